From an optimization exercise on the open Yosys and OpenROAD flow, aimed at small area and a short achievable clock period; shortcuts taken in it are not production practice.
Where RTL was checked, it was by simulation tests only, not by an equivalence proof against the original.
The runs stand in the order in which they began. Some may have run side by side, so a run need not build on the results above it, and the first need not be the original design.
Some runs may be left out. An edit can pass the tests and still lose a function that they never use.
Only the layout flow was run in runs 9, 13, 16, 18 to 20, 24 and 27; the RTL was not checked for function there.
Power is estimated from default activity; no workload was simulated.

--- config.mk ---
export PLATFORM = sky130hd
export DESIGN_NAME = fp_adder_synth
export DESIGN_NICKNAME = fp_adder_synth
export VERILOG_FILES = /design/flow/design.v
export SDC_FILE = /design/flow/constraint.sdc
export NUM_CORES = 4
export LEC_CHECK = 0
export CAP_MARGIN = 20
export CORE_MARGIN = 2
export CORE_UTILIZATION = 40
export SLEW_MARGIN = 20
--- constraint.sdc ---
create_clock -name core_clock -period 12.5 [get_ports {clk}]
set_input_delay 2.5000 -clock core_clock [delete_from_list [all_inputs] [get_ports {clk}]]
set_output_delay 2.5000 -clock core_clock [all_outputs]
set_load 0.01 [all_outputs]
--- design.v ---
module FpAdd (
    input      [31:0] iA,
    input      [31:0] iB,
    output     [31:0] oSum
);
    wire        A_s;
    wire [7:0]  A_e;
    wire [23:0] A_f; 
    wire        B_s;
    wire [7:0]  B_e;
    wire [23:0] B_f;
    assign A_s = iA[31];
    assign A_e = iA[30:23];
    assign A_f = {1'b1, iA[22:0]};  
    assign B_s = iB[31];
    assign B_e = iB[30:23];
    assign B_f = {1'b1, iB[22:0]};
    wire A_larger;
    wire [7:0]  exp_diff_A;
    wire [7:0]  exp_diff_B;
    wire [7:0]  larger_exp;
    wire [48:0] A_f_shifted;  
    wire [48:0] B_f_shifted;
    assign exp_diff_A = B_e - A_e;  
    assign exp_diff_B = A_e - B_e;  
    assign larger_exp = (B_e > A_e) ? B_e : A_e;
    assign A_f_shifted = A_larger             ? {1'b0,  A_f, 24'b0} :
                         ({1'b0, A_f, 24'b0} >> exp_diff_A);  
    assign B_f_shifted = ~A_larger            ? {1'b0,  B_f, 24'b0} :  
                         ({1'b0, B_f, 24'b0} >> exp_diff_B);
    assign A_larger =    (A_e > B_e)                   ? 1'b1  :
                         ((A_e == B_e) && (A_f > B_f)) ? 1'b1  :
                         1'b0;
    wire [48:0] pre_sum;  
    assign pre_sum = ((A_s^B_s) &  A_larger) ? A_f_shifted - B_f_shifted :
                     ((A_s^B_s) & ~A_larger) ? B_f_shifted - A_f_shifted :
                     A_f_shifted + B_f_shifted;
    wire  [48:0] buf_pre_sum;
    wire  [7:0]  buf_larger_exp;
    wire         buf_A_e_zero;
    wire         buf_B_e_zero;
    wire  [31:0] buf_A;
    wire  [31:0] buf_B;
    wire        buf_oSum_s;
    assign    buf_pre_sum  = pre_sum;
    assign    buf_larger_exp = larger_exp;
    assign    buf_A_e_zero   = (A_e == 8'b0);
    assign    buf_B_e_zero   = (B_e == 8'b0);
    assign    buf_A          = iA;
    assign    buf_B          = iB;
    assign    buf_oSum_s     = A_larger ? A_s : B_s;
    wire [48:0] pre_frac;
    assign pre_frac = buf_pre_sum;
    wire [22:0] oSum_f;
    wire [7:0]  shft_amt;
    assign shft_amt = pre_frac[48] ? 8'd0  : pre_frac[47] ? 8'd1  :
    pre_frac[46] ? 8'd2  : pre_frac[45] ? 8'd3  :
    pre_frac[44] ? 8'd4  : pre_frac[43] ? 8'd5  :
    pre_frac[42] ? 8'd6  : pre_frac[41] ? 8'd7  :
    pre_frac[40] ? 8'd8  : pre_frac[39] ? 8'd9  :
    pre_frac[38] ? 8'd10 : pre_frac[37] ? 8'd11 :
    pre_frac[36] ? 8'd12 : pre_frac[35] ? 8'd13 :
    pre_frac[34] ? 8'd14 : pre_frac[33] ? 8'd15 :
    pre_frac[32] ? 8'd16 : pre_frac[31] ? 8'd17 :
    pre_frac[30] ? 8'd18 : pre_frac[29] ? 8'd19 :
    pre_frac[28] ? 8'd20 : pre_frac[27] ? 8'd21 :
    pre_frac[26] ? 8'd22 : pre_frac[25] ? 8'd23 :
    pre_frac[24] ? 8'd24 : pre_frac[23] ? 8'd25 :
    pre_frac[22] ? 8'd26 : pre_frac[21] ? 8'd27 :
    pre_frac[20] ? 8'd28 : pre_frac[19] ? 8'd29 :
    pre_frac[18] ? 8'd30 : pre_frac[17] ? 8'd31 :
    pre_frac[16] ? 8'd32 : pre_frac[15] ? 8'd33 :
    pre_frac[14] ? 8'd34 : pre_frac[13] ? 8'd35 :
    pre_frac[12] ? 8'd36 : pre_frac[11] ? 8'd37 :
    pre_frac[10] ? 8'd38 : pre_frac[9] ? 8'd39  :
    pre_frac[8] ? 8'd40  : pre_frac[7] ? 8'd41  :
    pre_frac[6] ? 8'd42  : pre_frac[5] ? 8'd43  :
    pre_frac[4] ? 8'd44  : pre_frac[3] ? 8'd45  :
    pre_frac[2] ? 8'd46  : pre_frac[1] ? 8'd47  :
    pre_frac[0] ? 8'd48  : 8'd49;
    wire [64:0] pre_frac_shft;  
    assign pre_frac_shft = {pre_frac, 16'b0} << (shft_amt);  
    assign oSum_f = pre_frac_shft[63:41];  
    wire [7:0] oSum_e;
    assign oSum_e = buf_larger_exp - shft_amt + 8'b1;
    wire underflow;
    assign underflow = ~oSum_e[7] && buf_larger_exp[7] && (shft_amt != 8'b0);
    assign oSum = (buf_A_e_zero && buf_B_e_zero)    ? 32'b0 :
                  buf_A_e_zero                     ? buf_B :
                  buf_B_e_zero                     ? buf_A :
                  underflow                        ? 32'b0 :
                  (pre_frac == 0)                  ? 32'b0 :
                  {buf_oSum_s, oSum_e, oSum_f};
endmodule
`timescale 1ns/10ps
module fp_adder_synth
                                (data,  
                                value, row, clk, rst);
    output [31:0] data;
    input [31:0] value;
    input [31:0] row;
    input clk;
    input rst;
    wire [31:0] value_w;
    wire [31:0] row_w;
    wire [31:0] data_w;
    D_FF_32 DF1(row_w, row, clk, rst);
    D_FF_32 DF2(value_w, value, clk, rst);
    FpAdd FP1(value_w, row_w, data_w);
    D_FF_32 DF3(data, data_w, clk, rst);
endmodule
module D_FF_32(q, in, clk, reset);  
  	output [31:0] q;
  	input [31:0] in;
  	input clk, reset;
  	reg [31:0] q;
    	always @ (posedge clk)
  	  begin
      	   if(!reset)
             q <= 32'b0;
            else
             q <= in;
      end
endmodule
--- run.sh ---
#!/bin/bash
# synth_recipe.tcl (not shown) runs the flow's synth.tcl, then flattens the netlist and writes it again
# the make line also repeats each setting of config.mk as NAME=value (left out here)
make -C /OpenROAD-flow-scripts/flow DESIGN_CONFIG=/design/flow/config.mk WORK_HOME=/design/flow/orfs CLKGATE_MAP_FILE= SYNTH_SCRIPT=/design/flow/synth_recipe.tcl finish
==> impl_metrics.json, run 1 <==
{
  "regToRegStartpoint": "DF2.q[23]",
  "tritoncts_clock_tree": "done",
  "hpwlAfterDp_mm": 93.55,
  "final_min_period_over_clock_period_pct": 96.42,
  "delay_of_the_slowest_critical_path_stage_ns": 0.83,
  "post_drt_wl_per_cell_um": 29.64,
  "rr_endpoint": "DF3.q[4]",
  "synth-xor-area-share_pct": 4.891,
  "fmax_mhz": 82.97,
  "post_route_skew_ns": 0.01213,
  "result_of_the_run": "timing/DRC/antenna clean",
  "synth_warnings": 1,
  "grt_max_degree": 88,
  "design.die.area_sq_um": 56310,
  "start_kind": "register",
  "mux_share_of_post_synthesis_cell_area_pct": 13.33,
  "setup-violations-final": 0,
  "grt-ovfl-total": 0,
  "critical_path_required_ns": 12.77,
  "synth-async-reset-ratio_pct": 0,
  "timing.reg2reg.setup_slack_ns": 0.45,
  "first_iter_violations": 3558,
  "synth-main-ff-cell": "sky130_fd_sc_hd__dfxtp_1",
  "combinational_family_with_the_most_area_after_synthesis": "compound AO/OA/AOI/OAI gates",
  "critical-path-top-cell-by-count": "sky130_fd_sc_hd__a21o_1",
  "power.static_leakage_nw": 10.76,
  "placement.io_buffers": 97,
  "syn_inst": 3068,
  "worst_hold_path_type": "reg -> reg",
  "number_of_flip_flops_and_latches_in_the_synthesized_netlist": 96,
  "cts.sink_count": 96,
  "slowest_library_cell_on_the_worst_path": "sky130_fd_sc_hd__xor2_2",
  "synth_cell_types": 126,
  "post_synth_instance_area_sq_um": 21770,
  "top_level_ports": 98,
  "grt_util_all_layers_pct": 39.33,
  "cts-hold-fix-buffers": 0,
  "synth_compound_gate_area_share_pct": 32.39,
  "post_route_cells_drive_above_1_share_pct": 12.97,
  "finalWeightedCongestion": 1.035,
  "cp.buffers_inverters": 4,
  "worst_slew_margin_pct": 13.17,
  "detailroute.via_count": 26370,
  "placedCellCount": 3862,
  "clkSlewWorstSetupHoldPaths_ns": 0.07,
  "cap_violations": 0,
  "cts_buffers": 9,
  "worst_ir_drop_vdd_mv": 0.2279,
  "critical_path.max_fanout": 15,
  "cts_buffer_depth": 2,
  "detailedRoute.firstPassIterationCount": 6,
  "worst-r2r-cell-count": 43,
  "die_w_um": 237.3,
  "die_y_um": 237.3,
  "synth_area_per_cell_sq_um": 7.096,
  "detail-route-antenna-nets": 0,
  "synth_sequential_area_ratio_pct": 8.828,
  "finalNetCount": 3396,
  "drv_slew": 0,
  "num_antenna_cells": 0,
  "vias_in_the_first_global_route": 24440,
  "fraction_of_the_mapped_netlist_area_in_simple_logic_gates_pct": 26.29,
  "powerDensity_nw_per_um2": 300.6,
  "areaGrowthSynthToFinish_pct": 14.03,
  "final_period_minus_worst_setup_slack_ns": 12.05,
  "post_synth_edffs": 0,
  "rows": 85,
  "critical-path-top-delay-family": "compound AO/OA/AOI/OAI gates",
  "floorplan.initialDensity_pct": 40.46,
  "fp.coreArea_sq_um": 53810,
  "seqCellArea_sq_um": 1922,
  "timing.critical_path.arrival_ns": 12.32,
  "critical_path.endpoint_type": "register",
  "synthAdderAreaFrac_pct": 7.897,
  "worst_hold_path.num_cells": 2,
  "utilization_pct": 46.13,
  "vias_per_cell": 6.770,
  "worstMarginPinSlew_ns": 1.289,
  "combined_area_of_the_multi_input_logic_cells_sq_um": 18750,
  "path_class": "reg -> reg",
  "layoutNonFillerInstCount": 3895,
  "worst_hold_path.endpoint": "DF3.q[29]",
  "worstSkewPairLatency_ns": 0.36,
  "h_tree_depth": 3,
  "antenna_found_initial": 1,
  "cts_root_buf": "sky130_fd_sc_hd__clkbuf_16",
  "grt_pass1_wl_mm": 166.2,
  "number_of_filler_cells_placed_in_the_layout": 5501,
  "worstHoldStart": "DF1.q[29]",
  "routed_wl_mm": 115.5,
  "hold_viol": 0,
  "detail_route.drc_violations": 0
}
-- worst max-delay path by stage --
stage	cells after the start	slack, ns	end	from
floorplan	56	0.77	DF3.q[4]	DF1.q[23]
global placement	53	0.22	DF3.q[12]	DF1.q[23]
detailed placement	54	0.14	DF3.q[1]	DF1.q[23]
CTS	54	0.07	DF3.q[1]	DF1.q[23]
global route	56	-0.002	DF3.q[10]	DF1.q[23]
finish	43	0.45	DF3.q[4]	DF2.q[23]
-- what timing repair did --
action                     4_1_cts  5_1_grt
setup endpoints to repair        0       32
gates resized for setup          0       45
buffers inserted                 0       18
-- logic make-up (layout without fill, tap and decap cells) --
| group | count (synthesis) | in the layout |
|---|---|---|
| flip-flops | 96 | 96 |
| buffers and inverters | 321 | 452 |
| AO/OA/AOI/OAI | 1010 | 1010 |
| multiplexers | 254 | 254 |
| adder cells (fa/ha/maj) | 135 | 135 |
| XOR/XNOR | 113 | 113 |
| AND/OR/NAND/NOR | 1139 | 1139 |
-- cell usage after synthesis (49+ instances only) --
library cell / number / share of area (%)
sky130_fd_sc_hd__nand3_1: 108 / 2.5
sky130_fd_sc_hd__nand2_1: 299 / 5.2
sky130_fd_sc_hd__nor2_1: 234 / 4.0
sky130_fd_sc_hd__a21o_1: 78 / 2.7
sky130_fd_sc_hd__clkbuf_1: 87 / 1.5
sky130_fd_sc_hd__xnor2_1: 64 / 2.6
sky130_fd_sc_hd__a21oi_1: 229 / 5.3
sky130_fd_sc_hd__o21ai_0: 150 / 3.4
sky130_fd_sc_hd__inv_1: 142 / 2.4
sky130_fd_sc_hd__ha_1: 131 / 7.5
sky130_fd_sc_hd__mux2i_1: 182 / 8.4
sky130_fd_sc_hd__nor3_1: 106 / 2.4
sky130_fd_sc_hd__buf_2: 49 / 1.1
sky130_fd_sc_hd__dfxtp_1: 96 / 8.8
sky130_fd_sc_hd__and2_1: 103 / 3.0
-- per-stage QoR --
step,setup WS (ns),TNS [ns],area (sq um),hold slack (ns),power (mW)
after floorplan,0.7692,0,21770,0.4829,4.473
after global placement,0.2181,0,24150,0.5455,6.786
after detailed placement,0.1403,0,24150,0.5514,6.763
after CTS,0.06776,0,24450,0.5648,7.078
after global routing,-0.002173,-0.002173,24830,0.5975,7.769
final,0.4469,0,24830,0.5670,7.462
-- worst reg2reg max path, delay by kind of cell, from the launching register on --
family / cells / cell delay (ns)
compound gates: 18 / 4.96
xor+xnor: 4 / 1.33
fa+ha+maj: 5 / 1.90
buf+inv: 4 / 0.43
flops: 1 / 0.37
mux: 3 / 0.75
simple gates: 9 / 2.26
-- area by class of cell --
cell class                      count  area share [%]
Inverter                          148           2.243
Tap cell                          696           3.508
Clock inverter                      5          0.2570
Timing Repair Buffer              289           9.758
Multi-Input combinational cell   2651           75.53
Sequential cell                    96           7.742
Clock buffer                       10          0.9627
-- routing by layer --
layer | wire [um] | track usage (%) | vias up | share of wire (%)
li1 | - | - | 11770 | -
met1 | 50380 | 55.15 | 12730 | 44
met2 | 48080 | 58.44 | 1614 | 42
met3 | 10800 | 7.119 | 257 | 9.4
met4 | 6189 | 17.55 | 2 | 5.4
met5 | 13 | 0 | - | 0.011
-- cell usage in the layout (no fill, tap or decap), types with 20 or more instances in the layout --
cell type / instances
sky130_fd_sc_hd__or3_1: 40
sky130_fd_sc_hd__o21a_1: 32
sky130_fd_sc_hd__ha_1: 125
sky130_fd_sc_hd__mux2i_1: 179
sky130_fd_sc_hd__nor2_1: 229
sky130_fd_sc_hd__inv_1: 142
sky130_fd_sc_hd__nand2b_1: 35
sky130_fd_sc_hd__a22oi_1: 28
sky130_fd_sc_hd__o21ai_0: 147
sky130_fd_sc_hd__nor4_1: 29
sky130_fd_sc_hd__nor2b_1: 23
sky130_fd_sc_hd__xnor2_1: 61
sky130_fd_sc_hd__buf_4: 190
sky130_fd_sc_hd__mux4_2: 24
sky130_fd_sc_hd__dfxtp_1: 96
sky130_fd_sc_hd__o21ai_1: 27
sky130_fd_sc_hd__o21bai_1: 20
sky130_fd_sc_hd__o22ai_1: 29
sky130_fd_sc_hd__a21oi_1: 228
sky130_fd_sc_hd__a31oi_1: 47
sky130_fd_sc_hd__nand4_1: 34
sky130_fd_sc_hd__nor3_1: 105
sky130_fd_sc_hd__mux2_2: 43
sky130_fd_sc_hd__and3_1: 32
sky130_fd_sc_hd__o211ai_1: 46
sky130_fd_sc_hd__xor2_1: 40
sky130_fd_sc_hd__and2_1: 102
sky130_fd_sc_hd__nand2_1: 297
sky130_fd_sc_hd__o31ai_1: 25
sky130_fd_sc_hd__a211oi_1: 46
sky130_fd_sc_hd__nand3_1: 107
sky130_fd_sc_hd__a21o_1: 78
sky130_fd_sc_hd__clkdlybuf4s50_1: 96
-- report_power, final --
part / internal [mW] / switching, mW / total, mW
sequential: 0.361 / 0.0450 / 0.406
combinational: 2.30 / 4.47 / 6.77
clock: 0.161 / 0.123 / 0.284
total: 2.82 / 4.64 / 7.46
-- flip-flops by register name, indices dropped and copies added, names as in the netlist --
name	cells
DF2.q	32
DF1.q	32
DF3.q	32
==> run 2, diff against run 1 <==
==> design.v (replaced) <==
module FpAlign (
    input  [31:0] iA,
    input  [31:0] iB,
    output        oLs,
    output [7:0]  oLe,
    output [22:0] oLf,
    output [24:0] oSal,      
    output        oSticky,   
    output        oSez,      
    output        oSub
);
    wire a_larger = iA[30:0] > iB[30:0];
    wire [7:0]  a_e = iA[30:23];
    wire [7:0]  b_e = iB[30:23];
    wire [7:0]  d_ab = a_e - b_e;
    wire [7:0]  d_ba = b_e - a_e;
    wire [7:0]  d = a_larger ? d_ab : d_ba;
    wire [31:0] l = a_larger ? iA : iB;
    wire [22:0] s_f = a_larger ? iB[22:0] : iA[22:0];
    wire [7:0]  s_e = a_larger ? b_e : a_e;
    assign oLs  = l[31];
    assign oLe  = l[30:23];
    assign oLf  = l[22:0];
    assign oSub = iA[31] ^ iB[31];
    assign oSez = (s_e == 8'b0);
    wire [24:0] x = {1'b1, s_f, 1'b0};
    assign oSal = (d[7:5] != 3'b0) ? 25'b0 : (x >> d[4:0]);
    wire [22:0] mask;
    genvar i;
    generate
        for (i = 0; i < 23; i = i + 1) begin : g_mask
            assign mask[i] = (d >= i + 2);
        end
    endgenerate
    assign oSticky = (d <= 8'd47) && ((d >= 8'd25) || |(s_f & mask));
endmodule
module FpNorm (
    input         iV,
    input         iLs,
    input  [7:0]  iLe,
    input  [22:0] iLf,
    input  [24:0] iSal,
    input         iSticky,
    input         iSez,
    input         iSub,
    output [31:0] oSum
);
    wire [25:0] lsh = {2'b01, iLf, 1'b0};
    wire [25:0] pre = lsh + ({1'b0, iSal} ^ {26{iSub}}) + (iSub & ~iSticky);
    wire        z16 = (pre[25:10] == 16'b0);
    wire [25:0] n1  = z16 ? {pre[9:0], 16'b0} : pre;
    wire        z8  = (n1[25:18] == 8'b0);
    wire [25:0] n2  = z8 ? {n1[17:0], 8'b0} : n1;
    wire        z4  = (n2[25:22] == 4'b0);
    wire [25:0] n3  = z4 ? {n2[21:0], 4'b0} : n2;
    wire        z2  = (n3[25:24] == 2'b0);
    wire [25:0] n4  = z2 ? {n3[23:0], 2'b0} : n3;
    wire        z1  = ~n4[25];
    wire [25:0] n5  = z1 ? {n4[24:0], 1'b0} : n4;
    wire [4:0]  s   = {z16, z8, z4, z2, z1};
    wire [22:0] frac = n5[24:2];
    wire [7:0]  e    = iLe + 8'd1 - {3'b0, s};
    wire [25:0] top;
    genvar i;
    generate
        for (i = 0; i < 26; i = i + 1) begin : g_top
            assign top[25 - i] = ({1'b0, iLe[6:0]} + 8'd2 > i);
        end
    endgenerate
    wire underflow = iLe[7] && ((pre & top) == 26'b0);
    wire zero      = (pre == 26'b0);
    assign oSum = (!iV || iLe == 8'b0) ? 32'b0 :
                  iSez                 ? {iLs, iLe, iLf} :
                  (underflow || zero)  ? 32'b0 :
                  {iLs, e, frac};
endmodule
`timescale 1ns/10ps
module fp_adder_synth (data, value, row, clk, rst);
    output [31:0] data;
    input  [31:0] value;
    input  [31:0] row;
    input         clk;
    input         rst;
    wire        l_s;
    wire [7:0]  l_e;
    wire [22:0] l_f;
    wire [24:0] s_al;
    wire        s_sticky;
    wire        s_ez;
    wire        op_sub;
    FpAlign AL (.iA(value), .iB(row), .oLs(l_s), .oLe(l_e), .oLf(l_f),
                .oSal(s_al), .oSticky(s_sticky), .oSez(s_ez), .oSub(op_sub));
    reg         r_v;
    reg         r_ls;
    reg  [7:0]  r_le;
    reg  [22:0] r_lf;
    reg  [24:0] r_sal;
    reg         r_sticky;
    reg         r_sez;
    reg         r_sub;
    always @(posedge clk) begin
        r_v      <= rst;
        r_ls     <= l_s;
        r_le     <= l_e;
        r_lf     <= l_f;
        r_sal    <= s_al;
        r_sticky <= s_sticky;
        r_sez    <= s_ez;
        r_sub    <= op_sub;
    end
    wire [31:0] sum;
    FpNorm NM (.iV(r_v), .iLs(r_ls), .iLe(r_le), .iLf(r_lf), .iSal(r_sal),
               .iSticky(r_sticky), .iSez(r_sez), .iSub(r_sub), .oSum(sum));
    reg [31:0] data;
    always @(posedge clk) begin
        if (!rst)
            data <= 32'b0;
        else
            data <= sum;
    end
endmodule
==> impl_metrics.json, run 2 <==
{
  "result_of_the_run": "timing/DRC/antenna clean",
  "post_synth_edffs": 0,
  "placement.io_buffers": 97,
  "floorplan.initialDensity_pct": 40.98,
  "fin_ws_ns": 4.470,
  "setup-violations-final": 0,
  "cts_post_setup_buffers_inserted": 0,
  "drv_slew": 0,
  "synth_top_cells_by_count": "sky130_fd_sc_hd__nand2_1, sky130_fd_sc_hd__a21oi_1, sky130_fd_sc_hd__nor2_1",
  "worst_hold_path.endpoint": "data[31]",
  "number_of_filler_cells_placed_in_the_layout": 2551,
  "synth_top_area_share_pct": 17.94,
  "utilization_pct": 47.29,
  "power_switching_mw": 1.009,
  "delay_of_the_slowest_critical_path_stage_ns": 0.73,
  "antenna_found_initial": 0,
  "post_route_cells_drive_above_1_share_pct": 5.007,
  "postCtsResizedCells": 0,
  "final_period_minus_worst_setup_slack_ns": 8.030,
  "tritoncts_clock_tree": "done",
  "grt_pass1_wl_mm": 56.52,
  "worstMarginPinSlew_ns": 1.160,
  "die_y_um": 165.1,
  "cap_violations": 0,
  "timing.reg2reg.setup_slack_ns": 4.47,
  "routed_wl_mm": 36.28,
  "detailroute.via_count": 11040,
  "most_common_cell_after_layout_fill_and_taps_aside": "sky130_fd_sc_hd__nand2_1",
  "worst-r2r-cell-count": 28,
  "global_route.usage.met3_pct": 2.922,
  "cellInternalPower_mw": 1.035,
  "post_drt_wl_per_cell_um": 20.29,
  "hold_viol": 0,
  "layoutNonFillerInstCount": 1788,
  "combined_area_of_the_multi_input_logic_cells_sq_um": 7945,
  "top_level_ports": 98,
  "start_kind": "register",
  "synth_sequential_area_ratio_pct": 17.94,
  "cts-hold-fix-buffers": 0,
  "timing.critical_path.arrival_ns": 8.28,
  "pwr-share-seq_pct": 18.7,
  "critical_path.max_fanout": 33,
  "powerDensity_nw_per_um2": 170.7,
  "unrepaired_setup_endpoints_after_global_routing": "false",
  "yosys.area.top_type": "sky130_fd_sc_hd__dfxtp_1",
  "detail-route-antenna-nets": 0,
  "dpl_worst_slack_ns": 4.363,
  "critical_path_required_ns": 12.75,
  "finalNetCount": 1602,
  "synth-main-ff-cell": "sky130_fd_sc_hd__dfxtp_1",
  "grt_max_degree": 61,
  "finalWeightedCongestion": 0.9873,
  "rows": 58,
  "grt_util_all_layers_pct": 26.67,
  "gr-usage-met2_pct": 43.14,
  "power.static_leakage_nw": 5.100,
  "design.die.area_sq_um": 27250,
  "syn_inst": 1409,
  "layout_top_registers": "data: 32 flops, r_sal: 25 flops, r_lf: 23 flops",
  "final_cell_mix": "sky130_fd_sc_hd__nand2_1, sky130_fd_sc_hd__a21oi_1, sky130_fd_sc_hd__nor2_1, sky130_fd_sc_hd__clkdlybuf4s50_1, sky130_fd_sc_hd__dfxtp_1",
  "post_route_skew_ns": 0.01539,
  "worst_hold_path.num_cells": 2,
  "clkSlewWorstSetupHoldPaths_ns": 0.08,
  "die_w_um": 165.1,
  "synth_cell_types": 83,
  "worst_hold_path_type": "reg -> reg",
  "seqCellArea_sq_um": 1862,
  "cts_root_buf": "sky130_fd_sc_hd__clkbuf_16",
  "largest_register_ff_count": 32,
  "power.share.combinational_pct": 67.0,
  "synth_area_per_cell_sq_um": 7.366,
  "h_tree_depth": 3,
  "post_synth_instance_area_sq_um": 10380,
  "fp.coreArea_sq_um": 25330,
  "worst_ir_drop_vdd_mv": 0.1009,
  "count_leader_synth": "sky130_fd_sc_hd__nand2_1",
  "placedCellCount": 1770,
  "detailedRoute.firstPassIterationCount": 6,
  "worst_slew_margin_pct": 21.66,
  "grt.met1_usage_pct": 35.39,
  "areaGrowthSynthToFinish_pct": 15.39,
  "synth-async-reset-ratio_pct": 0,
  "num_antenna_cells": 0,
  "share_clk_of_total_power_pct": 14.3,
  "hpwlAfterDp_mm": 29.18,
  "worstSkewPairLatency_ns": 0.37,
  "slowest_library_cell_on_the_worst_path": "sky130_fd_sc_hd__a2111oi_1",
  "detail_route.drc_violations": 0,
  "vias_per_cell": 6.173,
  "cts_buffers": 9,
  "final_min_period_over_clock_period_pct": 64.24,
  "grt-ovfl-total": 0,
  "worstHoldStart": "r_ls",
  "cts_buffer_depth": 2,
  "fin_tns_setup_ns": 0,
  "switching_share_pct": 49.37,
  "max_flop_register": "data",
  "synth_warnings": 1,
  "grt-busiest-layer": "met2",
  "regToRegStartpoint": "r_sub",
  "synth.top_cells.by_area": "sky130_fd_sc_hd__dfxtp_1, sky130_fd_sc_hd__ha_1, sky130_fd_sc_hd__mux2i_1, sky130_fd_sc_hd__a21oi_1, sky130_fd_sc_hd__nand2_1",
  "rr_endpoint": "data[30]",
  "first_iter_violations": 974,
  "report.power.total_mw": 2.044,
  "fmax_mhz": 124.5,
  "critical_path.endpoint_type": "register",
  "vias_in_the_first_global_route": 10150,
  "cts.sink_count": 93,
  "cp-startpoint": "r_sub",
  "number_of_flip_flops_and_latches_in_the_synthesized_netlist": 93,
  "path_class": "reg -> reg"
}
run 2: metal layers:
metal	routed length, um	vias up
met4	1709	0
met1	16040	5178
met5	0	-
met3	2220	97
li1	-	5291
met2	16320	471
run 2: per-stage QoR:
stage,instance area (sq um),hold WS [ns]
floorplan,10380,0.3949
global route,11980,0.5135
detailed placement,11600,0.4958
CTS,11920,0.4914
finish,11980,0.4960
global placement,11600,0.5062
run 2: critical path: cells and delay by family, from the launching register on:
family,cells,cell delay [ns]
XOR/XNOR,2,0.33
buffers and inverters,3,0.76
AND/OR/NAND/NOR,6,1.64
flip-flops,1,0.31
adder cells (fa/ha/maj),5,1.48
AO/OA/AOI/OAI,12,3.36
run 2: final cells by class:
type,instances,share of cell area [%]
multi-input combinational,1161,66.34
sequential,93,15.55
timing repair buffer,120,9.883
tap,330,3.448
inverter,68,2.131
clock buffer,9,1.880
clock inverter,7,0.7731
run 2: power groups by stage:
| stage | registers [mW] | logic, mW | clock network [mW] |
|---|---|---|---|
| global placement | 0.388 | 1.33 | 0 |
| detailed placement | 0.389 | 1.33 | 0 |
| finish | 0.382 | 1.37 | 0.293 |
| global route | 0.387 | 1.49 | 0.311 |
| CTS | 0.382 | 1.33 | 0.299 |
| floorplan | 0.387 | 0.934 | 0 |
run 2: kinds of logic after synthesis:
kind of cell | synth area share, %
AND/OR/NAND/NOR | 20.35
flip-flops | 17.94
buffers and inverters | 6.172
adder cells (fa/ha/maj) | 10.39
XOR/XNOR | 4.557
multiplexers | 8.403
AO/OA/AOI/OAI | 32.19
run 2: worst max-delay path by stage:
| stage | cells after the start | slack (ns) | end |
|---|---|---|---|
| after floorplan | 31 | 5.57 | data[30] |
| after global placement | 16 | 4.41 | r_sticky |
| after detailed placement | 16 | 4.36 | r_sticky |
| after CTS | 28 | 4.52 | data[30] |
| after global routing | 28 | 3.80 | data[30] |
| final | 28 | 4.47 | data[30] |
==> run 3, diff against run 2 <==
==> design.v (replaced) <==
module FpAlign (
    input  [31:0] iA,
    input  [31:0] iB,
    output        oLs,
    output [7:0]  oLe,
    output [22:0] oLf,
    output [24:0] oSal,      
    output        oSticky,   
    output        oSub
);
    wire [7:0]  a_e = iA[30:23];
    wire [7:0]  b_e = iB[30:23];
    wire        a_larger = iA[30:0] > iB[30:0];
    wire        e_gt = a_e > b_e;
    wire        e_eq = a_e == b_e;
    wire [7:0]  d = e_gt ? a_e - b_e : b_e - a_e;
    wire [22:0] s_f  = e_gt ? iB[22:0] : iA[22:0];
    wire [22:0] s_fq = a_larger ? iB[22:0] : iA[22:0];
    assign oLs  = a_larger ? iA[31] : iB[31];
    assign oLe  = e_gt ? a_e : b_e;
    assign oLf  = a_larger ? iA[22:0] : iB[22:0];
    assign oSub = iA[31] ^ iB[31];
    wire   sez = (a_e == 8'b0) || (b_e == 8'b0);
    wire [24:0] x = {1'b1, s_f, 1'b0};
    assign oSal = e_eq ? {1'b1, s_fq, 1'b0} :
                  (sez || d[7:5] != 3'b0) ? 25'b0 : (x >> d[4:0]);
    wire [22:0] mask;
    genvar i;
    generate
        for (i = 0; i < 23; i = i + 1) begin : g_mask
            assign mask[i] = (d >= i + 2);
        end
    endgenerate
    assign oSticky = !sez && (d <= 8'd47) && ((d >= 8'd25) || |(s_f & mask));
endmodule
module FpNorm (
    input         iV,
    input         iLs,
    input  [7:0]  iLe,
    input  [22:0] iLf,
    input  [24:0] iSal,
    input         iSticky,
    input         iSub,
    output [31:0] oSum
);
    wire [25:0] lsh = {2'b01, iLf, 1'b0};
    wire [25:0] pre = lsh + ({1'b0, iSal} ^ {26{iSub}}) + (iSub & ~iSticky);
    reg [4:0] s;
    integer k;
    always @* begin
        s = 5'd31;
        for (k = 0; k < 26; k = k + 1)
            if (pre[k]) s = 25 - k;
    end
    wire [25:0] n5 = pre << s;
    wire [22:0] frac = n5[24:2];
    wire [7:0]  e    = iLe + 8'd1 - {3'b0, s};
    wire [25:0] top;
    genvar i;
    generate
        for (i = 0; i < 26; i = i + 1) begin : g_top
            assign top[25 - i] = ({1'b0, iLe[6:0]} + 8'd2 > i);
        end
    endgenerate
    wire underflow = iLe[7] && ((pre & top) == 26'b0);
    wire zero      = (pre == 26'b0);
    assign oSum = (!iV || iLe == 8'b0) ? 32'b0 :
                  (underflow || zero)  ? 32'b0 :
                  {iLs, e, frac};
endmodule
`timescale 1ns/10ps
module fp_adder_synth (data, value, row, clk, rst);
    output [31:0] data;
    input  [31:0] value;
    input  [31:0] row;
    input         clk;
    input         rst;
    wire        l_s;
    wire [7:0]  l_e;
    wire [22:0] l_f;
    wire [24:0] s_al;
    wire        s_sticky;
    wire        op_sub;
    FpAlign AL (.iA(value), .iB(row), .oLs(l_s), .oLe(l_e), .oLf(l_f),
                .oSal(s_al), .oSticky(s_sticky), .oSub(op_sub));
    reg         r_v;
    reg         r_ls;
    reg  [7:0]  r_le;
    reg  [22:0] r_lf;
    reg  [24:0] r_sal;
    reg         r_sticky;
    reg         r_sub;
    always @(posedge clk) begin
        r_v      <= rst;
        r_ls     <= l_s;
        r_le     <= l_e;
        r_lf     <= l_f;
        r_sal    <= s_al;
        r_sticky <= s_sticky;
        r_sub    <= op_sub;
    end
    wire [31:0] sum;
    FpNorm NM (.iV(r_v), .iLs(r_ls), .iLe(r_le), .iLf(r_lf), .iSal(r_sal),
               .iSticky(r_sticky), .iSub(r_sub), .oSum(sum));
    reg [31:0] data;
    always @(posedge clk) begin
        if (!rst)
            data <= 32'b0;
        else
            data <= sum;
    end
endmodule
==> impl_metrics.json, run 3 <==
{
  "result_of_the_run": "timing/DRC/antenna clean",
  "start_kind": "input pin",
  "post_drt_wl_per_cell_um": 19.22,
  "most_common_cell_after_layout_fill_and_taps_aside": "sky130_fd_sc_hd__a21oi_1",
  "max_flop_register": "data",
  "synth-main-ff-cell": "sky130_fd_sc_hd__dfxtp_1",
  "grt_max_degree": 36,
  "worstSkewPairLatency_ns": 0.35,
  "first_iter_violations": 769,
  "vias_in_the_first_global_route": 10030,
  "synth_warnings": 2,
  "cp.buffers_inverters": 3,
  "delay_of_the_slowest_critical_path_stage_ns": 0.70,
  "tritoncts_clock_tree": "done",
  "timing.critical_path.arrival_ns": 7.63,
  "setup-violations-final": 0,
  "worstMarginPinSlew_ns": 0.9315,
  "detailroute.via_count": 10540,
  "cts_buffer_depth": 2,
  "synth_top_cells_by_count": "sky130_fd_sc_hd__a21oi_1, sky130_fd_sc_hd__dfxtp_1, sky130_fd_sc_hd__mux2i_1",
  "synth.top_cells.by_area": "sky130_fd_sc_hd__dfxtp_1, sky130_fd_sc_hd__ha_1, sky130_fd_sc_hd__mux2i_1, sky130_fd_sc_hd__a21oi_1, sky130_fd_sc_hd__o21ai_0",
  "worst_slew_margin_pct": 37.63,
  "number_of_flip_flops_and_latches_in_the_synthesized_netlist": 92,
  "areaGrowthSynthToFinish_pct": 13.32,
  "drv_slew": 0,
  "die_y_um": 166.4,
  "vias_per_cell": 6.051,
  "cts_root_buf": "sky130_fd_sc_hd__clkbuf_16",
  "worst_hold_path_type": "reg -> reg",
  "synth_top_area_share_pct": 17.46,
  "grt_util_all_layers_pct": 23.48,
  "worst_hold_path.num_cells": 2,
  "design.die.area_sq_um": 27680,
  "critical_path.endpoint_type": "register",
  "clkSlewWorstSetupHoldPaths_ns": 0.07,
  "post_route_skew_ns": 0.007617,
  "post_route_cells_drive_above_1_share_pct": 7.747,
  "final_min_period_over_clock_period_pct": 58.99,
  "worst-r2r-cell-count": 22,
  "detail-route-antenna-nets": 0,
  "top_level_ports": 98,
  "h_tree_depth": 3,
  "final_cell_mix": "sky130_fd_sc_hd__a21oi_1, sky130_fd_sc_hd__clkdlybuf4s50_1, sky130_fd_sc_hd__dfxtp_1, sky130_fd_sc_hd__mux2i_1, sky130_fd_sc_hd__nand2_1",
  "regToRegStartpoint": "r_sub",
  "grt_pass1_wl_mm": 53.48,
  "report.power.total_mw": 2.177,
  "unrepaired_setup_endpoints_after_global_routing": "false",
  "path_class": "in -> reg",
  "post_synth_instance_area_sq_um": 10550,
  "cts-hold-fix-buffers": 0,
  "finalWeightedCongestion": 0.9205,
  "critical_path_required_ns": 12.75,
  "slowest_library_cell_on_the_worst_path": "sky130_fd_sc_hd__and2_1",
  "timing.reg2reg.setup_slack_ns": 5.67,
  "synth_cell_types": 95,
  "grt-ovfl-total": 0,
  "synth_sequential_area_ratio_pct": 17.46,
  "num_antenna_cells": 0,
  "hpwlAfterDp_mm": 26.76,
  "rows": 59,
  "power.static_leakage_nw": 4.998,
  "postCtsResizedCells": 0,
  "fp.coreArea_sq_um": 25980,
  "yosys.area.top_type": "sky130_fd_sc_hd__dfxtp_1",
  "hold_viol": 0,
  "worst_ir_drop_vdd_mv": 0.08599,
  "synth-async-reset-ratio_pct": 0,
  "powerDensity_nw_per_um2": 182.1,
  "fmax_mhz": 135.6,
  "antenna_found_initial": 0,
  "routed_wl_mm": 33.49,
  "worst_hold_path.endpoint": "data[31]",
  "cap_violations": 0,
  "critical_path.max_fanout": 35,
  "cp_cell_sequence": "clkdlybuf4s50_1 > inv_1 > ha_1 > buf_4 > and4_1 > and2_1 > or2_1 > mux2_2 > a21oi_1 > xnor2_1 > o311a_1 > o2111ai_1 > or3_1 > nor2_1 > o2bb2ai_1",
  "critical-path-top-delay-family": "simple AND/OR/NAND/NOR gates",
  "worstHoldStart": "r_ls",
  "final_period_minus_worst_setup_slack_ns": 7.374,
  "number_of_filler_cells_placed_in_the_layout": 2609,
  "layout_top_registers": "data: 32 flops, r_sal: 25 flops, r_lf: 23 flops",
  "finalNetCount": 1552,
  "detailedRoute.firstPassIterationCount": 5,
  "cts_post_setup_buffers_inserted": 0,
  "post_synth_edffs": 0,
  "syn_inst": 1362,
  "floorplan.initialDensity_pct": 40.59,
  "cts_buffers": 9,
  "largest_register_ff_count": 32,
  "die_w_um": 166.4,
  "placement.io_buffers": 97,
  "cts.sink_count": 92,
  "count_leader_synth": "sky130_fd_sc_hd__a21oi_1",
  "fin_tns_setup_ns": 0,
  "synth_area_per_cell_sq_um": 7.743,
  "detail_route.drc_violations": 0,
  "rr_endpoint": "data[30]"
}
-- run 3: how the worst max path moves through the flow --
stage | endpoint | cells past startpoint | start | slack, ns
CTS | r_sal[18] | 15 | value[23] | 5.18
global placement | r_sal[20] | 15 | value[23] | 4.99
global route | r_sal[18] | 15 | value[23] | 4.72
floorplan | r_sticky | 16 | value[23] | 6.43
detailed placement | r_sal[18] | 15 | value[23] | 4.83
finish | r_sal[18] | 15 | value[23] | 5.13
-- run 3: layout make-up --
cell class | count | area [sq um] | area share (%)
clock inverters | 5 | 36.28 | 0.3036
flip-flops and latches | 92 | 1842 | 15.41
clock buffers | 10 | 239.0 | 2.000
inverters | 80 | 300.3 | 2.513
multi-input cells | 1111 | 8054 | 67.39
repair buffers | 109 | 1061 | 8.878
well taps | 335 | 419.2 | 3.507
-- run 3: metal layers --
layer	routed length (um)	GRT usage, %
met3	1514	2.026
met1	15280	31.16
met5	0	0
met2	15800	39.99
met4	894	8.133
-- run 3: worst reg2reg max path, stage by stage, from the launching register on --
cell,delay [ns]
sky130_fd_sc_hd__dfxtp_1,0.30
sky130_fd_sc_hd__buf_4,0.38
sky130_fd_sc_hd__xor2_1,0.15
sky130_fd_sc_hd__ha_1,0.56
sky130_fd_sc_hd__o211ai_1,0.22
sky130_fd_sc_hd__a21oi_1,0.41
sky130_fd_sc_hd__a21oi_2,0.21
sky130_fd_sc_hd__nor4_1,0.50
sky130_fd_sc_hd__nor2_1,0.13
sky130_fd_sc_hd__nor3_1,0.34
sky130_fd_sc_hd__o211a_1,0.51
sky130_fd_sc_hd__nand4_1,0.39
sky130_fd_sc_hd__a21oi_2,0.72
sky130_fd_sc_hd__inv_2,0.27
sky130_fd_sc_hd__ha_1,0.35
sky130_fd_sc_hd__ha_1,0.32
sky130_fd_sc_hd__nor2b_1,0.15
sky130_fd_sc_hd__o21ai_0,0.15
sky130_fd_sc_hd__nand2b_1,0.11
sky130_fd_sc_hd__a21o_1,0.19
sky130_fd_sc_hd__a21oi_1,0.17
sky130_fd_sc_hd__xnor2_1,0.13
sky130_fd_sc_hd__nor2_1,0.05
-- run 3: cell families (layout without fill, tap and decap cells) --
family / Yosys count / count (layout) / synth area share [%]
AOI/OAI and AO/OA: 461 / 461 / 30.50
muxes: 124 / 124 / 12.27
DFF: 92 / 92 / 17.46
buffers and inverters: 159 / 204 / 6.371
xor gates and xnor gates: 57 / 57 / 4.734
and+or+nand+nor: 385 / 385 / 18.44
adders and majority gates: 84 / 84 / 10.23
-- run 3: power breakdown --
part           leakage [nW]  total (mW)  internal (mW)  switching [mW]
Combinational          4.11        1.55          0.593           0.956
Sequential            0.760       0.370          0.347          0.0231
Clock                 0.127       0.257          0.139           0.118
Total                  5.00        2.18           1.08            1.10
-- run 3: stage by stage --
step	util, %	hold slack [ns]	cell area (sq um)	instances	setup WS (ns)
after floorplan	-	0.3936	10550	1362	6.430
after global placement	44.93	0.5467	11680	1727	4.995
after detailed placement	44.93	0.5445	11680	1727	4.826
after CTS	45.99	0.5494	11950	1742	5.176
after global routing	45.99	0.5387	11950	1742	4.719
final	45.99	0.5140	11950	1742	5.126
==> run 4, diff against run 3 <==
--- a/config.mk
+++ b/config.mk
@@ -8,4 +8,5 @@
 export CAP_MARGIN = 20
 export CORE_MARGIN = 2
 export CORE_UTILIZATION = 40
+export SETUP_SLACK_MARGIN = 5
 export SLEW_MARGIN = 20
==> impl_metrics.json, run 4 <==
{
  "result_of_the_run": "timing/DRC/antenna clean",
  "worst_hold_path_type": "reg -> reg",
  "final_min_period_over_clock_period_pct": 57.05,
  "fin_tns_setup_ns": 0,
  "layoutNonFillerInstCount": 1742,
  "vias_in_the_first_global_route": 10030,
  "routed_wl_mm": 33.49,
  "hold_viol": 0,
  "detailedRoute.firstPassIterationCount": 6,
  "synth-async-reset-ratio_pct": 0,
  "gr-usage-met2_pct": 39.99,
  "die_y_um": 166.4,
  "setup-violations-final": 0,
  "cts_buffers": 9,
  "powerDensity_nw_per_um2": 182.0,
  "power.share.combinational_pct": 71.2,
  "placed_area_sq_um": 11680,
  "post_route_cells_drive_above_1_share_pct": 7.818,
  "detail_route.drc_violations": 0,
  "top_level_ports": 98,
  "slowest_library_cell_on_the_worst_path": "sky130_fd_sc_hd__or3_1",
  "syn_inst": 1362,
  "most_common_cell_after_layout_fill_and_taps_aside": "sky130_fd_sc_hd__a21oi_1",
  "report.power.total_mw": 2.176,
  "tritoncts_clock_tree": "done",
  "grt_max_degree": 36,
  "cts_root_buf": "sky130_fd_sc_hd__clkbuf_16",
  "cts_buffer_depth": 2,
  "synth_warnings": 2,
  "grt-ovfl-total": 0,
  "cts.sink_count": 92,
  "cp_cell_sequence": "clkdlybuf4s50_1 > inv_1 > ha_1 > buf_4 > and4_1 > and2_2 > or2_1 > mux2_2 > a21oi_1 > xnor2_1 > o311a_1 > o2111ai_1 > or3_1 > nor2_1 > o2bb2ai_1",
  "path_class": "in -> reg",
  "synth.top_cells.by_area": "sky130_fd_sc_hd__dfxtp_1, sky130_fd_sc_hd__ha_1, sky130_fd_sc_hd__mux2i_1, sky130_fd_sc_hd__a21oi_1, sky130_fd_sc_hd__o21ai_0",
  "layout_top_registers": "data: 32 flops, r_sal: 25 flops, r_lf: 23 flops",
  "post_synth_instance_area_sq_um": 10550,
  "synth_area_per_cell_sq_um": 7.743,
  "utilization_pct": 46.00,
  "die_w_um": 166.4,
  "post_route_skew_ns": 0.007615,
  "drv_slew": 0,
  "critical_path.max_fanout": 35,
  "fin_ws_ns": 5.369,
  "cellInternalPower_mw": 1.080,
  "switching_share_pct": 50.38,
  "fp.coreArea_sq_um": 25980,
  "delay_of_the_slowest_critical_path_stage_ns": 0.63,
  "dpl_worst_slack_ns": 4.826,
  "first_iter_violations": 769,
  "worst_ir_drop_vdd_mv": 0.08598,
  "number_of_flip_flops_and_latches_in_the_synthesized_netlist": 92,
  "worstSkewPairLatency_ns": 0.35,
  "cap_violations": 0,
  "detailroute.via_count": 10540,
  "final_cell_mix": "sky130_fd_sc_hd__a21oi_1, sky130_fd_sc_hd__clkdlybuf4s50_1, sky130_fd_sc_hd__dfxtp_1, sky130_fd_sc_hd__mux2i_1, sky130_fd_sc_hd__nand2_1",
  "share_clk_of_total_power_pct": 11.8,
  "final_period_minus_worst_setup_slack_ns": 7.131,
  "placedCellCount": 1727,
  "timing.hold.ws_ns": 0.5143,
  "finalNetCount": 1552,
  "synth-main-ff-cell": "sky130_fd_sc_hd__dfxtp_1",
  "clkSlewWorstSetupHoldPaths_ns": 0.07,
  "hpwlAfterDp_mm": 26.76,
  "critical_path.endpoint_type": "register",
  "critical-path-top-delay-family": "simple AND/OR/NAND/NOR gates",
  "synth_top_area_share_pct": 17.46,
  "grt.met1_usage_pct": 31.16,
  "finalInstanceArea_sq_um": 11950,
  "fmax_mhz": 140.2,
  "critical_path_required_ns": 12.76,
  "unrepaired_setup_endpoints_after_global_routing": "false",
  "worst_slew_margin_pct": 37.62,
  "count_leader_synth": "sky130_fd_sc_hd__a21oi_1",
  "cp.buffers_inverters": 3,
  "largest_register_ff_count": 32,
  "yosys.area.top_type": "sky130_fd_sc_hd__dfxtp_1",
  "power_switching_mw": 1.096,
  "h_tree_depth": 3,
  "areaGrowthSynthToFinish_pct": 13.33,
  "vias_per_cell": 6.052,
  "detail-route-antenna-nets": 0,
  "post_synth_edffs": 0,
  "max_flop_register": "data",
  "placement.io_buffers": 97,
  "worstMarginPinSlew_ns": 0.9317,
  "timing.critical_path.arrival_ns": 7.39,
  "pwr-share-seq_pct": 17.0,
  "grt_util_all_layers_pct": 23.48,
  "antenna_found_initial": 0,
  "finalWeightedCongestion": 0.9205,
  "design.die.area_sq_um": 27680,
  "grt_pass1_wl_mm": 53.48,
  "synth_top_cells_by_count": "sky130_fd_sc_hd__a21oi_1, sky130_fd_sc_hd__dfxtp_1, sky130_fd_sc_hd__mux2i_1",
  "cts_post_setup_buffers_inserted": 0,
  "start_kind": "input pin",
  "power.static_leakage_nw": 4.999,
  "synth_cell_types": 95,
  "floorplan.initialDensity_pct": 40.59,
  "grt-busiest-layer": "met2",
  "num_antenna_cells": 0,
  "global_route.usage.met3_pct": 2.026,
  "post_drt_wl_per_cell_um": 19.23,
  "rows": 59,
  "synth_sequential_area_ratio_pct": 17.46
}
==> run 4: path summary, 6_finish.rpt <==
check / cells past startpoint / startpoint / end / slack, ns
hold / removal: 2 / r_ls / data[31] / 0.51
hold reg to reg: 2 / r_ls / data[31] / 0.51
setup reg to reg: 22 / r_sub / data[30] / 5.68
setup / recovery: 15 / value[23] / r_sal[18] / 5.37
==> run 4: kinds of logic (layout without fill, tap and decap cells) <==
family,count (synthesis),count (layout),share of synthesized area (%)
adders and majority gates,84,84,10.23
and+or+nand+nor,385,385,18.44
muxes,124,124,12.27
AOI/OAI and AO/OA,461,461,30.50
buffers and inverters,159,204,6.371
xor gates and xnor gates,57,57,4.734
DFF,92,92,17.46
==> run 4: routing by layer <==
metal / wire length, um / share of wire, %
met1: 15280 / 46
met2: 15820 / 47
met3: 1502 / 4.5
met4: 881 / 2.6
met5: 0 / 0
==> run 4: area by class of cell <==
type | instances | area (sq um)
inverter | 80 | 300.3
clock inverter | 5 | 36.28
tap | 335 | 419.2
multi-input combinational | 1111 | 8055
fill | 2609 | 14030
sequential | 92 | 1842
timing repair buffer | 109 | 1061
clock buffer | 10 | 239.0
==> run 4: repair_timing <==
item,4_1_cts,5_1_grt
hold buffers,0,0
endpoints found under the setup margin,0,9
gates resized for setup,0,1
==> run 4: power by group through the flow <==
stage | clock [mW] | sequential (mW) | combinational (mW)
global route | 0.277 | 0.376 | 1.69
finish | 0.257 | 0.370 | 1.55
global placement | 0 | 0.377 | 1.52
floorplan | 0 | 0.389 | 1.12
detailed placement | 0 | 0.378 | 1.52
CTS | 0.263 | 0.371 | 1.52
==> run 4: worst reg2reg max path, delay by kind of cell, from the launching register on <==
kind / cells / cell delay, ns
and+or+nand+nor: 7 / 1.67
AOI/OAI and AO/OA: 8 / 2.57
adders and majority gates: 3 / 1.23
xor gates and xnor gates: 2 / 0.28
DFF: 1 / 0.30
buffers and inverters: 2 / 0.65
==> run 5, diff against run 4 <==
--- a/design.v
+++ b/design.v
@@ -13,17 +13,20 @@
     wire        a_larger = iA[30:0] > iB[30:0];
     wire        e_gt = a_e > b_e;
     wire        e_eq = a_e == b_e;
+    wire        sub  = iA[31] ^ iB[31];
     wire [7:0]  d = e_gt ? a_e - b_e : b_e - a_e;
     wire [22:0] s_f  = e_gt ? iB[22:0] : iA[22:0];
     wire [22:0] s_fq = a_larger ? iB[22:0] : iA[22:0];
     assign oLs  = a_larger ? iA[31] : iB[31];
     assign oLe  = e_gt ? a_e : b_e;
     assign oLf  = a_larger ? iA[22:0] : iB[22:0];
-    assign oSub = iA[31] ^ iB[31];
+    assign oSub = sub;
     wire   sez = (a_e == 8'b0) || (b_e == 8'b0);
-    wire [24:0] x = {1'b1, s_f, 1'b0};
-    assign oSal = e_eq ? {1'b1, s_fq, 1'b0} :
-                  (sez || d[7:5] != 3'b0) ? 25'b0 : (x >> d[4:0]);
+    wire [24:0] x   = {1'b1, s_f, 1'b0} ^ {25{sub}};
+    wire [24:0] xq  = {1'b1, s_fq, 1'b0} ^ {25{sub}};
+    wire [55:0] xs  = {{31{sub}}, x} >> d[4:0];
+    assign oSal = e_eq ? xq :
+                  (sez || d[7:5] != 3'b0) ? {25{sub}} : xs[24:0];
     wire [22:0] mask;
     genvar i;
     generate
@@ -44,7 +47,7 @@
     output [31:0] oSum
 );
     wire [25:0] lsh = {2'b01, iLf, 1'b0};
-    wire [25:0] pre = lsh + ({1'b0, iSal} ^ {26{iSub}}) + (iSub & ~iSticky);
+    wire [25:0] pre = lsh + {iSub, iSal} + (iSub & ~iSticky);
     reg [4:0] s;
     integer k;
     always @* begin
@@ -52,7 +55,11 @@
         for (k = 0; k < 26; k = k + 1)
             if (pre[k]) s = 25 - k;
     end
-    wire [25:0] n5 = pre << s;
+    wire [25:0] n1 = s[4] ? {pre[9:0], 16'b0} : pre;
+    wire [25:0] n2 = s[3] ? {n1[17:0], 8'b0} : n1;
+    wire [25:0] n3 = s[2] ? {n2[21:0], 4'b0} : n2;
+    wire [25:0] n4 = s[1] ? {n3[23:0], 2'b0} : n3;
+    wire [25:0] n5 = s[0] ? {n4[24:0], 1'b0} : n4;
     wire [22:0] frac = n5[24:2];
     wire [7:0]  e    = iLe + 8'd1 - {3'b0, s};
     wire [25:0] top;
==> impl_metrics.json, run 5 <==
{
  "clkSlewWorstSetupHoldPaths_ns": 0.08,
  "post_route_skew_ns": 0.01376,
  "fmax_mhz": 140.1,
  "timing.critical_path.arrival_ns": 7.35,
  "layoutNonFillerInstCount": 1813,
  "cts_buffers": 9,
  "start_kind": "input pin",
  "cp_cell_sequence": "clkdlybuf4s50_1 > inv_1 > ha_1 > and2_1 > nand3_2 > or2_2 > nand2_1 > buf_6 > a21oi_1 > mux2i_1 > xnor2_1 > o21ai_0 > o21ai_0 > a221oi_1 > a211oi_1",
  "post_synth_instance_area_sq_um": 10800,
  "synth_cell_types": 96,
  "report.power.total_mw": 2.267,
  "fraction_of_the_mapped_netlist_area_in_simple_logic_gates_pct": 18.98,
  "fin_ws_ns": 5.361,
  "design.die.area_sq_um": 28320,
  "synth.top_cells.by_area": "sky130_fd_sc_hd__dfxtp_1, sky130_fd_sc_hd__mux2i_1, sky130_fd_sc_hd__ha_1, sky130_fd_sc_hd__a21oi_1, sky130_fd_sc_hd__xnor2_1",
  "path_class": "in -> reg",
  "unrepaired_setup_endpoints_after_global_routing": "false",
  "floorplan.initialDensity_pct": 40.39,
  "cap_violations": 0,
  "worst_hold_path.endpoint": "data[31]",
  "post_route_cells_drive_above_1_share_pct": 6.793,
  "powerDensity_nw_per_um2": 184.5,
  "hpwlAfterDp_mm": 29.06,
  "post_drt_wl_per_cell_um": 20.36,
  "worst-r2r-cell-count": 22,
  "mux_share_of_post_synthesis_cell_area_pct": 12.40,
  "regToRegStartpoint": "r_sub",
  "die_w_um": 168.3,
  "critical_path.endpoint_type": "register",
  "combinational_family_with_the_most_area_after_synthesis": "compound AO/OA/AOI/OAI gates",
  "hold_viol": 0,
  "antenna_found_initial": 1,
  "setup-violations-final": 0,
  "layout_top_registers": "data: 32 flops, r_sal: 25 flops, r_lf: 23 flops",
  "fp.coreArea_sq_um": 26730,
  "synth_area_per_cell_sq_um": 7.549,
  "most_common_cell_after_layout_fill_and_taps_aside": "sky130_fd_sc_hd__nand2_1",
  "slowest_library_cell_on_the_worst_path": "sky130_fd_sc_hd__a21oi_1",
  "first_iter_violations": 859,
  "synth-main-ff-cell": "sky130_fd_sc_hd__dfxtp_1",
  "power.static_leakage_nw": 4.931,
  "detail_route.drc_violations": 0,
  "detailroute.via_count": 10920,
  "final_period_minus_worst_setup_slack_ns": 7.139,
  "number_of_flip_flops_and_latches_in_the_synthesized_netlist": 92,
  "vias_per_cell": 6.023,
  "dpl_worst_slack_ns": 4.809,
  "synth_warnings": 2,
  "rr_endpoint": "data[30]",
  "areaGrowthSynthToFinish_pct": 13.80,
  "cts.sink_count": 92,
  "drv_slew": 0,
  "worst_slew_margin_pct": 33.05,
  "grt_pass1_wl_mm": 57.13,
  "finalWeightedCongestion": 0.9771,
  "num_antenna_cells": 0,
  "worstHoldStart": "r_ls",
  "delay_of_the_slowest_critical_path_stage_ns": 0.73,
  "fin_tns_setup_ns": 0,
  "final_cell_mix": "sky130_fd_sc_hd__nand2_1, sky130_fd_sc_hd__a21oi_1, sky130_fd_sc_hd__mux2i_1, sky130_fd_sc_hd__nor2_1, sky130_fd_sc_hd__clkdlybuf4s50_1",
  "yosys.area.top_type": "sky130_fd_sc_hd__dfxtp_1",
  "worstSkewPairLatency_ns": 0.36,
  "critical_path_required_ns": 12.71,
  "critical_path.max_fanout": 43,
  "count_leader_synth": "sky130_fd_sc_hd__nand2_1",
  "critical-path-top-cell-by-count": "sky130_fd_sc_hd__o21ai_0",
  "grt-ovfl-total": 0,
  "cts_root_buf": "sky130_fd_sc_hd__clkbuf_16",
  "synth_compound_gate_area_share_pct": 28.77,
  "cts_buffer_depth": 2,
  "synth_top_area_share_pct": 17.06,
  "h_tree_depth": 3,
  "syn_inst": 1430,
  "grt_util_all_layers_pct": 25.46,
  "max_flop_register": "data",
  "placedCellCount": 1797,
  "synth_sequential_area_ratio_pct": 17.06,
  "synth-async-reset-ratio_pct": 0,
  "timing.reg2reg.setup_slack_ns": 5.91,
  "vias_in_the_first_global_route": 10180,
  "synth-xor-area-share_pct": 6.467,
  "largest_register_ff_count": 32,
  "finalNetCount": 1616,
  "utilization_pct": 45.97,
  "tritoncts_clock_tree": "done",
  "detail-route-antenna-nets": 0,
  "worst_ir_drop_vdd_mv": 0.1022,
  "routed_wl_mm": 36.91,
  "synthAdderAreaFrac_pct": 9.991,
  "final_min_period_over_clock_period_pct": 57.11,
  "rows": 60,
  "placement.io_buffers": 97,
  "worst_hold_path.num_cells": 1,
  "worstMarginPinSlew_ns": 1.004,
  "die_y_um": 168.3,
  "cp-startpoint": "value[27]",
  "post_synth_edffs": 0,
  "synth_top_cells_by_count": "sky130_fd_sc_hd__nand2_1, sky130_fd_sc_hd__a21oi_1, sky130_fd_sc_hd__mux2i_1",
  "worst_hold_path_type": "reg -> reg",
  "grt_max_degree": 53,
  "detailedRoute.firstPassIterationCount": 7,
  "top_level_ports": 98,
  "result_of_the_run": "timing/DRC/antenna clean"
}
run 5: cells by family after synthesis:
| group | Yosys count |
|---|---|
| xor gates and xnor gates | 78 |
| AOI/OAI and AO/OA | 467 |
| muxes | 124 |
| DFF | 92 |
| and+or+nand+nor | 427 |
| adders and majority gates | 84 |
| buffers and inverters | 158 |
run 5: stage by stage:
stage | hold slack (ns) | area [sq um]
finish | 0.4282 | 12290
CTS | 0.4331 | 12250
global placement | 0.4142 | 11940
floorplan | 0.4057 | 10800
detailed placement | 0.4139 | 11940
global route | 0.4445 | 12290
run 5: metal layers:
layer | part of all wire [%] | vias to the layer above | wire length, um | track usage (%)
li1 | - | 5344 | - | -
met1 | 44 | 5102 | 16180 | 33.84
met2 | 45 | 403 | 16700 | 40.70
met3 | 7.7 | 71 | 2858 | 5.454
met4 | 3.2 | 0 | 1174 | 9.108
met5 | 0 | - | 0 | 0
run 5: worst max-delay path by stage:
stage	depth (start not counted)	end	slack, ns
after floorplan	17	r_sal[3]	6.66
after global placement	15	r_sal[9]	4.91
after detailed placement	15	r_sal[9]	4.81
after CTS	15	r_sal[9]	5.19
after global routing	15	r_sal[23]	5.04
final	15	r_sal[3]	5.36
run 5: area by class of cell:
type,count,area [sq um]
flip-flops and latches,92,1842
fillers,2729,14440
clock buffers,9,225.2
inverters,72,270.3
well taps,341,426.7
multi-input cells,1180,8343
repair buffers,112,1087
clock inverters,7,91.34
run 5: where the power goes:
part           switching, mW  internal [mW]  total [mW]
sequential            0.0288          0.368       0.396
clock                  0.130          0.160       0.291
combinational          0.961          0.619        1.58
run 5: worst max-delay path, delay by kind of cell:
kind                     cells  cell delay (ns)
AO/OA/AOI/OAI                5             1.76
XOR/XNOR                     1             0.10
adder cells (fa/ha/maj)      1             0.38
buffers and inverters        3             0.95
multiplexers                 1             0.30
AND/OR/NAND/NOR              4             1.33
run 5: timing repair:
item | 4_1_cts | 5_1_grt
resized for setup | 0 | 5
setup buffers | 0 | 0
hold buffers | 0 | 0
setup endpoints to repair | 0 | 22
==> run 6, diff against run 5 <==
==> flow/run.sh (new file) <==
#!/bin/bash
# Standard synthesis and layout; the port buffers use plain buffers instead
# of the default delay cells, and timing repair aims for more setup slack.
set -euo pipefail
bash standard.sh BUFFER_PORTS_ARGS="-buffer_cell sky130_fd_sc_hd__buf_2" SETUP_SLACK_MARGIN=7 finish > standard.log 2>&1
==> standard.sh (new file) <==
#!/bin/bash
# synth_recipe.tcl (not shown) runs the flow's synth.tcl, then flattens the netlist and writes it again
# the make line also repeats each setting of config.mk as NAME=value (left out here)
make -C /OpenROAD-flow-scripts/flow DESIGN_CONFIG=/design/flow/config.mk WORK_HOME=/design/flow/orfs CLKGATE_MAP_FILE= SYNTH_SCRIPT=/design/flow/synth_recipe.tcl "${@:-finish}"
--- a/config.mk
+++ b/config.mk
@@ -8,5 +8,4 @@
 export CAP_MARGIN = 20
 export CORE_MARGIN = 2
 export CORE_UTILIZATION = 40
-export SETUP_SLACK_MARGIN = 5
 export SLEW_MARGIN = 20
removed: run.sh
==> impl_metrics.json, run 6 <==
{
  "finalWeightedCongestion": 0.9756,
  "floorplan.initialDensity_pct": 40.39,
  "largest_register_ff_count": 32,
  "cts_buffer_depth": 2,
  "hold_viol": 0,
  "cp-startpoint": "value[23]",
  "detailroute.via_count": 11730,
  "critical_path.endpoint_type": "register",
  "finalNetCount": 1683,
  "power_switching_mw": 1.211,
  "max_flop_register": "data",
  "setup-violations-final": 0,
  "worst-r2r-cell-count": 24,
  "final_period_minus_worst_setup_slack_ns": 5.622,
  "detail_route.drc_violations": 0,
  "synth_warnings": 2,
  "cts-hold-fix-buffers": 0,
  "syn_inst": 1430,
  "hpwlAfterDp_mm": 28.71,
  "count_leader_synth": "sky130_fd_sc_hd__nand2_1",
  "final_cell_mix": "sky130_fd_sc_hd__nand2_1, sky130_fd_sc_hd__a21oi_1, sky130_fd_sc_hd__buf_2, sky130_fd_sc_hd__nor2_1",
  "cts_root_buf": "sky130_fd_sc_hd__clkbuf_16",
  "synth-main-ff-cell": "sky130_fd_sc_hd__dfxtp_1",
  "clkSlewWorstSetupHoldPaths_ns": 0.08,
  "post_route_skew_ns": 0.01311,
  "worst_hold_path.endpoint": "data[31]",
  "synth_top_cells_by_count": "sky130_fd_sc_hd__nand2_1, sky130_fd_sc_hd__a21oi_1, sky130_fd_sc_hd__mux2i_1",
  "top_level_ports": 98,
  "synth_area_per_cell_sq_um": 7.549,
  "result_of_the_run": "timing/DRC/antenna clean",
  "layoutNonFillerInstCount": 1881,
  "gr-usage-met2_pct": 42.76,
  "timing.hold.ws_ns": 0.4310,
  "worst_hold_path.num_cells": 1,
  "share_clk_of_total_power_pct": 11.3,
  "tritoncts_clock_tree": "done",
  "fmax_mhz": 177.9,
  "post_synth_edffs": 0,
  "power.static_leakage_nw": 5.459,
  "worstMarginPinSlew_ns": 0.9133,
  "critical_path.max_fanout": 6,
  "most_common_cell_after_layout_fill_and_taps_aside": "sky130_fd_sc_hd__nand2_1",
  "grt_util_all_layers_pct": 26.81,
  "start_kind": "input pin",
  "worstHoldStart": "r_ls",
  "switching_share_pct": 50.77,
  "number_of_flip_flops_and_latches_in_the_synthesized_netlist": 92,
  "h_tree_depth": 3,
  "worst_hold_path_type": "reg -> reg",
  "delay_of_the_slowest_critical_path_stage_ns": 0.36,
  "dpl_worst_slack_ns": 5.190,
  "synth_sequential_area_ratio_pct": 17.06,
  "worst_slew_margin_pct": 38.68,
  "cts.sink_count": 92,
  "utilization_pct": 49.14,
  "power.share.combinational_pct": 72.2,
  "fin_ws_ns": 6.878,
  "final_min_period_over_clock_period_pct": 44.98,
  "vias_per_cell": 6.238,
  "rr_endpoint": "data[30]",
  "powerDensity_nw_per_um2": 181.7,
  "finalInstanceArea_sq_um": 13130,
  "routed_wl_mm": 40.11,
  "post_route_cells_drive_above_1_share_pct": 22.35,
  "placed_area_sq_um": 11490,
  "synth.top_cells.by_area": "sky130_fd_sc_hd__dfxtp_1, sky130_fd_sc_hd__mux2i_1, sky130_fd_sc_hd__ha_1, sky130_fd_sc_hd__a21oi_1, sky130_fd_sc_hd__xnor2_1",
  "worst_ir_drop_vdd_mv": 0.09329,
  "timing.critical_path.arrival_ns": 5.86,
  "areaGrowthSynthToFinish_pct": 21.66,
  "synth_cell_types": 96,
  "yosys.area.top_type": "sky130_fd_sc_hd__dfxtp_1",
  "cap_violations": 0,
  "first_iter_violations": 1058,
  "antenna_found_initial": 1,
  "unrepaired_setup_endpoints_after_global_routing": "true",
  "cts_buffers": 9,
  "vias_in_the_first_global_route": 10750,
  "placedCellCount": 1795,
  "grt_pass1_wl_mm": 59.85,
  "regToRegStartpoint": "r_sub",
  "worstSkewPairLatency_ns": 0.36,
  "synth_top_area_share_pct": 17.06,
  "cellInternalPower_mw": 1.175,
  "post_drt_wl_per_cell_um": 21.33,
  "cp_cell_sequence": "buf_12 > inv_12 > ha_4 > inv_2 > fa_2 > a21o_1 > a21oi_4 > o221a_4 > nor2_4 > buf_12 > mux2_4 > o2111ai_2 > o211ai_1 > nor4_4 > buf_4 > buf_4 > nand2_8 > o32ai_2 > a31oi_2 > xnor2_1",
  "grt-ovfl-total": 0,
  "pwr-share-seq_pct": 16.6,
  "grt.met1_usage_pct": 33.85,
  "post_synth_instance_area_sq_um": 10800,
  "timing.reg2reg.setup_slack_ns": 7.04,
  "report.power.total_mw": 2.386,
  "design.die.area_sq_um": 28320,
  "grt-busiest-layer": "met2",
  "critical_path_required_ns": 12.73,
  "placement.io_buffers": 97,
  "layout_top_registers": "data: 32 flops, r_sal: 25 flops, r_lf: 23 flops",
  "path_class": "in -> reg",
  "fp.coreArea_sq_um": 26730,
  "global_route.usage.met3_pct": 6.323,
  "detailedRoute.firstPassIterationCount": 7,
  "drv_slew": 0,
  "detail-route-antenna-nets": 0,
  "die_w_um": 168.3,
  "synth-async-reset-ratio_pct": 0,
  "rows": 60,
  "die_y_um": 168.3,
  "grt_max_degree": 71,
  "slowest_library_cell_on_the_worst_path": "sky130_fd_sc_hd__fa_2",
  "fin_tns_setup_ns": 0
}
## run 6: cell counts after synthesis
No cell type changed its count.
## run 6: repair_timing
action | 4_1_cts | 5_1_grt
setup endpoints to repair | 31 | 29
buffers inserted | 39 | 19
cloned | 8 | 3
resized for setup | 83 | 65
pin swaps | 27 | 25
## run 6: worst max-delay path by stage
| stage | to | slack, ns | cells after the start |
|---|---|---|---|
| after floorplan | r_sal[22] | 6.85 | 17 |
| after global placement | r_sal[23] | 5.24 | 16 |
| after detailed placement | r_sal[23] | 5.19 | 16 |
| after CTS | r_sal[2] | 6.88 | 19 |
| after global routing | r_sal[18] | 6.76 | 19 |
| final | r_sal[23] | 6.88 | 20 |
## run 6: metal layers
metal,routed length (um),vias up
met3,3677,136
li1,-,5498
met5,0,-
met1,16570,5482
met4,1990,0
met2,17870,618
## run 6: logic make-up after synthesis
group | after synthesis | synth area share [%]
XOR/XNOR | 78 | 6.467
buffers and inverters | 158 | 6.328
AND/OR/NAND/NOR | 427 | 18.98
multiplexers | 124 | 12.40
AO/OA/AOI/OAI | 467 | 28.77
adder cells (fa/ha/maj) | 84 | 9.991
flip-flops | 92 | 17.06
## run 6: layout make-up
class                      count  area (sq um)
antenna                        1         2.502
multi-input combinational   1186          9062
clock buffer                   9         225.2
tap                          341         426.7
timing repair buffer         173          1232
clock inverter                 7         56.30
fill                        2684         13590
sequential                    92          1843
inverter                      72         285.3
## run 6: power groups by stage
| stage | clock, mW | combinational [mW] | sequential (mW) |
|---|---|---|---|
| 3_5_place_dp | 0 | 1.49 | 0.403 |
| 2_1_floorplan | 0 | 1.09 | 0.417 |
| 4_1_cts | 0.274 | 1.61 | 0.396 |
| 6_report | 0.269 | 1.72 | 0.395 |
| 3_3_place_gp | 0 | 1.49 | 0.401 |
| 5_1_grt | 0.285 | 1.85 | 0.401 |
## run 6: worst max-delay path: cells and delay by family
kind / cells / cell delay [ns]
xor gates and xnor gates: 1 / 0.17
muxes: 1 / 0.32
buffers and inverters: 6 / 0.67
AOI/OAI and AO/OA: 7 / 1.33
and+or+nand+nor: 3 / 0.36
adders and majority gates: 2 / 0.49
==> run 7, diff against run 6 <==
--- a/design.v
+++ b/design.v
@@ -8,25 +8,22 @@
     output        oSticky,   
     output        oSub
 );
+    wire a_larger = iA[30:0] > iB[30:0];
     wire [7:0]  a_e = iA[30:23];
     wire [7:0]  b_e = iB[30:23];
-    wire        a_larger = iA[30:0] > iB[30:0];
-    wire        e_gt = a_e > b_e;
-    wire        e_eq = a_e == b_e;
-    wire        sub  = iA[31] ^ iB[31];
-    wire [7:0]  d = e_gt ? a_e - b_e : b_e - a_e;
-    wire [22:0] s_f  = e_gt ? iB[22:0] : iA[22:0];
-    wire [22:0] s_fq = a_larger ? iB[22:0] : iA[22:0];
-    assign oLs  = a_larger ? iA[31] : iB[31];
-    assign oLe  = e_gt ? a_e : b_e;
-    assign oLf  = a_larger ? iA[22:0] : iB[22:0];
-    assign oSub = sub;
+    wire [7:0]  d_ab = a_e - b_e;
+    wire [7:0]  d_ba = b_e - a_e;
+    wire [7:0]  d = a_larger ? d_ab : d_ba;
+    wire [31:0] l = a_larger ? iA : iB;
+    wire [22:0] s_f = a_larger ? iB[22:0] : iA[22:0];
+    wire [7:0]  s_e = a_larger ? b_e : a_e;
+    assign oLs  = l[31];
+    assign oLe  = l[30:23];
+    assign oLf  = l[22:0];
+    assign oSub = iA[31] ^ iB[31];
     wire   sez = (a_e == 8'b0) || (b_e == 8'b0);
-    wire [24:0] x   = {1'b1, s_f, 1'b0} ^ {25{sub}};
-    wire [24:0] xq  = {1'b1, s_fq, 1'b0} ^ {25{sub}};
-    wire [55:0] xs  = {{31{sub}}, x} >> d[4:0];
-    assign oSal = e_eq ? xq :
-                  (sez || d[7:5] != 3'b0) ? {25{sub}} : xs[24:0];
+    wire [24:0] x = {1'b1, s_f, 1'b0};
+    assign oSal = (sez || d[7:5] != 3'b0) ? 25'b0 : (x >> d[4:0]);
     wire [22:0] mask;
     genvar i;
     generate
@@ -47,7 +44,7 @@
     output [31:0] oSum
 );
     wire [25:0] lsh = {2'b01, iLf, 1'b0};
-    wire [25:0] pre = lsh + {iSub, iSal} + (iSub & ~iSticky);
+    wire [25:0] pre = lsh + ({1'b0, iSal} ^ {26{iSub}}) + (iSub & ~iSticky);
     reg [4:0] s;
     integer k;
     always @* begin
@@ -55,11 +52,7 @@
         for (k = 0; k < 26; k = k + 1)
             if (pre[k]) s = 25 - k;
     end
-    wire [25:0] n1 = s[4] ? {pre[9:0], 16'b0} : pre;
-    wire [25:0] n2 = s[3] ? {n1[17:0], 8'b0} : n1;
-    wire [25:0] n3 = s[2] ? {n2[21:0], 4'b0} : n2;
-    wire [25:0] n4 = s[1] ? {n3[23:0], 2'b0} : n3;
-    wire [25:0] n5 = s[0] ? {n4[24:0], 1'b0} : n4;
+    wire [25:0] n5 = pre << s;
     wire [22:0] frac = n5[24:2];
     wire [7:0]  e    = iLe + 8'd1 - {3'b0, s};
     wire [25:0] top;
==> run.sh (new file) <==
#!/bin/bash
# synth_recipe.tcl (not shown) runs the flow's synth.tcl, then flattens the netlist and writes it again
# the make line also repeats each setting of config.mk as NAME=value (left out here)
make -C /OpenROAD-flow-scripts/flow DESIGN_CONFIG=/design/flow/config.mk WORK_HOME=/design/flow/orfs CLKGATE_MAP_FILE= SYNTH_SCRIPT=/design/flow/synth_recipe.tcl finish
--- a/config.mk
+++ b/config.mk
@@ -5,7 +5,9 @@
 export SDC_FILE = /design/flow/constraint.sdc
 export NUM_CORES = 4
 export LEC_CHECK = 0
+export ABC_AREA = 1
 export CAP_MARGIN = 20
 export CORE_MARGIN = 2
 export CORE_UTILIZATION = 40
+export SETUP_SLACK_MARGIN = 5
 export SLEW_MARGIN = 20
removed: flow/run.sh
removed: standard.sh
==> impl_metrics.json, run 7 <==
{
  "detailedRoute.firstPassIterationCount": 5,
  "final_period_minus_worst_setup_slack_ns": 7.000,
  "cap_violations": 0,
  "first_iter_violations": 735,
  "post_route_skew_ns": 0.01133,
  "dpl_worst_slack_ns": 4.109,
  "grt_max_degree": 107,
  "syn_inst": 1531,
  "die_y_um": 156.8,
  "fp.coreArea_sq_um": 22780,
  "worst_slew_margin_pct": 53.86,
  "grt_util_all_layers_pct": 25.02,
  "worst_ir_drop_vdd_mv": 0.06187,
  "h_tree_depth": 3,
  "synth_area_per_cell_sq_um": 6.102,
  "areaGrowthSynthToFinish_pct": 15.94,
  "cts_root_buf": "sky130_fd_sc_hd__clkbuf_16",
  "detailroute.via_count": 10050,
  "fmax_mhz": 142.9,
  "tritoncts_clock_tree": "done",
  "most_common_cell_after_layout_fill_and_taps_aside": "sky130_fd_sc_hd__nand2_1",
  "detail_route.drc_violations": 0,
  "placed_area_sq_um": 10500,
  "power_switching_mw": 0.9588,
  "routed_wl_mm": 30.35,
  "detail-route-antenna-nets": 0,
  "finalNetCount": 1743,
  "switching_share_pct": 51.06,
  "vias_per_cell": 5.257,
  "post_drt_wl_per_cell_um": 15.88,
  "cts-hold-fix-buffers": 0,
  "timing.critical_path.arrival_ns": 7.22,
  "worstMarginPinSlew_ns": 0.6848,
  "cts_buffers": 9,
  "placedCellCount": 1894,
  "synth-main-ff-cell": "sky130_fd_sc_hd__dfxtp_1",
  "path_class": "in -> reg",
  "critical_path_required_ns": 12.72,
  "post_route_cells_drive_above_1_share_pct": 5.194,
  "final_cell_mix": "sky130_fd_sc_hd__nand2_1, sky130_fd_sc_hd__inv_1, sky130_fd_sc_hd__nand3_1, sky130_fd_sc_hd__o21ai_0, sky130_fd_sc_hd__nor2_1",
  "top_level_ports": 98,
  "synth-async-reset-ratio_pct": 0,
  "max_flop_register": "data",
  "final_min_period_over_clock_period_pct": 56.00,
  "worst_hold_path.num_cells": 2,
  "hpwlAfterDp_mm": 25.02,
  "clkSlewWorstSetupHoldPaths_ns": 0.07,
  "setup-violations-final": 0,
  "number_of_flip_flops_and_latches_in_the_synthesized_netlist": 92,
  "placement.io_buffers": 97,
  "synth_cell_types": 57,
  "synth_sequential_area_ratio_pct": 19.71,
  "power.static_leakage_nw": 5.376,
  "cellInternalPower_mw": 0.9190,
  "result_of_the_run": "timing/DRC/antenna clean",
  "design.die.area_sq_um": 24600,
  "synth.top_cells.by_area": "sky130_fd_sc_hd__dfxtp_1, sky130_fd_sc_hd__nand2_1, sky130_fd_sc_hd__ha_1, sky130_fd_sc_hd__nand3_1, sky130_fd_sc_hd__inv_1",
  "cts.sink_count": 92,
  "post_synth_edffs": 0,
  "floorplan.initialDensity_pct": 41.02,
  "seqCellArea_sq_um": 1842,
  "power.share.combinational_pct": 65.4,
  "vias_in_the_first_global_route": 9253,
  "post_synth_instance_area_sq_um": 9343,
  "worst-r2r-cell-count": 34,
  "synth_top_cells_by_count": "sky130_fd_sc_hd__nand2_1, sky130_fd_sc_hd__inv_1, sky130_fd_sc_hd__nand3_1",
  "antenna_found_initial": 1,
  "layoutNonFillerInstCount": 1911,
  "synth_warnings": 2,
  "finalInstanceArea_sq_um": 10830,
  "grt_pass1_wl_mm": 48.44,
  "powerDensity_nw_per_um2": 173.4,
  "cts_buffer_depth": 2,
  "worstSkewPairLatency_ns": 0.35,
  "worst_hold_path_type": "reg -> reg",
  "unrepaired_setup_endpoints_after_global_routing": "false",
  "largest_register_ff_count": 32,
  "critical_path.max_fanout": 106,
  "yosys.area.top_type": "sky130_fd_sc_hd__dfxtp_1",
  "pwr-share-seq_pct": 19.5,
  "fin_ws_ns": 5.500,
  "finalWeightedCongestion": 0.9380,
  "start_kind": "input pin",
  "fin_tns_setup_ns": 0,
  "synth_top_area_share_pct": 19.71,
  "layout_top_registers": "data: 32 flops, r_sal: 25 flops, r_lf: 23 flops",
  "num_antenna_cells": 0,
  "hold_viol": 0,
  "number_of_filler_cells_placed_in_the_layout": 2415,
  "rows": 55,
  "utilization_pct": 47.55,
  "drv_slew": 0,
  "grt-ovfl-total": 0,
  "share_clk_of_total_power_pct": 15.1,
  "combined_area_of_the_multi_input_logic_cells_sq_um": 6492,
  "critical_path.endpoint_type": "register",
  "count_leader_synth": "sky130_fd_sc_hd__nand2_1",
  "die_w_um": 156.8
}
-- run 7: cell types whose count changed after synthesis, sizes merged, moves of 25 or more --
| cell | change |
|---|---|
| a21o | -25 |
| xor2 | +25 |
| xnor2 | -58 |
| inv | +131 |
| o21ai | +33 |
| a21oi | -44 |
| mux2i | -96 |
| nor3 | -25 |
| nand3 | +134 |
| nand2 | +293 |
-- run 7: logic make-up after synthesis --
group	Yosys count	share of synthesized area, %
AND/OR/NAND/NOR	762	35.56
AO/OA/AOI/OAI	286	17.42
buffers and inverters	258	11.01
flip-flops	92	19.71
adder cells (fa/ha/maj)	84	11.57
XOR/XNOR	45	4.299
multiplexers	4	0.4286
-- run 7: final timing paths --
path	slack (ns)	startpoint	end
worst max register to register	6.52	r_sub	data[30]
worst min register to register	0.41	r_ls	data[31]
worst min-delay path	0.41	r_ls	data[31]
worst max-delay path	5.50	row[23]	r_sal[1]
-- run 7: worst max-delay path, stage by stage --
cell and delay, ns:
sky130_fd_sc_hd__clkdlybuf4s50_1 0.55, sky130_fd_sc_hd__inv_1 0.07, sky130_fd_sc_hd__ha_1 0.22, sky130_fd_sc_hd__fa_1 0.43, sky130_fd_sc_hd__inv_1 0.11, sky130_fd_sc_hd__o21ai_1 0.08, sky130_fd_sc_hd__nand2_1 0.07, sky130_fd_sc_hd__o311ai_1 0.15
sky130_fd_sc_hd__a31oi_1 0.17, sky130_fd_sc_hd__o21ai_1 0.10, sky130_fd_sc_hd__nand2_2 0.07, sky130_fd_sc_hd__buf_6 0.47, sky130_fd_sc_hd__inv_2 0.26, sky130_fd_sc_hd__nand2_1 0.13, sky130_fd_sc_hd__nand2_2 0.28, sky130_fd_sc_hd__nand2_1 0.47
sky130_fd_sc_hd__clkinv_1 0.37, sky130_fd_sc_hd__o31ai_1 0.24, sky130_fd_sc_hd__o221ai_1 0.20, sky130_fd_sc_hd__o21ai_0 0.20, sky130_fd_sc_hd__a21oi_1 0.06
-- run 7: metal layers --
metal  vias to the layer above  wire length (um)  GRT usage [%]
met5                         -                 0              0
met4                         0               847          8.650
met3                        47              1491          3.434
met2                       321             14440          43.36
met1                      4525             13560          31.72
li1                       5154                 -              -
-- run 7: through the flow --
step	power (mW)	hold slack, ns
2_1_floorplan	1.251	0.3936
3_3_place_gp	1.582	0.3990
3_5_place_dp	1.580	0.4052
4_1_cts	1.872	0.4163
5_1_grt	2.052	0.4294
6_report	1.878	0.4130
-- run 7: cell type report --
cell class	count	area share (%)
multi-input combinational	1181	59.94
inverter	206	7.197
timing repair buffer	102	9.345
tap	313	3.616
timing repair inverter	1	0.04621
clock inverter	6	0.6469
sequential	92	17.00
clock buffer	10	2.206
-- run 7: power groups by stage --
stage	Combinational [mW]	Sequential [mW]	Clock [mW]
floorplan	0.871	0.379	0
global placement	1.21	0.373	0
detailed placement	1.21	0.373	0
CTS	1.21	0.367	0.293
global route	1.38	0.371	0.302
finish	1.23	0.366	0.284
-- run 7: what timing repair did --
action / CTS / global route
resized for setup: 2 / 5
endpoints found under the setup margin: 20 / 26
gates cloned: 0 / 1
pin swaps: 0 / 0
buffers inserted: 0 / 0
hold endpoints to repair: 0 / 0
==> run 8, diff against run 7 <==
==> flow/run.sh (new file) <==
#!/bin/bash
# Standard synthesis and layout; the port buffers use plain buffers instead
# of the default delay cells, and timing repair aims for more setup slack.
set -euo pipefail
bash standard.sh BUFFER_PORTS_ARGS="-buffer_cell sky130_fd_sc_hd__buf_2" SETUP_SLACK_MARGIN=7 finish > standard.log 2>&1
==> standard.sh (new file) <==
#!/bin/bash
# synth_recipe.tcl (not shown) runs the flow's synth.tcl, then flattens the netlist and writes it again
# the make line also repeats each setting of config.mk as NAME=value (left out here)
make -C /OpenROAD-flow-scripts/flow DESIGN_CONFIG=/design/flow/config.mk WORK_HOME=/design/flow/orfs CLKGATE_MAP_FILE= SYNTH_SCRIPT=/design/flow/synth_recipe.tcl "${@:-finish}"
--- a/config.mk
+++ b/config.mk
@@ -9,5 +9,4 @@
 export CAP_MARGIN = 20
 export CORE_MARGIN = 2
 export CORE_UTILIZATION = 40
-export SETUP_SLACK_MARGIN = 5
 export SLEW_MARGIN = 20
removed: run.sh
==> impl_metrics.json, run 8 <==
{
  "yosys.area.top_type": "sky130_fd_sc_hd__dfxtp_1",
  "grt_util_all_layers_pct": 26.15,
  "drv_slew": 0,
  "largest_register_ff_count": 32,
  "fin_ws_ns": 7.116,
  "cts_buffers": 9,
  "final_period_minus_worst_setup_slack_ns": 5.384,
  "top_level_ports": 98,
  "post_synth_edffs": 0,
  "tritoncts_clock_tree": "done",
  "vias_in_the_first_global_route": 9647,
  "power.static_leakage_nw": 5.912,
  "die_y_um": 156.8,
  "hold_viol": 0,
  "final_cell_mix": "sky130_fd_sc_hd__nand2_1, sky130_fd_sc_hd__inv_1, sky130_fd_sc_hd__nand3_1, sky130_fd_sc_hd__nor2_1, sky130_fd_sc_hd__buf_2",
  "syn_inst": 1531,
  "detailroute.via_count": 10540,
  "synth_cell_types": 57,
  "global_route.usage.met3_pct": 3.019,
  "combined_area_of_the_multi_input_logic_cells_sq_um": 7123,
  "synth_area_per_cell_sq_um": 6.102,
  "fin_tns_setup_ns": 0,
  "result_of_the_run": "timing/DRC/antenna clean",
  "synth-main-ff-cell": "sky130_fd_sc_hd__dfxtp_1",
  "cts.sink_count": 92,
  "areaGrowthSynthToFinish_pct": 25.20,
  "fp.coreArea_sq_um": 22780,
  "synth_top_cells_by_count": "sky130_fd_sc_hd__nand2_1, sky130_fd_sc_hd__inv_1, sky130_fd_sc_hd__nand3_1",
  "powerDensity_nw_per_um2": 174.0,
  "cts-hold-fix-buffers": 0,
  "rows": 55,
  "fmax_mhz": 185.7,
  "unrepaired_setup_endpoints_after_global_routing": "true",
  "cts_buffer_depth": 2,
  "floorplan.initialDensity_pct": 41.02,
  "delay_of_the_slowest_critical_path_stage_ns": 0.37,
  "clkSlewWorstSetupHoldPaths_ns": 0.07,
  "h_tree_depth": 3,
  "start_kind": "input pin",
  "detail_route.drc_violations": 0,
  "critical-path-top-cell-by-count": "sky130_fd_sc_hd__nand2_1",
  "worstSkewPairLatency_ns": 0.36,
  "worstMarginPinSlew_ns": 0.6831,
  "timing.critical_path.arrival_ns": 5.63,
  "timing.reg2reg.setup_slack_ns": 7.31,
  "detailedRoute.firstPassIterationCount": 8,
  "worst_ir_drop_vdd_mv": 0.07153,
  "critical_path.max_fanout": 7,
  "cp-startpoint": "row[23]",
  "most_common_cell_after_layout_fill_and_taps_aside": "sky130_fd_sc_hd__nand2_1",
  "setup-violations-final": 0,
  "grt-busiest-layer": "met2",
  "placement.io_buffers": 97,
  "grt_pass1_wl_mm": 50.41,
  "die_w_um": 156.8,
  "cp.buffers_inverters": 7,
  "post_synth_instance_area_sq_um": 9343,
  "finalNetCount": 1805,
  "gr-usage-met2_pct": 45.22,
  "worst-r2r-cell-count": 39,
  "slowest_library_cell_on_the_worst_path": "sky130_fd_sc_hd__fa_2",
  "rr_endpoint": "data[29]",
  "regToRegStartpoint": "r_sub",
  "layout_top_registers": "data: 32 flops, r_sal: 25 flops, r_lf: 23 flops",
  "grt_max_degree": 54,
  "post_drt_wl_per_cell_um": 16.67,
  "critPathCapture": "r_sticky",
  "cap_violations": 0,
  "detail-route-antenna-nets": 0,
  "placedCellCount": 1893,
  "finalWeightedCongestion": 0.9602,
  "synth.top_cells.by_area": "sky130_fd_sc_hd__dfxtp_1, sky130_fd_sc_hd__nand2_1, sky130_fd_sc_hd__ha_1, sky130_fd_sc_hd__nand3_1, sky130_fd_sc_hd__inv_1",
  "post_route_cells_drive_above_1_share_pct": 20.31,
  "cp_cell_sequence": "buf_2 > inv_1 > ha_2 > fa_2 > inv_2 > o21ai_1 > nand2_1 > o311ai_2 > a31oi_1 > o21ai_1 > nand2_2 > buf_4 > clkbuf_16 > nand2_1 > nand3_1 > nand2_1 > nor2_4 > inv_1 > nor2_4 > inv_2 > o21ai_0 > nand4_1 > nor2_1 > nor2_1",
  "max_flop_register": "data",
  "path_class": "in -> reg",
  "critical_path_required_ns": 12.74,
  "synth-async-reset-ratio_pct": 0,
  "worst_hold_path_type": "reg -> reg",
  "vias_per_cell": 5.343,
  "number_of_flip_flops_and_latches_in_the_synthesized_netlist": 92,
  "critical_path.endpoint_type": "register",
  "count_leader_synth": "sky130_fd_sc_hd__nand2_1",
  "number_of_filler_cells_placed_in_the_layout": 2365,
  "first_iter_violations": 813,
  "utilization_pct": 51.35,
  "synth_sequential_area_ratio_pct": 19.71,
  "synth_top_area_share_pct": 19.71,
  "critical-path-top-delay-family": "simple AND/OR/NAND/NOR gates",
  "cts_root_buf": "sky130_fd_sc_hd__clkbuf_16",
  "design.die.area_sq_um": 24600,
  "layoutNonFillerInstCount": 1972,
  "post_route_skew_ns": 0.008950,
  "seqCellArea_sq_um": 1846,
  "timing.critical_path.depth": 24,
  "hpwlAfterDp_mm": 24.40,
  "dpl_worst_slack_ns": 4.542,
  "routed_wl_mm": 32.88,
  "grt.met1_usage_pct": 32.95,
  "synth_warnings": 2,
  "worst_slew_margin_pct": 54.46,
  "grt-ovfl-total": 0,
  "antenna_found_initial": 0,
  "final_min_period_over_clock_period_pct": 43.07,
  "num_antenna_cells": 0
}
==> run 8: cell counts after synthesis <==
No cell type changed its count.
==> run 8: power by group <==
part	switching [mW]	leakage (nW)	total (mW)	internal, mW
sequential	0.0233	0.760	0.366	0.343
clock	0.124	0.131	0.279	0.155
combinational	0.902	5.02	1.39	0.488
==> run 8: worst register-to-register path, delay by kind of cell, from the launching register on <==
family / cells / cell delay (ns)
AND/OR/NAND/NOR: 28 / 2.91
adder cells (fa/ha/maj): 4 / 1.01
buffers and inverters: 4 / 0.43
AO/OA/AOI/OAI: 3 / 0.38
flip-flops: 1 / 0.37
==> run 8: how the worst min path moves through the flow <==
stage	startpoint	endpoint	depth (start not counted)
after floorplan	r_ls	data[31]	2
after global routing	r_ls	data[31]	2
after global placement	r_ls	data[31]	2
after detailed placement	r_ls	data[31]	2
final	r_ls	data[31]	2
after CTS	r_ls	data[31]	2
==> run 8: final cells by class <==
class	instances	area share, %
flip-flops and latches	92	15.78
clock inverters	5	0.5241
repair buffers	157	10.24
clock buffers	10	1.957
multi-input cells	1186	60.89
inverters	206	7.070
repair inverters	3	0.1925
well taps	313	3.348
==> run 8: cell families (layout without fill, tap and decap cells) <==
logic type,Yosys count,in the layout,synth area share (%)
AND/OR/NAND/NOR,762,766,35.56
multiplexers,4,4,0.4286
buffers and inverters,258,381,11.01
flip-flops,92,92,19.71
XOR/XNOR,45,45,4.299
adder cells (fa/ha/maj),84,84,11.57
AO/OA/AOI/OAI,286,287,17.42
==> run 8: what timing repair did <==
action,4_1_cts,5_1_grt
setup endpoints to repair,39,29
pin swaps,6,43
setup buffers,15,34
resized for setup,57,175
cloned,8,7
==> run 8: stage by stage <==
stage / power, mW / hold slack [ns] / instance area (sq um)
after CTS: 1.892 / 0.4111 / 10760
after global routing: 2.209 / 0.4681 / 11700
after detailed placement: 1.535 / 0.3993 / 10010
after global placement: 1.537 / 0.4015 / 10010
final: 2.035 / 0.4106 / 11700
after floorplan: 1.251 / 0.3936 / 9343
==> run 8: layer usage <==
| metal | share of wire (%) | vias to the layer above |
|---|---|---|
| met3 | 6.0 | 79 |
| met4 | 3.7 | 0 |
| met1 | 42 | 4749 |
| met2 | 48 | 423 |
| met5 | 0 | - |
| li1 | - | 5285 |
==> run 9, diff against run 8 <==
--- a/design.v
+++ b/design.v
@@ -6,7 +6,8 @@
     output [22:0] oLf,
     output [24:0] oSal,      
     output        oSticky,   
-    output        oSub
+    output        oSub,
+    output        oNear      
 );
     wire a_larger = iA[30:0] > iB[30:0];
     wire [7:0]  a_e = iA[30:23];
@@ -21,6 +22,7 @@
     assign oLe  = l[30:23];
     assign oLf  = l[22:0];
     assign oSub = iA[31] ^ iB[31];
+    assign oNear = oSub && (d[7:1] == 7'b0);
     wire   sez = (a_e == 8'b0) || (b_e == 8'b0);
     wire [24:0] x = {1'b1, s_f, 1'b0};
     assign oSal = (sez || d[7:5] != 3'b0) ? 25'b0 : (x >> d[4:0]);
@@ -41,20 +43,31 @@
     input  [24:0] iSal,
     input         iSticky,
     input         iSub,
+    input         iNear,
     output [31:0] oSum
 );
-    wire [25:0] lsh = {2'b01, iLf, 1'b0};
-    wire [25:0] pre = lsh + ({1'b0, iSal} ^ {26{iSub}}) + (iSub & ~iSticky);
-    reg [4:0] s;
+    wire [25:0] x   = {2'b01, iLf, 1'b0};
+    wire [25:0] y   = {1'b0, iSal};
+    wire [25:0] pre = x + (y ^ {26{iSub}}) + (iSub & ~iSticky);
+    wire [25:0] kill = ~x & y;
+    wire [25:0] f    = (x ^ y) & ~{kill[24:0], 1'b0};
+    reg  [4:0]  lza;
     integer k;
     always @* begin
-        s = 5'd31;
+        lza = 5'd0;
         for (k = 0; k < 26; k = k + 1)
-            if (pre[k]) s = 25 - k;
+            if (f[k]) lza = 25 - k;
     end
-    wire [25:0] n5 = pre << s;
-    wire [22:0] frac = n5[24:2];
-    wire [7:0]  e    = iLe + 8'd1 - {3'b0, s};
+    wire [4:0]  p  = iNear ? lza : {4'b0, iSub};
+    wire [25:0] n1 = p[4] ? {pre[9:0], 16'b0} : pre;
+    wire [25:0] n2 = p[3] ? {n1[17:0], 8'b0} : n1;
+    wire [25:0] n3 = p[2] ? {n2[21:0], 4'b0} : n2;
+    wire [25:0] n4 = p[1] ? {n3[23:0], 2'b0} : n3;
+    wire [25:0] n5 = p[0] ? {n4[24:0], 1'b0} : n4;
+    wire        c  = ~n5[25];
+    wire [22:0] frac = c ? n5[23:1] : n5[24:2];
+    wire [7:0]  ep = iLe + 8'd1 - {3'b0, p};
+    wire [7:0]  e  = c ? ep - 8'd1 : ep;
     wire [25:0] top;
     genvar i;
     generate
@@ -81,8 +94,9 @@
     wire [24:0] s_al;
     wire        s_sticky;
     wire        op_sub;
+    wire        op_near;
     FpAlign AL (.iA(value), .iB(row), .oLs(l_s), .oLe(l_e), .oLf(l_f),
-                .oSal(s_al), .oSticky(s_sticky), .oSub(op_sub));
+                .oSal(s_al), .oSticky(s_sticky), .oSub(op_sub), .oNear(op_near));
     reg         r_v;
     reg         r_ls;
     reg  [7:0]  r_le;
@@ -90,6 +104,7 @@
     reg  [24:0] r_sal;
     reg         r_sticky;
     reg         r_sub;
+    reg         r_near;
     always @(posedge clk) begin
         r_v      <= rst;
         r_ls     <= l_s;
@@ -98,10 +113,11 @@
         r_sal    <= s_al;
         r_sticky <= s_sticky;
         r_sub    <= op_sub;
+        r_near   <= op_near;
     end
     wire [31:0] sum;
     FpNorm NM (.iV(r_v), .iLs(r_ls), .iLe(r_le), .iLf(r_lf), .iSal(r_sal),
-               .iSticky(r_sticky), .iSub(r_sub), .oSum(sum));
+               .iSticky(r_sticky), .iSub(r_sub), .iNear(r_near), .oSum(sum));
     reg [31:0] data;
     always @(posedge clk) begin
         if (!rst)
==> flow/run.sh (replaced) <==
#!/bin/bash
# Standard synthesis and layout; the port buffers use plain buffers instead
# of the default delay cells, and timing repair aims for more setup slack.
set -euo pipefail
bash standard.sh BUFFER_PORTS_ARGS="-buffer_cell sky130_fd_sc_hd__buf_1" SETUP_SLACK_MARGIN=7 finish > standard.log 2>&1
==> impl_metrics.json, run 9 <==
{
  "cts-hold-fix-buffers": 0,
  "synth_cell_types": 61,
  "synth_top_cells_by_count": "sky130_fd_sc_hd__nand2_1, sky130_fd_sc_hd__inv_1, sky130_fd_sc_hd__nor2_1",
  "timing.reg2reg.setup_slack_ns": 7.40,
  "fin_tns_setup_ns": 0,
  "grt-ovfl-total": 0,
  "grt_max_degree": 58,
  "synth_warnings": 2,
  "largest_register_ff_count": 32,
  "fin_ws_ns": 7.056,
  "critical_path.max_fanout": 15,
  "areaGrowthSynthToFinish_pct": 10.80,
  "final_min_period_over_clock_period_pct": 43.55,
  "detail_route.drc_violations": 0,
  "synth_sequential_area_ratio_pct": 17.05,
  "dr.max_layer_used": "met4",
  "worst_ir_drop_vdd_mv": 0.08327,
  "grt_pass1_wl_mm": 56.08,
  "dpl_worst_slack_ns": 5.642,
  "placedCellCount": 2183,
  "max_flop_register": "data",
  "design.die.area_sq_um": 28630,
  "grt_util_all_layers_pct": 24.51,
  "rows": 60,
  "post_route_skew_ns": 0.01389,
  "start_kind": "input pin",
  "placed_area_sq_um": 11310,
  "slowest_library_cell_on_the_worst_path": "sky130_fd_sc_hd__fa_1",
  "cts.sink_count": 93,
  "rr_endpoint": "data[29]",
  "worstMarginPinSlew_ns": 0.9772,
  "synth_area_per_cell_sq_um": 6.031,
  "worst_hold_path.num_cells": 2,
  "worst_hold_path_type": "reg -> reg",
  "vias_in_the_first_global_route": 10950,
  "detailroute.via_count": 11790,
  "die_y_um": 169.2,
  "synth-main-ff-cell": "sky130_fd_sc_hd__dfxtp_1",
  "top_level_ports": 98,
  "synth_top_area_share_pct": 17.98,
  "post_drt_wl_per_cell_um": 15.90,
  "floorplan.initialDensity_pct": 40.62,
  "synth-async-reset-ratio_pct": 0,
  "cts_buffer_depth": 2,
  "finalNetCount": 2059,
  "layoutNonFillerInstCount": 2232,
  "cts_root_buf": "sky130_fd_sc_hd__clkbuf_16",
  "fp.coreArea_sq_um": 26880,
  "timing.critical_path.arrival_ns": 5.69,
  "number_of_flip_flops_and_latches_in_the_synthesized_netlist": 93,
  "hold_viol": 0,
  "count_leader_synth": "sky130_fd_sc_hd__nand2_1",
  "cap_violations": 0,
  "result_of_the_run": "timing/DRC/antenna clean",
  "syn_inst": 1810,
  "path_class": "in -> reg",
  "detail-route-antenna-nets": 0,
  "die_w_um": 169.2,
  "detailroute.wirelength.met2_mm": 15.81,
  "worst_hold_path.endpoint": "data[31]",
  "cp_cell_sequence": "buf_1 > inv_1 > ha_1 > fa_1 > nand2_1 > nand2_1 > nand2_1 > o211ai_1 > a21oi_2 > nand2_4 > buf_12 > nand2_8 > o21ai_1 > or2_2 > o21ai_1 > o21ai_1 > nand2_1 > nand2_1 > nand2_1 > nor2_1",
  "hpwlAfterDp_mm": 27.89,
  "clkSlewWorstSetupHoldPaths_ns": 0.07,
  "unrepaired_setup_endpoints_after_global_routing": "true",
  "critical_path.endpoint_type": "register",
  "worst_slew_margin_pct": 34.78,
  "routed_wl_mm": 35.50,
  "vias_per_cell": 5.283,
  "tritoncts_clock_tree": "done",
  "post_synth_edffs": 0,
  "post_synth_instance_area_sq_um": 10920,
  "cts_buffers": 9,
  "final_period_minus_worst_setup_slack_ns": 5.444,
  "most_common_cell_after_layout_fill_and_taps_aside": "sky130_fd_sc_hd__nand2_1",
  "finalInstanceArea_sq_um": 12100,
  "powerDensity_nw_per_um2": 159.0,
  "power.static_leakage_nw": 6.150,
  "layout_top_registers": "data: 32 flops, r_sal: 25 flops, r_lf: 23 flops",
  "post_route_cells_drive_above_1_share_pct": 7.615,
  "final_cell_mix": "sky130_fd_sc_hd__nand2_1, sky130_fd_sc_hd__inv_1, sky130_fd_sc_hd__nor2_1, sky130_fd_sc_hd__o21ai_0, sky130_fd_sc_hd__nand3_1",
  "drv_slew": 0,
  "num_antenna_cells": 0,
  "delay_of_the_slowest_critical_path_stage_ns": 0.43,
  "critical_path_required_ns": 12.74,
  "regToRegStartpoint": "r_sal[3]",
  "setup-violations-final": 0,
  "synth.top_cells.by_area": "sky130_fd_sc_hd__nand2_1, sky130_fd_sc_hd__dfxtp_1, sky130_fd_sc_hd__ha_1, sky130_fd_sc_hd__inv_1, sky130_fd_sc_hd__nor2_1",
  "worst-r2r-cell-count": 18,
  "wl_met3_mm": 2.223,
  "worstHoldStart": "r_ls",
  "first_iter_violations": 875,
  "worstSkewPairLatency_ns": 0.36,
  "yosys.area.top_type": "sky130_fd_sc_hd__nand2_1",
  "critical-path-top-cell-by-count": "sky130_fd_sc_hd__nand2_1",
  "route.layer.met1.wl_mm": 16.25,
  "report.power.total_mw": 1.923,
  "finalWeightedCongestion": 0.9704,
  "h_tree_depth": 3,
  "detailedRoute.firstPassIterationCount": 5,
  "fmax_mhz": 183.7,
  "antenna_found_initial": 0,
  "placement.io_buffers": 97
}
==> run 9: what timing repair did <==
action	4_1_cts	5_1_grt
gates resized for setup	15	39
buffers inserted	6	19
pin swaps	1	8
setup endpoints to repair	27	28
cloned	4	4
==> run 9: through the flow <==
stage / utilization [%] / hold WS (ns)
6_report: 45.00 / 0.4152
5_1_grt: 45.00 / 0.4592
4_1_cts: 43.67 / 0.4196
3_5_place_dp: 42.09 / 0.4069
3_3_place_gp: 42.09 / 0.4021
2_1_floorplan: - / 0.3936
==> run 9: logic make-up (layout without fill, tap and decap cells) <==
family,after synthesis,after routing,synth area share [%]
and+or+nand+nor,907,913,35.54
AOI/OAI and AO/OA,340,340,17.68
buffers and inverters,293,368,11.54
adders and majority gates,107,107,12.54
DFF,93,93,17.05
xor gates and xnor gates,69,69,5.536
muxes,1,1,0.1031
==> run 9: power by group <==
| part | switching [mW] | internal, mW | total (mW) |
|---|---|---|---|
| Clock | 0.134 | 0.139 | 0.273 |
| Combinational | 0.860 | 0.422 | 1.28 |
| Sequential | 0.0278 | 0.341 | 0.369 |
==> run 9: critical path, delay by kind of cell <==
kind / cells / cell delay, ns
and+or+nand+nor: 10 / 1.10
AOI/OAI and AO/OA: 5 / 1.03
adders and majority gates: 2 / 0.66
buffers and inverters: 3 / 0.41
==> run 9: area by class of cell <==
type | instances | area [sq um]
flip-flops and latches | 93 | 1862
fillers | 2926 | 14780
multi-input cells | 1430 | 8055
repair buffers | 124 | 594.3
inverters | 226 | 859.6
repair inverters | 2 | 15.01
clock buffers | 10 | 229.0
well taps | 341 | 426.7
clock inverters | 6 | 53.80
==> run 9: worst max path at each step <==
| stage | start | end | slack [ns] | cells after the start |
|---|---|---|---|---|
| finish | row[23] | r_sal[1] | 7.06 | 20 |
| global route | row[23] | r_sal[3] | 6.88 | 21 |
| CTS | value[24] | r_sticky | 6.96 | 20 |
| detailed placement | value[23] | r_sal[3] | 5.64 | 16 |
| global placement | value[23] | r_sal[3] | 5.69 | 16 |
| floorplan | row[23] | r_sticky | 7.62 | 21 |
==> run 9: routing by layer <==
metal | track usage [%] | vias to the layer above
li1 | - | 6026
met5 | 0 | -
met2 | 40.09 | 410
met1 | 33.25 | 5282
met3 | 3.032 | 74
met4 | 8.621 | 0
==> run 10, diff against run 9 <==
==> design.v: back to that of run 7 <==
==> flow/run.sh (replaced) <==
#!/bin/bash
# Standard synthesis and layout; the port buffers use plain buffers instead
# of the default delay cells, and timing repair aims for more setup slack.
set -euo pipefail
bash standard.sh BUFFER_PORTS_ARGS="-buffer_cell sky130_fd_sc_hd__buf_1" SETUP_SLACK_MARGIN=9 finish > standard.log 2>&1
==> impl_metrics.json, run 10 <==
{
  "final_min_period_over_clock_period_pct": 42.69,
  "path_class": "in -> reg",
  "die_w_um": 156.8,
  "critical_path_required_ns": 12.75,
  "grt-ovfl-total": 0,
  "unrepaired_setup_endpoints_after_global_routing": "true",
  "critical_path.max_fanout": 13,
  "post_route_cells_drive_above_1_share_pct": 34.79,
  "placed_area_sq_um": 10350,
  "finalNetCount": 1933,
  "fp.coreArea_sq_um": 22780,
  "detail_route.drc_violations": 0,
  "largest_register_ff_count": 32,
  "synth_cell_types": 57,
  "power_switching_mw": 1.440,
  "pwr-share-seq_pct": 13.5,
  "placedCellCount": 1890,
  "powerDensity_nw_per_um2": 186.8,
  "finalInstanceArea_sq_um": 14540,
  "detailroute.via_count": 12080,
  "cts-hold-fix-buffers": 0,
  "hold_viol": 0,
  "detail-route-antenna-nets": 0,
  "cts_root_buf": "sky130_fd_sc_hd__clkbuf_16",
  "grt_util_all_layers_pct": 32.14,
  "timing.hold.ws_ns": 0.4326,
  "cts.sink_count": 92,
  "vias_per_cell": 5.741,
  "top_level_ports": 98,
  "worst_hold_path_type": "reg -> reg",
  "h_tree_depth": 3,
  "synth_area_per_cell_sq_um": 6.102,
  "synth.top_cells.by_area": "sky130_fd_sc_hd__dfxtp_1, sky130_fd_sc_hd__nand2_1, sky130_fd_sc_hd__ha_1, sky130_fd_sc_hd__nand3_1, sky130_fd_sc_hd__inv_1",
  "layoutNonFillerInstCount": 2104,
  "critical_path.endpoint_type": "register",
  "cap_violations": 0,
  "post_synth_instance_area_sq_um": 9343,
  "post_route_skew_ns": 0.01938,
  "final_cell_mix": "sky130_fd_sc_hd__nand2_1, sky130_fd_sc_hd__inv_1, sky130_fd_sc_hd__buf_4, sky130_fd_sc_hd__nand3_1, sky130_fd_sc_hd__dfxtp_1",
  "worst_ir_drop_vdd_mv": 0.08967,
  "setup-violations-final": 0,
  "cts_buffer_depth": 2,
  "tritoncts_clock_tree": "done",
  "most_common_cell_after_layout_fill_and_taps_aside": "sky130_fd_sc_hd__nand2_1",
  "switching_share_pct": 53.00,
  "cts_buffers": 9,
  "start_kind": "input pin",
  "areaGrowthSynthToFinish_pct": 55.64,
  "worst_slew_margin_pct": 14.93,
  "grt_max_degree": 30,
  "final_period_minus_worst_setup_slack_ns": 5.336,
  "first_iter_violations": 1552,
  "worstMarginPinSlew_ns": 1.276,
  "routed_wl_mm": 41.32,
  "synth-async-reset-ratio_pct": 0,
  "yosys.area.top_type": "sky130_fd_sc_hd__dfxtp_1",
  "layout_top_registers": "data: 32 flops, r_sal: 25 flops, r_lf: 23 flops",
  "share_clk_of_total_power_pct": 10.4,
  "design.die.area_sq_um": 24600,
  "result_of_the_run": "timing/DRC/antenna clean",
  "synth-main-ff-cell": "sky130_fd_sc_hd__dfxtp_1",
  "hpwlAfterDp_mm": 25.55,
  "detailedRoute.firstPassIterationCount": 8,
  "timing.critical_path.arrival_ns": 5.58,
  "drv_slew": 0,
  "syn_inst": 1531,
  "post_drt_wl_per_cell_um": 19.64,
  "floorplan.initialDensity_pct": 41.02,
  "fin_tns_setup_ns": 0,
  "count_leader_synth": "sky130_fd_sc_hd__nand2_1",
  "rows": 55,
  "finalWeightedCongestion": 0.9481,
  "clkSlewWorstSetupHoldPaths_ns": 0.07,
  "number_of_flip_flops_and_latches_in_the_synthesized_netlist": 92,
  "worstSkewPairLatency_ns": 0.36,
  "synth_warnings": 2,
  "vias_in_the_first_global_route": 11370,
  "synth_top_area_share_pct": 19.71,
  "die_y_um": 156.8,
  "synth_top_cells_by_count": "sky130_fd_sc_hd__nand2_1, sky130_fd_sc_hd__inv_1, sky130_fd_sc_hd__nand3_1",
  "placement.io_buffers": 97,
  "cellInternalPower_mw": 1.277,
  "grt_pass1_wl_mm": 61.09,
  "power.static_leakage_nw": 6.713,
  "synth_sequential_area_ratio_pct": 19.71,
  "power.share.combinational_pct": 76.1,
  "utilization_pct": 63.84,
  "max_flop_register": "data",
  "post_synth_edffs": 0,
  "antenna_found_initial": 6,
  "fmax_mhz": 187.4
}
## run 10: cell types whose count changed after synthesis, sizes merged, moves of 24 or more
cell,before,now
o21ai,173,147
a21oi,109,80
nand2,541,423
nand3,115,166
nor2,189,117
buf,48,24
## run 10: final cells by class
class	instances	area [sq um]
Antenna cell	3	7.507
Clock inverter	7	76.32
Multi-Input combinational cell	1201	8927
Timing Repair inverter	4	48.80
Tap cell	313	391.6
Clock buffer	9	225.2
Timing Repair Buffer	269	2115
Fill cell	1942	8237
Inverter	206	904.6
Sequential cell	92	1846
## run 10: power groups by stage
stage	clock network [mW]	logic [mW]	registers [mW]
global placement	0	1.26	0.375
CTS	0.286	1.73	0.366
finish	0.282	2.07	0.368
floorplan	0	0.981	0.380
detailed placement	0	1.26	0.376
global route	0.300	2.20	0.373
## run 10: through the flow
step	worst slack [ns]	total power, mW
2_1_floorplan	7.554	1.361
3_3_place_gp	4.503	1.638
3_5_place_dp	4.360	1.638
4_1_cts	7.344	2.378
5_1_grt	6.983	2.869
6_report	7.164	2.716
## run 10: cell families (layout without fill, tap and decap cells)
logic type,Yosys count,in the layout,share of synthesized area (%)
AOI/OAI and AO/OA,286,287,17.42
xor gates and xnor gates,45,45,4.299
adders and majority gates,84,84,11.57
buffers and inverters,258,495,11.01
DFF,92,92,19.71
muxes,4,4,0.4286
other,0,3,0
and+or+nand+nor,762,781,35.56
## run 10: worst paths after layout
path               to  startpoint  cells after the start  slack [ns]
max          r_sal[7]     row[20]                     20        7.16
min          data[31]        r_ls                      2        0.43
max reg2reg  data[30]       r_sub                     35        7.51
min reg2reg  data[31]        r_ls                      2        0.43
## run 10: routing by layer
metal / wire length (um) / up-vias / track usage (%)
li1: - / 5605 / -
met1: 16930 / 5503 / 42.68
met2: 18330 / 768 / 51.00
met3: 3999 / 204 / 6.702
met4: 2049 / 0 / 12.41
met5: 0 / - / 0
## run 10: what timing repair did
action	in CTS	in global routing
endpoints found under the setup margin	90	90
pin swaps	108	93
resized for setup	365	150
buffers inserted	119	49
gates cloned	22	5
## run 10: worst max-delay path, cell delays in order
cell and delay (ns):
sky130_fd_sc_hd__buf_1 0.23, sky130_fd_sc_hd__inv_1 0.08, sky130_fd_sc_hd__ha_1 0.30, sky130_fd_sc_hd__nand2_1 0.05
sky130_fd_sc_hd__nor2_1 0.21, sky130_fd_sc_hd__nand2_1 0.09, sky130_fd_sc_hd__o211ai_1 0.17, sky130_fd_sc_hd__a31oi_4 0.15
sky130_fd_sc_hd__o21ai_4 0.12, sky130_fd_sc_hd__buf_4 0.16, sky130_fd_sc_hd__buf_12 0.13, sky130_fd_sc_hd__nand2_8 0.11
sky130_fd_sc_hd__o21ai_4 0.23, sky130_fd_sc_hd__nand2_1 0.07, sky130_fd_sc_hd__o21ai_1 0.22, sky130_fd_sc_hd__mux2i_4 0.15
sky130_fd_sc_hd__o211ai_1 0.20, sky130_fd_sc_hd__o221ai_1 0.14, sky130_fd_sc_hd__a21oi_1 0.18, sky130_fd_sc_hd__nor2_1 0.06
==> run 11, diff against run 10 <==
--- a/design.v
+++ b/design.v
@@ -34,7 +34,7 @@
     assign oSticky = !sez && (d <= 8'd47) && ((d >= 8'd25) || |(s_f & mask));
 endmodule
 module FpNorm (
-    input         iV,
+    input         iV,        
     input         iLs,
     input  [7:0]  iLe,
     input  [22:0] iLf,
@@ -64,7 +64,7 @@
     endgenerate
     wire underflow = iLe[7] && ((pre & top) == 26'b0);
     wire zero      = (pre == 26'b0);
-    assign oSum = (!iV || iLe == 8'b0) ? 32'b0 :
+    assign oSum = !iV                  ? 32'b0 :
                   (underflow || zero)  ? 32'b0 :
                   {iLs, e, frac};
 endmodule
@@ -90,8 +90,9 @@
     reg  [24:0] r_sal;
     reg         r_sticky;
     reg         r_sub;
+    wire both_ez = (value[30:23] == 8'b0) && (row[30:23] == 8'b0);
     always @(posedge clk) begin
-        r_v      <= rst;
+        r_v      <= rst && !both_ez;
         r_ls     <= l_s;
         r_le     <= l_e;
         r_lf     <= l_f;
==> flow/run.sh (replaced) <==
#!/bin/bash
# Standard synthesis and layout; the port buffers use plain buffers instead
# of the default delay cells, and timing repair aims for more setup slack.
set -euo pipefail
bash standard.sh BUFFER_PORTS_ARGS="-buffer_cell sky130_fd_sc_hd__buf_1" SETUP_SLACK_MARGIN=7.5 finish > standard.log 2>&1
==> impl_metrics.json, run 11 <==
{
  "synth_area_per_cell_sq_um": 6.121,
  "timing.hold.ws_ns": 0.4090,
  "die_y_um": 158.6,
  "critical_path_required_ns": 12.74,
  "grt_pass1_wl_mm": 52.71,
  "num_antenna_cells": 0,
  "power.static_leakage_nw": 5.866,
  "final_cell_mix": "sky130_fd_sc_hd__nand2_1, sky130_fd_sc_hd__inv_1, sky130_fd_sc_hd__nand3_1, sky130_fd_sc_hd__nor2_1, sky130_fd_sc_hd__dfxtp_1",
  "post_synth_instance_area_sq_um": 9560,
  "detail_route.drc_violations": 0,
  "design.die.area_sq_um": 25150,
  "count_leader_synth": "sky130_fd_sc_hd__nand2_1",
  "utilization_pct": 51.74,
  "fp.coreArea_sq_um": 23470,
  "yosys.area.top_type": "sky130_fd_sc_hd__dfxtp_1",
  "drv_slew": 0,
  "post_synth_edffs": 0,
  "powerDensity_nw_per_um2": 176.1,
  "floorplan.initialDensity_pct": 40.73,
  "antenna_found_initial": 1,
  "fin_tns_setup_ns": 0,
  "synth-main-ff-cell": "sky130_fd_sc_hd__dfxtp_1",
  "unrepaired_setup_endpoints_after_global_routing": "true",
  "placedCellCount": 1930,
  "worstMarginPinSlew_ns": 0.8906,
  "worst_slew_margin_pct": 40.56,
  "dpl_worst_slack_ns": 5.428,
  "fmax_mhz": 186.7,
  "cts_buffer_depth": 2,
  "number_of_filler_cells_placed_in_the_layout": 2407,
  "placed_area_sq_um": 10180,
  "synth_sequential_area_ratio_pct": 19.26,
  "hpwlAfterDp_mm": 25.37,
  "routed_wl_mm": 33.87,
  "final_period_minus_worst_setup_slack_ns": 5.357,
  "hold_viol": 0,
  "setup-violations-final": 0,
  "clkSlewWorstSetupHoldPaths_ns": 0.07,
  "finalInstanceArea_sq_um": 12140,
  "syn_inst": 1562,
  "grt-ovfl-total": 0,
  "post_drt_wl_per_cell_um": 16.77,
  "cts_buffers": 9,
  "max_flop_register": "data",
  "grt_util_all_layers_pct": 27.06,
  "h_tree_depth": 3,
  "placement.io_buffers": 97,
  "critical_path.max_fanout": 11,
  "synth-async-reset-ratio_pct": 0,
  "layout_top_registers": "data: 32 flops, r_sal: 25 flops, r_lf: 23 flops",
  "worst-r2r-cell-count": 24,
  "worst_hold_path_type": "reg -> reg",
  "cts_root_buf": "sky130_fd_sc_hd__clkbuf_16",
  "top_level_ports": 98,
  "timing.critical_path.arrival_ns": 5.60,
  "fin_ws_ns": 7.143,
  "synth.top_cells.by_area": "sky130_fd_sc_hd__dfxtp_1, sky130_fd_sc_hd__nand2_1, sky130_fd_sc_hd__ha_1, sky130_fd_sc_hd__nand3_1, sky130_fd_sc_hd__inv_1",
  "cap_violations": 0,
  "cts.sink_count": 92,
  "detail-route-antenna-nets": 0,
  "tritoncts_clock_tree": "done",
  "worst_hold_path.endpoint": "data[31]",
  "grt_max_degree": 54,
  "largest_register_ff_count": 32,
  "worstHoldStart": "r_ls",
  "result_of_the_run": "timing/DRC/antenna clean",
  "timing.reg2reg.setup_slack_ns": 7.35,
  "synth_cell_types": 65,
  "die_w_um": 158.6,
  "worstSkewPairLatency_ns": 0.35,
  "first_iter_violations": 776,
  "synth_top_area_share_pct": 19.26,
  "critical_path.endpoint_type": "register",
  "rows": 56,
  "vias_per_cell": 5.388,
  "post_route_cells_drive_above_1_share_pct": 17.35,
  "synth_top_cells_by_count": "sky130_fd_sc_hd__nand2_1, sky130_fd_sc_hd__inv_1, sky130_fd_sc_hd__nand3_1",
  "path_class": "in -> reg",
  "final_min_period_over_clock_period_pct": 42.85,
  "vias_in_the_first_global_route": 10030,
  "number_of_flip_flops_and_latches_in_the_synthesized_netlist": 92,
  "synth_warnings": 2,
  "detailroute.via_count": 10880,
  "layoutNonFillerInstCount": 2019,
  "finalNetCount": 1845,
  "most_common_cell_after_layout_fill_and_taps_aside": "sky130_fd_sc_hd__nand2_1",
  "rr_endpoint": "data[30]",
  "finalWeightedCongestion": 0.9616,
  "start_kind": "input pin",
  "worst_hold_path.num_cells": 2,
  "worst_ir_drop_vdd_mv": 0.07394,
  "report.power.total_mw": 2.139,
  "post_route_skew_ns": 0.01353,
  "detailedRoute.firstPassIterationCount": 8,
  "areaGrowthSynthToFinish_pct": 27.02,
  "regToRegStartpoint": "r_sub"
}
[run 11: worst max-delay path by stage]
stage / start / slack, ns / end
after floorplan: row[2] / 7.47 / r_sticky
after detailed placement: value[23] / 5.43 / r_sticky
after CTS: row[2] / 7.19 / r_sticky
after global placement: value[23] / 5.54 / r_sticky
final: value[23] / 7.14 / r_sticky
after global routing: row[2] / 6.90 / r_sticky
[run 11: worst max-delay path: stages]
cell                         delay (ns)
sky130_fd_sc_hd__buf_1             0.12
sky130_fd_sc_hd__inv_1             0.10
sky130_fd_sc_hd__ha_4              0.39
sky130_fd_sc_hd__nand2_1           0.14
sky130_fd_sc_hd__nor4_1            0.34
sky130_fd_sc_hd__nand4_1           0.15
sky130_fd_sc_hd__buf_4             0.18
sky130_fd_sc_hd__nand2_8           0.09
sky130_fd_sc_hd__buf_12            0.14
sky130_fd_sc_hd__bufbuf_16         0.28
sky130_fd_sc_hd__nand2_2           0.07
sky130_fd_sc_hd__nand2_4           0.16
sky130_fd_sc_hd__clkinvlp_4        0.20
sky130_fd_sc_hd__a21oi_1           0.19
sky130_fd_sc_hd__nor2_1            0.06
sky130_fd_sc_hd__nor2_1            0.11
sky130_fd_sc_hd__nand2_1           0.07
sky130_fd_sc_hd__nor2_1            0.10
sky130_fd_sc_hd__nand3_1           0.10
sky130_fd_sc_hd__nand2_1           0.07
sky130_fd_sc_hd__inv_1             0.04
[run 11: cell type report]
type	instances	area [sq um]	area share, %
clock inverters	5	85.08	0.7006
flip-flops and latches	92	1843	15.18
inverters	208	844.6	6.954
repair buffers	166	1155	9.510
clock buffers	10	239.0	1.968
repair inverters	1	5.005	0.04121
multi-input cells	1218	7574	62.36
well taps	319	399.1	3.287
[run 11: logic make-up (layout without fill, tap and decap cells)]
kind of cell    after synthesis  in the layout  synth area share (%)
compound gates              290            291                 17.21
xor+xnor                     48             48                 4.554
fa+ha+maj                    83             83                 11.18
buf+inv                     258            390                 11.03
flops                        92             92                 19.26
mux                           9              9                0.9554
simple gates                782            787                 35.81
[run 11: routing by layer]
layer	track usage, %	share of wire (%)
met1	35.34	44
met2	44.65	45
met3	2.912	5.9
met4	12.74	5.0
met5	0	0
[run 11: repair_timing]
item,CTS,global route
hold buffers,0,0
gates cloned,12,1
pin swaps,43,16
gates resized for setup,206,30
setup endpoints to repair,62,31
buffers inserted,53,8
[run 11: power by group]
group,internal (mW),switching [mW]
combinational,0.494,0.979
sequential,0.345,0.0200
clock,0.181,0.121
==> run 12, diff against run 11 <==
==> flow/run.sh (replaced) <==
#!/bin/bash
# Standard synthesis and layout; the port buffers use plain buffers instead
# of the default delay cells, and timing repair aims for more setup slack.
set -euo pipefail
bash standard.sh BUFFER_PORTS_ARGS="-buffer_cell sky130_fd_sc_hd__buf_1" SETUP_SLACK_MARGIN=6 finish > standard.log 2>&1
==> impl_metrics.json, run 12 <==
{
  "delay_of_the_slowest_critical_path_stage_ns": 0.62,
  "share_clk_of_total_power_pct": 14.5,
  "gr-usage-met2_pct": 40.69,
  "final_cell_mix": "sky130_fd_sc_hd__nand2_1, sky130_fd_sc_hd__inv_1, sky130_fd_sc_hd__nand3_1, sky130_fd_sc_hd__o21ai_0, sky130_fd_sc_hd__nor2_1",
  "timing.reg2reg.setup_slack_ns": 6.71,
  "count_leader_synth": "sky130_fd_sc_hd__nand2_1",
  "syn_inst": 1562,
  "tritoncts_clock_tree": "done",
  "cts.sink_count": 92,
  "power_switching_mw": 1.010,
  "die_w_um": 158.6,
  "cp.buffers_inverters": 2,
  "synth-async-reset-ratio_pct": 0,
  "grt.met1_usage_pct": 34.54,
  "post_synth_edffs": 0,
  "start_kind": "input pin",
  "cts_buffer_depth": 2,
  "power.share.combinational_pct": 65.9,
  "clkSlewWorstSetupHoldPaths_ns": 0.08,
  "worstHoldStart": "r_ls",
  "slowest_library_cell_on_the_worst_path": "sky130_fd_sc_hd__o21ai_0",
  "dpl_worst_slack_ns": 4.893,
  "post_drt_wl_per_cell_um": 15.77,
  "post_route_cells_drive_above_1_share_pct": 5.457,
  "switching_share_pct": 54.23,
  "finalNetCount": 1775,
  "vias_per_cell": 5.207,
  "top_level_ports": 98,
  "routed_wl_mm": 30.77,
  "timing.critical_path.depth": 15,
  "h_tree_depth": 3,
  "synth.top_cells.by_area": "sky130_fd_sc_hd__dfxtp_1, sky130_fd_sc_hd__nand2_1, sky130_fd_sc_hd__ha_1, sky130_fd_sc_hd__nand3_1, sky130_fd_sc_hd__inv_1",
  "grt-busiest-layer": "met2",
  "post_route_skew_ns": 0.01214,
  "setup-violations-final": 0,
  "worst_ir_drop_vdd_mv": 0.06846,
  "worst-r2r-cell-count": 38,
  "floorplan.initialDensity_pct": 40.73,
  "worst_slew_margin_pct": 54.23,
  "hold_viol": 0,
  "rows": 56,
  "fmax_mhz": 161.1,
  "largest_register_ff_count": 32,
  "drv_slew": 0,
  "worst_hold_path_type": "reg -> reg",
  "utilization_pct": 44.48,
  "cp-startpoint": "value[24]",
  "antenna_found_initial": 0,
  "global_route.usage.met3_pct": 2.749,
  "post_synth_instance_area_sq_um": 9560,
  "placement.io_buffers": 97,
  "synth_area_per_cell_sq_um": 6.121,
  "cp_cell_sequence": "buf_1 > inv_1 > ha_1 > nand2_1 > nor3b_1 > nand2_1 > o21ai_4 > nand2_8 > o21ai_0 > o21ai_0 > a21boi_1 > o21ai_0 > nand2_1 > a21oi_1 > o21a_1",
  "fin_tns_setup_ns": 0,
  "yosys.area.top_type": "sky130_fd_sc_hd__dfxtp_1",
  "cts_root_buf": "sky130_fd_sc_hd__clkbuf_16",
  "synth_sequential_area_ratio_pct": 19.26,
  "max_flop_register": "data",
  "grt_pass1_wl_mm": 48.99,
  "cts_buffers": 9,
  "critical-path-top-delay-family": "compound AO/OA/AOI/OAI gates",
  "grt_max_degree": 60,
  "grt_util_all_layers_pct": 24.96,
  "critical_path_required_ns": 12.74,
  "timing.critical_path.arrival_ns": 6.45,
  "critical_path.endpoint_type": "register",
  "layout_top_registers": "data: 32 flops, r_sal: 25 flops, r_lf: 23 flops",
  "fp.coreArea_sq_um": 23470,
  "synth-main-ff-cell": "sky130_fd_sc_hd__dfxtp_1",
  "final_period_minus_worst_setup_slack_ns": 6.206,
  "detailroute.via_count": 10160,
  "vias_in_the_first_global_route": 9342,
  "most_common_cell_after_layout_fill_and_taps_aside": "sky130_fd_sc_hd__nand2_1",
  "powerDensity_nw_per_um2": 178.4,
  "result_of_the_run": "timing/DRC/antenna clean",
  "synth_cell_types": 65,
  "worst_hold_path.endpoint": "data[31]",
  "fin_ws_ns": 6.294,
  "synth_warnings": 2,
  "critical_path.max_fanout": 60,
  "synth_top_cells_by_count": "sky130_fd_sc_hd__nand2_1, sky130_fd_sc_hd__inv_1, sky130_fd_sc_hd__nand3_1",
  "power.static_leakage_nw": 5.226,
  "worstSkewPairLatency_ns": 0.36,
  "finalWeightedCongestion": 0.9829,
  "grt-ovfl-total": 0,
  "design.die.area_sq_um": 25150,
  "hpwlAfterDp_mm": 25.00,
  "final_min_period_over_clock_period_pct": 49.65,
  "number_of_flip_flops_and_latches_in_the_synthesized_netlist": 92,
  "rr_endpoint": "data[30]",
  "synth_top_area_share_pct": 19.26,
  "unrepaired_setup_endpoints_after_global_routing": "false",
  "cellInternalPower_mw": 0.8526,
  "worst_hold_path.num_cells": 2,
  "die_y_um": 158.6,
  "first_iter_violations": 694,
  "worstMarginPinSlew_ns": 0.6842,
  "cap_violations": 0,
  "detail-route-antenna-nets": 0,
  "pwr-share-seq_pct": 19.6,
  "detailedRoute.firstPassIterationCount": 6,
  "path_class": "in -> reg",
  "detail_route.drc_violations": 0,
  "regToRegStartpoint": "r_sub",
  "cts-hold-fix-buffers": 0,
  "areaGrowthSynthToFinish_pct": 9.214
}
## run 12: cell count changes in the layout (fill, tap and decap cells not counted), sizes merged, moves of 2 or more
cell,before,now
inv,205,210
nand2,450,448
bufinv,2,0
bufbuf,3,0
nand3,167,165
buf,163,101
clkinvlp,3,1
## run 12: power by group through the flow
stage	combinational (mW)	clock (mW)	sequential, mW
2_1_floorplan	0.899	0	0.382
3_3_place_gp	1.20	0	0.372
3_5_place_dp	1.20	0	0.372
4_1_cts	1.21	0.277	0.365
5_1_grt	1.39	0.290	0.372
6_report	1.23	0.270	0.365
## run 12: cell type report
class                           instances  area (sq um)
Fill cell                            2536         13030
Multi-Input combinational cell       1214          6728
Sequential cell                        92          1842
Inverter                              208         790.8
Tap cell                              319         399.1
Timing Repair Buffer                  101         394.1
Clock buffer                           10         229.0
Clock inverter                          6         56.30
Antenna cell                            1         2.502
## run 12: per-stage QoR
stage | instance area, sq um | total power [mW] | cells | hold WS, ns
after floorplan | 9560 | 1.281 | 1562 | 0.3936
after global placement | 10070 | 1.572 | 1930 | 0.3972
after detailed placement | 10070 | 1.570 | 1930 | 0.4150
after CTS | 10410 | 1.850 | 1949 | 0.4238
after global routing | 10440 | 2.048 | 1950 | 0.4802
final | 10440 | 1.863 | 1951 | 0.4194
## run 12: how the worst max path moves through the flow
stage	end	slack, ns
2_1_floorplan	r_sal[0]	7.27
3_3_place_gp	r_sticky	5.12
3_5_place_dp	r_sticky	4.89
4_1_cts	r_sticky	6.16
5_1_grt	r_sticky	6.02
6_report	r_sal[1]	6.29
## run 12: cell families (layout without fill, tap and decap cells)
family                     count (synthesis)  count (layout)  share of synthesized area (%)
and+or+nand+nor                          782             783                          35.81
AOI/OAI and AO/OA                        290             291                          17.21
buffers and inverters                    258             325                          11.03
DFF                                       92              92                          19.26
adders and majority gates                 83              83                          11.18
xor gates and xnor gates                  48              48                          4.554
muxes                                      9               9                         0.9554
other                                      0               1                              0
## run 12: routing by layer
layer,vias to the layer above,part of all wire [%]
met5,-,0
met4,0,2.7
met3,52,5.4
met2,348,44
met1,4507,47
li1,5252,-
## run 12: worst reg2reg max path: cells and delay by family (launching register included)
kind / cells / cell delay [ns]
AOI/OAI and AO/OA: 6 / 1.14
buffers and inverters: 7 / 1.02
and+or+nand+nor: 20 / 2.08
adders and majority gates: 5 / 1.19
DFF: 1 / 0.32
## run 12: repair_timing
item,4_1_cts,5_1_grt
setup endpoints to repair,20,6
setup buffers,2,0
cloned,1,1
pin swaps,2,1
gates resized for setup,6,6
==> run 13, diff against run 12 <==
==> design.v (replaced) <==
module FpAlign (
    input  [31:0] iA,
    input  [31:0] iB,
    output        oLs,
    output [7:0]  oLe,
    output [22:0] oLf,
    output [24:0] oSal,      
    output        oSh16,     
    output        oKill,     
    output        oSticky,   
    output        oSub
);
    wire [7:0]  a_e = iA[30:23];
    wire [7:0]  b_e = iB[30:23];
    wire        a_larger;
    FpGreater #(.W(31)) CA (.iA(iA[30:0]), .iB(iB[30:0]), .oGt(a_larger));
    wire        e_gt;
    FpGreater #(.W(8)) CE (.iA(a_e), .iB(b_e), .oGt(e_gt));
    wire        e_eq = (a_e == b_e);
    wire [7:0]  d_ab = a_e - b_e;
    wire [7:0]  d_ba = b_e - a_e;
    wire [7:0]  d    = e_gt ? d_ab : d_ba;
    wire [22:0] s_f  = e_gt ? iB[22:0] : iA[22:0];
    wire [22:0] s_fq = a_larger ? iB[22:0] : iA[22:0];
    assign oLs  = a_larger ? iA[31] : iB[31];
    assign oLe  = e_gt ? a_e : b_e;
    assign oLf  = a_larger ? iA[22:0] : iB[22:0];
    assign oSub = iA[31] ^ iB[31];
    wire   sez = (a_e == 8'b0) || (b_e == 8'b0);
    wire [24:0] x = {1'b1, s_f, 1'b0};
    assign oSal  = e_eq ? {1'b1, s_fq, 1'b0} : (x >> d[3:0]);
    assign oSh16 = !e_eq && d[4];
    assign oKill = !e_eq && (sez || d[7:5] != 3'b0);
    wire [4:0]  tz_a = fp_tz(iA[22:0]);
    wire [4:0]  tz_b = fp_tz(iB[22:0]);
    wire        st_a = (d_ba >= {3'b0, tz_a} + 8'd2) && (d_ba <= 8'd47);
    wire        st_b = (d_ab >= {3'b0, tz_b} + 8'd2) && (d_ab <= 8'd47);
    assign oSticky = !sez && !e_eq && (e_gt ? st_b : st_a);
    function [4:0] fp_tz(input [22:0] f);
        integer k;
        begin
            fp_tz = 5'd23;
            for (k = 22; k >= 0; k = k - 1)
                if (f[k]) fp_tz = k;
        end
    endfunction
endmodule
module FpNorm (
    input         iV,        
    input         iLs,
    input  [7:0]  iLe,
    input  [22:0] iLf,
    input  [24:0] iSal,
    input         iSh16,
    input         iKill,
    input         iSticky,
    input         iSub,
    output [31:0] oSum
);
    wire [25:0] lsh = {2'b01, iLf, 1'b0};
    wire [24:0] sal = iKill ? 25'b0 : iSh16 ? {16'b0, iSal[24:16]} : iSal;
    wire [25:0] pre = lsh + ({1'b0, sal} ^ {26{iSub}}) + (iSub & ~iSticky);
    reg [4:0] s;
    integer k;
    always @* begin
        s = 5'd31;
        for (k = 0; k < 26; k = k + 1)
            if (pre[k]) s = 25 - k;
    end
    wire [25:0] n5 = pre << s;
    wire [22:0] frac = n5[24:2];
    wire [7:0]  e1   = iLe + 8'd1;
    wire [4:0]  eh0  = e1[7:3];
    wire [4:0]  eh1  = eh0 - 5'd1;
    wire [4:0]  eh2  = eh0 - 5'd2;
    wire [4:0]  eh3  = eh0 - 5'd3;
    wire [4:0]  eh4  = eh0 - 5'd4;
    reg  [2:0]  el_c [0:7];
    reg  [7:0]  el_b;
    integer j;
    always @* begin
        for (j = 0; j < 8; j = j + 1) begin
            el_c[j] = e1[2:0] - j;
            el_b[j] = (j > e1[2:0]);
        end
    end
    wire [3:0]  el   = {el_b[s[2:0]], el_c[s[2:0]]};
    reg  [4:0]  eh;
    always @* begin
        case ({s[4:3], el[3]})
            3'b000:  eh = eh0;
            3'b001:  eh = eh1;
            3'b010:  eh = eh1;
            3'b011:  eh = eh2;
            3'b100:  eh = eh2;
            3'b101:  eh = eh3;
            3'b110:  eh = eh3;
            default: eh = eh4;
        endcase
    end
    wire [7:0]  e    = {eh, el[2:0]};
    wire [25:0] top;
    genvar i;
    generate
        for (i = 0; i < 26; i = i + 1) begin : g_top
            assign top[25 - i] = ({1'b0, iLe[6:0]} + 8'd2 > i);
        end
    endgenerate
    wire underflow = iLe[7] && ((pre & top) == 26'b0);
    wire zero      = (pre == 26'b0);
    assign oSum = !iV                  ? 32'b0 :
                  (underflow || zero)  ? 32'b0 :
                  {iLs, e, frac};
endmodule
module FpGreater #(parameter W = 31) (
    input  [W-1:0] iA,
    input  [W-1:0] iB,
    output         oGt
);
    localparam N = 1 << $clog2(W);
    wire [2*N-2:0] g, l;
    genvar i;
    generate
        for (i = 0; i < N; i = i + 1) begin : g_leaf
            if (i < W) begin : g_bit
                assign g[N-1+i] = iA[i] & ~iB[i];
                assign l[N-1+i] = ~iA[i] & iB[i];
            end else begin : g_pad
                assign g[N-1+i] = 1'b0;
                assign l[N-1+i] = 1'b0;
            end
        end
        for (i = N - 2; i >= 0; i = i - 1) begin : g_node
            assign g[i] = g[2*i+2] | (~l[2*i+2] & g[2*i+1]);
            assign l[i] = l[2*i+2] | (~g[2*i+2] & l[2*i+1]);
        end
    endgenerate
    assign oGt = g[0];
endmodule
`timescale 1ns/10ps
module fp_adder_synth (data, value, row, clk, rst);
    output [31:0] data;
    input  [31:0] value;
    input  [31:0] row;
    input         clk;
    input         rst;
    wire        l_s;
    wire [7:0]  l_e;
    wire [22:0] l_f;
    wire [24:0] s_al;
    wire        s_sticky;
    wire        s_sh16;
    wire        s_kill;
    wire        op_sub;
    FpAlign AL (.iA(value), .iB(row), .oLs(l_s), .oLe(l_e), .oLf(l_f),
                .oSal(s_al), .oSh16(s_sh16), .oKill(s_kill), .oSticky(s_sticky), .oSub(op_sub));
    reg         r_v;
    reg         r_ls;
    reg  [7:0]  r_le;
    reg  [22:0] r_lf;
    reg  [24:0] r_sal;
    reg         r_sticky;
    reg         r_sh16;
    reg         r_kill;
    reg         r_sub;
    wire both_ez = (value[30:23] == 8'b0) && (row[30:23] == 8'b0);
    always @(posedge clk) begin
        r_v      <= rst && !both_ez;
        r_ls     <= l_s;
        r_le     <= l_e;
        r_lf     <= l_f;
        r_sal    <= s_al;
        r_sticky <= s_sticky;
        r_sh16   <= s_sh16;
        r_kill   <= s_kill;
        r_sub    <= op_sub;
    end
    wire [31:0] sum;
    FpNorm NM (.iV(r_v), .iLs(r_ls), .iLe(r_le), .iLf(r_lf), .iSal(r_sal), .iSh16(r_sh16), .iKill(r_kill),
               .iSticky(r_sticky), .iSub(r_sub), .oSum(sum));
    reg [31:0] data;
    always @(posedge clk) begin
        if (!rst)
            data <= 32'b0;
        else
            data <= sum;
    end
endmodule
==> flow/run.sh (replaced) <==
#!/bin/bash
# Standard synthesis and layout; the port buffers use plain buffers instead
# of the default delay cells, and timing repair aims for more setup slack.
set -euo pipefail
bash standard.sh BUFFER_PORTS_ARGS="-buffer_cell sky130_fd_sc_hd__buf_1" SETUP_SLACK_MARGIN=6.5 finish > standard.log 2>&1
==> impl_metrics.json, run 13 <==
{
  "fin_tns_setup_ns": 0,
  "layout_top_registers": "data: 32 flops, r_sal: 25 flops, r_lf: 23 flops",
  "most_common_cell_after_layout_fill_and_taps_aside": "sky130_fd_sc_hd__nand2_1",
  "tritoncts_clock_tree": "done",
  "placement.io_buffers": 97,
  "worst_ir_drop_vdd_mv": 0.08362,
  "antenna_found_initial": 0,
  "worst-r2r-cell-count": 34,
  "count_leader_synth": "sky130_fd_sc_hd__nand2_1",
  "routed_wl_mm": 35.93,
  "critical_path_required_ns": 12.75,
  "vias_in_the_first_global_route": 10700,
  "placed_area_sq_um": 11220,
  "finalNetCount": 1979,
  "vias_per_cell": 5.396,
  "finalInstanceArea_sq_um": 11850,
  "detailedRoute.firstPassIterationCount": 16,
  "final_min_period_over_clock_period_pct": 45.03,
  "finalWeightedCongestion": 0.9949,
  "worstSkewPairLatency_ns": 0.36,
  "post_synth_edffs": 0,
  "cts_root_buf": "sky130_fd_sc_hd__clkbuf_16",
  "first_iter_violations": 1018,
  "critical_path.max_fanout": 19,
  "critPathCapture": "data[30]",
  "cp-startpoint": "r_sub",
  "worstMarginPinSlew_ns": 0.8350,
  "synth_sequential_area_ratio_pct": 17.66,
  "cts.sink_count": 94,
  "fmax_mhz": 177.7,
  "detailroute.via_count": 11740,
  "delay_of_the_slowest_critical_path_stage_ns": 0.47,
  "grt-ovfl-total": 0,
  "cap_violations": 0,
  "rr_endpoint": "data[30]",
  "cts_buffers": 9,
  "final_period_minus_worst_setup_slack_ns": 5.629,
  "top_level_ports": 98,
  "detail_route.drc_violations": 0,
  "areaGrowthSynthToFinish_pct": 11.22,
  "fp.coreArea_sq_um": 26130,
  "grt_pass1_wl_mm": 55.55,
  "cts_buffer_depth": 2,
  "start_kind": "register",
  "synth_warnings": 4,
  "post_synth_instance_area_sq_um": 10660,
  "post_route_cells_drive_above_1_share_pct": 7.609,
  "number_of_filler_cells_placed_in_the_layout": 2838,
  "hold_viol": 0,
  "yosys.area.top_type": "sky130_fd_sc_hd__dfxtp_1",
  "slowest_library_cell_on_the_worst_path": "sky130_fd_sc_hd__fa_1",
  "worst_slew_margin_pct": 44.14,
  "grt_max_degree": 82,
  "max_flop_register": "data",
  "clkSlewWorstSetupHoldPaths_ns": 0.08,
  "synth.top_cells.by_area": "sky130_fd_sc_hd__dfxtp_1, sky130_fd_sc_hd__nand2_1, sky130_fd_sc_hd__o21ai_0, sky130_fd_sc_hd__ha_1, sky130_fd_sc_hd__inv_1",
  "h_tree_depth": 3,
  "setup-violations-final": 0,
  "result_of_the_run": "timing/DRC/antenna clean",
  "post_drt_wl_per_cell_um": 16.51,
  "largest_register_ff_count": 32,
  "die_y_um": 167.2,
  "floorplan.initialDensity_pct": 40.78,
  "powerDensity_nw_per_um2": 224.6,
  "drv_slew": 0,
  "synth_area_per_cell_sq_um": 6.062,
  "hpwlAfterDp_mm": 29.12,
  "die_w_um": 167.2,
  "timing.hold.ws_ns": 0.4503,
  "path_class": "reg -> reg",
  "regToRegStartpoint": "r_sub",
  "number_of_flip_flops_and_latches_in_the_synthesized_netlist": 94,
  "synth_top_cells_by_count": "sky130_fd_sc_hd__nand2_1, sky130_fd_sc_hd__inv_1, sky130_fd_sc_hd__o21ai_0",
  "critical-path-top-cell-by-count": "sky130_fd_sc_hd__nand2_1",
  "synth_top_area_share_pct": 17.66,
  "syn_inst": 1758,
  "detail-route-antenna-nets": 0,
  "final_cell_mix": "sky130_fd_sc_hd__nand2_1, sky130_fd_sc_hd__inv_1, sky130_fd_sc_hd__o21ai_0, sky130_fd_sc_hd__nor2_1, sky130_fd_sc_hd__buf_1",
  "synth-main-ff-cell": "sky130_fd_sc_hd__dfxtp_1",
  "worst_hold_path_type": "reg -> reg",
  "synth-async-reset-ratio_pct": 0,
  "grt_util_all_layers_pct": 24.68,
  "critical_path.endpoint_type": "register",
  "rows": 59,
  "timing.reg2reg.setup_slack_ns": 6.87,
  "post_route_skew_ns": 0.01144,
  "timing.critical_path.arrival_ns": 5.88,
  "design.die.area_sq_um": 27970,
  "unrepaired_setup_endpoints_after_global_routing": "true",
  "synth_cell_types": 66,
  "power.static_leakage_nw": 5.636
}
[run 13: per-stage QoR]
stage	cells	utilization, %	total power, mW	setup slack [ns]
floorplan	1759	-	1.852	7.302
detailed placement	2137	42.92	2.266	5.719
finish	2176	45.36	2.662	6.871
global placement	2137	42.92	2.270	5.893
global route	2175	45.35	2.900	6.417
CTS	2158	44.39	2.561	6.559
[run 13: repair_timing]
action / 4_1_cts / 5_1_grt
pin swaps: 1 / 5
resized for setup: 11 / 24
gates cloned: 0 / 5
endpoints found under the setup margin: 4 / 14
hold buffers: 0 / 0
buffers inserted: 5 / 12
[run 13: how the worst min path moves through the flow]
stage | endpoint | slack (ns) | cells past startpoint | start
2_1_floorplan | data[31] | 0.39 | 2 | r_ls
4_1_cts | data[31] | 0.47 | 2 | r_ls
3_3_place_gp | data[31] | 0.46 | 2 | r_ls
5_1_grt | data[31] | 0.49 | 2 | r_ls
6_report | data[31] | 0.45 | 2 | r_ls
3_5_place_dp | data[31] | 0.46 | 2 | r_ls
[run 13: where the power goes]
group / internal (mW) / switching (mW) / total [mW]
clock network: 0.143 / 0.134 / 0.278
registers: 0.400 / 0.0440 / 0.444
logic: 0.617 / 1.32 / 1.94
[run 13: cell type report]
class	instances	area, sq um	share of cell area [%]
clock buffers	9	225.2	1.900
multi-input cells	1364	7714	65.07
well taps	335	419.2	3.536
diodes	1	2.502	0.02111
flip-flops and latches	94	1891	15.95
inverters	244	948.4	8.001
repair buffers	121	560.5	4.729
clock inverters	7	88.84	0.7494
repair inverters	1	5.005	0.04222
[run 13: cell families (layout without fill, tap and decap cells)]
family                   count (synthesis)  after routing  share of synthesized area [%]
other                                    1              3                        0.03519
multiplexers                            12             12                          1.127
AND/OR/NAND/NOR                        748            752                          29.74
AO/OA/AOI/OAI                          452            452                          24.74
adder cells (fa/ha/maj)                 78             78                          9.439
buffers and inverters                  305            382                          11.33
XOR/XNOR                                68             68                          5.940
flip-flops                              94             94                          17.66
[run 13: routing by layer]
layer / GRT usage [%] / share of wire [%]
met1: 30.97 / 43
met2: 43.30 / 48
met3: 2.883 / 5.5
met4: 9.527 / 3.5
met5: 0 / 0
[run 13: worst max-delay path, delay by kind of cell (launching register included)]
family                   cells  cell delay, ns
AO/OA/AOI/OAI                5            0.81
AND/OR/NAND/NOR             18            1.94
adder cells (fa/ha/maj)      2            0.83
flip-flops                   1            0.43
buffers and inverters        6            0.81
XOR/XNOR                     3            0.68
==> run 14, diff against run 13 <==
==> design.v: back to that of run 11 <==
==> impl_metrics.json, run 14 <==
{
  "finalNetCount": 1788,
  "critical_path_required_ns": 12.74,
  "die_w_um": 158.6,
  "cap_violations": 0,
  "final_cell_mix": "sky130_fd_sc_hd__nand2_1, sky130_fd_sc_hd__inv_1, sky130_fd_sc_hd__nand3_1, sky130_fd_sc_hd__o21ai_0, sky130_fd_sc_hd__nor2_1",
  "number_of_flip_flops_and_latches_in_the_synthesized_netlist": 92,
  "synth_cell_types": 65,
  "result_of_the_run": "timing/DRC/antenna clean",
  "synth_warnings": 2,
  "antenna_found_initial": 0,
  "timing.critical_path.arrival_ns": 6.01,
  "grt_util_all_layers_pct": 25.09,
  "top_level_ports": 98,
  "pwr-share-seq_pct": 19.3,
  "critical_path.max_fanout": 30,
  "clkSlewWorstSetupHoldPaths_ns": 0.07,
  "share_clk_of_total_power_pct": 14.2,
  "cellInternalPower_mw": 0.8703,
  "fmax_mhz": 173.5,
  "cts.sink_count": 92,
  "die_y_um": 158.6,
  "synth.top_cells.by_area": "sky130_fd_sc_hd__dfxtp_1, sky130_fd_sc_hd__nand2_1, sky130_fd_sc_hd__ha_1, sky130_fd_sc_hd__nand3_1, sky130_fd_sc_hd__inv_1",
  "placement.io_buffers": 97,
  "regToRegStartpoint": "r_sub",
  "synth-main-ff-cell": "sky130_fd_sc_hd__dfxtp_1",
  "power.static_leakage_nw": 5.302,
  "worst_hold_path.endpoint": "data[31]",
  "layoutNonFillerInstCount": 1963,
  "grt_max_degree": 61,
  "synth-async-reset-ratio_pct": 0,
  "finalWeightedCongestion": 0.9829,
  "first_iter_violations": 738,
  "switching_share_pct": 54.10,
  "layout_top_registers": "data: 32 flops, r_sal: 25 flops, r_lf: 23 flops",
  "start_kind": "input pin",
  "worst_slew_margin_pct": 52.40,
  "grt_pass1_wl_mm": 49.19,
  "timing.hold.ws_ns": 0.4186,
  "finalInstanceArea_sq_um": 10630,
  "num_antenna_cells": 0,
  "placedCellCount": 1930,
  "combined_area_of_the_multi_input_logic_cells_sq_um": 6798,
  "timing.reg2reg.setup_slack_ns": 6.99,
  "mux_share_of_post_synthesis_cell_area_pct": 0.9554,
  "number_of_filler_cells_placed_in_the_layout": 2537,
  "synthAdderAreaFrac_pct": 11.18,
  "utilization_pct": 45.29,
  "cts_root_buf": "sky130_fd_sc_hd__clkbuf_16",
  "most_common_cell_after_layout_fill_and_taps_aside": "sky130_fd_sc_hd__nand2_1",
  "final_period_minus_worst_setup_slack_ns": 5.765,
  "cts_buffers": 9,
  "fp.coreArea_sq_um": 23470,
  "grt-ovfl-total": 0,
  "synth-xor-area-share_pct": 4.554,
  "critical_path.endpoint_type": "register",
  "worstSkewPairLatency_ns": 0.36,
  "syn_inst": 1562,
  "combinational_family_with_the_most_area_after_synthesis": "simple AND/OR/NAND/NOR gates",
  "floorplan.initialDensity_pct": 40.73,
  "synth_sequential_area_ratio_pct": 19.26,
  "vias_in_the_first_global_route": 9371,
  "placed_area_sq_um": 10070,
  "design.die.area_sq_um": 25150,
  "hpwlAfterDp_mm": 25.00,
  "worst_ir_drop_vdd_mv": 0.06787,
  "worst_hold_path.num_cells": 2,
  "rr_endpoint": "data[30]",
  "tritoncts_clock_tree": "done",
  "areaGrowthSynthToFinish_pct": 11.19,
  "fin_tns_setup_ns": 0,
  "unrepaired_setup_endpoints_after_global_routing": "true",
  "cts-hold-fix-buffers": 0,
  "worst_hold_path_type": "reg -> reg",
  "largest_register_ff_count": 32,
  "worstMarginPinSlew_ns": 0.7133,
  "post_synth_instance_area_sq_um": 9560,
  "fraction_of_the_mapped_netlist_area_in_simple_logic_gates_pct": 35.81,
  "synth_compound_gate_area_share_pct": 17.21,
  "detailedRoute.firstPassIterationCount": 6,
  "detailroute.via_count": 10250,
  "post_synth_edffs": 0,
  "synth_top_area_share_pct": 19.26,
  "worstHoldStart": "r_ls",
  "max_flop_register": "data",
  "powerDensity_nw_per_um2": 178.4,
  "seqCellArea_sq_um": 1842,
  "drv_slew": 0,
  "final_min_period_over_clock_period_pct": 46.12,
  "cts_buffer_depth": 2,
  "synth_area_per_cell_sq_um": 6.121,
  "setup-violations-final": 0,
  "post_route_cells_drive_above_1_share_pct": 6.630,
  "power_switching_mw": 1.026,
  "synth_top_cells_by_count": "sky130_fd_sc_hd__nand2_1, sky130_fd_sc_hd__inv_1, sky130_fd_sc_hd__nand3_1",
  "path_class": "in -> reg",
  "h_tree_depth": 3,
  "yosys.area.top_type": "sky130_fd_sc_hd__dfxtp_1",
  "detail-route-antenna-nets": 0,
  "count_leader_synth": "sky130_fd_sc_hd__nand2_1",
  "post_drt_wl_per_cell_um": 15.87,
  "vias_per_cell": 5.220,
  "power.share.combinational_pct": 66.5,
  "post_route_skew_ns": 0.01213,
  "hold_viol": 0,
  "rows": 56,
  "detail_route.drc_violations": 0,
  "routed_wl_mm": 31.16,
  "worst-r2r-cell-count": 37
}
-- run 14: logic make-up after synthesis --
logic type / after synthesis
flops: 92
xor+xnor: 48
mux: 9
buf+inv: 258
simple gates: 782
compound gates: 290
fa+ha+maj: 83
-- run 14: what timing repair did --
| item | in CTS | in global routing |
|---|---|---|
| gates cloned | 2 | 1 |
| pin swaps | 3 | 3 |
| setup endpoints to repair | 26 | 27 |
| hold endpoints to repair | 0 | 0 |
| gates resized for setup | 13 | 23 |
| buffers inserted | 2 | 12 |
-- run 14: critical path, stage by stage --
cell                       delay [ns]
sky130_fd_sc_hd__buf_1           0.13
sky130_fd_sc_hd__inv_1           0.06
sky130_fd_sc_hd__ha_1            0.27
sky130_fd_sc_hd__nand2_1         0.07
sky130_fd_sc_hd__o21ai_1         0.12
sky130_fd_sc_hd__a21oi_1         0.08
sky130_fd_sc_hd__o211ai_1        0.19
sky130_fd_sc_hd__a21oi_1         0.11
sky130_fd_sc_hd__nor2_1          0.09
sky130_fd_sc_hd__nor2_1          0.04
sky130_fd_sc_hd__nor2_1          0.08
sky130_fd_sc_hd__nor2_1          0.08
sky130_fd_sc_hd__o21ai_4         0.33
sky130_fd_sc_hd__nand2_8         0.21
sky130_fd_sc_hd__o21ai_1         0.40
sky130_fd_sc_hd__o21ai_0         0.25
sky130_fd_sc_hd__a21boi_1        0.45
sky130_fd_sc_hd__o21ai_0         0.20
sky130_fd_sc_hd__nand2_1         0.15
sky130_fd_sc_hd__a21oi_1         0.09
sky130_fd_sc_hd__o21a_1          0.11
-- run 14: layer usage --
metal | global-route usage (%) | wire [um]
met3 | 2.749 | 1672
met2 | 41.00 | 13880
met5 | 0 | 0
met1 | 34.66 | 14790
met4 | 7.679 | 814
-- run 14: layout make-up --
| class | count | area share [%] |
|---|---|---|
| timing repair buffer | 113 | 4.790 |
| inverter | 208 | 7.498 |
| multi-input combinational | 1215 | 63.95 |
| clock buffer | 10 | 2.154 |
| clock inverter | 6 | 0.5297 |
| sequential | 92 | 17.33 |
| tap | 319 | 3.755 |
-- run 14: power groups by stage --
stage                     Sequential (mW)  Combinational (mW)  Clock, mW
after floorplan                     0.382               0.899          0
after CTS                           0.365                1.21      0.277
after global routing                0.372                1.42      0.290
final                               0.365                1.26      0.270
after global placement              0.372                1.20          0
after detailed placement            0.372                1.20          0
-- run 14: worst max-delay path by stage --
stage / slack [ns] / endpoint / start
finish: 6.73 / r_sal[1] / row[1]
global route: 6.46 / r_sticky / row[2]
CTS: 6.51 / r_sal[2] / value[24]
detailed placement: 4.89 / r_sticky / value[23]
global placement: 5.12 / r_sticky / value[23]
floorplan: 7.27 / r_sal[0] / row[23]
-- run 14: through the flow --
| stage | total power [mW] | setup slack (ns) |
|---|---|---|
| floorplan | 1.281 | 7.273 |
| global placement | 1.572 | 5.116 |
| detailed placement | 1.570 | 4.893 |
| CTS | 1.855 | 6.510 |
| global route | 2.078 | 6.465 |
| finish | 1.896 | 6.735 |
==> run 15, diff against run 14 <==
--- a/config.mk
+++ b/config.mk
@@ -8,5 +8,5 @@
 export ABC_AREA = 1
 export CAP_MARGIN = 20
 export CORE_MARGIN = 2
-export CORE_UTILIZATION = 40
+export CORE_UTILIZATION = 55
 export SLEW_MARGIN = 20
==> impl_metrics.json, run 15 <==
{
  "rows": 48,
  "critical-path-top-delay-family": "simple AND/OR/NAND/NOR gates",
  "largest_register_ff_count": 32,
  "post_synth_instance_area_sq_um": 9560,
  "cts_buffer_depth": 2,
  "synth.top_cells.by_area": "sky130_fd_sc_hd__dfxtp_1, sky130_fd_sc_hd__nand2_1, sky130_fd_sc_hd__ha_1, sky130_fd_sc_hd__nand3_1, sky130_fd_sc_hd__inv_1",
  "grt-ovfl-total": 0,
  "cts.sink_count": 92,
  "cts-hold-fix-buffers": 0,
  "final_cell_mix": "sky130_fd_sc_hd__nand2_1, sky130_fd_sc_hd__inv_1, sky130_fd_sc_hd__nand3_1, sky130_fd_sc_hd__o21ai_0, sky130_fd_sc_hd__nor2_1",
  "vias_in_the_first_global_route": 9494,
  "placed_area_sq_um": 9947,
  "finalNetCount": 1787,
  "clkSlewWorstSetupHoldPaths_ns": 0.07,
  "powerDensity_nw_per_um2": 183.3,
  "cts_buffers": 9,
  "finalWeightedCongestion": 0.9681,
  "vias_per_cell": 5.680,
  "power.static_leakage_nw": 5.325,
  "setup-violations-final": 0,
  "synth_top_cells_by_count": "sky130_fd_sc_hd__nand2_1, sky130_fd_sc_hd__inv_1, sky130_fd_sc_hd__nand3_1",
  "synth-async-reset-ratio_pct": 0,
  "finalInstanceArea_sq_um": 10550,
  "fin_tns_setup_ns": 0,
  "synth_warnings": 2,
  "yosys.area.top_type": "sky130_fd_sc_hd__dfxtp_1",
  "worst_slew_margin_pct": 36.33,
  "unrepaired_setup_endpoints_after_global_routing": "true",
  "grt_util_all_layers_pct": 32.95,
  "post_route_skew_ns": 0.009117,
  "synth_sequential_area_ratio_pct": 19.26,
  "critical_path.max_fanout": 15,
  "first_iter_violations": 1091,
  "design.die.area_sq_um": 18450,
  "top_level_ports": 98,
  "detail-route-antenna-nets": 0,
  "fmax_mhz": 175.1,
  "path_class": "in -> reg",
  "routed_wl_mm": 30.51,
  "post_route_cells_drive_above_1_share_pct": 6.756,
  "worstHoldStart": "r_ls",
  "hold_viol": 0,
  "cts_root_buf": "sky130_fd_sc_hd__clkbuf_16",
  "placement.io_buffers": 97,
  "final_period_minus_worst_setup_slack_ns": 5.710,
  "synth_area_per_cell_sq_um": 6.121,
  "worst-r2r-cell-count": 38,
  "detail_route.drc_violations": 0,
  "cap_violations": 0,
  "grt_max_degree": 61,
  "start_kind": "input pin",
  "critical_path.endpoint_type": "register",
  "timing.reg2reg.setup_slack_ns": 7.00,
  "detailedRoute.firstPassIterationCount": 5,
  "synth_top_area_share_pct": 19.26,
  "result_of_the_run": "timing/DRC/antenna clean",
  "worst_hold_path.endpoint": "data[31]",
  "floorplan.initialDensity_pct": 55.86,
  "tritoncts_clock_tree": "done",
  "synth-main-ff-cell": "sky130_fd_sc_hd__dfxtp_1",
  "antenna_found_initial": 2,
  "synth_cell_types": 65,
  "worst_ir_drop_vdd_mv": 0.1017,
  "number_of_flip_flops_and_latches_in_the_synthesized_netlist": 92,
  "layout_top_registers": "data: 32 flops, r_sal: 25 flops, r_lf: 23 flops",
  "layoutNonFillerInstCount": 1870,
  "placedCellCount": 1835,
  "cp.buffers_inverters": 5,
  "post_synth_edffs": 0,
  "worst_hold_path_type": "reg -> reg",
  "critical-path-top-cell-by-count": "sky130_fd_sc_hd__nor2_1",
  "regToRegStartpoint": "r_sub",
  "critical_path_required_ns": 12.76,
  "delay_of_the_slowest_critical_path_stage_ns": 0.34,
  "final_min_period_over_clock_period_pct": 45.68,
  "die_y_um": 135.8,
  "grt_pass1_wl_mm": 47.89,
  "most_common_cell_after_layout_fill_and_taps_aside": "sky130_fd_sc_hd__nand2_1",
  "fp.coreArea_sq_um": 17120,
  "post_drt_wl_per_cell_um": 16.31,
  "hpwlAfterDp_mm": 23.87,
  "dpl_worst_slack_ns": 4.884,
  "die_w_um": 135.8,
  "h_tree_depth": 3,
  "worstMarginPinSlew_ns": 0.9543,
  "slowest_library_cell_on_the_worst_path": "sky130_fd_sc_hd__o21ai_4",
  "count_leader_synth": "sky130_fd_sc_hd__nand2_1",
  "worst_hold_path.num_cells": 2,
  "drv_slew": 0,
  "report.power.total_mw": 1.934,
  "fin_ws_ns": 6.790,
  "areaGrowthSynthToFinish_pct": 10.37,
  "timing.critical_path.arrival_ns": 5.97,
  "syn_inst": 1562,
  "utilization_pct": 61.64,
  "rr_endpoint": "data[30]",
  "detailroute.via_count": 10620,
  "worstSkewPairLatency_ns": 0.36,
  "max_flop_register": "data",
  "timing.hold.ws_ns": 0.4238
}
run 15: cell counts after synthesis:
No cell type changed its count.
run 15: worst max-delay path by stage:
stage,from,slack [ns],end,cells after the start
6_report,row[2],6.79,r_sticky,27
5_1_grt,row[23],6.47,r_sticky,25
4_1_cts,value[29],6.53,r_sal[1],17
3_5_place_dp,value[23],4.88,r_sticky,22
3_3_place_gp,value[23],5.09,r_sticky,22
2_1_floorplan,row[23],7.27,r_sal[0],20
run 15: logic make-up after synthesis:
| group | synth area share (%) |
|---|---|
| muxes | 0.9554 |
| adders and majority gates | 11.18 |
| xor gates and xnor gates | 4.554 |
| buffers and inverters | 11.03 |
| and+or+nand+nor | 35.81 |
| DFF | 19.26 |
| AOI/OAI and AO/OA | 17.21 |
run 15: area by class of cell:
| class | instances | area (sq um) |
|---|---|---|
| inverters | 208 | 795.8 |
| flip-flops and latches | 92 | 1842 |
| fillers | 1708 | 6565 |
| clock buffers | 9 | 225.2 |
| multi-input cells | 1217 | 6827 |
| clock inverters | 7 | 93.84 |
| repair buffers | 110 | 481.7 |
| diodes | 2 | 5.005 |
| well taps | 225 | 281.5 |
run 15: per-layer routing:
metal,vias up,routed length (um),GRT usage [%]
li1,5285,-,-
met1,4767,12440,39.70
met2,456,14700,57.52
met3,113,1835,4.661
met4,0,1532,16.03
met5,-,0,0
run 15: worst reg2reg max path, delay by kind of cell, from the launching register on:
kind                       cells  cell delay, ns
AOI/OAI and AO/OA              6            1.13
DFF                            1            0.34
and+or+nand+nor               20            2.00
buffers and inverters          7            0.81
adders and majority gates      5            1.18
run 15: what timing repair did:
item,in CTS,in global routing
cloned,2,3
resized for setup,9,29
buffers inserted,2,10
setup endpoints to repair,26,28
pin swaps,3,5
run 15: power by group:
part           internal [mW]  switching [mW]  leakage [nW]
clock                  0.161           0.140         0.153
combinational          0.382           0.882          4.41
sequential             0.345          0.0246         0.760
total                  0.887            1.05          5.32
==> run 16, diff against run 15 <==
--- a/design.v
+++ b/design.v
@@ -8,15 +8,16 @@
     output        oSticky,   
     output        oSub
 );
-    wire a_larger = iA[30:0] > iB[30:0];
     wire [7:0]  a_e = iA[30:23];
     wire [7:0]  b_e = iB[30:23];
-    wire [7:0]  d_ab = a_e - b_e;
+    wire [8:0]  d_ab = {1'b0, a_e} - {1'b0, b_e};
     wire [7:0]  d_ba = b_e - a_e;
-    wire [7:0]  d = a_larger ? d_ab : d_ba;
+    wire        e_eq = (a_e == b_e);
+    wire        f_gt = iA[22:0] > iB[22:0];
+    wire        a_larger = e_eq ? f_gt : !d_ab[8];
+    wire [7:0]  d = d_ab[8] ? d_ba : d_ab[7:0];
     wire [31:0] l = a_larger ? iA : iB;
     wire [22:0] s_f = a_larger ? iB[22:0] : iA[22:0];
-    wire [7:0]  s_e = a_larger ? b_e : a_e;
     assign oLs  = l[31];
     assign oLe  = l[30:23];
     assign oLf  = l[22:0];
--- a/config.mk
+++ b/config.mk
@@ -8,5 +8,5 @@
 export ABC_AREA = 1
 export CAP_MARGIN = 20
 export CORE_MARGIN = 2
-export CORE_UTILIZATION = 55
+export CORE_UTILIZATION = 40
 export SLEW_MARGIN = 20
==> impl_metrics.json, run 16 <==
{
  "result_of_the_run": "timing/DRC/antenna clean",
  "timing.critical_path.arrival_ns": 6.06,
  "hold_viol": 0,
  "final_min_period_over_clock_period_pct": 46.59,
  "critical_path_required_ns": 12.73,
  "fin_tns_setup_ns": 0,
  "fraction_of_the_mapped_netlist_area_in_simple_logic_gates_pct": 34.27,
  "path_class": "in -> reg",
  "count_leader_synth": "sky130_fd_sc_hd__nand2_1",
  "clkSlewWorstSetupHoldPaths_ns": 0.07,
  "grt.met1_usage_pct": 30.25,
  "delay_of_the_slowest_critical_path_stage_ns": 0.36,
  "synth_top_area_share_pct": 19.99,
  "die_w_um": 155.8,
  "post_route_cells_drive_above_1_share_pct": 6.654,
  "synth-async-reset-ratio_pct": 0,
  "start_kind": "input pin",
  "mux_share_of_post_synthesis_cell_area_pct": 0.5569,
  "post_synth_instance_area_sq_um": 9211,
  "vias_in_the_first_global_route": 9081,
  "most_common_cell_after_layout_fill_and_taps_aside": "sky130_fd_sc_hd__nand2_1",
  "unrepaired_setup_endpoints_after_global_routing": "true",
  "synth_warnings": 2,
  "worst_slew_margin_pct": 52.15,
  "grt_pass1_wl_mm": 46.14,
  "gr-usage-met2_pct": 40.58,
  "final_period_minus_worst_setup_slack_ns": 5.824,
  "detailedRoute.firstPassIterationCount": 5,
  "synthAdderAreaFrac_pct": 11.60,
  "vias_per_cell": 5.306,
  "setup-violations-final": 0,
  "areaGrowthSynthToFinish_pct": 12.05,
  "global_route.usage.met3_pct": 2.556,
  "finalWeightedCongestion": 0.9636,
  "worst-r2r-cell-count": 37,
  "cts_root_buf": "sky130_fd_sc_hd__clkbuf_16",
  "antenna_found_initial": 0,
  "grt_max_degree": 97,
  "placement.io_buffers": 97,
  "synth_top_cells_by_count": "sky130_fd_sc_hd__nand2_1, sky130_fd_sc_hd__inv_1, sky130_fd_sc_hd__nand3_1",
  "final_cell_mix": "sky130_fd_sc_hd__nand2_1, sky130_fd_sc_hd__inv_1, sky130_fd_sc_hd__nand3_1, sky130_fd_sc_hd__o21ai_0, sky130_fd_sc_hd__nor2_1",
  "die_y_um": 155.8,
  "worstMarginPinSlew_ns": 0.7170,
  "synth-xor-area-share_pct": 4.632,
  "design.die.area_sq_um": 24260,
  "syn_inst": 1494,
  "cts_buffer_depth": 2,
  "fp.coreArea_sq_um": 22640,
  "post_synth_edffs": 0,
  "synth_compound_gate_area_share_pct": 17.89,
  "synth_cell_types": 59,
  "worst_ir_drop_vdd_mv": 0.07087,
  "synth_sequential_area_ratio_pct": 19.99,
  "regToRegStartpoint": "r_sub",
  "floorplan.initialDensity_pct": 40.69,
  "grt-ovfl-total": 0,
  "max_flop_register": "data",
  "post_route_skew_ns": 0.007556,
  "post_drt_wl_per_cell_um": 15.72,
  "number_of_filler_cells_placed_in_the_layout": 2453,
  "largest_register_ff_count": 32,
  "combinational_family_with_the_most_area_after_synthesis": "simple AND/OR/NAND/NOR gates",
  "powerDensity_nw_per_um2": 190.0,
  "slowest_library_cell_on_the_worst_path": "sky130_fd_sc_hd__mux2i_1",
  "finalNetCount": 1722,
  "synth-main-ff-cell": "sky130_fd_sc_hd__dfxtp_1",
  "rows": 55,
  "number_of_flip_flops_and_latches_in_the_synthesized_netlist": 92,
  "detail-route-antenna-nets": 0,
  "num_antenna_cells": 0,
  "cts.sink_count": 92,
  "drv_slew": 0,
  "cp_cell_sequence": "buf_1 > inv_1 > ha_2 > inv_1 > fa_1 > inv_1 > o21ai_1 > nand2_1 > nand2_2 > mux2i_1 > xor2_1 > buf_4 > nand2_1 > nor2_1 > o21ai_0 > nand2_1 > o2111ai_1 > nor3_1 > a21oi_1",
  "first_iter_violations": 660,
  "grt_util_all_layers_pct": 23.77,
  "h_tree_depth": 3,
  "cp-startpoint": "value[23]",
  "layout_top_registers": "data: 32 flops, r_sal: 25 flops, r_lf: 23 flops",
  "cts_buffers": 9,
  "critical_path.endpoint_type": "register",
  "worst_hold_path.num_cells": 2,
  "utilization_pct": 45.59,
  "detailroute.via_count": 9886,
  "critical_path.max_fanout": 15,
  "tritoncts_clock_tree": "done",
  "grt-busiest-layer": "met2",
  "top_level_ports": 98,
  "cap_violations": 0,
  "worstSkewPairLatency_ns": 0.36,
  "yosys.area.top_type": "sky130_fd_sc_hd__dfxtp_1",
  "synth_area_per_cell_sq_um": 6.166,
  "synth.top_cells.by_area": "sky130_fd_sc_hd__dfxtp_1, sky130_fd_sc_hd__nand2_1, sky130_fd_sc_hd__ha_1, sky130_fd_sc_hd__nand3_1, sky130_fd_sc_hd__inv_1",
  "fmax_mhz": 171.7,
  "hpwlAfterDp_mm": 23.29,
  "detail_route.drc_violations": 0,
  "power.static_leakage_nw": 5.130,
  "routed_wl_mm": 29.28,
  "worst_hold_path_type": "reg -> reg",
  "report.power.total_mw": 1.961,
  "worstHoldStart": "r_ls"
}
-- run 16: cell types whose count changed in the layout (fill, tap and decap cells not counted), sizes merged, moves of 4 or more --
cell and change:
a21oi +5, clkinv +4, inv -7, mux2i -4, nand2 -49, nand3 -8, nor2 +4, nor3 -8
o21a -5, o21ai -10, o22ai +10, xor2 -5
-- run 16: metrics by stage --
stage	worst slack, ns	cell area, sq um	hold slack (ns)	cells
floorplan	7.030	9211	0.3936	1494
global placement	5.820	9762	0.3997	1835
detailed placement	5.902	9762	0.4043	1835
CTS	6.490	10150	0.4154	1853
global route	6.360	10320	0.4497	1863
finish	6.676	10320	0.4139	1863
-- run 16: final timing paths --
check / endpoint / slack (ns)
worst max-delay path: r_sticky / 6.68
worst min-delay path: data[31] / 0.41
worst min register to register: data[31] / 0.41
worst max register to register: data[30] / 6.91
-- run 16: area by class of cell --
type                    count  area, sq um  area share, %
multi-input cells        1148         6426          62.26
clock inverters             6        116.4          1.127
inverters                 207        778.2          7.540
clock buffers              10        239.0          2.315
repair buffers            115        559.3          5.419
well taps                 285        356.6          3.455
flip-flops and latches     92         1846          17.88
-- run 16: where the power goes --
part	total (mW)	switching (mW)	internal (mW)
Sequential	0.371	0.0250	0.346
Combinational	1.26	0.857	0.405
Clock	0.327	0.124	0.203
-- run 16: cells by family after synthesis --
kind of cell             Yosys count
flip-flops                        92
adder cells (fa/ha/maj)           83
AND/OR/NAND/NOR                  724
buffers and inverters            255
AO/OA/AOI/OAI                    291
multiplexers                       5
XOR/XNOR                          44
-- run 16: worst max-delay path, delay by kind of cell --
kind	cells	cell delay, ns
compound gates	4	0.67
xor+xnor	1	0.19
fa+ha+maj	2	0.38
buf+inv	5	0.60
mux	1	0.36
simple gates	6	1.35
-- run 16: per-layer routing --
metal  routed length, um  vias up
met3                1470       64
li1                    -     5061
met4                1058        0
met5                   0        -
met1               12900     4422
met2               13850      339
-- run 16: timing repair --
item,4_1_cts,5_1_grt
buffers inserted,1,8
setup endpoints to repair,23,29
gates cloned,1,2
gates resized for setup,5,18
pin swaps,1,5
hold buffers,0,0
==> run 17, diff against run 16 <==
--- a/design.v
+++ b/design.v
@@ -56,14 +56,7 @@
     wire [25:0] n5 = pre << s;
     wire [22:0] frac = n5[24:2];
     wire [7:0]  e    = iLe + 8'd1 - {3'b0, s};
-    wire [25:0] top;
-    genvar i;
-    generate
-        for (i = 0; i < 26; i = i + 1) begin : g_top
-            assign top[25 - i] = ({1'b0, iLe[6:0]} + 8'd2 > i);
-        end
-    endgenerate
-    wire underflow = iLe[7] && ((pre & top) == 26'b0);
+    wire underflow = iLe[7] && ({3'b0, s} >= {1'b0, iLe[6:0]} + 8'd2);
     wire zero      = (pre == 26'b0);
     assign oSum = !iV                  ? 32'b0 :
                   (underflow || zero)  ? 32'b0 :
==> impl_metrics.json, run 17 <==
{
  "detail-route-antenna-nets": 0,
  "grt_pass1_wl_mm": 44.15,
  "detailedRoute.firstPassIterationCount": 7,
  "cap_violations": 0,
  "fmax_mhz": 174.7,
  "floorplan.initialDensity_pct": 40.91,
  "power.static_leakage_nw": 4.931,
  "finalNetCount": 1647,
  "synth_area_per_cell_sq_um": 6.271,
  "worst-r2r-cell-count": 31,
  "timing.critical_path.arrival_ns": 5.96,
  "finalWeightedCongestion": 0.9607,
  "critical_path_required_ns": 12.74,
  "worstSkewPairLatency_ns": 0.36,
  "critical-path-top-delay-family": "compound AO/OA/AOI/OAI gates",
  "synth-async-reset-ratio_pct": 0,
  "critical_path.max_fanout": 11,
  "final_min_period_over_clock_period_pct": 45.79,
  "synth_top_cells_by_count": "sky130_fd_sc_hd__nand2_1, sky130_fd_sc_hd__nand3_1, sky130_fd_sc_hd__inv_1",
  "vias_in_the_first_global_route": 8753,
  "synth.top_cells.by_area": "sky130_fd_sc_hd__dfxtp_1, sky130_fd_sc_hd__nand2_1, sky130_fd_sc_hd__nand3_1, sky130_fd_sc_hd__ha_1, sky130_fd_sc_hd__inv_1",
  "worst_slew_margin_pct": 48.82,
  "delay_of_the_slowest_critical_path_stage_ns": 0.36,
  "hpwlAfterDp_mm": 21.55,
  "number_of_filler_cells_placed_in_the_layout": 2379,
  "clkSlewWorstSetupHoldPaths_ns": 0.07,
  "largest_register_ff_count": 32,
  "cts_root_buf": "sky130_fd_sc_hd__clkbuf_16",
  "timing.hold.ws_ns": 0.4246,
  "post_route_skew_ns": 0.01551,
  "cp_cell_sequence": "buf_1 > inv_1 > ha_1 > a21oi_1 > o21bai_1 > a21oi_2 > nand2_4 > mux2i_4 > o221ai_1 > xor2_1 > nand2_1 > inv_1 > nand2_1 > nor2_2 > clkinv_2 > a211oi_2",
  "placement.io_buffers": 97,
  "final_period_minus_worst_setup_slack_ns": 5.723,
  "syn_inst": 1428,
  "worst_hold_path_type": "reg -> reg",
  "fp.coreArea_sq_um": 21890,
  "vias_per_cell": 5.386,
  "tritoncts_clock_tree": "done",
  "slowest_library_cell_on_the_worst_path": "sky130_fd_sc_hd__ha_1",
  "setup-violations-final": 0,
  "hold_viol": 0,
  "worstMarginPinSlew_ns": 0.7669,
  "first_iter_violations": 825,
  "unrepaired_setup_endpoints_after_global_routing": "false",
  "design.die.area_sq_um": 23600,
  "post_drt_wl_per_cell_um": 15.51,
  "combined_area_of_the_multi_input_logic_cells_sq_um": 6334,
  "post_route_cells_drive_above_1_share_pct": 7.053,
  "areaGrowthSynthToFinish_pct": 12.00,
  "detail_route.drc_violations": 0,
  "share_clk_of_total_power_pct": 14.9,
  "synth_top_area_share_pct": 20.57,
  "post_synth_edffs": 0,
  "result_of_the_run": "timing/DRC/antenna clean",
  "cts.sink_count": 92,
  "worst_hold_path.num_cells": 2,
  "detailroute.via_count": 9604,
  "cellInternalPower_mw": 0.9130,
  "cts_buffers": 9,
  "path_class": "in -> reg",
  "finalInstanceArea_sq_um": 10030,
  "layout_top_registers": "data: 32 flops, r_sal: 25 flops, r_lf: 23 flops",
  "pwr-share-seq_pct": 19.3,
  "antenna_found_initial": 0,
  "num_antenna_cells": 0,
  "dpl_worst_slack_ns": 5.347,
  "grt_util_all_layers_pct": 22.74,
  "top_level_ports": 98,
  "placed_area_sq_um": 9434,
  "final_cell_mix": "sky130_fd_sc_hd__nand2_1, sky130_fd_sc_hd__nand3_1, sky130_fd_sc_hd__inv_1, sky130_fd_sc_hd__buf_1, sky130_fd_sc_hd__nor2_1",
  "rows": 54,
  "synth_warnings": 2,
  "number_of_flip_flops_and_latches_in_the_synthesized_netlist": 92,
  "grt_max_degree": 109,
  "power.share.combinational_pct": 65.8,
  "synth_cell_types": 56,
  "power_switching_mw": 1.021,
  "fin_ws_ns": 6.777,
  "worst_ir_drop_vdd_mv": 0.08222,
  "report.power.total_mw": 1.934,
  "h_tree_depth": 3,
  "post_synth_instance_area_sq_um": 8955,
  "yosys.area.top_type": "sky130_fd_sc_hd__dfxtp_1",
  "drv_slew": 0,
  "grt-ovfl-total": 0,
  "fin_tns_setup_ns": 0,
  "switching_share_pct": 52.80,
  "cts_buffer_depth": 2,
  "start_kind": "input pin",
  "die_y_um": 153.6,
  "cp.buffers_inverters": 4,
  "most_common_cell_after_layout_fill_and_taps_aside": "sky130_fd_sc_hd__nand2_1",
  "die_w_um": 153.6,
  "timing.critical_path.depth": 16,
  "count_leader_synth": "sky130_fd_sc_hd__nand2_1",
  "seqCellArea_sq_um": 1843,
  "synth-main-ff-cell": "sky130_fd_sc_hd__dfxtp_1",
  "powerDensity_nw_per_um2": 192.9,
  "routed_wl_mm": 27.66,
  "critical_path.endpoint_type": "register",
  "synth_sequential_area_ratio_pct": 20.57,
  "max_flop_register": "data"
}
-- run 17: changes by cell type in the layout (fill, tap and decap cells not counted), sizes merged, moves of 7 or more --
cell,delta
nor2,-17
a21oi,-19
inv,-28
o22ai,-11
nand2,-22
o21ai,-46
nand3,+62
a211oi,+7
-- run 17: routing by layer --
metal	wire, um	up-vias	global-route usage (%)
met1	12830	4347	31.71
met2	12510	354	37.02
met4	484	0	5.941
li1	-	4874	-
met3	1837	29	3.129
met5	0	-	0
-- run 17: final timing paths --
kind / from / end / slack, ns
worst max register to register: r_sub / data[29] / 6.99
worst max-delay path: value[28] / r_sal[12] / 6.78
worst min register to register: r_ls / data[31] / 0.42
worst min-delay path: r_ls / data[31] / 0.42
-- run 17: worst min-delay path, stage by stage, from the launching register on --
cell and delay, ns:
sky130_fd_sc_hd__dfxtp_1 0.30, sky130_fd_sc_hd__inv_1 0.05, sky130_fd_sc_hd__nor2_1 0.04
-- run 17: cell type report --
class	instances	area share [%]
Timing Repair inverter	1	0.04990
Clock inverter	7	0.8234
Inverter	178	6.911
Clock buffer	9	2.246
Timing Repair Buffer	109	4.953
Tap cell	280	3.493
Sequential cell	92	18.38
Multi-Input combinational cell	1107	63.15
-- run 17: kinds of logic (layout without fill, tap and decap cells) --
| logic type | count (synthesis) | count (layout) | share of synthesized area (%) |
|---|---|---|---|
| multiplexers | 2 | 2 | 0.2375 |
| flip-flops | 92 | 92 | 20.57 |
| XOR/XNOR | 48 | 49 | 5.030 |
| buffers and inverters | 233 | 304 | 10.58 |
| AO/OA/AOI/OAI | 226 | 227 | 15.45 |
| AND/OR/NAND/NOR | 744 | 746 | 36.12 |
| adder cells (fa/ha/maj) | 83 | 83 | 12.02 |
-- run 17: power by group through the flow --
stage	Sequential, mW	Combinational [mW]	Clock, mW
finish	0.374	1.27	0.288
CTS	0.374	1.22	0.293
floorplan	0.390	0.928	0
global placement	0.381	1.20	0
global route	0.380	1.43	0.304
detailed placement	0.381	1.20	0
-- run 17: what timing repair did --
action	in CTS	in global routing
resized for setup	18	29
setup buffers	0	6
setup endpoints to repair	57	47
hold buffers	0	0
cloned	1	5
pin swaps	1	5
-- run 17: stage by stage --
stage,instances,utilization [%]
after floorplan,1428,-
after global placement,1755,43.10
after detailed placement,1755,43.10
after CTS,1772,44.84
after global routing,1783,45.82
final,1783,45.82
==> run 18, diff against run 17 <==
--- a/design.v
+++ b/design.v
@@ -10,12 +10,14 @@
 );
     wire [7:0]  a_e = iA[30:23];
     wire [7:0]  b_e = iB[30:23];
-    wire [8:0]  d_ab = {1'b0, a_e} - {1'b0, b_e};
+    wire [7:0]  d_ab = a_e - b_e;
     wire [7:0]  d_ba = b_e - a_e;
-    wire        e_eq = (a_e == b_e);
-    wire        f_gt = iA[22:0] > iB[22:0];
-    wire        a_larger = e_eq ? f_gt : !d_ab[8];
-    wire [7:0]  d = d_ab[8] ? d_ba : d_ab[7:0];
+    wire        e_gt, e_lt, f_gt, f_lt;
+    FpGreater #(.W(8))  CE (.iA(a_e), .iB(b_e), .oGt(e_gt), .oLt(e_lt));
+    FpGreater #(.W(23)) CF (.iA(iA[22:0]), .iB(iB[22:0]), .oGt(f_gt), .oLt(f_lt));
+    wire        e_eq = !e_gt && !e_lt;
+    wire        a_larger = e_eq ? f_gt : e_gt;
+    wire [7:0]  d = e_gt ? d_ab : d_ba;
     wire [31:0] l = a_larger ? iA : iB;
     wire [22:0] s_f = a_larger ? iB[22:0] : iA[22:0];
     assign oLs  = l[31];
@@ -62,6 +64,33 @@
                   (underflow || zero)  ? 32'b0 :
                   {iLs, e, frac};
 endmodule
+module FpGreater #(parameter W = 31) (
+    input  [W-1:0] iA,
+    input  [W-1:0] iB,
+    output         oGt,
+    output         oLt
+);
+    localparam N = 1 << $clog2(W);
+    wire [2*N-2:0] g, l;
+    genvar i;
+    generate
+        for (i = 0; i < N; i = i + 1) begin : g_leaf
+            if (i < W) begin : g_bit
+                assign g[N-1+i] = iA[i] & ~iB[i];
+                assign l[N-1+i] = ~iA[i] & iB[i];
+            end else begin : g_pad
+                assign g[N-1+i] = 1'b0;
+                assign l[N-1+i] = 1'b0;
+            end
+        end
+        for (i = N - 2; i >= 0; i = i - 1) begin : g_node
+            assign g[i] = g[2*i+2] | (~l[2*i+2] & g[2*i+1]);
+            assign l[i] = l[2*i+2] | (~g[2*i+2] & l[2*i+1]);
+        end
+    endgenerate
+    assign oGt = g[0];
+    assign oLt = l[0];
+endmodule
 `timescale 1ns/10ps
 module fp_adder_synth (data, value, row, clk, rst);
     output [31:0] data;
==> impl_metrics.json, run 18 <==
{
  "regToRegStartpoint": "r_sub",
  "routed_wl_mm": 27.74,
  "post_synth_instance_area_sq_um": 9196,
  "detail_route.drc_violations": 0,
  "post_synth_edffs": 0,
  "number_of_filler_cells_placed_in_the_layout": 2440,
  "slowest_library_cell_on_the_worst_path": "sky130_fd_sc_hd__nand2_1",
  "cp_cell_sequence": "buf_1 > inv_1 > ha_1 > inv_1 > fa_1 > inv_1 > o21ai_0 > xor2_1 > nand2_1 > nand2_1 > inv_1 > nor2_4 > clkinv_1 > o21ai_0 > o21ai_1 > nor2_1 > nand4_1 > nor2_1 > a21oi_1",
  "grt-ovfl-total": 0,
  "num_antenna_cells": 0,
  "grt_max_degree": 66,
  "hpwlAfterDp_mm": 22.18,
  "drv_slew": 0,
  "timing.reg2reg.setup_slack_ns": 7.00,
  "fp.coreArea_sq_um": 22570,
  "cts_root_buf": "sky130_fd_sc_hd__clkbuf_16",
  "cts_buffer_depth": 2,
  "count_leader_synth": "sky130_fd_sc_hd__nand2_1",
  "critical_path_required_ns": 12.73,
  "cts_buffers": 9,
  "detail-route-antenna-nets": 0,
  "syn_inst": 1503,
  "critical-path-top-cell-by-count": "sky130_fd_sc_hd__inv_1",
  "design.die.area_sq_um": 24220,
  "worst_hold_path.num_cells": 2,
  "vias_per_cell": 5.312,
  "rr_endpoint": "data[29]",
  "detailedRoute.firstPassIterationCount": 6,
  "hold_viol": 0,
  "layoutNonFillerInstCount": 1866,
  "first_iter_violations": 732,
  "rows": 55,
  "cts.sink_count": 92,
  "unrepaired_setup_endpoints_after_global_routing": "true",
  "power_switching_mw": 1.063,
  "fin_tns_setup_ns": 0,
  "critical_path.max_fanout": 14,
  "placedCellCount": 1840,
  "setup-violations-final": 0,
  "cap_violations": 0,
  "synth_top_cells_by_count": "sky130_fd_sc_hd__nand2_1, sky130_fd_sc_hd__nand3_1, sky130_fd_sc_hd__inv_1",
  "synth_sequential_area_ratio_pct": 20.03,
  "switching_share_pct": 52.67,
  "critical_path.endpoint_type": "register",
  "worstSkewPairLatency_ns": 0.35,
  "synth_warnings": 2,
  "cts-hold-fix-buffers": 0,
  "path_class": "in -> reg",
  "number_of_flip_flops_and_latches_in_the_synthesized_netlist": 92,
  "vias_in_the_first_global_route": 8932,
  "detailroute.via_count": 9913,
  "largest_register_ff_count": 32,
  "h_tree_depth": 3,
  "worst_ir_drop_vdd_mv": 0.07512,
  "post_drt_wl_per_cell_um": 14.87,
  "power.static_leakage_nw": 5.094,
  "worst_hold_path_type": "reg -> reg",
  "final_period_minus_worst_setup_slack_ns": 5.700,
  "cellInternalPower_mw": 0.9555,
  "power.share.combinational_pct": 67.7,
  "tritoncts_clock_tree": "done",
  "clkSlewWorstSetupHoldPaths_ns": 0.07,
  "synth-async-reset-ratio_pct": 0,
  "worst-r2r-cell-count": 30,
  "start_kind": "input pin",
  "finalNetCount": 1704,
  "areaGrowthSynthToFinish_pct": 10.72,
  "timing.critical_path.arrival_ns": 5.93,
  "grt_pass1_wl_mm": 44.93,
  "post_route_cells_drive_above_1_share_pct": 6.388,
  "synth-main-ff-cell": "sky130_fd_sc_hd__dfxtp_1",
  "finalInstanceArea_sq_um": 10180,
  "result_of_the_run": "timing/DRC/antenna clean",
  "finalWeightedCongestion": 1.013,
  "final_cell_mix": "sky130_fd_sc_hd__nand2_1, sky130_fd_sc_hd__nand3_1, sky130_fd_sc_hd__inv_1, sky130_fd_sc_hd__nor2_1, sky130_fd_sc_hd__buf_1",
  "most_common_cell_after_layout_fill_and_taps_aside": "sky130_fd_sc_hd__nand2_1",
  "synth_area_per_cell_sq_um": 6.119,
  "share_clk_of_total_power_pct": 13.6,
  "placement.io_buffers": 97,
  "die_w_um": 155.6,
  "worstHoldStart": "r_ls",
  "synth_top_area_share_pct": 20.03,
  "final_min_period_over_clock_period_pct": 45.60,
  "worst_hold_path.endpoint": "data[31]",
  "post_route_skew_ns": 0.008538,
  "die_y_um": 155.6,
  "synth_cell_types": 63,
  "worst_slew_margin_pct": 53.66,
  "worstMarginPinSlew_ns": 0.6944,
  "layout_top_registers": "data: 32 flops, r_sal: 25 flops, r_lf: 23 flops",
  "pwr-share-seq_pct": 18.7,
  "powerDensity_nw_per_um2": 198.3,
  "delay_of_the_slowest_critical_path_stage_ns": 0.39,
  "fmax_mhz": 175.4,
  "grt_util_all_layers_pct": 22.65,
  "seqCellArea_sq_um": 1842,
  "antenna_found_initial": 0,
  "synth.top_cells.by_area": "sky130_fd_sc_hd__dfxtp_1, sky130_fd_sc_hd__nand3_1, sky130_fd_sc_hd__nand2_1, sky130_fd_sc_hd__ha_1, sky130_fd_sc_hd__inv_1",
  "floorplan.initialDensity_pct": 40.74,
  "placed_area_sq_um": 9694,
  "max_flop_register": "data",
  "yosys.area.top_type": "sky130_fd_sc_hd__dfxtp_1",
  "combined_area_of_the_multi_input_logic_cells_sq_um": 6416,
  "top_level_ports": 98
}
[run 18: cell count changes after synthesis, sizes merged, moves of 4 or more]
| cell | change |
|---|---|
| nand3 | +86 |
| ha | -21 |
| inv | +16 |
| nor2 | +14 |
| o21ai | -7 |
| o22ai | +7 |
| a31oi | +6 |
| a21oi | +4 |
| buf | -4 |
| o2111ai | -4 |
[run 18: repair_timing]
item                                    4_1_cts  5_1_grt
pin swaps                                     1        4
gates cloned                                  1        2
resized for setup                             3       26
setup buffers                                 0        7
endpoints found under the setup margin       15       41
[run 18: final cells by class]
class                      instances  area share [%]
timing repair buffer             111           4.854
multi-input combinational       1168           63.01
tap                              285           3.502
clock buffer                      12           2.421
clock inverter                     4          0.5530
sequential                        92           18.09
inverter                         194           7.569
[run 18: worst max-delay path by stage]
| stage | start | end | slack (ns) |
|---|---|---|---|
| global route | r_sub | data[30] | 6.49 |
| CTS | r_sub | data[19] | 6.52 |
| global placement | r_sub | data[19] | 6.40 |
| detailed placement | r_sub | data[19] | 6.28 |
| finish | value[23] | r_sticky | 6.80 |
| floorplan | r_sub | data[30] | 7.13 |
[run 18: logic make-up (layout without fill, tap and decap cells)]
| group | count (synthesis) | in the layout | synth area share [%] |
|---|---|---|---|
| AOI/OAI and AO/OA | 219 | 219 | 14.30 |
| xor gates and xnor gates | 47 | 47 | 4.844 |
| adders and majority gates | 63 | 63 | 8.952 |
| buffers and inverters | 246 | 321 | 10.99 |
| DFF | 92 | 92 | 20.03 |
| muxes | 1 | 1 | 0.1224 |
| and+or+nand+nor | 835 | 838 | 40.76 |
[run 18: metal layers]
layer,GRT usage [%],part of all wire (%),vias to the layer above
li1,-,-,5113
met1,31.49,46,4455
met2,38.26,47,314
met3,1.722,4.8,31
met4,5.242,1.6,0
met5,0,0,-
[run 18: per-stage QoR]
stage	power, mW	hold slack, ns	setup WS (ns)	util, %
after floorplan	1.419	0.3936	7.132	-
after global placement	1.692	0.3962	6.403	42.95
after detailed placement	1.694	0.4095	6.277	42.95
after CTS	1.979	0.4197	6.515	44.35
after global routing	2.225	0.4471	6.492	45.11
final	2.019	0.4151	6.800	45.11
[run 18: power groups by stage]
stage	clock network, mW	registers [mW]	logic, mW
floorplan	0	0.396	1.02
global placement	0	0.383	1.31
detailed placement	0	0.383	1.31
CTS	0.283	0.377	1.32
global route	0.295	0.382	1.55
finish	0.275	0.377	1.37
[run 18: worst max-delay path, delay by kind of cell]
kind                       cells  cell delay, ns
buffers and inverters          6            1.07
adders and majority gates      2            0.45
AOI/OAI and AO/OA              4            0.61
xor gates and xnor gates       1            0.17
and+or+nand+nor                6            1.11
==> run 19, diff against run 18 <==
--- a/design.v
+++ b/design.v
@@ -25,16 +25,17 @@
     assign oLf  = l[22:0];
     assign oSub = iA[31] ^ iB[31];
     wire   sez = (a_e == 8'b0) || (b_e == 8'b0);
-    wire [24:0] x = {1'b1, s_f, 1'b0};
-    assign oSal = (sez || d[7:5] != 3'b0) ? 25'b0 : (x >> d[4:0]);
-    wire [22:0] mask;
-    genvar i;
-    generate
-        for (i = 0; i < 23; i = i + 1) begin : g_mask
-            assign mask[i] = (d >= i + 2);
-        end
-    endgenerate
-    assign oSticky = !sez && (d <= 8'd47) && ((d >= 8'd25) || |(s_f & mask));
+    wire [24:0] t0 = {1'b1, s_f, 1'b0};
+    wire [24:0] t1 = d[0] ? {1'b0, t0[24:1]} : t0;
+    wire [24:0] t2 = d[1] ? {2'b0, t1[24:2]} : t1;
+    wire [24:0] t3 = d[2] ? {4'b0, t2[24:4]} : t2;
+    wire [24:0] t4 = d[3] ? {8'b0, t3[24:8]} : t3;
+    wire [24:0] t5 = d[4] ? {16'b0, t4[24:16]} : t4;
+    wire        out_low = (d[0] & t0[0]) | (d[1] & |t1[1:0]) | (d[2] & |t2[3:0]) |
+                          (d[3] & |t3[7:0]) | (d[4] & |t4[15:0]);
+    wire        d_hi = (d[7:5] != 3'b0);
+    assign oSal = (sez || d_hi) ? 25'b0 : t5;
+    assign oSticky = !sez && (d_hi ? (d <= 8'd47) : out_low);
 endmodule
 module FpNorm (
     input         iV,        
==> impl_metrics.json, run 19 <==
{
  "max_flop_register": "data",
  "power.static_leakage_nw": 4.983,
  "die_w_um": 152.6,
  "path_class": "in -> reg",
  "final_min_period_over_clock_period_pct": 46.27,
  "worstSkewPairLatency_ns": 0.35,
  "finalInstanceArea_sq_um": 10050,
  "finalNetCount": 1666,
  "setup-violations-final": 0,
  "cts_buffers": 9,
  "placed_area_sq_um": 9319,
  "cts.sink_count": 92,
  "pwr-share-seq_pct": 18.4,
  "powerDensity_nw_per_um2": 203.6,
  "synth_top_cells_by_count": "sky130_fd_sc_hd__nand2_1, sky130_fd_sc_hd__nand3_1, sky130_fd_sc_hd__inv_1",
  "finalWeightedCongestion": 0.8856,
  "areaGrowthSynthToFinish_pct": 13.82,
  "cp-startpoint": "row[23]",
  "grt_max_degree": 72,
  "utilization_pct": 46.18,
  "worstHoldStart": "r_ls",
  "vias_in_the_first_global_route": 8601,
  "placedCellCount": 1781,
  "most_common_cell_after_layout_fill_and_taps_aside": "sky130_fd_sc_hd__nand2_1",
  "critical_path.endpoint_type": "register",
  "design.die.area_sq_um": 23270,
  "antenna_found_initial": 0,
  "worst_hold_path_type": "reg -> reg",
  "report.power.total_mw": 2.046,
  "critical_path_required_ns": 12.73,
  "fmax_mhz": 172.9,
  "synth_sequential_area_ratio_pct": 20.86,
  "yosys.area.top_type": "sky130_fd_sc_hd__dfxtp_1",
  "fin_ws_ns": 6.717,
  "first_iter_violations": 684,
  "detailroute.via_count": 9546,
  "synth-async-reset-ratio_pct": 0,
  "detail-route-antenna-nets": 0,
  "grt_pass1_wl_mm": 42.37,
  "clkSlewWorstSetupHoldPaths_ns": 0.06,
  "worstMarginPinSlew_ns": 0.8539,
  "timing.hold.ws_ns": 0.4089,
  "fin_tns_setup_ns": 0,
  "worst_ir_drop_vdd_mv": 0.08380,
  "detailedRoute.firstPassIterationCount": 6,
  "regToRegStartpoint": "r_sub",
  "cts_buffer_depth": 2,
  "post_route_cells_drive_above_1_share_pct": 7.902,
  "timing.critical_path.arrival_ns": 6.01,
  "synth.top_cells.by_area": "sky130_fd_sc_hd__dfxtp_1, sky130_fd_sc_hd__nand2_1, sky130_fd_sc_hd__nand3_1, sky130_fd_sc_hd__ha_1, sky130_fd_sc_hd__inv_1",
  "h_tree_depth": 3,
  "worst_hold_path.num_cells": 2,
  "number_of_flip_flops_and_latches_in_the_synthesized_netlist": 92,
  "floorplan.initialDensity_pct": 40.57,
  "start_kind": "input pin",
  "layout_top_registers": "data: 32 flops, r_sal: 25 flops, r_lf: 23 flops",
  "largest_register_ff_count": 32,
  "post_synth_edffs": 0,
  "rows": 54,
  "drv_slew": 0,
  "hold_viol": 0,
  "placement.io_buffers": 97,
  "die_y_um": 152.6,
  "grt_util_all_layers_pct": 22.17,
  "cap_violations": 0,
  "unrepaired_setup_endpoints_after_global_routing": "true",
  "layoutNonFillerInstCount": 1824,
  "power_switching_mw": 1.067,
  "cts_root_buf": "sky130_fd_sc_hd__clkbuf_16",
  "top_level_ports": 98,
  "cellInternalPower_mw": 0.9785,
  "power.share.combinational_pct": 68.0,
  "synth-main-ff-cell": "sky130_fd_sc_hd__dfxtp_1",
  "result_of_the_run": "timing/DRC/antenna clean",
  "switching_share_pct": 52.16,
  "fp.coreArea_sq_um": 21760,
  "post_route_skew_ns": 0.009533,
  "num_antenna_cells": 0,
  "vias_per_cell": 5.234,
  "dpl_worst_slack_ns": 5.623,
  "count_leader_synth": "sky130_fd_sc_hd__nand2_1",
  "final_cell_mix": "sky130_fd_sc_hd__nand2_1, sky130_fd_sc_hd__nand3_1, sky130_fd_sc_hd__inv_1, sky130_fd_sc_hd__nor2_1, sky130_fd_sc_hd__buf_1",
  "synth_top_area_share_pct": 20.86,
  "number_of_filler_cells_placed_in_the_layout": 2382,
  "hpwlAfterDp_mm": 20.70,
  "critical_path.max_fanout": 26,
  "share_clk_of_total_power_pct": 13.7,
  "worst-r2r-cell-count": 31,
  "post_drt_wl_per_cell_um": 14.52,
  "post_synth_instance_area_sq_um": 8827,
  "grt-ovfl-total": 0,
  "final_period_minus_worst_setup_slack_ns": 5.783,
  "synth_warnings": 2,
  "synth_cell_types": 52,
  "syn_inst": 1451,
  "tritoncts_clock_tree": "done",
  "worst_slew_margin_pct": 43.01,
  "routed_wl_mm": 26.49,
  "detail_route.drc_violations": 0,
  "synth_area_per_cell_sq_um": 6.084
}
==> run 19: changes by cell type after synthesis, moves of 5 or more <==
cell / previous run / this run
sky130_fd_sc_hd__nor2_1: 112 / 107
sky130_fd_sc_hd__inv_1: 183 / 159
sky130_fd_sc_hd__nand3_1: 300 / 231
sky130_fd_sc_hd__o21ai_0: 81 / 94
sky130_fd_sc_hd__nand2_2: 20 / 12
sky130_fd_sc_hd__a21oi_1: 66 / 58
sky130_fd_sc_hd__a31oi_1: 12 / 6
sky130_fd_sc_hd__nor3_1: 9 / 20
sky130_fd_sc_hd__o21ai_2: 0 / 5
sky130_fd_sc_hd__nand2_1: 354 / 408
sky130_fd_sc_hd__o22ai_1: 8 / 2
==> run 19: final timing paths <==
check             endpoint  slack (ns)
setup / recovery  r_sticky        6.72
setup reg to reg  data[16]        6.85
hold / removal    data[31]        0.41
hold reg to reg   data[31]        0.41
==> run 19: kinds of logic after synthesis <==
family / count (synthesis) / share of synthesized area (%)
buffers and inverters: 219 / 10.19
xor gates and xnor gates: 49 / 5.202
and+or+nand+nor: 815 / 40.11
AOI/OAI and AO/OA: 213 / 14.32
adders and majority gates: 61 / 9.072
DFF: 92 / 20.86
muxes: 2 / 0.2410
==> run 19: final cells by class <==
cell class | instances | area, sq um | share of cell area [%]
multi-input combinational | 1145 | 6284 | 62.54
sequential | 92 | 1843 | 18.34
inverter | 168 | 663.1 | 6.600
timing repair buffer | 123 | 596.8 | 5.940
tap | 280 | 350.3 | 3.487
clock buffer | 11 | 252.7 | 2.516
clock inverter | 5 | 57.56 | 0.5729
==> run 19: critical path, cell delays in order <==
cell	delay, ns
sky130_fd_sc_hd__buf_1	0.10
sky130_fd_sc_hd__inv_1	0.08
sky130_fd_sc_hd__ha_1	0.21
sky130_fd_sc_hd__fa_1	0.39
sky130_fd_sc_hd__nand2_1	0.08
sky130_fd_sc_hd__nand2_1	0.05
sky130_fd_sc_hd__nand2_1	0.08
sky130_fd_sc_hd__nand2_2	0.18
sky130_fd_sc_hd__o21ai_1	0.43
sky130_fd_sc_hd__xor2_4	0.60
sky130_fd_sc_hd__clkinvlp_4	0.51
sky130_fd_sc_hd__nand3_1	0.23
sky130_fd_sc_hd__nand2_1	0.07
sky130_fd_sc_hd__nor2_1	0.10
sky130_fd_sc_hd__nand2_1	0.07
sky130_fd_sc_hd__nor2_1	0.15
sky130_fd_sc_hd__nand2_1	0.07
sky130_fd_sc_hd__nand2_1	0.05
sky130_fd_sc_hd__a21oi_1	0.05
==> run 19: per-layer routing <==
metal	global-route usage, %	up-vias	wire length [um]
li1	-	4937	-
met1	29.57	4310	12180
met2	37.39	257	12190
met3	3.328	42	1625
met4	6.261	0	490
met5	0	-	0
==> run 19: repair_timing <==
action / CTS / global route
setup buffers: 0 / 21
setup endpoints to repair: 50 / 56
cloned: 3 / 3
hold buffers: 0 / 0
pin swaps: 1 / 11
resized for setup: 16 / 31
==> run 19: power groups by stage <==
stage | clock network (mW) | registers (mW) | logic, mW
2_1_floorplan | 0 | 0.394 | 0.998
3_3_place_gp | 0 | 0.382 | 1.28
3_5_place_dp | 0 | 0.382 | 1.28
4_1_cts | 0.286 | 0.376 | 1.32
5_1_grt | 0.300 | 0.382 | 1.57
6_report | 0.280 | 0.376 | 1.39
==> run 20, diff against run 19 <==
--- a/design.v
+++ b/design.v
@@ -10,14 +10,12 @@
 );
     wire [7:0]  a_e = iA[30:23];
     wire [7:0]  b_e = iB[30:23];
-    wire [7:0]  d_ab = a_e - b_e;
+    wire [8:0]  d_ab = {1'b0, a_e} - {1'b0, b_e};
     wire [7:0]  d_ba = b_e - a_e;
-    wire        e_gt, e_lt, f_gt, f_lt;
-    FpGreater #(.W(8))  CE (.iA(a_e), .iB(b_e), .oGt(e_gt), .oLt(e_lt));
-    FpGreater #(.W(23)) CF (.iA(iA[22:0]), .iB(iB[22:0]), .oGt(f_gt), .oLt(f_lt));
-    wire        e_eq = !e_gt && !e_lt;
-    wire        a_larger = e_eq ? f_gt : e_gt;
-    wire [7:0]  d = e_gt ? d_ab : d_ba;
+    wire        e_eq = (a_e == b_e);
+    wire        f_gt = iA[22:0] > iB[22:0];
+    wire        a_larger = e_eq ? f_gt : !d_ab[8];
+    wire [7:0]  d = d_ab[8] ? d_ba : d_ab[7:0];
     wire [31:0] l = a_larger ? iA : iB;
     wire [22:0] s_f = a_larger ? iB[22:0] : iA[22:0];
     assign oLs  = l[31];
@@ -65,33 +63,6 @@
                   (underflow || zero)  ? 32'b0 :
                   {iLs, e, frac};
 endmodule
-module FpGreater #(parameter W = 31) (
-    input  [W-1:0] iA,
-    input  [W-1:0] iB,
-    output         oGt,
-    output         oLt
-);
-    localparam N = 1 << $clog2(W);
-    wire [2*N-2:0] g, l;
-    genvar i;
-    generate
-        for (i = 0; i < N; i = i + 1) begin : g_leaf
-            if (i < W) begin : g_bit
-                assign g[N-1+i] = iA[i] & ~iB[i];
-                assign l[N-1+i] = ~iA[i] & iB[i];
-            end else begin : g_pad
-                assign g[N-1+i] = 1'b0;
-                assign l[N-1+i] = 1'b0;
-            end
-        end
-        for (i = N - 2; i >= 0; i = i - 1) begin : g_node
-            assign g[i] = g[2*i+2] | (~l[2*i+2] & g[2*i+1]);
-            assign l[i] = l[2*i+2] | (~g[2*i+2] & l[2*i+1]);
-        end
-    endgenerate
-    assign oGt = g[0];
-    assign oLt = l[0];
-endmodule
 `timescale 1ns/10ps
 module fp_adder_synth (data, value, row, clk, rst);
     output [31:0] data;
==> impl_metrics.json, run 20 <==
{
  "result_of_the_run": "timing/DRC/antenna clean",
  "clkSlewWorstSetupHoldPaths_ns": 0.06,
  "post_synth_instance_area_sq_um": 8924,
  "final_min_period_over_clock_period_pct": 45.55,
  "drv_slew": 0,
  "cts_root_buf": "sky130_fd_sc_hd__clkbuf_16",
  "worst_slew_margin_pct": 48.24,
  "path_class": "in -> reg",
  "slowest_library_cell_on_the_worst_path": "sky130_fd_sc_hd__and3_2",
  "placedCellCount": 1755,
  "timing.critical_path.arrival_ns": 5.93,
  "synth.top_cells.by_area": "sky130_fd_sc_hd__dfxtp_1, sky130_fd_sc_hd__nand3_1, sky130_fd_sc_hd__nand2_1, sky130_fd_sc_hd__ha_1, sky130_fd_sc_hd__inv_1",
  "max_flop_register": "data",
  "worst_ir_drop_vdd_mv": 0.07000,
  "synth-async-reset-ratio_pct": 0,
  "synth_cell_types": 56,
  "hpwlAfterDp_mm": 21.16,
  "cts-hold-fix-buffers": 0,
  "detailedRoute.firstPassIterationCount": 5,
  "design.die.area_sq_um": 23520,
  "die_y_um": 153.4,
  "synth-main-ff-cell": "sky130_fd_sc_hd__dfxtp_1",
  "first_iter_violations": 675,
  "finalInstanceArea_sq_um": 10120,
  "critical_path_required_ns": 12.73,
  "worstSkewPairLatency_ns": 0.35,
  "areaGrowthSynthToFinish_pct": 13.43,
  "cap_violations": 0,
  "post_synth_edffs": 0,
  "layout_top_registers": "data: 32 flops, r_sal: 25 flops, r_lf: 23 flops",
  "worstMarginPinSlew_ns": 0.7756,
  "start_kind": "input pin",
  "grt.met1_usage_pct": 30.92,
  "unrepaired_setup_endpoints_after_global_routing": "false",
  "count_leader_synth": "sky130_fd_sc_hd__nand2_1",
  "synth_top_area_share_pct": 20.64,
  "timing.hold.ws_ns": 0.4172,
  "grt_util_all_layers_pct": 22.25,
  "grt-busiest-layer": "met2",
  "fp.coreArea_sq_um": 21890,
  "final_cell_mix": "sky130_fd_sc_hd__nand2_1, sky130_fd_sc_hd__nand3_1, sky130_fd_sc_hd__inv_1, sky130_fd_sc_hd__buf_1, sky130_fd_sc_hd__dfxtp_1",
  "worst_hold_path_type": "reg -> reg",
  "yosys.area.top_type": "sky130_fd_sc_hd__dfxtp_1",
  "critical_path.endpoint_type": "register",
  "synth_sequential_area_ratio_pct": 20.64,
  "grt-ovfl-total": 0,
  "grt_max_degree": 75,
  "synth_area_per_cell_sq_um": 6.258,
  "fmax_mhz": 175.6,
  "detail_route.drc_violations": 0,
  "antenna_found_initial": 0,
  "regToRegStartpoint": "r_sub",
  "cts.sink_count": 92,
  "top_level_ports": 98,
  "critical_path.max_fanout": 12,
  "placed_area_sq_um": 9394,
  "die_w_um": 153.4,
  "report.power.total_mw": 1.898,
  "worstHoldStart": "r_ls",
  "delay_of_the_slowest_critical_path_stage_ns": 0.39,
  "num_antenna_cells": 0,
  "post_drt_wl_per_cell_um": 15.09,
  "detailroute.via_count": 9460,
  "cts_buffer_depth": 2,
  "cp-startpoint": "value[28]",
  "syn_inst": 1426,
  "cts_buffers": 9,
  "fin_tns_setup_ns": 0,
  "grt_pass1_wl_mm": 43.06,
  "rows": 54,
  "powerDensity_nw_per_um2": 187.5,
  "most_common_cell_after_layout_fill_and_taps_aside": "sky130_fd_sc_hd__nand2_1",
  "gr-usage-met2_pct": 36.90,
  "finalWeightedCongestion": 0.9270,
  "largest_register_ff_count": 32,
  "vias_in_the_first_global_route": 8783,
  "hold_viol": 0,
  "global_route.usage.met3_pct": 3.119,
  "vias_per_cell": 5.276,
  "power.static_leakage_nw": 4.999,
  "setup-violations-final": 0,
  "finalNetCount": 1657,
  "cp_cell_sequence": "buf_1 > inv_1 > ha_1 > a21oi_1 > o21bai_1 > a21oi_1 > nand2_2 > inv_1 > or2_2 > o221ai_1 > a21oi_1 > o211ai_1 > xor2_1 > nor2_1 > and3_2 > nand2_1 > o21ai_1",
  "synth_top_cells_by_count": "sky130_fd_sc_hd__nand2_1, sky130_fd_sc_hd__nand3_1, sky130_fd_sc_hd__inv_1",
  "number_of_flip_flops_and_latches_in_the_synthesized_netlist": 92,
  "post_route_skew_ns": 0.006832,
  "layoutNonFillerInstCount": 1793,
  "routed_wl_mm": 27.06,
  "floorplan.initialDensity_pct": 40.76,
  "placement.io_buffers": 97,
  "post_route_cells_drive_above_1_share_pct": 8.130,
  "h_tree_depth": 3,
  "final_period_minus_worst_setup_slack_ns": 5.694,
  "detail-route-antenna-nets": 0,
  "synth_warnings": 2,
  "tritoncts_clock_tree": "done",
  "critical-path-top-cell-by-count": "sky130_fd_sc_hd__a21oi_1"
}
==> run 20: worst paths after layout <==
check             slack (ns)  depth (start not counted)  endpoint
hold reg to reg         0.42                          2  data[31]
hold / removal          0.42                          2  data[31]
setup / recovery        6.81                         17  r_sal[7]
setup reg to reg        6.85                         36  data[16]
==> run 20: cells by family (layout without fill, tap and decap cells) <==
logic type               after synthesis  count (layout)  synth area share, %
AO/OA/AOI/OAI                        179             179                11.65
XOR/XNOR                              44              44                4.697
adder cells (fa/ha/maj)               83              83                12.06
buffers and inverters                220             304                10.32
flip-flops                            92              92                20.64
multiplexers                           2               2               0.2384
AND/OR/NAND/NOR                      806             809                40.40
==> run 20: report_power, final <==
group	switching (mW)	internal (mW)
Clock	0.113	0.140
Sequential	0.0208	0.349
Combinational	0.857	0.419
==> run 20: repair_timing <==
item,in CTS,in global routing
gates resized for setup,11,51
cloned,0,7
pin swaps,0,10
setup buffers,0,15
hold endpoints to repair,0,0
setup endpoints to repair,37,57
==> run 20: final cells by class <==
class,count,area (sq um)
clock buffer,11,242.7
clock inverter,5,37.54
fill,2409,11770
inverter,166,665.6
multi-input combinational,1117,6354
sequential,92,1843
tap,280,350.3
timing repair buffer,120,616.8
timing repair inverter,2,12.51
==> run 20: metal layers <==
| layer | wire length, um | share of wire (%) | up-vias |
|---|---|---|---|
| li1 | - | - | 4880 |
| met4 | 376 | 1.4 | 0 |
| met5 | 0 | 0 | - |
| met3 | 1433 | 5.3 | 29 |
| met1 | 12880 | 48 | 4316 |
| met2 | 12370 | 46 | 235 |
==> run 20: critical path, delay by kind of cell <==
family / cells / cell delay, ns
AOI/OAI and AO/OA: 7 / 1.25
adders and majority gates: 1 / 0.36
xor gates and xnor gates: 1 / 0.15
buffers and inverters: 3 / 0.44
and+or+nand+nor: 5 / 1.21
==> run 20: through the flow <==
stage	setup slack [ns]	utilization [%]
2_1_floorplan	7.175	-
3_3_place_gp	5.389	42.91
3_5_place_dp	5.380	42.91
4_1_cts	6.474	44.40
5_1_grt	6.458	46.24
6_report	6.806	46.24
==> run 21, diff against run 20 <==
--- a/design.v
+++ b/design.v
@@ -23,17 +23,16 @@
     assign oLf  = l[22:0];
     assign oSub = iA[31] ^ iB[31];
     wire   sez = (a_e == 8'b0) || (b_e == 8'b0);
-    wire [24:0] t0 = {1'b1, s_f, 1'b0};
-    wire [24:0] t1 = d[0] ? {1'b0, t0[24:1]} : t0;
-    wire [24:0] t2 = d[1] ? {2'b0, t1[24:2]} : t1;
-    wire [24:0] t3 = d[2] ? {4'b0, t2[24:4]} : t2;
-    wire [24:0] t4 = d[3] ? {8'b0, t3[24:8]} : t3;
-    wire [24:0] t5 = d[4] ? {16'b0, t4[24:16]} : t4;
-    wire        out_low = (d[0] & t0[0]) | (d[1] & |t1[1:0]) | (d[2] & |t2[3:0]) |
-                          (d[3] & |t3[7:0]) | (d[4] & |t4[15:0]);
-    wire        d_hi = (d[7:5] != 3'b0);
-    assign oSal = (sez || d_hi) ? 25'b0 : t5;
-    assign oSticky = !sez && (d_hi ? (d <= 8'd47) : out_low);
+    wire [24:0] x = {1'b1, s_f, 1'b0};
+    assign oSal = (sez || d[7:5] != 3'b0) ? 25'b0 : (x >> d[4:0]);
+    wire [22:0] mask;
+    genvar i;
+    generate
+        for (i = 0; i < 23; i = i + 1) begin : g_mask
+            assign mask[i] = (d >= i + 2);
+        end
+    endgenerate
+    assign oSticky = !sez && (d <= 8'd47) && ((d >= 8'd25) || |(s_f & mask));
 endmodule
 module FpNorm (
     input         iV,        
==> flow/run.sh (replaced) <==
#!/bin/bash
# Standard synthesis and layout; the port buffers use plain buffers instead
# of the default delay cells, and timing repair aims for more setup slack.
set -euo pipefail
bash standard.sh BUFFER_PORTS_ARGS="-buffer_cell sky130_fd_sc_hd__buf_1" SETUP_SLACK_MARGIN=7 finish > standard.log 2>&1
==> impl_metrics.json, run 21 <==
{
  "hpwlAfterDp_mm": 21.55,
  "grt-busiest-layer": "met2",
  "result_of_the_run": "timing/DRC/antenna clean",
  "worstMarginPinSlew_ns": 0.7079,
  "detailedRoute.firstPassIterationCount": 7,
  "global_route.usage.met3_pct": 3.692,
  "critical-path-top-delay-family": "compound AO/OA/AOI/OAI gates",
  "h_tree_depth": 3,
  "fin_tns_setup_ns": 0,
  "hold_viol": 0,
  "post_drt_wl_per_cell_um": 16.06,
  "post_synth_instance_area_sq_um": 8955,
  "detail_route.drc_violations": 0,
  "critical_path_required_ns": 12.76,
  "number_of_filler_cells_placed_in_the_layout": 2308,
  "cts_buffer_depth": 2,
  "synth-main-ff-cell": "sky130_fd_sc_hd__dfxtp_1",
  "num_antenna_cells": 0,
  "worstSkewPairLatency_ns": 0.36,
  "critical-path-top-cell-by-count": "sky130_fd_sc_hd__nand2_1",
  "cp_cell_sequence": "buf_1 > ha_1 > nand2_1 > nor2_1 > a211oi_2 > o221ai_2 > nand3_1 > o2111ai_1 > nand2_1 > nand2_4 > clkbuf_16 > nand2_1 > o21ai_0 > o21ai_1 > nand2_1 > nand2_1 > nand2_1 > a21oi_1 > o21ai_0 > a41oi_1",
  "max_flop_register": "data",
  "rows": 54,
  "layout_top_registers": "data: 32 flops, r_sal: 25 flops, r_lf: 23 flops",
  "post_synth_edffs": 0,
  "final_cell_mix": "sky130_fd_sc_hd__nand2_1, sky130_fd_sc_hd__nand3_1, sky130_fd_sc_hd__inv_1, sky130_fd_sc_hd__buf_1, sky130_fd_sc_hd__nor2_1",
  "number_of_flip_flops_and_latches_in_the_synthesized_netlist": 92,
  "detailroute.via_count": 9848,
  "cp.buffers_inverters": 2,
  "timing.critical_path.arrival_ns": 5.67,
  "vias_in_the_first_global_route": 8899,
  "die_y_um": 153.6,
  "synth_warnings": 2,
  "first_iter_violations": 823,
  "die_w_um": 153.6,
  "grt-ovfl-total": 0,
  "count_leader_synth": "sky130_fd_sc_hd__nand2_1",
  "synth_top_cells_by_count": "sky130_fd_sc_hd__nand2_1, sky130_fd_sc_hd__nand3_1, sky130_fd_sc_hd__inv_1",
  "combined_area_of_the_multi_input_logic_cells_sq_um": 6551,
  "gr-usage-met2_pct": 37.90,
  "finalWeightedCongestion": 0.9607,
  "worst_ir_drop_vdd_mv": 0.07847,
  "power.static_leakage_nw": 5.184,
  "grt_max_degree": 109,
  "start_kind": "input pin",
  "finalNetCount": 1680,
  "final_period_minus_worst_setup_slack_ns": 5.403,
  "cts_root_buf": "sky130_fd_sc_hd__clkbuf_16",
  "synth_sequential_area_ratio_pct": 20.57,
  "worst_slew_margin_pct": 52.81,
  "drv_slew": 0,
  "seqCellArea_sq_um": 1846,
  "syn_inst": 1428,
  "fin_ws_ns": 7.097,
  "grt_pass1_wl_mm": 45.44,
  "post_route_skew_ns": 0.01404,
  "cts.sink_count": 92,
  "final_min_period_over_clock_period_pct": 43.23,
  "powerDensity_nw_per_um2": 194.7,
  "areaGrowthSynthToFinish_pct": 18.35,
  "largest_register_ff_count": 32,
  "path_class": "in -> reg",
  "critical_path.max_fanout": 27,
  "placement.io_buffers": 97,
  "design.die.area_sq_um": 23600,
  "setup-violations-final": 0,
  "yosys.area.top_type": "sky130_fd_sc_hd__dfxtp_1",
  "post_route_cells_drive_above_1_share_pct": 11.59,
  "synth_top_area_share_pct": 20.57,
  "floorplan.initialDensity_pct": 40.91,
  "clkSlewWorstSetupHoldPaths_ns": 0.07,
  "detail-route-antenna-nets": 0,
  "most_common_cell_after_layout_fill_and_taps_aside": "sky130_fd_sc_hd__nand2_1",
  "worst_hold_path_type": "reg -> reg",
  "unrepaired_setup_endpoints_after_global_routing": "true",
  "synth_cell_types": 56,
  "critical_path.endpoint_type": "register",
  "grt_util_all_layers_pct": 23.58,
  "timing.hold.ws_ns": 0.4266,
  "vias_per_cell": 5.423,
  "grt.met1_usage_pct": 32.88,
  "synth.top_cells.by_area": "sky130_fd_sc_hd__dfxtp_1, sky130_fd_sc_hd__nand2_1, sky130_fd_sc_hd__nand3_1, sky130_fd_sc_hd__ha_1, sky130_fd_sc_hd__inv_1",
  "dpl_worst_slack_ns": 5.347,
  "cap_violations": 0,
  "cts-hold-fix-buffers": 0,
  "top_level_ports": 98,
  "delay_of_the_slowest_critical_path_stage_ns": 0.32,
  "cts_buffers": 9,
  "slowest_library_cell_on_the_worst_path": "sky130_fd_sc_hd__ha_1",
  "fmax_mhz": 185.1,
  "antenna_found_initial": 0,
  "tritoncts_clock_tree": "done",
  "synth-async-reset-ratio_pct": 0,
  "routed_wl_mm": 29.17,
  "fp.coreArea_sq_um": 21890,
  "synth_area_per_cell_sq_um": 6.271
}
run 21: logic make-up after synthesis:
family          Yosys count  share of synthesized area [%]
simple gates            744                          36.12
buf+inv                 233                          10.58
compound gates          226                          15.45
mux                       2                         0.2375
flops                    92                          20.57
fa+ha+maj                83                          12.02
xor+xnor                 48                          5.030
run 21: final cells by class:
cell class              count  area share, %
multi-input cells        1108          61.82
flip-flops and latches     92          17.41
repair buffers            140          7.639
inverters                 178          6.800
well taps                 280          3.306
clock buffers               9          2.125
clock inverters             7         0.7792
repair inverters            2         0.1181
run 21: power breakdown:
group          internal (mW)  total, mW  switching [mW]
clock                  0.158      0.288           0.130
combinational          0.476       1.40           0.925
sequential             0.350      0.374          0.0244
total                  0.984       2.06            1.08
run 21: repair_timing:
item                                    4_1_cts  5_1_grt
gates cloned                                  6        4
pin swaps                                     7       26
resized for setup                            55       65
endpoints found under the setup margin       58       57
setup buffers                                 8       27
run 21: path summary, 6_finish.rpt:
kind / from / cells past startpoint / end / slack (ns)
worst min-delay path: r_ls / 2 / data[31] / 0.43
worst max register to register: r_sub / 32 / data[11] / 7.25
worst max-delay path: value[2] / 20 / r_sal[1] / 7.10
worst min register to register: r_ls / 2 / data[31] / 0.43
run 21: per-stage QoR:
step	instance area, sq um	power [mW]	std cells	utilization (%)
after floorplan	8955	1.318	1428	-
after global placement	9434	1.583	1755	43.10
after detailed placement	9434	1.583	1755	43.10
after CTS	10080	1.936	1785	46.05
after global routing	10600	2.242	1816	48.41
final	10600	2.063	1816	48.41
run 21: worst reg2reg max path: cells and delay by family (launching register included):
| family | cells | cell delay, ns |
|---|---|---|
| DFF | 1 | 0.36 |
| buffers and inverters | 5 | 0.60 |
| adders and majority gates | 4 | 1.17 |
| xor gates and xnor gates | 2 | 0.42 |
| and+or+nand+nor | 11 | 1.04 |
| AOI/OAI and AO/OA | 10 | 1.60 |
run 21: routing by layer:
metal | up-vias | routed length, um | part of all wire, %
met2 | 378 | 13090 | 45
met3 | 44 | 2047 | 7.0
met4 | 0 | 707 | 2.4
li1 | 4942 | - | -
met5 | - | 0 | 0
met1 | 4484 | 13330 | 46
==> run 22, diff against run 21 <==
==> flow/run.sh (replaced) <==
#!/bin/bash
# Standard synthesis and layout; the port buffers use plain buffers instead
# of the default delay cells, and timing repair aims for more setup slack.
set -euo pipefail
bash standard.sh BUFFER_PORTS_ARGS="-buffer_cell sky130_fd_sc_hd__buf_1" SETUP_SLACK_MARGIN=6.75 finish > standard.log 2>&1
--- a/config.mk
+++ b/config.mk
@@ -6,7 +6,7 @@
 export NUM_CORES = 4
 export LEC_CHECK = 0
 export ABC_AREA = 1
-export CAP_MARGIN = 20
+export CAP_MARGIN = 5
 export CORE_MARGIN = 2
 export CORE_UTILIZATION = 40
-export SLEW_MARGIN = 20
+export SLEW_MARGIN = 5
==> impl_metrics.json, run 22 <==
{
  "synth_cell_types": 56,
  "final_cell_mix": "sky130_fd_sc_hd__nand2_1, sky130_fd_sc_hd__nand3_1, sky130_fd_sc_hd__inv_1, sky130_fd_sc_hd__buf_1, sky130_fd_sc_hd__nor2_1",
  "path_class": "in -> reg",
  "timing.critical_path.arrival_ns": 5.76,
  "post_route_skew_ns": 0.01259,
  "top_level_ports": 98,
  "antenna_found_initial": 0,
  "combinational_family_with_the_most_area_after_synthesis": "simple AND/OR/NAND/NOR gates",
  "grt_pass1_wl_mm": 44.52,
  "post_route_cells_drive_above_1_share_pct": 9.342,
  "fp.coreArea_sq_um": 21890,
  "worst_ir_drop_vdd_mv": 0.07973,
  "final_period_minus_worst_setup_slack_ns": 5.524,
  "report.power.total_mw": 1.999,
  "synth_top_area_share_pct": 20.57,
  "worst_slew_margin_pct": 52.95,
  "fmax_mhz": 181.0,
  "count_leader_synth": "sky130_fd_sc_hd__nand2_1",
  "most_common_cell_after_layout_fill_and_taps_aside": "sky130_fd_sc_hd__nand2_1",
  "max_flop_register": "data",
  "first_iter_violations": 844,
  "synthAdderAreaFrac_pct": 12.02,
  "worstSkewPairLatency_ns": 0.36,
  "grt_util_all_layers_pct": 22.98,
  "critical_path.max_fanout": 11,
  "areaGrowthSynthToFinish_pct": 14.83,
  "cts_buffer_depth": 2,
  "synth_warnings": 2,
  "h_tree_depth": 3,
  "powerDensity_nw_per_um2": 194.5,
  "worstMarginPinSlew_ns": 0.7057,
  "grt-ovfl-total": 0,
  "cts_root_buf": "sky130_fd_sc_hd__clkbuf_16",
  "synth_area_per_cell_sq_um": 6.271,
  "detailedRoute.firstPassIterationCount": 8,
  "hold_viol": 0,
  "layout_top_registers": "data: 32 flops, r_sal: 25 flops, r_lf: 23 flops",
  "layoutNonFillerInstCount": 1800,
  "unrepaired_setup_endpoints_after_global_routing": "true",
  "post_drt_wl_per_cell_um": 15.67,
  "post_synth_instance_area_sq_um": 8955,
  "drv_slew": 0,
  "synth_top_cells_by_count": "sky130_fd_sc_hd__nand2_1, sky130_fd_sc_hd__nand3_1, sky130_fd_sc_hd__inv_1",
  "critical_path.endpoint_type": "register",
  "hpwlAfterDp_mm": 21.55,
  "dpl_worst_slack_ns": 5.347,
  "number_of_filler_cells_placed_in_the_layout": 2357,
  "die_w_um": 153.6,
  "fraction_of_the_mapped_netlist_area_in_simple_logic_gates_pct": 36.12,
  "fin_ws_ns": 6.976,
  "die_y_um": 153.6,
  "grt_max_degree": 109,
  "cts.sink_count": 92,
  "setup-violations-final": 0,
  "detail_route.drc_violations": 0,
  "power.static_leakage_nw": 5.025,
  "start_kind": "input pin",
  "finalWeightedCongestion": 0.9607,
  "vias_in_the_first_global_route": 8822,
  "synth-main-ff-cell": "sky130_fd_sc_hd__dfxtp_1",
  "post_synth_edffs": 0,
  "detailroute.via_count": 9721,
  "vias_per_cell": 5.401,
  "rows": 54,
  "number_of_flip_flops_and_latches_in_the_synthesized_netlist": 92,
  "detail-route-antenna-nets": 0,
  "cts_buffers": 9,
  "cts-hold-fix-buffers": 0,
  "synth_compound_gate_area_share_pct": 15.45,
  "design.die.area_sq_um": 23600,
  "result_of_the_run": "timing/DRC/antenna clean",
  "worst_hold_path_type": "reg -> reg",
  "synth-async-reset-ratio_pct": 0,
  "syn_inst": 1428,
  "floorplan.initialDensity_pct": 40.91,
  "largest_register_ff_count": 32,
  "clkSlewWorstSetupHoldPaths_ns": 0.07,
  "placement.io_buffers": 97,
  "finalNetCount": 1664,
  "num_antenna_cells": 0,
  "critical_path_required_ns": 12.74,
  "cap_violations": 0,
  "synth_sequential_area_ratio_pct": 20.57,
  "final_min_period_over_clock_period_pct": 44.19,
  "mux_share_of_post_synthesis_cell_area_pct": 0.2375,
  "synth.top_cells.by_area": "sky130_fd_sc_hd__dfxtp_1, sky130_fd_sc_hd__nand2_1, sky130_fd_sc_hd__nand3_1, sky130_fd_sc_hd__ha_1, sky130_fd_sc_hd__inv_1",
  "yosys.area.top_type": "sky130_fd_sc_hd__dfxtp_1",
  "tritoncts_clock_tree": "done",
  "synth-xor-area-share_pct": 5.030,
  "placedCellCount": 1755,
  "fin_tns_setup_ns": 0,
  "routed_wl_mm": 28.21
}
## run 22: routing by layer
metal	track usage [%]	wire length (um)	up-vias
met5	0	0	-
li1	-	-	4900
met1	32.14	12970	4398
met4	6.466	637	0
met2	37.08	12650	370
met3	3.129	1955	53
## run 22: cells by family (layout without fill, tap and decap cells)
logic type / after synthesis / after routing
fa+ha+maj: 83 / 83
mux: 2 / 2
flops: 92 / 92
compound gates: 226 / 227
simple gates: 744 / 747
buf+inv: 233 / 320
xor+xnor: 48 / 49
## run 22: area by class of cell
cell class	instances	area [sq um]	area share (%)
repair buffers	124	629.4	6.121
clock buffers	9	225.2	2.190
flip-flops and latches	92	1843	17.92
clock inverters	7	82.58	0.8031
repair inverters	2	10.01	0.09735
well taps	280	350.3	3.407
inverters	178	710.7	6.912
multi-input cells	1108	6431	62.55
## run 22: critical path, cell delays in order
cell and delay [ns]:
sky130_fd_sc_hd__buf_1 0.19, sky130_fd_sc_hd__inv_1 0.07, sky130_fd_sc_hd__ha_1 0.36, sky130_fd_sc_hd__a21oi_1 0.21, sky130_fd_sc_hd__o21bai_1 0.09, sky130_fd_sc_hd__a21oi_2 0.28
sky130_fd_sc_hd__nand2_4 0.17, sky130_fd_sc_hd__mux2i_4 0.23, sky130_fd_sc_hd__o221ai_1 0.20, sky130_fd_sc_hd__xor2_1 0.26, sky130_fd_sc_hd__nand2_2 0.18, sky130_fd_sc_hd__inv_1 0.17
sky130_fd_sc_hd__nand2_2 0.14, sky130_fd_sc_hd__nor2_4 0.18, sky130_fd_sc_hd__clkinv_2 0.19, sky130_fd_sc_hd__a211oi_2 0.34
## run 22: report_power, final
part	internal [mW]	switching (mW)	total [mW]
logic	0.441	0.897	1.34
clock network	0.158	0.129	0.287
registers	0.350	0.0241	0.374
total	0.949	1.05	2.00
## run 22: stage by stage
| step | hold slack [ns] | util [%] | area (sq um) |
|---|---|---|---|
| global placement | 0.4250 | 43.10 | 9434 |
| CTS | 0.4321 | 45.27 | 9910 |
| detailed placement | 0.4222 | 43.10 | 9434 |
| finish | 0.4239 | 46.97 | 10280 |
| global route | 0.4505 | 46.97 | 10280 |
| floorplan | 0.3936 | - | 8955 |
## run 22: timing repair
action,CTS,global route
setup buffers,3,18
gates cloned,3,5
pin swaps,1,9
endpoints found under the setup margin,58,53
gates resized for setup,29,46
## run 22: path summary, 6_finish.rpt
path              from        end  slack [ns]  cells past startpoint
max          value[28]  r_sal[12]        6.98                     16
min               r_ls   data[31]        0.42                      2
max reg2reg      r_sub   data[11]        7.17                     35
min reg2reg       r_ls   data[31]        0.42                      2
==> run 23, diff against run 22 <==
--- a/config.mk
+++ b/config.mk
@@ -6,7 +6,7 @@
 export NUM_CORES = 4
 export LEC_CHECK = 0
 export ABC_AREA = 1
-export CAP_MARGIN = 5
+export CAP_MARGIN = 20
 export CORE_MARGIN = 2
 export CORE_UTILIZATION = 40
-export SLEW_MARGIN = 5
+export SLEW_MARGIN = 20
==> impl_metrics.json, run 23 <==
{
  "synth_cell_types": 56,
  "most_common_cell_after_layout_fill_and_taps_aside": "sky130_fd_sc_hd__nand2_1",
  "rows": 54,
  "antenna_found_initial": 0,
  "post_route_cells_drive_above_1_share_pct": 9.342,
  "critical_path.max_fanout": 11,
  "max_flop_register": "data",
  "critical_path.endpoint_type": "register",
  "worst_hold_path.num_cells": 2,
  "post_synth_edffs": 0,
  "yosys.area.top_type": "sky130_fd_sc_hd__dfxtp_1",
  "path_class": "in -> reg",
  "post_synth_instance_area_sq_um": 8955,
  "delay_of_the_slowest_critical_path_stage_ns": 0.36,
  "worstSkewPairLatency_ns": 0.36,
  "areaGrowthSynthToFinish_pct": 14.83,
  "fp.coreArea_sq_um": 21890,
  "synth_sequential_area_ratio_pct": 20.57,
  "synth-main-ff-cell": "sky130_fd_sc_hd__dfxtp_1",
  "cts_buffers": 9,
  "combined_area_of_the_multi_input_logic_cells_sq_um": 6431,
  "final_min_period_over_clock_period_pct": 44.19,
  "cts.sink_count": 92,
  "largest_register_ff_count": 32,
  "result_of_the_run": "timing/DRC/antenna clean",
  "cts_buffer_depth": 2,
  "powerDensity_nw_per_um2": 194.5,
  "grt_pass1_wl_mm": 44.52,
  "start_kind": "input pin",
  "design.die.area_sq_um": 23600,
  "detailedRoute.firstPassIterationCount": 8,
  "floorplan.initialDensity_pct": 40.91,
  "critical-path-top-delay-family": "compound AO/OA/AOI/OAI gates",
  "number_of_flip_flops_and_latches_in_the_synthesized_netlist": 92,
  "critical_path_required_ns": 12.74,
  "timing.critical_path.arrival_ns": 5.76,
  "post_route_skew_ns": 0.01259,
  "layout_top_registers": "data: 32 flops, r_sal: 25 flops, r_lf: 23 flops",
  "hpwlAfterDp_mm": 21.55,
  "setup-violations-final": 0,
  "slowest_library_cell_on_the_worst_path": "sky130_fd_sc_hd__ha_1",
  "worst_ir_drop_vdd_mv": 0.07973,
  "seqCellArea_sq_um": 1843,
  "tritoncts_clock_tree": "done",
  "synth_warnings": 2,
  "detailroute.via_count": 9721,
  "synth_area_per_cell_sq_um": 6.271,
  "worst_hold_path_type": "reg -> reg",
  "routed_wl_mm": 28.21,
  "grt_max_degree": 109,
  "worst_hold_path.endpoint": "data[31]",
  "cp-startpoint": "value[28]",
  "first_iter_violations": 844,
  "detail_route.drc_violations": 0,
  "power.static_leakage_nw": 5.025,
  "cp_cell_sequence": "buf_1 > inv_1 > ha_1 > a21oi_1 > o21bai_1 > a21oi_2 > nand2_4 > mux2i_4 > o221ai_1 > xor2_1 > nand2_2 > inv_1 > nand2_2 > nor2_4 > clkinv_2 > a211oi_2",
  "finalNetCount": 1664,
  "final_period_minus_worst_setup_slack_ns": 5.524,
  "grt_util_all_layers_pct": 22.98,
  "fin_tns_setup_ns": 0,
  "worstHoldStart": "r_ls",
  "syn_inst": 1428,
  "drv_slew": 0,
  "utilization_pct": 46.97,
  "die_y_um": 153.6,
  "num_antenna_cells": 0,
  "cp.buffers_inverters": 4,
  "cts_root_buf": "sky130_fd_sc_hd__clkbuf_16",
  "vias_in_the_first_global_route": 8822,
  "vias_per_cell": 5.401,
  "final_cell_mix": "sky130_fd_sc_hd__nand2_1, sky130_fd_sc_hd__nand3_1, sky130_fd_sc_hd__inv_1, sky130_fd_sc_hd__buf_1, sky130_fd_sc_hd__nor2_1",
  "synth_top_cells_by_count": "sky130_fd_sc_hd__nand2_1, sky130_fd_sc_hd__nand3_1, sky130_fd_sc_hd__inv_1",
  "grt-ovfl-total": 0,
  "unrepaired_setup_endpoints_after_global_routing": "true",
  "cap_violations": 0,
  "fmax_mhz": 181.0,
  "die_w_um": 153.6,
  "timing.reg2reg.setup_slack_ns": 7.17,
  "synth.top_cells.by_area": "sky130_fd_sc_hd__dfxtp_1, sky130_fd_sc_hd__nand2_1, sky130_fd_sc_hd__nand3_1, sky130_fd_sc_hd__ha_1, sky130_fd_sc_hd__inv_1",
  "post_drt_wl_per_cell_um": 15.67,
  "cts-hold-fix-buffers": 0,
  "hold_viol": 0,
  "worstMarginPinSlew_ns": 0.7057,
  "placement.io_buffers": 97,
  "worst-r2r-cell-count": 35,
  "finalWeightedCongestion": 0.9607,
  "regToRegStartpoint": "r_sub",
  "clkSlewWorstSetupHoldPaths_ns": 0.07,
  "top_level_ports": 98,
  "worst_slew_margin_pct": 52.95,
  "h_tree_depth": 3,
  "synth-async-reset-ratio_pct": 0,
  "detail-route-antenna-nets": 0,
  "synth_top_area_share_pct": 20.57,
  "count_leader_synth": "sky130_fd_sc_hd__nand2_1",
  "number_of_filler_cells_placed_in_the_layout": 2357,
  "rr_endpoint": "data[11]",
  "placedCellCount": 1755,
  "layoutNonFillerInstCount": 1800
}
-- run 23: per-layer routing --
layer / global-route usage, % / routed length [um]
met3: 3.129 / 1955
met5: 0 / 0
met2: 37.08 / 12650
met4: 6.466 / 637
met1: 32.14 / 12970
-- run 23: layout make-up --
type / count / share of cell area (%)
tap: 280 / 3.407
multi-input combinational: 1108 / 62.55
sequential: 92 / 17.92
timing repair buffer: 124 / 6.121
clock buffer: 9 / 2.190
clock inverter: 7 / 0.8031
inverter: 178 / 6.912
timing repair inverter: 2 / 0.09735
-- run 23: what timing repair did --
item	4_1_cts	5_1_grt
gates cloned	3	5
buffers inserted	3	18
gates resized for setup	29	46
pin swaps	1	9
setup endpoints to repair	58	53
-- run 23: power by group --
| part | internal, mW | switching [mW] |
|---|---|---|
| registers | 0.350 | 0.0241 |
| clock network | 0.158 | 0.129 |
| logic | 0.441 | 0.897 |
-- run 23: worst reg2reg max path: cells and delay by family, from the launching register on --
| family | cells | cell delay (ns) |
|---|---|---|
| AOI/OAI and AO/OA | 8 | 1.17 |
| xor gates and xnor gates | 2 | 0.46 |
| adders and majority gates | 3 | 0.86 |
| buffers and inverters | 6 | 0.82 |
| DFF | 1 | 0.36 |
| and+or+nand+nor | 16 | 1.61 |
-- run 23: worst max-delay path by stage --
stage / endpoint / slack (ns) / depth (start not counted)
2_1_floorplan: data[30] / 7.14 / 30
3_3_place_gp: data[20] / 5.30 / 26
3_5_place_dp: data[19] / 5.35 / 26
4_1_cts: r_sticky / 6.75 / 18
5_1_grt: data[20] / 6.72 / 40
6_report: r_sal[12] / 6.98 / 16
-- run 23: metrics by stage --
step	instance area (sq um)	setup slack [ns]	total power, mW	hold slack (ns)
2_1_floorplan	8955	7.145	1.318	0.3936
3_3_place_gp	9434	5.304	1.583	0.4250
3_5_place_dp	9434	5.347	1.583	0.4222
4_1_cts	9910	6.754	1.898	0.4321
5_1_grt	10280	6.718	2.180	0.4505
6_report	10280	6.976	1.999	0.4239
-- run 23: logic make-up (layout without fill, tap and decap cells) --
family,count (synthesis),in the layout,synth area share [%]
compound gates,226,227,15.45
xor+xnor,48,49,5.030
fa+ha+maj,83,83,12.02
buf+inv,233,320,10.58
flops,92,92,20.57
mux,2,2,0.2375
simple gates,744,747,36.12
==> run 24, diff against run 23 <==
--- a/design.v
+++ b/design.v
@@ -5,6 +5,7 @@
     output [7:0]  oLe,
     output [22:0] oLf,
     output [24:0] oSal,      
+    output        oKill,     
     output        oSticky,   
     output        oSub
 );
@@ -24,7 +25,8 @@
     assign oSub = iA[31] ^ iB[31];
     wire   sez = (a_e == 8'b0) || (b_e == 8'b0);
     wire [24:0] x = {1'b1, s_f, 1'b0};
-    assign oSal = (sez || d[7:5] != 3'b0) ? 25'b0 : (x >> d[4:0]);
+    assign oSal  = x >> d[4:0];
+    assign oKill = sez || d[7:5] != 3'b0;
     wire [22:0] mask;
     genvar i;
     generate
@@ -40,12 +42,14 @@
     input  [7:0]  iLe,
     input  [22:0] iLf,
     input  [24:0] iSal,
+    input         iKill,
     input         iSticky,
     input         iSub,
     output [31:0] oSum
 );
     wire [25:0] lsh = {2'b01, iLf, 1'b0};
-    wire [25:0] pre = lsh + ({1'b0, iSal} ^ {26{iSub}}) + (iSub & ~iSticky);
+    wire [24:0] sal = iKill ? 25'b0 : iSal;
+    wire [25:0] pre = lsh + ({1'b0, sal} ^ {26{iSub}}) + (iSub & ~iSticky);
     reg [4:0] s;
     integer k;
     always @* begin
@@ -74,15 +78,17 @@
     wire [22:0] l_f;
     wire [24:0] s_al;
     wire        s_sticky;
+    wire        s_kill;
     wire        op_sub;
     FpAlign AL (.iA(value), .iB(row), .oLs(l_s), .oLe(l_e), .oLf(l_f),
-                .oSal(s_al), .oSticky(s_sticky), .oSub(op_sub));
+                .oSal(s_al), .oKill(s_kill), .oSticky(s_sticky), .oSub(op_sub));
     reg         r_v;
     reg         r_ls;
     reg  [7:0]  r_le;
     reg  [22:0] r_lf;
     reg  [24:0] r_sal;
     reg         r_sticky;
+    reg         r_kill;
     reg         r_sub;
     wire both_ez = (value[30:23] == 8'b0) && (row[30:23] == 8'b0);
     always @(posedge clk) begin
@@ -92,10 +98,11 @@
         r_lf     <= l_f;
         r_sal    <= s_al;
         r_sticky <= s_sticky;
+        r_kill   <= s_kill;
         r_sub    <= op_sub;
     end
     wire [31:0] sum;
-    FpNorm NM (.iV(r_v), .iLs(r_ls), .iLe(r_le), .iLf(r_lf), .iSal(r_sal),
+    FpNorm NM (.iV(r_v), .iLs(r_ls), .iLe(r_le), .iLf(r_lf), .iSal(r_sal), .iKill(r_kill),
                .iSticky(r_sticky), .iSub(r_sub), .oSum(sum));
     reg [31:0] data;
     always @(posedge clk) begin
==> impl_metrics.json, run 24 <==
{
  "result_of_the_run": "timing/DRC/antenna clean",
  "h_tree_depth": 3,
  "timing.hold.ws_ns": 0.4625,
  "critical_path.max_fanout": 20,
  "synth-async-reset-ratio_pct": 0,
  "grt_pass1_wl_mm": 43.92,
  "cp-startpoint": "value[23]",
  "detail-route-antenna-nets": 0,
  "synth_top_area_share_pct": 20.62,
  "power.static_leakage_nw": 5.205,
  "synth-main-ff-cell": "sky130_fd_sc_hd__dfxtp_1",
  "clkSlewWorstSetupHoldPaths_ns": 0.06,
  "number_of_filler_cells_placed_in_the_layout": 2376,
  "vias_per_cell": 5.274,
  "cts_buffer_depth": 2,
  "setup-violations-final": 0,
  "timing.reg2reg.setup_slack_ns": 7.15,
  "regToRegStartpoint": "r_kill",
  "die_w_um": 154.3,
  "cp_cell_sequence": "buf_1 > inv_1 > ha_1 > inv_1 > fa_1 > nand3_1 > nand2_1 > nand2_1 > nand2_4 > inv_4 > nand3_1 > o21ai_2 > xor2_1 > buf_4 > clkinv_1 > nor2_2 > inv_1 > o211ai_1",
  "antenna_found_initial": 0,
  "powerDensity_nw_per_um2": 197.4,
  "tritoncts_clock_tree": "done",
  "grt_util_all_layers_pct": 22.73,
  "report.power.total_mw": 2.093,
  "worst_hold_path_type": "reg -> reg",
  "cts_buffers": 9,
  "finalWeightedCongestion": 0.9601,
  "number_of_flip_flops_and_latches_in_the_synthesized_netlist": 93,
  "synth_area_per_cell_sq_um": 6.190,
  "vias_in_the_first_global_route": 8789,
  "post_route_cells_drive_above_1_share_pct": 11.23,
  "die_y_um": 154.3,
  "post_synth_instance_area_sq_um": 9031,
  "synth_sequential_area_ratio_pct": 20.62,
  "detailroute.via_count": 9789,
  "detail_route.drc_violations": 0,
  "worst_ir_drop_vdd_mv": 0.07160,
  "cts_root_buf": "sky130_fd_sc_hd__clkbuf_16",
  "syn_inst": 1459,
  "final_cell_mix": "sky130_fd_sc_hd__nand2_1, sky130_fd_sc_hd__inv_1, sky130_fd_sc_hd__nand3_1, sky130_fd_sc_hd__o21ai_0, sky130_fd_sc_hd__buf_1",
  "first_iter_violations": 742,
  "unrepaired_setup_endpoints_after_global_routing": "true",
  "rows": 54,
  "final_min_period_over_clock_period_pct": 44.51,
  "areaGrowthSynthToFinish_pct": 17.41,
  "largest_register_ff_count": 32,
  "design.die.area_sq_um": 23800,
  "most_common_cell_after_layout_fill_and_taps_aside": "sky130_fd_sc_hd__nand2_1",
  "count_leader_synth": "sky130_fd_sc_hd__nand2_1",
  "start_kind": "input pin",
  "max_flop_register": "data",
  "delay_of_the_slowest_critical_path_stage_ns": 0.40,
  "path_class": "in -> reg",
  "critical_path.endpoint_type": "register",
  "finalNetCount": 1720,
  "placement.io_buffers": 97,
  "synth_top_cells_by_count": "sky130_fd_sc_hd__nand2_1, sky130_fd_sc_hd__inv_1, sky130_fd_sc_hd__nand3_1",
  "top_level_ports": 98,
  "synth_cell_types": 60,
  "synth_warnings": 2,
  "hold_viol": 0,
  "final_period_minus_worst_setup_slack_ns": 5.564,
  "drv_slew": 0,
  "grt-ovfl-total": 0,
  "fp.coreArea_sq_um": 22030,
  "layout_top_registers": "data: 32 flops, r_sal: 25 flops, r_lf: 23 flops",
  "cap_violations": 0,
  "synth.top_cells.by_area": "sky130_fd_sc_hd__dfxtp_1, sky130_fd_sc_hd__nand2_1, sky130_fd_sc_hd__ha_1, sky130_fd_sc_hd__inv_1, sky130_fd_sc_hd__nand3_1",
  "num_antenna_cells": 0,
  "post_route_skew_ns": 0.01040,
  "cts.sink_count": 93,
  "post_drt_wl_per_cell_um": 15.01,
  "detailedRoute.firstPassIterationCount": 6,
  "cts-hold-fix-buffers": 0,
  "slowest_library_cell_on_the_worst_path": "sky130_fd_sc_hd__nor2_2",
  "worst_slew_margin_pct": 53.26,
  "floorplan.initialDensity_pct": 41.00,
  "hpwlAfterDp_mm": 21.34,
  "rr_endpoint": "data[19]",
  "worstMarginPinSlew_ns": 0.6938,
  "routed_wl_mm": 27.87,
  "worstSkewPairLatency_ns": 0.36,
  "fmax_mhz": 179.7,
  "yosys.area.top_type": "sky130_fd_sc_hd__dfxtp_1",
  "post_synth_edffs": 0,
  "utilization_pct": 48.14,
  "critical-path-top-cell-by-count": "sky130_fd_sc_hd__inv_1",
  "timing.critical_path.arrival_ns": 5.81,
  "critical_path_required_ns": 12.74,
  "fin_tns_setup_ns": 0,
  "worst-r2r-cell-count": 39,
  "critPathCapture": "r_sal[8]",
  "grt_max_degree": 99
}
## run 24: cell count changes after synthesis, moves of 5 or more
cell and delta:
sky130_fd_sc_hd__a211oi_1 -5, sky130_fd_sc_hd__buf_2 -6, sky130_fd_sc_hd__clkbuf_1 +6, sky130_fd_sc_hd__inv_1 +25, sky130_fd_sc_hd__inv_2 -6, sky130_fd_sc_hd__nand2_1 +60, sky130_fd_sc_hd__nand2_2 +5, sky130_fd_sc_hd__nand3_1 -86
sky130_fd_sc_hd__nor2_1 -6, sky130_fd_sc_hd__o211ai_1 +13, sky130_fd_sc_hd__o21ai_0 +41
## run 24: logic make-up after synthesis
logic type               synth area share [%]
AO/OA/AOI/OAI                           16.94
XOR/XNOR                                5.043
buffers and inverters                   11.18
adder cells (fa/ha/maj)                 11.91
AND/OR/NAND/NOR                         34.19
multiplexers                           0.1108
flip-flops                              20.62
## run 24: critical path, delay by kind of cell
kind	cells	cell delay (ns)
adder cells (fa/ha/maj)	2	0.57
buffers and inverters	7	1.20
AND/OR/NAND/NOR	6	0.95
AO/OA/AOI/OAI	2	0.40
XOR/XNOR	1	0.19
## run 24: layer usage
layer,part of all wire (%),vias to the layer above,GRT usage [%]
met5,0,-,0
met3,6.2,46,2.690
met1,46,4442,31.79
met4,1.7,0,5.952
li1,-,4986,-
met2,46,315,37.24
## run 24: what timing repair did
| action | 4_1_cts | 5_1_grt |
|---|---|---|
| pin swaps | 3 | 16 |
| buffers inserted | 4 | 38 |
| resized for setup | 34 | 71 |
| endpoints found under the setup margin | 54 | 53 |
| cloned | 4 | 3 |
## run 24: cell type report
class                           instances  area (sq um)  share of cell area, %
Multi-Input combinational cell       1118          6425                  60.59
Clock inverter                          7         98.84                 0.9322
Timing Repair Buffer                  150         853.3                  8.047
Clock buffer                            9         225.2                  2.124
Timing Repair inverter                  2         10.01                0.09440
Tap cell                              280         350.3                  3.304
Inverter                              197         777.0                  7.327
Sequential cell                        93          1864                  17.58
## run 24: how the worst min path moves through the flow
stage / start / end / slack (ns) / cells past startpoint
CTS: r_ls / data[31] / 0.46 / 2
finish: r_ls / data[31] / 0.46 / 2
global route: r_ls / data[31] / 0.48 / 2
floorplan: r_ls / data[31] / 0.39 / 2
detailed placement: r_ls / data[31] / 0.46 / 2
global placement: r_ls / data[31] / 0.46 / 2
## run 24: per-stage QoR
stage          instances  instance area, sq um  setup slack (ns)
2_1_floorplan       1459                  9031             6.958
3_3_place_gp        1791                  9559             5.652
3_5_place_dp        1791                  9559             5.678
4_1_cts             1815                 10080             6.744
5_1_grt             1856                 10600             6.685
6_report            1856                 10600             6.936
## run 24: power breakdown
part / internal, mW / switching, mW / leakage (nW)
registers: 0.377 / 0.0315 / 0.773
clock network: 0.176 / 0.120 / 0.156
logic: 0.484 / 0.905 / 4.28
==> run 25, diff against run 24 <==
--- a/design.v
+++ b/design.v
@@ -5,7 +5,6 @@
     output [7:0]  oLe,
     output [22:0] oLf,
     output [24:0] oSal,      
-    output        oKill,     
     output        oSticky,   
     output        oSub
 );
@@ -25,8 +24,7 @@
     assign oSub = iA[31] ^ iB[31];
     wire   sez = (a_e == 8'b0) || (b_e == 8'b0);
     wire [24:0] x = {1'b1, s_f, 1'b0};
-    assign oSal  = x >> d[4:0];
-    assign oKill = sez || d[7:5] != 3'b0;
+    assign oSal = (sez || d[7:5] != 3'b0) ? 25'b0 : (x >> d[4:0]);
     wire [22:0] mask;
     genvar i;
     generate
@@ -42,14 +40,12 @@
     input  [7:0]  iLe,
     input  [22:0] iLf,
     input  [24:0] iSal,
-    input         iKill,
     input         iSticky,
     input         iSub,
     output [31:0] oSum
 );
     wire [25:0] lsh = {2'b01, iLf, 1'b0};
-    wire [24:0] sal = iKill ? 25'b0 : iSal;
-    wire [25:0] pre = lsh + ({1'b0, sal} ^ {26{iSub}}) + (iSub & ~iSticky);
+    wire [25:0] pre = lsh + ({1'b0, iSal} ^ {26{iSub}}) + (iSub & ~iSticky);
     reg [4:0] s;
     integer k;
     always @* begin
@@ -78,17 +74,15 @@
     wire [22:0] l_f;
     wire [24:0] s_al;
     wire        s_sticky;
-    wire        s_kill;
     wire        op_sub;
     FpAlign AL (.iA(value), .iB(row), .oLs(l_s), .oLe(l_e), .oLf(l_f),
-                .oSal(s_al), .oKill(s_kill), .oSticky(s_sticky), .oSub(op_sub));
+                .oSal(s_al), .oSticky(s_sticky), .oSub(op_sub));
     reg         r_v;
     reg         r_ls;
     reg  [7:0]  r_le;
     reg  [22:0] r_lf;
     reg  [24:0] r_sal;
     reg         r_sticky;
-    reg         r_kill;
     reg         r_sub;
     wire both_ez = (value[30:23] == 8'b0) && (row[30:23] == 8'b0);
     always @(posedge clk) begin
@@ -98,11 +92,10 @@
         r_lf     <= l_f;
         r_sal    <= s_al;
         r_sticky <= s_sticky;
-        r_kill   <= s_kill;
         r_sub    <= op_sub;
     end
     wire [31:0] sum;
-    FpNorm NM (.iV(r_v), .iLs(r_ls), .iLe(r_le), .iLf(r_lf), .iSal(r_sal), .iKill(r_kill),
+    FpNorm NM (.iV(r_v), .iLs(r_ls), .iLe(r_le), .iLf(r_lf), .iSal(r_sal),
                .iSticky(r_sticky), .iSub(r_sub), .oSum(sum));
     reg [31:0] data;
     always @(posedge clk) begin
==> flow/run.sh (replaced) <==
#!/bin/bash
# Standard synthesis and layout; the port buffers use plain buffers instead
# of the default delay cells, and timing repair aims for more setup slack.
set -euo pipefail
bash standard.sh BUFFER_PORTS_ARGS="-buffer_cell sky130_fd_sc_hd__buf_1" SETUP_SLACK_MARGIN=6.85 finish > standard.log 2>&1
==> impl_metrics.json, run 25 <==
{
  "vias_in_the_first_global_route": 8873,
  "detail-route-antenna-nets": 0,
  "fmax_mhz": 182.9,
  "layoutNonFillerInstCount": 1806,
  "regToRegStartpoint": "r_sub",
  "timing.reg2reg.setup_slack_ns": 7.17,
  "rr_endpoint": "data[20]",
  "synth_top_area_share_pct": 20.57,
  "grt_util_all_layers_pct": 23.35,
  "worst_ir_drop_vdd_mv": 0.08659,
  "cts_root_buf": "sky130_fd_sc_hd__clkbuf_16",
  "synth_cell_types": 56,
  "number_of_filler_cells_placed_in_the_layout": 2337,
  "power.share.combinational_pct": 67.3,
  "unrepaired_setup_endpoints_after_global_routing": "true",
  "finalNetCount": 1670,
  "antenna_found_initial": 0,
  "timing.critical_path.arrival_ns": 5.70,
  "die_w_um": 153.6,
  "design.die.area_sq_um": 23600,
  "cts_buffers": 9,
  "fp.coreArea_sq_um": 21890,
  "finalWeightedCongestion": 0.9607,
  "syn_inst": 1428,
  "number_of_flip_flops_and_latches_in_the_synthesized_netlist": 92,
  "detailroute.via_count": 9736,
  "worst_slew_margin_pct": 51.01,
  "worst-r2r-cell-count": 31,
  "cts_buffer_depth": 2,
  "most_common_cell_after_layout_fill_and_taps_aside": "sky130_fd_sc_hd__nand2_1",
  "num_antenna_cells": 0,
  "placed_area_sq_um": 9434,
  "detailedRoute.firstPassIterationCount": 5,
  "finalInstanceArea_sq_um": 10400,
  "fin_tns_setup_ns": 0,
  "cts.sink_count": 92,
  "critical_path.endpoint_type": "register",
  "cts-hold-fix-buffers": 0,
  "drv_slew": 0,
  "cellInternalPower_mw": 0.9640,
  "timing.hold.ws_ns": 0.4253,
  "areaGrowthSynthToFinish_pct": 16.17,
  "result_of_the_run": "timing/DRC/antenna clean",
  "synth_area_per_cell_sq_um": 6.271,
  "utilization_pct": 47.52,
  "grt-ovfl-total": 0,
  "post_synth_instance_area_sq_um": 8955,
  "synth_warnings": 2,
  "rows": 54,
  "yosys.area.top_type": "sky130_fd_sc_hd__dfxtp_1",
  "die_y_um": 153.6,
  "vias_per_cell": 5.391,
  "pwr-share-seq_pct": 18.4,
  "cap_violations": 0,
  "layout_top_registers": "data: 32 flops, r_sal: 25 flops, r_lf: 23 flops",
  "final_cell_mix": "sky130_fd_sc_hd__nand2_1, sky130_fd_sc_hd__nand3_1, sky130_fd_sc_hd__inv_1, sky130_fd_sc_hd__buf_1, sky130_fd_sc_hd__nor2_1",
  "grt_max_degree": 109,
  "post_route_skew_ns": 0.01264,
  "first_iter_violations": 767,
  "synth_top_cells_by_count": "sky130_fd_sc_hd__nand2_1, sky130_fd_sc_hd__nand3_1, sky130_fd_sc_hd__inv_1",
  "floorplan.initialDensity_pct": 40.91,
  "post_drt_wl_per_cell_um": 15.93,
  "post_route_cells_drive_above_1_share_pct": 10.35,
  "critical_path_required_ns": 12.73,
  "grt_pass1_wl_mm": 45.10,
  "max_flop_register": "data",
  "critical_path.max_fanout": 54,
  "worstSkewPairLatency_ns": 0.36,
  "synth-async-reset-ratio_pct": 0,
  "power.static_leakage_nw": 5.081,
  "final_min_period_over_clock_period_pct": 43.74,
  "final_period_minus_worst_setup_slack_ns": 5.467,
  "power_switching_mw": 1.067,
  "worstMarginPinSlew_ns": 0.7348,
  "synth.top_cells.by_area": "sky130_fd_sc_hd__dfxtp_1, sky130_fd_sc_hd__nand2_1, sky130_fd_sc_hd__nand3_1, sky130_fd_sc_hd__ha_1, sky130_fd_sc_hd__inv_1",
  "dpl_worst_slack_ns": 5.347,
  "report.power.total_mw": 2.031,
  "synth-main-ff-cell": "sky130_fd_sc_hd__dfxtp_1",
  "share_clk_of_total_power_pct": 14.2,
  "detail_route.drc_violations": 0,
  "top_level_ports": 98,
  "placedCellCount": 1755,
  "setup-violations-final": 0,
  "fin_ws_ns": 7.033,
  "path_class": "in -> reg",
  "h_tree_depth": 3,
  "powerDensity_nw_per_um2": 195.2,
  "start_kind": "input pin",
  "worstHoldStart": "r_ls",
  "routed_wl_mm": 28.76,
  "largest_register_ff_count": 32,
  "worst_hold_path.endpoint": "data[31]",
  "post_synth_edffs": 0,
  "clkSlewWorstSetupHoldPaths_ns": 0.07,
  "hpwlAfterDp_mm": 21.55,
  "hold_viol": 0,
  "placement.io_buffers": 97,
  "worst_hold_path.num_cells": 2,
  "tritoncts_clock_tree": "done",
  "switching_share_pct": 52.53,
  "count_leader_synth": "sky130_fd_sc_hd__nand2_1",
  "synth_sequential_area_ratio_pct": 20.57,
  "worst_hold_path_type": "reg -> reg"
}
-- run 25: cell count changes in the layout (fill, tap and decap cells not counted), sizes merged, moves of 4 or more --
cell    previous run  this run
o311ai             5         1
nor2              97       105
o21ai            136       102
a21o               1         5
inv              192       176
nand2            447       381
o211ai            19         6
a211oi             4         9
buf              148       127
nand3            136       219
or2                8         4
nor4               4         8
-- run 25: layout make-up --
class / count / area [sq um] / share of cell area [%]
sequential: 92 / 1846 / 17.74
timing repair inverter: 2 / 12.51 / 0.1203
multi-input combinational: 1108 / 6487 / 62.36
inverter: 178 / 714.4 / 6.868
clock buffer: 9 / 225.2 / 2.165
timing repair buffer: 130 / 684.4 / 6.579
clock inverter: 7 / 82.58 / 0.7938
tap: 280 / 350.3 / 3.368
-- run 25: worst max-delay path: stages --
cell and delay, ns:
sky130_fd_sc_hd__buf_1 0.23, sky130_fd_sc_hd__ha_1 0.31, sky130_fd_sc_hd__nand2_1 0.07, sky130_fd_sc_hd__nor2_1 0.04, sky130_fd_sc_hd__a211oi_1 0.26, sky130_fd_sc_hd__o221ai_1 0.24
sky130_fd_sc_hd__nand3_1 0.15, sky130_fd_sc_hd__o2111ai_1 0.13, sky130_fd_sc_hd__nand2_1 0.13, sky130_fd_sc_hd__nand2_2 0.14, sky130_fd_sc_hd__buf_16 0.22, sky130_fd_sc_hd__o21ai_0 0.38
sky130_fd_sc_hd__inv_1 0.17, sky130_fd_sc_hd__nand2_1 0.12, sky130_fd_sc_hd__nand3_1 0.13, sky130_fd_sc_hd__a311oi_1 0.28, sky130_fd_sc_hd__nand2_1 0.08, sky130_fd_sc_hd__nand2_1 0.06
sky130_fd_sc_hd__a31oi_1 0.04
-- run 25: cells by family (layout without fill, tap and decap cells) --
kind of cell / after synthesis / count (layout) / synth area share [%]
simple gates: 744 / 747 / 36.12
buf+inv: 233 / 326 / 10.58
compound gates: 226 / 227 / 15.45
flops: 92 / 92 / 20.57
fa+ha+maj: 83 / 83 / 12.02
xor+xnor: 48 / 49 / 5.030
mux: 2 / 2 / 0.2375
-- run 25: how the worst max path moves through the flow --
stage / slack [ns] / end / start
final: 7.03 / r_sal[0] / value[2]
after global routing: 6.84 / r_sal[0] / value[2]
after CTS: 6.85 / data[11] / r_sub
after detailed placement: 5.35 / data[19] / r_sub
after global placement: 5.30 / data[20] / r_sub
after floorplan: 7.14 / data[30] / r_sub
-- run 25: power by group through the flow --
stage	clock network (mW)	registers [mW]	logic, mW
6_report	0.289	0.374	1.37
5_1_grt	0.305	0.380	1.52
4_1_cts	0.293	0.374	1.25
3_5_place_dp	0	0.381	1.20
3_3_place_gp	0	0.381	1.20
2_1_floorplan	0	0.390	0.928
-- run 25: repair_timing --
action                                  in CTS  in global routing
setup buffers                                3                 23
resized for setup                           39                 62
cloned                                       5                  4
pin swaps                                    3                 19
endpoints found under the setup margin      58                 57
-- run 25: layer usage --
metal | vias up | routed length (um) | GRT usage [%]
met3 | 34 | 1862 | 4.115
met5 | - | 0 | 0
met2 | 359 | 12950 | 37.61
li1 | 4927 | - | -
met4 | 0 | 605 | 6.073
met1 | 4416 | 13340 | 32.35
==> run 26, diff against run 25 <==
==> flow/run.sh (replaced) <==
#!/bin/bash
# Standard synthesis and layout; the port buffers use plain buffers instead
# of the default delay cells, and timing repair aims for more setup slack.
set -euo pipefail
bash standard.sh BUFFER_PORTS_ARGS="-buffer_cell sky130_fd_sc_hd__buf_1" SETUP_SLACK_MARGIN=6.75 finish > standard.log 2>&1
--- a/config.mk
+++ b/config.mk
@@ -5,7 +5,6 @@
 export SDC_FILE = /design/flow/constraint.sdc
 export NUM_CORES = 4
 export LEC_CHECK = 0
-export ABC_AREA = 1
 export CAP_MARGIN = 20
 export CORE_MARGIN = 2
 export CORE_UTILIZATION = 40
==> impl_metrics.json, run 26 <==
{
  "top_level_ports": 98,
  "vias_in_the_first_global_route": 8786,
  "cts_root_buf": "sky130_fd_sc_hd__clkbuf_16",
  "fmax_mhz": 173.5,
  "cap_violations": 0,
  "cts_buffer_depth": 2,
  "critical_path_required_ns": 12.73,
  "fp.coreArea_sq_um": 23330,
  "cp-startpoint": "value[23]",
  "synth-main-ff-cell": "sky130_fd_sc_hd__dfxtp_1",
  "clkSlewWorstSetupHoldPaths_ns": 0.07,
  "final_cell_mix": "sky130_fd_sc_hd__nand2_1, sky130_fd_sc_hd__buf_1, sky130_fd_sc_hd__dfxtp_1, sky130_fd_sc_hd__a21oi_1, sky130_fd_sc_hd__mux2i_1",
  "antenna_found_initial": 0,
  "largest_register_ff_count": 32,
  "path_class": "in -> reg",
  "floorplan.initialDensity_pct": 40.42,
  "hpwlAfterDp_mm": 21.96,
  "detail-route-antenna-nets": 0,
  "number_of_flip_flops_and_latches_in_the_synthesized_netlist": 92,
  "count_leader_synth": "sky130_fd_sc_hd__nand2_1",
  "timing.critical_path.arrival_ns": 6.00,
  "final_min_period_over_clock_period_pct": 46.12,
  "cts_buffers": 9,
  "routed_wl_mm": 30.40,
  "share_clk_of_total_power_pct": 11.2,
  "power_switching_mw": 1.204,
  "num_antenna_cells": 0,
  "timing.reg2reg.setup_slack_ns": 6.84,
  "h_tree_depth": 3,
  "pwr-share-seq_pct": 15.7,
  "worst_slew_margin_pct": 32.19,
  "detail_route.drc_violations": 0,
  "syn_inst": 1197,
  "worstMarginPinSlew_ns": 1.010,
  "report.power.total_mw": 2.393,
  "switching_share_pct": 50.31,
  "finalNetCount": 1491,
  "most_common_cell_after_layout_fill_and_taps_aside": "sky130_fd_sc_hd__nand2_1",
  "detailroute.via_count": 9610,
  "regToRegStartpoint": "r_sub",
  "first_iter_violations": 661,
  "design.die.area_sq_um": 24820,
  "post_synth_edffs": 0,
  "powerDensity_nw_per_um2": 199.9,
  "cts.sink_count": 92,
  "die_y_um": 157.5,
  "post_route_skew_ns": 0.006882,
  "rows": 56,
  "rr_endpoint": "data[20]",
  "power.share.combinational_pct": 73.1,
  "synth_area_per_cell_sq_um": 7.878,
  "worst-r2r-cell-count": 27,
  "detailedRoute.firstPassIterationCount": 5,
  "setup-violations-final": 0,
  "final_period_minus_worst_setup_slack_ns": 5.765,
  "finalWeightedCongestion": 0.9163,
  "fin_tns_setup_ns": 0,
  "grt_max_degree": 54,
  "synth.top_cells.by_area": "sky130_fd_sc_hd__dfxtp_1, sky130_fd_sc_hd__ha_1, sky130_fd_sc_hd__mux2i_1, sky130_fd_sc_hd__nand2_1, sky130_fd_sc_hd__a21oi_1",
  "drv_slew": 0,
  "synth_cell_types": 101,
  "power.static_leakage_nw": 5.001,
  "cellInternalPower_mw": 1.189,
  "worst_ir_drop_vdd_mv": 0.1204,
  "unrepaired_setup_endpoints_after_global_routing": "true",
  "max_flop_register": "data",
  "synth_top_area_share_pct": 19.53,
  "die_w_um": 157.5,
  "result_of_the_run": "timing/DRC/antenna clean",
  "tritoncts_clock_tree": "done",
  "layout_top_registers": "data: 32 flops, r_sal: 25 flops, r_lf: 23 flops",
  "critPathCapture": "r_sticky",
  "synth_sequential_area_ratio_pct": 19.53,
  "post_synth_instance_area_sq_um": 9430,
  "synth_warnings": 2,
  "critical_path.max_fanout": 4,
  "grt_pass1_wl_mm": 47.15,
  "start_kind": "input pin",
  "post_route_cells_drive_above_1_share_pct": 21.75,
  "vias_per_cell": 5.768,
  "synth-async-reset-ratio_pct": 0,
  "worstSkewPairLatency_ns": 0.35,
  "post_drt_wl_per_cell_um": 18.25,
  "worst_hold_path_type": "reg -> reg",
  "critical_path.endpoint_type": "register",
  "yosys.area.top_type": "sky130_fd_sc_hd__dfxtp_1",
  "hold_viol": 0,
  "synth_top_cells_by_count": "sky130_fd_sc_hd__nand2_1, sky130_fd_sc_hd__a21oi_1, sky130_fd_sc_hd__dfxtp_1",
  "placement.io_buffers": 97,
  "areaGrowthSynthToFinish_pct": 26.96,
  "grt_util_all_layers_pct": 23.77,
  "grt-ovfl-total": 0
}
## run 26: changes by cell type after synthesis, sizes merged, moves of 15 or more
| cell | delta |
|---|---|
| nand2 | -251 |
| nand3 | -187 |
| inv | -104 |
| mux2i | +87 |
| a21oi | +30 |
| nor2 | -24 |
| a21o | +20 |
| xnor2 | +20 |
| o21ai | -18 |
| nor3 | +15 |
## run 26: critical path, cell delays in order
cell and delay [ns]:
sky130_fd_sc_hd__buf_8 0.11, sky130_fd_sc_hd__inv_4 0.05, sky130_fd_sc_hd__ha_4 0.12, sky130_fd_sc_hd__inv_4 0.03, sky130_fd_sc_hd__fa_2 0.35, sky130_fd_sc_hd__a21o_1 0.20, sky130_fd_sc_hd__a21oi_4 0.17, sky130_fd_sc_hd__o221ai_4 0.16
sky130_fd_sc_hd__buf_6 0.16, sky130_fd_sc_hd__mux2_4 0.30, sky130_fd_sc_hd__a31oi_4 0.23, sky130_fd_sc_hd__o221ai_4 0.14, sky130_fd_sc_hd__a21bo_2 0.23, sky130_fd_sc_hd__o32a_1 0.18, sky130_fd_sc_hd__o22ai_2 0.19, sky130_fd_sc_hd__nand2_2 0.13
sky130_fd_sc_hd__or4_1 0.48, sky130_fd_sc_hd__o31a_1 0.25
## run 26: cell families after synthesis
| family | after synthesis | synth area share, % |
|---|---|---|
| AND/OR/NAND/NOR | 347 | 17.25 |
| AO/OA/AOI/OAI | 372 | 27.50 |
| adder cells (fa/ha/maj) | 84 | 11.52 |
| buffers and inverters | 131 | 5.931 |
| XOR/XNOR | 67 | 6.661 |
| flip-flops | 92 | 19.53 |
| multiplexers | 104 | 11.61 |
## run 26: what timing repair did
action	4_1_cts	5_1_grt
setup buffers	27	57
gates resized for setup	72	98
pin swaps	22	63
endpoints found under the setup margin	58	56
cloned	5	2
hold buffers	0	0
## run 26: how the worst min path moves through the flow
stage          startpoint  endpoint  slack [ns]  cells past startpoint
3_3_place_gp         r_ls  data[31]        0.40                      2
5_1_grt              r_ls  data[31]        0.46                      2
4_1_cts              r_ls  data[31]        0.41                      2
2_1_floorplan        r_ls  data[31]        0.39                      2
6_report             r_ls  data[31]        0.41                      2
3_5_place_dp         r_ls  data[31]        0.40                      2
## run 26: routing by layer
metal	vias up	track usage, %	wire length, um	part of all wire [%]
met2	363	39.16	14380	47
met3	76	2.175	1417	4.7
met4	0	10.13	1107	3.6
li1	4688	-	-	-
met1	4483	31.75	13500	44
met5	-	0	0	0
## run 26: layout make-up
type / count / area (sq um)
fillers: 2219 / 11360
inverters: 71 / 286.5
clock buffers: 11 / 232.7
clock inverters: 5 / 60.06
well taps: 319 / 399.1
repair buffers: 188 / 1170
flip-flops and latches: 92 / 1846
repair inverters: 1 / 6.256
multi-input cells: 979 / 7973
## run 26: power by group through the flow
stage               sequential, mW  clock [mW]  combinational, mW
floorplan                    0.398           0               1.11
global placement             0.381           0               1.44
detailed placement           0.381           0               1.45
CTS                          0.375       0.275               1.56
global route                 0.381       0.289               1.88
finish                       0.375       0.269               1.75
## run 26: stage by stage
step	instances	worst slack [ns]	instance area (sq um)	hold WS (ns)	util, %
2_1_floorplan	1197	6.755	9598	0.3936	-
3_3_place_gp	1559	5.503	10090	0.4002	43.26
3_5_place_dp	1559	5.429	10090	0.4037	43.26
4_1_cts	1607	6.734	10990	0.4149	47.11
5_1_grt	1666	6.552	11970	0.4609	51.31
6_report	1666	6.735	11970	0.4114	51.31
==> run 27, diff against run 26 <==
--- a/design.v
+++ b/design.v
@@ -11,11 +11,10 @@
     wire [7:0]  a_e = iA[30:23];
     wire [7:0]  b_e = iB[30:23];
     wire [8:0]  d_ab = {1'b0, a_e} - {1'b0, b_e};
-    wire [7:0]  d_ba = b_e - a_e;
     wire        e_eq = (a_e == b_e);
     wire        f_gt = iA[22:0] > iB[22:0];
     wire        a_larger = e_eq ? f_gt : !d_ab[8];
-    wire [7:0]  d = d_ab[8] ? d_ba : d_ab[7:0];
+    wire [7:0]  d = d_ab[8] ? -d_ab[7:0] : d_ab[7:0];
     wire [31:0] l = a_larger ? iA : iB;
     wire [22:0] s_f = a_larger ? iB[22:0] : iA[22:0];
     assign oLs  = l[31];
--- a/config.mk
+++ b/config.mk
@@ -5,6 +5,7 @@
 export SDC_FILE = /design/flow/constraint.sdc
 export NUM_CORES = 4
 export LEC_CHECK = 0
+export ABC_AREA = 1
 export CAP_MARGIN = 20
 export CORE_MARGIN = 2
 export CORE_UTILIZATION = 40
==> impl_metrics.json, run 27 <==
{
  "number_of_filler_cells_placed_in_the_layout": 2278,
  "number_of_flip_flops_and_latches_in_the_synthesized_netlist": 92,
  "synth_area_per_cell_sq_um": 6.250,
  "final_min_period_over_clock_period_pct": 44.27,
  "cts-hold-fix-buffers": 0,
  "synth.top_cells.by_area": "sky130_fd_sc_hd__dfxtp_1, sky130_fd_sc_hd__nand2_1, sky130_fd_sc_hd__nand3_1, sky130_fd_sc_hd__ha_1, sky130_fd_sc_hd__inv_1",
  "areaGrowthSynthToFinish_pct": 17.17,
  "result_of_the_run": "timing/DRC/antenna clean",
  "utilization_pct": 47.44,
  "power.static_leakage_nw": 5.021,
  "placed_area_sq_um": 9326,
  "power.share.combinational_pct": 69.7,
  "timing.reg2reg.setup_slack_ns": 7.01,
  "grt_max_degree": 47,
  "final_period_minus_worst_setup_slack_ns": 5.534,
  "vias_per_cell": 5.352,
  "report.power.total_mw": 2.121,
  "post_drt_wl_per_cell_um": 15.85,
  "drv_slew": 0,
  "timing.critical_path.arrival_ns": 5.77,
  "floorplan.initialDensity_pct": 40.49,
  "pwr-share-seq_pct": 17.9,
  "power_switching_mw": 1.125,
  "rows": 54,
  "detail-route-antenna-nets": 0,
  "worst_ir_drop_vdd_mv": 0.08565,
  "worst_hold_path_type": "reg -> reg",
  "hpwlAfterDp_mm": 21.35,
  "start_kind": "input pin",
  "worstSkewPairLatency_ns": 0.35,
  "post_synth_edffs": 0,
  "fin_tns_setup_ns": 0,
  "vias_in_the_first_global_route": 8750,
  "post_route_cells_drive_above_1_share_pct": 10.41,
  "grt_pass1_wl_mm": 44.97,
  "critical_path.endpoint_type": "register",
  "share_clk_of_total_power_pct": 12.4,
  "routed_wl_mm": 28.49,
  "cts_root_buf": "sky130_fd_sc_hd__clkbuf_16",
  "worstMarginPinSlew_ns": 0.6811,
  "first_iter_violations": 1226,
  "grt-ovfl-total": 0,
  "layout_top_registers": "data: 32 flops, r_sal: 25 flops, r_lf: 23 flops",
  "worst_slew_margin_pct": 54.59,
  "critical_path.max_fanout": 13,
  "synth_warnings": 2,
  "most_common_cell_after_layout_fill_and_taps_aside": "sky130_fd_sc_hd__nand2_1",
  "setup-violations-final": 0,
  "syn_inst": 1405,
  "count_leader_synth": "sky130_fd_sc_hd__nand2_1",
  "critical_path_required_ns": 12.73,
  "hold_viol": 0,
  "finalInstanceArea_sq_um": 10290,
  "fp.coreArea_sq_um": 21690,
  "placement.io_buffers": 97,
  "die_w_um": 152.2,
  "grt_util_all_layers_pct": 23.76,
  "detailroute.via_count": 9623,
  "synth-main-ff-cell": "sky130_fd_sc_hd__dfxtp_1",
  "synth_top_area_share_pct": 20.97,
  "path_class": "in -> reg",
  "post_synth_instance_area_sq_um": 8781,
  "num_antenna_cells": 0,
  "h_tree_depth": 3,
  "cellInternalPower_mw": 0.9966,
  "synth_sequential_area_ratio_pct": 20.97,
  "powerDensity_nw_per_um2": 206.2,
  "synth-async-reset-ratio_pct": 0,
  "switching_share_pct": 53.02,
  "cap_violations": 0,
  "finalWeightedCongestion": 0.9984,
  "max_flop_register": "data",
  "top_level_ports": 98,
  "finalNetCount": 1655,
  "cts.sink_count": 92,
  "tritoncts_clock_tree": "done",
  "unrepaired_setup_endpoints_after_global_routing": "true",
  "cts_buffer_depth": 2,
  "fmax_mhz": 180.7,
  "detailedRoute.firstPassIterationCount": 6,
  "synth_cell_types": 56,
  "cts_buffers": 9,
  "detail_route.drc_violations": 0,
  "antenna_found_initial": 0,
  "die_y_um": 152.2,
  "largest_register_ff_count": 32,
  "final_cell_mix": "sky130_fd_sc_hd__nand2_1, sky130_fd_sc_hd__nand3_1, sky130_fd_sc_hd__inv_1, sky130_fd_sc_hd__buf_1, sky130_fd_sc_hd__nor2_1",
  "clkSlewWorstSetupHoldPaths_ns": 0.06,
  "yosys.area.top_type": "sky130_fd_sc_hd__dfxtp_1",
  "synth_top_cells_by_count": "sky130_fd_sc_hd__nand2_1, sky130_fd_sc_hd__nand3_1, sky130_fd_sc_hd__inv_1",
  "post_route_skew_ns": 0.007486,
  "design.die.area_sq_um": 23150
}
## run 27: cell types whose count changed after synthesis, sizes merged, moves of 12 or more
cell,previous run,this run
inv,71,161
mux2,13,1
nand2,128,394
xnor2,26,10
nand2b,13,0
nand3,32,184
nor2,80,102
a21oi,96,64
mux2i,88,1
o21ai,84,108
a211oi,22,4
o221ai,13,1
a21o,25,3
## run 27: timing repair
| action | in CTS | in global routing |
|---|---|---|
| gates resized for setup | 31 | 52 |
| buffers inserted | 5 | 27 |
| cloned | 6 | 4 |
| endpoints found under the hold margin | 0 | 0 |
| pin swaps | 2 | 12 |
| endpoints found under the setup margin | 73 | 53 |
## run 27: power by group through the flow
stage	clock network [mW]	logic [mW]	registers (mW)
2_1_floorplan	0	1.00	0.394
3_3_place_gp	0	1.31	0.387
3_5_place_dp	0	1.31	0.387
4_1_cts	0.268	1.36	0.381
5_1_grt	0.283	1.65	0.387
6_report	0.262	1.48	0.380
## run 27: critical path: stages
cell	delay, ns
sky130_fd_sc_hd__buf_1	0.19
sky130_fd_sc_hd__ha_4	0.16
sky130_fd_sc_hd__inv_1	0.05
sky130_fd_sc_hd__fa_1	0.54
sky130_fd_sc_hd__inv_1	0.06
sky130_fd_sc_hd__ha_1	0.21
sky130_fd_sc_hd__inv_1	0.18
sky130_fd_sc_hd__nor2_1	0.11
sky130_fd_sc_hd__nand4_1	0.10
sky130_fd_sc_hd__nand2_1	0.06
sky130_fd_sc_hd__xor2_1	0.14
sky130_fd_sc_hd__nor2_1	0.18
sky130_fd_sc_hd__nand2_1	0.14
sky130_fd_sc_hd__inv_2	0.15
sky130_fd_sc_hd__nand2_2	0.16
sky130_fd_sc_hd__nor2_4	0.19
sky130_fd_sc_hd__inv_2	0.16
sky130_fd_sc_hd__nor2_4	0.15
sky130_fd_sc_hd__buf_4	0.14
sky130_fd_sc_hd__nand3_1	0.08
sky130_fd_sc_hd__o31ai_1	0.10
## run 27: final cells by class
type | count | area [sq um] | share of cell area, %
multi-input cells | 1105 | 6380 | 62.01
inverters | 163 | 638.1 | 6.202
well taps | 280 | 350.3 | 3.405
clock buffers | 9 | 225.2 | 2.189
flip-flops and latches | 92 | 1843 | 17.91
repair inverters | 3 | 16.27 | 0.1581
repair buffers | 139 | 780.7 | 7.588
clock inverters | 7 | 55.05 | 0.5351
## run 27: cells by family after synthesis
kind of cell | share of synthesized area (%)
adders and majority gates | 11.17
muxes | 0.2422
AOI/OAI and AO/OA | 15.03
DFF | 20.97
and+or+nand+nor | 36.99
buffers and inverters | 9.661
xor gates and xnor gates | 5.928
## run 27: per-stage QoR
step / worst slack (ns) / hold slack [ns] / std cells
after floorplan: 7.209 / 0.3936 / 1405
after global placement: 5.014 / 0.4272 / 1740
after detailed placement: 4.957 / 0.4251 / 1740
after CTS: 6.751 / 0.4369 / 1767
after global routing: 6.654 / 0.4473 / 1798
final: 6.966 / 0.4317 / 1798
## run 27: path summary, 6_finish.rpt
path                                  to  cells after the start  startpoint
worst min-delay path            data[31]                      2        r_ls
worst max register to register  data[17]                     36       r_sub
worst max-delay path            r_sal[9]                     21     row[23]
worst min register to register  data[31]                      2        r_ls
## run 27: routing by layer
layer / share of wire (%) / GRT usage, % / vias up
met2: 45 / 38.10 / 382
met5: 0 / 0 / -
met3: 7.8 / 4.266 / 43
met4: 2.5 / 7.165 / 0
met1: 45 / 32.66 / 4339
li1: - / - / 4859
==> run 28, diff against run 27 <==
--- a/design.v
+++ b/design.v
@@ -11,10 +11,11 @@
     wire [7:0]  a_e = iA[30:23];
     wire [7:0]  b_e = iB[30:23];
     wire [8:0]  d_ab = {1'b0, a_e} - {1'b0, b_e};
+    wire [7:0]  d_ba = b_e - a_e;
     wire        e_eq = (a_e == b_e);
     wire        f_gt = iA[22:0] > iB[22:0];
     wire        a_larger = e_eq ? f_gt : !d_ab[8];
-    wire [7:0]  d = d_ab[8] ? -d_ab[7:0] : d_ab[7:0];
+    wire [7:0]  d = d_ab[8] ? d_ba : d_ab[7:0];
     wire [31:0] l = a_larger ? iA : iB;
     wire [22:0] s_f = a_larger ? iB[22:0] : iA[22:0];
     assign oLs  = l[31];
--- a/config.mk
+++ b/config.mk
@@ -9,4 +9,5 @@
 export CAP_MARGIN = 20
 export CORE_MARGIN = 2
 export CORE_UTILIZATION = 40
+export PLACE_DENSITY = 0.9
 export SLEW_MARGIN = 20
==> impl_metrics.json, run 28 <==
{
  "share_clk_of_total_power_pct": 13.9,
  "synth-async-reset-ratio_pct": 0,
  "fmax_mhz": 178.0,
  "routed_wl_mm": 28.42,
  "pwr-share-seq_pct": 18.7,
  "max_flop_register": "data",
  "die_y_um": 153.6,
  "detail-route-antenna-nets": 0,
  "power.share.combinational_pct": 67.5,
  "grt-ovfl-total": 0,
  "cts_buffer_depth": 2,
  "grt_util_all_layers_pct": 22.53,
  "grt_max_degree": 109,
  "post_synth_instance_area_sq_um": 8955,
  "fin_ws_ns": 6.883,
  "clkSlewWorstSetupHoldPaths_ns": 0.06,
  "count_leader_synth": "sky130_fd_sc_hd__nand2_1",
  "cts_buffers": 9,
  "post_synth_edffs": 0,
  "critical_path.max_fanout": 16,
  "slowest_library_cell_on_the_worst_path": "sky130_fd_sc_hd__fa_2",
  "drv_slew": 0,
  "post_route_skew_ns": 0.007206,
  "delay_of_the_slowest_critical_path_stage_ns": 0.41,
  "critical-path-top-delay-family": "simple AND/OR/NAND/NOR gates",
  "post_route_cells_drive_above_1_share_pct": 8.520,
  "cap_violations": 0,
  "critical_path.endpoint_type": "register",
  "worst-r2r-cell-count": 34,
  "timing.reg2reg.setup_slack_ns": 6.88,
  "synth_area_per_cell_sq_um": 6.271,
  "top_level_ports": 98,
  "worstSkewPairLatency_ns": 0.36,
  "first_iter_violations": 1033,
  "synth_sequential_area_ratio_pct": 20.57,
  "tritoncts_clock_tree": "done",
  "synth-main-ff-cell": "sky130_fd_sc_hd__dfxtp_1",
  "cts_root_buf": "sky130_fd_sc_hd__clkbuf_16",
  "h_tree_depth": 3,
  "hold_viol": 0,
  "synth_top_cells_by_count": "sky130_fd_sc_hd__nand2_1, sky130_fd_sc_hd__nand3_1, sky130_fd_sc_hd__inv_1",
  "cts-hold-fix-buffers": 0,
  "synth_warnings": 2,
  "detailroute.via_count": 10020,
  "dpl_worst_slack_ns": 5.787,
  "layoutNonFillerInstCount": 1794,
  "cts.sink_count": 92,
  "timing.critical_path.depth": 34,
  "detailedRoute.firstPassIterationCount": 6,
  "critical-path-top-cell-by-count": "sky130_fd_sc_hd__nand2_1",
  "number_of_flip_flops_and_latches_in_the_synthesized_netlist": 92,
  "num_antenna_cells": 0,
  "rows": 54,
  "timing.critical_path.arrival_ns": 5.91,
  "setup-violations-final": 0,
  "power.static_leakage_nw": 5.009,
  "fp.coreArea_sq_um": 21890,
  "placement.io_buffers": 97,
  "largest_register_ff_count": 32,
  "post_drt_wl_per_cell_um": 15.84,
  "power_switching_mw": 1.063,
  "grt_pass1_wl_mm": 43.99,
  "final_min_period_over_clock_period_pct": 44.94,
  "areaGrowthSynthToFinish_pct": 13.79,
  "yosys.area.top_type": "sky130_fd_sc_hd__dfxtp_1",
  "synth_top_area_share_pct": 20.57,
  "unrepaired_setup_endpoints_after_global_routing": "true",
  "worst_ir_drop_vdd_mv": 0.08219,
  "synth_cell_types": 56,
  "switching_share_pct": 52.95,
  "powerDensity_nw_per_um2": 197.0,
  "vias_per_cell": 5.586,
  "vias_in_the_first_global_route": 9121,
  "hpwlAfterDp_mm": 21.25,
  "fin_tns_setup_ns": 0,
  "layout_top_registers": "data: 32 flops, r_sal: 25 flops, r_lf: 23 flops",
  "antenna_found_initial": 0,
  "cp.buffers_inverters": 4,
  "cellInternalPower_mw": 0.9444,
  "die_w_um": 153.6,
  "worst_slew_margin_pct": 51.79,
  "synth.top_cells.by_area": "sky130_fd_sc_hd__dfxtp_1, sky130_fd_sc_hd__nand2_1, sky130_fd_sc_hd__nand3_1, sky130_fd_sc_hd__ha_1, sky130_fd_sc_hd__inv_1",
  "worst_hold_path.num_cells": 2,
  "critical_path_required_ns": 12.79,
  "finalWeightedCongestion": 0.9572,
  "path_class": "reg -> reg",
  "final_cell_mix": "sky130_fd_sc_hd__nand2_1, sky130_fd_sc_hd__nand3_1, sky130_fd_sc_hd__inv_1, sky130_fd_sc_hd__buf_1, sky130_fd_sc_hd__nor2_1",
  "worstMarginPinSlew_ns": 0.7223,
  "worst_hold_path_type": "reg -> reg",
  "most_common_cell_after_layout_fill_and_taps_aside": "sky130_fd_sc_hd__nand2_1",
  "start_kind": "register",
  "placedCellCount": 1756,
  "finalNetCount": 1658,
  "final_period_minus_worst_setup_slack_ns": 5.617,
  "floorplan.initialDensity_pct": 40.91,
  "result_of_the_run": "timing/DRC/antenna clean",
  "detail_route.drc_violations": 0,
  "syn_inst": 1428,
  "design.die.area_sq_um": 23600
}
-- run 28: cell count changes in the layout (fill, tap and decap cells not counted), sizes merged, moves of 4 or more --
cell,change
a211oi,+5
o21ai,-7
nand2,-13
buf,-19
xnor2,-4
inv,+13
o31ai,-5
nand3,+35
ha,+6
xor2,-4
or2,-10
nor3,-6
-- run 28: path summary, 6_finish.rpt --
check | startpoint | to
min | r_ls | data[31]
min reg2reg | r_ls | data[31]
max | r_sub | data[12]
max reg2reg | r_sub | data[12]
-- run 28: area by class of cell --
cell class,count,area (sq um)
Multi-Input combinational cell,1108,6405
Clock inverter,6,63.81
Tap cell,280,350.3
Inverter,178,686.9
Fill cell,2228,11700
Timing Repair inverter,1,5.005
Timing Repair Buffer,119,596.8
Sequential cell,92,1843
Clock buffer,10,239.0
-- run 28: logic make-up after synthesis --
logic type / Yosys count / share of synthesized area (%)
flops: 92 / 20.57
mux: 2 / 0.2375
xor+xnor: 48 / 5.030
fa+ha+maj: 83 / 12.02
simple gates: 744 / 36.12
compound gates: 226 / 15.45
buf+inv: 233 / 10.58
-- run 28: timing repair --
action                     in CTS  in global routing
gates cloned                    2                  6
setup endpoints to repair      55                 57
setup buffers                   1                 13
pin swaps                       1                 15
resized for setup              15                 61
-- run 28: power by group through the flow --
stage                     clock network (mW)  registers [mW]  logic [mW]
final                                  0.278           0.375        1.35
after global routing                   0.291           0.380        1.50
after CTS                              0.281           0.375        1.22
after detailed placement                   0           0.382        1.19
after global placement                     0           0.382        1.17
after floorplan                            0           0.390       0.928
-- run 28: layer usage --
layer	up-vias	part of all wire, %	global-route usage (%)
li1	4890	-	-
met1	4511	42	28.92
met2	519	45	37.02
met3	102	8.7	4.397
met4	0	4.6	9.393
met5	-	0	0
-- run 28: worst reg2reg max path, delay by kind of cell, from the launching register on --
| family | cells | cell delay (ns) |
|---|---|---|
| AO/OA/AOI/OAI | 9 | 1.42 |
| flip-flops | 1 | 0.34 |
| adder cells (fa/ha/maj) | 4 | 1.20 |
| AND/OR/NAND/NOR | 15 | 1.49 |
| XOR/XNOR | 2 | 0.51 |
| buffers and inverters | 4 | 0.58 |
-- run 28: metrics by stage --
stage	total power, mW	util, %	area, sq um	hold WS (ns)
3_3_place_gp	1.554	43.11	9438	0.4465
3_5_place_dp	1.574	43.11	9438	0.4499
4_1_cts	1.872	44.84	9816	0.4595
2_1_floorplan	1.318	-	8955	0.3936
6_report	2.007	46.55	10190	0.4488
5_1_grt	2.171	46.55	10190	0.4695
==> run 29, diff against run 28 <==
==> flow/run.sh (replaced) <==
#!/bin/bash
# Standard synthesis and layout; the port buffers use plain buffers instead
# of the default delay cells, and timing repair aims for more setup slack.
set -euo pipefail
bash standard.sh BUFFER_PORTS_ARGS="-buffer_cell sky130_fd_sc_hd__buf_1" SETUP_SLACK_MARGIN=7 finish > standard.log 2>&1
--- a/config.mk
+++ b/config.mk
@@ -9,5 +9,5 @@
 export CAP_MARGIN = 20
 export CORE_MARGIN = 2
 export CORE_UTILIZATION = 40
-export PLACE_DENSITY = 0.9
+export PLACE_DENSITY = 0.8
 export SLEW_MARGIN = 20
==> impl_metrics.json, run 29 <==
{
  "utilization_pct": 48.62,
  "synth-main-ff-cell": "sky130_fd_sc_hd__dfxtp_1",
  "hpwlAfterDp_mm": 21.55,
  "route.layer.met1.wl_mm": 11.96,
  "synth_area_per_cell_sq_um": 6.271,
  "max_flop_register": "data",
  "unrepaired_setup_endpoints_after_global_routing": "false",
  "tritoncts_clock_tree": "done",
  "grt-ovfl-total": 0,
  "num_antenna_cells": 0,
  "cts_buffers": 9,
  "areaGrowthSynthToFinish_pct": 18.85,
  "finalNetCount": 1685,
  "worstSkewPairLatency_ns": 0.36,
  "finalInstanceArea_sq_um": 10640,
  "wl_met3_mm": 2.216,
  "antenna_found_initial": 0,
  "synth.top_cells.by_area": "sky130_fd_sc_hd__dfxtp_1, sky130_fd_sc_hd__nand2_1, sky130_fd_sc_hd__nand3_1, sky130_fd_sc_hd__ha_1, sky130_fd_sc_hd__inv_1",
  "placement.io_buffers": 97,
  "synth_top_cells_by_count": "sky130_fd_sc_hd__nand2_1, sky130_fd_sc_hd__nand3_1, sky130_fd_sc_hd__inv_1",
  "die_w_um": 153.6,
  "final_min_period_over_clock_period_pct": 42.49,
  "detail_route.drc_violations": 0,
  "post_synth_instance_area_sq_um": 8955,
  "result_of_the_run": "timing/DRC/antenna clean",
  "floorplan.initialDensity_pct": 40.91,
  "critical_path_required_ns": 12.79,
  "placedCellCount": 1756,
  "critical-path-top-cell-by-count": "sky130_fd_sc_hd__nor2_1",
  "cts.sink_count": 92,
  "slowest_library_cell_on_the_worst_path": "sky130_fd_sc_hd__dfxtp_4",
  "fmax_mhz": 188.3,
  "worst_hold_path_type": "reg -> reg",
  "setup-violations-final": 0,
  "power.static_leakage_nw": 5.203,
  "synth_cell_types": 56,
  "layoutNonFillerInstCount": 1821,
  "critical_path.max_fanout": 26,
  "dr.max_layer_used": "met4",
  "h_tree_depth": 3,
  "powerDensity_nw_per_um2": 195.1,
  "drv_slew": 0,
  "clkSlewWorstSetupHoldPaths_ns": 0.07,
  "worstMarginPinSlew_ns": 0.6749,
  "delay_of_the_slowest_critical_path_stage_ns": 0.37,
  "die_y_um": 153.6,
  "synth-async-reset-ratio_pct": 0,
  "post_synth_edffs": 0,
  "final_period_minus_worst_setup_slack_ns": 5.311,
  "start_kind": "register",
  "fin_tns_setup_ns": 0,
  "critical-path-top-delay-family": "simple AND/OR/NAND/NOR gates",
  "detailedRoute.firstPassIterationCount": 7,
  "worst_slew_margin_pct": 55.00,
  "grt_util_all_layers_pct": 23.02,
  "fp.coreArea_sq_um": 21890,
  "synth_top_area_share_pct": 20.57,
  "dpl_worst_slack_ns": 5.647,
  "hold_viol": 0,
  "timing.hold.ws_ns": 0.4566,
  "count_leader_synth": "sky130_fd_sc_hd__nand2_1",
  "number_of_flip_flops_and_latches_in_the_synthesized_netlist": 92,
  "synth_sequential_area_ratio_pct": 20.57,
  "final_cell_mix": "sky130_fd_sc_hd__nand2_1, sky130_fd_sc_hd__nand3_1, sky130_fd_sc_hd__inv_1, sky130_fd_sc_hd__buf_1, sky130_fd_sc_hd__dfxtp_1",
  "top_level_ports": 98,
  "cts_buffer_depth": 2,
  "vias_per_cell": 5.561,
  "post_route_skew_ns": 0.01165,
  "syn_inst": 1428,
  "cp.buffers_inverters": 4,
  "detailroute.wirelength.met2_mm": 13.56,
  "vias_in_the_first_global_route": 9120,
  "routed_wl_mm": 29.14,
  "worst_ir_drop_vdd_mv": 0.08823,
  "timing.critical_path.arrival_ns": 5.60,
  "path_class": "reg -> reg",
  "post_drt_wl_per_cell_um": 16.00,
  "layout_top_registers": "data: 32 flops, r_sal: 25 flops, r_lf: 23 flops",
  "design.die.area_sq_um": 23600,
  "timing.reg2reg.setup_slack_ns": 7.19,
  "rows": 54,
  "most_common_cell_after_layout_fill_and_taps_aside": "sky130_fd_sc_hd__nand2_1",
  "fin_ws_ns": 7.189,
  "detailroute.via_count": 10130,
  "synth_warnings": 2,
  "largest_register_ff_count": 32,
  "number_of_filler_cells_placed_in_the_layout": 2206,
  "yosys.area.top_type": "sky130_fd_sc_hd__dfxtp_1",
  "grt_pass1_wl_mm": 44.63,
  "detail-route-antenna-nets": 0,
  "first_iter_violations": 1150,
  "post_route_cells_drive_above_1_share_pct": 11.94,
  "grt_max_degree": 59,
  "finalWeightedCongestion": 0.9636,
  "cap_violations": 0,
  "cts_root_buf": "sky130_fd_sc_hd__clkbuf_16",
  "critical_path.endpoint_type": "register",
  "cts-hold-fix-buffers": 0,
  "placed_area_sq_um": 9438,
  "report.power.total_mw": 2.076
}
==> run 29: worst paths after layout <==
| kind | start | to | cells past startpoint |
|---|---|---|---|
| setup / recovery | r_sub | data[29] | 32 |
| hold / removal | r_ls | data[31] | 2 |
| hold reg to reg | r_ls | data[31] | 2 |
| setup reg to reg | r_sub | data[29] | 32 |
==> run 29: cell type report <==
type	count	area [sq um]	area share, %
multi-input combinational	1109	6590	61.92
sequential	92	1846	17.34
timing repair buffer	145	815.8	7.665
inverter	178	720.7	6.772
tap	280	350.3	3.292
clock buffer	11	252.7	2.375
clock inverter	5	60.06	0.5643
timing repair inverter	1	7.507	0.07054
==> run 29: cell families (layout without fill, tap and decap cells) <==
| logic type | after synthesis | count (layout) | synth area share (%) |
|---|---|---|---|
| compound gates | 226 | 227 | 15.45 |
| xor+xnor | 48 | 48 | 5.030 |
| fa+ha+maj | 83 | 83 | 12.02 |
| buf+inv | 233 | 340 | 10.58 |
| flops | 92 | 92 | 20.57 |
| mux | 2 | 2 | 0.2375 |
| simple gates | 744 | 749 | 36.12 |
==> run 29: timing repair <==
| action | in CTS | in global routing |
|---|---|---|
| pin swaps | 9 | 32 |
| gates cloned | 3 | 6 |
| gates resized for setup | 45 | 89 |
| setup buffers | 10 | 30 |
| endpoints found under the setup margin | 58 | 55 |
==> run 29: worst min-delay path: stages (launching register included) <==
cell                      delay, ns
sky130_fd_sc_hd__dfxtp_1       0.30
sky130_fd_sc_hd__inv_1         0.07
sky130_fd_sc_hd__nor2_1        0.05
==> run 29: report_power, final <==
| group | switching (mW) | internal, mW | leakage, nW |
|---|---|---|---|
| sequential | 0.0238 | 0.350 | 0.760 |
| clock | 0.116 | 0.166 | 0.152 |
| combinational | 0.944 | 0.477 | 4.29 |
==> run 29: metal layers <==
metal | up-vias | track usage [%]
met5 | - | 0
met4 | 0 | 9.262
met3 | 106 | 3.636
met2 | 482 | 39.51
met1 | 4595 | 28.81
li1 | 4944 | -
==> run 30, diff against run 29 <==
==> flow/run.sh (replaced) <==
#!/bin/bash
# Standard synthesis and layout; the port buffers use plain buffers instead
# of the default delay cells, and timing repair aims for more setup slack.
set -euo pipefail
bash standard.sh BUFFER_PORTS_ARGS="-buffer_cell sky130_fd_sc_hd__buf_1" SETUP_SLACK_MARGIN=6.75 finish > standard.log 2>&1
==> impl_metrics.json, run 30 <==
{
  "antenna_found_initial": 0,
  "setup-violations-final": 0,
  "timing.reg2reg.setup_slack_ns": 7.04,
  "post_drt_wl_per_cell_um": 15.39,
  "detail_route.drc_violations": 0,
  "areaGrowthSynthToFinish_pct": 13.76,
  "worst_slew_margin_pct": 54.98,
  "critical_path.max_fanout": 58,
  "post_route_cells_drive_above_1_share_pct": 8.124,
  "worst_ir_drop_vdd_mv": 0.08737,
  "largest_register_ff_count": 32,
  "finalWeightedCongestion": 0.9636,
  "rr_endpoint": "data[19]",
  "critical_path.endpoint_type": "register",
  "grt-ovfl-total": 0,
  "detailroute.via_count": 9842,
  "synth_cell_types": 56,
  "cts-hold-fix-buffers": 0,
  "post_synth_edffs": 0,
  "floorplan.initialDensity_pct": 40.91,
  "grt_max_degree": 59,
  "most_common_cell_after_layout_fill_and_taps_aside": "sky130_fd_sc_hd__nand2_1",
  "rows": 54,
  "powerDensity_nw_per_um2": 194.5,
  "first_iter_violations": 1066,
  "cts_root_buf": "sky130_fd_sc_hd__clkbuf_16",
  "top_level_ports": 98,
  "fp.coreArea_sq_um": 21890,
  "number_of_flip_flops_and_latches_in_the_synthesized_netlist": 92,
  "worst_hold_path_type": "reg -> reg",
  "layout_top_registers": "data: 32 flops, r_sal: 25 flops, r_lf: 23 flops",
  "finalNetCount": 1658,
  "cts_buffer_depth": 2,
  "synth.top_cells.by_area": "sky130_fd_sc_hd__dfxtp_1, sky130_fd_sc_hd__nand2_1, sky130_fd_sc_hd__nand3_1, sky130_fd_sc_hd__ha_1, sky130_fd_sc_hd__inv_1",
  "result_of_the_run": "timing/DRC/antenna clean",
  "count_leader_synth": "sky130_fd_sc_hd__nand2_1",
  "num_antenna_cells": 0,
  "synth_area_per_cell_sq_um": 6.271,
  "worst_hold_path.num_cells": 2,
  "synth_sequential_area_ratio_pct": 20.57,
  "placement.io_buffers": 97,
  "final_period_minus_worst_setup_slack_ns": 5.555,
  "unrepaired_setup_endpoints_after_global_routing": "true",
  "final_cell_mix": "sky130_fd_sc_hd__nand2_1, sky130_fd_sc_hd__nand3_1, sky130_fd_sc_hd__inv_1, sky130_fd_sc_hd__buf_1, sky130_fd_sc_hd__nor2_1",
  "power.static_leakage_nw": 5.005,
  "post_route_skew_ns": 0.01037,
  "vias_per_cell": 5.486,
  "start_kind": "input pin",
  "detailedRoute.firstPassIterationCount": 6,
  "drv_slew": 0,
  "design.die.area_sq_um": 23600,
  "hpwlAfterDp_mm": 21.55,
  "timing.critical_path.arrival_ns": 5.79,
  "routed_wl_mm": 27.61,
  "worst_hold_path.endpoint": "data[31]",
  "worstMarginPinSlew_ns": 0.6752,
  "die_y_um": 153.6,
  "post_synth_instance_area_sq_um": 8955,
  "synth-async-reset-ratio_pct": 0,
  "cts_buffers": 9,
  "worst-r2r-cell-count": 34,
  "h_tree_depth": 3,
  "grt_util_all_layers_pct": 22.86,
  "syn_inst": 1428,
  "synth_warnings": 2,
  "placed_area_sq_um": 9438,
  "final_min_period_over_clock_period_pct": 44.44,
  "vias_in_the_first_global_route": 9104,
  "detail-route-antenna-nets": 0,
  "synth_top_cells_by_count": "sky130_fd_sc_hd__nand2_1, sky130_fd_sc_hd__nand3_1, sky130_fd_sc_hd__inv_1",
  "yosys.area.top_type": "sky130_fd_sc_hd__dfxtp_1",
  "max_flop_register": "data",
  "critical_path_required_ns": 12.73,
  "worstSkewPairLatency_ns": 0.35,
  "cts.sink_count": 92,
  "tritoncts_clock_tree": "done",
  "clkSlewWorstSetupHoldPaths_ns": 0.07,
  "worstHoldStart": "r_ls",
  "grt_pass1_wl_mm": 44.35,
  "fin_tns_setup_ns": 0,
  "hold_viol": 0,
  "finalInstanceArea_sq_um": 10190,
  "cap_violations": 0,
  "path_class": "in -> reg",
  "fmax_mhz": 180.0,
  "synth-main-ff-cell": "sky130_fd_sc_hd__dfxtp_1",
  "regToRegStartpoint": "r_sub",
  "die_w_um": 153.6,
  "synth_top_area_share_pct": 20.57
}
run 30: cell counts after synthesis:
No cell type changed its count.
run 30: critical path, cell delays in order:
cell and delay (ns):
sky130_fd_sc_hd__buf_1 0.24, sky130_fd_sc_hd__ha_1 0.32, sky130_fd_sc_hd__nand2_1 0.08, sky130_fd_sc_hd__nor2_1 0.04
sky130_fd_sc_hd__a211oi_1 0.21, sky130_fd_sc_hd__o221ai_1 0.19, sky130_fd_sc_hd__nand3_1 0.12, sky130_fd_sc_hd__o2111ai_1 0.24
sky130_fd_sc_hd__nand2_2 0.22, sky130_fd_sc_hd__nand2_8 0.19, sky130_fd_sc_hd__buf_12 0.25, sky130_fd_sc_hd__o21ai_0 0.40
sky130_fd_sc_hd__nand2_1 0.14, sky130_fd_sc_hd__nand3_1 0.09, sky130_fd_sc_hd__a21oi_1 0.09, sky130_fd_sc_hd__a311oi_1 0.27
sky130_fd_sc_hd__nand2_1 0.09, sky130_fd_sc_hd__nand2_1 0.07, sky130_fd_sc_hd__a31oi_1 0.04
run 30: what timing repair did:
item	CTS	global route
setup buffers	4	13
endpoints found under the setup margin	57	55
cloned	2	3
pin swaps	1	12
gates resized for setup	24	47
run 30: routing by layer:
layer	GRT usage, %	part of all wire (%)	up-vias
li1	-	-	4893
met1	28.86	41	4411
met2	39.05	46	451
met3	3.467	7.9	87
met4	9.218	4.7	0
met5	0	0	-
run 30: cell type report:
class                      instances  area [sq um]
multi-input combinational       1107          6387
sequential                        92          1843
timing repair buffer             121         586.8
tap                              280         350.3
inverter                         178         706.9
fill                            2268         11700
clock buffer                      11         252.7
clock inverter                     5         60.06
run 30: cell families after synthesis:
kind of cell    after synthesis  share of synthesized area (%)
compound gates              226                          15.45
xor+xnor                     48                          5.030
fa+ha+maj                    83                          12.02
buf+inv                     233                          10.58
flops                        92                          20.57
mux                           2                         0.2375
simple gates                744                          36.12
run 30: report_power, final:
part / internal (mW) / switching, mW / total [mW]
Combinational: 0.434 / 0.893 / 1.33
Clock: 0.166 / 0.114 / 0.280
Sequential: 0.350 / 0.0235 / 0.374
Total: 0.951 / 1.03 / 1.98
run 30: worst max-delay path by stage:
| stage | cells after the start | start | to | slack (ns) |
|---|---|---|---|---|
| global route | 17 | value[28] | r_sticky | 6.68 |
| global placement | 26 | r_sub | data[18] | 5.69 |
| floorplan | 30 | r_sub | data[30] | 7.14 |
| detailed placement | 26 | r_sub | data[19] | 5.65 |
| CTS | 34 | r_sub | data[19] | 6.75 |
| finish | 19 | value[2] | r_sal[0] | 6.94 |
run 30: per-stage QoR:
step           std cells  setup WS, ns  utilization (%)  hold slack [ns]  total power, mW
2_1_floorplan       1428         7.145                -           0.3936            1.318
3_3_place_gp        1756         5.693            43.11           0.4663            1.563
3_5_place_dp        1756         5.647            43.11           0.4626            1.578
4_1_cts             1778         6.749            45.18           0.4681            1.886
5_1_grt             1794         6.685            46.54           0.4899            2.151
6_report            1794         6.945            46.54           0.4512            1.981
==> run 31, diff against run 30 <==
--- a/config.mk
+++ b/config.mk
@@ -11,3 +11,4 @@
 export CORE_UTILIZATION = 40
 export PLACE_DENSITY = 0.8
 export SLEW_MARGIN = 20
+export TNS_END_PERCENT = 50
==> impl_metrics.json, run 31 <==
{
  "result_of_the_run": "timing/DRC/antenna clean",
  "layoutNonFillerInstCount": 1801,
  "syn_inst": 1428,
  "cts-hold-fix-buffers": 0,
  "die_y_um": 153.6,
  "placement.io_buffers": 97,
  "yosys.area.top_type": "sky130_fd_sc_hd__dfxtp_1",
  "fp.coreArea_sq_um": 21890,
  "routed_wl_mm": 27.88,
  "top_level_ports": 98,
  "synth_sequential_area_ratio_pct": 20.57,
  "cts_buffer_depth": 2,
  "regToRegStartpoint": "r_sub",
  "design.die.area_sq_um": 23600,
  "slowest_library_cell_on_the_worst_path": "sky130_fd_sc_hd__ha_1",
  "largest_register_ff_count": 32,
  "cts_root_buf": "sky130_fd_sc_hd__clkbuf_16",
  "finalWeightedCongestion": 0.9636,
  "max_flop_register": "data",
  "synth_top_area_share_pct": 20.57,
  "detailedRoute.firstPassIterationCount": 7,
  "synth-xor-area-share_pct": 5.030,
  "mux_share_of_post_synthesis_cell_area_pct": 0.2375,
  "critical_path_required_ns": 12.74,
  "cp-startpoint": "value[2]",
  "setup-violations-final": 0,
  "cp_cell_sequence": "buf_1 > ha_1 > nand2_1 > nor2_1 > a211oi_1 > o221ai_1 > nand3_1 > o2111ai_1 > nand2_2 > nand2_8 > buf_12 > o21ai_0 > nand2_1 > nand2_1 > nor2_1 > a31oi_1 > nand2_1 > nand3_1 > a31oi_1 > o21ai_0 > inv_1",
  "number_of_flip_flops_and_latches_in_the_synthesized_netlist": 92,
  "fin_ws_ns": 6.922,
  "synth-main-ff-cell": "sky130_fd_sc_hd__dfxtp_1",
  "post_synth_instance_area_sq_um": 8955,
  "count_leader_synth": "sky130_fd_sc_hd__nand2_1",
  "detail_route.drc_violations": 0,
  "synth_area_per_cell_sq_um": 6.271,
  "worstMarginPinSlew_ns": 0.6934,
  "grt_pass1_wl_mm": 44.24,
  "timing.reg2reg.setup_slack_ns": 7.06,
  "synthAdderAreaFrac_pct": 12.02,
  "cts_buffers": 9,
  "most_common_cell_after_layout_fill_and_taps_aside": "sky130_fd_sc_hd__nand2_1",
  "critical-path-top-delay-family": "compound AO/OA/AOI/OAI gates",
  "post_synth_edffs": 0,
  "critical-path-top-cell-by-count": "sky130_fd_sc_hd__nand2_1",
  "post_route_skew_ns": 0.01007,
  "clkSlewWorstSetupHoldPaths_ns": 0.07,
  "vias_per_cell": 5.486,
  "synth_warnings": 2,
  "cp.buffers_inverters": 3,
  "first_iter_violations": 1097,
  "critical_path.endpoint_type": "register",
  "hpwlAfterDp_mm": 21.55,
  "post_route_cells_drive_above_1_share_pct": 8.679,
  "worst_hold_path_type": "reg -> reg",
  "delay_of_the_slowest_critical_path_stage_ns": 0.32,
  "drv_slew": 0,
  "post_drt_wl_per_cell_um": 15.48,
  "synth-async-reset-ratio_pct": 0,
  "hold_viol": 0,
  "synth_top_cells_by_count": "sky130_fd_sc_hd__nand2_1, sky130_fd_sc_hd__nand3_1, sky130_fd_sc_hd__inv_1",
  "combinational_family_with_the_most_area_after_synthesis": "simple AND/OR/NAND/NOR gates",
  "timing.critical_path.arrival_ns": 5.81,
  "antenna_found_initial": 0,
  "start_kind": "input pin",
  "critical_path.max_fanout": 58,
  "detailroute.via_count": 9881,
  "rows": 54,
  "unrepaired_setup_endpoints_after_global_routing": "false",
  "layout_top_registers": "data: 32 flops, r_sal: 25 flops, r_lf: 23 flops",
  "dpl_worst_slack_ns": 5.647,
  "num_antenna_cells": 0,
  "fin_tns_setup_ns": 0,
  "placedCellCount": 1756,
  "path_class": "in -> reg",
  "worstHoldStart": "r_ls",
  "final_period_minus_worst_setup_slack_ns": 5.578,
  "report.power.total_mw": 1.993,
  "cap_violations": 0,
  "tritoncts_clock_tree": "done",
  "power.static_leakage_nw": 5.040,
  "worst_ir_drop_vdd_mv": 0.08675,
  "number_of_filler_cells_placed_in_the_layout": 2262,
  "fmax_mhz": 179.3,
  "cts.sink_count": 92,
  "finalNetCount": 1665,
  "detail-route-antenna-nets": 0,
  "worstSkewPairLatency_ns": 0.35,
  "fraction_of_the_mapped_netlist_area_in_simple_logic_gates_pct": 36.12,
  "areaGrowthSynthToFinish_pct": 14.62,
  "final_cell_mix": "sky130_fd_sc_hd__nand2_1, sky130_fd_sc_hd__nand3_1, sky130_fd_sc_hd__inv_1, sky130_fd_sc_hd__buf_1, sky130_fd_sc_hd__nor2_1",
  "grt_max_degree": 59,
  "synth_cell_types": 56,
  "synth_compound_gate_area_share_pct": 15.45,
  "worst_slew_margin_pct": 53.77,
  "die_w_um": 153.6,
  "vias_in_the_first_global_route": 9093,
  "synth.top_cells.by_area": "sky130_fd_sc_hd__dfxtp_1, sky130_fd_sc_hd__nand2_1, sky130_fd_sc_hd__nand3_1, sky130_fd_sc_hd__ha_1, sky130_fd_sc_hd__inv_1",
  "final_min_period_over_clock_period_pct": 44.62,
  "h_tree_depth": 3,
  "powerDensity_nw_per_um2": 194.2,
  "grt_util_all_layers_pct": 22.81,
  "floorplan.initialDensity_pct": 40.91,
  "grt-ovfl-total": 0
}
==> run 31: worst paths after layout <==
path | to | cells past startpoint
hold / removal | data[31] | 2
hold reg to reg | data[31] | 2
setup reg to reg | data[19] | 34
setup / recovery | r_sal[5] | 21
==> run 31: metrics by stage <==
stage               utilization (%)  hold slack, ns  cell area (sq um)
floorplan                         -          0.3936               8955
global placement              43.11          0.4663               9438
detailed placement            43.11          0.4626               9438
CTS                           45.04          0.4681               9861
global route                  46.89          0.4899              10260
finish                        46.89          0.4524              10260
==> run 31: final cells by class <==
class / count / area [sq um] / area share (%)
multi-input combinational: 1108 / 6404 / 62.39
sequential: 92 / 1843 / 17.96
inverter: 178 / 709.4 / 6.912
timing repair buffer: 127 / 644.4 / 6.278
tap: 280 / 350.3 / 3.413
clock buffer: 11 / 252.7 / 2.463
clock inverter: 5 / 60.06 / 0.5852
==> run 31: where the power goes <==
part           internal (mW)  switching (mW)  leakage (nW)
Combinational          0.442           0.898          4.13
Sequential             0.350          0.0236         0.760
Clock                  0.166           0.113         0.152
Total                  0.958            1.03          5.04
==> run 31: cell families (layout without fill, tap and decap cells) <==
logic type / after synthesis / in the layout
adders and majority gates: 83 / 83
muxes: 2 / 2
and+or+nand+nor: 744 / 748
buffers and inverters: 233 / 321
xor gates and xnor gates: 48 / 48
AOI/OAI and AO/OA: 226 / 227
DFF: 92 / 92
==> run 31: worst min-delay path, stage by stage, from the launching register on <==
cell and delay, ns:
sky130_fd_sc_hd__dfxtp_1 0.30, sky130_fd_sc_hd__inv_1 0.07, sky130_fd_sc_hd__nor2_1 0.05
==> run 31: timing repair <==
action | CTS | global route
endpoints found under the setup margin | 57 | 57
resized for setup | 21 | 48
buffers inserted | 1 | 22
cloned | 2 | 4
pin swaps | 1 | 13
==> run 31: layer usage <==
layer | wire length (um) | vias up | GRT usage [%]
li1 | - | 4909 | -
met1 | 11630 | 4453 | 28.81
met2 | 13070 | 444 | 38.96
met3 | 2067 | 75 | 3.439
met4 | 1120 | 0 | 9.218
met5 | 0 | - | 0
==> run 32, diff against run 31 <==
==> flow/run.sh (replaced) <==
#!/bin/bash
# Standard synthesis and layout; the port buffers use plain buffers instead
# of the default delay cells, and timing repair aims for more setup slack.
set -euo pipefail
bash standard.sh BUFFER_PORTS_ARGS="-buffer_cell sky130_fd_sc_hd__buf_1" SETUP_SLACK_MARGIN=6.85 finish > standard.log 2>&1
--- a/config.mk
+++ b/config.mk
@@ -11,4 +11,3 @@
 export CORE_UTILIZATION = 40
 export PLACE_DENSITY = 0.8
 export SLEW_MARGIN = 20
-export TNS_END_PERCENT = 50
==> impl_metrics.json, run 32 <==
{
  "areaGrowthSynthToFinish_pct": 15.62,
  "antenna_found_initial": 0,
  "powerDensity_nw_per_um2": 196.0,
  "synth_sequential_area_ratio_pct": 20.57,
  "placement.io_buffers": 97,
  "rows": 54,
  "rr_endpoint": "data[19]",
  "vias_per_cell": 5.555,
  "design.die.area_sq_um": 23600,
  "fin_ws_ns": 7.039,
  "final_min_period_over_clock_period_pct": 43.69,
  "routed_wl_mm": 28.39,
  "cts.sink_count": 92,
  "num_antenna_cells": 0,
  "result_of_the_run": "timing/DRC/antenna clean",
  "synth_top_cells_by_count": "sky130_fd_sc_hd__nand2_1, sky130_fd_sc_hd__nand3_1, sky130_fd_sc_hd__inv_1",
  "grt_util_all_layers_pct": 22.96,
  "timing.critical_path.arrival_ns": 5.64,
  "synth-main-ff-cell": "sky130_fd_sc_hd__dfxtp_1",
  "critPathCapture": "r_sal[9]",
  "yosys.area.top_type": "sky130_fd_sc_hd__dfxtp_1",
  "post_synth_edffs": 0,
  "cap_violations": 0,
  "detailedRoute.firstPassIterationCount": 8,
  "cts_buffers": 9,
  "die_w_um": 153.6,
  "layout_top_registers": "data: 32 flops, r_sal: 25 flops, r_lf: 23 flops",
  "worst_hold_path_type": "reg -> reg",
  "synth_cell_types": 56,
  "clkSlewWorstSetupHoldPaths_ns": 0.07,
  "fin_tns_setup_ns": 0,
  "final_period_minus_worst_setup_slack_ns": 5.461,
  "post_synth_instance_area_sq_um": 8955,
  "start_kind": "input pin",
  "synth_area_per_cell_sq_um": 6.271,
  "grt-ovfl-total": 0,
  "cts-hold-fix-buffers": 0,
  "grt_max_degree": 59,
  "h_tree_depth": 3,
  "synth-async-reset-ratio_pct": 0,
  "post_route_cells_drive_above_1_share_pct": 9.627,
  "dpl_worst_slack_ns": 5.647,
  "worstSkewPairLatency_ns": 0.35,
  "floorplan.initialDensity_pct": 40.91,
  "grt_pass1_wl_mm": 44.54,
  "grt.met1_usage_pct": 28.95,
  "most_common_cell_after_layout_fill_and_taps_aside": "sky130_fd_sc_hd__nand2_1",
  "hold_viol": 0,
  "regToRegStartpoint": "r_sub",
  "max_flop_register": "data",
  "power.static_leakage_nw": 5.093,
  "cts_buffer_depth": 2,
  "synth.top_cells.by_area": "sky130_fd_sc_hd__dfxtp_1, sky130_fd_sc_hd__nand2_1, sky130_fd_sc_hd__nand3_1, sky130_fd_sc_hd__ha_1, sky130_fd_sc_hd__inv_1",
  "number_of_filler_cells_placed_in_the_layout": 2252,
  "critical_path.max_fanout": 58,
  "hpwlAfterDp_mm": 21.55,
  "cp-startpoint": "value[2]",
  "gr-usage-met2_pct": 39.09,
  "final_cell_mix": "sky130_fd_sc_hd__nand2_1, sky130_fd_sc_hd__nand3_1, sky130_fd_sc_hd__inv_1, sky130_fd_sc_hd__buf_1, sky130_fd_sc_hd__nor2_1",
  "fp.coreArea_sq_um": 21890,
  "synth_warnings": 2,
  "die_y_um": 153.6,
  "critical_path.endpoint_type": "register",
  "count_leader_synth": "sky130_fd_sc_hd__nand2_1",
  "vias_in_the_first_global_route": 9145,
  "drv_slew": 0,
  "grt-busiest-layer": "met2",
  "detailroute.via_count": 10040,
  "synth_top_area_share_pct": 20.57,
  "first_iter_violations": 956,
  "detail-route-antenna-nets": 0,
  "top_level_ports": 98,
  "number_of_flip_flops_and_latches_in_the_synthesized_netlist": 92,
  "fmax_mhz": 183.1,
  "worst_ir_drop_vdd_mv": 0.08795,
  "worstMarginPinSlew_ns": 0.7002,
  "tritoncts_clock_tree": "done",
  "syn_inst": 1428,
  "setup-violations-final": 0,
  "timing.reg2reg.setup_slack_ns": 7.05,
  "post_drt_wl_per_cell_um": 15.71,
  "unrepaired_setup_endpoints_after_global_routing": "true",
  "cts_root_buf": "sky130_fd_sc_hd__clkbuf_16",
  "critical_path_required_ns": 12.68,
  "worst-r2r-cell-count": 31,
  "path_class": "in -> reg",
  "largest_register_ff_count": 32,
  "global_route.usage.met3_pct": 3.523,
  "detail_route.drc_violations": 0,
  "finalNetCount": 1671,
  "post_route_skew_ns": 0.01082,
  "worst_slew_margin_pct": 53.32,
  "finalWeightedCongestion": 0.9636
}
[run 32: cell count changes in the layout (fill, tap and decap cells not counted), sizes merged]
cell and change:
inv +1, buf +5
[run 32: worst min path at each step]
stage,from,end,cells after the start
after floorplan,r_ls,data[31],2
after global placement,r_ls,data[31],2
after detailed placement,r_ls,data[31],2
after CTS,r_ls,data[31],2
after global routing,r_ls,data[31],2
final,r_ls,data[31],2
[run 32: where the power goes]
part | total [mW] | internal, mW | switching, mW
Sequential | 0.374 | 0.350 | 0.0236
Clock | 0.279 | 0.166 | 0.113
Combinational | 1.38 | 0.457 | 0.919
[run 32: critical path, stage by stage]
cell,delay (ns)
sky130_fd_sc_hd__buf_1,0.24
sky130_fd_sc_hd__ha_1,0.32
sky130_fd_sc_hd__nand2_1,0.08
sky130_fd_sc_hd__nor2_1,0.04
sky130_fd_sc_hd__a211oi_1,0.20
sky130_fd_sc_hd__o221ai_1,0.18
sky130_fd_sc_hd__nand3_1,0.12
sky130_fd_sc_hd__o2111ai_1,0.24
sky130_fd_sc_hd__nand2_2,0.24
sky130_fd_sc_hd__nand2_8,0.13
sky130_fd_sc_hd__buf_12,0.21
sky130_fd_sc_hd__o21ai_0,0.17
sky130_fd_sc_hd__inv_1,0.08
sky130_fd_sc_hd__o21ai_0,0.34
sky130_fd_sc_hd__nand2_1,0.14
sky130_fd_sc_hd__nand2_1,0.09
sky130_fd_sc_hd__nand2_1,0.07
sky130_fd_sc_hd__a21oi_1,0.16
sky130_fd_sc_hd__a311oi_1,0.08
[run 32: metrics by stage]
stage / utilization [%] / hold slack, ns / cells / power [mW] / area [sq um]
floorplan: - / 0.3936 / 1428 / 1.318 / 8955
global placement: 43.11 / 0.4663 / 1756 / 1.563 / 9438
detailed placement: 43.11 / 0.4626 / 1756 / 1.578 / 9438
CTS: 45.44 / 0.4681 / 1779 / 1.899 / 9948
global route: 47.30 / 0.4900 / 1807 / 2.195 / 10350
finish: 47.30 / 0.4511 / 1807 / 2.030 / 10350
[run 32: timing repair]
action                                  CTS  global route
pin swaps                                 4            20
endpoints found under the setup margin   58            55
buffers inserted                          4            24
cloned                                    3             4
gates resized for setup                  34            54
[run 32: metal layers]
layer / wire length (um) / up-vias / part of all wire [%]
met5: 0 / - / 0
met4: 1391 / 0 / 4.9
met3: 2244 / 109 / 7.9
met2: 13210 / 474 / 47
met1: 11540 / 4540 / 41
li1: - / 4915 / -
[run 32: cell families after synthesis]
family	after synthesis	share of synthesized area, %
compound gates	226	15.45
xor+xnor	48	5.030
fa+ha+maj	83	12.02
buf+inv	233	10.58
flops	92	20.57
mux	2	0.2375
simple gates	744	36.12
[run 32: final cells by class]
cell class / count / area (sq um) / area share, %
repair inverters: 1 / 5.005 / 0.04834
multi-input cells: 1108 / 6447 / 62.27
inverters: 178 / 710.7 / 6.864
clock inverters: 5 / 60.06 / 0.5801
clock buffers: 11 / 252.7 / 2.441
flip-flops and latches: 92 / 1846 / 17.82
repair buffers: 132 / 681.9 / 6.586
well taps: 280 / 350.3 / 3.384

-- re-timing with driven ports --
In the flow no input, the clock included, has a driving cell. The finished layouts below were timed again as built, in two steps.
Step 1, drivers: a clkbuf_16 drives clk and a buf_2 each remaining input, both assumed.
Step 2 times the ports against the registers' clock, not the clock port: input delays grow and output delays shrink by t, the midpoint of the rising clock arrivals with the driver on.
Slacks: ideal ports / drivers / drivers and shift; pairs: ideal ports / drivers.
run	shift t [ns]	slack for setup (ns)	clock arrival spread, ns
run 1	0.401	0.447 / 0.447 / 0.447	0.012 / 0.012
run 2	0.400	4.470 / 4.470 / 4.470	0.015 / 0.016
run 3	0.398	5.126 / 5.146 / 4.749	0.008 / 0.007
run 4	0.397	5.369 / 5.389 / 4.992	0.008 / 0.008
run 5	0.392	5.361 / 5.377 / 4.985	0.013 / 0.014
run 6	0.400	6.878 / 6.871 / 6.471	0.013 / 0.013
run 7	0.389	5.500 / 5.524 / 5.136	0.011 / 0.011
run 8	0.397	7.116 / 7.137 / 6.740	0.009 / 0.009
run 9	0.399	7.056 / 7.081 / 6.682	0.014 / 0.014
run 10	0.403	7.164 / 7.166 / 6.763	0.020 / 0.020
run 11	0.386	7.143 / 7.141 / 6.755	0.014 / 0.014
run 12	0.394	6.294 / 6.309 / 5.915	0.012 / 0.012
run 13	0.398	6.871 / 6.871 / 6.516	0.014 / 0.014
run 14	0.400	6.735 / 6.760 / 6.360	0.012 / 0.013
run 15	0.408	6.790 / 6.812 / 6.404	0.010 / 0.011
run 16	0.400	6.676 / 6.700 / 6.300	0.008 / 0.008
run 17	0.395	6.777 / 6.799 / 6.404	0.016 / 0.016
run 18	0.384	6.800 / 6.807 / 6.423	0.009 / 0.009
run 19	0.385	6.717 / 6.736 / 6.351	0.010 / 0.009
run 20	0.394	6.806 / 6.829 / 6.435	0.008 / 0.007
run 21	0.397	7.097 / 7.120 / 6.723	0.014 / 0.014
run 22	0.395	6.976 / 6.998 / 6.603	0.013 / 0.012
run 23	0.395	6.976 / 6.998 / 6.603	0.013 / 0.012
run 24	0.393	6.936 / 6.960 / 6.567	0.010 / 0.011
run 25	0.400	7.033 / 7.049 / 6.649	0.012 / 0.013
run 26	0.388	6.735 / 6.743 / 6.355	0.008 / 0.008
run 27	0.394	6.966 / 6.989 / 6.595	0.007 / 0.008
run 28	0.396	6.883 / 6.883 / 6.575	0.008 / 0.009
run 29	0.394	7.189 / 7.189 / 6.832	0.012 / 0.012
run 30	0.391	6.945 / 6.966 / 6.575	0.011 / 0.011
run 31	0.389	6.922 / 6.943 / 6.554	0.011 / 0.010
run 32	0.392	7.039 / 7.050 / 6.671	0.012 / 0.011
After both steps every run listed still meets setup and hold. For run 6, which loses most, drivers alone change the setup slack by -0.007 ns; drivers and shift together by -0.407 ns.
